Context: an optimization exercise on an open-source flow, tuned for small area and a short achievable clock period. The choices shown serve that exercise and are no tape-out recipe.
RTL that was checked went through simulation tests only; none was proved equivalent to the original.
Runs are listed by start time; runs that overlapped did not see each other's results, and the first one shown may already differ from the original design.
Some runs may be left out. An edit can pass the tests and still lose a function that they never use.
For runs 2 to 13, 15, 16, 18 and 20 to 22, only the layout was checked, not whether the RTL still works.
Power figures rest on the tool's default switching activity, not on a simulated workload.

`flow/design.v`:
```
module FA_Structural(a,b,cin,sum,cout);
	input a,b,cin;
    output sum,cout;
    wire x,y,z;
    xor(x,a,b);
    xor(sum,x,cin);
    and(y,cin,x);
    and(z,a,b);
    or(cout,y,z);
endmodule
module RPA(a,b,cin,sum,cout);
	input [63:0] a,b;
    input cin;
    output wire [63:0] sum;
    output wire cout;
	wire c0,c1,c2,c3,c4,c5,c6,c7,c8,c9,c10,c11,c12,c13,c14,c15,c16,c17,c18,c19,c20,c21,c22,c23,c24,c25,c26,c27,c28,c29,c30,c31,c32,c33,c34,c35,c36,c37,c38,c39,c40,c41,c42,c43,c44,c45,c46,c47,c48,c49,c50,c51,c52,c53,c54,c55,c56,c57,c58,c59,c60,c61,c62;
	FA_Structural fa1(a[0],b[0],cin,sum[0],c0);
	FA_Structural fa2(a[1],b[1],c0,sum[1],c1);
	FA_Structural fa3(a[2],b[2],c1,sum[2],c2);
	FA_Structural fa4(a[3],b[3],c2,sum[3],c3);
    FA_Structural fa5(a[4],b[4],c3,sum[4],c4);
    FA_Structural fa6(a[5],b[5],c4,sum[5],c5);
    FA_Structural fa7(a[6],b[6],c5,sum[6],c6);
    FA_Structural fa8(a[7],b[7],c6,sum[7],c7);
    FA_Structural fa9(a[8],b[8],c7,sum[8],c8);
    FA_Structural fa10(a[9],b[9],c8,sum[9],c9);
    FA_Structural fa11(a[10],b[10],c9,sum[10],c10);
    FA_Structural fa12(a[11],b[11],c10,sum[11],c11);
    FA_Structural fa13(a[12],b[12],c11,sum[12],c12);
    FA_Structural fa14(a[13],b[13],c12,sum[13],c13);
    FA_Structural fa15(a[14],b[14],c13,sum[14],c14);
    FA_Structural fa16(a[15],b[15],c14,sum[15],c15);
    FA_Structural fa17(a[16],b[16],c15,sum[16],c16);
    FA_Structural fa18(a[17],b[17],c16,sum[17],c17);
    FA_Structural fa19(a[18],b[18],c17,sum[18],c18);
    FA_Structural fa20(a[19],b[19],c18,sum[19],c19);
    FA_Structural fa21(a[20],b[20],c19,sum[20],c20);
    FA_Structural fa22(a[21],b[21],c20,sum[21],c21);
    FA_Structural fa23(a[22],b[22],c21,sum[22],c22);
    FA_Structural fa24(a[23],b[23],c22,sum[23],c23);
    FA_Structural fa25(a[24],b[24],c23,sum[24],c24);
    FA_Structural fa26(a[25],b[25],c24,sum[25],c25);
    FA_Structural fa27(a[26],b[26],c25,sum[26],c26);
    FA_Structural fa28(a[27],b[27],c26,sum[27],c27);
    FA_Structural fa29(a[28],b[28],c27,sum[28],c28);
    FA_Structural fa30(a[29],b[29],c28,sum[29],c29);
    FA_Structural fa31(a[30],b[30],c29,sum[30],c30);
    FA_Structural fa32(a[31],b[31],c30,sum[31],c31);
    FA_Structural fa33(a[32],b[32],c31,sum[32],c32);
    FA_Structural fa34(a[33],b[33],c32,sum[33],c33);
    FA_Structural fa35(a[34],b[34],c33,sum[34],c34);
    FA_Structural fa36(a[35],b[35],c34,sum[35],c35);
    FA_Structural fa37(a[36],b[36],c35,sum[36],c36);	
    FA_Structural fa38(a[37],b[37],c36,sum[37],c37);
    FA_Structural fa39(a[38],b[38],c37,sum[38],c38);
    FA_Structural fa40(a[39],b[39],c38,sum[39],c39);
    FA_Structural fa41(a[40],b[40],c39,sum[40],c40);
    FA_Structural fa42(a[41],b[41],c40,sum[41],c41);
    FA_Structural fa43(a[42],b[42],c41,sum[42],c42);
    FA_Structural fa44(a[43],b[43],c42,sum[43],c43);
    FA_Structural fa45(a[44],b[44],c43,sum[44],c44);
    FA_Structural fa46(a[45],b[45],c44,sum[45],c45);
    FA_Structural fa47(a[46],b[46],c45,sum[46],c46);
    FA_Structural fa48(a[47],b[47],c46,sum[47],c47);
    FA_Structural fa49(a[48],b[48],c47,sum[48],c48);
    FA_Structural fa50(a[49],b[49],c48,sum[49],c49);
    FA_Structural fa51(a[50],b[50],c49,sum[50],c50);
    FA_Structural fa52(a[51],b[51],c50,sum[51],c51);
    FA_Structural fa53(a[52],b[52],c51,sum[52],c52);
    FA_Structural fa54(a[53],b[53],c52,sum[53],c53);
    FA_Structural fa55(a[54],b[54],c53,sum[54],c54);
    FA_Structural fa56(a[55],b[55],c54,sum[55],c55);
    FA_Structural fa57(a[56],b[56],c55,sum[56],c56);
    FA_Structural fa58(a[57],b[57],c56,sum[57],c57);
    FA_Structural fa59(a[58],b[58],c57,sum[58],c58);
    FA_Structural fa60(a[59],b[59],c58,sum[59],c59);
    FA_Structural fa61(a[60],b[60],c59,sum[60],c60);
    FA_Structural fa62(a[61],b[61],c60,sum[61],c61);
    FA_Structural fa63(a[62],b[62],c61,sum[62],c62);
    FA_Structural fa64(a[63],b[63],c62,sum[63],cout);
endmodule
module swap(input [63:0]in1, input [63:0]in2, output reg [63:0]out1, output reg [63:0]out2);
    always @(in1 or in2)
    begin
        if(in2[62:0]>in1[62:0])
        begin
            out2 = in1;
            out1 = in2;
        end
        else
        begin
            out1 = in1;
            out2 = in2;
        end
    end
endmodule
module shifter(input [63:0]A, input [10:0]shift, output [63:0]B);
    assign B = A>>shift;
endmodule
module split(input [63:0]A, output sign, output [10:0]exp, output [51:0]man);
    assign sign = A[63];
    assign exp  = A[62:52];
    assign man  = A[51:0];
endmodule
module dfa(input [63:0] I1, input [63:0] I2, output reg [63:0] Final_exp);
    wire[63:0] A,B;
    swap SW(I1,I2,A,B); 
    wire S1,S2;        
    wire [10:0] E1,E2; 
    wire [51:0] M1,M2; 
    split SP1(A,S1,E1,M1); 
    split SP2(B,S2,E2,M2); 
    wire [10:0]Expdiff; 
    assign Expdiff = E1-E2;
    wire [63:0] T1,T2,T3;  
    assign T1= {|E1,M1};   
    assign T2= {|E2,M2};   
    shifter BS(T2,Expdiff,T3); 
    wire [63:0]T4;
    assign T4 = {64{S1^S2}}^T3; 
    wire [63:0]Sum;
    wire Carry;
    RPA C1(T1,T4,S1^S2,Sum,Carry); 
    reg [51:0] M3,tmp; 
    reg [10:0] E3;
    integer i, j;
    reg found;
    always @(*)
    begin
        i=53;
        j=0;
        found=1'b0;
        tmp=Sum[51:0];
        if(Sum[53]==1)
        begin 
            M3=Sum[52:1];
            E3 = E1 + 1'b1;
        end
        else if(Sum[52]==0)
        begin
            for(j=1;j<=52;j=j+1)
            begin
                if(!found && Sum[52-j]==1'b1)
                begin
                    i=j;
                    found=1'b1;
                end
            end
            E3=E1-i;
            tmp=Sum[51:0];
            M3=tmp<<i;
        end
        else
        begin
            M3=Sum[51:0];
            E3=E1;
        end
    end
    always@(*) begin
        if(&E1 == 1'b1 || &E2 == 1'b1) begin
            Final_exp = 64'b0_11111111111_1111111111111111111111111111111111111111111111111111;	
        end
        else if((|E1== 1'b0) && (|M1[51:0]== 1'b0)) begin
            Final_exp = {S2,E2,M2[51:0]};
        end
        else if((|E2== 1'b0) && (|M2[51:0]== 1'b0)) begin
            Final_exp = {S1,E1,M1[51:0]};
        end
        else if(Sum[63:0] == 63'b0) begin
            Final_exp=64'b0;
        end
        else begin
            Final_exp = {S1,{11{|Sum}} & E3,M3};
        end
    end
endmodule
module fp64_add(input clk, input [63:0] a, input [63:0] b, output reg [63:0] s);
    reg  [63:0] a_q, b_q;
    wire [63:0] sum;
    dfa u_dfa(.I1(a_q), .I2(b_q), .Final_exp(sum));
    always @(posedge clk) begin
        a_q <= a;
        b_q <= b;
        s   <= sum;
    end
endmodule
```
`flow/config.mk`:
```
export PLATFORM = sky130hd
export DESIGN_NAME = fp64_add
export DESIGN_NICKNAME = fp64_add
export VERILOG_FILES = /design/flow/design.v
export SDC_FILE = /design/flow/constraint.sdc
export NUM_CORES = 4
export LEC_CHECK = 0
export CAP_MARGIN = 20
export CORE_MARGIN = 2
export CORE_UTILIZATION = 25
export SLEW_MARGIN = 20
```
`flow/constraint.sdc`:
```
create_clock -name core_clock -period 30.0 [get_ports {clk}]
set_input_delay 6.0000 -clock core_clock [delete_from_list [all_inputs] [get_ports {clk}]]
set_output_delay 6.0000 -clock core_clock [all_outputs]
set_load 0.01 [all_outputs]
```
`flow/run.sh`:
```
#!/bin/bash
# synth_recipe.tcl (not shown) runs the flow's synth.tcl, then flattens the netlist and writes it again
# the make line also repeats each setting of config.mk as NAME=value (left out here)
make -C /OpenROAD-flow-scripts/flow DESIGN_CONFIG=/design/flow/config.mk WORK_HOME=/design/flow/orfs CLKGATE_MAP_FILE= SYNTH_SCRIPT=/design/flow/synth_recipe.tcl finish
```
==> impl_metrics.py, run 1 <==
metrics = {
    "drt": {
        "drc": 0,
        "drt_wl_total_um": 117000,
        "ant_nets": 0,
        "firstDrtPassIters": 7,
        "drt_iter0_markers": 3769,
        "avgViaCountPerCell": 5.98,
        "vias": 23900,
        "wire_per_inst_um": 29.2,
    },
    "clock_network": {
        "cts_buffer_depth": 2,
        "cts_tree": "done",
        "path_clk_slew_ps": 100,
        "cts-htree-levels": 4,
        "clkLatencyLatePin_ps": 520,
        "cts.sinks": 192,
        "cts_buffers": 17,
        "cts-root-buf": "clkbuf_16",
    },
    "synth": {
        "synth.largest_area_cell": "dfxtp_1",
        "syn_inst": 2719,
        "synth_warnings": 3,
        "yosysTopAreaCellShare_pct": 19.1,
        "synthFlopType": "dfxtp_1",
        "ys_seq_elements": 192,
        "synthArstFlopShare_pct": 0,
        "yosysMostFrequentCell": "nand2_1",
        "synth_seq_area_share_pct": 19.1,
        "synth_edf_count": 0,
        "syn_nets": 2974,
        "syn_area_um2": 20200,
        "yosys-top-cells-area": "dfxtp_1, mux2i_1, nand2_1",
        "synth_cell_type_count": 98,
        "yosys-top-cells-count": "nand2_1, nor2_1, a21oi_1",
        "syn_area_per_cell_um2": 7.42,
    },
    "power": {
        "irDropWorstVdd_mv": 0.0522,
        "power.density_nw_per_um2": 94.4,
        "leakage_nw": 9.74,
        "finalPower_w": 0.00238,
    },
    "critical_path": {
        "r2r_cells": 91,
        "max_stage_delay_ps": 580,
        "path_buf_inv": 5,
        "cp_num_cells": 91,
        "cp.arrival_ps": 29680,
        "crit_path_max_fanout": 66,
        "cp-start-kind": "flop",
        "critPathTopFamily": "adder cells",
        "required_ps": 30420,
        "endpoint_kind": "flop",
        "cp_common_cell": "fa_1",
        "cpMaxStageDelayCell": "o311a_2",
        "crit_type": "flop to flop",
    },
    "hold_path": {
        "min_path_cells": 2,
        "hold_class": "flop to flop",
    },
    "timing": {
        "rsz0062_at_grt": "false",
        "post-route-period-util_pct": 97.5,
        "fin_setup_tns_ps": 0,
        "setup_violations": 0,
        "worst_pin_slew_ps": 1230,
        "slew_headroom_pct": 17.9,
        "fin_skew_ps": 37.2,
        "layout_setup_ws_ps": 741,
        "drv_slew": 0,
        "whs_ps": 664,
        "fin_crit_ps": 29260,
        "finalHoldViolCount": 0,
        "fmax_mhz": 34.2,
    },
    "floorplan": {
        "start_util_pct": 25.2,
        "coreArea_um2": 80200,
        "fp-row-count": 104,
        "die_x_um": 288,
        "die_area_um2": 82900,
        "io_pins": 193,
        "die_h_um": 288,
    },
    "finish": {
        "drive_gt1_share_pct": 13.0,
        "n_antenna_cell": 0,
        "nNetsFinal": 3183,
        "final_cell_area_um2": 25200,
        "area_delta_synth_final_pct": 25.0,
    },
    "global_routing": {
        "grtUsageTotal_pct": 27.2,
        "use_met1_pct": 36.6,
        "grt_pass1_wl_um": 163000,
        "grt_max_degree": 78,
        "gr-usage-met2_pct": 41.3,
        "grt-ovfl-total": 0,
        "use_met3_pct": 5.93,
        "antenna_found_initial": 3,
        "grt_pass1_vias": 22200,
        "grt.busiest_layer": "met2",
    },
    "job": {
        "drv_cap": 0,
    },
    "place": {
        "gp_congestion": 1.05,
        "dpl_cell_area_um2": 24200,
        "place_hpwl_um": 94200,
        "portBuffers": 192,
        "dpl_worst_slack_ps": 311,
    },
    "status": {
        "status": "finished clean",
    },
}
==> worst paths after layout <==
check                           startpoint  endpoint  slack (ps)
worst min-delay path                a_q[7]      s[7]         660
worst max register to register      a_q[4]     s[31]         740
worst max-delay path                a_q[4]     s[31]         740
worst min register to register      a_q[7]      s[7]         660
==> power breakdown <==
part | switching [W] | internal (W) | total (W)
Clock | 0.000140 | 0.000119 | 0.000258
Combinational | 0.00114 | 0.000642 | 0.00178
Sequential | 0.0000325 | 0.000309 | 0.000342
==> layer usage <==
layer	vias up	share of wire (%)
met4	2	5.6
met3	295	11
met1	11400	41
li1	10500	-
met2	1729	42
met5	-	0.010
==> worst register-to-register path: cells and delay by family (launching register included) <==
| family | cells | cell delay, ps |
|---|---|---|
| buffers and inverters | 5 | 860 |
| DFF | 1 | 390 |
| adders and majority gates | 52 | 20000 |
| and+or+nand+nor | 13 | 2500 |
| AOI/OAI and AO/OA | 18 | 4220 |
| xor gates and xnor gates | 1 | 160 |
| muxes | 2 | 1010 |
==> cell usage in the layout, fill, tap and decap left out, drive strengths merged, types with 8 or more instances in the layout <==
cell type      netlist  layout
a22o                 8       8
nand2b               8       8
a22oi               24      24
a21o                20      20
or3                 19      19
a211oi              34      34
fa                  53      53
and2                27      27
nand2              344     344
o211ai              54      54
mux2i              129     129
nor4                60      60
xnor2               67      67
a311oi               9       9
a221oi              54      54
a21oi              256     256
clkbuf             137      20
or4                 14      14
nand4               46      46
o22ai               29      29
inv                148     160
o21a                13      13
nand3               63      63
o21ai              184     184
nor2               265     265
o31ai               18      18
nor2b               14      14
nor3                45      45
xor2                11      11
a31oi               32      32
mux4                33      33
dfxtp              192     192
and3                16      16
o221ai              22      22
buf                 59     191
mux2                16      16
ha                  73      73
clkdlybuf4s50        0     192
a221o               10      10
==> sequential cells by signal, summed over array words and instances (netlist names) <==
signal and count:
s 64, a_q 64, b_q 64
==> cell type report <==
cell class              count  area (um^2)
clock inverters            15          221
well taps                1060         1330
flip-flops and latches    192         3850
clock buffers              17          425
multi-input cells        2182        15300
inverters                 149          559
fillers                  8724        55000
repair buffers            386         3510
==> what timing repair did <==
item                       4_1_cts  5_1_grt
setup endpoints to repair        0       62
setup buffers                    0       15
hold buffers                     0        0
resized for setup                0       45
==> through the flow <==
step	utilization [%]	cells
detailed placement	30.2	3951
global route	31.4	4001
finish	31.4	4001
CTS	31.0	3983
global placement	30.2	3949
floorplan	-	2719
==> cell families (layout without fill, tap and decap cells) <==
family	count (synthesis)	after routing	share of synthesized area [%]
multiplexers	178	178	11.1
AND/OR/NAND/NOR	946	946	21.8
adder cells (fa/ha/maj)	126	126	9.79
buffers and inverters	345	567	6.74
flip-flops	192	192	19.1
XOR/XNOR	78	78	3.42
AO/OA/AOI/OAI	854	854	28.1
==> run 2: changes to the inputs <==
==> flow/design.v (replaced) <==
module lzc54(input [53:0] x, output [5:0] n);
    wire [63:0] v = {x, 10'h3ff};    
    wire [31:0] z1;        
    wire [31:0] c1;        
    genvar i;
    generate
        for (i = 0; i < 32; i = i + 1) begin : l1
            assign z1[i] = ~(v[2*i+1] | v[2*i]);
            assign c1[i] = ~v[2*i+1];
        end
    endgenerate
    wire [15:0] z2; wire [31:0] c2;
    generate
        for (i = 0; i < 16; i = i + 1) begin : l2
            assign z2[i] = z1[2*i+1] & z1[2*i];
            assign c2[2*i+1:2*i] = z1[2*i+1] ? {1'b1, c1[2*i]} : {1'b0, c1[2*i+1]};
        end
    endgenerate
    wire [7:0] z3; wire [23:0] c3;
    generate
        for (i = 0; i < 8; i = i + 1) begin : l3
            assign z3[i] = z2[2*i+1] & z2[2*i];
            assign c3[3*i+2:3*i] = z2[2*i+1] ? {1'b1, c2[4*i+1:4*i]} : {1'b0, c2[4*i+3:4*i+2]};
        end
    endgenerate
    wire [3:0] z4; wire [15:0] c4;
    generate
        for (i = 0; i < 4; i = i + 1) begin : l4
            assign z4[i] = z3[2*i+1] & z3[2*i];
            assign c4[4*i+3:4*i] = z3[2*i+1] ? {1'b1, c3[6*i+2:6*i]} : {1'b0, c3[6*i+5:6*i+3]};
        end
    endgenerate
    wire [1:0] z5; wire [9:0] c5;
    generate
        for (i = 0; i < 2; i = i + 1) begin : l5
            assign z5[i] = z4[2*i+1] & z4[2*i];
            assign c5[5*i+4:5*i] = z4[2*i+1] ? {1'b1, c4[8*i+3:8*i]} : {1'b0, c4[8*i+7:8*i+4]};
        end
    endgenerate
    assign n = z5[1] ? {1'b1, c5[4:0]} : {1'b0, c5[9:5]};
endmodule
module sigadd(input [52:0] t1, input [52:0] t3, input sub, output [53:0] sum);
    assign sum = {1'b0, t1} + ({1'b0, t3} ^ {54{sub}}) + {53'd0, sub};
endmodule
module dfa_pre(
    input  [63:0] a, input [63:0] b,
    output        s1,         
    output [10:0] e1,         
    output [51:0] m1,         
    output [52:0] t2,         
    output [5:0]  dsh,        
    output        sub,        
    output        inf,        
    output        lzero,      
    output        zsign       
);
    wire [62:0] ma = a[62:0], mb = b[62:0];
    wire swap = mb > ma;
    wire [10:0] ea = a[62:52], eb = b[62:52];
    wire [10:0] dab = ea - eb, dba = eb - ea;
    wire [10:0] d = swap ? dba : dab;
    assign s1  = swap ? b[63] : a[63];
    assign e1  = swap ? eb : ea;
    assign m1  = swap ? b[51:0] : a[51:0];
    assign t2  = swap ? {|ea, a[51:0]} : {|eb, b[51:0]};
    assign dsh = (|d[10:6]) ? 6'd63 : d[5:0];
    assign sub = a[63] ^ b[63];
    assign inf = (&ea) | (&eb);
    wire az = ~|ma, bz = ~|mb;
    assign lzero = az | bz;
    assign zsign = az & bz & b[63];
endmodule
module dfa_post(
    input         s1, input [10:0] e1, input [51:0] m1, input [52:0] t2,
    input  [5:0]  dsh, input sub, input inf, input lzero, input zsign,
    output [63:0] r
);
    wire [52:0] t1 = {|e1, m1};
    wire [52:0] t3 = t2 >> dsh;
    wire [53:0] sum;
    sigadd u_add(.t1(t1), .t3(t3), .sub(sub), .sum(sum));
    wire [5:0]  lz;
    lzc54 u_lzc(.x(sum), .n(lz));
    wire        zres = sum == 54'd0;
    wire [5:0]  sh = lzero ? 6'd1 : lz;
    wire [53:0] nrm = sum << sh;
    wire [10:0] e = e1 + 11'd1 - {5'd0, sh};
    assign r[63]    = ~inf & (zres ? zsign : s1);
    assign r[62:52] = inf ? 11'h7ff : (zres ? 11'd0 : e);
    assign r[51:0]  = {52{inf}} | nrm[52:1];
endmodule
module fp64_add(input clk, input [63:0] a, input [63:0] b, output reg [63:0] s);
    wire        s1_d, sub_d, inf_d, lzero_d, zsign_d;
    wire [10:0] e1_d;
    wire [51:0] m1_d;
    wire [52:0] t2_d;
    wire [5:0]  dsh_d;
    reg         s1_q, sub_q, inf_q, lzero_q, zsign_q;
    reg  [10:0] e1_q;
    reg  [51:0] m1_q;
    reg  [52:0] t2_q;
    reg  [5:0]  dsh_q;
    wire [63:0] r;
    dfa_pre  u_pre(.a(a), .b(b), .s1(s1_d), .e1(e1_d), .m1(m1_d), .t2(t2_d), .dsh(dsh_d),
                   .sub(sub_d), .inf(inf_d), .lzero(lzero_d), .zsign(zsign_d));
    dfa_post u_post(.s1(s1_q), .e1(e1_q), .m1(m1_q), .t2(t2_q), .dsh(dsh_q), .sub(sub_q),
                    .inf(inf_q), .lzero(lzero_q), .zsign(zsign_q), .r(r));
    always @(posedge clk) begin
        s1_q    <= s1_d;
        e1_q    <= e1_d;
        m1_q    <= m1_d;
        t2_q    <= t2_d;
        dsh_q   <= dsh_d;
        sub_q   <= sub_d;
        inf_q   <= inf_d;
        lzero_q <= lzero_d;
        zsign_q <= zsign_d;
        s       <= r;
    end
endmodule
==> run 2 against run 1 <==
Effect of this change: sequential power increased by 4%; worst hold slack got worse by 160 ps; register-to-register slack improved by 19000 ps; critical path depth decreased by 73; sequential share of layout area increased by 0.66 points; largest power group unchanged; largest cell class unchanged; critical path type is now primary input to flop; still clean; clock power decreased by 12%.
==> impl_metrics.py, run 2 <==
metrics = {
    "critical_path": {
        "r2r_slack_ps": 19390,
        "cp.arrival_ps": 11450,
        "endpoint_kind": "flop",
        "crit_type": "primary input to flop",
        "crit_path_max_fanout": 101,
        "required_ps": 30370,
        "cp-start-kind": "primary input",
    },
    "global_routing": {
        "grt_pass1_vias": 20300,
        "grt-ovfl-total": 0,
        "grtUsageTotal_pct": 18.8,
        "antenna_found_initial": 0,
        "grt_max_degree": 102,
        "grt_pass1_wl_um": 125000,
    },
    "timing": {
        "finalHoldViolCount": 0,
        "fin_crit_ps": 11080,
        "drv_slew": 0,
        "setup_violations": 0,
        "fin_setup_tns_ps": 0,
        "fmax_mhz": 90.2,
        "rsz0062_at_grt": "false",
        "fin_skew_ps": 20.7,
        "whs_ps": 505,
        "slew_headroom_pct": 20.6,
        "worst_pin_slew_ps": 1180,
        "post-route-period-util_pct": 36.9,
    },
    "finish": {
        "n_antenna_cell": 0,
        "top_register": "s",
        "largest_reg_flops": 64,
        "nNetsFinal": 3055,
        "fin_util_pct": 29.3,
        "drive_gt1_share_pct": 8.47,
        "area_delta_synth_final_pct": 16.2,
        "reg.largest.list": "s (64), t2_q (53), m1_q (52)",
        "final_common_cell": "nand2_1",
        "final_cell_mix": "nand2_1, a21oi_1, o21ai_0",
    },
    "hold_path": {
        "hold_class": "flop to flop",
    },
    "clock_network": {
        "cts_hold_buf": 0,
        "clkLatencyLatePin_ps": 500,
        "cts_tree": "done",
        "cts_buffer_depth": 2,
        "cts.sinks": 191,
        "cts-root-buf": "clkbuf_16",
        "cts-htree-levels": 4,
        "post_cts_buffers": 0,
        "cts_resized": 0,
        "cts_buffers": 17,
        "path_clk_slew_ps": 80,
    },
    "floorplan": {
        "coreArea_um2": 82000,
        "start_util_pct": 25.2,
        "io_pins": 193,
        "die_h_um": 291,
        "die_x_um": 291,
        "fp-row-count": 105,
        "die_area_um2": 84900,
    },
    "synth": {
        "yosysMostFrequentCell": "nand2_1",
        "yosysTopAreaCellShare_pct": 18.5,
        "yosys-top-cells-count": "nand2_1, o21ai_0, a21oi_1",
        "syn_nets": 2978,
        "synth.largest_area_cell": "dfxtp_1",
        "synth_warnings": 1,
        "ys_seq_elements": 191,
        "syn_area_per_cell_um2": 7.66,
        "synthFlopType": "dfxtp_1",
        "yosys-top-cells-area": "dfxtp_1, ha_1, mux2i_1",
        "syn_inst": 2696,
        "synth_cell_type_count": 106,
        "syn_area_um2": 20600,
        "synth_seq_area_share_pct": 18.5,
        "synthArstFlopShare_pct": 0,
        "synth_edf_count": 0,
    },
    "place": {
        "place_hpwl_um": 66800,
        "gp_congestion": 0.962,
        "portBuffers": 192,
    },
    "drt": {
        "drc": 0,
        "vias": 21300,
        "wire_per_inst_um": 21.2,
        "firstDrtPassIters": 6,
        "ant_nets": 0,
        "drt_iter0_markers": 1962,
        "drt_wl_total_um": 81700,
        "avgViaCountPerCell": 5.51,
    },
    "power": {
        "leakage_nw": 9.86,
        "irDropWorstVdd_mv": 0.0396,
        "power.density_nw_per_um2": 70.8,
    },
    "status": {
        "status": "finished clean",
    },
    "job": {
        "drv_cap": 0,
    },
}
==> run 2: final timing paths <==
| path | cells after the start | endpoint | start |
|---|---|---|---|
| worst min register to register | 2 | s[63] | s1_q |
| worst min-delay path | 2 | s[63] | s1_q |
| worst max register to register | 35 | s[62] | dsh_q[1] |
| worst max-delay path | 18 | m1_q[10] | a[1] |
==> run 2: kinds of logic after synthesis <==
family | synth area share (%)
buffers and inverters | 6.00
adders and majority gates | 9.42
xor gates and xnor gates | 4.75
DFF | 18.5
muxes | 14.9
AOI/OAI and AO/OA | 27.3
and+or+nand+nor | 19.2
==> run 2: power by group <==
group          leakage, nW  switching (W)  internal [W]  total (W)
registers             1.61      0.0000338      0.000322   0.000356
clock network        0.276       0.000116      0.000111   0.000227
logic                 7.97       0.000665      0.000451    0.00112
total                 9.86       0.000815      0.000883    0.00170
==> run 2: area by class of cell <==
class	instances	area, um^2
Timing Repair Buffer	222	2150
Tap cell	1070	1340
Inverter	135	509
Multi-Input combinational cell	2206	15600
Clock buffer	18	429
Sequential cell	191	3820
Fill cell	9017	58000
Clock inverter	14	146
==> run 2: through the flow <==
| step | instance area (um^2) | std cells | worst slack, ps | total power [W] |
|---|---|---|---|---|
| 6_report | 24000 | 3856 | 18920 | 0.00170 |
| 5_1_grt | 24000 | 3856 | 18610 | 0.00181 |
| 4_1_cts | 24000 | 3856 | 18970 | 0.00169 |
| 3_5_place_dp | 23400 | 3824 | 18460 | 0.00145 |
| 3_3_place_gp | 23400 | 3824 | 18470 | 0.00145 |
| 2_1_floorplan | 20600 | 2696 | 20120 | 0.00107 |
==> run 2: metal layers <==
layer	wire, um	global-route usage [%]	vias up
met5	0	0	-
met4	2190	5.92	0
met3	4760	2.50	123
met2	38600	31.8	819
met1	36200	24.6	10100
li1	-	-	10200
==> run 2: worst max-delay path, cell delays in order <==
cell and delay, ps:
clkdlybuf4s50_1 570, inv_1 80, ha_1 320, nor2b_1 140
o21a_1 160, o21a_1 160, o21a_1 160, o21a_1 170
o21a_1 160, o21a_1 160, o21a_1 160, o21a_1 160
o21ai_0 140, a21oi_1 200, o21ai_4 610, buf_4 710
buf_4 850, mux2_2 430
==> run 3: changes to the inputs <==
==> flow/flow/run.sh (new file) <==
#!/bin/bash
# Layout flow: the standard flow with an area-oriented ABC mapping script
# (flow/abc.script replaces ORFS's abc_speed.script; registers unchanged).
set -euo pipefail
cp -r "$FLOW_HOME/scripts" scripts_mod
cp flow/abc.script scripts_mod/abc_speed.script
bash standard.sh SCRIPTS_DIR="$PWD/scripts_mod" finish > standard.log 2>&1
==> flow/flow/abc.script (new file) <==
strash
dch
map -a
topo
stime -c
==> flow/standard.sh (new file) <==
#!/bin/bash
# synth_recipe.tcl (not shown) runs the flow's synth.tcl, then flattens the netlist and writes it again
# the make line also repeats each setting of config.mk as NAME=value (left out here)
make -C /OpenROAD-flow-scripts/flow DESIGN_CONFIG=/design/flow/config.mk WORK_HOME=/design/flow/orfs CLKGATE_MAP_FILE= SYNTH_SCRIPT=/design/flow/synth_recipe.tcl "${@:-finish}"
removed: flow/run.sh
==> run 3 against run 2 <==
Effect of this change: sequential power hardly changed; setup slack worse by 440 ps; fmax is 3.8% lower; area after synthesis is 14% lower; global-route usage is 1.1 points lower; final area is 9.5% lower; combinational power is 5% lower; sequential cell count stayed put.
==> impl_metrics.py, run 3 <==
metrics = {
    "status": {
        "status": "finished clean",
    },
    "timing": {
        "fmax_mhz": 86.8,
        "fin_setup_tns_ps": 0,
        "rsz0062_at_grt": "false",
        "drv_slew": 0,
        "post-route-period-util_pct": 38.4,
        "slew_headroom_pct": 30.3,
        "worst_pin_slew_ps": 1040,
        "whs_ps": 520,
        "fin_skew_ps": 15.7,
        "finalHoldViolCount": 0,
        "setup_violations": 0,
        "fin_crit_ps": 11530,
    },
    "power": {
        "power_frac_seq_pct": 21.5,
        "power.density_nw_per_um2": 76.2,
        "irDropWorstVdd_mv": 0.0565,
        "combinationalPowerShare_pct": 64.2,
        "leakage_nw": 8.67,
        "internal-power_w": 0.000837,
        "switchingPower_w": 0.000818,
        "switching_share_pct": 49.4,
        "p_clk_share_pct": 14.3,
    },
    "finish": {
        "final_cell_mix": "nand2_1, o21ai_0, nor2_1",
        "stdcell_count": 4069,
        "n_antenna_cell": 0,
        "largest_reg_flops": 64,
        "seqCellArea_um2": 3820,
        "area_delta_synth_final_pct": 22.3,
        "final_common_cell": "nand2_1",
        "fillers": 7994,
        "nNetsFinal": 3398,
        "top_register": "s",
        "fin_util_pct": 31.0,
        "multi_input_area_um2": 12700,
        "reg.largest.list": "s (64), t2_q (53), m1_q (52)",
        "drive_gt1_share_pct": 2.88,
    },
    "synth": {
        "yosysTopAreaCellShare_pct": 21.5,
        "synth_seq_area_share_pct": 21.5,
        "yosysMostFrequentCell": "nand2_1",
        "synth_warnings": 1,
        "yosys-top-cells-count": "nand2_1, o21ai_0, nor2_1",
        "syn_area_um2": 17800,
        "synth.largest_area_cell": "dfxtp_1",
        "syn_inst": 2877,
        "syn_area_per_cell_um2": 6.17,
        "yosys-top-cells-area": "dfxtp_1, nand2_1, o21ai_0",
        "synth_edf_count": 0,
        "synthFlopType": "dfxtp_1",
        "synthArstFlopShare_pct": 0,
        "synth_cell_type_count": 41,
        "ys_seq_elements": 191,
        "syn_nets": 3159,
    },
    "place": {
        "placed_cells": 4037,
        "portBuffers": 192,
        "place_hpwl_um": 55900,
        "gp_congestion": 0.949,
    },
    "job": {
        "drv_cap": 0,
    },
    "drt": {
        "wire_per_inst_um": 16.3,
        "drc": 0,
        "ant_nets": 0,
        "m1WireLength_um": 31400,
        "firstDrtPassIters": 5,
        "drt_wl_total_um": 66200,
        "wl_met3_um": 2370,
        "drt_iter0_markers": 1375,
        "top_layer_used": "met4",
        "wl_met2_um": 30900,
        "vias": 19400,
        "avgViaCountPerCell": 4.77,
    },
    "clock_network": {
        "cts_buffer_depth": 2,
        "cts-root-buf": "clkbuf_16",
        "post_cts_buffers": 0,
        "cts_resized": 0,
        "cts_hold_buf": 0,
        "cts.sinks": 191,
        "cts_buffers": 17,
        "cts_tree": "done",
        "cts-htree-levels": 4,
        "path_clk_slew_ps": 70,
        "clkLatencyLatePin_ps": 490,
    },
    "global_routing": {
        "grtUsageTotal_pct": 17.7,
        "grt_max_degree": 110,
        "grt-ovfl-total": 0,
        "grt_pass1_vias": 17800,
        "grt_pass1_wl_um": 101000,
        "antenna_found_initial": 0,
    },
    "critical_path": {
        "crit_end": "s[62]",
        "rr_endpoint": "s[62]",
        "crit_path_max_fanout": 98,
        "cp-start-kind": "flop",
        "endpoint_kind": "flop",
        "r2r_start": "dsh_q[0]",
        "crit_type": "flop to flop",
        "max_stage_delay_ps": 890,
        "required_ps": 30350,
        "r2r_slack_ps": 18470,
        "cpMaxStageDelayCell": "clkinv_1",
        "r2r_cells": 53,
        "critical_path.startpoint": "dsh_q[0]",
        "cp.arrival_ps": 11880,
    },
    "floorplan": {
        "io_pins": 193,
        "fp-row-count": 97,
        "die_h_um": 271,
        "die_area_um2": 73200,
        "coreArea_um2": 70100,
        "start_util_pct": 25.3,
        "die_x_um": 271,
    },
    "hold_path": {
        "hold_class": "flop to flop",
    },
}
[run 3: cell count changes after synthesis, sizes merged, moves of 65 or more]
cell,delta
clkbuf,-108
mux2,-107
clkinv,+347
o21ai,+188
mux2i,-107
a21o,-71
nand2,+440
xnor2,-65
inv,-132
xor2,+74
nor2,+160
[run 3: cell families after synthesis]
logic type	synth area share [%]
AOI/OAI and AO/OA	25.1
xor gates and xnor gates	5.97
adders and majority gates	10.9
buffers and inverters	7.40
DFF	21.5
muxes	1.30
and+or+nand+nor	27.7
[run 3: critical path, delay by kind of cell, from the launching register on]
family,cells,cell delay (ps)
compound gates,21,4470
xor+xnor,3,560
fa+ha+maj,3,1380
buf+inv,7,2330
flops,1,310
simple gates,19,2280
[run 3: stage by stage]
step                      setup slack (ps)  instance area, um^2  power (W)
after detailed placement             17980                21100    0.00142
after global placement               17120                21100    0.00142
after floorplan                      13110                17800    0.00106
final                                18470                21700    0.00165
after CTS                            18500                21700    0.00167
after global routing                 17040                21700    0.00181
[run 3: worst min path at each step]
stage                 start    end  slack [ps]  cells after the start
finish              zsign_q  s[63]         520                      2
CTS                 zsign_q  s[63]         540                      2
global route        zsign_q  s[63]         580                      2
floorplan           zsign_q  s[63]         420                      2
global placement    zsign_q  s[63]         490                      2
detailed placement  zsign_q  s[63]         520                      2
[run 3: metal layers]
metal  global-route usage [%]  vias to the layer above
met1                     23.4                     8713
met3                     1.97                       50
met5                        0                        -
li1                         -                    10300
met2                     30.1                      408
met4                     5.42                        0
[run 3: final cells by class]
cell class                      count  area share [%]
Clock buffer                       18            2.02
Sequential cell                   191            17.6
Multi-Input combinational cell   2336            58.3
Timing Repair Buffer              220            9.81
Tap cell                          940            5.41
Clock inverter                     14           0.795
Inverter                          350            6.05
[run 3: power by group through the flow]
stage          registers [W]  clock network (W)  logic (W)
6_report            0.000356           0.000236    0.00106
3_3_place_gp        0.000362                  0    0.00106
4_1_cts             0.000357           0.000246    0.00106
2_1_floorplan       0.000380                  0   0.000681
3_5_place_dp        0.000362                  0    0.00106
5_1_grt             0.000363           0.000253    0.00120
==> run 4: changes to the inputs <==
==> flow/flow/abc.script (replaced) <==
strash
dch -f
amap
topo
stime -c
==> run 4 against run 3 <==
Effect of this change: die area is 5.4% lower; critical path depth shrank 8; register-to-register slack lost 910 ps; sequential share of layout area is 0.92 points higher.
==> impl_metrics.py, run 4 <==
metrics = {
    "floorplan": {
        "start_util_pct": 25.4,
        "coreArea_um2": 66100,
        "die_h_um": 263,
        "die_x_um": 263,
        "fp-row-count": 94,
        "io_pins": 193,
        "die_area_um2": 69200,
    },
    "finish": {
        "area_delta_synth_final_pct": 23.1,
        "reg.largest.list": "s (64), t2_q (53), m1_q (52)",
        "final_cell_mix": "nor2_1, a21oi_1, o22a_1, clkdlybuf4s50_1, nand2_1",
        "seqCellArea_um2": 3820,
        "fillers": 7240,
        "top_register": "s",
        "drive_gt1_share_pct": 2.55,
        "final_common_cell": "nor2_1",
        "fin_util_pct": 31.2,
        "largest_reg_flops": 64,
        "nNetsFinal": 2899,
        "n_antenna_cell": 0,
        "multi_input_area_um2": 12400,
    },
    "drt": {
        "firstDrtPassIters": 8,
        "drt_wl_total_um": 68700,
        "vias": 19200,
        "avgViaCountPerCell": 5.50,
        "drt_iter0_markers": 1818,
        "drc": 0,
        "wire_per_inst_um": 19.7,
        "ant_nets": 0,
    },
    "clock_network": {
        "cts_buffers": 17,
        "cts-root-buf": "clkbuf_16",
        "cts.sinks": 191,
        "cts_tree": "done",
        "clkLatencyLatePin_ps": 470,
        "cts_hold_buf": 0,
        "post_cts_buffers": 0,
        "cts-htree-levels": 4,
        "path_clk_slew_ps": 70,
        "cts_buffer_depth": 2,
        "cts_resized": 0,
    },
    "synth": {
        "ys_seq_elements": 191,
        "syn_nets": 2661,
        "synth_cell_type_count": 49,
        "yosysMostFrequentCell": "nor2_1",
        "synthArstFlopShare_pct": 0,
        "synth_seq_area_share_pct": 22.8,
        "syn_inst": 2379,
        "syn_area_per_cell_um2": 7.05,
        "yosys-top-cells-area": "dfxtp_1, ha_1, a21oi_1",
        "synth.largest_area_cell": "dfxtp_1",
        "synthFlopType": "dfxtp_1",
        "yosysTopAreaCellShare_pct": 22.8,
        "syn_area_um2": 16800,
        "synth_warnings": 1,
        "synth_edf_count": 0,
        "yosys-top-cells-count": "nor2_1, a21oi_1, o22a_1",
    },
    "power": {
        "combinationalPowerShare_pct": 59.8,
        "leakage_nw": 7.29,
        "switchingPower_w": 0.000646,
        "power.density_nw_per_um2": 70.8,
        "internal-power_w": 0.000816,
        "switching_share_pct": 44.2,
        "power_frac_seq_pct": 24.2,
        "p_clk_share_pct": 16.0,
        "irDropWorstVdd_mv": 0.0451,
    },
    "hold_path": {
        "hold_class": "flop to flop",
    },
    "global_routing": {
        "grt_pass1_vias": 18000,
        "grt-ovfl-total": 0,
        "grt_max_degree": 105,
        "grtUsageTotal_pct": 19.4,
        "grt_pass1_wl_um": 106000,
        "antenna_found_initial": 1,
    },
    "critical_path": {
        "cp.arrival_ps": 12780,
        "required_ps": 30340,
        "max_stage_delay_ps": 650,
        "endpoint_kind": "flop",
        "crit_path_max_fanout": 54,
        "cpMaxStageDelayCell": "clkinv_2",
        "crit_type": "flop to flop",
        "cp-start-kind": "flop",
    },
    "timing": {
        "fin_setup_tns_ps": 0,
        "fin_skew_ps": 12.0,
        "rsz0062_at_grt": "false",
        "drv_slew": 0,
        "slew_headroom_pct": 27.4,
        "fin_crit_ps": 12430,
        "setup_violations": 0,
        "worst_pin_slew_ps": 1060,
        "finalHoldViolCount": 0,
        "fmax_mhz": 80.4,
        "post-route-period-util_pct": 41.4,
    },
    "place": {
        "portBuffers": 192,
        "gp_congestion": 0.973,
        "place_hpwl_um": 56400,
    },
    "status": {
        "status": "finished clean",
    },
    "job": {
        "drv_cap": 0,
    },
}
[run 4: final timing paths]
kind / startpoint / end / slack, ps / cells after the start
hold / removal: zsign_q / s[63] / 490 / 2
hold reg to reg: zsign_q / s[63] / 490 / 2
setup reg to reg: dsh_q[1] / s[49] / 17570 / 45
setup / recovery: dsh_q[1] / s[49] / 17570 / 45
[run 4: metal layers]
metal | wire length (um) | GRT usage [%]
met1 | 29700 | 24.3
met4 | 2220 | 6.89
met5 | 0 | 0
met3 | 4740 | 4.77
met2 | 32000 | 32.3
[run 4: kinds of logic (layout without fill, tap and decap cells)]
family                   Yosys count  count (layout)  synth area share (%)
AO/OA/AOI/OAI                   1050            1050                  40.4
buffers and inverters            154             402                  3.45
adder cells (fa/ha/maj)          153             153                  11.6
XOR/XNOR                           2               2                 0.104
flip-flops                       191             191                  22.8
AND/OR/NAND/NOR                  829             829                  21.7
[run 4: area by class of cell]
class	instances	area share (%)
clock buffer	18	2.08
multi-input combinational	2034	60.3
inverter	154	2.81
tap	864	5.24
clock inverter	11	0.782
sequential	191	18.5
timing repair buffer	219	10.3
[run 4: critical path: cells and delay by family (launching register included)]
| kind | cells | cell delay, ps |
|---|---|---|
| AOI/OAI and AO/OA | 24 | 6670 |
| and+or+nand+nor | 11 | 1880 |
| DFF | 1 | 310 |
| adders and majority gates | 1 | 280 |
| buffers and inverters | 9 | 3120 |
[run 4: power by group through the flow]
| stage | combinational [W] | sequential [W] | clock [W] |
|---|---|---|---|
| after floorplan | 0.000542 | 0.000374 | 0 |
| after global placement | 0.000863 | 0.000361 | 0 |
| after detailed placement | 0.000859 | 0.000360 | 0 |
| after CTS | 0.000864 | 0.000356 | 0.000241 |
| after global routing | 0.000960 | 0.000360 | 0.000249 |
| final | 0.000874 | 0.000354 | 0.000234 |
[run 4: metrics by stage]
step                      total power (W)  instances  hold slack, ps  setup slack (ps)  area [um^2]
after floorplan                  0.000916       2379             438              7880        16800
after global placement            0.00122       3462             467             17290        20000
after detailed placement          0.00122       3462             465             17900        20000
after CTS                         0.00146       3491             494             17840        20600
after global routing              0.00157       3491             524             16120        20600
final                             0.00146       3491             491             17570        20600
==> run 5: changes to the inputs <==
--- a/flow/design.v
+++ b/flow/design.v
@@ -42,6 +42,39 @@
 module sigadd(input [52:0] t1, input [52:0] t3, input sub, output [53:0] sum);
     assign sum = {1'b0, t1} + ({1'b0, t3} ^ {54{sub}}) + {53'd0, sub};
 endmodule
+module magcmp63(input [62:0] a, input [62:0] b, output gt);
+    wire [63:0] g0 = {1'b0, b & ~a};
+    wire [63:0] e0 = {1'b1, ~(a ^ b)};
+    wire [31:0] g1, e1;
+    wire [15:0] g2, e2;
+    wire [7:0]  g3, e3;
+    wire [3:0]  g4, e4;
+    wire [1:0]  g5, e5;
+    genvar i;
+    generate
+        for (i = 0; i < 32; i = i + 1) begin : l1
+            assign g1[i] = g0[2*i+1] | (e0[2*i+1] & g0[2*i]);
+            assign e1[i] = e0[2*i+1] & e0[2*i];
+        end
+        for (i = 0; i < 16; i = i + 1) begin : l2
+            assign g2[i] = g1[2*i+1] | (e1[2*i+1] & g1[2*i]);
+            assign e2[i] = e1[2*i+1] & e1[2*i];
+        end
+        for (i = 0; i < 8; i = i + 1) begin : l3
+            assign g3[i] = g2[2*i+1] | (e2[2*i+1] & g2[2*i]);
+            assign e3[i] = e2[2*i+1] & e2[2*i];
+        end
+        for (i = 0; i < 4; i = i + 1) begin : l4
+            assign g4[i] = g3[2*i+1] | (e3[2*i+1] & g3[2*i]);
+            assign e4[i] = e3[2*i+1] & e3[2*i];
+        end
+        for (i = 0; i < 2; i = i + 1) begin : l5
+            assign g5[i] = g4[2*i+1] | (e4[2*i+1] & g4[2*i]);
+            assign e5[i] = e4[2*i+1] & e4[2*i];
+        end
+    endgenerate
+    assign gt = g5[1] | (e5[1] & g5[0]);
+endmodule
 module dfa_pre(
     input  [63:0] a, input [63:0] b,
     output        s1,         
@@ -55,7 +88,8 @@
     output        zsign       
 );
     wire [62:0] ma = a[62:0], mb = b[62:0];
-    wire swap = mb > ma;
+    wire swap;
+    magcmp63 u_cmp(.a(ma), .b(mb), .gt(swap));
     wire [10:0] ea = a[62:52], eb = b[62:52];
     wire [10:0] dab = ea - eb, dba = eb - ea;
     wire [10:0] d = swap ? dba : dab;
@@ -79,12 +113,14 @@
     wire [52:0] t3 = t2 >> dsh;
     wire [53:0] sum;
     sigadd u_add(.t1(t1), .t3(t3), .sub(sub), .sum(sum));
-    wire [5:0]  lz;
-    lzc54 u_lzc(.x(sum), .n(lz));
+    wire [5:0]  sh;
+    lzc54 u_lzc(.x({sum[53], sum[52] | lzero, sum[51:0]}), .n(sh));
     wire        zres = sum == 54'd0;
-    wire [5:0]  sh = lzero ? 6'd1 : lz;
     wire [53:0] nrm = sum << sh;
-    wire [10:0] e = e1 + 11'd1 - {5'd0, sh};
+    wire [10:0] e1p = e1 + 11'd1;
+    wire [4:0]  eh1 = e1p[10:6] - 5'd1;
+    wire [6:0]  el  = {1'b0, e1p[5:0]} - {1'b0, sh};
+    wire [10:0] e   = {el[6] ? eh1 : e1p[10:6], el[5:0]};
     assign r[63]    = ~inf & (zres ? zsign : s1);
     assign r[62:52] = inf ? 11'h7ff : (zres ? 11'd0 : e);
     assign r[51:0]  = {52{inf}} | nrm[52:1];
==> flow/flow/run.sh (replaced) <==
#!/bin/bash
# Layout flow: the standard flow with an area-oriented ABC mapping script
# (flow/abc.script replaces ORFS's abc_speed.script; registers unchanged),
# plain buffers on the ports and a denser floorplan.
set -euo pipefail
cp -r "$FLOW_HOME/scripts" scripts_mod
cp flow/abc.script scripts_mod/abc_speed.script
bash standard.sh SCRIPTS_DIR="$PWD/scripts_mod" \
  "BUFFER_PORTS_ARGS=-buffer_cell sky130_fd_sc_hd__buf_1" \
  CORE_UTILIZATION=50 finish > standard.log 2>&1
==> flow/flow/abc.script (replaced) <==
strash
dch
map -a
topo
stime -c
==> run 5 against run 4 <==
Effect of this change: sequential share of layout area increased by 0.82 points; clock power hardly changed; first-iteration DRC count rose by 2.6%; sequential power barely moved; non-clock buffer count increased by 1; combinational power rose by about 10%; critical path type unchanged; critical endpoint is now s[62]; largest cell class unchanged; highest routed layer unchanged.
==> impl_metrics.py, run 5 <==
metrics = {
    "status": {
        "status": "finished clean",
    },
    "global_routing": {
        "antenna_found_initial": 1,
        "gr-usage-met2_pct": 53.1,
        "grt.busiest_layer": "met2",
        "grt_pass1_wl_um": 96900,
        "grtUsageTotal_pct": 33.7,
        "grt_max_degree": 125,
        "grt_pass1_vias": 18400,
        "use_met3_pct": 6.49,
        "grt-ovfl-total": 0,
        "use_met1_pct": 46.3,
    },
    "clock_network": {
        "clkLatencyLatePin_ps": 460,
        "cts-htree-levels": 4,
        "cts.sinks": 191,
        "path_clk_slew_ps": 70,
        "post_cts_buffers": 0,
        "cts-root-buf": "clkbuf_16",
        "cts_buffer_depth": 2,
        "cts_hold_buf": 0,
        "cts_tree": "done",
        "cts_buffers": 17,
        "cts_resized": 0,
    },
    "synth": {
        "synth_warnings": 1,
        "synthFlopType": "dfxtp_1",
        "yosys-top-cells-area": "dfxtp_1, nand2_1, o21ai_0",
        "yosys-top-cells-count": "nand2_1, o21ai_0, clkinv_1",
        "syn_nets": 3129,
        "synth_cell_type_count": 40,
        "yosysTopAreaCellShare_pct": 21.7,
        "synthArstFlopShare_pct": 0,
        "syn_area_per_cell_um2": 6.17,
        "yosysMostFrequentCell": "nand2_1",
        "ys_seq_elements": 191,
        "syn_area_um2": 17600,
        "synth.largest_area_cell": "dfxtp_1",
        "synth_seq_area_share_pct": 21.7,
        "syn_inst": 2860,
        "synth_edf_count": 0,
    },
    "drt": {
        "ant_nets": 0,
        "drt_wl_total_um": 61700,
        "drc": 0,
        "drt_iter0_markers": 1866,
        "wire_per_inst_um": 17.3,
        "avgViaCountPerCell": 5.64,
        "vias": 20100,
        "firstDrtPassIters": 6,
    },
    "hold_path": {
        "min_path_cells": 2,
        "hold_class": "flop to flop",
    },
    "critical_path": {
        "cp_num_cells": 55,
        "max_stage_delay_ps": 740,
        "required_ps": 30300,
        "crit_path_max_fanout": 52,
        "endpoint_kind": "flop",
        "cpMaxStageDelayCell": "and3_2",
        "cp.arrival_ps": 12400,
        "crit_type": "flop to flop",
        "critPathTopFamily": "simple AND/OR/NAND/NOR gates",
        "cp-start-kind": "flop",
        "path_buf_inv": 12,
        "r2r_cells": 55,
        "r2r_slack_ps": 17900,
    },
    "place": {
        "gp_congestion": 0.984,
        "dpl_worst_slack_ps": 18270,
        "place_hpwl_um": 50500,
        "portBuffers": 192,
    },
    "finish": {
        "final_common_cell": "nand2_1",
        "drive_gt1_share_pct": 2.80,
        "area_delta_synth_final_pct": 12.1,
        "largest_reg_flops": 64,
        "top_register": "s",
        "reg.largest.list": "s (64), t2_q (53), m1_q (52)",
        "nNetsFinal": 3368,
        "final_cell_mix": "nand2_1, o21ai_0, clkinv_1",
    },
    "timing": {
        "setup_violations": 0,
        "whs_ps": 515,
        "fin_crit_ps": 12100,
        "slew_headroom_pct": 29.9,
        "finalHoldViolCount": 0,
        "worst_pin_slew_ps": 1050,
        "rsz0062_at_grt": "false",
        "fmax_mhz": 82.7,
        "fin_skew_ps": 9.77,
        "drv_slew": 0,
        "layout_setup_ws_ps": 17900,
        "post-route-period-util_pct": 40.3,
        "fin_setup_tns_ps": 0,
    },
    "power": {
        "power.density_nw_per_um2": 78.0,
        "leakage_nw": 8.11,
        "irDropWorstVdd_mv": 0.0573,
    },
    "job": {
        "drv_cap": 0,
    },
    "floorplan": {
        "coreArea_um2": 34600,
        "die_area_um2": 36800,
        "die_x_um": 192,
        "start_util_pct": 50.9,
        "fp-row-count": 68,
        "die_h_um": 192,
        "io_pins": 193,
    },
}
==> run 5: metal layers <==
layer	part of all wire, %	routed length [um]	vias up
met1	46	28700	9183
met2	43	26600	663
met4	2.6	1600	0
met3	7.8	4840	82
met5	0	0	-
li1	-	-	10200
==> run 5: worst reg2reg max path, delay by kind of cell, from the launching register on <==
| family | cells | cell delay, ps |
|---|---|---|
| compound gates | 15 | 2810 |
| fa+ha+maj | 2 | 730 |
| buf+inv | 12 | 3510 |
| simple gates | 23 | 3530 |
| flops | 1 | 350 |
| xor+xnor | 3 | 980 |
==> run 5: layout make-up <==
cell class / instances / area (um^2)
Fill cell: 3588 / 14900
Multi-Input combinational cell: 2312 / 12500
Sequential cell: 191 / 3820
Inverter: 357 / 1340
Timing Repair Buffer: 220 / 951
Tap cell: 455 / 569
Clock buffer: 18 / 439
Clock inverter: 14 / 151
Antenna cell: 1 / 2.50
==> run 5: per-stage QoR <==
step	std cells	area, um^2	power [W]	utilization, %
after floorplan	2860	17600	0.00102	-
after global placement	3534	19100	0.00128	55.3
after detailed placement	3534	19100	0.00129	55.3
after CTS	3566	19700	0.00153	57.0
after global routing	3567	19800	0.00169	57.1
final	3568	19800	0.00154	57.1
==> run 5: worst paths after layout <==
check,startpoint,to
max reg2reg,dsh_q[1],s[62]
max,dsh_q[1],s[62]
min reg2reg,s1_q,s[63]
min,s1_q,s[63]
==> run 5: cells by family after synthesis <==
group / share of synthesized area, %
buffers and inverters: 7.60
and+or+nand+nor: 27.4
AOI/OAI and AO/OA: 25.5
DFF: 21.7
adders and majority gates: 10.1
xor gates and xnor gates: 6.56
muxes: 1.25
==> run 5: report_power, final <==
group | internal, W | switching [W] | total, W
Sequential | 0.000324 | 0.0000268 | 0.000351
Combinational | 0.000302 | 0.000658 | 0.000961
Clock | 0.000120 | 0.000111 | 0.000231
==> run 6: changes to the inputs <==
--- a/flow/flow/run.sh
+++ b/flow/flow/run.sh
@@ -7,4 +7,4 @@
 cp flow/abc.script scripts_mod/abc_speed.script
 bash standard.sh SCRIPTS_DIR="$PWD/scripts_mod" \
   "BUFFER_PORTS_ARGS=-buffer_cell sky130_fd_sc_hd__buf_1" \
-  CORE_UTILIZATION=50 finish > standard.log 2>&1
+  CORE_UTILIZATION=50 SETUP_SLACK_MARGIN=21 finish > standard.log 2>&1
==> run 6 against run 5 <==
Effect of this change: non-clock buffer count rose by 31; synthesized cell count did not move; sequential power barely moved; worst hold slack got worse by 8.0 ps; final area rose by 5.3%; sequential share of layout area fell by 0.92 points; power rose by 4.2%; combinational power rose by 6%; core utilization rose by 3.1 points; highest routed layer unchanged.
==> impl_metrics.py, run 6 <==
metrics = {
    "status": {
        "status": "finished clean",
    },
    "synth": {
        "syn_inst": 2860,
        "synthFlopType": "dfxtp_1",
        "synth_edf_count": 0,
        "synth_seq_area_share_pct": 21.7,
        "synth.largest_area_cell": "dfxtp_1",
        "syn_area_per_cell_um2": 6.17,
        "ys_seq_elements": 191,
        "yosys-top-cells-area": "dfxtp_1, nand2_1, o21ai_0",
        "syn_nets": 3129,
        "synthArstFlopShare_pct": 0,
        "yosysTopAreaCellShare_pct": 21.7,
        "synth_cell_type_count": 40,
        "synth_warnings": 1,
        "yosysMostFrequentCell": "nand2_1",
        "syn_area_um2": 17600,
        "yosys-top-cells-count": "nand2_1, o21ai_0, clkinv_1",
    },
    "place": {
        "gp_congestion": 1.00,
        "place_hpwl_um": 51700,
        "portBuffers": 192,
    },
    "global_routing": {
        "grt_pass1_wl_um": 103000,
        "antenna_found_initial": 2,
        "grt-ovfl-total": 0,
        "grt_max_degree": 137,
        "grt_pass1_vias": 19200,
        "grtUsageTotal_pct": 35.9,
    },
    "finish": {
        "drive_gt1_share_pct": 7.24,
        "final_cell_mix": "nand2_1, o21ai_0, clkinv_1",
        "final_common_cell": "nand2_1",
        "nNetsFinal": 3406,
        "n_antenna_cell": 0,
        "reg.largest.list": "s (64), t2_q (53), m1_q (52)",
        "top_register": "s",
        "fin_util_pct": 60.2,
        "area_delta_synth_final_pct": 18.1,
        "largest_reg_flops": 64,
    },
    "floorplan": {
        "die_area_um2": 36800,
        "die_h_um": 192,
        "coreArea_um2": 34600,
        "die_x_um": 192,
        "start_util_pct": 50.9,
        "io_pins": 193,
        "fp-row-count": 68,
    },
    "power": {
        "power.density_nw_per_um2": 77.2,
        "irDropWorstVdd_mv": 0.0616,
        "finalPower_w": 0.00161,
        "leakage_nw": 8.54,
    },
    "timing": {
        "worst_pin_slew_ps": 818,
        "fmax_mhz": 111,
        "slew_headroom_pct": 45.0,
        "drv_slew": 0,
        "post-route-period-util_pct": 30.0,
        "fin_setup_tns_ps": 0,
        "rsz0062_at_grt": "true",
        "finalHoldViolCount": 0,
        "fin_skew_ps": 18.4,
        "fin_crit_ps": 8990,
        "setup_violations": 0,
    },
    "drt": {
        "firstDrtPassIters": 6,
        "avgViaCountPerCell": 5.83,
        "drc": 0,
        "drt_wl_total_um": 67800,
        "ant_nets": 0,
        "wire_per_inst_um": 18.8,
        "drt_iter0_markers": 2303,
        "vias": 21000,
    },
    "clock_network": {
        "cts_hold_buf": 0,
        "cts_buffers": 17,
        "clkLatencyLatePin_ps": 480,
        "cts-htree-levels": 4,
        "cts-root-buf": "clkbuf_16",
        "cts.sinks": 191,
        "path_clk_slew_ps": 80,
        "cts_tree": "done",
        "cts_buffer_depth": 2,
    },
    "hold_path": {
        "hold_class": "flop to flop",
        "min_path_cells": 2,
    },
    "critical_path": {
        "critPathTopFamily": "compound AO/OA/AOI/OAI gates",
        "cp.arrival_ps": 9320,
        "required_ps": 30330,
        "crit_type": "primary input to flop",
        "r2r_cells": 50,
        "max_stage_delay_ps": 470,
        "crit_path_max_fanout": 6,
        "path_buf_inv": 5,
        "cpMaxStageDelayCell": "ha_1",
        "endpoint_kind": "flop",
        "cp-start-kind": "primary input",
        "path_cells": "buf_1 -> clkinv_1 -> ha_1 -> nand4_1 -> o221ai_2 -> a21oi_2 -> nor2_2 -> a211oi_4 -> o21ai_2 -> nand4_1 -> buf_6 -> nand2_8 -> buf_8 -> nor3_2 -> a21oi_1 -> o21ai_2 -> xor2_1 -> nor3_4 -> buf_6 -> o211ai_1",
        "cp_num_cells": 20,
    },
    "job": {
        "drv_cap": 0,
    },
}
run 6: cell counts after synthesis:
Identical to the previous run, type by type.
run 6: kinds of logic (layout without fill, tap and decap cells):
logic type,count (synthesis),count (layout),share of synthesized area [%]
buffers and inverters,357,641,7.60
DFF,191,191,21.7
muxes,22,22,1.25
and+or+nand+nor,1200,1206,27.4
xor gates and xnor gates,132,132,6.56
AOI/OAI and AO/OA,818,818,25.5
adders and majority gates,140,140,10.1
run 6: what timing repair did:
| item | in CTS | in global routing |
|---|---|---|
| pin swaps | 26 | 25 |
| setup buffers | 22 | 23 |
| endpoints found under the setup margin | 138 | 167 |
| hold endpoints to repair | 0 | 0 |
| cloned | 6 | 3 |
| gates resized for setup | 90 | 77 |
run 6: report_power, final:
| part | total (W) | internal (W) | leakage (nW) | switching, W |
|---|---|---|---|---|
| logic | 0.00102 | 0.000324 | 6.65 | 0.000697 |
| clock network | 0.000232 | 0.000112 | 0.286 | 0.000121 |
| registers | 0.000354 | 0.000324 | 1.61 | 0.0000294 |
run 6: worst paths after layout:
| path | startpoint | to | slack, ps |
|---|---|---|---|
| max | a[10] | dsh_q[1] | 21010 |
| min | s1_q | s[63] | 510 |
| max reg2reg | dsh_q[0] | s[62] | 21300 |
| min reg2reg | s1_q | s[63] | 510 |
run 6: final cells by class:
| cell class | instances | area [um^2] |
|---|---|---|
| fill | 3449 | 13800 |
| multi-input combinational | 2318 | 13000 |
| sequential | 191 | 3840 |
| inverter | 357 | 1440 |
| timing repair buffer | 251 | 1370 |
| tap | 455 | 569 |
| clock buffer | 17 | 425 |
| clock inverter | 15 | 168 |
| timing repair inverter | 1 | 8.76 |
run 6: worst register-to-register path: cells and delay by family, from the launching register on:
family	cells	cell delay, ps
xor+xnor	3	550
compound gates	14	2880
fa+ha+maj	2	630
flops	1	380
simple gates	22	2770
buf+inv	9	1330
run 6: through the flow:
| stage | worst slack (ps) | cells | cell area (um^2) | hold WS [ps] |
|---|---|---|---|---|
| floorplan | 20730 | 2860 | 17800 | 431 |
| global placement | 18770 | 3519 | 19200 | 506 |
| detailed placement | 18420 | 3519 | 19200 | 498 |
| CTS | 20950 | 3579 | 20300 | 521 |
| global route | 20710 | 3605 | 20800 | 549 |
| finish | 21010 | 3605 | 20800 | 507 |
run 6: routing by layer:
| layer | GRT usage (%) | routed length, um | part of all wire (%) | vias to the layer above |
|---|---|---|---|---|
| li1 | - | - | - | 10300 |
| met1 | 48.8 | 30100 | 44 | 9631 |
| met2 | 57.7 | 29600 | 44 | 997 |
| met3 | 6.40 | 6170 | 9.1 | 116 |
| met4 | 10.9 | 2000 | 2.9 | 0 |
| met5 | 0 | 0 | 0 | - |
==> run 7: changes to the inputs <==
--- a/flow/design.v
+++ b/flow/design.v
@@ -39,8 +39,48 @@
     endgenerate
     assign n = z5[1] ? {1'b1, c5[4:0]} : {1'b0, c5[9:5]};
 endmodule
-module sigadd(input [52:0] t1, input [52:0] t3, input sub, output [53:0] sum);
-    assign sum = {1'b0, t1} + ({1'b0, t3} ^ {54{sub}}) + {53'd0, sub};
+module pfx_add #(parameter N = 54, parameter KIND = 0) (input [N-1:0] x, input [N-1:0] y, input cin, output [N-1:0] s);
+    localparam L = $clog2(N);
+    wire [N-1:0] g0 = x & y;
+    wire [N-1:0] p0 = x ^ y;
+    wire [N-1:0] G [0:L];
+    wire [N-1:0] P [0:L];
+    assign G[0] = {g0[N-1:1], g0[0] | (p0[0] & cin)};
+    assign P[0] = p0;
+    genvar l, i;
+    generate
+        if (KIND == 0) begin : sk   
+            for (l = 0; l < L; l = l + 1) begin : lv
+                for (i = 0; i < N; i = i + 1) begin : b
+                    if ((i >> l) & 1) begin
+                        localparam integer j = ((i >> l) << l) - 1;
+                        assign G[l+1][i] = G[l][i] | (P[l][i] & G[l][j]);
+                        assign P[l+1][i] = P[l][i] & P[l][j];
+                    end else begin
+                        assign G[l+1][i] = G[l][i];
+                        assign P[l+1][i] = P[l][i];
+                    end
+                end
+            end
+        end else begin : ks   
+            for (l = 0; l < L; l = l + 1) begin : lv
+                for (i = 0; i < N; i = i + 1) begin : b
+                    if (i >= (1 << l)) begin
+                        assign G[l+1][i] = G[l][i] | (P[l][i] & G[l][i - (1 << l)]);
+                        assign P[l+1][i] = P[l][i] & P[l][i - (1 << l)];
+                    end else begin
+                        assign G[l+1][i] = G[l][i];
+                        assign P[l+1][i] = P[l][i];
+                    end
+                end
+            end
+        end
+    endgenerate
+    wire [N-1:0] c = {G[L][N-2:0], cin};
+    assign s = p0 ^ c;
+endmodule
+module sigadd(input [53:0] x, input [53:0] y, input cin, output [53:0] sum);
+    pfx_add #(.N(54), .KIND(0)) u_pfx(.x(x), .y(y), .cin(cin), .s(sum));
 endmodule
 module magcmp63(input [62:0] a, input [62:0] b, output gt);
     wire [63:0] g0 = {1'b0, b & ~a};
@@ -78,46 +118,55 @@
 module dfa_pre(
     input  [63:0] a, input [63:0] b,
     output        s1,         
-    output [10:0] e1,         
-    output [51:0] m1,         
-    output [52:0] t2,         
+    output [10:0] ex,         
+    output [51:0] mx,         
+    output [52:0] ty,         
     output [5:0]  dsh,        
     output        sub,        
+    output        invx,       
+    output        invy,       
     output        inf,        
     output        lzero,      
     output        zsign       
 );
     wire [62:0] ma = a[62:0], mb = b[62:0];
-    wire swap;
+    wire [10:0] ea = a[62:52], eb = b[62:52];
+    wire [11:0] dab, dba;
+    pfx_add #(.N(12), .KIND(0)) u_dab(.x({1'b0, ea}), .y({1'b1, ~eb}), .cin(1'b1), .s(dab));
+    pfx_add #(.N(12), .KIND(0)) u_dba(.x({1'b0, eb}), .y({1'b1, ~ea}), .cin(1'b1), .s(dba));
+    wire        swe = dab[11];                  
+    wire [10:0] d   = swe ? dba[10:0] : dab[10:0];
+    wire        swap;                           
     magcmp63 u_cmp(.a(ma), .b(mb), .gt(swap));
-    wire [10:0] ea = a[62:52], eb = b[62:52];
-    wire [10:0] dab = ea - eb, dba = eb - ea;
-    wire [10:0] d = swap ? dba : dab;
-    assign s1  = swap ? b[63] : a[63];
-    assign e1  = swap ? eb : ea;
-    assign m1  = swap ? b[51:0] : a[51:0];
-    assign t2  = swap ? {|ea, a[51:0]} : {|eb, b[51:0]};
-    assign dsh = (|d[10:6]) ? 6'd63 : d[5:0];
-    assign sub = a[63] ^ b[63];
-    assign inf = (&ea) | (&eb);
+    wire        tie = swap & ~swe;              
+    assign s1   = swap ? b[63] : a[63];
+    assign ex   = swe ? eb : ea;
+    assign mx   = swe ? b[51:0] : a[51:0];
+    assign ty   = swe ? {|ea, a[51:0]} : {|eb, b[51:0]};
+    assign dsh  = (|d[10:6]) ? 6'd63 : d[5:0];
+    assign sub  = a[63] ^ b[63];
+    assign invx = sub & tie;
+    assign invy = sub & ~tie;
+    assign inf  = (&ea) | (&eb);
     wire az = ~|ma, bz = ~|mb;
     assign lzero = az | bz;
     assign zsign = az & bz & b[63];
 endmodule
 module dfa_post(
-    input         s1, input [10:0] e1, input [51:0] m1, input [52:0] t2,
-    input  [5:0]  dsh, input sub, input inf, input lzero, input zsign,
+    input         s1, input [10:0] ex, input [51:0] mx, input [52:0] ty,
+    input  [5:0]  dsh, input sub, input invx, input invy, input inf,
+    input         lzero, input zsign,
     output [63:0] r
 );
-    wire [52:0] t1 = {|e1, m1};
-    wire [52:0] t3 = t2 >> dsh;
+    wire [52:0] tx = {|ex, mx};
+    wire [52:0] t3 = ty >> dsh;
     wire [53:0] sum;
-    sigadd u_add(.t1(t1), .t3(t3), .sub(sub), .sum(sum));
+    sigadd u_add(.x({invx, tx ^ {53{invx}}}), .y({invy, t3 ^ {53{invy}}}), .cin(sub), .sum(sum));
     wire [5:0]  sh;
     lzc54 u_lzc(.x({sum[53], sum[52] | lzero, sum[51:0]}), .n(sh));
     wire        zres = sum == 54'd0;
     wire [53:0] nrm = sum << sh;
-    wire [10:0] e1p = e1 + 11'd1;
+    wire [10:0] e1p = ex + 11'd1;
     wire [4:0]  eh1 = e1p[10:6] - 5'd1;
     wire [6:0]  el  = {1'b0, e1p[5:0]} - {1'b0, sh};
     wire [10:0] e   = {el[6] ? eh1 : e1p[10:6], el[5:0]};
@@ -126,28 +175,32 @@
     assign r[51:0]  = {52{inf}} | nrm[52:1];
 endmodule
 module fp64_add(input clk, input [63:0] a, input [63:0] b, output reg [63:0] s);
-    wire        s1_d, sub_d, inf_d, lzero_d, zsign_d;
-    wire [10:0] e1_d;
-    wire [51:0] m1_d;
-    wire [52:0] t2_d;
+    wire        s1_d, sub_d, invx_d, invy_d, inf_d, lzero_d, zsign_d;
+    wire [10:0] ex_d;
+    wire [51:0] mx_d;
+    wire [52:0] ty_d;
     wire [5:0]  dsh_d;
-    reg         s1_q, sub_q, inf_q, lzero_q, zsign_q;
-    reg  [10:0] e1_q;
-    reg  [51:0] m1_q;
-    reg  [52:0] t2_q;
+    reg         s1_q, sub_q, invx_q, invy_q, inf_q, lzero_q, zsign_q;
+    reg  [10:0] ex_q;
+    reg  [51:0] mx_q;
+    reg  [52:0] ty_q;
     reg  [5:0]  dsh_q;
     wire [63:0] r;
-    dfa_pre  u_pre(.a(a), .b(b), .s1(s1_d), .e1(e1_d), .m1(m1_d), .t2(t2_d), .dsh(dsh_d),
-                   .sub(sub_d), .inf(inf_d), .lzero(lzero_d), .zsign(zsign_d));
-    dfa_post u_post(.s1(s1_q), .e1(e1_q), .m1(m1_q), .t2(t2_q), .dsh(dsh_q), .sub(sub_q),
-                    .inf(inf_q), .lzero(lzero_q), .zsign(zsign_q), .r(r));
+    dfa_pre  u_pre(.a(a), .b(b), .s1(s1_d), .ex(ex_d), .mx(mx_d), .ty(ty_d), .dsh(dsh_d),
+                   .sub(sub_d), .invx(invx_d), .invy(invy_d), .inf(inf_d), .lzero(lzero_d),
+                   .zsign(zsign_d));
+    dfa_post u_post(.s1(s1_q), .ex(ex_q), .mx(mx_q), .ty(ty_q), .dsh(dsh_q), .sub(sub_q),
+                    .invx(invx_q), .invy(invy_q), .inf(inf_q), .lzero(lzero_q),
+                    .zsign(zsign_q), .r(r));
     always @(posedge clk) begin
         s1_q    <= s1_d;
-        e1_q    <= e1_d;
-        m1_q    <= m1_d;
-        t2_q    <= t2_d;
+        ex_q    <= ex_d;
+        mx_q    <= mx_d;
+        ty_q    <= ty_d;
         dsh_q   <= dsh_d;
         sub_q   <= sub_d;
+        invx_q  <= invx_d;
+        invy_q  <= invy_d;
         inf_q   <= inf_d;
         lzero_q <= lzero_d;
         zsign_q <= zsign_d;
==> flow/flow/run.sh (replaced) <==
#!/bin/bash
# Layout flow: the standard flow with an area-oriented ABC mapping script
# (flow/abc.script replaces ORFS's abc_speed.script; registers unchanged),
# plain buffers on the ports, a denser floorplan, and timing repair that
# aims for setup slack of 23 ns at the design's clock.
set -euo pipefail
cp -r "$FLOW_HOME/scripts" scripts_mod
cp flow/abc.script scripts_mod/abc_speed.script
bash standard.sh SCRIPTS_DIR="$PWD/scripts_mod" \
  "BUFFER_PORTS_ARGS=-buffer_cell sky130_fd_sc_hd__buf_1" \
  CORE_UTILIZATION=50 SETUP_SLACK_MARGIN=23 finish > standard.log 2>&1
==> run 7 against run 6 <==
Effect of this change: the layout now fails its checks (max-capacitance violations, max-slew violations); largest power group unchanged; count of clock-buffer cells in the layout up 2; combinational power up 130%; area after synthesis down 2.2%; register-to-register slack worse by 140 ps; first-iteration DRC count up 39%; critical path depth up 19; final cell count up 3.4%; worst hold slack better by 31 ps; sequential share of layout area down 3.9 points; setup slack better by 140 ps.
==> impl_metrics.py, run 7 <==
metrics = {
    "floorplan": {
        "die_area_um2": 36000,
        "coreArea_um2": 34300,
        "start_util_pct": 50.3,
        "io_pins": 193,
        "die_h_um": 190,
        "fp-row-count": 68,
        "die_x_um": 190,
    },
    "synth": {
        "syn_area_um2": 17200,
        "synth_seq_area_share_pct": 22.4,
        "yosysTopAreaCellShare_pct": 22.4,
        "yosys-top-cells-area": "dfxtp_1, nand2_1, o21ai_0",
        "syn_inst": 2678,
        "synthArstFlopShare_pct": 0,
        "syn_nets": 2956,
        "ys_seq_elements": 193,
        "synth_warnings": 3,
        "yosysMostFrequentCell": "nand2_1",
        "yosys-top-cells-count": "nand2_1, o21ai_0, clkinv_1",
        "syn_area_per_cell_um2": 6.44,
        "synth_cell_type_count": 39,
        "synth_edf_count": 0,
        "synth.largest_area_cell": "dfxtp_1",
        "synthFlopType": "dfxtp_1",
    },
    "clock_network": {
        "cts_tree": "done",
        "cts_buffers": 17,
        "cts_buffer_depth": 2,
        "clkLatencyLatePin_ps": 480,
        "cts-htree-levels": 4,
        "cts.sinks": 193,
        "path_clk_slew_ps": 80,
        "cts-root-buf": "clkbuf_16",
    },
    "critical_path": {
        "endpoint_kind": "flop",
        "max_stage_delay_ps": 1290,
        "crit_type": "flop to flop",
        "cp-start-kind": "flop",
        "crit_path_max_fanout": 7,
        "cpMaxStageDelayCell": "o21ai_0",
        "required_ps": 30400,
        "cp_common_cell": "nand2_1",
        "cp.arrival_ps": 9240,
    },
    "finish": {
        "final_common_cell": "nand2_1",
        "largest_reg_flops": 64,
        "drive_gt1_share_pct": 30.7,
        "fin_util_pct": 78.1,
        "stdcell_count": 3727,
        "top_register": "s",
        "area_delta_synth_final_pct": 55.4,
        "reg.largest.list": "s (64), ty_q (53), mx_q (52)",
        "nNetsFinal": 3537,
        "final_cell_mix": "nand2_1, clkinv_1, nor2_1",
        "final_cell_area_um2": 26800,
    },
    "power": {
        "irDropWorstVdd_mv": 0.0933,
        "leakage_nw": 11.4,
        "finalPower_w": 0.00292,
        "power.density_nw_per_um2": 109,
    },
    "hold_path": {
        "hold_class": "flop to flop",
    },
    "timing": {
        "fin_crit_ps": 8840,
        "rsz0062_at_grt": "true",
        "post-route-period-util_pct": 29.5,
        "drv_slew": 3,
        "finalHoldViolCount": 0,
        "fin_skew_ps": 22.0,
        "worst_pin_slew_ps": 1620,
        "fmax_mhz": 113,
        "setup_violations": 0,
        "fin_setup_tns_ps": 0,
        "slew_headroom_pct": -9.24,
    },
    "drt": {
        "vias": 23400,
        "firstDrtPassIters": 16,
        "ant_nets": 0,
        "drt_wl_total_um": 86900,
        "drc": 0,
        "avgViaCountPerCell": 6.29,
        "wire_per_inst_um": 23.3,
        "drt_iter0_markers": 3209,
    },
    "global_routing": {
        "grt_max_degree": 64,
        "grt-ovfl-total": 0,
        "grt_pass1_wl_um": 117000,
        "grt_pass1_vias": 20900,
        "grtUsageTotal_pct": 41.7,
        "antenna_found_initial": 5,
    },
    "status": {
        "violatedChecks": "max-capacitance violations, max-slew violations",
        "status": "failed layout checks",
    },
    "place": {
        "portBuffers": 192,
        "dpl_cell_area_um2": 19300,
        "gp_congestion": 0.965,
        "place_hpwl_um": 47000,
        "placed_cells": 3341,
    },
    "job": {
        "drv_cap": 1,
    },
}
==> run 7: cell count changes in the layout (fill, tap and decap cells not counted), sizes merged, moves of 6 or more <==
cell | before | now
a21oi | 242 | 177
a221oi | 7 | 21
buf | 245 | 501
bufbuf | 0 | 9
clkbuf | 23 | 30
clkinv | 355 | 314
fa | 4 | 16
inv | 16 | 32
nand2 | 705 | 679
nand3 | 69 | 75
nor2 | 322 | 270
o21ai | 419 | 366
or2 | 7 | 22
xor2 | 117 | 153
==> run 7: timing repair <==
item | in CTS | in global routing
resized for setup | 655 | 285
endpoints found under the setup margin | 191 | 192
hold buffers | 0 | 0
setup buffers | 205 | 76
cloned | 54 | 19
pin swaps | 200 | 135
==> run 7: per-stage QoR <==
step           hold WS (ps)  worst slack [ps]
6_report                538             21160
5_1_grt                 579             20920
4_1_cts                 549             21840
3_5_place_dp            532             20210
3_3_place_gp            523             20300
2_1_floorplan           431             20820
==> run 7: critical path, delay by kind of cell (launching register included) <==
family	cells	cell delay, ps
XOR/XNOR	1	240
buffers and inverters	7	1340
AO/OA/AOI/OAI	15	4320
AND/OR/NAND/NOR	15	2070
flip-flops	1	430
adder cells (fa/ha/maj)	1	310
==> run 7: per-layer routing <==
metal	share of wire (%)	vias up	wire, um	track usage (%)
li1	-	10300	-	-
met1	37	10700	32000	53.2
met2	42	1839	36900	67.0
met3	13	611	11100	10.0
met4	7.8	8	6770	18.8
met5	0.14	-	119	0
==> run 7: final cells by class <==
class	instances	area, um^2
Inverter	338	1530
Multi-Input combinational cell	2185	15500
Clock buffer	19	433
Timing Repair Buffer	521	4690
Timing Repair inverter	3	33.8
Sequential cell	193	3880
Fill cell	2317	7500
Clock inverter	11	155
Tap cell	455	569
Antenna cell	2	5.00
==> run 7: final timing paths <==
kind            start  endpoint  slack [ps]  cells past startpoint
max reg2reg  dsh_q[0]     s[47]       21160                     39
max          dsh_q[0]     s[47]       21160                     39
min              s1_q     s[63]         540                      2
min reg2reg      s1_q     s[63]         540                      2
==> run 7: kinds of logic (layout without fill, tap and decap cells) <==
kind of cell	Yosys count	after routing	share of synthesized area [%]
AO/OA/AOI/OAI	700	700	22.7
XOR/XNOR	170	170	8.64
adder cells (fa/ha/maj)	149	149	11.5
buffers and inverters	338	892	7.36
flip-flops	193	193	22.4
multiplexers	27	27	1.57
other	0	2	0
AND/OR/NAND/NOR	1101	1139	25.8
==> run 7: power breakdown <==
part | switching (W) | internal [W]
sequential | 0.0000308 | 0.000331
combinational | 0.00142 | 0.000899
clock | 0.000110 | 0.000131
total | 0.00156 | 0.00136
==> run 8: changes to the inputs <==
==> flow/flow/run.sh (replaced) <==
#!/bin/bash
# Layout flow: the standard flow with an area-oriented ABC mapping script
# (flow/abc.script replaces ORFS's abc_speed.script; registers unchanged),
# plain buffers on the ports, a denser floorplan, and timing repair that
# aims for setup slack of 22 ns at the design's clock.
set -euo pipefail
cp -r "$FLOW_HOME/scripts" scripts_mod
cp flow/abc.script scripts_mod/abc_speed.script
bash standard.sh SCRIPTS_DIR="$PWD/scripts_mod" \
  "BUFFER_PORTS_ARGS=-buffer_cell sky130_fd_sc_hd__buf_1" \
  CORE_UTILIZATION=50 SETUP_SLACK_MARGIN=22 finish > standard.log 2>&1
==> run 8 against run 7 <==
Effect of this change: now clean on timing, DRC and antenna; sequential power fell by 1%; count of clock-buffer cells in the layout rose by 1; critical path depth fell by 26; power fell by 28%; worst hold slack got worse by 16 ps; critical path type is now primary input to flop; highest routed layer unchanged.
==> impl_metrics.py, run 8 <==
metrics = {
    "status": {
        "status": "finished clean",
    },
    "drt": {
        "drc": 0,
        "avgViaCountPerCell": 5.82,
        "drt_wl_total_um": 68100,
        "drt_iter0_markers": 2169,
        "vias": 20400,
        "firstDrtPassIters": 6,
        "ant_nets": 0,
        "wire_per_inst_um": 19.4,
    },
    "floorplan": {
        "io_pins": 193,
        "die_x_um": 190,
        "die_area_um2": 36000,
        "die_h_um": 190,
        "coreArea_um2": 34300,
        "start_util_pct": 50.3,
        "fp-row-count": 68,
    },
    "power": {
        "leakage_nw": 9.40,
        "irDropWorstVdd_mv": 0.0609,
        "power.density_nw_per_um2": 95.0,
        "finalPower_w": 0.00209,
    },
    "clock_network": {
        "cts-root-buf": "clkbuf_16",
        "cts_buffers": 17,
        "cts-htree-levels": 4,
        "path_clk_slew_ps": 70,
        "cts.sinks": 193,
        "cts_buffer_depth": 2,
        "cts_tree": "done",
        "clkLatencyLatePin_ps": 460,
    },
    "synth": {
        "synth_edf_count": 0,
        "yosysMostFrequentCell": "nand2_1",
        "syn_area_per_cell_um2": 6.44,
        "synth.largest_area_cell": "dfxtp_1",
        "synthArstFlopShare_pct": 0,
        "syn_area_um2": 17200,
        "yosysTopAreaCellShare_pct": 22.4,
        "syn_inst": 2678,
        "ys_seq_elements": 193,
        "yosys-top-cells-area": "dfxtp_1, nand2_1, o21ai_0",
        "synth_cell_type_count": 39,
        "synthFlopType": "dfxtp_1",
        "syn_nets": 2956,
        "yosys-top-cells-count": "nand2_1, o21ai_0, clkinv_1",
        "synth_warnings": 3,
        "synth_seq_area_share_pct": 22.4,
    },
    "global_routing": {
        "grt_max_degree": 99,
        "grt_pass1_wl_um": 101000,
        "grtUsageTotal_pct": 36.0,
        "antenna_found_initial": 2,
        "grt-ovfl-total": 0,
        "grt_pass1_vias": 18600,
    },
    "timing": {
        "fmax_mhz": 122,
        "whs_ps": 522,
        "fin_setup_tns_ps": 0,
        "setup_violations": 0,
        "finalHoldViolCount": 0,
        "post-route-period-util_pct": 27.3,
        "fin_skew_ps": 12.7,
        "fin_crit_ps": 8190,
        "rsz0062_at_grt": "true",
        "worst_pin_slew_ps": 1290,
        "drv_slew": 0,
        "slew_headroom_pct": 13.4,
    },
    "finish": {
        "final_cell_mix": "nand2_1, clkinv_1, o21ai_0",
        "final_cell_area_um2": 22000,
        "nNetsFinal": 3318,
        "area_delta_synth_final_pct": 27.8,
        "multi_input_area_um2": 13400,
        "seqCellArea_um2": 3880,
        "largest_reg_flops": 64,
        "top_register": "s",
        "fillers": 3277,
        "reg.largest.list": "s (64), ty_q (53), mx_q (52)",
        "fin_util_pct": 64.2,
        "drive_gt1_share_pct": 15.0,
        "final_common_cell": "nand2_1",
    },
    "critical_path": {
        "cp-start-kind": "primary input",
        "cp.arrival_ps": 8500,
        "max_stage_delay_ps": 490,
        "cpMaxStageDelayCell": "fa_1",
        "endpoint_kind": "flop",
        "r2r_cells": 47,
        "crit_type": "primary input to flop",
        "required_ps": 30310,
        "crit_path_max_fanout": 6,
        "path_cells": "buf_4 -> clkinv_1 -> ha_1 -> fa_2 -> o21ai_2 -> a21oi_2 -> fa_1 -> mux2i_1 -> a21oi_1 -> o21ai_2 -> nor4_4 -> buf_4 -> o211ai_1",
    },
    "place": {
        "place_hpwl_um": 47600,
        "dpl_cell_area_um2": 19000,
        "portBuffers": 192,
        "gp_congestion": 0.988,
    },
    "job": {
        "drv_cap": 0,
    },
    "hold_path": {
        "hold_class": "flop to flop",
        "min_path_cells": 2,
    },
}
run 8: metrics by stage:
| stage | worst slack (ps) | instances |
|---|---|---|
| final | 21810 | 3508 |
| after global routing | 21650 | 3507 |
| after CTS | 21800 | 3432 |
| after detailed placement | 20070 | 3338 |
| after global placement | 20180 | 3338 |
| after floorplan | 20820 | 2678 |
run 8: what timing repair did:
action | CTS | global route
buffers inserted | 48 | 65
resized for setup | 125 | 257
gates cloned | 15 | 10
pin swaps | 33 | 69
setup endpoints to repair | 187 | 173
hold buffers | 0 | 0
run 8: layout make-up:
type | instances | share of cell area [%]
flip-flops and latches | 193 | 17.6
inverters | 338 | 6.49
clock buffers | 20 | 2.12
multi-input cells | 2164 | 61.0
clock inverters | 11 | 0.676
diodes | 1 | 0.0114
repair buffers | 326 | 9.47
well taps | 455 | 2.58
run 8: worst paths after layout:
| check | from | slack, ps | endpoint |
|---|---|---|---|
| min | inf_q | 520 | s[36] |
| min reg2reg | inf_q | 520 | s[36] |
| max reg2reg | dsh_q[0] | 22080 | s[50] |
| max | b[52] | 21810 | dsh_q[2] |
run 8: logic make-up after synthesis:
group	after synthesis	share of synthesized area (%)
AND/OR/NAND/NOR	1101	25.8
AO/OA/AOI/OAI	700	22.7
buffers and inverters	338	7.36
flip-flops	193	22.4
XOR/XNOR	170	8.64
adder cells (fa/ha/maj)	149	11.5
multiplexers	27	1.57
run 8: critical path: cells and delay by family:
family | cells | cell delay [ps]
adder cells (fa/ha/maj) | 3 | 1080
buffers and inverters | 3 | 380
AND/OR/NAND/NOR | 1 | 260
AO/OA/AOI/OAI | 5 | 700
multiplexers | 1 | 60
run 8: where the power goes:
group,internal [W],switching [W],total (W)
Sequential,0.000331,0.0000257,0.000357
Combinational,0.000516,0.000978,0.00149
Clock,0.000138,0.000103,0.000242
Total,0.000985,0.00111,0.00209
run 8: layer usage:
layer | share of wire, % | track usage, %
met4 | 4.0 | 13.8
met5 | 0.018 | 0
met1 | 42 | 46.9
met3 | 9.9 | 9.13
met2 | 44 | 57.1
==> run 9: changes to the inputs <==
--- a/flow/design.v
+++ b/flow/design.v
@@ -82,9 +82,9 @@
 module sigadd(input [53:0] x, input [53:0] y, input cin, output [53:0] sum);
     pfx_add #(.N(54), .KIND(0)) u_pfx(.x(x), .y(y), .cin(cin), .s(sum));
 endmodule
-module magcmp63(input [62:0] a, input [62:0] b, output gt);
-    wire [63:0] g0 = {1'b0, b & ~a};
-    wire [63:0] e0 = {1'b1, ~(a ^ b)};
+module magcmp52(input [51:0] a, input [51:0] b, output gt);
+    wire [63:0] g0 = {12'd0, b & ~a};
+    wire [63:0] e0 = {12'hfff, ~(a ^ b)};
     wire [31:0] g1, e1;
     wire [15:0] g2, e2;
     wire [7:0]  g3, e3;
@@ -125,21 +125,19 @@
     output        sub,        
     output        invx,       
     output        invy,       
-    output        inf,        
-    output        lzero,      
-    output        zsign       
+    output        lzero       
 );
-    wire [62:0] ma = a[62:0], mb = b[62:0];
     wire [10:0] ea = a[62:52], eb = b[62:52];
     wire [11:0] dab, dba;
     pfx_add #(.N(12), .KIND(0)) u_dab(.x({1'b0, ea}), .y({1'b1, ~eb}), .cin(1'b1), .s(dab));
     pfx_add #(.N(12), .KIND(0)) u_dba(.x({1'b0, eb}), .y({1'b1, ~ea}), .cin(1'b1), .s(dba));
     wire        swe = dab[11];                  
     wire [10:0] d   = swe ? dba[10:0] : dab[10:0];
-    wire        swap;                           
-    magcmp63 u_cmp(.a(ma), .b(mb), .gt(swap));
-    wire        tie = swap & ~swe;              
-    assign s1   = swap ? b[63] : a[63];
+    wire        mgt;                            
+    magcmp52 u_cmp(.a(a[51:0]), .b(b[51:0]), .gt(mgt));
+    wire        tie = (ea == eb) & mgt;         
+    wire        az = ~|a[62:0], bz = ~|b[62:0];
+    assign s1   = (swe | tie | (az & bz)) ? b[63] : a[63];
     assign ex   = swe ? eb : ea;
     assign mx   = swe ? b[51:0] : a[51:0];
     assign ty   = swe ? {|ea, a[51:0]} : {|eb, b[51:0]};
@@ -147,51 +145,46 @@
     assign sub  = a[63] ^ b[63];
     assign invx = sub & tie;
     assign invy = sub & ~tie;
-    assign inf  = (&ea) | (&eb);
-    wire az = ~|ma, bz = ~|mb;
     assign lzero = az | bz;
-    assign zsign = az & bz & b[63];
 endmodule
 module dfa_post(
     input         s1, input [10:0] ex, input [51:0] mx, input [52:0] ty,
-    input  [5:0]  dsh, input sub, input invx, input invy, input inf,
-    input         lzero, input zsign,
+    input  [5:0]  dsh, input sub, input invx, input invy, input lzero,
     output [63:0] r
 );
+    wire        inf = &ex;                      
     wire [52:0] tx = {|ex, mx};
     wire [52:0] t3 = ty >> dsh;
     wire [53:0] sum;
     sigadd u_add(.x({invx, tx ^ {53{invx}}}), .y({invy, t3 ^ {53{invy}}}), .cin(sub), .sum(sum));
     wire [5:0]  sh;
     lzc54 u_lzc(.x({sum[53], sum[52] | lzero, sum[51:0]}), .n(sh));
-    wire        zres = sum == 54'd0;
+    wire        zres = sh[5] & sh[4] & sh[2] & sh[1];    
     wire [53:0] nrm = sum << sh;
     wire [10:0] e1p = ex + 11'd1;
     wire [4:0]  eh1 = e1p[10:6] - 5'd1;
     wire [6:0]  el  = {1'b0, e1p[5:0]} - {1'b0, sh};
     wire [10:0] e   = {el[6] ? eh1 : e1p[10:6], el[5:0]};
-    assign r[63]    = ~inf & (zres ? zsign : s1);
+    assign r[63]    = ~inf & ~zres & s1;
     assign r[62:52] = inf ? 11'h7ff : (zres ? 11'd0 : e);
     assign r[51:0]  = {52{inf}} | nrm[52:1];
 endmodule
 module fp64_add(input clk, input [63:0] a, input [63:0] b, output reg [63:0] s);
-    wire        s1_d, sub_d, invx_d, invy_d, inf_d, lzero_d, zsign_d;
+    wire        s1_d, sub_d, invx_d, invy_d, lzero_d;
     wire [10:0] ex_d;
     wire [51:0] mx_d;
     wire [52:0] ty_d;
     wire [5:0]  dsh_d;
-    reg         s1_q, sub_q, invx_q, invy_q, inf_q, lzero_q, zsign_q;
+    reg         s1_q, sub_q, invx_q, invy_q, lzero_q;
     reg  [10:0] ex_q;
     reg  [51:0] mx_q;
     reg  [52:0] ty_q;
     reg  [5:0]  dsh_q;
     wire [63:0] r;
     dfa_pre  u_pre(.a(a), .b(b), .s1(s1_d), .ex(ex_d), .mx(mx_d), .ty(ty_d), .dsh(dsh_d),
-                   .sub(sub_d), .invx(invx_d), .invy(invy_d), .inf(inf_d), .lzero(lzero_d),
-                   .zsign(zsign_d));
+                   .sub(sub_d), .invx(invx_d), .invy(invy_d), .lzero(lzero_d));
     dfa_post u_post(.s1(s1_q), .ex(ex_q), .mx(mx_q), .ty(ty_q), .dsh(dsh_q), .sub(sub_q),
-                    .invx(invx_q), .invy(invy_q), .inf(inf_q), .lzero(lzero_q),
-                    .zsign(zsign_q), .r(r));
+                    .invx(invx_q), .invy(invy_q), .lzero(lzero_q), .r(r));
     always @(posedge clk) begin
         s1_q    <= s1_d;
         ex_q    <= ex_d;
@@ -201,9 +194,7 @@
         sub_q   <= sub_d;
         invx_q  <= invx_d;
         invy_q  <= invy_d;
-        inf_q   <= inf_d;
         lzero_q <= lzero_d;
-        zsign_q <= zsign_d;
         s       <= r;
     end
 endmodule
==> run 9 against run 8 <==
Effect of this change: first-iteration DRC count grew 2.8%; routed wire length rose by 8.3%; sequential share of layout area fell by 1.6 points; core utilization increased by 7.5 points; global-route usage rose by 0.83 points; worst hold slack got worse by 58 ps; count of clock-buffer cells in the layout grew 3; sequential cell count fell by 2; largest power group unchanged.
==> impl_metrics.py, run 9 <==
metrics = {
    "status": {
        "status": "finished clean",
    },
    "clock_network": {
        "cts_buffer_depth": 2,
        "cts_tree": "done",
        "cts-htree-levels": 4,
        "cts.sinks": 191,
        "clkLatencyLatePin_ps": 480,
        "cts-root-buf": "clkbuf_16",
        "cts_hold_buf": 0,
        "path_clk_slew_ps": 70,
        "cts_buffers": 17,
    },
    "power": {
        "leakage_nw": 10.2,
        "power_frac_seq_pct": 20.5,
        "switchingPower_w": 0.000852,
        "switching_share_pct": 49.8,
        "internal-power_w": 0.000858,
        "power.density_nw_per_um2": 71.4,
        "irDropWorstVdd_mv": 0.0515,
        "p_clk_share_pct": 13.5,
        "combinationalPowerShare_pct": 66.1,
    },
    "timing": {
        "setup_violations": 0,
        "drv_slew": 0,
        "fin_crit_ps": 8630,
        "fin_setup_tns_ps": 0,
        "rsz0062_at_grt": "true",
        "slew_headroom_pct": 12.7,
        "worst_pin_slew_ps": 1300,
        "fmax_mhz": 116,
        "finalHoldViolCount": 0,
        "fin_skew_ps": 15.6,
        "post-route-period-util_pct": 28.8,
    },
    "critical_path": {
        "r2r_slack_ps": 22040,
        "r2r_start": "dsh_q[0]",
        "cp.arrival_ps": 8960,
        "cp-start-kind": "primary input",
        "endpoint_kind": "flop",
        "cpMaxStageDelayCell": "fa_2",
        "path_cells": "buf_12 -> clkinv_16 -> ha_4 -> fa_2 -> nor2_4 -> a211oi_4 -> nor2_1 -> nor2_1 -> o21a_1 -> nor2_2 -> a211oi_2 -> nor2_2 -> nor2_4 -> buf_6 -> nand2_4 -> o21ai_2 -> a211oi_2 -> o21ai_2 -> a2111oi_4 -> buf_4 -> o211ai_1",
        "rr_endpoint": "s[50]",
        "max_stage_delay_ps": 370,
        "crit_type": "primary input to flop",
        "r2r_cells": 47,
        "crit_path_max_fanout": 6,
        "required_ps": 30330,
    },
    "floorplan": {
        "die_h_um": 188,
        "io_pins": 193,
        "fp-row-count": 67,
        "start_util_pct": 50.5,
        "coreArea_um2": 33400,
        "die_x_um": 188,
        "die_area_um2": 35200,
    },
    "drt": {
        "drc": 0,
        "wl_met3_um": 6900,
        "vias": 21200,
        "ant_nets": 0,
        "drt_iter0_markers": 2230,
        "avgViaCountPerCell": 6.08,
        "m1WireLength_um": 29600,
        "drt_wl_total_um": 73800,
        "wire_per_inst_um": 21.2,
        "top_layer_used": "met4",
        "wl_met2_um": 33600,
        "firstDrtPassIters": 8,
    },
    "synth": {
        "yosysMostFrequentCell": "nand2_1",
        "syn_area_um2": 16800,
        "syn_nets": 2872,
        "yosys-top-cells-area": "dfxtp_1, nand2_1, o21ai_0",
        "yosys-top-cells-count": "nand2_1, o21ai_0, clkinv_1",
        "syn_area_per_cell_um2": 6.49,
        "ys_seq_elements": 191,
        "synthArstFlopShare_pct": 0,
        "synth.largest_area_cell": "dfxtp_1",
        "synth_cell_type_count": 40,
        "synth_seq_area_share_pct": 22.7,
        "synth_warnings": 3,
        "yosysTopAreaCellShare_pct": 22.7,
        "synth_edf_count": 0,
        "synthFlopType": "dfxtp_1",
        "syn_inst": 2595,
    },
    "hold_path": {
        "hold_class": "flop to flop",
        "min_path_cells": 1,
        "hold_end": "s[63]",
        "hp-start": "s1_q",
    },
    "finish": {
        "fillers": 2702,
        "top_register": "s",
        "final_common_cell": "nand2_1",
        "seqCellArea_um2": 3830,
        "final_cell_mix": "nand2_1, clkinv_1, o21ai_0",
        "drive_gt1_share_pct": 22.5,
        "largest_reg_flops": 64,
        "area_delta_synth_final_pct": 42.2,
        "reg.largest.list": "s (64), ty_q (53), mx_q (52)",
        "multi_input_area_um2": 14100,
        "fin_util_pct": 71.8,
        "nNetsFinal": 3295,
    },
    "global_routing": {
        "grt-ovfl-total": 0,
        "antenna_found_initial": 1,
        "grt_max_degree": 67,
        "grt_pass1_vias": 18600,
        "grtUsageTotal_pct": 36.8,
        "grt_pass1_wl_um": 102000,
    },
    "place": {
        "gp_congestion": 0.956,
        "portBuffers": 192,
        "place_hpwl_um": 44400,
    },
    "job": {
        "drv_cap": 0,
    },
}
==> run 9: changes by cell type in the layout (fill, tap and decap cells not counted), moves of 35 or more <==
cell      before  now
nor2_4         8   46
a21oi_1      146  111
o21ai_0      272  216
o21ai_2       32   68
clkinv_1     288  247
nand2_1      639  596
nor2_1       255  194
==> run 9: how the worst max path moves through the flow <==
stage / start / endpoint / slack, ps
after floorplan: a[52] / dsh_q[1] / 18460
after global placement: dsh_q[0] / s[62] / 19300
after detailed placement: dsh_q[0] / s[61] / 19040
after CTS: a[52] / dsh_q[4] / 21460
after global routing: a[52] / dsh_q[2] / 21260
final: a[52] / dsh_q[2] / 21370
==> run 9: layer usage <==
metal  GRT usage [%]  vias up
met4            13.1        0
met3            6.72      304
met5               0        -
li1                -     9720
met2            59.6     1302
met1            49.1     9839
==> run 9: power groups by stage <==
stage | Combinational (W) | Clock (W) | Sequential (W)
2_1_floorplan | 0.000574 | 0 | 0.000375
3_3_place_gp | 0.000836 | 0 | 0.000353
3_5_place_dp | 0.000839 | 0 | 0.000354
4_1_cts | 0.000950 | 0.000227 | 0.000348
5_1_grt | 0.00123 | 0.000238 | 0.000355
6_report | 0.00113 | 0.000230 | 0.000350
==> run 9: layout make-up <==
cell class,count,share of cell area (%)
Antenna cell,1,0.0105
Clock buffer,23,1.91
Clock inverter,9,0.465
Inverter,296,5.45
Multi-Input combinational cell,2120,59.0
Sequential cell,191,16.0
Tap cell,448,2.34
Timing Repair Buffer,388,14.7
Timing Repair inverter,4,0.152
==> run 9: worst max-delay path, delay by kind of cell <==
| family | cells | cell delay, ps |
|---|---|---|
| compound gates | 8 | 1130 |
| simple gates | 7 | 810 |
| fa+ha+maj | 2 | 510 |
| buf+inv | 4 | 490 |
==> run 9: logic make-up (layout without fill, tap and decap cells) <==
logic type / after synthesis / after routing / synth area share (%)
compound gates: 691 / 691 / 23.0
xor+xnor: 167 / 167 / 8.68
fa+ha+maj: 148 / 148 / 11.7
buf+inv: 296 / 720 / 6.60
flops: 191 / 191 / 22.7
mux: 28 / 28 / 1.67
other cells: 0 / 1 / 0
simple gates: 1074 / 1086 / 25.7
==> run 9: per-stage QoR <==
step	worst slack [ps]	total power, W	std cells	hold slack (ps)	cell area (um^2)
2_1_floorplan	18460	0.000949	2595	442	17000
3_3_place_gp	19300	0.00119	3255	449	18500
3_5_place_dp	19040	0.00119	3255	451	18500
4_1_cts	21460	0.00153	3387	467	21500
5_1_grt	21260	0.00182	3479	490	23900
6_report	21370	0.00171	3480	465	23900
==> run 9: what timing repair did <==
| action | CTS | global route |
|---|---|---|
| buffers inserted | 61 | 76 |
| setup endpoints to repair | 188 | 188 |
| resized for setup | 296 | 515 |
| cloned | 39 | 16 |
| pin swaps | 40 | 77 |
==> run 10: changes to the inputs <==
--- a/flow/design.v
+++ b/flow/design.v
@@ -118,13 +118,11 @@
 module dfa_pre(
     input  [63:0] a, input [63:0] b,
     output        s1,         
-    output [10:0] ex,         
-    output [51:0] mx,         
-    output [52:0] ty,         
+    output [10:0] e1,         
+    output [51:0] m1,         
+    output [52:0] t2,         
     output [5:0]  dsh,        
     output        sub,        
-    output        invx,       
-    output        invy,       
     output        lzero       
 );
     wire [10:0] ea = a[62:52], eb = b[62:52];
@@ -135,33 +133,31 @@
     wire [10:0] d   = swe ? dba[10:0] : dab[10:0];
     wire        mgt;                            
     magcmp52 u_cmp(.a(a[51:0]), .b(b[51:0]), .gt(mgt));
-    wire        tie = (ea == eb) & mgt;         
+    wire        swap = swe | ((ea == eb) & mgt);    
     wire        az = ~|a[62:0], bz = ~|b[62:0];
-    assign s1   = (swe | tie | (az & bz)) ? b[63] : a[63];
-    assign ex   = swe ? eb : ea;
-    assign mx   = swe ? b[51:0] : a[51:0];
-    assign ty   = swe ? {|ea, a[51:0]} : {|eb, b[51:0]};
+    assign s1   = (swap | (az & bz)) ? b[63] : a[63];
+    assign e1   = swe ? eb : ea;
+    assign m1   = swap ? b[51:0] : a[51:0];
+    assign t2   = swap ? {|ea, a[51:0]} : {|eb, b[51:0]};
     assign dsh  = (|d[10:6]) ? 6'd63 : d[5:0];
     assign sub  = a[63] ^ b[63];
-    assign invx = sub & tie;
-    assign invy = sub & ~tie;
     assign lzero = az | bz;
 endmodule
 module dfa_post(
-    input         s1, input [10:0] ex, input [51:0] mx, input [52:0] ty,
-    input  [5:0]  dsh, input sub, input invx, input invy, input lzero,
+    input         s1, input [10:0] e1, input [51:0] m1, input [52:0] t2,
+    input  [5:0]  dsh, input sub, input lzero,
     output [63:0] r
 );
-    wire        inf = &ex;                      
-    wire [52:0] tx = {|ex, mx};
-    wire [52:0] t3 = ty >> dsh;
+    wire        inf = &e1;                      
+    wire [52:0] t1 = {|e1, m1};
+    wire [52:0] t3 = t2 >> dsh;
     wire [53:0] sum;
-    sigadd u_add(.x({invx, tx ^ {53{invx}}}), .y({invy, t3 ^ {53{invy}}}), .cin(sub), .sum(sum));
+    sigadd u_add(.x({1'b0, t1}), .y({sub, t3 ^ {53{sub}}}), .cin(sub), .sum(sum));
     wire [5:0]  sh;
     lzc54 u_lzc(.x({sum[53], sum[52] | lzero, sum[51:0]}), .n(sh));
     wire        zres = sh[5] & sh[4] & sh[2] & sh[1];    
     wire [53:0] nrm = sum << sh;
-    wire [10:0] e1p = ex + 11'd1;
+    wire [10:0] e1p = e1 + 11'd1;
     wire [4:0]  eh1 = e1p[10:6] - 5'd1;
     wire [6:0]  el  = {1'b0, e1p[5:0]} - {1'b0, sh};
     wire [10:0] e   = {el[6] ? eh1 : e1p[10:6], el[5:0]};
@@ -170,30 +166,28 @@
     assign r[51:0]  = {52{inf}} | nrm[52:1];
 endmodule
 module fp64_add(input clk, input [63:0] a, input [63:0] b, output reg [63:0] s);
-    wire        s1_d, sub_d, invx_d, invy_d, lzero_d;
-    wire [10:0] ex_d;
-    wire [51:0] mx_d;
-    wire [52:0] ty_d;
+    wire        s1_d, sub_d, lzero_d;
+    wire [10:0] e1_d;
+    wire [51:0] m1_d;
+    wire [52:0] t2_d;
     wire [5:0]  dsh_d;
-    reg         s1_q, sub_q, invx_q, invy_q, lzero_q;
-    reg  [10:0] ex_q;
-    reg  [51:0] mx_q;
-    reg  [52:0] ty_q;
+    reg         s1_q, sub_q, lzero_q;
+    reg  [10:0] e1_q;
+    reg  [51:0] m1_q;
+    reg  [52:0] t2_q;
     reg  [5:0]  dsh_q;
     wire [63:0] r;
-    dfa_pre  u_pre(.a(a), .b(b), .s1(s1_d), .ex(ex_d), .mx(mx_d), .ty(ty_d), .dsh(dsh_d),
-                   .sub(sub_d), .invx(invx_d), .invy(invy_d), .lzero(lzero_d));
-    dfa_post u_post(.s1(s1_q), .ex(ex_q), .mx(mx_q), .ty(ty_q), .dsh(dsh_q), .sub(sub_q),
-                    .invx(invx_q), .invy(invy_q), .lzero(lzero_q), .r(r));
+    dfa_pre  u_pre(.a(a), .b(b), .s1(s1_d), .e1(e1_d), .m1(m1_d), .t2(t2_d), .dsh(dsh_d),
+                   .sub(sub_d), .lzero(lzero_d));
+    dfa_post u_post(.s1(s1_q), .e1(e1_q), .m1(m1_q), .t2(t2_q), .dsh(dsh_q), .sub(sub_q),
+                    .lzero(lzero_q), .r(r));
     always @(posedge clk) begin
         s1_q    <= s1_d;
-        ex_q    <= ex_d;
-        mx_q    <= mx_d;
-        ty_q    <= ty_d;
+        e1_q    <= e1_d;
+        m1_q    <= m1_d;
+        t2_q    <= t2_d;
         dsh_q   <= dsh_d;
         sub_q   <= sub_d;
-        invx_q  <= invx_d;
-        invy_q  <= invy_d;
         lzero_q <= lzero_d;
         s       <= r;
     end
--- a/flow/flow/run.sh
+++ b/flow/flow/run.sh
@@ -8,4 +8,4 @@
 cp flow/abc.script scripts_mod/abc_speed.script
 bash standard.sh SCRIPTS_DIR="$PWD/scripts_mod" \
   "BUFFER_PORTS_ARGS=-buffer_cell sky130_fd_sc_hd__buf_1" \
-  CORE_UTILIZATION=50 SETUP_SLACK_MARGIN=22 finish > standard.log 2>&1
+  CORE_UTILIZATION=50 SETUP_SLACK_MARGIN=22 ADDER_MAP_FILE= finish > standard.log 2>&1
==> run 10 against run 9 <==
Effect of this change: setup slack improved by 46 ps; count of clock-buffer cells in the layout shrank 4; clock skew decreased by 0.81 ps; sequential power is essentially flat; global-route usage up 0.34 points; register-to-register slack improved by 150 ps; critical path type unchanged; die area decreased by 4.3%; synthesized cell count grew 9.1%; worst hold slack gained 3.8 ps; area after synthesis down 4.4%; still clean on timing, DRC and antenna.
==> impl_metrics.py, run 10 <==
metrics = {
    "synth": {
        "synthFlopType": "dfxtp_1",
        "syn_area_per_cell_um2": 5.69,
        "synth_edf_count": 0,
        "synth_seq_area_share_pct": 23.5,
        "yosysMostFrequentCell": "nand2_1",
        "synth_cell_type_count": 38,
        "syn_nets": 2959,
        "yosysTopAreaCellShare_pct": 23.5,
        "synth_warnings": 3,
        "syn_inst": 2830,
        "syn_area_um2": 16100,
        "ys_seq_elements": 189,
        "synth.largest_area_cell": "dfxtp_1",
        "synthArstFlopShare_pct": 0,
        "yosys-top-cells-area": "dfxtp_1, nand2_1, o21ai_0",
        "yosys-top-cells-count": "nand2_1, nor2_1, clkinv_1",
    },
    "finish": {
        "reg.largest.list": "s (64), t2_q (53), m1_q (52)",
        "drive_gt1_share_pct": 19.7,
        "nNetsFinal": 3364,
        "top_register": "s",
        "final_common_cell": "nand2_1",
        "n_antenna_cell": 0,
        "final_cell_mix": "nand2_1, nor2_1, clkinv_1",
        "fillers": 2647,
        "area_delta_synth_final_pct": 40.5,
        "largest_reg_flops": 64,
    },
    "global_routing": {
        "grt_pass1_wl_um": 99000,
        "antenna_found_initial": 0,
        "grt_pass1_vias": 19000,
        "grt-ovfl-total": 0,
        "grtUsageTotal_pct": 37.1,
        "grt_max_degree": 58,
    },
    "clock_network": {
        "cts-root-buf": "clkbuf_16",
        "clkLatencyLatePin_ps": 480,
        "cts_buffers": 17,
        "cts_buffer_depth": 2,
        "cts_tree": "done",
        "cts-htree-levels": 4,
        "cts.sinks": 189,
        "path_clk_slew_ps": 70,
    },
    "critical_path": {
        "r2r_start": "dsh_q[0]",
        "cp.arrival_ps": 8980,
        "crit_type": "primary input to flop",
        "path_cells": "buf_8 -> a22oi_2 -> a21oi_2 -> o21ai_1 -> o221ai_1 -> a22oi_1 -> a21oi_1 -> o21ai_1 -> a21boi_1 -> o21ai_2 -> a211oi_4 -> nor2_4 -> nor3_2 -> a211oi_2 -> nor2_2 -> nor2_4 -> buf_12 -> buf_12 -> buf_6 -> buf_6 -> buf_16 -> nand2_4 -> o21ai_1",
        "cp_common_cell": "o21ai_1",
        "required_ps": 30400,
        "endpoint_kind": "flop",
        "max_stage_delay_ps": 260,
        "r2r_slack_ps": 22190,
        "cp-start-kind": "primary input",
        "cpMaxStageDelayCell": "o21ai_2",
        "r2r_cells": 48,
        "critPathTopFamily": "compound AO/OA/AOI/OAI gates",
        "crit_path_max_fanout": 7,
        "rr_endpoint": "s[51]",
        "path_buf_inv": 6,
    },
    "power": {
        "internal-power_w": 0.000808,
        "switching_share_pct": 49.0,
        "irDropWorstVdd_mv": 0.0484,
        "finalPower_w": 0.00158,
        "power_frac_seq_pct": 21.9,
        "switchingPower_w": 0.000775,
        "combinationalPowerShare_pct": 62.9,
        "power.density_nw_per_um2": 70.0,
        "p_clk_share_pct": 15.2,
        "leakage_nw": 9.40,
    },
    "timing": {
        "fin_crit_ps": 8580,
        "setup_violations": 0,
        "worst_pin_slew_ps": 732,
        "finalHoldViolCount": 0,
        "drv_slew": 0,
        "post-route-period-util_pct": 28.6,
        "slew_headroom_pct": 50.8,
        "fin_setup_tns_ps": 0,
        "rsz0062_at_grt": "true",
        "fin_skew_ps": 14.8,
        "fmax_mhz": 117,
    },
    "drt": {
        "drt_iter0_markers": 2424,
        "vias": 21500,
        "drt_wl_total_um": 68000,
        "firstDrtPassIters": 8,
        "wire_per_inst_um": 18.6,
        "ant_nets": 0,
        "avgViaCountPerCell": 5.90,
        "drc": 0,
    },
    "place": {
        "gp_congestion": 0.980,
        "portBuffers": 192,
        "place_hpwl_um": 42000,
    },
    "floorplan": {
        "die_area_um2": 33700,
        "io_pins": 193,
        "fp-row-count": 65,
        "die_x_um": 183,
        "start_util_pct": 50.9,
        "die_h_um": 183,
        "coreArea_um2": 31600,
    },
    "hold_path": {
        "hp-start": "s1_q",
        "hold_end": "s[63]",
        "hold_class": "flop to flop",
        "min_path_cells": 1,
    },
    "status": {
        "status": "finished clean",
    },
    "job": {
        "drv_cap": 0,
    },
}
[run 10: cell types whose count changed in the layout (fill, tap and decap cells not counted), sizes merged, moves of 36 or more]
cell and change:
o21ai +43, ha -132, xor2 -47, nand2 +95, nor2 +191, clkinv +111, a21oi -36
[run 10: cell families after synthesis]
logic type / after synthesis / synth area share [%]
buf+inv: 411 / 9.58
simple gates: 1368 / 33.8
flops: 189 / 23.5
mux: 26 / 1.62
xor+xnor: 121 / 6.58
compound gates: 715 / 24.9
[run 10: repair_timing]
action | 4_1_cts | 5_1_grt
pin swaps | 27 | 62
endpoints found under the setup margin | 186 | 186
hold buffers | 0 | 0
buffers inserted | 87 | 52
cloned | 39 | 8
resized for setup | 315 | 426
[run 10: worst max path at each step]
stage                     cells after the start  startpoint        to
after floorplan                              18        a[1]      s1_q
after global placement                       20        a[1]   m1_q[1]
after detailed placement                     20        a[1]   m1_q[8]
after CTS                                    27       a[53]  dsh_q[3]
after global routing                         26       b[52]  dsh_q[3]
final                                        23        b[1]   m1_q[9]
[run 10: cell type report]
class	instances	area, um^2	share of cell area, %
multi-input cells	2239	12600	55.7
flip-flops and latches	189	3800	16.8
repair buffers	375	3390	15.0
inverters	411	1700	7.51
well taps	402	503	2.22
clock buffers	19	443	1.96
clock inverters	12	160	0.708
repair inverters	2	17.5	0.0774
[run 10: power groups by stage]
| stage | Clock [W] | Sequential [W] | Combinational (W) |
|---|---|---|---|
| floorplan | 0 | 0.000370 | 0.000521 |
| global placement | 0 | 0.000351 | 0.000752 |
| detailed placement | 0 | 0.000352 | 0.000755 |
| global route | 0.000251 | 0.000352 | 0.00109 |
| CTS | 0.000238 | 0.000345 | 0.000865 |
| finish | 0.000241 | 0.000347 | 0.000995 |
[run 10: metrics by stage]
| step | hold slack (ps) | instance area (um^2) | setup slack (ps) | cells | util [%] |
|---|---|---|---|---|---|
| after floorplan | 442 | 16300 | 19900 | 2830 | - |
| after global placement | 470 | 17600 | 19900 | 3432 | 55.7 |
| after detailed placement | 471 | 17600 | 19760 | 3432 | 55.7 |
| after CTS | 476 | 20700 | 21550 | 3589 | 65.6 |
| after global routing | 490 | 22600 | 21210 | 3649 | 71.5 |
| final | 468 | 22600 | 21420 | 3649 | 71.5 |
[run 10: per-layer routing]
layer	GRT usage, %	share of wire, %	vias to the layer above
li1	-	-	10200
met1	47.7	40	9794
met2	59.8	44	1206
met3	7.07	9.4	279
met4	18.2	5.7	0
met5	0	0	-
==> run 11: changes to the inputs <==
--- a/flow/flow/run.sh
+++ b/flow/flow/run.sh
@@ -8,4 +8,4 @@
 cp flow/abc.script scripts_mod/abc_speed.script
 bash standard.sh SCRIPTS_DIR="$PWD/scripts_mod" \
   "BUFFER_PORTS_ARGS=-buffer_cell sky130_fd_sc_hd__buf_1" \
-  CORE_UTILIZATION=50 SETUP_SLACK_MARGIN=22 ADDER_MAP_FILE= finish > standard.log 2>&1
+  CORE_UTILIZATION=50 SETUP_SLACK_MARGIN=22 CTS_BUF_LIST=sky130_fd_sc_hd__clkbuf_8 ADDER_MAP_FILE= finish > standard.log 2>&1
==> run 11 against run 10 <==
Effect of this change: worst hold slack improved by 1.6 ps; sequential cell count unchanged; highest routed layer unchanged; setup slack improved by 30 ps.
==> impl_metrics.py, run 11 <==
metrics = {
    "finish": {
        "fillers": 2731,
        "final_common_cell": "nand2_1",
        "nNetsFinal": 3357,
        "area_delta_synth_final_pct": 38.3,
        "reg.largest.list": "s (64), t2_q (53), m1_q (52)",
        "top_register": "s",
        "multi_input_area_um2": 12600,
        "final_cell_mix": "nand2_1, nor2_1, clkinv_1",
        "largest_reg_flops": 64,
        "seqCellArea_um2": 3800,
        "fin_util_pct": 70.4,
        "drive_gt1_share_pct": 18.7,
    },
    "place": {
        "place_hpwl_um": 42000,
        "portBuffers": 192,
        "gp_congestion": 0.980,
    },
    "floorplan": {
        "die_h_um": 183,
        "die_x_um": 183,
        "coreArea_um2": 31600,
        "fp-row-count": 65,
        "start_util_pct": 50.9,
        "io_pins": 193,
        "die_area_um2": 33700,
    },
    "critical_path": {
        "endpoint_kind": "flop",
        "r2r_start": "dsh_q[0]",
        "cp-start-kind": "primary input",
        "crit_path_max_fanout": 7,
        "r2r_slack_ps": 22090,
        "r2r_cells": 50,
        "crit_type": "primary input to flop",
        "cp.arrival_ps": 8970,
        "required_ps": 30420,
        "rr_endpoint": "s[47]",
    },
    "clock_network": {
        "cts_hold_buf": 0,
        "cts_buffer_depth": 2,
        "clkLatencyLatePin_ps": 550,
        "path_clk_slew_ps": 90,
        "cts.sinks": 189,
        "cts_buffers": 17,
        "cts_tree": "done",
        "cts-root-buf": "clkbuf_8",
        "cts-htree-levels": 4,
    },
    "global_routing": {
        "grtUsageTotal_pct": 37.0,
        "gr-usage-met2_pct": 59.6,
        "grt_max_degree": 58,
        "antenna_found_initial": 0,
        "grt_pass1_wl_um": 98600,
        "use_met3_pct": 5.84,
        "grt_pass1_vias": 18800,
        "grt.busiest_layer": "met2",
        "use_met1_pct": 48.6,
        "grt-ovfl-total": 0,
    },
    "power": {
        "leakage_nw": 9.24,
        "irDropWorstVdd_mv": 0.0473,
        "power.density_nw_per_um2": 68.2,
    },
    "synth": {
        "ys_seq_elements": 189,
        "synthFlopType": "dfxtp_1",
        "synth_edf_count": 0,
        "syn_area_um2": 16100,
        "syn_nets": 2959,
        "syn_area_per_cell_um2": 5.69,
        "synth_cell_type_count": 38,
        "synth_seq_area_share_pct": 23.5,
        "yosys-top-cells-count": "nand2_1, nor2_1, clkinv_1",
        "yosysMostFrequentCell": "nand2_1",
        "synthArstFlopShare_pct": 0,
        "synth_warnings": 3,
        "yosys-top-cells-area": "dfxtp_1, nand2_1, o21ai_0",
        "synth.largest_area_cell": "dfxtp_1",
        "syn_inst": 2830,
        "yosysTopAreaCellShare_pct": 23.5,
    },
    "timing": {
        "finalHoldViolCount": 0,
        "setup_violations": 0,
        "fmax_mhz": 117,
        "slew_headroom_pct": 54.3,
        "worst_pin_slew_ps": 686,
        "post-route-period-util_pct": 28.5,
        "fin_skew_ps": 28.6,
        "fin_crit_ps": 8550,
        "fin_setup_tns_ps": 0,
        "drv_slew": 0,
        "rsz0062_at_grt": "true",
    },
    "drt": {
        "drt_wl_total_um": 66800,
        "avgViaCountPerCell": 5.82,
        "drc": 0,
        "ant_nets": 0,
        "vias": 21200,
        "wire_per_inst_um": 18.3,
        "firstDrtPassIters": 6,
        "drt_iter0_markers": 2292,
    },
    "hold_path": {
        "hold_end": "s[63]",
        "hold_class": "flop to flop",
        "hp-start": "s1_q",
        "min_path_cells": 1,
    },
    "status": {
        "status": "finished clean",
    },
    "job": {
        "drv_cap": 0,
    },
}
-- run 11: worst max-delay path: stages --
cell and delay (ps):
buf_1 340, o22ai_1 270, a2111oi_4 410, o21ai_2 180
a211oi_4 360, nor2_2 110, nor3_2 160, a211oi_2 70
nor2_2 230, nor2_4 100, buf_12 150, buf_12 120
buf_16 140, buf_16 150, nor2_1 120, a21oi_2 40
-- run 11: cells by family after synthesis --
kind of cell	share of synthesized area, %
XOR/XNOR	6.58
multiplexers	1.62
AND/OR/NAND/NOR	33.8
buffers and inverters	9.58
AO/OA/AOI/OAI	24.9
flip-flops	23.5
-- run 11: what timing repair did --
item | in CTS | in global routing
gates resized for setup | 319 | 383
endpoints found under the setup margin | 184 | 186
gates cloned | 38 | 7
setup buffers | 85 | 49
hold endpoints to repair | 0 | 0
pin swaps | 27 | 56
-- run 11: metrics by stage --
| step | setup WS (ps) | power, W | hold slack, ps | instance area, um^2 | std cells |
|---|---|---|---|---|---|
| 6_report | 21450 | 0.00152 | 470 | 22300 | 3643 |
| 4_1_cts | 21620 | 0.00139 | 477 | 20500 | 3586 |
| 3_5_place_dp | 19760 | 0.00111 | 471 | 17600 | 3432 |
| 5_1_grt | 21360 | 0.00162 | 490 | 22300 | 3642 |
| 2_1_floorplan | 19900 | 0.000891 | 442 | 16300 | 2830 |
| 3_3_place_gp | 19900 | 0.00110 | 470 | 17600 | 3432 |
-- run 11: area by class of cell --
class / instances / share of cell area, %
diodes: 1 / 0.0112
clock inverters: 13 / 0.736
flip-flops and latches: 189 / 17.1
clock buffers: 18 / 1.11
repair inverters: 3 / 0.118
multi-input cells: 2239 / 56.5
well taps: 402 / 2.26
repair buffers: 367 / 14.6
inverters: 411 / 7.59
-- run 11: worst max-delay path by stage --
stage / from / endpoint / slack, ps / cells past startpoint
after floorplan: a[1] / s1_q / 19900 / 18
after global placement: a[1] / m1_q[1] / 19900 / 20
after detailed placement: a[1] / m1_q[8] / 19760 / 20
after CTS: a[53] / dsh_q[3] / 21620 / 27
after global routing: b[52] / dsh_q[3] / 21360 / 26
final: a[12] / t2_q[6] / 21450 / 16
-- run 11: metal layers --
metal | vias up | wire (um)
li1 | 10200 | -
met1 | 9575 | 27200
met2 | 1167 | 29900
met3 | 243 | 6110
met4 | 0 | 3540
met5 | - | 0
-- run 11: power breakdown --
part | total, W | internal, W | switching (W)
registers | 0.000345 | 0.000318 | 0.0000265
logic | 0.000988 | 0.000351 | 0.000637
clock network | 0.000184 | 0.0000843 | 0.0000995
total | 0.00152 | 0.000754 | 0.000763
==> run 12: changes to the inputs <==
--- a/flow/design.v
+++ b/flow/design.v
@@ -118,11 +118,14 @@
 module dfa_pre(
     input  [63:0] a, input [63:0] b,
     output        s1,         
-    output [10:0] e1,         
-    output [51:0] m1,         
-    output [52:0] t2,         
+    output [10:0] ex,         
+    output [51:0] mx,         
+    output [52:0] ty,         
     output [5:0]  dsh,        
+    output        big,        
     output        sub,        
+    output        invx,       
+    output        invy,       
     output        lzero       
 );
     wire [10:0] ea = a[62:52], eb = b[62:52];
@@ -133,31 +136,34 @@
     wire [10:0] d   = swe ? dba[10:0] : dab[10:0];
     wire        mgt;                            
     magcmp52 u_cmp(.a(a[51:0]), .b(b[51:0]), .gt(mgt));
-    wire        swap = swe | ((ea == eb) & mgt);    
+    wire        tie = (ea == eb) & mgt;         
     wire        az = ~|a[62:0], bz = ~|b[62:0];
-    assign s1   = (swap | (az & bz)) ? b[63] : a[63];
-    assign e1   = swe ? eb : ea;
-    assign m1   = swap ? b[51:0] : a[51:0];
-    assign t2   = swap ? {|ea, a[51:0]} : {|eb, b[51:0]};
-    assign dsh  = (|d[10:6]) ? 6'd63 : d[5:0];
+    assign s1   = (swe | tie | (az & bz)) ? b[63] : a[63];
+    assign ex   = swe ? eb : ea;
+    assign mx   = swe ? b[51:0] : a[51:0];
+    assign ty   = swe ? {|ea, a[51:0]} : {|eb, b[51:0]};
+    assign dsh  = d[5:0];
+    assign big  = |d[10:6];
     assign sub  = a[63] ^ b[63];
+    assign invx = sub & tie;
+    assign invy = sub & ~tie;
     assign lzero = az | bz;
 endmodule
 module dfa_post(
-    input         s1, input [10:0] e1, input [51:0] m1, input [52:0] t2,
-    input  [5:0]  dsh, input sub, input lzero,
+    input         s1, input [10:0] ex, input [51:0] mx, input [52:0] ty,
+    input  [5:0]  dsh, input big, input sub, input invx, input invy, input lzero,
     output [63:0] r
 );
-    wire        inf = &e1;                      
-    wire [52:0] t1 = {|e1, m1};
-    wire [52:0] t3 = t2 >> dsh;
+    wire        inf = &ex;                      
+    wire [52:0] tx = {|ex, mx};
+    wire [52:0] t3 = ty >> (dsh | {6{big}});     
     wire [53:0] sum;
-    sigadd u_add(.x({1'b0, t1}), .y({sub, t3 ^ {53{sub}}}), .cin(sub), .sum(sum));
+    sigadd u_add(.x({invx, tx ^ {53{invx}}}), .y({invy, t3 ^ {53{invy}}}), .cin(sub), .sum(sum));
     wire [5:0]  sh;
     lzc54 u_lzc(.x({sum[53], sum[52] | lzero, sum[51:0]}), .n(sh));
     wire        zres = sh[5] & sh[4] & sh[2] & sh[1];    
     wire [53:0] nrm = sum << sh;
-    wire [10:0] e1p = e1 + 11'd1;
+    wire [10:0] e1p = ex + 11'd1;
     wire [4:0]  eh1 = e1p[10:6] - 5'd1;
     wire [6:0]  el  = {1'b0, e1p[5:0]} - {1'b0, sh};
     wire [10:0] e   = {el[6] ? eh1 : e1p[10:6], el[5:0]};
@@ -166,28 +172,31 @@
     assign r[51:0]  = {52{inf}} | nrm[52:1];
 endmodule
 module fp64_add(input clk, input [63:0] a, input [63:0] b, output reg [63:0] s);
-    wire        s1_d, sub_d, lzero_d;
-    wire [10:0] e1_d;
-    wire [51:0] m1_d;
-    wire [52:0] t2_d;
+    wire        s1_d, big_d, sub_d, invx_d, invy_d, lzero_d;
+    wire [10:0] ex_d;
+    wire [51:0] mx_d;
+    wire [52:0] ty_d;
     wire [5:0]  dsh_d;
-    reg         s1_q, sub_q, lzero_q;
-    reg  [10:0] e1_q;
-    reg  [51:0] m1_q;
-    reg  [52:0] t2_q;
+    reg         s1_q, big_q, sub_q, invx_q, invy_q, lzero_q;
+    reg  [10:0] ex_q;
+    reg  [51:0] mx_q;
+    reg  [52:0] ty_q;
     reg  [5:0]  dsh_q;
     wire [63:0] r;
-    dfa_pre  u_pre(.a(a), .b(b), .s1(s1_d), .e1(e1_d), .m1(m1_d), .t2(t2_d), .dsh(dsh_d),
-                   .sub(sub_d), .lzero(lzero_d));
-    dfa_post u_post(.s1(s1_q), .e1(e1_q), .m1(m1_q), .t2(t2_q), .dsh(dsh_q), .sub(sub_q),
-                    .lzero(lzero_q), .r(r));
+    dfa_pre  u_pre(.a(a), .b(b), .s1(s1_d), .ex(ex_d), .mx(mx_d), .ty(ty_d), .dsh(dsh_d), .big(big_d),
+                   .sub(sub_d), .invx(invx_d), .invy(invy_d), .lzero(lzero_d));
+    dfa_post u_post(.s1(s1_q), .ex(ex_q), .mx(mx_q), .ty(ty_q), .dsh(dsh_q), .big(big_q), .sub(sub_q),
+                    .invx(invx_q), .invy(invy_q), .lzero(lzero_q), .r(r));
     always @(posedge clk) begin
         s1_q    <= s1_d;
-        e1_q    <= e1_d;
-        m1_q    <= m1_d;
-        t2_q    <= t2_d;
+        ex_q    <= ex_d;
+        mx_q    <= mx_d;
+        ty_q    <= ty_d;
         dsh_q   <= dsh_d;
+        big_q   <= big_d;
         sub_q   <= sub_d;
+        invx_q  <= invx_d;
+        invy_q  <= invy_d;
         lzero_q <= lzero_d;
         s       <= r;
     end
==> run 12 against run 11 <==
Effect of this change: clock power decreased by 3%; core utilization increased by 1.0 points; final area is 4.1% higher; global-route usage fell by 0.81 points; sequential power increased by 2%; sequential cell count rose by 3; non-clock buffer count rose by 2; first-iteration DRC count grew 5.7%; routed wire length increased by 9.3%; still clean; setup slack improved by 130 ps; area after synthesis is 2.0% higher; worst hold slack better by 5.5 ps.
==> impl_metrics.py, run 12 <==
metrics = {
    "power": {
        "leakage_nw": 9.12,
        "finalPower_w": 0.00160,
        "power.density_nw_per_um2": 69.1,
        "irDropWorstVdd_mv": 0.0396,
    },
    "clock_network": {
        "cts.sinks": 192,
        "clkLatencyLatePin_ps": 530,
        "cts_tree": "done",
        "cts_buffer_depth": 2,
        "cts_buffers": 17,
        "cts-htree-levels": 4,
        "path_clk_slew_ps": 90,
        "cts-root-buf": "clkbuf_8",
    },
    "finish": {
        "reg.largest.list": "s (64), ty_q (53), mx_q (52)",
        "final_cell_mix": "nand2_1, nor2_1, clkinv_1",
        "final_common_cell": "nand2_1",
        "nNetsFinal": 3357,
        "stdcell_count": 3683,
        "drive_gt1_share_pct": 23.2,
        "area_delta_synth_final_pct": 41.1,
        "top_register": "s",
        "largest_reg_flops": 64,
        "n_antenna_cell": 0,
    },
    "timing": {
        "rsz0062_at_grt": "true",
        "fin_crit_ps": 8420,
        "drv_slew": 0,
        "layout_setup_ws_ps": 21580,
        "fin_skew_ps": 17.7,
        "slew_headroom_pct": 41.4,
        "post-route-period-util_pct": 28.1,
        "whs_ps": 476,
        "fmax_mhz": 119,
        "finalHoldViolCount": 0,
        "setup_violations": 0,
        "worst_pin_slew_ps": 873,
        "fin_setup_tns_ps": 0,
    },
    "critical_path": {
        "rr_endpoint": "s[46]",
        "cp_num_cells": 11,
        "crit_type": "primary input to flop",
        "path_buf_inv": 1,
        "endpoint_kind": "flop",
        "required_ps": 30410,
        "cp-start-kind": "primary input",
        "critical_path.startpoint": "a[23]",
        "r2r_start": "big_q",
        "path_cells": "buf_1 -> a221oi_1 -> o221ai_1 -> a211oi_2 -> nand3_1 -> a31oi_4 -> o21ai_4 -> a2111o_1 -> a21oi_2 -> nor2_1 -> mux2_4",
        "crit_end": "s1_q",
        "r2r_slack_ps": 22130,
        "r2r_cells": 48,
        "critPathTopFamily": "compound AO/OA/AOI/OAI gates",
        "max_stage_delay_ps": 470,
        "cpMaxStageDelayCell": "a2111o_1",
        "cp.arrival_ps": 8830,
        "crit_path_max_fanout": 7,
    },
    "status": {
        "status": "finished clean",
    },
    "drt": {
        "ant_nets": 0,
        "top_layer_used": "met4",
        "avgViaCountPerCell": 5.97,
        "wl_met3_um": 8520,
        "drt_iter0_markers": 2422,
        "m1WireLength_um": 28800,
        "drt_wl_total_um": 73100,
        "wl_met2_um": 31900,
        "vias": 22000,
        "firstDrtPassIters": 8,
        "drc": 0,
        "wire_per_inst_um": 19.8,
    },
    "place": {
        "gp_congestion": 1.01,
        "place_hpwl_um": 46200,
        "placed_cells": 3480,
        "portBuffers": 192,
        "dpl_worst_slack_ps": 19560,
    },
    "global_routing": {
        "grt-ovfl-total": 0,
        "grt_max_degree": 63,
        "antenna_found_initial": 0,
        "grt_pass1_wl_um": 96800,
        "grtUsageTotal_pct": 36.2,
        "grt_pass1_vias": 18600,
    },
    "job": {
        "drv_cap": 0,
    },
    "synth": {
        "synthFlopType": "dfxtp_1",
        "syn_area_per_cell_um2": 5.81,
        "ys_seq_elements": 192,
        "yosysTopAreaCellShare_pct": 23.4,
        "syn_inst": 2829,
        "synth_warnings": 3,
        "synth.largest_area_cell": "dfxtp_1",
        "synth_seq_area_share_pct": 23.4,
        "yosysMostFrequentCell": "nand2_1",
        "syn_area_um2": 16400,
        "synth_cell_type_count": 38,
        "yosys-top-cells-count": "nand2_1, nor2_1, o21ai_0",
        "yosys-top-cells-area": "dfxtp_1, nand2_1, o21ai_0",
        "syn_nets": 2958,
        "synth_edf_count": 0,
        "synthArstFlopShare_pct": 0,
    },
    "floorplan": {
        "io_pins": 193,
        "fp-row-count": 66,
        "start_util_pct": 50.6,
        "die_area_um2": 34300,
        "die_h_um": 185,
        "coreArea_um2": 32500,
        "die_x_um": 185,
    },
    "hold_path": {
        "hold_class": "flop to flop",
    },
}
-- run 12: cell count changes after synthesis, sizes merged, moves of 23 or more --
| cell | delta |
|---|---|
| o21ai | +23 |
| o211ai | -30 |
| a21oi | +37 |
| clkinv | -42 |
| xnor2 | +56 |
| nand2 | -48 |
-- run 12: per-layer routing --
metal	up-vias	GRT usage, %
li1	10300	-
met3	301	8.77
met5	-	0
met2	1412	58.1
met1	9968	47.1
met4	0	13.1
-- run 12: tightest hold or removal path: stages (launching register included) --
cell	delay [ps]
dfxtp_1	310
nand2_1	70
nor2_1	50
-- run 12: final cells by class --
cell class,instances,area (um^2)
Clock buffer,19,262
Clock inverter,13,139
Fill cell,2767,9280
Inverter,369,1580
Multi-Input combinational cell,2278,13600
Sequential cell,192,3850
Tap cell,442,553
Timing Repair Buffer,369,3220
Timing Repair inverter,1,5.00
-- run 12: worst min-delay path by stage --
| stage | startpoint | endpoint | cells after the start |
|---|---|---|---|
| 5_1_grt | s1_q | s[63] | 2 |
| 2_1_floorplan | s1_q | s[63] | 2 |
| 6_report | s1_q | s[63] | 2 |
| 3_5_place_dp | s1_q | s[63] | 2 |
| 3_3_place_gp | s1_q | s[63] | 2 |
| 4_1_cts | s1_q | s[63] | 2 |
-- run 12: cell families after synthesis --
group,share of synthesized area [%]
AOI/OAI and AO/OA,25.8
xor gates and xnor gates,9.12
buffers and inverters,8.43
DFF,23.4
muxes,1.41
and+or+nand+nor,31.9
-- run 12: timing repair --
item	in CTS	in global routing
pin swaps	51	98
endpoints found under the setup margin	188	187
gates cloned	18	39
setup buffers	39	75
resized for setup	175	644
hold endpoints to repair	0	0
hold buffers	0	0
-- run 12: metrics by stage --
step                      cell area (um^2)  util (%)
final                                23200      71.4
after global routing                 23200      71.4
after CTS                            19900      61.4
after detailed placement             18200      56.2
after global placement               18200      56.2
after floorplan                      16800         -
-- run 12: where the power goes --
| part | internal, W | switching, W | leakage [nW] |
|---|---|---|---|
| logic | 0.000375 | 0.000698 | 7.30 |
| clock network | 0.0000782 | 0.0000999 | 0.201 |
| registers | 0.000324 | 0.0000268 | 1.62 |
| total | 0.000777 | 0.000825 | 9.12 |
==> run 13: changes to the inputs <==
==> flow/flow/run.sh (replaced) <==
#!/bin/bash
# Layout flow: the standard flow with an area-oriented ABC mapping script
# (flow/abc.script replaces ORFS's abc_speed.script; registers unchanged),
# plain buffers on the ports, a denser floorplan, and timing repair that
# aims for setup slack of 21.5 ns at the design's clock.
set -euo pipefail
cp -r "$FLOW_HOME/scripts" scripts_mod
cp flow/abc.script scripts_mod/abc_speed.script
bash standard.sh SCRIPTS_DIR="$PWD/scripts_mod" \
  "BUFFER_PORTS_ARGS=-buffer_cell sky130_fd_sc_hd__buf_1" \
  CORE_UTILIZATION=45 SETUP_SLACK_MARGIN=21.5 CTS_BUF_LIST=sky130_fd_sc_hd__clkbuf_8 ADDER_MAP_FILE= finish > standard.log 2>&1
==> run 13 against run 12 <==
Effect of this change: largest power group unchanged; register-to-register slack got worse by 270 ps; via count shrank 9.2%; still clean; combinational power down 14%; clock power down 11%; final area shrank 14%; sequential cell count stayed put; count of clock-buffer cells in the layout decreased by 2; core utilization fell by 16 points; clock skew decreased by 1.4 ps; highest routed layer is now met5; non-clock buffer count down 96; global-route usage is 4.5 points lower; power down 11%.
==> impl_metrics.py, run 13 <==
metrics = {
    "status": {
        "status": "finished clean",
    },
    "timing": {
        "setup_violations": 0,
        "rsz0062_at_grt": "true",
        "post-route-period-util_pct": 28.3,
        "slew_headroom_pct": 41.1,
        "fmax_mhz": 118,
        "worst_pin_slew_ps": 876,
        "finalHoldViolCount": 0,
        "fin_crit_ps": 8500,
        "fin_setup_tns_ps": 0,
        "fin_skew_ps": 16.3,
        "drv_slew": 0,
    },
    "synth": {
        "ys_seq_elements": 192,
        "yosys-top-cells-area": "dfxtp_1, nand2_1, o21ai_0",
        "synthArstFlopShare_pct": 0,
        "synth_warnings": 3,
        "synth_seq_area_share_pct": 23.4,
        "yosys-top-cells-count": "nand2_1, nor2_1, o21ai_0",
        "syn_nets": 2958,
        "syn_area_per_cell_um2": 5.81,
        "synth.largest_area_cell": "dfxtp_1",
        "syn_inst": 2829,
        "syn_area_um2": 16400,
        "yosysMostFrequentCell": "nand2_1",
        "synthFlopType": "dfxtp_1",
        "synth_cell_type_count": 38,
        "yosysTopAreaCellShare_pct": 23.4,
        "synth_edf_count": 0,
    },
    "clock_network": {
        "path_clk_slew_ps": 100,
        "cts-htree-levels": 4,
        "cts_hold_buf": 0,
        "cts.sinks": 192,
        "cts-root-buf": "clkbuf_8",
        "cts_tree": "done",
        "cts_buffers": 17,
        "clkLatencyLatePin_ps": 520,
        "cts_buffer_depth": 2,
    },
    "global_routing": {
        "grt-ovfl-total": 0,
        "antenna_found_initial": 1,
        "grt_max_degree": 131,
        "grt_pass1_wl_um": 95500,
        "grt_pass1_vias": 17900,
        "grtUsageTotal_pct": 31.7,
    },
    "critical_path": {
        "path_buf_inv": 3,
        "r2r_cells": 52,
        "cp-start-kind": "primary input",
        "critPathTopFamily": "compound AO/OA/AOI/OAI gates",
        "cpMaxStageDelayCell": "a2111o_1",
        "r2r_slack_ps": 21860,
        "endpoint_kind": "flop",
        "path_cells": "buf_1 -> clkinv_1 -> a221oi_1 -> o221ai_1 -> a211oi_2 -> buf_4 -> nand3_1 -> a31oi_4 -> o21ai_4 -> a2111o_1 -> a21oi_2 -> nor2_1 -> mux2_4",
        "crit_path_max_fanout": 7,
        "max_stage_delay_ps": 490,
        "required_ps": 30410,
        "crit_type": "primary input to flop",
        "cp.arrival_ps": 8910,
        "r2r_start": "big_q",
        "rr_endpoint": "s[51]",
    },
    "job": {
        "drv_cap": 0,
    },
    "floorplan": {
        "fp-row-count": 69,
        "die_area_um2": 38000,
        "start_util_pct": 46.0,
        "io_pins": 193,
        "die_h_um": 195,
        "coreArea_um2": 35700,
        "die_x_um": 195,
    },
    "drt": {
        "vias": 19900,
        "drc": 0,
        "firstDrtPassIters": 6,
        "wire_per_inst_um": 17.2,
        "avgViaCountPerCell": 5.55,
        "drt_iter0_markers": 1738,
        "ant_nets": 0,
        "drt_wl_total_um": 62000,
    },
    "hold_path": {
        "hold_end": "s[63]",
        "min_path_cells": 2,
        "hp-start": "s1_q",
        "hold_class": "flop to flop",
    },
    "finish": {
        "fillers": 3763,
        "seqCellArea_um2": 3850,
        "n_antenna_cell": 0,
        "nNetsFinal": 3253,
        "top_register": "s",
        "area_delta_synth_final_pct": 21.1,
        "fin_util_pct": 55.7,
        "final_cell_mix": "nand2_1, nor2_1, o21ai_0",
        "final_common_cell": "nand2_1",
        "multi_input_area_um2": 11900,
        "reg.largest.list": "s (64), ty_q (53), mx_q (52)",
        "drive_gt1_share_pct": 9.44,
        "largest_reg_flops": 64,
    },
    "power": {
        "power.density_nw_per_um2": 71.8,
        "leakage_nw": 7.75,
        "irDropWorstVdd_mv": 0.0316,
    },
    "place": {
        "gp_congestion": 0.999,
        "place_hpwl_um": 47900,
        "portBuffers": 192,
    },
}
==> run 13: cell counts after synthesis <==
No cell type changed its count.
==> run 13: where the power goes <==
group	total, W	switching, W	internal [W]
Combinational	0.000919	0.000612	0.000307
Sequential	0.000353	0.0000287	0.000324
Clock	0.000158	0.0000994	0.0000584
==> run 13: how the worst max path moves through the flow <==
stage / start / end / slack (ps) / depth (start not counted)
after floorplan: a[54] / s1_q / 19260 / 16
after global placement: a[54] / mx_q[3] / 19840 / 16
after detailed placement: dsh_q[2] / s[59] / 19660 / 42
after CTS: b[2] / s1_q / 21460 / 18
after global routing: dsh_q[1] / s[51] / 21410 / 51
final: b[23] / s1_q / 21500 / 13
==> run 13: timing repair <==
item	4_1_cts	5_1_grt
gates cloned	6	5
endpoints found under the setup margin	184	89
pin swaps	22	35
resized for setup	68	130
setup buffers	12	43
==> run 13: per-stage QoR <==
stage	setup WS (ps)	instances	power [W]	hold slack, ps	cell area, um^2
5_1_grt	21410	3597	0.00154	523	19900
4_1_cts	21460	3549	0.00135	491	19000
2_1_floorplan	19260	2829	0.000926	410	16700
3_3_place_gp	19840	3500	0.00117	488	18200
6_report	21500	3597	0.00143	496	19900
3_5_place_dp	19660	3500	0.00117	482	18200
==> run 13: layout make-up <==
cell class | instances | area share, %
multi-input cells | 2271 | 59.9
flip-flops and latches | 192 | 19.3
repair buffers | 273 | 8.48
inverters | 369 | 7.70
well taps | 461 | 2.90
clock buffers | 17 | 1.18
clock inverters | 14 | 0.547
==> run 13: layer usage <==
layer	global-route usage [%]	up-vias	wire length, um
met5	0	-	13
met4	9.61	2	1540
li1	-	10000	-
met1	43.9	9038	28400
met2	50.6	753	27600
met3	5.04	107	4410
==> run 13: logic make-up after synthesis <==
group | Yosys count | synth area share, %
buf+inv | 369 | 8.43
mux | 23 | 1.41
compound gates | 763 | 25.8
simple gates | 1311 | 31.9
flops | 192 | 23.4
xor+xnor | 171 | 9.12
==> run 13: worst reg2reg max path: cells and delay by family (launching register included) <==
| family | cells | cell delay, ps |
|---|---|---|
| flops | 1 | 390 |
| simple gates | 25 | 3070 |
| buf+inv | 12 | 1720 |
| compound gates | 13 | 2500 |
| xor+xnor | 2 | 370 |
==> run 14: changes to the inputs <==
--- a/flow/design.v
+++ b/flow/design.v
@@ -40,7 +40,7 @@
     assign n = z5[1] ? {1'b1, c5[4:0]} : {1'b0, c5[9:5]};
 endmodule
 module pfx_add #(parameter N = 54, parameter KIND = 0) (input [N-1:0] x, input [N-1:0] y, input cin, output [N-1:0] s);
-    localparam L = $clog2(N);
+    localparam L = (N > 32) ? 6 : (N > 16) ? 5 : (N > 8) ? 4 : 3;   
     wire [N-1:0] g0 = x & y;
     wire [N-1:0] p0 = x ^ y;
     wire [N-1:0] G [0:L];
==> run 14 against run 13 <==
Effect of this change: highest routed layer unchanged; fmax unchanged; core utilization unchanged; sequential power about the same.
==> impl_metrics.py, run 14 <==
metrics = {
    "status": {
        "status": "finished clean",
    },
    "finish": {
        "top_register": "s",
        "final_common_cell": "nand2_1",
        "seqCellArea_um2": 3850,
        "reg.largest.list": "s (64), ty_q (53), mx_q (52)",
        "final_cell_mix": "nand2_1, nor2_1, o21ai_0",
        "fillers": 3763,
        "drive_gt1_share_pct": 9.44,
        "multi_input_area_um2": 11900,
        "area_delta_synth_final_pct": 21.1,
        "n_antenna_cell": 0,
        "stdcell_count": 3597,
        "largest_reg_flops": 64,
        "nNetsFinal": 3253,
    },
    "global_routing": {
        "grt_max_degree": 131,
        "grt-ovfl-total": 0,
        "grt_pass1_vias": 17900,
        "grtUsageTotal_pct": 31.7,
        "grt_pass1_wl_um": 95500,
        "antenna_found_initial": 1,
    },
    "hold_path": {
        "hold_class": "flop to flop",
    },
    "power": {
        "power_frac_seq_pct": 24.7,
        "internal-power_w": 0.000689,
        "leakage_nw": 7.75,
        "switching_share_pct": 51.8,
        "combinationalPowerShare_pct": 64.3,
        "p_clk_share_pct": 11.0,
        "switchingPower_w": 0.000740,
        "power.density_nw_per_um2": 71.8,
        "irDropWorstVdd_mv": 0.0316,
    },
    "synth": {
        "yosys-top-cells-area": "dfxtp_1, nand2_1, o21ai_0",
        "yosysTopAreaCellShare_pct": 23.4,
        "synth.largest_area_cell": "dfxtp_1",
        "synthFlopType": "dfxtp_1",
        "synth_warnings": 3,
        "yosys-top-cells-count": "nand2_1, nor2_1, o21ai_0",
        "syn_nets": 2958,
        "yosysMostFrequentCell": "nand2_1",
        "ys_seq_elements": 192,
        "syn_area_um2": 16400,
        "syn_inst": 2829,
        "synth_edf_count": 0,
        "synthArstFlopShare_pct": 0,
        "synth_cell_type_count": 38,
        "syn_area_per_cell_um2": 5.81,
        "synth_seq_area_share_pct": 23.4,
    },
    "critical_path": {
        "cp-start-kind": "primary input",
        "r2r_slack_ps": 21860,
        "r2r_cells": 52,
        "required_ps": 30410,
        "rr_endpoint": "s[51]",
        "crit_path_max_fanout": 7,
        "crit_type": "primary input to flop",
        "cp.arrival_ps": 8910,
        "critical_path.startpoint": "b[23]",
        "crit_end": "s1_q",
        "endpoint_kind": "flop",
        "r2r_start": "big_q",
    },
    "clock_network": {
        "cts.sinks": 192,
        "path_clk_slew_ps": 100,
        "clkLatencyLatePin_ps": 520,
        "cts-htree-levels": 4,
        "cts_buffer_depth": 2,
        "cts_hold_buf": 0,
        "cts_buffers": 17,
        "cts_tree": "done",
        "cts-root-buf": "clkbuf_8",
    },
    "place": {
        "placed_cells": 3500,
        "portBuffers": 192,
        "place_hpwl_um": 47900,
        "gp_congestion": 0.999,
    },
    "timing": {
        "drv_slew": 0,
        "fin_crit_ps": 8500,
        "fmax_mhz": 118,
        "slew_headroom_pct": 41.1,
        "worst_pin_slew_ps": 876,
        "finalHoldViolCount": 0,
        "rsz0062_at_grt": "true",
        "setup_violations": 0,
        "fin_setup_tns_ps": 0,
        "fin_skew_ps": 16.3,
        "post-route-period-util_pct": 28.3,
    },
    "floorplan": {
        "fp-row-count": 69,
        "coreArea_um2": 35700,
        "start_util_pct": 46.0,
        "die_h_um": 195,
        "die_area_um2": 38000,
        "io_pins": 193,
        "die_x_um": 195,
    },
    "drt": {
        "m1WireLength_um": 28400,
        "wl_met3_um": 4410,
        "wl_met2_um": 27600,
        "top_layer_used": "met5",
        "ant_nets": 0,
        "firstDrtPassIters": 6,
        "drt_wl_total_um": 62000,
        "avgViaCountPerCell": 5.55,
        "wire_per_inst_um": 17.2,
        "drc": 0,
        "drt_iter0_markers": 1738,
        "vias": 19900,
    },
    "job": {
        "drv_cap": 0,
    },
}
==> run 14: cell counts after synthesis <==
No cell type changed its count.
==> run 14: metal layers <==
metal | vias to the layer above | GRT usage (%)
met5 | - | 0
met4 | 2 | 9.61
met3 | 107 | 5.04
met2 | 753 | 50.6
met1 | 9038 | 43.9
li1 | 10000 | -
==> run 14: worst min path at each step <==
stage	from	end	slack [ps]	cells past startpoint
6_report	s1_q	s[63]	500	2
5_1_grt	s1_q	s[63]	520	2
4_1_cts	s1_q	s[63]	490	2
3_5_place_dp	s1_q	s[63]	480	2
3_3_place_gp	s1_q	s[63]	490	2
2_1_floorplan	s1_q	s[63]	410	2
==> run 14: critical path, cell delays in order <==
cell      delay, ps
buf_1            80
clkinv_1        230
a221oi_1        360
o221ai_1        210
a211oi_2        250
buf_4           180
nand3_1         130
a31oi_4         340
o21ai_4         100
a2111o_1        490
a21oi_2         180
nor2_1           70
mux2_4          290
==> run 14: cell type report <==
type | count | share of cell area (%)
Sequential cell | 192 | 19.3
Timing Repair Buffer | 273 | 8.48
Clock inverter | 14 | 0.547
Multi-Input combinational cell | 2271 | 59.9
Tap cell | 461 | 2.90
Clock buffer | 17 | 1.18
Inverter | 369 | 7.70
==> run 14: repair_timing <==
action,in CTS,in global routing
endpoints found under the setup margin,184,89
cloned,6,5
resized for setup,68,130
pin swaps,22,35
setup buffers,12,43
==> run 14: power groups by stage <==
stage | sequential, W | clock [W] | combinational (W)
final | 0.000353 | 0.000158 | 0.000919
after floorplan | 0.000375 | 0 | 0.000551
after CTS | 0.000354 | 0.000162 | 0.000834
after detailed placement | 0.000359 | 0 | 0.000812
after global placement | 0.000357 | 0 | 0.000815
after global routing | 0.000359 | 0.000171 | 0.00101
==> run 14: logic make-up after synthesis <==
group | share of synthesized area (%)
AND/OR/NAND/NOR | 31.9
AO/OA/AOI/OAI | 25.8
buffers and inverters | 8.43
flip-flops | 23.4
XOR/XNOR | 9.12
multiplexers | 1.41
==> run 14: metrics by stage <==
step                setup WS (ps)  hold WS, ps  total power (W)  util (%)  cell area (um^2)
global route                21410          523          0.00154      55.7             19900
finish                      21500          496          0.00143      55.7             19900
detailed placement          19660          482          0.00117      50.9             18200
global placement            19840          488          0.00117      50.9             18200
floorplan                   19260          410         0.000926         -             16700
CTS                         21460          491          0.00135      53.1             19000
==> run 15: changes to the inputs <==
--- a/flow/design.v
+++ b/flow/design.v
@@ -117,15 +117,15 @@
 endmodule
 module dfa_pre(
     input  [63:0] a, input [63:0] b,
-    output        s1,         
+    output        sx,         
     output [10:0] ex,         
     output [51:0] mx,         
     output [52:0] ty,         
     output [5:0]  dsh,        
     output        big,        
     output        sub,        
-    output        invx,       
-    output        invy,       
+    output        tie,        
+    output        hz,         
     output        lzero       
 );
     wire [10:0] ea = a[62:52], eb = b[62:52];
@@ -136,24 +136,26 @@
     wire [10:0] d   = swe ? dba[10:0] : dab[10:0];
     wire        mgt;                            
     magcmp52 u_cmp(.a(a[51:0]), .b(b[51:0]), .gt(mgt));
-    wire        tie = (ea == eb) & mgt;         
+    assign      tie = (ea == eb) & mgt;
     wire        az = ~|a[62:0], bz = ~|b[62:0];
-    assign s1   = (swe | tie | (az & bz)) ? b[63] : a[63];
+    assign      hz  = az & bz;
+    assign      sx  = swe ? b[63] : a[63];
     assign ex   = swe ? eb : ea;
     assign mx   = swe ? b[51:0] : a[51:0];
     assign ty   = swe ? {|ea, a[51:0]} : {|eb, b[51:0]};
     assign dsh  = d[5:0];
     assign big  = |d[10:6];
     assign sub  = a[63] ^ b[63];
-    assign invx = sub & tie;
-    assign invy = sub & ~tie;
     assign lzero = az | bz;
 endmodule
 module dfa_post(
-    input         s1, input [10:0] ex, input [51:0] mx, input [52:0] ty,
-    input  [5:0]  dsh, input big, input sub, input invx, input invy, input lzero,
+    input         sx, input [10:0] ex, input [51:0] mx, input [52:0] ty,
+    input  [5:0]  dsh, input big, input sub, input tie, input hz, input lzero,
     output [63:0] r
 );
+    wire        invx = sub & tie;               
+    wire        invy = sub & ~tie;              
+    wire        s1 = sx ^ (sub & (tie | hz));
     wire        inf = &ex;                      
     wire [52:0] tx = {|ex, mx};
     wire [52:0] t3 = ty >> (dsh | {6{big}});     
@@ -172,31 +174,31 @@
     assign r[51:0]  = {52{inf}} | nrm[52:1];
 endmodule
 module fp64_add(input clk, input [63:0] a, input [63:0] b, output reg [63:0] s);
-    wire        s1_d, big_d, sub_d, invx_d, invy_d, lzero_d;
+    wire        sx_d, big_d, sub_d, tie_d, hz_d, lzero_d;
     wire [10:0] ex_d;
     wire [51:0] mx_d;
     wire [52:0] ty_d;
     wire [5:0]  dsh_d;
-    reg         s1_q, big_q, sub_q, invx_q, invy_q, lzero_q;
+    reg         sx_q, big_q, sub_q, tie_q, hz_q, lzero_q;
     reg  [10:0] ex_q;
     reg  [51:0] mx_q;
     reg  [52:0] ty_q;
     reg  [5:0]  dsh_q;
     wire [63:0] r;
-    dfa_pre  u_pre(.a(a), .b(b), .s1(s1_d), .ex(ex_d), .mx(mx_d), .ty(ty_d), .dsh(dsh_d), .big(big_d),
-                   .sub(sub_d), .invx(invx_d), .invy(invy_d), .lzero(lzero_d));
-    dfa_post u_post(.s1(s1_q), .ex(ex_q), .mx(mx_q), .ty(ty_q), .dsh(dsh_q), .big(big_q), .sub(sub_q),
-                    .invx(invx_q), .invy(invy_q), .lzero(lzero_q), .r(r));
+    dfa_pre  u_pre(.a(a), .b(b), .sx(sx_d), .ex(ex_d), .mx(mx_d), .ty(ty_d), .dsh(dsh_d), .big(big_d),
+                   .sub(sub_d), .tie(tie_d), .hz(hz_d), .lzero(lzero_d));
+    dfa_post u_post(.sx(sx_q), .ex(ex_q), .mx(mx_q), .ty(ty_q), .dsh(dsh_q), .big(big_q), .sub(sub_q),
+                    .tie(tie_q), .hz(hz_q), .lzero(lzero_q), .r(r));
     always @(posedge clk) begin
-        s1_q    <= s1_d;
+        sx_q    <= sx_d;
         ex_q    <= ex_d;
         mx_q    <= mx_d;
         ty_q    <= ty_d;
         dsh_q   <= dsh_d;
         big_q   <= big_d;
         sub_q   <= sub_d;
-        invx_q  <= invx_d;
-        invy_q  <= invy_d;
+        tie_q   <= tie_d;
+        hz_q    <= hz_d;
         lzero_q <= lzero_d;
         s       <= r;
     end
==> run 15 against run 14 <==
Effect of this change: area after synthesis is 0.66% higher; sequential share of layout area up 0.063 points; highest routed layer is now met4; power is 0.87% lower.
==> impl_metrics.py, run 15 <==
metrics = {
    "clock_network": {
        "cts_tree": "done",
        "cts-root-buf": "clkbuf_8",
        "cts_hold_buf": 0,
        "clkLatencyLatePin_ps": 540,
        "cts.sinks": 192,
        "cts_buffers": 17,
        "path_clk_slew_ps": 110,
        "cts_buffer_depth": 2,
        "cts-htree-levels": 4,
    },
    "synth": {
        "synth_cell_type_count": 39,
        "syn_area_per_cell_um2": 5.80,
        "yosys-top-cells-count": "nand2_1, o21ai_0, clkinv_1",
        "yosys-top-cells-area": "dfxtp_1, nand2_1, o21ai_0",
        "synth_warnings": 3,
        "synthArstFlopShare_pct": 0,
        "synthAdderAreaFrac_pct": 0.242,
        "synth.largest_area_cell": "dfxtp_1",
        "synth_edf_count": 0,
        "syn_area_um2": 16500,
        "synth_xor_area_share_pct": 9.43,
        "yosysMostFrequentCell": "nand2_1",
        "yosys.area_share.simple_pct": 31.5,
        "syn_inst": 2850,
        "synth.area.mux_share_pct": 1.09,
        "ys_seq_elements": 192,
        "synthFlopType": "dfxtp_1",
        "synth_seq_area_share_pct": 23.2,
        "yosysTopAreaCellShare_pct": 23.2,
        "synth_top_family_by_area": "simple AND/OR/NAND/NOR gates",
        "synth_compound_area_share_pct": 25.4,
        "syn_nets": 2979,
    },
    "floorplan": {
        "io_pins": 193,
        "fp-row-count": 70,
        "die_x_um": 196,
        "die_area_um2": 38300,
        "start_util_pct": 45.4,
        "die_h_um": 196,
        "coreArea_um2": 36400,
    },
    "status": {
        "status": "finished clean",
    },
    "timing": {
        "fin_setup_tns_ps": 0,
        "fin_skew_ps": 25.0,
        "post-route-period-util_pct": 28.1,
        "slew_headroom_pct": 34.4,
        "fin_crit_ps": 8440,
        "whs_ps": 589,
        "setup_violations": 0,
        "worst_pin_slew_ps": 985,
        "fmax_mhz": 118,
        "drv_slew": 0,
        "layout_setup_ws_ps": 21560,
        "finalHoldViolCount": 0,
        "rsz0062_at_grt": "true",
    },
    "hold_path": {
        "hold_class": "flop to flop",
    },
    "power": {
        "power.density_nw_per_um2": 71.4,
        "finalPower_w": 0.00142,
        "leakage_nw": 7.73,
        "irDropWorstVdd_mv": 0.0370,
    },
    "global_routing": {
        "grt_pass1_wl_um": 95700,
        "grt-ovfl-total": 0,
        "grt_max_degree": 114,
        "antenna_found_initial": 0,
        "grt_pass1_vias": 17700,
        "grtUsageTotal_pct": 31.8,
    },
    "drt": {
        "drt_wl_total_um": 62000,
        "ant_nets": 0,
        "avgViaCountPerCell": 5.48,
        "firstDrtPassIters": 6,
        "vias": 19800,
        "drc": 0,
        "wire_per_inst_um": 17.2,
        "drt_iter0_markers": 1559,
    },
    "critical_path": {
        "endpoint_kind": "flop",
        "crit_type": "primary input to flop",
        "path_cells": "buf_2 -> nor2_4 -> a21oi_2 -> a21oi_2 -> clkinv_2 -> a21oi_4 -> nor2_2 -> a211oi_2 -> nor2_1 -> a211oi_2 -> o21bai_1 -> a21oi_1 -> nor2_2 -> nor2_4 -> buf_12 -> mux2i_2 -> nand2_1 -> nand3_2 -> xor2_1 -> a21oi_1 -> nand4_1",
        "required_ps": 30360,
        "cp-start-kind": "primary input",
        "max_stage_delay_ps": 220,
        "cpMaxStageDelayCell": "nor2_4",
        "crit_path_max_fanout": 6,
        "cp.arrival_ps": 8800,
    },
    "place": {
        "dpl_cell_area_um2": 18400,
        "dpl_worst_slack_ps": 19620,
        "portBuffers": 192,
        "gp_congestion": 0.956,
        "place_hpwl_um": 48200,
    },
    "finish": {
        "final_cell_mix": "nand2_1, clkinv_1, nor2_1",
        "largest_reg_flops": 64,
        "drive_gt1_share_pct": 8.91,
        "final_cell_area_um2": 19800,
        "top_register": "s",
        "area_delta_synth_final_pct": 20.0,
        "n_antenna_cell": 0,
        "fillers": 3947,
        "nNetsFinal": 3259,
        "final_common_cell": "nand2_1",
        "reg.largest.list": "s (64), ty_q (53), mx_q (52)",
    },
    "job": {
        "drv_cap": 0,
    },
}
-- run 15: cell count changes after synthesis, sizes merged, moves of 5 or more --
cell / previous run / this run
nor2: 432 / 386
nand4: 21 / 27
xor2: 94 / 110
o2111ai: 6 / 15
nand2: 708 / 752
a21oi: 171 / 160
a211oi: 12 / 21
nand3: 64 / 56
clkinv: 369 / 397
xnor2: 77 / 68
a31oi: 45 / 40
o211ai: 21 / 15
-- run 15: final cells by class --
class	instances	area, um^2	share of cell area (%)
multi-input combinational	2262	11800	59.6
inverter	397	1620	8.18
clock inverter	13	123	0.618
clock buffer	19	262	1.32
sequential	192	3850	19.4
tap	468	586	2.95
timing repair buffer	260	1580	7.96
-- run 15: logic make-up (layout without fill, tap and decap cells) --
group	Yosys count	after routing
AND/OR/NAND/NOR	1306	1307
AO/OA/AOI/OAI	755	755
buffers and inverters	397	689
flip-flops	192	192
XOR/XNOR	178	178
multiplexers	18	18
adder cells (fa/ha/maj)	4	4
-- run 15: critical path, delay by kind of cell --
kind | cells | cell delay, ps
AOI/OAI and AO/OA | 8 | 1150
and+or+nand+nor | 8 | 950
buffers and inverters | 3 | 410
muxes | 1 | 210
xor gates and xnor gates | 1 | 60
-- run 15: final timing paths --
path	from	to	slack (ps)	cells past startpoint
max	a[53]	big_q	21560	21
min	sx_q	s[63]	590	2
max reg2reg	big_q	s[36]	21890	44
min reg2reg	sx_q	s[63]	590	2
-- run 15: report_power, final --
part | internal [W] | leakage (nW) | switching [W]
clock network | 0.0000649 | 0.197 | 0.000107
logic | 0.000298 | 5.91 | 0.000595
registers | 0.000323 | 1.62 | 0.0000295
total | 0.000686 | 7.73 | 0.000731
-- run 15: what timing repair did --
| item | CTS | global route |
|---|---|---|
| cloned | 6 | 3 |
| setup endpoints to repair | 176 | 132 |
| setup buffers | 8 | 31 |
| gates resized for setup | 63 | 135 |
| pin swaps | 5 | 21 |
-- run 15: metal layers --
| metal | GRT usage (%) | vias up | wire [um] |
|---|---|---|---|
| li1 | - | 10100 | - |
| met5 | 0 | - | 0 |
| met4 | 10.7 | 0 | 2020 |
| met2 | 50.9 | 608 | 27400 |
| met1 | 44.2 | 9039 | 29100 |
| met3 | 4.21 | 81 | 3460 |
-- run 15: through the flow --
step / cells / util [%]
2_1_floorplan: 2850 / -
5_1_grt: 3611 / 54.4
3_3_place_gp: 3530 / 50.4
3_5_place_dp: 3531 / 50.5
4_1_cts: 3577 / 52.7
6_report: 3611 / 54.4
==> run 16: changes to the inputs <==
==> flow/flow/abc.script (replaced) <==
strash
map -a
topo
stime -c
==> run 16 against run 15 <==
Effect of this change: count of clock-buffer cells in the layout fell by 1; final area rose by 6.0%; combinational power rose by 27%; critical endpoint is now mx_q[14]; sequential power barely moved; via count rose by 5.6%; largest cell class unchanged; fmax rose by 1.6%; synthesized cell count rose by 5.4%; clock skew fell by 9.7 ps; largest power group unchanged; sequential share of layout area fell by 1.1 points; critical path depth fell by 9.
==> impl_metrics.py, run 16 <==
metrics = {
    "synth": {
        "synth.largest_area_cell": "dfxtp_1",
        "yosys-top-cells-area": "dfxtp_1, nand2_1, o21ai_0",
        "synth_cell_type_count": 39,
        "synth_edf_count": 0,
        "yosysMostFrequentCell": "nand2_1",
        "ys_seq_elements": 192,
        "syn_area_um2": 18000,
        "synthFlopType": "dfxtp_1",
        "syn_inst": 3003,
        "syn_nets": 3132,
        "yosys-top-cells-count": "nand2_1, o21ai_0, nor2_1",
        "synth_seq_area_share_pct": 21.3,
        "yosysTopAreaCellShare_pct": 21.3,
        "synthArstFlopShare_pct": 0,
        "syn_area_per_cell_um2": 6.00,
        "synth_warnings": 3,
    },
    "drt": {
        "wire_per_inst_um": 16.8,
        "drc": 0,
        "vias": 20900,
        "avgViaCountPerCell": 5.53,
        "ant_nets": 0,
        "drt_iter0_markers": 1503,
        "drt_wl_total_um": 63600,
        "firstDrtPassIters": 5,
    },
    "finish": {
        "multi_input_area_um2": 13700,
        "fin_util_pct": 53.0,
        "largest_reg_flops": 64,
        "final_cell_mix": "nand2_1, nor2_1, clkinv_1",
        "final_cell_area_um2": 21000,
        "n_antenna_cell": 0,
        "final_common_cell": "nand2_1",
        "seqCellArea_um2": 3850,
        "top_register": "s",
        "drive_gt1_share_pct": 7.28,
        "area_delta_synth_final_pct": 16.7,
        "reg.largest.list": "s (64), ty_q (53), mx_q (52)",
        "fillers": 4136,
        "nNetsFinal": 3370,
    },
    "timing": {
        "fmax_mhz": 120,
        "finalHoldViolCount": 0,
        "post-route-period-util_pct": 27.7,
        "fin_skew_ps": 15.3,
        "slew_headroom_pct": 30.7,
        "drv_slew": 0,
        "rsz0062_at_grt": "true",
        "setup_violations": 0,
        "worst_pin_slew_ps": 1030,
        "fin_setup_tns_ps": 0,
        "fin_crit_ps": 8310,
    },
    "critical_path": {
        "cp-start-kind": "primary input",
        "endpoint_kind": "flop",
        "cp.arrival_ps": 8690,
        "crit_path_max_fanout": 124,
        "cpMaxStageDelayCell": "buf_1",
        "r2r_start": "big_q",
        "critical_path.startpoint": "b[58]",
        "max_stage_delay_ps": 440,
        "crit_type": "primary input to flop",
        "critPathTopFamily": "buffers and inverters",
        "required_ps": 30380,
        "path_buf_inv": 5,
        "path_cells": "buf_1 -> nor2_4 -> nor2_4 -> clkinv_2 -> nor2_1 -> clkinv_1 -> nor2_2 -> a21oi_2 -> o21ai_4 -> buf_12 -> buf_12 -> o21ai_0",
    },
    "clock_network": {
        "path_clk_slew_ps": 100,
        "cts-root-buf": "clkbuf_8",
        "cts_buffers": 17,
        "cts_buffer_depth": 2,
        "cts.sinks": 192,
        "cts_tree": "done",
        "cts-htree-levels": 4,
        "clkLatencyLatePin_ps": 550,
    },
    "status": {
        "status": "finished clean",
    },
    "power": {
        "leakage_nw": 8.28,
        "power.density_nw_per_um2": 78.8,
        "irDropWorstVdd_mv": 0.0485,
        "finalPower_w": 0.00166,
    },
    "global_routing": {
        "grt_pass1_wl_um": 99600,
        "grt-ovfl-total": 0,
        "grt_max_degree": 125,
        "grtUsageTotal_pct": 30.1,
        "grt_pass1_vias": 18700,
        "antenna_found_initial": 1,
    },
    "hold_path": {
        "hp-start": "sx_q",
        "hold_class": "flop to flop",
    },
    "place": {
        "gp_congestion": 0.934,
        "dpl_cell_area_um2": 20200,
        "portBuffers": 192,
        "place_hpwl_um": 50000,
    },
    "job": {
        "drv_cap": 0,
    },
    "floorplan": {
        "die_x_um": 204,
        "die_h_um": 204,
        "die_area_um2": 41700,
        "io_pins": 193,
        "coreArea_um2": 39600,
        "start_util_pct": 45.5,
        "fp-row-count": 73,
    },
}
run 16: cell count changes after synthesis, moves of 20 or more:
cell      previous run  this run
nor2_1             386       365
clkinv_1           397       322
xnor2_1             68        97
nand2_1            752       826
o21ai_0            427       392
a31oi_1             40        15
mux2i_1             18        89
o211ai_1            15        35
xor2_1             110       167
a21oi_1            160       229
run 16: worst paths after layout:
path / to / slack [ps] / cells past startpoint
min: s[63] / 540 / 2
min reg2reg: s[63] / 540 / 2
max: mx_q[14] / 21690 / 12
max reg2reg: s[41] / 22050 / 45
run 16: area by class of cell:
type	instances	share of cell area, %
multi-input combinational	2489	65.1
sequential	192	18.3
inverter	322	6.56
timing repair buffer	219	5.07
tap	525	3.13
clock buffer	18	1.18
clock inverter	14	0.685
run 16: per-layer routing:
layer	track usage, %	vias up	share of wire [%]
li1	-	10600	-
met1	42.4	9557	47
met2	47.9	691	45
met3	4.11	80	6.1
met4	8.28	0	2.4
met5	0	-	0
run 16: timing repair:
item                                    in CTS  in global routing
hold buffers                                 0                  0
endpoints found under the setup margin     127                 87
resized for setup                           37                 58
setup buffers                                1                  5
cloned                                       0                  2
pin swaps                                    1                  7
run 16: cells by family after synthesis:
group	synth area share, %
and+or+nand+nor	30.6
AOI/OAI and AO/OA	23.2
buffers and inverters	6.71
xor gates and xnor gates	12.8
DFF	21.3
muxes	4.94
adders and majority gates	0.333
run 16: worst min-delay path, cell delays in order (launching register included):
cell     delay (ps)
dfxtp_1         320
xor2_1          140
nor3_1           50
run 16: power by group:
part | internal, W | switching [W]
Combinational | 0.000371 | 0.000757
Clock | 0.0000704 | 0.000102
Sequential | 0.000327 | 0.0000278
Total | 0.000768 | 0.000887
run 16: stage by stage:
step | hold WS [ps] | worst slack [ps] | cells
2_1_floorplan | 525 | 19150 | 3003
3_3_place_gp | 538 | 20290 | 3739
3_5_place_dp | 537 | 20130 | 3739
4_1_cts | 543 | 21500 | 3772
5_1_grt | 578 | 21450 | 3779
6_report | 536 | 21690 | 3779
==> run 17: changes to the inputs <==
--- a/flow/design.v
+++ b/flow/design.v
@@ -151,12 +151,15 @@
 module dfa_post(
     input         sx, input [10:0] ex, input [51:0] mx, input [52:0] ty,
     input  [5:0]  dsh, input big, input sub, input tie, input hz, input lzero,
-    output [63:0] r
+    output [52:0] p,          
+    output [1:0]  k,          
+    output [11:0] se,         
+    output        inf         
 );
     wire        invx = sub & tie;               
     wire        invy = sub & ~tie;              
     wire        s1 = sx ^ (sub & (tie | hz));
-    wire        inf = &ex;                      
+    assign      inf = &ex;                      
     wire [52:0] tx = {|ex, mx};
     wire [52:0] t3 = ty >> (dsh | {6{big}});     
     wire [53:0] sum;
@@ -164,16 +167,21 @@
     wire [5:0]  sh;
     lzc54 u_lzc(.x({sum[53], sum[52] | lzero, sum[51:0]}), .n(sh));
     wire        zres = sh[5] & sh[4] & sh[2] & sh[1];    
-    wire [53:0] nrm = sum << sh;
+    wire [53:0] nrm4 = sum << {sh[5:2], 2'b00};
+    assign      p = nrm4[52:0];
+    assign      k = sh[1:0];
     wire [10:0] e1p = ex + 11'd1;
     wire [4:0]  eh1 = e1p[10:6] - 5'd1;
     wire [6:0]  el  = {1'b0, e1p[5:0]} - {1'b0, sh};
     wire [10:0] e   = {el[6] ? eh1 : e1p[10:6], el[5:0]};
-    assign r[63]    = ~inf & ~zres & s1;
-    assign r[62:52] = inf ? 11'h7ff : (zres ? 11'd0 : e);
-    assign r[51:0]  = {52{inf}} | nrm[52:1];
-endmodule
-module fp64_add(input clk, input [63:0] a, input [63:0] b, output reg [63:0] s);
+    assign se[11]   = ~inf & ~zres & s1;
+    assign se[10:0] = inf ? 11'h7ff : (zres ? 11'd0 : e);
+endmodule
+module dfa_out(input [52:0] p, input [1:0] k, input inf, output [51:0] m);
+    wire [52:0] q = p << k;
+    assign m = {52{inf}} | q[52:1];
+endmodule
+module fp64_add(input clk, input [63:0] a, input [63:0] b, output [63:0] s);
     wire        sx_d, big_d, sub_d, tie_d, hz_d, lzero_d;
     wire [10:0] ex_d;
     wire [51:0] mx_d;
@@ -184,11 +192,20 @@
     reg  [51:0] mx_q;
     reg  [52:0] ty_q;
     reg  [5:0]  dsh_q;
-    wire [63:0] r;
+    wire [52:0] p_d;
+    wire [1:0]  k_d;
+    wire [11:0] se_d;
+    wire        inf_d;
+    reg  [52:0] p_q;
+    reg  [1:0]  k_q;
+    reg  [11:0] se_q;
+    reg         inf_q;
     dfa_pre  u_pre(.a(a), .b(b), .sx(sx_d), .ex(ex_d), .mx(mx_d), .ty(ty_d), .dsh(dsh_d), .big(big_d),
                    .sub(sub_d), .tie(tie_d), .hz(hz_d), .lzero(lzero_d));
     dfa_post u_post(.sx(sx_q), .ex(ex_q), .mx(mx_q), .ty(ty_q), .dsh(dsh_q), .big(big_q), .sub(sub_q),
-                    .tie(tie_q), .hz(hz_q), .lzero(lzero_q), .r(r));
+                    .tie(tie_q), .hz(hz_q), .lzero(lzero_q), .p(p_d), .k(k_d), .se(se_d), .inf(inf_d));
+    dfa_out  u_out(.p(p_q), .k(k_q), .inf(inf_q), .m(s[51:0]));
+    assign s[63:52] = se_q;
     always @(posedge clk) begin
         sx_q    <= sx_d;
         ex_q    <= ex_d;
@@ -200,6 +217,9 @@
         tie_q   <= tie_d;
         hz_q    <= hz_d;
         lzero_q <= lzero_d;
-        s       <= r;
+        p_q     <= p_d;
+        k_q     <= k_d;
+        se_q    <= se_d;
+        inf_q   <= inf_d;
     end
 endmodule
==> flow/flow/abc.script (replaced) <==
strash
dch
map -a
topo
stime -c
==> run 17 against run 16 <==
Effect of this change: area after synthesis is 6.7% lower; power is 18% lower; count of clock-buffer cells in the layout is 1 lower; global-route usage is 2.4 points higher; fmax is 0.19% higher; combinational power is 28% lower; routed wire length is 0.40% higher; core utilization is 0.35 points higher; final cell count is 2.5% lower; sequential share of layout area is 1.8 points higher; register-to-register slack worse by 40 ps.
==> impl_metrics.py, run 17 <==
metrics = {
    "status": {
        "status": "finished clean",
    },
    "hold_path": {
        "hp-start": "sx_q",
        "hold_end": "se_q[11]",
        "hold_class": "flop to flop",
        "min_path_cells": 2,
    },
    "floorplan": {
        "die_x_um": 197,
        "start_util_pct": 45.8,
        "fp-row-count": 70,
        "io_pins": 193,
        "die_h_um": 197,
        "coreArea_um2": 36700,
        "die_area_um2": 38900,
    },
    "finish": {
        "drive_gt1_share_pct": 6.22,
        "reg.largest.list": "p_q (53), ty_q (53), mx_q (52)",
        "final_cell_mix": "nand2_1, clkinv_1, nor2_1",
        "fillers": 4014,
        "area_delta_synth_final_pct": 16.6,
        "final_common_cell": "nand2_1",
        "fin_util_pct": 53.4,
        "nNetsFinal": 3332,
    },
    "clock_network": {
        "cts_tree": "done",
        "cts_buffers": 17,
        "cts-root-buf": "clkbuf_8",
        "path_clk_slew_ps": 110,
        "clkLatencyLatePin_ps": 530,
        "cts-htree-levels": 4,
        "cts.sinks": 196,
        "cts_buffer_depth": 2,
    },
    "synth": {
        "syn_area_per_cell_um2": 5.72,
        "ys_seq_elements": 196,
        "yosys-top-cells-count": "nand2_1, clkinv_1, nor2_1",
        "synthAdderAreaFrac_pct": 0.0596,
        "syn_inst": 2938,
        "syn_area_um2": 16800,
        "yosys-top-cells-area": "dfxtp_1, nand2_1, o21ai_0",
        "yosysTopAreaCellShare_pct": 23.3,
        "synth_compound_area_share_pct": 24.3,
        "synth.area.mux_share_pct": 0.238,
        "synth_xor_area_share_pct": 8.91,
        "synth.largest_area_cell": "dfxtp_1",
        "syn_nets": 3067,
        "synth_cell_type_count": 40,
        "synth_warnings": 3,
        "yosys.area_share.simple_pct": 33.6,
        "yosysMostFrequentCell": "nand2_1",
        "synth_seq_area_share_pct": 23.3,
        "synthArstFlopShare_pct": 0,
        "synthFlopType": "dfxtp_1",
        "synth_edf_count": 0,
        "synth_top_family_by_area": "simple AND/OR/NAND/NOR gates",
    },
    "timing": {
        "post-route-period-util_pct": 27.6,
        "fmax_mhz": 121,
        "setup_violations": 0,
        "fin_skew_ps": 18.7,
        "finalHoldViolCount": 0,
        "drv_slew": 0,
        "whs_ps": 527,
        "layout_setup_ws_ps": 21710,
        "rsz0062_at_grt": "false",
        "fin_crit_ps": 8290,
        "slew_headroom_pct": 28.2,
        "fin_setup_tns_ps": 0,
        "worst_pin_slew_ps": 1080,
    },
    "drt": {
        "ant_nets": 0,
        "drt_iter0_markers": 1747,
        "wire_per_inst_um": 17.3,
        "drc": 0,
        "vias": 20400,
        "avgViaCountPerCell": 5.53,
        "firstDrtPassIters": 8,
        "drt_wl_total_um": 63900,
    },
    "place": {
        "gp_congestion": 0.996,
        "place_hpwl_um": 48900,
        "portBuffers": 192,
        "dpl_worst_slack_ps": 19480,
    },
    "critical_path": {
        "rr_endpoint": "se_q[7]",
        "cp.arrival_ps": 8610,
        "required_ps": 30320,
        "r2r_start": "big_q",
        "cp_num_cells": 21,
        "max_stage_delay_ps": 330,
        "critPathTopFamily": "compound AO/OA/AOI/OAI gates",
        "path_buf_inv": 6,
        "r2r_cells": 45,
        "crit_type": "primary input to flop",
        "r2r_slack_ps": 22010,
        "crit_path_max_fanout": 5,
        "endpoint_kind": "flop",
        "cp-start-kind": "primary input",
        "path_cells": "clkbuf_4 -> clkinv_8 -> nor2_4 -> nor2_4 -> a21oi_2 -> inv_2 -> a21oi_2 -> inv_2 -> a21oi_4 -> o21ai_2 -> a221oi_2 -> o21ai_2 -> o21ai_4 -> nand2_8 -> clkinv_4 -> nor2_1 -> a31oi_1 -> nand2_1 -> buf_4 -> a21oi_1 -> nand4_1",
        "cpMaxStageDelayCell": "a221oi_2",
    },
    "global_routing": {
        "antenna_found_initial": 0,
        "grtUsageTotal_pct": 32.5,
        "grt_pass1_vias": 18400,
        "grt_pass1_wl_um": 99200,
        "grt_max_degree": 104,
        "grt-ovfl-total": 0,
    },
    "power": {
        "power.density_nw_per_um2": 69.2,
        "irDropWorstVdd_mv": 0.0344,
        "leakage_nw": 7.78,
    },
    "job": {
        "drv_cap": 0,
    },
}
run 17: changes by cell type after synthesis, moves of 21 or more:
cell	before	now
clkinv_1	322	427
xnor2_1	97	24
nand2_1	826	759
mux2i_1	89	4
nor2_1	365	414
a31oi_1	15	37
o211ai_1	35	12
a21oi_1	229	170
o22ai_1	0	21
nand3_1	58	108
run 17: cell families (layout without fill, tap and decap cells):
| kind of cell | count (synthesis) | in the layout |
|---|---|---|
| and+or+nand+nor | 1403 | 1412 |
| AOI/OAI and AO/OA | 736 | 737 |
| buffers and inverters | 427 | 695 |
| DFF | 196 | 196 |
| xor gates and xnor gates | 171 | 171 |
| muxes | 4 | 4 |
| adders and majority gates | 1 | 1 |
| other | 0 | 1 |
run 17: worst register-to-register path, delay by kind of cell, from the launching register on:
family,cells,cell delay [ps]
buffers and inverters,8,1180
AO/OA/AOI/OAI,16,3160
flip-flops,1,430
XOR/XNOR,2,460
AND/OR/NAND/NOR,19,2660
run 17: power breakdown:
group | switching (W) | internal [W] | leakage [nW] | total, W
Clock | 0.000106 | 0.0000692 | 0.207 | 0.000175
Sequential | 0.0000367 | 0.000329 | 1.65 | 0.000365
Combinational | 0.000564 | 0.000252 | 5.93 | 0.000816
run 17: what timing repair did:
| action | 4_1_cts | 5_1_grt |
|---|---|---|
| hold buffers | 0 | 0 |
| endpoints found under the hold margin | 0 | 0 |
| endpoints found under the setup margin | 135 | 170 |
| pin swaps | 6 | 21 |
| cloned | 11 | 3 |
| resized for setup | 35 | 101 |
| buffers inserted | 11 | 14 |
run 17: per-stage QoR:
stage | power (W) | area, um^2 | cells
2_1_floorplan | 0.000897 | 17000 | 2938
3_3_place_gp | 0.00114 | 18400 | 3613
3_5_place_dp | 0.00114 | 18400 | 3613
4_1_cts | 0.00133 | 19200 | 3667
5_1_grt | 0.00147 | 19600 | 3684
6_report | 0.00136 | 19600 | 3685
run 17: how the worst max path moves through the flow:
stage | startpoint | endpoint | slack, ps
final | b[53] | big_q | 21710
after global routing | big_q | se_q[7] | 21440
after CTS | big_q | se_q[10] | 21480
after detailed placement | big_q | se_q[10] | 19480
after global placement | big_q | se_q[9] | 19580
after floorplan | b[53] | big_q | 21140
run 17: area by class of cell:
class / instances / area [um^2] / share of cell area [%]
multi-input cells: 2325 / 11800 / 60.3
repair inverters: 2 / 17.5 / 0.0894
diodes: 1 / 2.50 / 0.0128
inverters: 427 / 1710 / 8.73
well taps: 468 / 586 / 2.99
flip-flops and latches: 196 / 3930 / 20.1
repair buffers: 234 / 1120 / 5.72
clock inverters: 15 / 169 / 0.862
clock buffers: 17 / 234 / 1.19
run 17: metal layers:
layer  GRT usage [%]  vias to the layer above  wire length, um
met5               0                        -                0
met4            11.5                        0             2020
met3            4.56                      112             4060
met2            51.9                      743            28200
met1            44.7                     9215            29700
li1                -                    10300                -
==> run 18: changes to the inputs <==
--- a/flow/design.v
+++ b/flow/design.v
@@ -82,39 +82,6 @@
 module sigadd(input [53:0] x, input [53:0] y, input cin, output [53:0] sum);
     pfx_add #(.N(54), .KIND(0)) u_pfx(.x(x), .y(y), .cin(cin), .s(sum));
 endmodule
-module magcmp52(input [51:0] a, input [51:0] b, output gt);
-    wire [63:0] g0 = {12'd0, b & ~a};
-    wire [63:0] e0 = {12'hfff, ~(a ^ b)};
-    wire [31:0] g1, e1;
-    wire [15:0] g2, e2;
-    wire [7:0]  g3, e3;
-    wire [3:0]  g4, e4;
-    wire [1:0]  g5, e5;
-    genvar i;
-    generate
-        for (i = 0; i < 32; i = i + 1) begin : l1
-            assign g1[i] = g0[2*i+1] | (e0[2*i+1] & g0[2*i]);
-            assign e1[i] = e0[2*i+1] & e0[2*i];
-        end
-        for (i = 0; i < 16; i = i + 1) begin : l2
-            assign g2[i] = g1[2*i+1] | (e1[2*i+1] & g1[2*i]);
-            assign e2[i] = e1[2*i+1] & e1[2*i];
-        end
-        for (i = 0; i < 8; i = i + 1) begin : l3
-            assign g3[i] = g2[2*i+1] | (e2[2*i+1] & g2[2*i]);
-            assign e3[i] = e2[2*i+1] & e2[2*i];
-        end
-        for (i = 0; i < 4; i = i + 1) begin : l4
-            assign g4[i] = g3[2*i+1] | (e3[2*i+1] & g3[2*i]);
-            assign e4[i] = e3[2*i+1] & e3[2*i];
-        end
-        for (i = 0; i < 2; i = i + 1) begin : l5
-            assign g5[i] = g4[2*i+1] | (e4[2*i+1] & g4[2*i]);
-            assign e5[i] = e4[2*i+1] & e4[2*i];
-        end
-    endgenerate
-    assign gt = g5[1] | (e5[1] & g5[0]);
-endmodule
 module dfa_pre(
     input  [63:0] a, input [63:0] b,
     output        sx,         
@@ -129,13 +96,11 @@
     output        lzero       
 );
     wire [10:0] ea = a[62:52], eb = b[62:52];
-    wire [11:0] dab, dba;
-    pfx_add #(.N(12), .KIND(0)) u_dab(.x({1'b0, ea}), .y({1'b1, ~eb}), .cin(1'b1), .s(dab));
-    pfx_add #(.N(12), .KIND(0)) u_dba(.x({1'b0, eb}), .y({1'b1, ~ea}), .cin(1'b1), .s(dba));
+    wire [11:0] dab = {1'b0, ea} - {1'b0, eb};
+    wire [10:0] dba = eb - ea;
     wire        swe = dab[11];                  
-    wire [10:0] d   = swe ? dba[10:0] : dab[10:0];
-    wire        mgt;                            
-    magcmp52 u_cmp(.a(a[51:0]), .b(b[51:0]), .gt(mgt));
+    wire [10:0] d   = swe ? dba : dab[10:0];
+    wire        mgt = b[51:0] > a[51:0];
     assign      tie = (ea == eb) & mgt;
     wire        az = ~|a[62:0], bz = ~|b[62:0];
     assign      hz  = az & bz;
@@ -167,8 +132,10 @@
     wire [5:0]  sh;
     lzc54 u_lzc(.x({sum[53], sum[52] | lzero, sum[51:0]}), .n(sh));
     wire        zres = sh[5] & sh[4] & sh[2] & sh[1];    
-    wire [53:0] nrm4 = sum << {sh[5:2], 2'b00};
-    assign      p = nrm4[52:0];
+    wire [52:0] n5 = sh[5] ? {sum[20:0], 32'd0} : sum[52:0];
+    wire [52:0] n4 = sh[4] ? {n5[36:0], 16'd0} : n5;
+    wire [52:0] n3 = sh[3] ? {n4[44:0], 8'd0} : n4;
+    assign      p  = sh[2] ? {n3[48:0], 4'd0} : n3;
     assign      k = sh[1:0];
     wire [10:0] e1p = ex + 11'd1;
     wire [4:0]  eh1 = e1p[10:6] - 5'd1;
==> run 18 against run 17 <==
Effect of this change: still clean on timing, DRC and antenna; routed wire length grew 2.4%; sequential power is 3% higher; worst hold slack better by 5.9 ps; sequential share of layout area is 0.35 points lower; critical endpoint is now tie_q.
==> impl_metrics.py, run 18 <==
metrics = {
    "drt": {
        "vias": 20700,
        "drc": 0,
        "drt_wl_total_um": 65400,
        "drt_iter0_markers": 1733,
        "wire_per_inst_um": 17.3,
        "firstDrtPassIters": 6,
        "ant_nets": 0,
        "avgViaCountPerCell": 5.47,
    },
    "power": {
        "internal-power_w": 0.000665,
        "switching_share_pct": 52.0,
        "combinationalPowerShare_pct": 59.6,
        "p_clk_share_pct": 13.2,
        "power_frac_seq_pct": 27.1,
        "finalPower_w": 0.00139,
        "leakage_nw": 7.80,
        "irDropWorstVdd_mv": 0.0329,
        "switchingPower_w": 0.000722,
        "power.density_nw_per_um2": 69.6,
    },
    "timing": {
        "finalHoldViolCount": 0,
        "setup_violations": 0,
        "fmax_mhz": 120,
        "drv_slew": 0,
        "fin_setup_tns_ps": 0,
        "post-route-period-util_pct": 27.8,
        "worst_pin_slew_ps": 819,
        "rsz0062_at_grt": "false",
        "slew_headroom_pct": 44.0,
        "fin_skew_ps": 18.0,
        "fin_crit_ps": 8350,
    },
    "hold_path": {
        "hp-start": "ex_q[10]",
        "hold_class": "flop to flop",
        "hold_end": "inf_q",
        "min_path_cells": 2,
    },
    "finish": {
        "drive_gt1_share_pct": 6.23,
        "area_delta_synth_final_pct": 16.5,
        "stdcell_count": 3788,
        "nNetsFinal": 3393,
        "n_antenna_cell": 0,
        "reg.largest.list": "p_q (53), ty_q (53), mx_q (52)",
        "final_cell_mix": "nand2_1, nor2_1, o21ai_0",
        "final_common_cell": "nand2_1",
    },
    "synth": {
        "synth_edf_count": 0,
        "yosys-top-cells-area": "dfxtp_1, nand2_1, o21ai_0",
        "synthFlopType": "dfxtp_1",
        "synth.largest_area_cell": "dfxtp_1",
        "yosys-top-cells-count": "nand2_1, nor2_1, clkinv_1",
        "synthArstFlopShare_pct": 0,
        "syn_nets": 3143,
        "ys_seq_elements": 196,
        "syn_inst": 3014,
        "syn_area_um2": 17100,
        "syn_area_per_cell_um2": 5.68,
        "synth_seq_area_share_pct": 22.9,
        "synth_warnings": 2,
        "yosysMostFrequentCell": "nand2_1",
        "yosysTopAreaCellShare_pct": 22.9,
        "synth_cell_type_count": 38,
    },
    "critical_path": {
        "required_ps": 30420,
        "crit_type": "primary input to flop",
        "cp-start-kind": "primary input",
        "r2r_start": "big_q",
        "crit_path_max_fanout": 4,
        "r2r_cells": 46,
        "r2r_slack_ps": 22110,
        "endpoint_kind": "flop",
        "cp.arrival_ps": 8770,
        "rr_endpoint": "se_q[4]",
    },
    "clock_network": {
        "cts_hold_buf": 0,
        "clkLatencyLatePin_ps": 540,
        "cts-root-buf": "clkbuf_8",
        "cts_buffers": 17,
        "path_clk_slew_ps": 110,
        "cts-htree-levels": 4,
        "cts_buffer_depth": 2,
        "cts_tree": "done",
        "cts.sinks": 196,
    },
    "status": {
        "status": "finished clean",
    },
    "place": {
        "portBuffers": 192,
        "placed_cells": 3734,
        "gp_congestion": 1.01,
        "place_hpwl_um": 52100,
    },
    "floorplan": {
        "fp-row-count": 71,
        "io_pins": 193,
        "die_area_um2": 39600,
        "die_h_um": 199,
        "die_x_um": 199,
        "coreArea_um2": 37600,
        "start_util_pct": 45.5,
    },
    "global_routing": {
        "grt_max_degree": 123,
        "grt_pass1_wl_um": 99700,
        "antenna_found_initial": 0,
        "grt-ovfl-total": 0,
        "grtUsageTotal_pct": 32.6,
        "grt_pass1_vias": 18400,
    },
    "job": {
        "drv_cap": 0,
    },
}
==> run 18: changes by cell type in the layout (fill, tap and decap cells not counted), sizes merged, moves of 6 or more <==
| cell | delta |
|---|---|
| o211ai | -7 |
| o21ai | +14 |
| mux2i | +14 |
| nand2 | +31 |
| xor2 | -42 |
| clkbuf | +6 |
| inv | -6 |
| buf | -14 |
| nor2 | +50 |
| xnor2 | +45 |
| a21oi | -28 |
==> run 18: power by group through the flow <==
stage	sequential (W)	clock, W	combinational, W
4_1_cts	0.000376	0.000188	0.000800
5_1_grt	0.000384	0.000198	0.000928
6_report	0.000376	0.000183	0.000827
3_5_place_dp	0.000381	0	0.000791
2_1_floorplan	0.000381	0	0.000536
3_3_place_gp	0.000380	0	0.000790
==> run 18: cell families (layout without fill, tap and decap cells) <==
kind of cell	after synthesis	after routing	synth area share [%]
flops	196	196	22.9
mux	18	18	1.05
buf+inv	430	688	9.43
compound gates	701	701	22.4
simple gates	1495	1500	35.2
xor+xnor	174	174	8.90
==> run 18: metal layers <==
layer,up-vias,part of all wire [%],track usage (%)
met2,742,45,52.8
met1,9443,45,44.1
li1,10500,-,-
met3,97,6.8,4.98
met4,0,2.9,11.0
met5,-,0,0
==> run 18: what timing repair did <==
action                                  in CTS  in global routing
buffers inserted                             6                  9
gates cloned                                 2                  5
gates resized for setup                     39                 67
endpoints found under the hold margin        0                  0
endpoints found under the setup margin     176                122
pin swaps                                    2                  8
==> run 18: area by class of cell <==
cell class | count | area [um^2]
sequential | 196 | 3930
fill | 4073 | 17600
timing repair buffer | 226 | 1070
inverter | 430 | 1770
multi-input combinational | 2393 | 12100
tap | 511 | 639
clock inverter | 14 | 173
clock buffer | 18 | 248
==> run 18: stage by stage <==
stage / worst slack, ps / util (%) / area (um^2) / hold slack, ps
after global placement: 20230 / 50.3 / 18900 / 520
after CTS: 21500 / 52.1 / 19600 / 547
after detailed placement: 19800 / 50.3 / 18900 / 535
final: 21650 / 53.1 / 19900 / 533
after floorplan: 20690 / - / 17400 / 466
after global routing: 21470 / 53.1 / 19900 / 594
==> run 18: worst max-delay path by stage <==
stage                     startpoint  cells after the start       to  slack, ps
after floorplan                b[61]                     18    big_q      20690
after global placement         big_q                     44  se_q[8]      20230
after detailed placement       big_q                     39  se_q[5]      19800
after CTS                       a[3]                     17    tie_q      21500
after global routing           big_q                     50  se_q[5]      21470
final                           a[3]                     18    tie_q      21650
==> run 18: critical path, cell delays in order <==
cell and delay (ps):
buf_1 200, clkinv_1 120, nor2_1 180, nor4_2 90
o21ai_0 80, o21ai_0 140, a21oi_1 190, o22ai_1 120
a21oi_1 150, nor2_1 50, nor3_1 280, nor3_2 100
o21ai_1 190, o221ai_1 150, nand4_1 140, a41oi_4 220
o21ai_2 270, a21oi_2 100
==> run 19: changes to the inputs <==
==> flow/design.v: back to that of run 17 <==
==> flow/flow/run.sh (replaced) <==
#!/bin/bash
# Layout flow: the standard flow with an area-oriented ABC mapping script
# (flow/abc.script replaces ORFS's abc_speed.script; registers unchanged),
# plain buffers on the ports, a denser floorplan, and timing repair that
# aims for setup slack of 22 ns at the design's clock.
set -euo pipefail
cp -r "$FLOW_HOME/scripts" scripts_mod
cp flow/abc.script scripts_mod/abc_speed.script
bash standard.sh SCRIPTS_DIR="$PWD/scripts_mod" \
  "BUFFER_PORTS_ARGS=-buffer_cell sky130_fd_sc_hd__buf_1" \
  CORE_UTILIZATION=45 SETUP_SLACK_MARGIN=22 ADDER_MAP_FILE= finish > standard.log 2>&1
==> run 19 against run 18 <==
Effect of this change: highest routed layer unchanged; via count fell by 1.2%; sequential share of layout area fell by 0.54 points; setup slack improved by 120 ps; combinational power rose by 2.5%; sequential power fell by 2%; clock power rose by 33%; clock skew fell by 6.8 ps; count of clock-buffer cells in the layout rose by 1.
==> impl_metrics.py, run 19 <==
metrics = {
    "drt": {
        "wire_per_inst_um": 17.3,
        "avgViaCountPerCell": 5.53,
        "firstDrtPassIters": 10,
        "ant_nets": 0,
        "drt_iter0_markers": 2058,
        "vias": 20500,
        "drc": 0,
        "drt_wl_total_um": 64200,
    },
    "synth": {
        "syn_inst": 2938,
        "yosys-top-cells-count": "nand2_1, clkinv_1, nor2_1",
        "yosysMostFrequentCell": "nand2_1",
        "synthFlopType": "dfxtp_1",
        "synth_cell_type_count": 40,
        "ys_seq_elements": 196,
        "synth_edf_count": 0,
        "syn_area_per_cell_um2": 5.72,
        "synth_seq_area_share_pct": 23.3,
        "synth.largest_area_cell": "dfxtp_1",
        "yosys-top-cells-area": "dfxtp_1, nand2_1, o21ai_0",
        "syn_area_um2": 16800,
        "syn_nets": 3067,
        "yosysTopAreaCellShare_pct": 23.3,
        "synth_warnings": 3,
        "synthArstFlopShare_pct": 0,
    },
    "critical_path": {
        "crit_type": "primary input to flop",
        "r2r_start": "big_q",
        "crit_path_max_fanout": 11,
        "rr_endpoint": "se_q[10]",
        "required_ps": 30250,
        "crit_end": "big_q",
        "cp-start-kind": "primary input",
        "endpoint_kind": "flop",
        "max_stage_delay_ps": 300,
        "r2r_cells": 51,
        "path_cells": "buf_12 -> clkinv_8 -> nor2_4 -> nor2_4 -> a21oi_2 -> clkinv_2 -> a21oi_2 -> clkinv_2 -> a21oi_4 -> o21ai_4 -> a221oi_4 -> o21ai_2 -> o21ai_4 -> nand2_8 -> buf_8 -> mux2i_1 -> xor2_1 -> a21oi_1 -> nand4_1",
        "cpMaxStageDelayCell": "a221oi_4",
        "cp.arrival_ps": 8480,
        "critical_path.startpoint": "a[53]",
        "r2r_slack_ps": 22550,
    },
    "power": {
        "combinationalPowerShare_pct": 58.1,
        "switchingPower_w": 0.000722,
        "switching_share_pct": 49.5,
        "power_frac_seq_pct": 25.2,
        "p_clk_share_pct": 16.7,
        "internal-power_w": 0.000737,
        "power.density_nw_per_um2": 71.2,
        "leakage_nw": 8.21,
        "irDropWorstVdd_mv": 0.0433,
    },
    "job": {
        "drv_cap": 0,
    },
    "finish": {
        "stdcell_count": 3706,
        "fin_util_pct": 55.9,
        "nNetsFinal": 3354,
        "fillers": 3863,
        "drive_gt1_share_pct": 8.93,
        "final_common_cell": "nand2_1",
        "area_delta_synth_final_pct": 22.0,
        "reg.largest.list": "p_q (53), ty_q (53), mx_q (52)",
        "n_antenna_cell": 0,
        "final_cell_mix": "nand2_1, clkinv_1, nor2_1",
    },
    "timing": {
        "fmax_mhz": 121,
        "finalHoldViolCount": 0,
        "fin_skew_ps": 11.2,
        "fin_setup_tns_ps": 0,
        "rsz0062_at_grt": "true",
        "drv_slew": 0,
        "slew_headroom_pct": 41.8,
        "worst_pin_slew_ps": 873,
        "fin_crit_ps": 8230,
        "whs_ps": 558,
        "setup_violations": 0,
        "post-route-period-util_pct": 27.4,
    },
    "global_routing": {
        "grtUsageTotal_pct": 32.0,
        "grt_pass1_wl_um": 98200,
        "grt_pass1_vias": 18200,
        "grt-ovfl-total": 0,
        "antenna_found_initial": 0,
        "grt_max_degree": 104,
    },
    "place": {
        "placed_cells": 3615,
        "portBuffers": 192,
        "place_hpwl_um": 48600,
        "gp_congestion": 0.963,
    },
    "floorplan": {
        "coreArea_um2": 36700,
        "die_x_um": 197,
        "die_h_um": 197,
        "start_util_pct": 45.8,
        "fp-row-count": 70,
        "die_area_um2": 38900,
        "io_pins": 193,
    },
    "clock_network": {
        "cts_buffer_depth": 2,
        "cts_buffers": 17,
        "cts_hold_buf": 0,
        "clkLatencyLatePin_ps": 470,
        "cts-htree-levels": 4,
        "cts-root-buf": "clkbuf_16",
        "cts.sinks": 196,
        "cts_tree": "done",
        "path_clk_slew_ps": 70,
    },
    "status": {
        "status": "finished clean",
    },
    "hold_path": {
        "hold_class": "flop to flop",
    },
}
run 19: cell types whose count changed in the layout (fill, tap and decap cells not counted), sizes merged, moves of 13 or more:
cell and delta:
xor2 +42, inv +13, buf +32, nor2 -50, o21ai -14, xnor2 -45
a21oi +28, clkinv -16, nand2 -31, mux2i -14
run 19: worst min-delay path by stage:
stage / startpoint / endpoint / slack, ps / cells after the start
final: ex_q[10] / inf_q / 560 / 2
after global routing: ex_q[10] / inf_q / 570 / 2
after CTS: ex_q[10] / inf_q / 550 / 2
after detailed placement: ex_q[10] / inf_q / 550 / 2
after global placement: ex_q[10] / inf_q / 550 / 2
after floorplan: ex_q[10] / inf_q / 470 / 2
run 19: cell type report:
| type | count | area (um^2) | area share, % |
|---|---|---|---|
| inverter | 427 | 1750 | 8.54 |
| clock buffer | 19 | 453 | 2.21 |
| multi-input combinational | 2321 | 12100 | 58.8 |
| tap | 468 | 586 | 2.86 |
| clock inverter | 13 | 169 | 0.824 |
| timing repair inverter | 3 | 26.3 | 0.128 |
| timing repair buffer | 259 | 1520 | 7.42 |
| sequential | 196 | 3930 | 19.2 |
run 19: logic make-up after synthesis:
family,count (synthesis),synth area share [%]
xor+xnor,171,8.91
simple gates,1403,33.6
mux,4,0.238
compound gates,736,24.3
fa+ha+maj,1,0.0596
flops,196,23.3
buf+inv,427,9.54
run 19: what timing repair did:
action,4_1_cts,5_1_grt
endpoints found under the hold margin,0,0
gates cloned,10,6
endpoints found under the setup margin,240,224
pin swaps,24,29
setup buffers,19,24
resized for setup,103,141
run 19: per-layer routing:
metal  vias to the layer above  part of all wire (%)  GRT usage [%]
li1                      10300                     -              -
met3                        88                   6.5           4.61
met2                       765                    45           52.3
met4                         0                   2.1           8.13
met1                      9294                    46           44.1
met5                         -                     0              0
run 19: power by group through the flow:
stage | Clock (W) | Combinational, W | Sequential (W)
2_1_floorplan | 0 | 0.000522 | 0.000377
3_3_place_gp | 0 | 0.000770 | 0.000371
3_5_place_dp | 0 | 0.000773 | 0.000371
4_1_cts | 0.000248 | 0.000798 | 0.000366
5_1_grt | 0.000259 | 0.000944 | 0.000374
6_report | 0.000244 | 0.000848 | 0.000367
run 19: metrics by stage:
stage / area (um^2) / power (W) / setup WS (ps)
final: 20500 / 0.00146 / 21770
after global routing: 20500 / 0.00158 / 21660
after CTS: 19800 / 0.00141 / 21740
after detailed placement: 18500 / 0.00114 / 20180
after global placement: 18500 / 0.00114 / 20210
after floorplan: 17100 / 0.000899 / 21150
run 19: worst max-delay path, delay by kind of cell:
kind / cells / cell delay [ps]
AO/OA/AOI/OAI: 8 / 1150
buffers and inverters: 5 / 490
multiplexers: 1 / 140
XOR/XNOR: 1 / 170
AND/OR/NAND/NOR: 4 / 530
==> run 20: changes to the inputs <==
--- a/flow/design.v
+++ b/flow/design.v
@@ -82,39 +82,6 @@
 module sigadd(input [53:0] x, input [53:0] y, input cin, output [53:0] sum);
     pfx_add #(.N(54), .KIND(0)) u_pfx(.x(x), .y(y), .cin(cin), .s(sum));
 endmodule
-module magcmp52(input [51:0] a, input [51:0] b, output gt);
-    wire [63:0] g0 = {12'd0, b & ~a};
-    wire [63:0] e0 = {12'hfff, ~(a ^ b)};
-    wire [31:0] g1, e1;
-    wire [15:0] g2, e2;
-    wire [7:0]  g3, e3;
-    wire [3:0]  g4, e4;
-    wire [1:0]  g5, e5;
-    genvar i;
-    generate
-        for (i = 0; i < 32; i = i + 1) begin : l1
-            assign g1[i] = g0[2*i+1] | (e0[2*i+1] & g0[2*i]);
-            assign e1[i] = e0[2*i+1] & e0[2*i];
-        end
-        for (i = 0; i < 16; i = i + 1) begin : l2
-            assign g2[i] = g1[2*i+1] | (e1[2*i+1] & g1[2*i]);
-            assign e2[i] = e1[2*i+1] & e1[2*i];
-        end
-        for (i = 0; i < 8; i = i + 1) begin : l3
-            assign g3[i] = g2[2*i+1] | (e2[2*i+1] & g2[2*i]);
-            assign e3[i] = e2[2*i+1] & e2[2*i];
-        end
-        for (i = 0; i < 4; i = i + 1) begin : l4
-            assign g4[i] = g3[2*i+1] | (e3[2*i+1] & g3[2*i]);
-            assign e4[i] = e3[2*i+1] & e3[2*i];
-        end
-        for (i = 0; i < 2; i = i + 1) begin : l5
-            assign g5[i] = g4[2*i+1] | (e4[2*i+1] & g4[2*i]);
-            assign e5[i] = e4[2*i+1] & e4[2*i];
-        end
-    endgenerate
-    assign gt = g5[1] | (e5[1] & g5[0]);
-endmodule
 module dfa_pre(
     input  [63:0] a, input [63:0] b,
     output        sx,         
@@ -124,19 +91,16 @@
     output [5:0]  dsh,        
     output        big,        
     output        sub,        
-    output        tie,        
+    output        eqe,        
     output        hz,         
     output        lzero       
 );
     wire [10:0] ea = a[62:52], eb = b[62:52];
-    wire [11:0] dab, dba;
-    pfx_add #(.N(12), .KIND(0)) u_dab(.x({1'b0, ea}), .y({1'b1, ~eb}), .cin(1'b1), .s(dab));
-    pfx_add #(.N(12), .KIND(0)) u_dba(.x({1'b0, eb}), .y({1'b1, ~ea}), .cin(1'b1), .s(dba));
+    wire [11:0] dab = {1'b0, ea} - {1'b0, eb};
+    wire [10:0] dba = eb - ea;
     wire        swe = dab[11];                  
-    wire [10:0] d   = swe ? dba[10:0] : dab[10:0];
-    wire        mgt;                            
-    magcmp52 u_cmp(.a(a[51:0]), .b(b[51:0]), .gt(mgt));
-    assign      tie = (ea == eb) & mgt;
+    wire [10:0] d   = swe ? dba : dab[10:0];
+    assign      eqe = ea == eb;
     wire        az = ~|a[62:0], bz = ~|b[62:0];
     assign      hz  = az & bz;
     assign      sx  = swe ? b[63] : a[63];
@@ -150,12 +114,13 @@
 endmodule
 module dfa_post(
     input         sx, input [10:0] ex, input [51:0] mx, input [52:0] ty,
-    input  [5:0]  dsh, input big, input sub, input tie, input hz, input lzero,
+    input  [5:0]  dsh, input big, input sub, input eqe, input hz, input lzero,
     output [52:0] p,          
     output [1:0]  k,          
     output [11:0] se,         
     output        inf         
 );
+    wire        tie = eqe & (ty[51:0] > mx);
     wire        invx = sub & tie;               
     wire        invy = sub & ~tie;              
     wire        s1 = sx ^ (sub & (tie | hz));
@@ -167,8 +132,10 @@
     wire [5:0]  sh;
     lzc54 u_lzc(.x({sum[53], sum[52] | lzero, sum[51:0]}), .n(sh));
     wire        zres = sh[5] & sh[4] & sh[2] & sh[1];    
-    wire [53:0] nrm4 = sum << {sh[5:2], 2'b00};
-    assign      p = nrm4[52:0];
+    wire [52:0] n5 = sh[5] ? {sum[20:0], 32'd0} : sum[52:0];
+    wire [52:0] n4 = sh[4] ? {n5[36:0], 16'd0} : n5;
+    wire [52:0] n3 = sh[3] ? {n4[44:0], 8'd0} : n4;
+    assign      p  = sh[2] ? {n3[48:0], 4'd0} : n3;
     assign      k = sh[1:0];
     wire [10:0] e1p = ex + 11'd1;
     wire [4:0]  eh1 = e1p[10:6] - 5'd1;
@@ -182,12 +149,12 @@
     assign m = {52{inf}} | q[52:1];
 endmodule
 module fp64_add(input clk, input [63:0] a, input [63:0] b, output [63:0] s);
-    wire        sx_d, big_d, sub_d, tie_d, hz_d, lzero_d;
+    wire        sx_d, big_d, sub_d, eqe_d, hz_d, lzero_d;
     wire [10:0] ex_d;
     wire [51:0] mx_d;
     wire [52:0] ty_d;
     wire [5:0]  dsh_d;
-    reg         sx_q, big_q, sub_q, tie_q, hz_q, lzero_q;
+    reg         sx_q, big_q, sub_q, eqe_q, hz_q, lzero_q;
     reg  [10:0] ex_q;
     reg  [51:0] mx_q;
     reg  [52:0] ty_q;
@@ -201,9 +168,9 @@
     reg  [11:0] se_q;
     reg         inf_q;
     dfa_pre  u_pre(.a(a), .b(b), .sx(sx_d), .ex(ex_d), .mx(mx_d), .ty(ty_d), .dsh(dsh_d), .big(big_d),
-                   .sub(sub_d), .tie(tie_d), .hz(hz_d), .lzero(lzero_d));
+                   .sub(sub_d), .eqe(eqe_d), .hz(hz_d), .lzero(lzero_d));
     dfa_post u_post(.sx(sx_q), .ex(ex_q), .mx(mx_q), .ty(ty_q), .dsh(dsh_q), .big(big_q), .sub(sub_q),
-                    .tie(tie_q), .hz(hz_q), .lzero(lzero_q), .p(p_d), .k(k_d), .se(se_d), .inf(inf_d));
+                    .eqe(eqe_q), .hz(hz_q), .lzero(lzero_q), .p(p_d), .k(k_d), .se(se_d), .inf(inf_d));
     dfa_out  u_out(.p(p_q), .k(k_q), .inf(inf_q), .m(s[51:0]));
     assign s[63:52] = se_q;
     always @(posedge clk) begin
@@ -214,7 +181,7 @@
         dsh_q   <= dsh_d;
         big_q   <= big_d;
         sub_q   <= sub_d;
-        tie_q   <= tie_d;
+        eqe_q   <= eqe_d;
         hz_q    <= hz_d;
         lzero_q <= lzero_d;
         p_q     <= p_d;
==> run 20 against run 19 <==
Effect of this change: critical endpoint unchanged; largest cell class unchanged; largest power group unchanged; routed wire length increased by 3.9%; via count increased by 4.4%; fmax increased by 3.8%.
==> impl_metrics.py, run 20 <==
metrics = {
    "synth": {
        "synth_xor_area_share_pct": 8.67,
        "syn_inst": 3015,
        "synth_top_family_by_area": "simple AND/OR/NAND/NOR gates",
        "yosys-top-cells-area": "dfxtp_1, nand2_1, o21ai_0",
        "synthAdderAreaFrac_pct": 0.0583,
        "yosysMostFrequentCell": "nand2_1",
        "syn_nets": 3144,
        "syn_area_um2": 17200,
        "synthArstFlopShare_pct": 0,
        "synth_warnings": 2,
        "synth_seq_area_share_pct": 22.9,
        "synth.area.mux_share_pct": 1.40,
        "synth_edf_count": 0,
        "yosysTopAreaCellShare_pct": 22.9,
        "synthFlopType": "dfxtp_1",
        "synth_compound_area_share_pct": 23.4,
        "ys_seq_elements": 196,
        "yosys.area_share.simple_pct": 33.8,
        "syn_area_per_cell_um2": 5.69,
        "yosys-top-cells-count": "nand2_1, nor2_1, clkinv_1",
        "synth.largest_area_cell": "dfxtp_1",
        "synth_cell_type_count": 43,
    },
    "timing": {
        "whs_ps": 440,
        "slew_headroom_pct": 29.6,
        "post-route-period-util_pct": 26.4,
        "drv_slew": 0,
        "fin_skew_ps": 13.4,
        "fmax_mhz": 126,
        "layout_setup_ws_ps": 22070,
        "setup_violations": 0,
        "worst_pin_slew_ps": 1050,
        "rsz0062_at_grt": "true",
        "fin_crit_ps": 7930,
        "finalHoldViolCount": 0,
        "fin_setup_tns_ps": 0,
    },
    "floorplan": {
        "coreArea_um2": 37600,
        "io_pins": 193,
        "die_x_um": 199,
        "fp-row-count": 71,
        "start_util_pct": 45.7,
        "die_area_um2": 39700,
        "die_h_um": 199,
    },
    "status": {
        "status": "finished clean",
    },
    "place": {
        "dpl_worst_slack_ps": 20090,
        "dpl_cell_area_um2": 19100,
        "portBuffers": 192,
        "placed_cells": 3733,
        "gp_congestion": 1.06,
        "place_hpwl_um": 51600,
    },
    "critical_path": {
        "cp-start-kind": "primary input",
        "cp.arrival_ps": 8270,
        "required_ps": 30340,
        "crit_path_max_fanout": 6,
        "max_stage_delay_ps": 450,
        "path_cells": "buf_2 -> clkinv_1 -> nor2_4 -> clkinv_1 -> a21oi_2 -> nand2_1 -> nand2_1 -> nand2_2 -> nand3_4 -> clkinv_4 -> buf_4 -> buf_4 -> o21ai_0 -> a221oi_4 -> a21oi_1 -> nand4_1",
        "critPathTopFamily": "compound AO/OA/AOI/OAI gates",
        "crit_type": "primary input to flop",
        "endpoint_kind": "flop",
        "path_buf_inv": 6,
        "r2r_slack_ps": 22210,
        "cpMaxStageDelayCell": "o21ai_0",
    },
    "global_routing": {
        "grt_max_degree": 112,
        "grt-ovfl-total": 0,
        "grt_pass1_vias": 19200,
        "grt_pass1_wl_um": 101000,
        "grtUsageTotal_pct": 32.8,
        "antenna_found_initial": 0,
    },
    "finish": {
        "area_delta_synth_final_pct": 27.2,
        "final_cell_area_um2": 21800,
        "n_antenna_cell": 0,
        "multi_input_area_um2": 12900,
        "seqCellArea_um2": 3930,
        "reg.largest.list": "p_q (53), ty_q (53), mx_q (52)",
        "nNetsFinal": 3476,
        "final_cell_mix": "nand2_1, nor2_1, o21ai_0",
        "final_common_cell": "nand2_1",
        "stdcell_count": 3871,
        "fillers": 3913,
        "drive_gt1_share_pct": 13.4,
    },
    "job": {
        "drv_cap": 0,
    },
    "drt": {
        "ant_nets": 0,
        "vias": 21400,
        "drc": 0,
        "firstDrtPassIters": 6,
        "drt_iter0_markers": 2023,
        "wire_per_inst_um": 17.2,
        "avgViaCountPerCell": 5.52,
        "drt_wl_total_um": 66700,
    },
    "power": {
        "combinationalPowerShare_pct": 60.7,
        "leakage_nw": 8.73,
        "power_frac_seq_pct": 24.3,
        "power.density_nw_per_um2": 70.7,
        "p_clk_share_pct": 15.0,
        "irDropWorstVdd_mv": 0.0426,
        "internal-power_w": 0.000762,
        "switchingPower_w": 0.000783,
        "switching_share_pct": 50.7,
    },
    "clock_network": {
        "clkLatencyLatePin_ps": 470,
        "cts_buffer_depth": 2,
        "cts_hold_buf": 0,
        "cts_buffers": 17,
        "cts-root-buf": "clkbuf_16",
        "cts-htree-levels": 4,
        "cts_tree": "done",
        "cts.sinks": 196,
        "path_clk_slew_ps": 80,
    },
    "hold_path": {
        "hold_class": "flop to flop",
    },
}
[run 20: repair_timing]
action,4_1_cts,5_1_grt
buffers inserted,57,38
gates resized for setup,145,213
setup endpoints to repair,226,118
hold endpoints to repair,0,0
pin swaps,44,76
gates cloned,8,3
[run 20: cells by family (layout without fill, tap and decap cells)]
logic type	after synthesis	count (layout)
and+or+nand+nor	1444	1449
buffers and inverters	449	789
DFF	196	196
adders and majority gates	1	1
xor gates and xnor gates	170	170
AOI/OAI and AO/OA	731	731
muxes	24	24
[run 20: per-stage QoR]
stage | utilization (%) | power, W
floorplan | - | 0.000951
global route | 58.1 | 0.00167
global placement | 50.8 | 0.00120
finish | 58.1 | 0.00155
CTS | 55.2 | 0.00148
detailed placement | 50.8 | 0.00121
[run 20: cell type report]
type                    instances  area share, %
multi-input cells            2375           58.9
clock inverters                15          0.751
flip-flops and latches        196           18.0
clock buffers                  17           1.95
inverters                     449           8.58
repair buffers                308           8.91
well taps                     511           2.93
[run 20: power groups by stage]
stage | clock network (W) | registers [W] | logic (W)
4_1_cts | 0.000237 | 0.000375 | 0.000870
5_1_grt | 0.000246 | 0.000382 | 0.00104
6_report | 0.000232 | 0.000376 | 0.000937
2_1_floorplan | 0 | 0.000385 | 0.000566
3_3_place_gp | 0 | 0.000379 | 0.000820
3_5_place_dp | 0 | 0.000380 | 0.000826
[run 20: worst paths after layout]
kind	from	endpoint	depth (start not counted)
setup reg to reg	ty_q[50]	p_q[45]	41
setup / recovery	a[56]	big_q	16
hold / removal	sx_q	se_q[11]	1
hold reg to reg	sx_q	se_q[11]	1
[run 20: per-layer routing]
layer | wire (um) | GRT usage [%]
met5 | 0 | 0
met4 | 2260 | 11.4
met3 | 4860 | 5.11
met2 | 30500 | 54.3
met1 | 29100 | 43.1
==> run 21: changes to the inputs <==
--- a/flow/design.v
+++ b/flow/design.v
@@ -91,9 +91,7 @@
     output [5:0]  dsh,        
     output        big,        
     output        sub,        
-    output        eqe,        
-    output        hz,         
-    output        lzero       
+    output        eqe         
 );
     wire [10:0] ea = a[62:52], eb = b[62:52];
     wire [11:0] dab = {1'b0, ea} - {1'b0, eb};
@@ -101,8 +99,6 @@
     wire        swe = dab[11];                  
     wire [10:0] d   = swe ? dba : dab[10:0];
     assign      eqe = ea == eb;
-    wire        az = ~|a[62:0], bz = ~|b[62:0];
-    assign      hz  = az & bz;
     assign      sx  = swe ? b[63] : a[63];
     assign ex   = swe ? eb : ea;
     assign mx   = swe ? b[51:0] : a[51:0];
@@ -110,16 +106,19 @@
     assign dsh  = d[5:0];
     assign big  = |d[10:6];
     assign sub  = a[63] ^ b[63];
-    assign lzero = az | bz;
 endmodule
 module dfa_post(
     input         sx, input [10:0] ex, input [51:0] mx, input [52:0] ty,
-    input  [5:0]  dsh, input big, input sub, input eqe, input hz, input lzero,
+    input  [5:0]  dsh, input big, input sub, input eqe,
     output [52:0] p,          
     output [1:0]  k,          
     output [11:0] se,         
     output        inf         
 );
+    wire        yz = ~|ty;
+    wire        xz = ~|{ex, mx};
+    wire        lzero = xz | yz;                
+    wire        hz = xz & yz;                   
     wire        tie = eqe & (ty[51:0] > mx);
     wire        invx = sub & tie;               
     wire        invy = sub & ~tie;              
@@ -149,12 +148,12 @@
     assign m = {52{inf}} | q[52:1];
 endmodule
 module fp64_add(input clk, input [63:0] a, input [63:0] b, output [63:0] s);
-    wire        sx_d, big_d, sub_d, eqe_d, hz_d, lzero_d;
+    wire        sx_d, big_d, sub_d, eqe_d;
     wire [10:0] ex_d;
     wire [51:0] mx_d;
     wire [52:0] ty_d;
     wire [5:0]  dsh_d;
-    reg         sx_q, big_q, sub_q, eqe_q, hz_q, lzero_q;
+    reg         sx_q, big_q, sub_q, eqe_q;
     reg  [10:0] ex_q;
     reg  [51:0] mx_q;
     reg  [52:0] ty_q;
@@ -168,9 +167,9 @@
     reg  [11:0] se_q;
     reg         inf_q;
     dfa_pre  u_pre(.a(a), .b(b), .sx(sx_d), .ex(ex_d), .mx(mx_d), .ty(ty_d), .dsh(dsh_d), .big(big_d),
-                   .sub(sub_d), .eqe(eqe_d), .hz(hz_d), .lzero(lzero_d));
+                   .sub(sub_d), .eqe(eqe_d));
     dfa_post u_post(.sx(sx_q), .ex(ex_q), .mx(mx_q), .ty(ty_q), .dsh(dsh_q), .big(big_q), .sub(sub_q),
-                    .eqe(eqe_q), .hz(hz_q), .lzero(lzero_q), .p(p_d), .k(k_d), .se(se_d), .inf(inf_d));
+                    .eqe(eqe_q), .p(p_d), .k(k_d), .se(se_d), .inf(inf_d));
     dfa_out  u_out(.p(p_q), .k(k_q), .inf(inf_q), .m(s[51:0]));
     assign s[63:52] = se_q;
     always @(posedge clk) begin
@@ -182,8 +181,6 @@
         big_q   <= big_d;
         sub_q   <= sub_d;
         eqe_q   <= eqe_d;
-        hz_q    <= hz_d;
-        lzero_q <= lzero_d;
         p_q     <= p_d;
         k_q     <= k_d;
         se_q    <= se_d;
==> flow/flow/run.sh (replaced) <==
#!/bin/bash
# Layout flow: the standard flow with an area-oriented ABC mapping script
# (flow/abc.script replaces ORFS's abc_speed.script; registers unchanged),
# plain buffers on the ports, a denser floorplan, and timing repair that
# aims for setup slack of 21.5 ns at the design's clock.
set -euo pipefail
cp -r "$FLOW_HOME/scripts" scripts_mod
cp flow/abc.script scripts_mod/abc_speed.script
bash standard.sh SCRIPTS_DIR="$PWD/scripts_mod" \
  "BUFFER_PORTS_ARGS=-buffer_cell sky130_fd_sc_hd__buf_1" \
  CORE_UTILIZATION=45 SETUP_SLACK_MARGIN=21.5 CTS_BUF_LIST=sky130_fd_sc_hd__clkbuf_8 ADDER_MAP_FILE= finish > standard.log 2>&1
==> run 21 against run 20 <==
Effect of this change: clock power shrank 33%; register-to-register slack lost 340 ps; first-iteration DRC count shrank 8.1%; power shrank 4.5%; non-clock buffer count shrank 8; count of clock-buffer cells in the layout is the same; fmax shrank 4.0%; final area shrank 3.4%; setup slack lost 330 ps; core utilization shrank 2.1 points; sequential cell count shrank 2; sequential power is essentially flat.
==> impl_metrics.py, run 21 <==
metrics = {
    "status": {
        "status": "finished clean",
    },
    "synth": {
        "synth_edf_count": 0,
        "syn_nets": 3152,
        "synthArstFlopShare_pct": 0,
        "yosys-top-cells-area": "dfxtp_1, nand2_1, o21ai_0",
        "yosys-top-cells-count": "nand2_1, nor2_1, clkinv_1",
        "synth.largest_area_cell": "dfxtp_1",
        "ys_seq_elements": 194,
        "yosysTopAreaCellShare_pct": 22.6,
        "syn_inst": 3023,
        "yosysMostFrequentCell": "nand2_1",
        "synthFlopType": "dfxtp_1",
        "syn_area_per_cell_um2": 5.68,
        "synth_cell_type_count": 41,
        "synth_warnings": 2,
        "synth_seq_area_share_pct": 22.6,
        "syn_area_um2": 17200,
    },
    "finish": {
        "final_cell_mix": "nand2_1, o21ai_0, nor2_1",
        "n_antenna_cell": 0,
        "reg.largest.list": "p_q (53), ty_q (53), mx_q (52)",
        "fillers": 4004,
        "area_delta_synth_final_pct": 22.8,
        "final_common_cell": "nand2_1",
        "drive_gt1_share_pct": 10.6,
        "nNetsFinal": 3483,
    },
    "power": {
        "combinationalPowerShare_pct": 63.9,
        "internal-power_w": 0.000691,
        "p_clk_share_pct": 10.6,
        "power_frac_seq_pct": 25.5,
        "switchingPower_w": 0.000784,
        "finalPower_w": 0.00148,
        "irDropWorstVdd_mv": 0.0392,
        "power.density_nw_per_um2": 69.9,
        "leakage_nw": 8.40,
        "switching_share_pct": 53.1,
    },
    "floorplan": {
        "die_area_um2": 39700,
        "io_pins": 193,
        "die_x_um": 199,
        "fp-row-count": 71,
        "coreArea_um2": 37700,
        "die_h_um": 199,
        "start_util_pct": 45.6,
    },
    "global_routing": {
        "use_met3_pct": 6.03,
        "grt.busiest_layer": "met2",
        "grt_pass1_wl_um": 99900,
        "grt-ovfl-total": 0,
        "grtUsageTotal_pct": 32.2,
        "grt_max_degree": 123,
        "grt_pass1_vias": 19200,
        "antenna_found_initial": 0,
        "use_met1_pct": 43.0,
        "gr-usage-met2_pct": 51.8,
    },
    "drt": {
        "drt_wl_total_um": 66300,
        "vias": 21500,
        "firstDrtPassIters": 6,
        "wire_per_inst_um": 17.1,
        "ant_nets": 0,
        "avgViaCountPerCell": 5.54,
        "drt_iter0_markers": 1859,
        "drc": 0,
    },
    "critical_path": {
        "required_ps": 24000,
        "cpMaxStageDelayCell": "dfxtp_1",
        "cp-start-kind": "flop",
        "max_stage_delay_ps": 550,
        "r2r_cells": 54,
        "path_cells": "clkinv_1 -> buf_8 -> nand3_1 -> buf_1",
        "crit_type": "flop to output pin",
        "rr_endpoint": "se_q[8]",
        "r2r_slack_ps": 21870,
        "cp.arrival_ps": 2260,
        "crit_path_max_fanout": 32,
        "endpoint_kind": "output pin",
        "r2r_start": "ty_q[51]",
    },
    "place": {
        "gp_congestion": 1.02,
        "portBuffers": 192,
        "place_hpwl_um": 50700,
    },
    "clock_network": {
        "cts_buffers": 17,
        "path_clk_slew_ps": 100,
        "clkLatencyLatePin_ps": 560,
        "cts.sinks": 194,
        "cts-root-buf": "clkbuf_8",
        "cts_tree": "done",
        "cts-htree-levels": 4,
        "cts_hold_buf": 0,
        "cts_buffer_depth": 2,
    },
    "timing": {
        "finalHoldViolCount": 0,
        "setup_violations": 0,
        "slew_headroom_pct": 30.4,
        "worst_pin_slew_ps": 1030,
        "rsz0062_at_grt": "false",
        "fin_skew_ps": 12.1,
        "drv_slew": 0,
        "post-route-period-util_pct": 27.5,
        "fmax_mhz": 121,
        "fin_setup_tns_ps": 0,
        "fin_crit_ps": 8260,
    },
    "hold_path": {
        "hp-start": "ex_q[10]",
        "min_path_cells": 2,
        "hold_end": "inf_q",
        "hold_class": "flop to flop",
    },
    "job": {
        "drv_cap": 0,
    },
}
run 21: changes by cell type in the layout (fill, tap and decap cells not counted), moves of 10 or more:
| cell | previous run | this run |
|---|---|---|
| buf_1 | 172 | 186 |
| nand2_1 | 735 | 725 |
| o21ai_1 | 20 | 10 |
| clkinv_1 | 377 | 414 |
| nand3_1 | 102 | 89 |
| o21ai_0 | 384 | 422 |
| nor2_4 | 52 | 25 |
| clkbuf_16 | 20 | 3 |
| nor2_1 | 384 | 419 |
| nor2_2 | 40 | 22 |
| clkbuf_8 | 0 | 17 |
| buf_4 | 98 | 88 |
| a21oi_1 | 163 | 176 |
run 21: critical path, delay by kind of cell (launching register included):
family        cells  cell delay, ps
simple gates      1             120
flops             1             550
buf+inv           3            1030
run 21: how the worst max path moves through the flow:
stage	depth (start not counted)	slack [ps]	start	endpoint
final	4	21740	inf_q	s[1]
after global routing	54	21330	ty_q[51]	se_q[5]
after CTS	45	21490	mx_q[51]	se_q[6]
after detailed placement	45	19900	ty_q[11]	se_q[6]
after global placement	43	20230	ty_q[11]	se_q[8]
after floorplan	17	20280	a[61]	big_q
run 21: cell type report:
type | count | area [um^2] | share of cell area, %
well taps | 511 | 639 | 3.03
multi-input cells | 2377 | 12600 | 59.6
repair buffers | 300 | 1740 | 8.26
flip-flops and latches | 194 | 3890 | 18.5
inverters | 462 | 1880 | 8.92
repair inverters | 2 | 22.5 | 0.107
clock buffers | 17 | 234 | 1.11
clock inverters | 15 | 113 | 0.534
run 21: routing by layer:
| layer | vias to the layer above | wire length, um |
|---|---|---|
| met1 | 9816 | 29700 |
| met3 | 149 | 5060 |
| met4 | 0 | 2150 |
| li1 | 10600 | - |
| met5 | - | 0 |
| met2 | 880 | 29400 |
run 21: metrics by stage:
| step | hold slack [ps] | utilization [%] | cells | setup WS [ps] | area [um^2] |
|---|---|---|---|---|---|
| after floorplan | 441 | - | 3023 | 20280 | 17600 |
| after global placement | 478 | 50.7 | 3741 | 20230 | 19100 |
| after detailed placement | 476 | 50.8 | 3742 | 19900 | 19100 |
| after CTS | 501 | 53.0 | 3810 | 21490 | 20000 |
| after global routing | 514 | 56.0 | 3878 | 21330 | 21100 |
| final | 504 | 56.0 | 3878 | 21740 | 21100 |
run 21: logic make-up after synthesis:
| logic type | Yosys count | synth area share [%] |
|---|---|---|
| xor+xnor | 176 | 8.98 |
| mux | 15 | 0.874 |
| simple gates | 1406 | 32.8 |
| flops | 194 | 22.6 |
| buf+inv | 462 | 10.1 |
| fa+ha+maj | 1 | 0.0583 |
| compound gates | 769 | 24.6 |
run 21: what timing repair did:
item,in CTS,in global routing
resized for setup,41,147
cloned,12,5
setup buffers,24,63
endpoints found under the setup margin,131,128
pin swaps,15,51
run 21: power by group through the flow:
stage	clock (W)	combinational (W)	sequential, W
finish	0.000156	0.000943	0.000376
global route	0.000170	0.00105	0.000383
CTS	0.000162	0.000870	0.000375
detailed placement	0	0.000849	0.000381
global placement	0	0.000842	0.000379
floorplan	0	0.000584	0.000385
==> run 22: changes to the inputs <==
==> flow/flow/run.sh (replaced) <==
#!/bin/bash
# Layout flow: the standard flow with an area-oriented ABC mapping script
# (flow/abc.script replaces ORFS's abc_speed.script; registers unchanged),
# plain buffers on the ports, a denser floorplan, and timing repair that
# aims for setup slack of 21 ns at the design's clock.
set -euo pipefail
cp -r "$FLOW_HOME/scripts" scripts_mod
cp flow/abc.script scripts_mod/abc_speed.script
bash standard.sh SCRIPTS_DIR="$PWD/scripts_mod" \
  "BUFFER_PORTS_ARGS=-buffer_cell sky130_fd_sc_hd__buf_1" \
  CORE_UTILIZATION=45 SETUP_SLACK_MARGIN=21 CTS_BUF_LIST=sky130_fd_sc_hd__clkbuf_8 ADDER_MAP_FILE= finish > standard.log 2>&1
==> run 22 against run 21 <==
Effect of this change: still clean on timing, DRC and antenna; sequential cell count unchanged; core utilization down 1.8 points; clock skew up 9.8 ps; final area down 3.2%; global-route usage down 0.81 points; worst hold slack worse by 0.57 ps; die area unchanged; fmax down 6.0%; non-clock buffer count down 42; routed wire length down 3.5%; count of clock-buffer cells in the layout up 1; critical endpoint is now big_q; largest power group unchanged.
==> impl_metrics.py, run 22 <==
metrics = {
    "status": {
        "status": "finished clean",
    },
    "synth": {
        "syn_area_per_cell_um2": 5.68,
        "synth_seq_area_share_pct": 22.6,
        "synthFlopType": "dfxtp_1",
        "syn_nets": 3152,
        "synth.largest_area_cell": "dfxtp_1",
        "syn_area_um2": 17200,
        "yosysTopAreaCellShare_pct": 22.6,
        "yosys-top-cells-count": "nand2_1, nor2_1, clkinv_1",
        "synth_edf_count": 0,
        "yosys-top-cells-area": "dfxtp_1, nand2_1, o21ai_0",
        "synth_cell_type_count": 41,
        "synth_warnings": 2,
        "syn_inst": 3023,
        "synthArstFlopShare_pct": 0,
        "yosysMostFrequentCell": "nand2_1",
        "ys_seq_elements": 194,
    },
    "global_routing": {
        "antenna_found_initial": 0,
        "grtUsageTotal_pct": 31.4,
        "grt_pass1_wl_um": 97500,
        "grt-ovfl-total": 0,
        "grt_pass1_vias": 18600,
        "grt_max_degree": 114,
    },
    "floorplan": {
        "fp-row-count": 71,
        "start_util_pct": 45.6,
        "die_h_um": 199,
        "die_area_um2": 39700,
        "die_x_um": 199,
        "io_pins": 193,
        "coreArea_um2": 37700,
    },
    "finish": {
        "reg.largest.list": "p_q (53), ty_q (53), mx_q (52)",
        "nNetsFinal": 3437,
        "final_cell_mix": "nand2_1, clkinv_1, o21ai_0",
        "final_common_cell": "nand2_1",
        "drive_gt1_share_pct": 7.59,
        "n_antenna_cell": 0,
        "area_delta_synth_final_pct": 18.9,
    },
    "critical_path": {
        "r2r_slack_ps": 21420,
        "cp_num_cells": 16,
        "max_stage_delay_ps": 410,
        "rr_endpoint": "se_q[9]",
        "required_ps": 30420,
        "critical_path.startpoint": "a[61]",
        "cp-start-kind": "primary input",
        "critPathTopFamily": "compound AO/OA/AOI/OAI gates",
        "crit_end": "big_q",
        "crit_type": "primary input to flop",
        "r2r_cells": 48,
        "r2r_start": "mx_q[38]",
        "path_cells": "buf_1 -> clkinv_8 -> nor2_4 -> nor2_4 -> clkinv_2 -> nor2_2 -> a221oi_2 -> nand3_4 -> buf_16 -> o21ai_0 -> a21oi_1 -> nor4_1 -> nor3_1 -> xor2_1 -> a211oi_2 -> o2111ai_1",
        "cp.arrival_ps": 9200,
        "path_buf_inv": 4,
        "crit_path_max_fanout": 52,
        "endpoint_kind": "flop",
        "cpMaxStageDelayCell": "a221oi_2",
        "cp_common_cell": "nor2_4",
    },
    "clock_network": {
        "path_clk_slew_ps": 90,
        "cts_tree": "done",
        "cts-htree-levels": 4,
        "cts.sinks": 194,
        "cts_hold_buf": 0,
        "clkLatencyLatePin_ps": 550,
        "cts_buffers": 17,
        "cts_buffer_depth": 2,
        "cts-root-buf": "clkbuf_8",
    },
    "drt": {
        "drt_wl_total_um": 64000,
        "vias": 21100,
        "wire_per_inst_um": 16.7,
        "ant_nets": 0,
        "avgViaCountPerCell": 5.50,
        "drc": 0,
        "firstDrtPassIters": 7,
        "drt_iter0_markers": 1920,
    },
    "job": {
        "drv_cap": 0,
    },
    "timing": {
        "drv_slew": 0,
        "fin_setup_tns_ps": 0,
        "post-route-period-util_pct": 29.3,
        "whs_ps": 503,
        "finalHoldViolCount": 0,
        "slew_headroom_pct": 26.5,
        "fin_skew_ps": 21.9,
        "fin_crit_ps": 8790,
        "worst_pin_slew_ps": 1090,
        "setup_violations": 0,
        "fmax_mhz": 114,
        "rsz0062_at_grt": "true",
    },
    "place": {
        "portBuffers": 192,
        "gp_congestion": 1.02,
        "place_hpwl_um": 50400,
    },
    "power": {
        "power.density_nw_per_um2": 71.1,
        "irDropWorstVdd_mv": 0.0534,
        "leakage_nw": 8.05,
    },
    "hold_path": {
        "hold_class": "flop to flop",
        "hp-start": "ex_q[10]",
    },
}
run 22: cell counts after synthesis:
Identical to the previous run, type by type.
run 22: kinds of logic (layout without fill, tap and decap cells):
family                     Yosys count  count (layout)  share of synthesized area [%]
AOI/OAI and AO/OA                  769             770                           24.6
xor gates and xnor gates           176             176                           8.98
adders and majority gates            1               1                         0.0583
buffers and inverters              462             752                           10.1
DFF                                194             194                           22.6
muxes                               15              15                          0.874
and+or+nand+nor                   1406            1413                           32.8
run 22: area by class of cell:
cell class | count | area [um^2]
fillers | 4092 | 17300
multi-input cells | 2375 | 12300
flip-flops and latches | 194 | 3890
inverters | 462 | 1850
repair buffers | 258 | 1370
well taps | 511 | 639
clock buffers | 18 | 248
clock inverters | 14 | 145
run 22: worst min-delay path by stage:
stage | cells after the start | slack, ps | to
after detailed placement | 2 | 480 | inf_q
after floorplan | 2 | 440 | inf_q
after global placement | 2 | 480 | inf_q
final | 2 | 500 | inf_q
after CTS | 2 | 500 | inf_q
after global routing | 2 | 530 | inf_q
run 22: worst reg2reg max path, delay by kind of cell, from the launching register on:
kind | cells | cell delay [ps]
XOR/XNOR | 2 | 370
AND/OR/NAND/NOR | 21 | 2970
AO/OA/AOI/OAI | 13 | 3310
buffers and inverters | 12 | 1470
flip-flops | 1 | 370
run 22: metrics by stage:
step / worst slack, ps / total power [W] / util [%] / instance area [um^2] / std cells
2_1_floorplan: 20280 / 0.000967 / - / 17600 / 3023
3_3_place_gp: 19710 / 0.00122 / 50.6 / 19100 / 3744
3_5_place_dp: 19460 / 0.00123 / 50.6 / 19100 / 3745
4_1_cts: 21020 / 0.00141 / 52.4 / 19800 / 3793
5_1_grt: 20870 / 0.00158 / 54.2 / 20400 / 3832
6_report: 21210 / 0.00145 / 54.2 / 20400 / 3832
run 22: metal layers:
metal	vias to the layer above	wire length (um)	GRT usage, %
li1	10600	-	-
met5	-	0	0
met2	830	28500	50.4
met3	121	5030	6.14
met1	9571	28600	42.1
met4	0	1860	10.7
run 22: repair_timing:
item                       CTS  global route
cloned                       5             6
pin swaps                    6            20
gates resized for setup     30            82
setup endpoints to repair   67            91
setup buffers               11            33
run 22: report_power, final:
group | internal [W] | switching, W
logic | 0.000287 | 0.000618
registers | 0.000328 | 0.0000473
clock network | 0.0000699 | 0.0000999
total | 0.000685 | 0.000765
==> run 23: changes to the inputs <==
==> flow/design.v: back to that of run 17 <==
==> flow/flow/run.sh (replaced) <==
#!/bin/bash
# Layout flow: the standard flow with an area-oriented ABC mapping script
# (flow/abc.script replaces ORFS's abc_speed.script; registers unchanged),
# plain buffers on the ports, a denser floorplan, and timing repair that
# aims for setup slack of 21.5 ns at the design's clock.
set -euo pipefail
cp -r "$FLOW_HOME/scripts" scripts_mod
cp flow/abc.script scripts_mod/abc_speed.script
bash standard.sh SCRIPTS_DIR="$PWD/scripts_mod" \
  "BUFFER_PORTS_ARGS=-buffer_cell sky130_fd_sc_hd__buf_1" \
  CORE_UTILIZATION=45 SETUP_SLACK_MARGIN=21.5 CTS_BUF_LIST=sky130_fd_sc_hd__clkbuf_8 ADDER_MAP_FILE= finish > standard.log 2>&1
==> flow/flow/abc.script (replaced) <==
strash
dc2
dch
map -a
topo
stime -c
==> run 23 against run 22 <==
Effect of this change: the layout now fails its checks (max-capacitance violations, max-slew violations); area after synthesis down 4.2%; die area decreased by 4.1%; global-route usage rose by 8.0 points; setup slack worse by 4900 ps; combinational power increased by 39%; routed wire length rose by 27%; critical path type is now flop to flop.
==> impl_metrics.py, run 23 <==
metrics = {
    "timing": {
        "finalHoldViolCount": 0,
        "rsz0062_at_grt": "true",
        "fmax_mhz": 73.3,
        "fin_skew_ps": 17.3,
        "setup_violations": 0,
        "fin_setup_tns_ps": 0,
        "drv_slew": 6,
        "slew_headroom_pct": -3.03,
        "whs_ps": 542,
        "fin_crit_ps": 13650,
        "post-route-period-util_pct": 45.5,
        "layout_setup_ws_ps": 16350,
        "worst_pin_slew_ps": 1540,
    },
    "synth": {
        "synth_seq_area_share_pct": 23.9,
        "synthArstFlopShare_pct": 0,
        "syn_area_per_cell_um2": 5.82,
        "syn_inst": 2827,
        "syn_area_um2": 16400,
        "yosys-top-cells-area": "dfxtp_1, nand2_1, o21ai_0",
        "yosysMostFrequentCell": "nand2_1",
        "yosys-top-cells-count": "nand2_1, nor2_1, o21ai_0",
        "synth.largest_area_cell": "dfxtp_1",
        "synthFlopType": "dfxtp_1",
        "synth_warnings": 3,
        "synth_cell_type_count": 38,
        "ys_seq_elements": 196,
        "yosysTopAreaCellShare_pct": 23.9,
        "syn_nets": 2956,
        "synth_edf_count": 0,
    },
    "drt": {
        "drt_wl_total_um": 81400,
        "vias": 22900,
        "avgViaCountPerCell": 5.80,
        "firstDrtPassIters": 10,
        "wire_per_inst_um": 20.6,
        "drt_iter0_markers": 2738,
        "drc": 0,
        "ant_nets": 0,
    },
    "critical_path": {
        "cp_common_cell": "buf_4",
        "cp.arrival_ps": 14140,
        "cp-start-kind": "flop",
        "endpoint_kind": "flop",
        "cpMaxStageDelayCell": "nor4_4",
        "critPathTopFamily": "buffers and inverters",
        "required_ps": 30490,
        "max_stage_delay_ps": 550,
        "crit_type": "flop to flop",
        "path_buf_inv": 59,
        "crit_path_max_fanout": 5,
    },
    "place": {
        "dpl_worst_slack_ps": 15390,
        "portBuffers": 192,
        "place_hpwl_um": 48300,
        "gp_congestion": 0.948,
        "dpl_cell_area_um2": 18300,
    },
    "floorplan": {
        "fp-row-count": 70,
        "start_util_pct": 45.4,
        "die_x_um": 195,
        "coreArea_um2": 36300,
        "die_h_um": 195,
        "io_pins": 193,
        "die_area_um2": 38100,
    },
    "finish": {
        "multi_input_area_um2": 13200,
        "seqCellArea_um2": 3930,
        "area_delta_synth_final_pct": 45.5,
        "reg.largest.list": "p_q (53), ty_q (53), mx_q (52)",
        "drive_gt1_share_pct": 24.2,
        "fillers": 3285,
        "final_common_cell": "nand2_1",
        "final_cell_area_um2": 23900,
        "nNetsFinal": 3590,
        "final_cell_mix": "nand2_1, buf_4, nor2_1",
    },
    "clock_network": {
        "cts.sinks": 196,
        "cts-root-buf": "clkbuf_8",
        "cts-htree-levels": 4,
        "path_clk_slew_ps": 110,
        "cts_buffer_depth": 2,
        "cts_hold_buf": 0,
        "cts_tree": "done",
        "clkLatencyLatePin_ps": 560,
        "cts_buffers": 17,
    },
    "status": {
        "status": "failed layout checks",
        "violatedChecks": "max-capacitance violations, max-slew violations",
    },
    "global_routing": {
        "grt_pass1_wl_um": 116000,
        "grtUsageTotal_pct": 39.4,
        "grt-ovfl-total": 0,
        "grt_max_degree": 104,
        "antenna_found_initial": 9,
        "grt_pass1_vias": 20500,
    },
    "hold_path": {
        "hold_class": "flop to flop",
    },
    "power": {
        "power.density_nw_per_um2": 76.1,
        "leakage_nw": 10.0,
        "irDropWorstVdd_mv": 0.0493,
    },
    "job": {
        "drv_cap": 1,
    },
}
-- run 23: kinds of logic (layout without fill, tap and decap cells) --
| logic type | Yosys count | after routing | synth area share, % |
|---|---|---|---|
| AND/OR/NAND/NOR | 1369 | 1383 | 33.7 |
| AO/OA/AOI/OAI | 711 | 714 | 23.9 |
| buffers and inverters | 359 | 989 | 8.19 |
| flip-flops | 196 | 196 | 23.9 |
| XOR/XNOR | 180 | 180 | 9.59 |
| multiplexers | 9 | 9 | 0.555 |
| adder cells (fa/ha/maj) | 3 | 3 | 0.183 |
| other | 0 | 6 | 0 |
-- run 23: worst reg2reg max path: cells and delay by family (launching register included) --
kind / cells / cell delay, ps
AOI/OAI and AO/OA: 11 / 2000
xor gates and xnor gates: 3 / 830
buffers and inverters: 59 / 8010
DFF: 1 / 380
and+or+nand+nor: 17 / 2390
-- run 23: through the flow --
stage	util [%]	instances	total power, W
floorplan	-	2827	0.000927
global placement	50.4	3506	0.00118
detailed placement	50.4	3506	0.00118
CTS	60.8	3858	0.00157
global route	65.9	3942	0.00193
finish	66.0	3948	0.00182
-- run 23: per-layer routing --
layer  global-route usage (%)  vias to the layer above  part of all wire, %  routed length, um
li1                         -                    10700                    -                  -
met4                     18.5                        6                  6.8               5560
met2                     62.7                     1318                   43              35000
met1                     47.6                    10400                   39              31400
met3                     14.0                      475                   11               9290
met5                        0                        -                 0.11                 86
-- run 23: final timing paths --
path | slack, ps | depth (start not counted) | to | from
worst min register to register | 540 | 2 | se_q[11] | sx_q
worst max-delay path | 16350 | 90 | se_q[2] | big_q
worst min-delay path | 540 | 2 | se_q[11] | sx_q
worst max register to register | 16350 | 90 | se_q[2] | big_q
-- run 23: where the power goes --
group          switching (W)  total (W)  internal [W]
sequential         0.0000406   0.000369      0.000328
combinational       0.000781    0.00126      0.000483
clock               0.000113   0.000188     0.0000743
-- run 23: cell type report --
type | instances | area share [%]
inverter | 359 | 6.42
multi-input combinational | 2289 | 55.0
sequential | 196 | 16.4
antenna | 6 | 0.0628
timing repair inverter | 4 | 0.188
tap | 468 | 2.45
timing repair buffer | 594 | 17.6
clock buffer | 19 | 1.09
clock inverter | 13 | 0.685
-- run 23: timing repair --
action	in CTS	in global routing
setup endpoints to repair	143	76
buffers inserted	298	74
pin swaps	52	128
resized for setup	202	301
cloned	22	10
==> run 24: changes to the inputs <==
--- a/flow/flow/run.sh
+++ b/flow/flow/run.sh
@@ -8,4 +8,4 @@
 cp flow/abc.script scripts_mod/abc_speed.script
 bash standard.sh SCRIPTS_DIR="$PWD/scripts_mod" \
   "BUFFER_PORTS_ARGS=-buffer_cell sky130_fd_sc_hd__buf_1" \
-  CORE_UTILIZATION=45 SETUP_SLACK_MARGIN=21.5 CTS_BUF_LIST=sky130_fd_sc_hd__clkbuf_8 ADDER_MAP_FILE= finish > standard.log 2>&1
+  CORE_UTILIZATION=55 SETUP_SLACK_MARGIN=21.5 CTS_BUF_LIST=sky130_fd_sc_hd__clkbuf_8 ADDER_MAP_FILE= finish > standard.log 2>&1
==> flow/flow/abc.script (replaced) <==
strash
dch
map -a
topo
stime -c
==> run 24 against run 23 <==
Effect of this change: the run now finishes clean; sequential power is essentially flat; via count is 9.4% lower; core utilization fell by 0.90 points; worst hold slack got worse by 2.1 ps; first-iteration DRC count shrank 11%; clock skew increased by 1.4 ps; critical path depth down 69; combinational power is 36% lower; largest cell class unchanged; highest routed layer unchanged.
==> impl_metrics.py, run 24 <==
metrics = {
    "timing": {
        "setup_violations": 0,
        "fin_setup_tns_ps": 0,
        "worst_pin_slew_ps": 928,
        "fin_crit_ps": 8400,
        "rsz0062_at_grt": "true",
        "whs_ps": 540,
        "post-route-period-util_pct": 28.0,
        "fmax_mhz": 119,
        "slew_headroom_pct": 38.1,
        "drv_slew": 0,
        "finalHoldViolCount": 0,
        "fin_skew_ps": 18.7,
    },
    "hold_path": {
        "hold_class": "flop to flop",
    },
    "clock_network": {
        "cts-root-buf": "clkbuf_8",
        "cts_buffer_depth": 2,
        "cts-htree-levels": 4,
        "cts_buffers": 17,
        "cts_tree": "done",
        "clkLatencyLatePin_ps": 530,
        "path_clk_slew_ps": 100,
        "cts.sinks": 196,
    },
    "synth": {
        "synth_warnings": 3,
        "yosys-top-cells-count": "nand2_1, clkinv_1, nor2_1",
        "synth_cell_type_count": 40,
        "syn_area_per_cell_um2": 5.72,
        "yosysMostFrequentCell": "nand2_1",
        "ys_seq_elements": 196,
        "yosysTopAreaCellShare_pct": 23.3,
        "syn_nets": 3067,
        "synthFlopType": "dfxtp_1",
        "syn_inst": 2938,
        "synthAdderAreaFrac_pct": 0.0596,
        "synthArstFlopShare_pct": 0,
        "syn_area_um2": 16800,
        "synth_xor_area_share_pct": 8.91,
        "synth_compound_area_share_pct": 24.3,
        "synth_edf_count": 0,
        "synth.area.mux_share_pct": 0.238,
        "synth_top_family_by_area": "simple AND/OR/NAND/NOR gates",
        "synth.largest_area_cell": "dfxtp_1",
        "yosys.area_share.simple_pct": 33.6,
        "synth_seq_area_share_pct": 23.3,
        "yosys-top-cells-area": "dfxtp_1, nand2_1, o21ai_0",
    },
    "global_routing": {
        "grtUsageTotal_pct": 36.7,
        "grt-ovfl-total": 0,
        "grt_pass1_vias": 18100,
        "antenna_found_initial": 2,
        "grt.busiest_layer": "met2",
        "use_met3_pct": 6.85,
        "use_met1_pct": 48.6,
        "grt_pass1_wl_um": 92300,
        "grt_max_degree": 104,
        "gr-usage-met2_pct": 58.5,
    },
    "drt": {
        "vias": 20700,
        "drc": 0,
        "wire_per_inst_um": 16.7,
        "firstDrtPassIters": 6,
        "drt_iter0_markers": 2433,
        "avgViaCountPerCell": 5.76,
        "ant_nets": 0,
        "drt_wl_total_um": 60200,
    },
    "floorplan": {
        "die_h_um": 179,
        "fp-row-count": 63,
        "die_x_um": 179,
        "start_util_pct": 56.3,
        "io_pins": 193,
        "die_area_um2": 32000,
        "coreArea_um2": 29900,
    },
    "finish": {
        "stdcell_count": 3603,
        "nNetsFinal": 3330,
        "n_antenna_cell": 0,
        "area_delta_synth_final_pct": 15.7,
        "multi_input_area_um2": 11700,
        "final_cell_mix": "nand2_1, clkinv_1, nor2_1",
        "fillers": 2886,
        "reg.largest.list": "p_q (53), ty_q (53), mx_q (52)",
        "drive_gt1_share_pct": 5.48,
        "final_cell_area_um2": 19400,
        "final_common_cell": "nand2_1",
        "seqCellArea_um2": 3930,
    },
    "critical_path": {
        "crit_path_max_fanout": 5,
        "endpoint_kind": "flop",
        "crit_type": "primary input to flop",
        "cpMaxStageDelayCell": "a221oi_2",
        "path_buf_inv": 5,
        "required_ps": 30340,
        "cp-start-kind": "primary input",
        "cp_common_cell": "a21oi_2",
        "max_stage_delay_ps": 280,
        "path_cells": "buf_2 -> clkinv_8 -> nor2_4 -> nor2_4 -> a21oi_2 -> clkinv_1 -> a21oi_2 -> inv_2 -> a21oi_2 -> o21ai_2 -> a221oi_2 -> o21ai_1 -> o21ai_4 -> nand2_8 -> clkinv_4 -> nor2_1 -> a31oi_1 -> nand2_1 -> o211ai_1 -> xor2_1 -> nand4_1",
        "cp.arrival_ps": 8740,
        "critPathTopFamily": "compound AO/OA/AOI/OAI gates",
    },
    "power": {
        "power.density_nw_per_um2": 69.2,
        "leakage_nw": 7.77,
        "irDropWorstVdd_mv": 0.0338,
        "finalPower_w": 0.00135,
    },
    "status": {
        "status": "finished clean",
    },
    "place": {
        "gp_congestion": 1.02,
        "placed_cells": 3535,
        "place_hpwl_um": 46000,
        "dpl_cell_area_um2": 18300,
        "portBuffers": 192,
    },
    "job": {
        "drv_cap": 0,
    },
}
## run 24: cell count changes in the layout (fill, tap and decap cells not counted), moves of 30 or more
cell / previous run / this run
nor2_1: 333 / 404
o21ai_2: 53 / 11
o21ai_0: 252 / 373
a21oi_1: 133 / 163
buf_4: 362 / 32
xnor2_1: 71 / 24
clkinv_1: 319 / 411
nand2_1: 700 / 754
xor2_1: 104 / 145
nand2_2: 52 / 5
## run 24: cell type report
cell class	count	area share (%)
Clock buffer	19	1.35
Clock inverter	12	0.676
Inverter	427	8.82
Multi-Input combinational cell	2323	60.3
Sequential cell	196	20.2
Tap cell	390	2.51
Timing Repair Buffer	234	6.05
Timing Repair inverter	2	0.0901
## run 24: where the power goes
group	switching (W)	total, W	internal, W
registers	0.0000377	0.000366	0.000329
clock network	0.0000954	0.000173	0.0000777
logic	0.000555	0.000806	0.000250
total	0.000688	0.00135	0.000657
## run 24: cell families (layout without fill, tap and decap cells)
family                   after synthesis  after routing
AND/OR/NAND/NOR                     1403           1410
AO/OA/AOI/OAI                        736            737
buffers and inverters                427            694
flip-flops                           196            196
XOR/XNOR                             171            171
multiplexers                           4              4
adder cells (fa/ha/maj)                1              1
## run 24: path summary, 6_finish.rpt
| path | slack [ps] | from | end | cells after the start |
|---|---|---|---|---|
| worst max-delay path | 21600 | b[53] | big_q | 21 |
| worst min-delay path | 540 | ex_q[10] | inf_q | 2 |
| worst max register to register | 21940 | big_q | se_q[9] | 46 |
| worst min register to register | 540 | ex_q[10] | inf_q | 2 |
## run 24: worst register-to-register path: cells and delay by family, from the launching register on
family          cells  cell delay (ps)
simple gates       19             2930
buf+inv            12             1650
xor+xnor            3              650
flops               1              390
compound gates     12             2340
## run 24: per-stage QoR
stage,util [%],setup slack (ps)
2_1_floorplan,-,21140
3_3_place_gp,61.4,20130
3_5_place_dp,61.4,19830
4_1_cts,63.7,21500
5_1_grt,65.1,21380
6_report,65.1,21600
## run 24: timing repair
action | 4_1_cts | 5_1_grt
gates resized for setup | 44 | 68
setup buffers | 6 | 17
pin swaps | 4 | 11
setup endpoints to repair | 158 | 165
gates cloned | 10 | 4
hold buffers | 0 | 0
## run 24: per-layer routing
layer / share of wire [%] / routed length [um]
met3: 9.0 / 5440
met2: 44 / 26600
met5: 0.043 / 26
met4: 3.8 / 2270
met1: 43 / 25800
==> run 25: changes to the inputs <==
==> flow/design.v (replaced) <==
module lzc54(input [53:0] x, output [5:0] n);
    wire [63:0] v = {x, 10'h3ff};    
    wire [63:0] z0 = ~v;
    wire [31:0] z1 = {z0[63], z0[61], z0[59], z0[57], z0[55], z0[53], z0[51], z0[49], z0[47], z0[45], z0[43], z0[41], z0[39], z0[37], z0[35], z0[33], z0[31], z0[29], z0[27], z0[25], z0[23], z0[21], z0[19], z0[17], z0[15], z0[13], z0[11], z0[9], z0[7], z0[5], z0[3], z0[1]} & {z0[62], z0[60], z0[58], z0[56], z0[54], z0[52], z0[50], z0[48], z0[46], z0[44], z0[42], z0[40], z0[38], z0[36], z0[34], z0[32], z0[30], z0[28], z0[26], z0[24], z0[22], z0[20], z0[18], z0[16], z0[14], z0[12], z0[10], z0[8], z0[6], z0[4], z0[2], z0[0]};
    wire [31:0] c1 = {z0[63], z0[61], z0[59], z0[57], z0[55], z0[53], z0[51], z0[49], z0[47], z0[45], z0[43], z0[41], z0[39], z0[37], z0[35], z0[33], z0[31], z0[29], z0[27], z0[25], z0[23], z0[21], z0[19], z0[17], z0[15], z0[13], z0[11], z0[9], z0[7], z0[5], z0[3], z0[1]};
    wire [15:0] z2 = {z1[31], z1[29], z1[27], z1[25], z1[23], z1[21], z1[19], z1[17], z1[15], z1[13], z1[11], z1[9], z1[7], z1[5], z1[3], z1[1]} & {z1[30], z1[28], z1[26], z1[24], z1[22], z1[20], z1[18], z1[16], z1[14], z1[12], z1[10], z1[8], z1[6], z1[4], z1[2], z1[0]};
    wire [15:0] cl2 = (({{1{z1[31]}}, {1{z1[29]}}, {1{z1[27]}}, {1{z1[25]}}, {1{z1[23]}}, {1{z1[21]}}, {1{z1[19]}}, {1{z1[17]}}, {1{z1[15]}}, {1{z1[13]}}, {1{z1[11]}}, {1{z1[9]}}, {1{z1[7]}}, {1{z1[5]}}, {1{z1[3]}}, {1{z1[1]}}} & {c1[30:30], c1[28:28], c1[26:26], c1[24:24], c1[22:22], c1[20:20], c1[18:18], c1[16:16], c1[14:14], c1[12:12], c1[10:10], c1[8:8], c1[6:6], c1[4:4], c1[2:2], c1[0:0]}) | (~{{1{z1[31]}}, {1{z1[29]}}, {1{z1[27]}}, {1{z1[25]}}, {1{z1[23]}}, {1{z1[21]}}, {1{z1[19]}}, {1{z1[17]}}, {1{z1[15]}}, {1{z1[13]}}, {1{z1[11]}}, {1{z1[9]}}, {1{z1[7]}}, {1{z1[5]}}, {1{z1[3]}}, {1{z1[1]}}} & {c1[31:31], c1[29:29], c1[27:27], c1[25:25], c1[23:23], c1[21:21], c1[19:19], c1[17:17], c1[15:15], c1[13:13], c1[11:11], c1[9:9], c1[7:7], c1[5:5], c1[3:3], c1[1:1]}));
    wire [31:0] c2 = {z1[31], cl2[15:15], z1[29], cl2[14:14], z1[27], cl2[13:13], z1[25], cl2[12:12], z1[23], cl2[11:11], z1[21], cl2[10:10], z1[19], cl2[9:9], z1[17], cl2[8:8], z1[15], cl2[7:7], z1[13], cl2[6:6], z1[11], cl2[5:5], z1[9], cl2[4:4], z1[7], cl2[3:3], z1[5], cl2[2:2], z1[3], cl2[1:1], z1[1], cl2[0:0]};
    wire [7:0] z3 = {z2[15], z2[13], z2[11], z2[9], z2[7], z2[5], z2[3], z2[1]} & {z2[14], z2[12], z2[10], z2[8], z2[6], z2[4], z2[2], z2[0]};
    wire [15:0] cl3 = (({{2{z2[15]}}, {2{z2[13]}}, {2{z2[11]}}, {2{z2[9]}}, {2{z2[7]}}, {2{z2[5]}}, {2{z2[3]}}, {2{z2[1]}}} & {c2[29:28], c2[25:24], c2[21:20], c2[17:16], c2[13:12], c2[9:8], c2[5:4], c2[1:0]}) | (~{{2{z2[15]}}, {2{z2[13]}}, {2{z2[11]}}, {2{z2[9]}}, {2{z2[7]}}, {2{z2[5]}}, {2{z2[3]}}, {2{z2[1]}}} & {c2[31:30], c2[27:26], c2[23:22], c2[19:18], c2[15:14], c2[11:10], c2[7:6], c2[3:2]}));
    wire [23:0] c3 = {z2[15], cl3[15:14], z2[13], cl3[13:12], z2[11], cl3[11:10], z2[9], cl3[9:8], z2[7], cl3[7:6], z2[5], cl3[5:4], z2[3], cl3[3:2], z2[1], cl3[1:0]};
    wire [3:0] z4 = {z3[7], z3[5], z3[3], z3[1]} & {z3[6], z3[4], z3[2], z3[0]};
    wire [11:0] cl4 = (({{3{z3[7]}}, {3{z3[5]}}, {3{z3[3]}}, {3{z3[1]}}} & {c3[20:18], c3[14:12], c3[8:6], c3[2:0]}) | (~{{3{z3[7]}}, {3{z3[5]}}, {3{z3[3]}}, {3{z3[1]}}} & {c3[23:21], c3[17:15], c3[11:9], c3[5:3]}));
    wire [15:0] c4 = {z3[7], cl4[11:9], z3[5], cl4[8:6], z3[3], cl4[5:3], z3[1], cl4[2:0]};
    wire [1:0] z5 = {z4[3], z4[1]} & {z4[2], z4[0]};
    wire [7:0] cl5 = (({{4{z4[3]}}, {4{z4[1]}}} & {c4[11:8], c4[3:0]}) | (~{{4{z4[3]}}, {4{z4[1]}}} & {c4[15:12], c4[7:4]}));
    wire [9:0] c5 = {z4[3], cl5[7:4], z4[1], cl5[3:0]};
    wire [0:0] z6 = {z5[1]} & {z5[0]};
    wire [4:0] cl6 = (({{5{z5[1]}}} & {c5[4:0]}) | (~{{5{z5[1]}}} & {c5[9:5]}));
    wire [5:0] c6 = {z5[1], cl6[4:0]};
    assign n = c6;
endmodule
module add54(input [53:0] x, input [53:0] y, input cin, output [53:0] s);
    wire [53:0] p0 = x ^ y;
    wire [53:0] g0 = {x[53:1] & y[53:1], (x[0] & y[0]) | (p0[0] & cin)};
    wire [53:0] gs0 = {g0[52], 1'b0, g0[50], 1'b0, g0[48], 1'b0, g0[46], 1'b0, g0[44], 1'b0, g0[42], 1'b0, g0[40], 1'b0, g0[38], 1'b0, g0[36], 1'b0, g0[34], 1'b0, g0[32], 1'b0, g0[30], 1'b0, g0[28], 1'b0, g0[26], 1'b0, g0[24], 1'b0, g0[22], 1'b0, g0[20], 1'b0, g0[18], 1'b0, g0[16], 1'b0, g0[14], 1'b0, g0[12], 1'b0, g0[10], 1'b0, g0[8], 1'b0, g0[6], 1'b0, g0[4], 1'b0, g0[2], 1'b0, g0[0], 1'b0};
    wire [53:0] ps0 = {p0[52], 1'b1, p0[50], 1'b1, p0[48], 1'b1, p0[46], 1'b1, p0[44], 1'b1, p0[42], 1'b1, p0[40], 1'b1, p0[38], 1'b1, p0[36], 1'b1, p0[34], 1'b1, p0[32], 1'b1, p0[30], 1'b1, p0[28], 1'b1, p0[26], 1'b1, p0[24], 1'b1, p0[22], 1'b1, p0[20], 1'b1, p0[18], 1'b1, p0[16], 1'b1, p0[14], 1'b1, p0[12], 1'b1, p0[10], 1'b1, p0[8], 1'b1, p0[6], 1'b1, p0[4], 1'b1, p0[2], 1'b1, p0[0], 1'b1};
    wire [53:0] g1 = g0 | (p0 & gs0);
    wire [53:0] p1 = p0 & ps0;
    wire [53:0] gs1 = {1'b0, 1'b0, g1[49], g1[49], 1'b0, 1'b0, g1[45], g1[45], 1'b0, 1'b0, g1[41], g1[41], 1'b0, 1'b0, g1[37], g1[37], 1'b0, 1'b0, g1[33], g1[33], 1'b0, 1'b0, g1[29], g1[29], 1'b0, 1'b0, g1[25], g1[25], 1'b0, 1'b0, g1[21], g1[21], 1'b0, 1'b0, g1[17], g1[17], 1'b0, 1'b0, g1[13], g1[13], 1'b0, 1'b0, g1[9], g1[9], 1'b0, 1'b0, g1[5], g1[5], 1'b0, 1'b0, g1[1], g1[1], 1'b0, 1'b0};
    wire [53:0] ps1 = {1'b1, 1'b1, p1[49], p1[49], 1'b1, 1'b1, p1[45], p1[45], 1'b1, 1'b1, p1[41], p1[41], 1'b1, 1'b1, p1[37], p1[37], 1'b1, 1'b1, p1[33], p1[33], 1'b1, 1'b1, p1[29], p1[29], 1'b1, 1'b1, p1[25], p1[25], 1'b1, 1'b1, p1[21], p1[21], 1'b1, 1'b1, p1[17], p1[17], 1'b1, 1'b1, p1[13], p1[13], 1'b1, 1'b1, p1[9], p1[9], 1'b1, 1'b1, p1[5], p1[5], 1'b1, 1'b1, p1[1], p1[1], 1'b1, 1'b1};
    wire [53:0] g2 = g1 | (p1 & gs1);
    wire [53:0] p2 = p1 & ps1;
    wire [53:0] gs2 = {g2[51], g2[51], 1'b0, 1'b0, 1'b0, 1'b0, g2[43], g2[43], g2[43], g2[43], 1'b0, 1'b0, 1'b0, 1'b0, g2[35], g2[35], g2[35], g2[35], 1'b0, 1'b0, 1'b0, 1'b0, g2[27], g2[27], g2[27], g2[27], 1'b0, 1'b0, 1'b0, 1'b0, g2[19], g2[19], g2[19], g2[19], 1'b0, 1'b0, 1'b0, 1'b0, g2[11], g2[11], g2[11], g2[11], 1'b0, 1'b0, 1'b0, 1'b0, g2[3], g2[3], g2[3], g2[3], 1'b0, 1'b0, 1'b0, 1'b0};
    wire [53:0] ps2 = {p2[51], p2[51], 1'b1, 1'b1, 1'b1, 1'b1, p2[43], p2[43], p2[43], p2[43], 1'b1, 1'b1, 1'b1, 1'b1, p2[35], p2[35], p2[35], p2[35], 1'b1, 1'b1, 1'b1, 1'b1, p2[27], p2[27], p2[27], p2[27], 1'b1, 1'b1, 1'b1, 1'b1, p2[19], p2[19], p2[19], p2[19], 1'b1, 1'b1, 1'b1, 1'b1, p2[11], p2[11], p2[11], p2[11], 1'b1, 1'b1, 1'b1, 1'b1, p2[3], p2[3], p2[3], p2[3], 1'b1, 1'b1, 1'b1, 1'b1};
    wire [53:0] g3 = g2 | (p2 & gs2);
    wire [53:0] p3 = p2 & ps2;
    wire [53:0] gs3 = {1'b0, 1'b0, 1'b0, 1'b0, 1'b0, 1'b0, g3[39], g3[39], g3[39], g3[39], g3[39], g3[39], g3[39], g3[39], 1'b0, 1'b0, 1'b0, 1'b0, 1'b0, 1'b0, 1'b0, 1'b0, g3[23], g3[23], g3[23], g3[23], g3[23], g3[23], g3[23], g3[23], 1'b0, 1'b0, 1'b0, 1'b0, 1'b0, 1'b0, 1'b0, 1'b0, g3[7], g3[7], g3[7], g3[7], g3[7], g3[7], g3[7], g3[7], 1'b0, 1'b0, 1'b0, 1'b0, 1'b0, 1'b0, 1'b0, 1'b0};
    wire [53:0] ps3 = {1'b1, 1'b1, 1'b1, 1'b1, 1'b1, 1'b1, p3[39], p3[39], p3[39], p3[39], p3[39], p3[39], p3[39], p3[39], 1'b1, 1'b1, 1'b1, 1'b1, 1'b1, 1'b1, 1'b1, 1'b1, p3[23], p3[23], p3[23], p3[23], p3[23], p3[23], p3[23], p3[23], 1'b1, 1'b1, 1'b1, 1'b1, 1'b1, 1'b1, 1'b1, 1'b1, p3[7], p3[7], p3[7], p3[7], p3[7], p3[7], p3[7], p3[7], 1'b1, 1'b1, 1'b1, 1'b1, 1'b1, 1'b1, 1'b1, 1'b1};
    wire [53:0] g4 = g3 | (p3 & gs3);
    wire [53:0] p4 = p3 & ps3;
    wire [53:0] gs4 = {g4[47], g4[47], g4[47], g4[47], g4[47], g4[47], 1'b0, 1'b0, 1'b0, 1'b0, 1'b0, 1'b0, 1'b0, 1'b0, 1'b0, 1'b0, 1'b0, 1'b0, 1'b0, 1'b0, 1'b0, 1'b0, g4[15], g4[15], g4[15], g4[15], g4[15], g4[15], g4[15], g4[15], g4[15], g4[15], g4[15], g4[15], g4[15], g4[15], g4[15], g4[15], 1'b0, 1'b0, 1'b0, 1'b0, 1'b0, 1'b0, 1'b0, 1'b0, 1'b0, 1'b0, 1'b0, 1'b0, 1'b0, 1'b0, 1'b0, 1'b0};
    wire [53:0] ps4 = {p4[47], p4[47], p4[47], p4[47], p4[47], p4[47], 1'b1, 1'b1, 1'b1, 1'b1, 1'b1, 1'b1, 1'b1, 1'b1, 1'b1, 1'b1, 1'b1, 1'b1, 1'b1, 1'b1, 1'b1, 1'b1, p4[15], p4[15], p4[15], p4[15], p4[15], p4[15], p4[15], p4[15], p4[15], p4[15], p4[15], p4[15], p4[15], p4[15], p4[15], p4[15], 1'b1, 1'b1, 1'b1, 1'b1, 1'b1, 1'b1, 1'b1, 1'b1, 1'b1, 1'b1, 1'b1, 1'b1, 1'b1, 1'b1, 1'b1, 1'b1};
    wire [53:0] g5 = g4 | (p4 & gs4);
    wire [53:0] p5 = p4 & ps4;
    wire [53:0] gs5 = {g5[31], g5[31], g5[31], g5[31], g5[31], g5[31], g5[31], g5[31], g5[31], g5[31], g5[31], g5[31], g5[31], g5[31], g5[31], g5[31], g5[31], g5[31], g5[31], g5[31], g5[31], g5[31], 1'b0, 1'b0, 1'b0, 1'b0, 1'b0, 1'b0, 1'b0, 1'b0, 1'b0, 1'b0, 1'b0, 1'b0, 1'b0, 1'b0, 1'b0, 1'b0, 1'b0, 1'b0, 1'b0, 1'b0, 1'b0, 1'b0, 1'b0, 1'b0, 1'b0, 1'b0, 1'b0, 1'b0, 1'b0, 1'b0, 1'b0, 1'b0};
    wire [53:0] ps5 = {p5[31], p5[31], p5[31], p5[31], p5[31], p5[31], p5[31], p5[31], p5[31], p5[31], p5[31], p5[31], p5[31], p5[31], p5[31], p5[31], p5[31], p5[31], p5[31], p5[31], p5[31], p5[31], 1'b1, 1'b1, 1'b1, 1'b1, 1'b1, 1'b1, 1'b1, 1'b1, 1'b1, 1'b1, 1'b1, 1'b1, 1'b1, 1'b1, 1'b1, 1'b1, 1'b1, 1'b1, 1'b1, 1'b1, 1'b1, 1'b1, 1'b1, 1'b1, 1'b1, 1'b1, 1'b1, 1'b1, 1'b1, 1'b1, 1'b1, 1'b1};
    wire [53:0] g6 = g5 | (p5 & gs5);
    wire [53:0] p6 = p5 & ps5;
    assign s = p0 ^ {g6[52:0], cin};
endmodule
module add12(input [11:0] x, input [11:0] y, input cin, output [11:0] s);
    wire [11:0] p0 = x ^ y;
    wire [11:0] g0 = {x[11:1] & y[11:1], (x[0] & y[0]) | (p0[0] & cin)};
    wire [11:0] gs0 = {g0[10], 1'b0, g0[8], 1'b0, g0[6], 1'b0, g0[4], 1'b0, g0[2], 1'b0, g0[0], 1'b0};
    wire [11:0] ps0 = {p0[10], 1'b1, p0[8], 1'b1, p0[6], 1'b1, p0[4], 1'b1, p0[2], 1'b1, p0[0], 1'b1};
    wire [11:0] g1 = g0 | (p0 & gs0);
    wire [11:0] p1 = p0 & ps0;
    wire [11:0] gs1 = {g1[9], g1[9], 1'b0, 1'b0, g1[5], g1[5], 1'b0, 1'b0, g1[1], g1[1], 1'b0, 1'b0};
    wire [11:0] ps1 = {p1[9], p1[9], 1'b1, 1'b1, p1[5], p1[5], 1'b1, 1'b1, p1[1], p1[1], 1'b1, 1'b1};
    wire [11:0] g2 = g1 | (p1 & gs1);
    wire [11:0] p2 = p1 & ps1;
    wire [11:0] gs2 = {1'b0, 1'b0, 1'b0, 1'b0, g2[3], g2[3], g2[3], g2[3], 1'b0, 1'b0, 1'b0, 1'b0};
    wire [11:0] ps2 = {1'b1, 1'b1, 1'b1, 1'b1, p2[3], p2[3], p2[3], p2[3], 1'b1, 1'b1, 1'b1, 1'b1};
    wire [11:0] g3 = g2 | (p2 & gs2);
    wire [11:0] p3 = p2 & ps2;
    wire [11:0] gs3 = {g3[7], g3[7], g3[7], g3[7], 1'b0, 1'b0, 1'b0, 1'b0, 1'b0, 1'b0, 1'b0, 1'b0};
    wire [11:0] ps3 = {p3[7], p3[7], p3[7], p3[7], 1'b1, 1'b1, 1'b1, 1'b1, 1'b1, 1'b1, 1'b1, 1'b1};
    wire [11:0] g4 = g3 | (p3 & gs3);
    wire [11:0] p4 = p3 & ps3;
    assign s = p0 ^ {g4[10:0], cin};
endmodule
module sigadd(input [53:0] x, input [53:0] y, input cin, output [53:0] sum);
    add54 u_add(.x(x), .y(y), .cin(cin), .s(sum));
endmodule
module magcmp52(input [51:0] a, input [51:0] b, output gt);
    wire [63:0] g0 = {12'd0, b & ~a};
    wire [63:0] e0 = {12'hfff, ~(a ^ b)};
    wire [31:0] g1 = {g0[63], g0[61], g0[59], g0[57], g0[55], g0[53], g0[51], g0[49], g0[47], g0[45], g0[43], g0[41], g0[39], g0[37], g0[35], g0[33], g0[31], g0[29], g0[27], g0[25], g0[23], g0[21], g0[19], g0[17], g0[15], g0[13], g0[11], g0[9], g0[7], g0[5], g0[3], g0[1]} | ({e0[63], e0[61], e0[59], e0[57], e0[55], e0[53], e0[51], e0[49], e0[47], e0[45], e0[43], e0[41], e0[39], e0[37], e0[35], e0[33], e0[31], e0[29], e0[27], e0[25], e0[23], e0[21], e0[19], e0[17], e0[15], e0[13], e0[11], e0[9], e0[7], e0[5], e0[3], e0[1]} & {g0[62], g0[60], g0[58], g0[56], g0[54], g0[52], g0[50], g0[48], g0[46], g0[44], g0[42], g0[40], g0[38], g0[36], g0[34], g0[32], g0[30], g0[28], g0[26], g0[24], g0[22], g0[20], g0[18], g0[16], g0[14], g0[12], g0[10], g0[8], g0[6], g0[4], g0[2], g0[0]});
    wire [31:0] e1 = {e0[63], e0[61], e0[59], e0[57], e0[55], e0[53], e0[51], e0[49], e0[47], e0[45], e0[43], e0[41], e0[39], e0[37], e0[35], e0[33], e0[31], e0[29], e0[27], e0[25], e0[23], e0[21], e0[19], e0[17], e0[15], e0[13], e0[11], e0[9], e0[7], e0[5], e0[3], e0[1]} & {e0[62], e0[60], e0[58], e0[56], e0[54], e0[52], e0[50], e0[48], e0[46], e0[44], e0[42], e0[40], e0[38], e0[36], e0[34], e0[32], e0[30], e0[28], e0[26], e0[24], e0[22], e0[20], e0[18], e0[16], e0[14], e0[12], e0[10], e0[8], e0[6], e0[4], e0[2], e0[0]};
    wire [15:0] g2 = {g1[31], g1[29], g1[27], g1[25], g1[23], g1[21], g1[19], g1[17], g1[15], g1[13], g1[11], g1[9], g1[7], g1[5], g1[3], g1[1]} | ({e1[31], e1[29], e1[27], e1[25], e1[23], e1[21], e1[19], e1[17], e1[15], e1[13], e1[11], e1[9], e1[7], e1[5], e1[3], e1[1]} & {g1[30], g1[28], g1[26], g1[24], g1[22], g1[20], g1[18], g1[16], g1[14], g1[12], g1[10], g1[8], g1[6], g1[4], g1[2], g1[0]});
    wire [15:0] e2 = {e1[31], e1[29], e1[27], e1[25], e1[23], e1[21], e1[19], e1[17], e1[15], e1[13], e1[11], e1[9], e1[7], e1[5], e1[3], e1[1]} & {e1[30], e1[28], e1[26], e1[24], e1[22], e1[20], e1[18], e1[16], e1[14], e1[12], e1[10], e1[8], e1[6], e1[4], e1[2], e1[0]};
    wire [7:0] g3 = {g2[15], g2[13], g2[11], g2[9], g2[7], g2[5], g2[3], g2[1]} | ({e2[15], e2[13], e2[11], e2[9], e2[7], e2[5], e2[3], e2[1]} & {g2[14], g2[12], g2[10], g2[8], g2[6], g2[4], g2[2], g2[0]});
    wire [7:0] e3 = {e2[15], e2[13], e2[11], e2[9], e2[7], e2[5], e2[3], e2[1]} & {e2[14], e2[12], e2[10], e2[8], e2[6], e2[4], e2[2], e2[0]};
    wire [3:0] g4 = {g3[7], g3[5], g3[3], g3[1]} | ({e3[7], e3[5], e3[3], e3[1]} & {g3[6], g3[4], g3[2], g3[0]});
    wire [3:0] e4 = {e3[7], e3[5], e3[3], e3[1]} & {e3[6], e3[4], e3[2], e3[0]};
    wire [1:0] g5 = {g4[3], g4[1]} | ({e4[3], e4[1]} & {g4[2], g4[0]});
    wire [1:0] e5 = {e4[3], e4[1]} & {e4[2], e4[0]};
    wire [0:0] g6 = {g5[1]} | ({e5[1]} & {g5[0]});
    wire [0:0] e6 = {e5[1]} & {e5[0]};
    assign gt = g6[0];
endmodule
module dfa_pre(
    input  [63:0] a, input [63:0] b,
    output        sx,         
    output [10:0] ex,         
    output [51:0] mx,         
    output [52:0] ty,         
    output [5:0]  dsh,        
    output        big,        
    output        sub,        
    output        tie,        
    output        hz,         
    output        lzero       
);
    wire [10:0] ea = a[62:52], eb = b[62:52];
    wire [11:0] dab, dba;
    add12 u_dab(.x({1'b0, ea}), .y({1'b1, ~eb}), .cin(1'b1), .s(dab));
    add12 u_dba(.x({1'b0, eb}), .y({1'b1, ~ea}), .cin(1'b1), .s(dba));
    wire        swe = dab[11];                  
    wire [10:0] d   = swe ? dba[10:0] : dab[10:0];
    wire        mgt;                            
    magcmp52 u_cmp(.a(a[51:0]), .b(b[51:0]), .gt(mgt));
    assign      tie = (ea == eb) & mgt;
    wire        az = ~|a[62:0], bz = ~|b[62:0];
    assign      hz  = az & bz;
    assign      sx  = swe ? b[63] : a[63];
    assign ex   = swe ? eb : ea;
    assign mx   = swe ? b[51:0] : a[51:0];
    assign ty   = swe ? {|ea, a[51:0]} : {|eb, b[51:0]};
    assign dsh  = d[5:0];
    assign big  = |d[10:6];
    assign sub  = a[63] ^ b[63];
    assign lzero = az | bz;
endmodule
module dfa_post(
    input         sx, input [10:0] ex, input [51:0] mx, input [52:0] ty,
    input  [5:0]  dsh, input big, input sub, input tie, input hz, input lzero,
    output [52:0] p,          
    output [1:0]  k,          
    output [11:0] se,         
    output        inf         
);
    wire        invx = sub & tie;               
    wire        invy = sub & ~tie;              
    wire        s1 = sx ^ (sub & (tie | hz));
    assign      inf = &ex;                      
    wire [52:0] tx = {|ex, mx};
    wire [52:0] t3 = ty >> (dsh | {6{big}});     
    wire [53:0] sum;
    sigadd u_add(.x({invx, tx ^ {53{invx}}}), .y({invy, t3 ^ {53{invy}}}), .cin(sub), .sum(sum));
    wire [5:0]  sh;
    lzc54 u_lzc(.x({sum[53], sum[52] | lzero, sum[51:0]}), .n(sh));
    wire        zres = sh[5] & sh[4] & sh[2] & sh[1];    
    wire [53:0] nrm4 = sum << {sh[5:2], 2'b00};
    assign      p = nrm4[52:0];
    assign      k = sh[1:0];
    wire [10:0] e1p = ex + 11'd1;
    wire [4:0]  eh1 = e1p[10:6] - 5'd1;
    wire [6:0]  el  = {1'b0, e1p[5:0]} - {1'b0, sh};
    wire [10:0] e   = {el[6] ? eh1 : e1p[10:6], el[5:0]};
    assign se[11]   = ~inf & ~zres & s1;
    assign se[10:0] = inf ? 11'h7ff : (zres ? 11'd0 : e);
endmodule
module dfa_out(input [52:0] p, input [1:0] k, input inf, output [51:0] m);
    wire [52:0] q = p << k;
    assign m = {52{inf}} | q[52:1];
endmodule
module fp64_add(input clk, input [63:0] a, input [63:0] b, output [63:0] s);
    wire        sx_d, big_d, sub_d, tie_d, hz_d, lzero_d;
    wire [10:0] ex_d;
    wire [51:0] mx_d;
    wire [52:0] ty_d;
    wire [5:0]  dsh_d;
    reg         sx_q, big_q, sub_q, tie_q, hz_q, lzero_q;
    reg  [10:0] ex_q;
    reg  [51:0] mx_q;
    reg  [52:0] ty_q;
    reg  [5:0]  dsh_q;
    wire [52:0] p_d;
    wire [1:0]  k_d;
    wire [11:0] se_d;
    wire        inf_d;
    reg  [52:0] p_q;
    reg  [1:0]  k_q;
    reg  [11:0] se_q;
    reg         inf_q;
    dfa_pre  u_pre(.a(a), .b(b), .sx(sx_d), .ex(ex_d), .mx(mx_d), .ty(ty_d), .dsh(dsh_d), .big(big_d),
                   .sub(sub_d), .tie(tie_d), .hz(hz_d), .lzero(lzero_d));
    dfa_post u_post(.sx(sx_q), .ex(ex_q), .mx(mx_q), .ty(ty_q), .dsh(dsh_q), .big(big_q), .sub(sub_q),
                    .tie(tie_q), .hz(hz_q), .lzero(lzero_q), .p(p_d), .k(k_d), .se(se_d), .inf(inf_d));
    dfa_out  u_out(.p(p_q), .k(k_q), .inf(inf_q), .m(s[51:0]));
    assign s[63:52] = se_q;
    always @(posedge clk) begin
        sx_q    <= sx_d;
        ex_q    <= ex_d;
        mx_q    <= mx_d;
        ty_q    <= ty_d;
        dsh_q   <= dsh_d;
        big_q   <= big_d;
        sub_q   <= sub_d;
        tie_q   <= tie_d;
        hz_q    <= hz_d;
        lzero_q <= lzero_d;
        p_q     <= p_d;
        k_q     <= k_d;
        se_q    <= se_d;
        inf_q   <= inf_d;
    end
endmodule
--- a/flow/flow/run.sh
+++ b/flow/flow/run.sh
@@ -8,4 +8,4 @@
 cp flow/abc.script scripts_mod/abc_speed.script
 bash standard.sh SCRIPTS_DIR="$PWD/scripts_mod" \
   "BUFFER_PORTS_ARGS=-buffer_cell sky130_fd_sc_hd__buf_1" \
-  CORE_UTILIZATION=55 SETUP_SLACK_MARGIN=21.5 CTS_BUF_LIST=sky130_fd_sc_hd__clkbuf_8 ADDER_MAP_FILE= finish > standard.log 2>&1
+  CORE_UTILIZATION=45 SETUP_SLACK_MARGIN=21.5 CTS_BUF_LIST=sky130_fd_sc_hd__clkbuf_8 ADDER_MAP_FILE= finish > standard.log 2>&1
==> run 25 against run 24 <==
Effect of this change: still clean; setup slack better by 98 ps; first-iteration DRC count down 18%; sequential power up 3%; power up 0.26%; critical endpoint is now mx_q[40].
==> impl_metrics.py, run 25 <==
metrics = {
    "timing": {
        "fin_skew_ps": 23.3,
        "finalHoldViolCount": 0,
        "post-route-period-util_pct": 27.7,
        "drv_slew": 0,
        "fmax_mhz": 120,
        "fin_crit_ps": 8300,
        "setup_violations": 0,
        "whs_ps": 609,
        "fin_setup_tns_ps": 0,
        "rsz0062_at_grt": "false",
        "slew_headroom_pct": 29.1,
        "layout_setup_ws_ps": 21700,
        "worst_pin_slew_ps": 1060,
    },
    "synth": {
        "ys_seq_elements": 196,
        "synth_cell_type_count": 40,
        "yosys-top-cells-count": "nand2_1, o21ai_0, nor2_1",
        "yosysTopAreaCellShare_pct": 23.4,
        "yosysMostFrequentCell": "nand2_1",
        "synth_edf_count": 0,
        "synth_warnings": 1,
        "syn_nets": 3064,
        "syn_area_um2": 16800,
        "syn_inst": 2935,
        "synthArstFlopShare_pct": 0,
        "synthFlopType": "dfxtp_1",
        "synth.largest_area_cell": "dfxtp_1",
        "synth_seq_area_share_pct": 23.4,
        "yosys-top-cells-area": "dfxtp_1, nand2_1, o21ai_0",
        "syn_area_per_cell_um2": 5.71,
    },
    "finish": {
        "fillers": 4002,
        "n_antenna_cell": 0,
        "reg.largest.list": "p_q (53), ty_q (53), mx_q (52)",
        "drive_gt1_share_pct": 5.49,
        "final_common_cell": "nand2_1",
        "area_delta_synth_final_pct": 15.7,
        "final_cell_mix": "nand2_1, nor2_1, o21ai_0",
        "nNetsFinal": 3323,
    },
    "drt": {
        "avgViaCountPerCell": 5.45,
        "wire_per_inst_um": 16.7,
        "drt_iter0_markers": 2002,
        "firstDrtPassIters": 6,
        "drt_wl_total_um": 61200,
        "ant_nets": 0,
        "drc": 0,
        "vias": 20000,
    },
    "floorplan": {
        "fp-row-count": 70,
        "die_h_um": 197,
        "coreArea_um2": 36700,
        "die_x_um": 197,
        "start_util_pct": 45.7,
        "die_area_um2": 38800,
        "io_pins": 193,
    },
    "critical_path": {
        "endpoint_kind": "flop",
        "required_ps": 30440,
        "cp.arrival_ps": 8740,
        "crit_path_max_fanout": 108,
        "crit_type": "primary input to flop",
        "cp-start-kind": "primary input",
    },
    "place": {
        "portBuffers": 192,
        "gp_congestion": 1.01,
        "place_hpwl_um": 48300,
        "dpl_worst_slack_ps": 19730,
    },
    "clock_network": {
        "cts_hold_buf": 0,
        "cts-htree-levels": 4,
        "path_clk_slew_ps": 120,
        "cts_buffer_depth": 2,
        "clkLatencyLatePin_ps": 520,
        "cts_buffers": 17,
        "cts.sinks": 196,
        "cts_tree": "done",
        "cts-root-buf": "clkbuf_8",
    },
    "global_routing": {
        "grt_pass1_wl_um": 94400,
        "gr-usage-met2_pct": 50.9,
        "grt.busiest_layer": "met2",
        "grt_pass1_vias": 17800,
        "grtUsageTotal_pct": 31.0,
        "use_met3_pct": 3.86,
        "antenna_found_initial": 0,
        "use_met1_pct": 43.6,
        "grt-ovfl-total": 0,
        "grt_max_degree": 109,
    },
    "hold_path": {
        "hold_class": "flop to flop",
    },
    "power": {
        "irDropWorstVdd_mv": 0.0397,
        "power.density_nw_per_um2": 69.5,
        "leakage_nw": 7.62,
    },
    "status": {
        "status": "finished clean",
    },
    "job": {
        "drv_cap": 0,
    },
}
run 25: cell types whose count changed after synthesis, sizes merged, moves of 15 or more:
| cell | delta |
|---|---|
| xor2 | -44 |
| nor2 | +19 |
| o21ai | +28 |
| a21oi | +16 |
| nand2 | -18 |
| xnor2 | +42 |
| nor3 | -15 |
run 25: timing repair:
item,in CTS,in global routing
gates cloned,4,5
resized for setup,30,76
endpoints found under the setup margin,175,128
setup buffers,2,21
pin swaps,4,9
run 25: worst paths after layout:
kind / from / end / slack [ps] / cells past startpoint
worst max-delay path: a[54] / mx_q[40] / 21700 / 17
worst min-delay path: sx_q / se_q[11] / 610 / 2
worst max register to register: big_q / p_q[48] / 22170 / 47
worst min register to register: sx_q / se_q[11] / 610 / 2
run 25: power breakdown:
| part | switching (W) | total, W | internal, W |
|---|---|---|---|
| clock network | 0.000111 | 0.000173 | 0.0000623 |
| registers | 0.0000469 | 0.000377 | 0.000330 |
| logic | 0.000545 | 0.000799 | 0.000253 |
run 25: metal layers:
layer  part of all wire (%)  wire length (um)  vias up
met1                     47             28700     9062
met4                    1.6              1010        0
met2                     45             27700      668
met5                      0                 0        -
li1                       -                 -    10200
met3                    6.3              3840       62
run 25: cell families after synthesis:
kind of cell / share of synthesized area (%)
xor gates and xnor gates: 8.83
muxes: 0.962
DFF: 23.4
buffers and inverters: 9.51
AOI/OAI and AO/OA: 24.4
and+or+nand+nor: 32.9
run 25: stage by stage:
stage	utilization, %	std cells	cell area (um^2)	total power (W)
floorplan	-	2935	17000	0.000904
global placement	50.1	3611	18400	0.00114
detailed placement	50.1	3611	18400	0.00115
CTS	51.6	3649	19000	0.00133
global route	52.9	3675	19400	0.00147
finish	52.9	3675	19400	0.00135
run 25: cell type report:
type                       count  area [um^2]  area share (%)
inverter                     425         1710            8.83
sequential                   196         3930            20.3
clock buffer                  17          234            1.21
timing repair buffer         233         1140            5.88
tap                          468          586            3.02
clock inverter                15          161           0.832
multi-input combinational   2321        11600            60.0
run 25: critical path: stages:
cell and delay (ps):
buf_1 290, clkinv_8 80, nor2_4 170, nor2_4 60
a21oi_2 130, clkinv_2 80, a21oi_2 150, o21ai_1 90
clkinv_1 70, o21ai_2 80, nand2_1 110, a21oi_4 90
nor2_4 270, buf_12 340, buf_16 330, nor2_1 70
a21oi_1 190
==> run 26: changes to the inputs <==
--- a/flow/flow/run.sh
+++ b/flow/flow/run.sh
@@ -8,4 +8,4 @@
 cp flow/abc.script scripts_mod/abc_speed.script
 bash standard.sh SCRIPTS_DIR="$PWD/scripts_mod" \
   "BUFFER_PORTS_ARGS=-buffer_cell sky130_fd_sc_hd__buf_1" \
-  CORE_UTILIZATION=45 SETUP_SLACK_MARGIN=21.5 CTS_BUF_LIST=sky130_fd_sc_hd__clkbuf_8 ADDER_MAP_FILE= finish > standard.log 2>&1
+  CORE_UTILIZATION=45 SETUP_SLACK_MARGIN=21.5 CTS_BUF_LIST=sky130_fd_sc_hd__clkbuf_8 CTS_CLUSTER_SIZE=16 ADDER_MAP_FILE= finish > standard.log 2>&1
==> run 26 against run 25 <==
Effect of this change: still clean on timing, DRC and antenna; worst hold slack unchanged; register-to-register slack about the same; routed wire length unchanged.
==> impl_metrics.py, run 26 <==
metrics = {
    "status": {
        "status": "finished clean",
    },
    "timing": {
        "worst_pin_slew_ps": 1060,
        "slew_headroom_pct": 29.1,
        "fmax_mhz": 120,
        "whs_ps": 609,
        "fin_skew_ps": 23.3,
        "post-route-period-util_pct": 27.7,
        "fin_crit_ps": 8300,
        "drv_slew": 0,
        "layout_setup_ws_ps": 21700,
        "fin_setup_tns_ps": 0,
        "setup_violations": 0,
        "rsz0062_at_grt": "false",
        "finalHoldViolCount": 0,
    },
    "global_routing": {
        "grt_pass1_wl_um": 94400,
        "grt-ovfl-total": 0,
        "grtUsageTotal_pct": 31.0,
        "grt_pass1_vias": 17800,
        "grt_max_degree": 109,
        "antenna_found_initial": 0,
    },
    "drt": {
        "avgViaCountPerCell": 5.45,
        "drc": 0,
        "drt_iter0_markers": 2002,
        "vias": 20000,
        "firstDrtPassIters": 6,
        "drt_wl_total_um": 61200,
        "ant_nets": 0,
        "wire_per_inst_um": 16.7,
    },
    "synth": {
        "synth.largest_area_cell": "dfxtp_1",
        "synthFlopType": "dfxtp_1",
        "synth_cell_type_count": 40,
        "syn_area_um2": 16800,
        "yosysTopAreaCellShare_pct": 23.4,
        "synth_warnings": 1,
        "syn_inst": 2935,
        "ys_seq_elements": 196,
        "synth_seq_area_share_pct": 23.4,
        "yosysMostFrequentCell": "nand2_1",
        "syn_area_per_cell_um2": 5.71,
        "synthArstFlopShare_pct": 0,
        "yosys-top-cells-count": "nand2_1, o21ai_0, nor2_1",
        "syn_nets": 3064,
        "yosys-top-cells-area": "dfxtp_1, nand2_1, o21ai_0",
        "synth_edf_count": 0,
    },
    "floorplan": {
        "start_util_pct": 45.7,
        "die_h_um": 197,
        "die_area_um2": 38800,
        "coreArea_um2": 36700,
        "die_x_um": 197,
        "io_pins": 193,
        "fp-row-count": 70,
    },
    "hold_path": {
        "hp-start": "sx_q",
        "hold_class": "flop to flop",
        "min_path_cells": 2,
        "hold_end": "se_q[11]",
    },
    "finish": {
        "fillers": 4002,
        "final_cell_mix": "nand2_1, nor2_1, o21ai_0",
        "drive_gt1_share_pct": 5.49,
        "nNetsFinal": 3323,
        "final_common_cell": "nand2_1",
        "reg.largest.list": "p_q (53), ty_q (53), mx_q (52)",
        "area_delta_synth_final_pct": 15.7,
        "n_antenna_cell": 0,
        "final_cell_area_um2": 19400,
    },
    "clock_network": {
        "cts_hold_buf": 0,
        "cts.sinks": 196,
        "clkLatencyLatePin_ps": 520,
        "cts_tree": "done",
        "cts-root-buf": "clkbuf_8",
        "cts_buffer_depth": 2,
        "path_clk_slew_ps": 120,
        "cts_buffers": 17,
        "cts-htree-levels": 4,
    },
    "critical_path": {
        "required_ps": 30440,
        "r2r_start": "big_q",
        "path_cells": "buf_1 -> clkinv_8 -> nor2_4 -> nor2_4 -> a21oi_2 -> clkinv_2 -> a21oi_2 -> o21ai_1 -> clkinv_1 -> o21ai_2 -> nand2_1 -> a21oi_4 -> nor2_4 -> buf_12 -> buf_16 -> nor2_1 -> a21oi_1",
        "r2r_cells": 47,
        "crit_type": "primary input to flop",
        "cpMaxStageDelayCell": "buf_12",
        "cp_common_cell": "nor2_4",
        "rr_endpoint": "p_q[48]",
        "crit_path_max_fanout": 108,
        "max_stage_delay_ps": 340,
        "r2r_slack_ps": 22170,
        "endpoint_kind": "flop",
        "cp.arrival_ps": 8740,
        "cp-start-kind": "primary input",
    },
    "place": {
        "portBuffers": 192,
        "place_hpwl_um": 48300,
        "dpl_cell_area_um2": 18400,
        "dpl_worst_slack_ps": 19730,
        "gp_congestion": 1.01,
    },
    "power": {
        "irDropWorstVdd_mv": 0.0397,
        "leakage_nw": 7.62,
        "finalPower_w": 0.00135,
        "power.density_nw_per_um2": 69.5,
    },
    "job": {
        "drv_cap": 0,
    },
}
==> run 26: worst max-delay path, delay by kind of cell <==
| family | cells | cell delay [ps] |
|---|---|---|
| buf+inv | 6 | 1190 |
| compound gates | 6 | 730 |
| simple gates | 5 | 680 |
==> run 26: logic make-up (layout without fill, tap and decap cells) <==
family | Yosys count | after routing | share of synthesized area (%)
xor+xnor | 169 | 169 | 8.83
buf+inv | 425 | 690 | 9.51
flops | 196 | 196 | 23.4
mux | 16 | 16 | 0.962
simple gates | 1375 | 1382 | 32.9
compound gates | 754 | 754 | 24.4
==> run 26: metrics by stage <==
stage	util, %	instances
after floorplan	-	2935
after CTS	51.6	3649
after global placement	50.1	3611
after detailed placement	50.1	3611
after global routing	52.9	3675
final	52.9	3675
==> run 26: cell type report <==
| cell class | count | area (um^2) | share of cell area, % |
|---|---|---|---|
| clock buffer | 17 | 234 | 1.21 |
| inverter | 425 | 1710 | 8.83 |
| multi-input combinational | 2321 | 11600 | 60.0 |
| sequential | 196 | 3930 | 20.3 |
| timing repair buffer | 233 | 1140 | 5.88 |
| tap | 468 | 586 | 3.02 |
| clock inverter | 15 | 161 | 0.832 |
==> run 26: how the worst max path moves through the flow <==
stage / from / end / slack [ps] / cells after the start
2_1_floorplan: a[54] / big_q / 19560 / 18
3_3_place_gp: big_q / se_q[8] / 19990 / 45
3_5_place_dp: big_q / se_q[5] / 19730 / 45
4_1_cts: a[54] / mx_q[40] / 21490 / 17
5_1_grt: big_q / p_q[48] / 21430 / 46
6_report: a[54] / mx_q[40] / 21700 / 17
==> run 26: where the power goes <==
part / switching [W] / internal [W] / leakage, nW / total (W)
Combinational: 0.000545 / 0.000253 / 5.78 / 0.000799
Clock: 0.000111 / 0.0000623 / 0.196 / 0.000173
Sequential: 0.0000469 / 0.000330 / 1.65 / 0.000377
Total: 0.000703 / 0.000645 / 7.62 / 0.00135
==> run 26: metal layers <==
metal  part of all wire, %  up-vias  GRT usage (%)  wire length, um
met5                     0        -              0                0
met4                   1.6        0           6.04             1010
met3                   6.3       62           3.86             3840
met2                    45      668           50.9            27700
met1                    47     9062           43.6            28700
li1                      -    10200              -                -
==> run 26: what timing repair did <==
item / CTS / global route
pin swaps: 4 / 9
gates cloned: 4 / 5
gates resized for setup: 30 / 76
endpoints found under the setup margin: 175 / 128
buffers inserted: 2 / 21
==> run 27: changes to the inputs <==
==> flow/flow/run.sh (replaced) <==
#!/bin/bash
# Layout flow: the standard flow with an area-oriented ABC mapping script
# (flow/abc.script replaces ORFS's abc_speed.script; registers unchanged),
# plain buffers on the ports, a denser floorplan, and timing repair that
# aims for setup slack of 21 ns at the design's clock.
set -euo pipefail
cp -r "$FLOW_HOME/scripts" scripts_mod
cp flow/abc.script scripts_mod/abc_speed.script
bash standard.sh SCRIPTS_DIR="$PWD/scripts_mod" \
  "BUFFER_PORTS_ARGS=-buffer_cell sky130_fd_sc_hd__buf_1" \
  CORE_UTILIZATION=45 SETUP_SLACK_MARGIN=21 CTS_BUF_LIST=sky130_fd_sc_hd__clkbuf_8 ADDER_MAP_FILE= finish > standard.log 2>&1
==> run 27 against run 26 <==
Effect of this change: synthesized cell count is the same; combinational power fell by 2%; critical path depth fell by 1; critical endpoint is now mx_q[42].
==> impl_metrics.py, run 27 <==
metrics = {
    "drt": {
        "firstDrtPassIters": 8,
        "wire_per_inst_um": 16.6,
        "drt_iter0_markers": 1698,
        "drt_wl_total_um": 60800,
        "avgViaCountPerCell": 5.42,
        "drc": 0,
        "ant_nets": 0,
        "vias": 19900,
    },
    "finish": {
        "fillers": 4061,
        "n_antenna_cell": 0,
        "nNetsFinal": 3310,
        "area_delta_synth_final_pct": 14.4,
        "final_cell_mix": "nand2_1, o21ai_0, nor2_1",
        "seqCellArea_um2": 3930,
        "drive_gt1_share_pct": 4.45,
        "multi_input_area_um2": 11500,
        "reg.largest.list": "p_q (53), ty_q (53), mx_q (52)",
        "stdcell_count": 3662,
        "final_common_cell": "nand2_1",
    },
    "synth": {
        "synth_edf_count": 0,
        "synth.largest_area_cell": "dfxtp_1",
        "yosys-top-cells-area": "dfxtp_1, nand2_1, o21ai_0",
        "synthArstFlopShare_pct": 0,
        "yosysTopAreaCellShare_pct": 23.4,
        "synth_seq_area_share_pct": 23.4,
        "syn_inst": 2935,
        "yosys-top-cells-count": "nand2_1, o21ai_0, nor2_1",
        "syn_nets": 3064,
        "syn_area_um2": 16800,
        "syn_area_per_cell_um2": 5.71,
        "synth_warnings": 1,
        "yosysMostFrequentCell": "nand2_1",
        "synthFlopType": "dfxtp_1",
        "synth_cell_type_count": 40,
        "ys_seq_elements": 196,
    },
    "job": {
        "drv_cap": 0,
    },
    "clock_network": {
        "cts_hold_buf": 0,
        "path_clk_slew_ps": 120,
        "cts_tree": "done",
        "cts-htree-levels": 4,
        "cts_buffers": 17,
        "cts_buffer_depth": 2,
        "cts.sinks": 196,
        "cts-root-buf": "clkbuf_8",
        "clkLatencyLatePin_ps": 520,
    },
    "timing": {
        "whs_ps": 576,
        "layout_setup_ws_ps": 21340,
        "fin_crit_ps": 8660,
        "fmax_mhz": 115,
        "fin_setup_tns_ps": 0,
        "slew_headroom_pct": 29.9,
        "rsz0062_at_grt": "true",
        "finalHoldViolCount": 0,
        "post-route-period-util_pct": 28.9,
        "fin_skew_ps": 23.9,
        "drv_slew": 0,
        "worst_pin_slew_ps": 1040,
        "setup_violations": 0,
    },
    "global_routing": {
        "grtUsageTotal_pct": 31.0,
        "antenna_found_initial": 1,
        "grt_pass1_wl_um": 94200,
        "grt_pass1_vias": 17900,
        "grt-ovfl-total": 0,
        "grt_max_degree": 120,
    },
    "place": {
        "place_hpwl_um": 48700,
        "portBuffers": 192,
        "dpl_worst_slack_ps": 19020,
        "placed_cells": 3611,
        "gp_congestion": 0.968,
    },
    "floorplan": {
        "io_pins": 193,
        "die_h_um": 197,
        "start_util_pct": 45.7,
        "die_area_um2": 38800,
        "fp-row-count": 70,
        "die_x_um": 197,
        "coreArea_um2": 36700,
    },
    "power": {
        "power.density_nw_per_um2": 70.3,
        "internal-power_w": 0.000655,
        "p_clk_share_pct": 13.9,
        "combinationalPowerShare_pct": 58.3,
        "leakage_nw": 7.55,
        "switching_share_pct": 51.4,
        "switchingPower_w": 0.000694,
        "power_frac_seq_pct": 27.8,
        "irDropWorstVdd_mv": 0.0365,
    },
    "critical_path": {
        "critical_path.startpoint": "a[54]",
        "crit_type": "primary input to flop",
        "r2r_slack_ps": 21690,
        "rr_endpoint": "se_q[7]",
        "r2r_cells": 42,
        "cp-start-kind": "primary input",
        "endpoint_kind": "flop",
        "crit_path_max_fanout": 119,
        "crit_end": "mx_q[42]",
        "required_ps": 30350,
        "cp.arrival_ps": 9010,
        "r2r_start": "big_q",
    },
    "hold_path": {
        "hold_class": "flop to flop",
    },
    "status": {
        "status": "finished clean",
    },
}
-- run 27: routing by layer --
metal | track usage, % | share of wire [%] | vias to the layer above
li1 | - | - | 10200
met1 | 41.9 | 46 | 8952
met4 | 10.4 | 3.2 | 2
met2 | 49.8 | 44 | 623
met3 | 5.45 | 6.9 | 96
met5 | 0 | 0.020 | -
-- run 27: worst min path at each step --
stage,startpoint,end,slack [ps],cells after the start
after CTS,sx_q,se_q[11],590,2
final,sx_q,se_q[11],580,2
after global routing,sx_q,se_q[11],600,2
after detailed placement,sx_q,se_q[11],580,2
after floorplan,sx_q,se_q[11],520,2
after global placement,sx_q,se_q[11],560,2
-- run 27: critical path, stage by stage --
cell and delay (ps):
buf_1 300, clkinv_8 80, nor2_4 160, nor2_4 60, a21oi_2 130, clkinv_2 80, a21oi_2 160, o21ai_1 90
clkinv_1 70, o21ai_2 80, nand2_1 90, a21oi_2 80, nor2_4 310, buf_12 340, buf_6 550, o21ai_0 240
-- run 27: logic make-up after synthesis --
family,share of synthesized area (%)
buf+inv,9.51
flops,23.4
simple gates,32.9
mux,0.962
xor+xnor,8.83
compound gates,24.4
-- run 27: stage by stage --
stage	total power [W]	area (um^2)	util, %
floorplan	0.000905	16900	-
global placement	0.00114	18400	50.1
detailed placement	0.00115	18400	50.1
CTS	0.00134	18900	51.6
global route	0.00147	19200	52.3
finish	0.00135	19200	52.3
-- run 27: repair_timing --
| item | CTS | global route |
|---|---|---|
| cloned | 3 | 4 |
| resized for setup | 24 | 42 |
| pin swaps | 3 | 6 |
| buffers inserted | 2 | 10 |
| endpoints found under the setup margin | 126 | 105 |
-- run 27: power groups by stage --
stage               clock, W  combinational, W  sequential (W)
floorplan                  0          0.000525        0.000380
global placement           0          0.000762        0.000380
detailed placement         0          0.000765        0.000381
CTS                 0.000193          0.000772        0.000375
global route        0.000203          0.000889        0.000382
finish              0.000188          0.000787        0.000375
-- run 27: area by class of cell --
type | instances | area share (%)
multi-input combinational | 2319 | 60.1
clock inverter | 15 | 1.03
sequential | 196 | 20.5
timing repair inverter | 1 | 0.0456
inverter | 425 | 8.85
clock buffer | 17 | 1.22
tap | 468 | 3.05
timing repair buffer | 221 | 5.22
==> run 28: changes to the inputs <==
==> flow/flow/run.sh (replaced) <==
#!/bin/bash
# Layout flow: the standard flow with an area-oriented ABC mapping script
# (flow/abc.script replaces ORFS's abc_speed.script; registers unchanged),
# plain buffers on the ports, a denser floorplan, and timing repair that
# aims for setup slack of 21.75 ns at the design's clock.
set -euo pipefail
cp -r "$FLOW_HOME/scripts" scripts_mod
cp flow/abc.script scripts_mod/abc_speed.script
bash standard.sh SCRIPTS_DIR="$PWD/scripts_mod" \
  "BUFFER_PORTS_ARGS=-buffer_cell sky130_fd_sc_hd__buf_1" \
  CORE_UTILIZATION=45 SETUP_SLACK_MARGIN=21.75 CTS_BUF_LIST=sky130_fd_sc_hd__clkbuf_8 ADDER_MAP_FILE= finish > standard.log 2>&1
==> run 28 against run 27 <==
Effect of this change: still clean; via count rose by 1.7%; sequential share of layout area fell by 0.78 points; routed wire length rose by 3.4%; largest power group unchanged; highest routed layer is now met4.
==> impl_metrics.py, run 28 <==
metrics = {
    "critical_path": {
        "r2r_slack_ps": 22260,
        "crit_path_max_fanout": 4,
        "crit_type": "primary input to flop",
        "cp-start-kind": "primary input",
        "r2r_cells": 48,
        "endpoint_kind": "flop",
        "required_ps": 30450,
        "r2r_start": "big_q",
        "critical_path.startpoint": "a[30]",
        "cp.arrival_ps": 8670,
        "rr_endpoint": "p_q[16]",
    },
    "timing": {
        "fin_setup_tns_ps": 0,
        "fin_skew_ps": 17.7,
        "drv_slew": 0,
        "rsz0062_at_grt": "false",
        "setup_violations": 0,
        "worst_pin_slew_ps": 951,
        "post-route-period-util_pct": 27.4,
        "fin_crit_ps": 8220,
        "fmax_mhz": 122,
        "slew_headroom_pct": 36.1,
        "finalHoldViolCount": 0,
    },
    "clock_network": {
        "cts-htree-levels": 4,
        "clkLatencyLatePin_ps": 530,
        "cts_tree": "done",
        "cts.sinks": 196,
        "cts-root-buf": "clkbuf_8",
        "cts_buffer_depth": 2,
        "cts_buffers": 17,
        "path_clk_slew_ps": 110,
    },
    "floorplan": {
        "die_x_um": 197,
        "io_pins": 193,
        "coreArea_um2": 36700,
        "fp-row-count": 70,
        "die_h_um": 197,
        "start_util_pct": 45.7,
        "die_area_um2": 38800,
    },
    "synth": {
        "yosys.area_share.simple_pct": 32.9,
        "synthFlopType": "dfxtp_1",
        "synth_edf_count": 0,
        "synthAdderAreaFrac_pct": 0,
        "ys_seq_elements": 196,
        "yosysMostFrequentCell": "nand2_1",
        "synth_top_family_by_area": "simple AND/OR/NAND/NOR gates",
        "yosys-top-cells-count": "nand2_1, o21ai_0, nor2_1",
        "synth_xor_area_share_pct": 8.83,
        "syn_nets": 3064,
        "syn_area_per_cell_um2": 5.71,
        "synth_compound_area_share_pct": 24.4,
        "synthArstFlopShare_pct": 0,
        "syn_area_um2": 16800,
        "synth.area.mux_share_pct": 0.962,
        "synth.largest_area_cell": "dfxtp_1",
        "synth_warnings": 1,
        "synth_cell_type_count": 40,
        "yosysTopAreaCellShare_pct": 23.4,
        "syn_inst": 2935,
        "synth_seq_area_share_pct": 23.4,
        "yosys-top-cells-area": "dfxtp_1, nand2_1, o21ai_0",
    },
    "place": {
        "gp_congestion": 1.01,
        "portBuffers": 192,
        "place_hpwl_um": 48400,
    },
    "global_routing": {
        "grt-ovfl-total": 0,
        "grt_max_degree": 102,
        "antenna_found_initial": 0,
        "grt_pass1_wl_um": 96100,
        "grtUsageTotal_pct": 31.6,
        "grt_pass1_vias": 18200,
    },
    "finish": {
        "final_cell_mix": "nand2_1, nor2_1, clkinv_1",
        "n_antenna_cell": 0,
        "drive_gt1_share_pct": 8.04,
        "seqCellArea_um2": 3930,
        "reg.largest.list": "p_q (53), ty_q (53), mx_q (52)",
        "area_delta_synth_final_pct": 19.1,
        "nNetsFinal": 3340,
        "final_common_cell": "nand2_1",
        "multi_input_area_um2": 11900,
        "fillers": 3941,
    },
    "power": {
        "finalPower_w": 0.00137,
        "internal-power_w": 0.000657,
        "switchingPower_w": 0.000712,
        "combinationalPowerShare_pct": 61.2,
        "p_clk_share_pct": 12.1,
        "leakage_nw": 7.85,
        "irDropWorstVdd_mv": 0.0412,
        "power.density_nw_per_um2": 68.6,
        "switching_share_pct": 52.0,
        "power_frac_seq_pct": 26.6,
    },
    "status": {
        "status": "finished clean",
    },
    "drt": {
        "drt_iter0_markers": 1896,
        "firstDrtPassIters": 6,
        "wire_per_inst_um": 17.0,
        "drt_wl_total_um": 62900,
        "drc": 0,
        "vias": 20200,
        "avgViaCountPerCell": 5.47,
        "ant_nets": 0,
    },
    "hold_path": {
        "hp-start": "sx_q",
        "hold_end": "se_q[11]",
        "min_path_cells": 2,
        "hold_class": "flop to flop",
    },
    "job": {
        "drv_cap": 0,
    },
}
-- run 28: stage by stage --
step	std cells	hold slack [ps]	instance area [um^2]	setup WS [ps]	utilization, %
after floorplan	2935	525	17000	19560	-
final	3690	605	20000	21780	54.4
after global placement	3614	602	18400	20090	50.3
after detailed placement	3614	593	18400	20020	50.3
after global routing	3690	637	20000	21720	54.4
after CTS	3658	619	19200	21740	52.3
-- run 28: worst max-delay path by stage --
stage	endpoint	slack, ps	depth (start not counted)
after floorplan	big_q	19560	18
after global placement	mx_q[42]	20090	16
after detailed placement	mx_q[42]	20020	16
after CTS	se_q[8]	21740	50
after global routing	se_q[8]	21720	49
final	hz_q	21780	6
-- run 28: power groups by stage --
stage                     combinational, W  sequential, W  clock, W
after floorplan                   0.000524       0.000380         0
after global placement            0.000773       0.000370         0
after detailed placement          0.000777       0.000371         0
after CTS                         0.000796       0.000365  0.000170
after global routing              0.000940       0.000372  0.000180
final                             0.000839       0.000365  0.000166
-- run 28: timing repair --
item	CTS	global route
pin swaps	11	28
gates cloned	8	5
setup buffers	6	27
gates resized for setup	61	158
hold buffers	0	0
endpoints found under the setup margin	224	172
-- run 28: cells by family (layout without fill, tap and decap cells) --
logic type      after synthesis  after routing
xor+xnor                    169            169
simple gates               1375           1381
buf+inv                     425            706
mux                          16             16
flops                       196            196
compound gates              754            754
-- run 28: area by class of cell --
type                    instances  area share [%]
well taps                     468            2.93
repair buffers                251            7.18
clock inverters                13           0.620
multi-input cells            2320            59.7
flip-flops and latches        196            19.7
inverters                     425            8.69
clock buffers                  17            1.17
-- run 28: worst max-delay path: stages --
cell and delay (ps):
buf_1 120, nor4_1 780, nand4_1 230, nor3_1 780
nand4_1 490, nor2_1 270
-- run 28: per-layer routing --
metal / share of wire, % / GRT usage [%] / vias up
met1: 45 / 42.0 / 9105
met3: 7.7 / 6.54 / 109
li1: - / - / 10300
met2: 44 / 50.4 / 697
met5: 0 / 0 / -
met4: 3.5 / 12.1 / 0
==> run 29: changes to the inputs <==
==> flow/flow/run.sh (replaced) <==
#!/bin/bash
# Layout flow: the standard flow with an area-oriented ABC mapping script
# (flow/abc.script replaces ORFS's abc_speed.script; registers unchanged),
# plain buffers on the ports, a denser floorplan, and timing repair that
# aims for setup slack of 21.5 ns at the design's clock.
set -euo pipefail
cp -r "$FLOW_HOME/scripts" scripts_mod
cp flow/abc.script scripts_mod/abc_speed.script
bash standard.sh SCRIPTS_DIR="$PWD/scripts_mod" \
  "BUFFER_PORTS_ARGS=-buffer_cell sky130_fd_sc_hd__buf_1" \
  CORE_UTILIZATION=50 SETUP_SLACK_MARGIN=21.5 CTS_BUF_LIST=sky130_fd_sc_hd__clkbuf_8 ADDER_MAP_FILE= finish > standard.log 2>&1
==> run 29 against run 28 <==
Effect of this change: still clean on timing, DRC and antenna; count of clock-buffer cells in the layout stayed put; die area decreased by 9.8%; final area decreased by 2.5%; critical endpoint is now tie_q; highest routed layer is now met5.
==> impl_metrics.py, run 29 <==
metrics = {
    "timing": {
        "fin_setup_tns_ps": 0,
        "setup_violations": 0,
        "fmax_mhz": 120,
        "post-route-period-util_pct": 27.8,
        "slew_headroom_pct": 39.2,
        "drv_slew": 0,
        "worst_pin_slew_ps": 906,
        "fin_crit_ps": 8330,
        "fin_skew_ps": 17.3,
        "whs_ps": 608,
        "rsz0062_at_grt": "true",
        "layout_setup_ws_ps": 21670,
        "finalHoldViolCount": 0,
    },
    "drt": {
        "drt_iter0_markers": 2113,
        "vias": 20500,
        "drc": 0,
        "firstDrtPassIters": 5,
        "avgViaCountPerCell": 5.61,
        "wire_per_inst_um": 16.6,
        "drt_wl_total_um": 60600,
        "ant_nets": 0,
    },
    "synth": {
        "syn_area_um2": 16800,
        "synth.largest_area_cell": "dfxtp_1",
        "syn_area_per_cell_um2": 5.71,
        "synth_seq_area_share_pct": 23.4,
        "yosysMostFrequentCell": "nand2_1",
        "synth_cell_type_count": 40,
        "syn_nets": 3064,
        "yosys-top-cells-count": "nand2_1, o21ai_0, nor2_1",
        "yosysTopAreaCellShare_pct": 23.4,
        "ys_seq_elements": 196,
        "syn_inst": 2935,
        "synthArstFlopShare_pct": 0,
        "synth_warnings": 1,
        "yosys-top-cells-area": "dfxtp_1, nand2_1, o21ai_0",
        "synthFlopType": "dfxtp_1",
        "synth_edf_count": 0,
    },
    "critical_path": {
        "path_cells": "buf_1 -> clkinv_1 -> a22oi_1 -> a22oi_1 -> o21ai_0 -> o21ai_0 -> o21ai_0 -> a21oi_1 -> a221oi_1 -> o21ai_0 -> o211ai_1 -> a31oi_1 -> o21ai_1 -> nand4_1 -> a311o_2 -> a41oi_2",
        "crit_path_max_fanout": 3,
        "cpMaxStageDelayCell": "a311o_2",
        "required_ps": 30430,
        "path_buf_inv": 2,
        "endpoint_kind": "flop",
        "cp.arrival_ps": 8760,
        "cp_common_cell": "o21ai_0",
        "critPathTopFamily": "compound AO/OA/AOI/OAI gates",
        "max_stage_delay_ps": 430,
        "cp-start-kind": "primary input",
        "crit_type": "primary input to flop",
    },
    "power": {
        "leakage_nw": 7.65,
        "p_clk_share_pct": 13.3,
        "power_frac_seq_pct": 26.8,
        "internal-power_w": 0.000649,
        "switchingPower_w": 0.000713,
        "combinationalPowerShare_pct": 59.9,
        "switching_share_pct": 52.4,
        "power.density_nw_per_um2": 70.0,
        "irDropWorstVdd_mv": 0.0522,
    },
    "finish": {
        "final_cell_mix": "nand2_1, nor2_1, clkinv_1",
        "fillers": 3494,
        "area_delta_synth_final_pct": 16.1,
        "fin_util_pct": 58.5,
        "drive_gt1_share_pct": 5.65,
        "final_common_cell": "nand2_1",
        "final_cell_area_um2": 19500,
        "nNetsFinal": 3322,
        "reg.largest.list": "p_q (53), ty_q (53), mx_q (52)",
    },
    "clock_network": {
        "cts_buffer_depth": 2,
        "cts_tree": "done",
        "path_clk_slew_ps": 120,
        "cts-htree-levels": 4,
        "cts.sinks": 196,
        "clkLatencyLatePin_ps": 530,
        "cts-root-buf": "clkbuf_8",
        "cts_hold_buf": 0,
        "cts_buffers": 17,
    },
    "status": {
        "status": "finished clean",
    },
    "floorplan": {
        "start_util_pct": 50.4,
        "fp-row-count": 67,
        "coreArea_um2": 33300,
        "die_x_um": 187,
        "die_h_um": 187,
        "die_area_um2": 35000,
        "io_pins": 193,
    },
    "place": {
        "portBuffers": 192,
        "dpl_cell_area_um2": 18400,
        "gp_congestion": 0.994,
        "place_hpwl_um": 46900,
        "dpl_worst_slack_ps": 19800,
    },
    "job": {
        "drv_cap": 0,
    },
    "global_routing": {
        "grt_pass1_vias": 18100,
        "grt-ovfl-total": 0,
        "grt_pass1_wl_um": 95100,
        "grtUsageTotal_pct": 33.8,
        "antenna_found_initial": 2,
        "grt_max_degree": 118,
    },
    "hold_path": {
        "hold_class": "flop to flop",
    },
}
-- run 29: per-layer routing --
layer	vias to the layer above	part of all wire (%)	GRT usage, %
met5	-	0.021	0
met4	2	3.3	12.5
met3	111	8.2	4.75
met2	862	44	53.8
met1	9267	44	46.6
li1	10300	-	-
-- run 29: area by class of cell --
type	count	area, um^2	area share [%]
Timing Repair inverter	1	8.76	0.0450
Timing Repair Buffer	231	1140	5.87
Antenna cell	1	2.50	0.0129
Clock inverter	15	183	0.938
Sequential cell	196	3930	20.2
Inverter	425	1730	8.87
Clock buffer	17	234	1.20
Multi-Input combinational cell	2321	11700	60.0
Tap cell	448	561	2.88
-- run 29: cell families (layout without fill, tap and decap cells) --
group,Yosys count,after routing,share of synthesized area (%)
flip-flops,196,196,23.4
multiplexers,16,16,0.962
other,0,1,0
buffers and inverters,425,689,9.51
AND/OR/NAND/NOR,1375,1382,32.9
AO/OA/AOI/OAI,754,754,24.4
XOR/XNOR,169,169,8.83
-- run 29: per-stage QoR --
stage	power [W]	cells
after floorplan	0.000904	2935
final	0.00136	3655
after CTS	0.00133	3633
after global routing	0.00147	3654
after detailed placement	0.00114	3593
after global placement	0.00113	3593
-- run 29: tightest hold or removal path: stages (launching register included) --
cell and delay, ps:
dfxtp_1 340, xor2_1 160, nor3_1 70
-- run 29: power by group through the flow --
| stage | sequential [W] | combinational [W] | clock (W) |
|---|---|---|---|
| final | 0.000365 | 0.000816 | 0.000181 |
| after global routing | 0.000371 | 0.000910 | 0.000194 |
| after CTS | 0.000365 | 0.000783 | 0.000185 |
| after detailed placement | 0.000371 | 0.000772 | 0 |
| after global placement | 0.000370 | 0.000764 | 0 |
| after floorplan | 0.000380 | 0.000524 | 0 |
-- run 29: worst paths after layout --
| path | start | endpoint | slack, ps | cells after the start |
|---|---|---|---|---|
| worst min-delay path | sx_q | se_q[11] | 610 | 2 |
| worst max-delay path | b[1] | tie_q | 21670 | 16 |
| worst min register to register | sx_q | se_q[11] | 610 | 2 |
| worst max register to register | big_q | p_q[48] | 21970 | 47 |
-- run 29: timing repair --
item,in CTS,in global routing
gates cloned,7,4
pin swaps,6,13
endpoints found under the setup margin,125,120
gates resized for setup,36,88
endpoints found under the hold margin,0,0
setup buffers,1,17
==> run 30: changes to the inputs <==
--- a/flow/flow/run.sh
+++ b/flow/flow/run.sh
@@ -8,4 +8,4 @@
 cp flow/abc.script scripts_mod/abc_speed.script
 bash standard.sh SCRIPTS_DIR="$PWD/scripts_mod" \
   "BUFFER_PORTS_ARGS=-buffer_cell sky130_fd_sc_hd__buf_1" \
-  CORE_UTILIZATION=50 SETUP_SLACK_MARGIN=21.5 CTS_BUF_LIST=sky130_fd_sc_hd__clkbuf_8 ADDER_MAP_FILE= finish > standard.log 2>&1
+  CORE_UTILIZATION=45 SETUP_SLACK_MARGIN=21.5 CTS_BUF_LIST=sky130_fd_sc_hd__clkbuf_8 ADDER_MAP_FILE= finish > standard.log 2>&1
==> flow/flow/abc.script (replaced) <==
strash
&get -n
&dch -f
&nf -R 1000
&put
topo
stime -c
==> run 30 against run 29 <==
Effect of this change: area after synthesis shrank 1.1%; via count fell by 14%; setup slack lost 120 ps; global-route usage down 4.3 points; routed wire length down 2.8%; clock skew decreased by 1.7 ps; count of clock-buffer cells in the layout did not move; register-to-register slack worse by 180 ps; clock power fell by 5%; final area decreased by 0.41%; synthesized cell count down 19%; fmax decreased by 1.4%; critical path type unchanged; critical endpoint is now big_q; highest routed layer is now met4.
==> impl_metrics.py, run 30 <==
metrics = {
    "clock_network": {
        "clkLatencyLatePin_ps": 520,
        "cts-htree-levels": 4,
        "cts_tree": "done",
        "cts-root-buf": "clkbuf_8",
        "cts_buffer_depth": 2,
        "cts_buffers": 17,
        "path_clk_slew_ps": 120,
        "cts.sinks": 196,
    },
    "synth": {
        "synthAdderAreaFrac_pct": 0.905,
        "synth_warnings": 1,
        "syn_nets": 2512,
        "yosysMostFrequentCell": "nor2_1",
        "ys_seq_elements": 196,
        "yosys-top-cells-count": "nor2_1, nand2_1, a21oi_1",
        "synth.largest_area_cell": "dfxtp_1",
        "syn_area_per_cell_um2": 6.96,
        "synth.area.mux_share_pct": 10.3,
        "yosys-top-cells-area": "dfxtp_1, nor2_1, xor2_1",
        "synth_edf_count": 0,
        "synth_xor_area_share_pct": 14.6,
        "syn_area_um2": 16600,
        "synth_cell_type_count": 52,
        "syn_inst": 2383,
        "synthArstFlopShare_pct": 0,
        "yosys.area_share.simple_pct": 31.1,
        "synth_seq_area_share_pct": 23.7,
        "synthFlopType": "dfxtp_1",
        "synth_top_family_by_area": "simple AND/OR/NAND/NOR gates",
        "synth_compound_area_share_pct": 18.4,
        "yosysTopAreaCellShare_pct": 23.7,
    },
    "finish": {
        "drive_gt1_share_pct": 6.83,
        "stdcell_count": 3131,
        "n_antenna_cell": 0,
        "seqCellArea_um2": 3930,
        "area_delta_synth_final_pct": 16.9,
        "nNetsFinal": 2779,
        "final_cell_mix": "nor2_1, nand2_1, a21oi_1",
        "multi_input_area_um2": 13000,
        "reg.largest.list": "p_q (53), ty_q (53), mx_q (52)",
        "fillers": 3668,
        "final_common_cell": "nor2_1",
    },
    "timing": {
        "post-route-period-util_pct": 28.2,
        "fmax_mhz": 118,
        "rsz0062_at_grt": "true",
        "fin_skew_ps": 15.5,
        "whs_ps": 519,
        "layout_setup_ws_ps": 21550,
        "setup_violations": 0,
        "fin_setup_tns_ps": 0,
        "slew_headroom_pct": 31.6,
        "finalHoldViolCount": 0,
        "worst_pin_slew_ps": 1020,
        "fin_crit_ps": 8450,
        "drv_slew": 0,
    },
    "critical_path": {
        "rr_endpoint": "p_q[43]",
        "path_cells": "buf_1 -> xor2_2 -> or2_0 -> clkinv_1 -> a21oi_2 -> o221a_1 -> o221ai_2 -> o21ai_2 -> a21boi_4 -> buf_12 -> mux2i_4 -> a221oi_1 -> xnor2_1 -> nand4_1",
        "max_stage_delay_ps": 320,
        "crit_type": "primary input to flop",
        "required_ps": 30350,
        "r2r_start": "big_q",
        "r2r_cells": 35,
        "endpoint_kind": "flop",
        "path_buf_inv": 3,
        "crit_path_max_fanout": 21,
        "cpMaxStageDelayCell": "a221oi_1",
        "cp.arrival_ps": 8800,
        "cp-start-kind": "primary input",
        "r2r_slack_ps": 21790,
        "critPathTopFamily": "compound AO/OA/AOI/OAI gates",
    },
    "global_routing": {
        "antenna_found_initial": 1,
        "grtUsageTotal_pct": 29.5,
        "grt_pass1_wl_um": 88800,
        "grt_max_degree": 86,
        "grt_pass1_vias": 16100,
        "grt-ovfl-total": 0,
    },
    "hold_path": {
        "hp-start": "sx_q",
        "hold_end": "se_q[11]",
        "hold_class": "flop to flop",
        "min_path_cells": 2,
    },
    "drt": {
        "drt_wl_total_um": 58900,
        "avgViaCountPerCell": 5.65,
        "firstDrtPassIters": 5,
        "drc": 0,
        "vias": 17700,
        "wire_per_inst_um": 18.8,
        "ant_nets": 0,
        "drt_iter0_markers": 1119,
    },
    "floorplan": {
        "die_h_um": 196,
        "die_x_um": 196,
        "coreArea_um2": 36400,
        "die_area_um2": 38400,
        "fp-row-count": 70,
        "start_util_pct": 45.5,
        "io_pins": 193,
    },
    "power": {
        "power.density_nw_per_um2": 75.4,
        "irDropWorstVdd_mv": 0.0341,
        "leakage_nw": 7.23,
        "finalPower_w": 0.00146,
    },
    "place": {
        "dpl_worst_slack_ps": 20350,
        "place_hpwl_um": 46600,
        "placed_cells": 3067,
        "gp_congestion": 0.971,
        "portBuffers": 192,
    },
    "job": {
        "drv_cap": 0,
    },
    "status": {
        "status": "finished clean",
    },
}
-- run 30: cell count changes in the layout (fill, tap and decap cells not counted), sizes merged, moves of 20 or more --
cell    change
or2        +20
xnor2      +57
clkinv    -379
nor2      +161
nand3      -67
or3        +64
a21oi      +20
nand2     -510
nand2b     +50
nor2b      +26
mux2i     +117
o21ai     -272
xor2       +51
-- run 30: cell type report --
| cell class | instances | share of cell area, % |
|---|---|---|
| tap | 468 | 3.02 |
| multi-input combinational | 2145 | 67.0 |
| timing repair buffer | 246 | 6.72 |
| clock inverter | 15 | 0.839 |
| sequential | 196 | 20.3 |
| clock buffer | 17 | 1.21 |
| inverter | 44 | 0.916 |
-- run 30: power by group --
| group | switching (W) | total, W | internal [W] | leakage (nW) |
|---|---|---|---|---|
| Clock | 0.000110 | 0.000172 | 0.0000624 | 0.194 |
| Sequential | 0.0000520 | 0.000383 | 0.000331 | 1.65 |
| Combinational | 0.000572 | 0.000906 | 0.000334 | 5.38 |
-- run 30: layer usage --
layer  share of wire, %  track usage, %  vias to the layer above
met5                  0               0                        -
met1                 44            37.6                     8148
met2                 46            49.3                      550
met4                4.8            13.9                        0
li1                   -               -                     8872
met3                4.4            4.04                      124
-- run 30: tightest hold or removal path, stage by stage (launching register included) --
cell     delay [ps]
dfxtp_1         340
xor2_1           60
nor2_1           80
-- run 30: cell families after synthesis --
| logic type | count (synthesis) |
|---|---|
| simple gates | 1167 |
| mux | 159 |
| flops | 196 |
| fa+ha+maj | 15 |
| buf+inv | 44 |
| compound gates | 525 |
| xor+xnor | 277 |
-- run 30: how the worst max path moves through the flow --
stage               depth (start not counted)  start  endpoint
global placement                           17  b[53]     big_q
global route                               42  big_q  se_q[10]
detailed placement                         37  big_q   se_q[8]
CTS                                        38  big_q   se_q[7]
floorplan                                  15  b[53]     big_q
finish                                     14  a[56]     big_q
-- run 30: stage by stage --
step / utilization, % / cell area [um^2]
3_5_place_dp: 50.1 / 18300
4_1_cts: 51.9 / 18900
2_1_floorplan: - / 16800
6_report: 53.2 / 19400
3_3_place_gp: 50.1 / 18300
5_1_grt: 53.2 / 19400
-- run 30: timing repair --
| action | CTS | global route |
|---|---|---|
| buffers inserted | 3 | 23 |
| setup endpoints to repair | 156 | 146 |
| cloned | 3 | 3 |
| hold buffers | 0 | 0 |
| resized for setup | 39 | 58 |
| pin swaps | 12 | 28 |
==> run 31: changes to the inputs <==
==> flow/flow/abc.script (replaced) <==
strash
&get -n
&dch
&nf -R 1000
&put
topo
stime -c
==> run 31 against run 30 <==
Effect of this change: still clean; synthesized cell count fell by 1.5%; sequential share of layout area up 0.11 points; final cell count shrank 1.2%; count of clock-buffer cells in the layout is the same; combinational power fell by 5.8%; clock skew rose by 13 ps; clock power increased by 6%; first-iteration DRC count is 20% higher; final area down 0.54%; highest routed layer unchanged.
==> impl_metrics.py, run 31 <==
metrics = {
    "critical_path": {
        "critPathTopFamily": "simple AND/OR/NAND/NOR gates",
        "cp-start-kind": "primary input",
        "r2r_slack_ps": 21930,
        "crit_type": "primary input to flop",
        "cpMaxStageDelayCell": "or3_1",
        "cp_common_cell": "o21ai_2",
        "max_stage_delay_ps": 350,
        "r2r_start": "big_q",
        "critical_path.startpoint": "b[53]",
        "r2r_cells": 39,
        "required_ps": 30420,
        "cp.arrival_ps": 8760,
        "crit_path_max_fanout": 16,
        "path_buf_inv": 1,
        "rr_endpoint": "se_q[5]",
        "endpoint_kind": "flop",
        "path_cells": "buf_1 -> nor2b_2 -> a21oi_2 -> maj3_2 -> o21ai_2 -> a31oi_1 -> nand2b_1 -> o211a_1 -> o21ai_2 -> nand2_4 -> and2_4 -> or3_1 -> o21ai_1 -> xnor2_1 -> nor3_1 -> nand3_1",
    },
    "drt": {
        "drt_iter0_markers": 1342,
        "m1WireLength_um": 25900,
        "drc": 0,
        "wl_met2_um": 27700,
        "wire_per_inst_um": 19.1,
        "firstDrtPassIters": 9,
        "drt_wl_total_um": 58900,
        "ant_nets": 0,
        "avgViaCountPerCell": 5.70,
        "vias": 17600,
        "top_layer_used": "met4",
        "wl_met3_um": 2730,
    },
    "finish": {
        "stdcell_count": 3092,
        "final_common_cell": "nand2_1",
        "area_delta_synth_final_pct": 17.1,
        "reg.largest.list": "p_q (53), ty_q (53), mx_q (52)",
        "drive_gt1_share_pct": 6.90,
        "nNetsFinal": 2740,
        "final_cell_mix": "nand2_1, o21ai_0, dfxtp_1",
        "n_antenna_cell": 0,
    },
    "floorplan": {
        "die_x_um": 195,
        "die_area_um2": 38200,
        "die_h_um": 195,
        "fp-row-count": 70,
        "coreArea_um2": 36300,
        "io_pins": 193,
        "start_util_pct": 45.3,
    },
    "synth": {
        "syn_area_per_cell_um2": 7.02,
        "synth_warnings": 1,
        "synth.largest_area_cell": "dfxtp_1",
        "synth_edf_count": 0,
        "syn_inst": 2348,
        "synth_cell_type_count": 49,
        "syn_nets": 2477,
        "synth_seq_area_share_pct": 23.8,
        "yosys-top-cells-area": "dfxtp_1, nand2_1, mux2i_1",
        "ys_seq_elements": 196,
        "synthArstFlopShare_pct": 0,
        "synthFlopType": "dfxtp_1",
        "yosysTopAreaCellShare_pct": 23.8,
        "syn_area_um2": 16500,
        "yosysMostFrequentCell": "nand2_1",
        "yosys-top-cells-count": "nand2_1, o21ai_0, nor2_1",
    },
    "place": {
        "dpl_worst_slack_ps": 20430,
        "place_hpwl_um": 45500,
        "gp_congestion": 0.976,
        "placed_cells": 3029,
        "portBuffers": 192,
    },
    "clock_network": {
        "cts-root-buf": "clkbuf_8",
        "clkLatencyLatePin_ps": 550,
        "cts_buffer_depth": 2,
        "cts.sinks": 196,
        "cts_buffers": 17,
        "cts_tree": "done",
        "cts_hold_buf": 0,
        "path_clk_slew_ps": 120,
        "cts-htree-levels": 4,
    },
    "timing": {
        "rsz0062_at_grt": "false",
        "finalHoldViolCount": 0,
        "post-route-period-util_pct": 27.8,
        "fin_crit_ps": 8340,
        "setup_violations": 0,
        "drv_slew": 0,
        "whs_ps": 598,
        "fmax_mhz": 120,
        "fin_setup_tns_ps": 0,
        "worst_pin_slew_ps": 974,
        "slew_headroom_pct": 34.8,
        "fin_skew_ps": 28.4,
        "layout_setup_ws_ps": 21660,
    },
    "power": {
        "irDropWorstVdd_mv": 0.0377,
        "finalPower_w": 0.00142,
        "leakage_nw": 7.45,
        "power.density_nw_per_um2": 73.5,
    },
    "hold_path": {
        "hp-start": "sx_q",
        "hold_class": "flop to flop",
        "min_path_cells": 2,
        "hold_end": "se_q[11]",
    },
    "global_routing": {
        "grt_pass1_vias": 15800,
        "grt_pass1_wl_um": 87700,
        "grt-ovfl-total": 0,
        "antenna_found_initial": 0,
        "grtUsageTotal_pct": 29.2,
        "grt_max_degree": 118,
    },
    "status": {
        "status": "finished clean",
    },
    "job": {
        "drv_cap": 0,
    },
}
## run 31: cell count changes in the layout (fill, tap and decap cells not counted), sizes merged, moves of 11 or more
cell / delta
nor2: -398
nand2: +248
o21ai: +102
clkinv: +62
or3: -48
nand2b: -16
nor2b: +15
mux2: +13
a21oi: -11
xor2: -11
## run 31: timing repair
action                                  CTS  global route
pin swaps                                 3            27
endpoints found under the setup margin   90           120
gates resized for setup                  27            75
cloned                                    1             9
hold endpoints to repair                  0             0
setup buffers                             4            17
## run 31: per-stage QoR
step                utilization [%]  instance area (um^2)
floorplan                         -                 16600
global route                   53.1                 19300
finish                         53.1                 19300
global placement               49.9                 18100
detailed placement             49.9                 18100
CTS                            51.5                 18700
## run 31: layout make-up
class	instances	area, um^2
Inverter	104	393
Tap cell	468	586
Fill cell	3670	17100
Timing Repair Buffer	242	1280
Sequential cell	196	3930
Clock buffer	17	234
Multi-Input combinational cell	2050	12700
Clock inverter	15	188
## run 31: report_power, final
group | leakage [nW] | internal (W) | switching [W]
Sequential | 1.65 | 0.000331 | 0.0000515
Clock | 0.211 | 0.0000707 | 0.000112
Combinational | 5.59 | 0.000299 | 0.000554
## run 31: worst register-to-register path, delay by kind of cell, from the launching register on
kind,cells,cell delay (ps)
simple gates,18,3660
compound gates,10,1600
mux,3,770
buf+inv,4,610
xor+xnor,3,510
flops,1,410
fa+ha+maj,1,370
## run 31: cell families after synthesis
kind of cell               Yosys count  share of synthesized area, %
buffers and inverters              104                          2.37
DFF                                196                          23.8
AOI/OAI and AO/OA                  608                          20.9
and+or+nand+nor                    971                          26.2
adders and majority gates           21                          1.28
xor gates and xnor gates           274                          14.6
muxes                              174                          10.8
## run 31: how the worst max path moves through the flow
| stage | end | cells after the start | slack, ps |
|---|---|---|---|
| 3_3_place_gp | p_q[50] | 36 | 20570 |
| 4_1_cts | dsh_q[5] | 14 | 21460 |
| 3_5_place_dp | p_q[50] | 34 | 20430 |
| 6_report | big_q | 16 | 21660 |
| 5_1_grt | se_q[5] | 40 | 21430 |
| 2_1_floorplan | p_q[48] | 38 | 20130 |
## run 31: routing by layer
layer / vias up / global-route usage, %
li1: 8780 / -
met2: 583 / 49.2
met4: 0 / 13.1
met5: - / 0
met1: 8126 / 37.8
met3: 128 / 2.90
==> run 32: changes to the inputs <==
--- a/flow/flow/run.sh
+++ b/flow/flow/run.sh
@@ -8,4 +8,4 @@
 cp flow/abc.script scripts_mod/abc_speed.script
 bash standard.sh SCRIPTS_DIR="$PWD/scripts_mod" \
   "BUFFER_PORTS_ARGS=-buffer_cell sky130_fd_sc_hd__buf_1" \
-  CORE_UTILIZATION=45 SETUP_SLACK_MARGIN=21.5 CTS_BUF_LIST=sky130_fd_sc_hd__clkbuf_8 ADDER_MAP_FILE= finish > standard.log 2>&1
+  CORE_UTILIZATION=45 SETUP_SLACK_MARGIN=21.5 ADDER_MAP_FILE= finish > standard.log 2>&1
==> run 32 against run 31 <==
Effect of this change: still clean; count of clock-buffer cells in the layout did not move; core utilization rose by 0.63 points; non-clock buffer count did not move; global-route usage rose by 0.35 points; fmax barely moved; register-to-register slack barely moved; sequential power barely moved; final area rose by 1.2%; synthesized cell count did not move.
==> impl_metrics.py, run 32 <==
metrics = {
    "timing": {
        "whs_ps": 598,
        "fin_crit_ps": 8340,
        "rsz0062_at_grt": "false",
        "worst_pin_slew_ps": 994,
        "fin_setup_tns_ps": 0,
        "layout_setup_ws_ps": 21660,
        "setup_violations": 0,
        "drv_slew": 0,
        "finalHoldViolCount": 0,
        "fin_skew_ps": 14.0,
        "slew_headroom_pct": 33.5,
        "fmax_mhz": 120,
        "post-route-period-util_pct": 27.8,
    },
    "drt": {
        "drc": 0,
        "ant_nets": 0,
        "firstDrtPassIters": 6,
        "drt_wl_total_um": 59500,
        "wire_per_inst_um": 19.2,
        "drt_iter0_markers": 1442,
        "vias": 17700,
        "avgViaCountPerCell": 5.71,
    },
    "synth": {
        "synth_seq_area_share_pct": 23.8,
        "syn_area_um2": 16500,
        "yosysMostFrequentCell": "nand2_1",
        "synthFlopType": "dfxtp_1",
        "synth_compound_area_share_pct": 20.9,
        "yosys-top-cells-count": "nand2_1, o21ai_0, nor2_1",
        "syn_area_per_cell_um2": 7.02,
        "ys_seq_elements": 196,
        "yosys.area_share.simple_pct": 26.2,
        "synth_top_family_by_area": "simple AND/OR/NAND/NOR gates",
        "syn_inst": 2348,
        "synth.area.mux_share_pct": 10.8,
        "synth_warnings": 1,
        "synth_cell_type_count": 49,
        "yosysTopAreaCellShare_pct": 23.8,
        "synth.largest_area_cell": "dfxtp_1",
        "synth_xor_area_share_pct": 14.6,
        "syn_nets": 2477,
        "synthAdderAreaFrac_pct": 1.28,
        "synth_edf_count": 0,
        "yosys-top-cells-area": "dfxtp_1, nand2_1, mux2i_1",
        "synthArstFlopShare_pct": 0,
    },
    "finish": {
        "reg.largest.list": "p_q (53), ty_q (53), mx_q (52)",
        "final_common_cell": "nand2_1",
        "stdcell_count": 3093,
        "drive_gt1_share_pct": 7.09,
        "nNetsFinal": 2741,
        "n_antenna_cell": 0,
        "area_delta_synth_final_pct": 18.4,
        "final_cell_area_um2": 19500,
        "final_cell_mix": "nand2_1, o21ai_0, dfxtp_1",
        "fillers": 3644,
    },
    "global_routing": {
        "grt_max_degree": 117,
        "grt-ovfl-total": 0,
        "grt_pass1_wl_um": 88600,
        "grt_pass1_vias": 15900,
        "antenna_found_initial": 0,
        "grtUsageTotal_pct": 29.5,
    },
    "power": {
        "irDropWorstVdd_mv": 0.0470,
        "switchingPower_w": 0.000726,
        "switching_share_pct": 49.2,
        "power_frac_seq_pct": 25.9,
        "power.density_nw_per_um2": 75.7,
        "leakage_nw": 7.55,
        "combinationalPowerShare_pct": 57.9,
        "p_clk_share_pct": 16.1,
        "internal-power_w": 0.000750,
    },
    "place": {
        "dpl_worst_slack_ps": 20430,
        "placed_cells": 3029,
        "portBuffers": 192,
        "dpl_cell_area_um2": 18100,
        "gp_congestion": 0.976,
        "place_hpwl_um": 45500,
    },
    "critical_path": {
        "cp-start-kind": "primary input",
        "cp.arrival_ps": 8750,
        "required_ps": 30410,
        "r2r_slack_ps": 21920,
        "crit_type": "primary input to flop",
        "endpoint_kind": "flop",
        "crit_path_max_fanout": 5,
        "critical_path.startpoint": "a[2]",
        "r2r_start": "big_q",
    },
    "job": {
        "drv_cap": 0,
    },
    "floorplan": {
        "fp-row-count": 70,
        "io_pins": 193,
        "coreArea_um2": 36300,
        "die_x_um": 195,
        "start_util_pct": 45.3,
        "die_area_um2": 38200,
        "die_h_um": 195,
    },
    "clock_network": {
        "cts-root-buf": "clkbuf_16",
        "cts-htree-levels": 4,
        "path_clk_slew_ps": 80,
        "cts_buffers": 17,
        "cts.sinks": 196,
        "cts_tree": "done",
        "cts_buffer_depth": 2,
        "clkLatencyLatePin_ps": 470,
    },
    "status": {
        "status": "finished clean",
    },
    "hold_path": {
        "hp-start": "sx_q",
        "hold_class": "flop to flop",
    },
}
==> run 32: repair_timing <==
| action | 4_1_cts | 5_1_grt |
|---|---|---|
| setup endpoints to repair | 156 | 81 |
| cloned | 2 | 8 |
| setup buffers | 6 | 16 |
| resized for setup | 28 | 80 |
| pin swaps | 4 | 27 |
| hold buffers | 0 | 0 |
==> run 32: logic make-up (layout without fill, tap and decap cells) <==
family / Yosys count / count (layout)
fa+ha+maj: 21 / 21
flops: 196 / 196
compound gates: 608 / 608
xor+xnor: 274 / 274
buf+inv: 104 / 378
mux: 174 / 174
simple gates: 971 / 974
==> run 32: through the flow <==
step	power, W	util (%)
after floorplan	0.000937	-
after global placement	0.00119	49.9
after detailed placement	0.00120	49.9
after CTS	0.00145	52.1
after global routing	0.00158	53.7
final	0.00148	53.7
==> run 32: final timing paths <==
kind         endpoint  cells past startpoint
max             tie_q                     17
min          se_q[11]                      2
max reg2reg   se_q[5]                     37
min reg2reg  se_q[11]                      2
==> run 32: cell type report <==
class / count / area [um^2] / area share (%)
Sequential cell: 196 / 3930 / 20.2
Clock inverter: 15 / 188 / 0.962
Inverter: 104 / 393 / 2.01
Tap cell: 468 / 586 / 3.00
Multi-Input combinational cell: 2051 / 12700 / 65.1
Timing Repair Buffer: 242 / 1280 / 6.58
Clock buffer: 17 / 425 / 2.18
==> run 32: critical path, stage by stage <==
cell,delay [ps]
buf_4,130
nor2b_4,120
a21oi_2,120
a21oi_2,60
a21oi_1,110
o2bb2ai_1,80
maj3_2,290
maj3_2,310
o21ai_2,60
a31oi_1,110
o21ai_1,210
nand4_1,180
a21oi_4,220
nor3_4,90
nor4_4,410
nor4_4,80
nor3_2,140
==> run 32: power by group through the flow <==
| stage | Clock, W | Sequential [W] | Combinational, W |
|---|---|---|---|
| finish | 0.000238 | 0.000383 | 0.000855 |
| global route | 0.000252 | 0.000390 | 0.000942 |
| floorplan | 0 | 0.000389 | 0.000548 |
| global placement | 0 | 0.000389 | 0.000806 |
| CTS | 0.000241 | 0.000383 | 0.000821 |
| detailed placement | 0 | 0.000389 | 0.000812 |
==> run 32: per-layer routing <==
layer  track usage, %  vias to the layer above  share of wire, %
met5                0                        -                 0
met4             12.6                        0               3.9
met3             2.78                      118               4.3
met2             50.0                      583                47
met1             38.5                     8191                44
li1                 -                     8777                 -
==> run 33: changes to the inputs <==
==> flow/flow/run.sh (replaced) <==
#!/bin/bash
# Layout flow: the standard flow with an area-oriented ABC mapping script
# (flow/abc.script replaces ORFS's abc_speed.script; registers unchanged),
# plain buffers on the ports, a denser floorplan, and timing repair that
# aims for setup slack of 22 ns at the design's clock.
set -euo pipefail
cp -r "$FLOW_HOME/scripts" scripts_mod
cp flow/abc.script scripts_mod/abc_speed.script
bash standard.sh SCRIPTS_DIR="$PWD/scripts_mod" \
  "BUFFER_PORTS_ARGS=-buffer_cell sky130_fd_sc_hd__buf_1" \
  CORE_UTILIZATION=45 SETUP_SLACK_MARGIN=22 CTS_BUF_LIST=sky130_fd_sc_hd__clkbuf_8 ADDER_MAP_FILE= finish > standard.log 2>&1
==> run 33 against run 32 <==
Effect of this change: final area rose by 17%; synthesized cell count stayed put; register-to-register slack improved by 180 ps; via count rose by 7.1%; sequential power is about 10% higher; clock skew is 3.3 ps higher; sequential share of layout area is 3.0 points lower; combinational power increased by 39%; critical path depth is the same; global-route usage increased by 2.2 points; critical path type unchanged; critical endpoint is now big_q; highest routed layer is now met5.
==> impl_metrics.py, run 33 <==
metrics = {
    "global_routing": {
        "grt_pass1_vias": 16600,
        "grtUsageTotal_pct": 31.7,
        "grt_max_degree": 104,
        "grt-ovfl-total": 0,
        "antenna_found_initial": 2,
        "grt_pass1_wl_um": 94300,
    },
    "critical_path": {
        "cp_num_cells": 17,
        "required_ps": 30370,
        "crit_path_max_fanout": 6,
        "cp-start-kind": "primary input",
        "path_cells": "buf_4 -> nand2b_4 -> a21oi_4 -> maj3_2 -> o21ai_4 -> a31oi_4 -> nand2b_4 -> o211a_4 -> o21ai_4 -> nand2_4 -> and2_4 -> buf_6 -> nand2_2 -> o21ai_2 -> a221oi_2 -> xnor2_1 -> nand3_2",
        "path_buf_inv": 2,
        "endpoint_kind": "flop",
        "crit_type": "primary input to flop",
        "rr_endpoint": "se_q[5]",
        "cp.arrival_ps": 8530,
        "critPathTopFamily": "compound AO/OA/AOI/OAI gates",
        "r2r_cells": 37,
        "r2r_start": "big_q",
        "crit_end": "big_q",
        "r2r_slack_ps": 22100,
        "max_stage_delay_ps": 330,
        "cpMaxStageDelayCell": "maj3_2",
        "critical_path.startpoint": "b[52]",
    },
    "synth": {
        "yosysTopAreaCellShare_pct": 23.8,
        "synthArstFlopShare_pct": 0,
        "synth_seq_area_share_pct": 23.8,
        "syn_area_per_cell_um2": 7.02,
        "yosys-top-cells-count": "nand2_1, o21ai_0, nor2_1",
        "syn_area_um2": 16500,
        "syn_nets": 2477,
        "yosysMostFrequentCell": "nand2_1",
        "ys_seq_elements": 196,
        "synth_edf_count": 0,
        "synth.largest_area_cell": "dfxtp_1",
        "yosys-top-cells-area": "dfxtp_1, nand2_1, mux2i_1",
        "synth_cell_type_count": 49,
        "synthFlopType": "dfxtp_1",
        "syn_inst": 2348,
        "synth_warnings": 1,
    },
    "drt": {
        "firstDrtPassIters": 6,
        "wire_per_inst_um": 21.5,
        "drt_wl_total_um": 69400,
        "drt_iter0_markers": 1580,
        "avgViaCountPerCell": 5.85,
        "ant_nets": 0,
        "vias": 18900,
        "drc": 0,
    },
    "timing": {
        "setup_violations": 0,
        "fin_crit_ps": 8160,
        "worst_pin_slew_ps": 1190,
        "fmax_mhz": 123,
        "post-route-period-util_pct": 27.2,
        "slew_headroom_pct": 20.7,
        "rsz0062_at_grt": "true",
        "finalHoldViolCount": 0,
        "fin_setup_tns_ps": 0,
        "drv_slew": 0,
        "fin_skew_ps": 17.3,
    },
    "floorplan": {
        "die_h_um": 195,
        "coreArea_um2": 36300,
        "die_x_um": 195,
        "fp-row-count": 70,
        "die_area_um2": 38200,
        "io_pins": 193,
        "start_util_pct": 45.3,
    },
    "status": {
        "status": "finished clean",
    },
    "finish": {
        "reg.largest.list": "p_q (53), ty_q (53), mx_q (52)",
        "final_cell_mix": "nand2_1, dfxtp_1, nor2_1",
        "fillers": 3283,
        "final_common_cell": "nand2_1",
        "n_antenna_cell": 0,
        "nNetsFinal": 2880,
        "area_delta_synth_final_pct": 39.1,
        "final_cell_area_um2": 22900,
        "drive_gt1_share_pct": 25.5,
    },
    "power": {
        "leakage_nw": 9.07,
        "power.density_nw_per_um2": 77.9,
        "irDropWorstVdd_mv": 0.0375,
    },
    "place": {
        "gp_congestion": 1.00,
        "portBuffers": 192,
        "dpl_cell_area_um2": 18200,
        "place_hpwl_um": 46400,
    },
    "clock_network": {
        "cts.sinks": 196,
        "cts_hold_buf": 0,
        "clkLatencyLatePin_ps": 540,
        "cts_buffer_depth": 2,
        "path_clk_slew_ps": 110,
        "cts-htree-levels": 4,
        "cts_buffers": 17,
        "cts_tree": "done",
        "cts-root-buf": "clkbuf_8",
    },
    "job": {
        "drv_cap": 0,
    },
    "hold_path": {
        "hold_class": "flop to flop",
    },
}
==> run 33: cell count changes in the layout (fill, tap and decap cells not counted), sizes merged <==
cell          before  now
and2              19   20
buf              233  357
clkbuf            26   40
clkinv           110   72
clkinvlp           0    1
dlymetal6s2s       0    1
inv                8   45
nand2            482  481
==> run 33: worst reg2reg max path, delay by kind of cell, from the launching register on <==
family,cells,cell delay (ps)
mux,1,230
flops,1,390
xor+xnor,3,720
simple gates,17,3540
compound gates,11,2240
buf+inv,5,680
==> run 33: cell families (layout without fill, tap and decap cells) <==
kind of cell | after synthesis | in the layout | share of synthesized area (%)
multiplexers | 174 | 174 | 10.8
XOR/XNOR | 274 | 274 | 14.6
AND/OR/NAND/NOR | 971 | 974 | 26.2
buffers and inverters | 104 | 517 | 2.37
flip-flops | 196 | 196 | 23.8
adder cells (fa/ha/maj) | 21 | 21 | 1.28
AO/OA/AOI/OAI | 608 | 608 | 20.9
==> run 33: worst min-delay path by stage <==
stage | startpoint | end | cells past startpoint
after floorplan | sx_q | se_q[11] | 2
after global placement | sx_q | se_q[11] | 2
after detailed placement | sx_q | se_q[11] | 2
after CTS | sx_q | se_q[11] | 2
after global routing | sx_q | se_q[11] | 2
final | sx_q | se_q[11] | 2
==> run 33: timing repair <==
action	CTS	global route
gates resized for setup	123	616
pin swaps	41	88
setup endpoints to repair	224	215
gates cloned	11	27
setup buffers	32	98
==> run 33: metrics by stage <==
step,setup WS [ps],std cells,utilization [%],hold WS [ps],total power [W]
floorplan,20130,2348,-,566,0.000939
global placement,20610,3032,50.1,580,0.00121
detailed placement,20580,3032,50.1,594,0.00121
CTS,21770,3107,53.9,605,0.00144
global route,21710,3232,63.0,629,0.00188
finish,21840,3232,63.0,600,0.00179
==> run 33: final cells by class <==
type	count	area [um^2]	share of cell area [%]
clock buffer	17	234	1.02
clock inverter	15	149	0.650
inverter	104	398	1.74
multi-input combinational	2051	14400	62.9
sequential	196	3940	17.2
tap	468	586	2.56
timing repair buffer	381	3210	14.0
==> run 33: layer usage <==
metal  vias up  global-route usage (%)  wire, um
li1       9073                       -         -
met1      8889                    40.5     28600
met2       762                    53.7     33000
met3       192                    4.09      3480
met4         2                    13.5      4370
met5         -                       0        11
==> run 33: power breakdown <==
part           internal (W)  switching [W]  total, W
clock network     0.0000679       0.000107  0.000174
logic              0.000514       0.000675   0.00119
registers          0.000331      0.0000909  0.000422

==> port drivers added, routing unchanged <==
The results above use ideal ports. As a check the final layouts listed here were re-extracted and re-timed, cells and wires unchanged. Step 1 (the two cells are an assumption about what drives the block):
set clk [get_ports {clk}]
set_driving_cell -lib_cell sky130_fd_sc_hd__clkbuf_16 $clk
set_driving_cell -lib_cell sky130_fd_sc_hd__buf_2 [delete_from_list [all_inputs] $clk]
Step 2 moves the port delays by t, midway between the first and last clock arrival at a register: inputs arrive t later, outputs are due t later. That takes back most of the time a late clock gives input paths. a / b / c = ideal / step 1 / step 2; a / b = the first two.
| run | t (ns) | setup WS [ns] | hold slack, ns |
|---|---|---|---|
| run 1 | 0.575 | 0.741 / 0.741 / 0.741 | 0.664 / 0.664 / 0.664 |
| run 2 | 0.548 | 18.918 / 18.958 / 18.410 | 0.505 / 0.505 / 0.505 |
| run 3 | 0.543 | 18.475 / 18.475 / 18.087 | 0.520 / 0.520 / 0.520 |
| run 4 | 0.522 | 17.566 / 17.566 / 17.566 | 0.491 / 0.491 / 0.491 |
| run 5 | 0.515 | 17.902 / 17.902 / 17.902 | 0.515 / 0.515 / 0.515 |
| run 6 | 0.528 | 21.013 / 21.045 / 20.517 | 0.507 / 0.507 / 0.507 |
| run 7 | 0.529 | 21.157 / 21.157 / 21.157 | 0.538 / 0.538 / 0.538 |
| run 8 | 0.518 | 21.808 / 21.818 / 21.300 | 0.522 / 0.522 / 0.522 |
| run 9 | 0.528 | 21.372 / 21.354 / 20.825 | 0.465 / 0.465 / 0.465 |
| run 10 | 0.520 | 21.418 / 21.410 / 20.889 | 0.468 / 0.468 / 0.468 |
| run 11 | 0.583 | 21.448 / 21.444 / 20.861 | 0.470 / 0.470 / 0.470 |
| run 12 | 0.572 | 21.575 / 21.609 / 21.037 | 0.476 / 0.476 / 0.476 |
| run 13 | 0.562 | 21.501 / 21.529 / 20.967 | 0.496 / 0.496 / 0.496 |
| run 14 | 0.562 | 21.501 / 21.529 / 20.967 | 0.496 / 0.496 / 0.496 |
| run 15 | 0.579 | 21.556 / 21.543 / 20.964 | 0.589 / 0.589 / 0.589 |
| run 16 | 0.595 | 21.693 / 21.717 / 21.122 | 0.536 / 0.536 / 0.536 |
| run 17 | 0.575 | 21.709 / 21.713 / 21.162 | 0.527 / 0.527 / 0.527 |
| run 18 | 0.583 | 21.649 / 21.684 / 21.100 | 0.533 / 0.533 / 0.533 |
| run 19 | 0.520 | 21.766 / 21.759 / 21.239 | 0.558 / 0.558 / 0.558 |
| run 20 | 0.530 | 22.066 / 22.073 / 21.559 | 0.440 / 0.440 / 0.440 |
| run 21 | 0.605 | 21.738 / 21.683 / 21.138 | 0.504 / 0.504 / 0.504 |
| run 22 | 0.593 | 21.212 / 21.243 / 20.650 | 0.503 / 0.503 / 0.503 |
| run 23 | 0.602 | 16.351 / 16.351 / 16.351 | 0.542 / 0.542 / 0.542 |
| run 24 | 0.569 | 21.599 / 21.629 / 21.061 | 0.540 / 0.540 / 0.540 |
| run 25 | 0.565 | 21.697 / 21.720 / 21.155 | 0.609 / 0.609 / 0.609 |
| run 26 | 0.565 | 21.697 / 21.720 / 21.155 | 0.609 / 0.609 / 0.609 |
| run 27 | 0.560 | 21.340 / 21.363 / 20.802 | 0.576 / 0.576 / 0.576 |
| run 28 | 0.571 | 21.778 / 21.807 / 21.236 | 0.605 / 0.605 / 0.605 |
| run 29 | 0.570 | 21.669 / 21.681 / 21.119 | 0.608 / 0.608 / 0.608 |
| run 30 | 0.570 | 21.550 / 21.581 / 21.011 | 0.519 / 0.519 / 0.519 |
| run 31 | 0.587 | 21.657 / 21.666 / 21.101 | 0.598 / 0.598 / 0.598 |
| run 32 | 0.522 | 21.656 / 21.685 / 21.163 | 0.598 / 0.598 / 0.598 |
| run 33 | 0.579 | 21.840 / 21.825 / 21.257 | 0.600 / 0.600 / 0.600 |
The setup slack of run 21, which loses most, moves by -0.055 ns with the drivers and by -0.600 ns with both steps.
